Source: an optimization exercise on an open RTL-to-GDS flow (aim: small area). Production flows keep margins and buffers that such runs may drop. At most, simulation tests tie the RTL to the original design; equivalence was not proved. The runs stand in the order in which they began. Some may have run side by side, so a run need not build on the results above it, and the first need not be the original design. The series may have gaps, and a smaller design here may also do less where the tests do not look. The RTL of runs 1 to 8, 10 to 13, 19, 22, 25, 27, 28 and 34 was laid out without a check of its function. No activity file was given, so power comes from the tool's default toggle rates. The flow treats the clock pin as an ideal source, which a real chip does not have.

===== design/flow/config.mk =====
export PLATFORM = sky130hd
export DESIGN_NAME = conv
export DESIGN_NICKNAME = conv
export VERILOG_FILES = /design/flow/design.v
export SDC_FILE = /design/flow/constraint.sdc
export NUM_CORES = 4
export LEC_CHECK = 0
export CAP_MARGIN = 20
export CORE_MARGIN = 2
export CORE_UTILIZATION = 40
export SLEW_MARGIN = 20

===== design/flow/constraint.sdc =====
create_clock -name core_clock -period 7.5 [get_ports {clk}]
set_input_delay 1.5000 -clock core_clock [delete_from_list [all_inputs] [get_ports {clk}]]
set_output_delay 1.5000 -clock core_clock [all_outputs]
set_load 0.01 [all_outputs]

===== design/flow/design.v =====
module mac(
    input [15:0] in,
    input [15:0] w,
    input [15:0] b,
    output [15:0] out
    );
wire [15:0] d;
assign d = w * in;
assign out = d + b;
endmodule
module register(
    input clk,
    input reset,
    input [15:0] in,
    output [15:0] out
    );
reg [15:0] data;
assign out[15:0] = data[15:0];
always @(posedge clk) begin
	if (reset) begin
		data[15:0] <= 16'b0000000000000000;
	end
	else begin
		data[15:0] <= in[15:0];
	end
end
endmodule
module shift
(
  input clk,
  input [15:0] data_in,
  output [15:0] data_out
);
parameter D = 25;
reg [D-1:0] hr_0; reg [D-1:0] hr_1; reg [D-1:0] hr_2; reg [D-1:0] hr_3;
reg [D-1:0] hr_4; reg [D-1:0] hr_5; reg [D-1:0] hr_6; reg [D-1:0] hr_7;
reg [D-1:0] hr_8; reg [D-1:0] hr_9; reg [D-1:0] hr_10; reg [D-1:0] hr_11;
reg [D-1:0] hr_12; reg [D-1:0] hr_13; reg [D-1:0] hr_14; reg [D-1:0] hr_15;
always @ (posedge clk) begin
  hr_0 [D-1:0] <= {hr_0[D-2:0], data_in[0]};
  hr_1 [D-1:0] <= {hr_1[D-2:0], data_in[1]};
  hr_2 [D-1:0] <= {hr_2[D-2:0], data_in[2]};
  hr_3 [D-1:0] <= {hr_3[D-2:0], data_in[3]};
  hr_4 [D-1:0] <= {hr_4[D-2:0], data_in[4]};
  hr_5 [D-1:0] <= {hr_5[D-2:0], data_in[5]};
  hr_6 [D-1:0] <= {hr_6[D-2:0], data_in[6]};
  hr_7 [D-1:0] <= {hr_7[D-2:0], data_in[7]};
  hr_8 [D-1:0] <= {hr_8[D-2:0], data_in[8]};
  hr_9 [D-1:0] <= {hr_9[D-2:0], data_in[9]};
  hr_10 [D-1:0] <= {hr_10[D-2:0], data_in[10]};
  hr_11 [D-1:0] <= {hr_11[D-2:0], data_in[11]};
  hr_12 [D-1:0] <= {hr_12[D-2:0], data_in[12]};
  hr_13 [D-1:0] <= {hr_13[D-2:0], data_in[13]};
  hr_14 [D-1:0] <= {hr_14[D-2:0], data_in[14]};
  hr_15 [D-1:0] <= {hr_15[D-2:0], data_in[15]};
end
assign data_out[0] = hr_0[D-1]; assign data_out[1] = hr_1[D-1];
assign data_out[2] = hr_2[D-1]; assign data_out[3] = hr_3[D-1];
assign data_out[4] = hr_4[D-1]; assign data_out[5] = hr_5[D-1];
assign data_out[6] = hr_6[D-1]; assign data_out[7] = hr_7[D-1];
assign data_out[8] = hr_8[D-1]; assign data_out[9] = hr_9[D-1];
assign data_out[10] = hr_10[D-1]; assign data_out[11] = hr_11[D-1];
assign data_out[12] = hr_12[D-1]; assign data_out[13] = hr_13[D-1];
assign data_out[14] = hr_14[D-1]; assign data_out[15] = hr_15[D-1];
endmodule
module conv(
    	input clk,
    	input reset,
    	input [15:0] pxl_in,
	output [15:0] pxl_out,
	output [9:0] count,
	output valid
    );
	localparam N = 28;	 
	localparam M = 28;	 
	localparam K = 3; 	 
	wire [15:0] wire_00; wire [15:0] wire_01; wire [15:0] wire_02;
	wire [15:0] wire_10; wire [15:0] wire_11; wire [15:0] wire_12;
	wire [15:0] wire_20; wire [15:0] wire_21; wire [15:0] wire_22;
	wire [15:0] reg_00; wire [15:0] reg_01; wire [15:0] reg_02; wire [15:0] sr_0;
	wire [15:0] reg_10; wire [15:0] reg_11; wire [15:0] reg_12; wire [15:0] sr_1;
	wire [15:0] reg_20; wire [15:0] reg_21; wire [15:0] reg_22;
	localparam [15:0] kernel_00 = -75; localparam [15:0] kernel_01 = 87; localparam [15:0] kernel_02 = -35;
	localparam [15:0] kernel_10 = 51; localparam [15:0] kernel_11 = 21; localparam [15:0] kernel_12 = 29;
	localparam [15:0] kernel_20 = -40; localparam [15:0] kernel_21 = 89; localparam [15:0] kernel_22 = -22;
	mac mac_00(pxl_in, kernel_00, 16'd0, wire_00);
	register r_00(clk, reset, wire_00, reg_00); 
	mac mac_01(pxl_in, kernel_01, reg_00, wire_01); 
	register r_01(clk, reset, wire_01, reg_01); 
	mac mac_02(pxl_in, kernel_02, reg_01, wire_02); 
	register r_02(clk, reset, wire_02, reg_02); 
	shift row_1(clk, reg_02, sr_0);
	mac mac_10(pxl_in, kernel_10, sr_0, wire_10); 
	register r_10(clk, reset, wire_10, reg_10); 
	mac mac_11(pxl_in, kernel_11, reg_10, wire_11); 
	register r_11(clk, reset, wire_11, reg_11); 
	mac mac_12(pxl_in, kernel_12, reg_11, wire_12); 
	register r_12(clk, reset, wire_12, reg_12); 
	shift row_2(clk, reg_12, sr_1);
	mac mac_20(pxl_in, kernel_20, sr_1, wire_20); 
	register r_20(clk, reset, wire_20, reg_20); 
	mac mac_21(pxl_in, kernel_21, reg_20, wire_21); 
	register r_21(clk, reset, wire_21, reg_21); 
	mac mac_22(pxl_in, kernel_22, reg_21, wire_22); 
	register r_22(clk, reset, wire_22, reg_22); 
	assign pxl_out = reg_22;	
	reg [9:0] counter;
	reg temp;
	always @(posedge clk) begin
		if (reset == 1) begin
			temp <= 0;
			counter = 0;
		end else begin
			counter = counter + 1;
			if (counter > ((K-1)*N + (K-1)) && counter < (M*N) + (K-1)) begin
				if ((counter - (K-1)) % N > 1) begin
					temp <= 1;
				end else begin
					temp <= 0;
				end
			end else begin
				temp <= 0; 
			end
		end
	end
	assign count = counter;
	assign valid = temp;
endmodule

===== design/flow/run.sh =====
#!/bin/bash
# synth_recipe.tcl (not shown) runs the flow's synth.tcl, then flattens the netlist and writes it again
# the make line also repeats each setting of config.mk as NAME=value (left out here)
make -C /OpenROAD-flow-scripts/flow DESIGN_CONFIG=/design/flow/config.mk WORK_HOME=/design/flow/orfs CLKGATE_MAP_FILE= SYNTH_SCRIPT=/design/flow/synth_recipe.tcl finish

==> summary.md, run 1 <==
| Metric | Value |
|---|---|
| DR vias | `19130` |
| Share of cells above drive strength 1 | `roughly 7.4%` |
| Final setup violation count | `0` |
| Status | `finished clean` |
| Setup CP Type | `input port to flip-flop` |
| Post-synthesis sequential area ratio | `a little over half` |
| Root Buffer Master | `clkbuf_16` |
| Prevailing post-synth register cell | `dfxtp_1` |
| CTS Sinks | `between 900 and 1000` |
| Cts bufs inserted | `approximately 90` |
| Die footprint | `~0.093 mm²` |
| Total wire length | `70.7 mm` |
| Worst-margin pin slew | `approximately 0.86 ns` |
| Sw Ratio | `a little over a third` |
| Area grow syn2layout | `14.3%` |
| Setup WS post-layout | `slightly above 0.8 ns` |
| Pwr dens | `531 mW/mm²` |
| Maximum number of pins on one net before global-route repair | `59` |
| RSZ-0062 raised after global routing | `false` |
| Setup Skew | `approximately 0.024 ns` |
| Critical path's largest stage delay | `between 0.7 and 0.8 ns` |
| Total grt overflow | `0` |
| VDD IR-drop max | `0.405 mV` |
| Number of global-route vias before repair | `20231` |
| Die Width | `306 µm` |
| Max-cap violation count | `0` |
| Asr flop ratio synth | `0%` |
| Dpl ws | `between 0.1 and 0.15 ns` |
| Wire per inst | `roughly 16 µm` |
| Yosys cell types | `78` |
| TritonRoute pass-1 iters | `5` |
| Initial antenna violation count | `3` |
| RePlAce Congestion | `slightly above 0.9` |
| Post-route DRC | `0` |
| CTS tree | `built` |
| Hold Path Class | `flip-flop to flip-flop` |
| Fmax | `150 MHz` |
| Tmin final | `approximately 6.7 ns` |
| Hold Violations, Final | `0` |
| Critical path buffers and inverters | `6` |
| CP Capture Type | `flip-flop` |
| Clock slew at reported path FFs | `0.06 ns` |
| Net Sw Power | `roughly 0.0080 W` |
| Setup_tns | `0 ns` |
| Period utilization | `approximately nine tenths` |
| IO buf count | `44` |
| Syn nets | `3527` |
| Nets | `3684` |
| Int Power | `0.0141 W` |
| CORE AREA | `approximately 0.090 mm²` |
| Vias/cell | `4.46` |
| Final ANT Viol Nets | `0` |
| Final Max Tran Viols | `0` |
| Standard-cell rows | `110` |
| Post-Syn Area | `roughly 0.036 mm²` |
| Register bit total from synthesis | `around 960` |
| Cell count after synthesis | `2890` |
| Starting Density | `approximately 40%` |
| Ports | `between 40 and 50` |
| Clk network pwr share | `between 20% and 30%` |
| Util after Layout | `46.2%` |
| Part of the power in registers | `approximately a third` |
| Detailed placement HPWL | `around 53 mm` |
| First-pass GRT wire length | `between 100 and 150 mm` |
| Clock Latency Late Sink | `approximately 0.65 ns` |
| CP Launch Type | `input port` |
| Max clock buf depth | `3` |
| Initial DRC Count | `just under 900` |
| Relative slew slack | `a little over two fifths` |
| Synth warn | `3` |
| Logic pwr share | `a little under half` |
| Cell family with the largest share of critical-path delay | `adder cells` |
| Avg Cell Area, Syn | `about 13 µm²` |
| Critical Path AT | `between 7 and 8 ns` |
| Required time of the worst setup path | `roughly 8.0 ns` |
| Critical path peak fanout | `8` |
| Slowest CP cell | `clkdlybuf4s50_1` |
| Leakage | `18.8 nW` |
| Post-synth EDFFs | `0` |
| GRT Util Overall | `between 10% and 20%` |
| H-tree Lvls | `3` |
| Die height | `just over 300 µm` |
-- synthesized netlist by cell type, drive strengths merged (5+ instances only) --
master  number  area share (%)
a211oi      11            0.25
a21o        27            0.56
a21oi      118             1.6
a31oi        5           0.086
and2        10            0.17
and3         9            0.15
buf         12            0.20
clkbuf      19            0.20
dfxtp      955              53
fa         288              16
ha         331              11
inv        435             4.5
nand2       26            0.29
nand2b       7            0.12
nand3       14            0.19
nor2       159             1.6
nor2b       41            0.71
nor3        19            0.26
nor4         9            0.20
o21ai       30            0.43
o21bai      72             1.5
or2          7            0.12
or3          6            0.12
xnor2      183             4.4
xor2        26            0.65
-- cells in the final DEF, fill, tap and decap left out, drive strengths merged, types with 4 or more instances in the layout --
cell	count
a2111oi	4
a211o	4
a211oi	11
a21boi	4
a21o	27
a21oi	118
a31oi	5
and2	10
and3	9
buf	52
clkbuf	124
clkdlybuf4s50	42
clkinv	24
clkinvlp	6
dfxtp	955
fa	288
ha	331
inv	442
nand2	26
nand2b	7
nand3	14
nor2	159
nor2b	41
nor3	19
nor3b	4
nor4	9
o211ai	4
o21a	4
o21ai	30
o21bai	72
o22ai	4
or2	7
or3	6
xnor2	183
xor2	26
-- metrics by stage --
step | cells | area [µm²] | power (W) | hold slack, ns
final | 4293 | 41600 | 0.0221 | 0.309
after global routing | 4293 | 41600 | 0.0241 | 0.318
after CTS | 4292 | 41600 | 0.0224 | 0.314
after detailed placement | 4129 | 38500 | 0.0177 | 0.312
after global placement | 4129 | 38500 | 0.0176 | 0.310
after floorplan | 2890 | 36400 | 0.0151 | 0.310
-- cell families after synthesis --
group / Yosys count / share of synthesized area [%]
buffers and inverters: 467 / 4.90
DFF: 955 / 52.6
muxes: 4 / 0.127
xor gates and xnor gates: 209 / 5.07
and+or+nand+nor: 327 / 4.43
AOI/OAI and AO/OA: 309 / 5.66
adders and majority gates: 619 / 27.2
-- repair_timing --
item | in CTS | in global routing
setup buffers | 0 | 0
gates resized for setup | 0 | 1
setup endpoints to repair | 0 | 1
hold buffers | 0 | 0
-- path summary, 6_finish.rpt --
kind | start | end | slack (ns) | cells after the start
hold reg to reg | row_2.hr_5[15] | row_2.hr_5[16] | 0.31 | 0
hold / removal | row_2.hr_5[15] | row_2.hr_5[16] | 0.31 | 0
setup reg to reg | counter[1] | temp | 0.84 | 21
setup / recovery | pxl_in[4] | r_22.data[15] | 0.83 | 25
-- final cells by class --
cell class,instances,area (µm²)
fillers,8203,48400
diodes,1,2.50
flip-flops and latches,955,19100
clock buffers,124,2620
multi-input cells,1468,15500
well taps,1176,1470
inverters,436,1640
repair buffers,94,850
clock inverters,39,414
-- metal layers --
metal | GRT usage [%] | vias to the layer above | part of all wire (%)
met4 | 4.32 | 0 | 2.1
met1 | 22.1 | 9222 | 48
met5 | 0 | - | 0
met2 | 24.7 | 332 | 45
met3 | 3.46 | 103 | 5.0
li1 | - | 9473 | -
-- power groups by stage --
stage	Combinational, W	Clock [W]	Sequential, W
2_1_floorplan	0.00771	0	0.00738
3_3_place_gp	0.0101	0	0.00757
3_5_place_dp	0.0101	0	0.00759
4_1_cts	0.0102	0.00466	0.00752
5_1_grt	0.0116	0.00487	0.00766
6_report	0.0101	0.00451	0.00747
==> run 2, diff against run 1 <==
==> design/flow/design.v (replaced) <==
module conv(
  input clk,
  input reset,
  input [15:0] pxl_in,
  output [15:0] pxl_out,
  output [9:0] count,
  output valid
);
  reg [15:0] xr;
  reg [15:0] q00, q01, q02, q10, q11, q12, q20, q21;
  reg [25*16-1:0] l1, l2;
  wire [15:0] l1o = l1[25*16-1:24*16];
  wire [15:0] l2o = l2[25*16-1:24*16];
  wire s1, c2;
  ha us1 (xr[0], xr[1], s1, c2);
  wire s3, c4;
  fa us3 (xr[1], xr[2], c2, s3, c4);
  wire s5, c6;
  fa us5 (xr[2], xr[3], c4, s5, c6);
  wire s7, c8;
  fa us7 (xr[3], xr[4], c6, s7, c8);
  wire s9, c10;
  fa us9 (xr[4], xr[5], c8, s9, c10);
  wire s11, c12;
  fa us11 (xr[5], xr[6], c10, s11, c12);
  wire s13, c14;
  fa us13 (xr[6], xr[7], c12, s13, c14);
  wire s15, c16;
  fa us15 (xr[7], xr[8], c14, s15, c16);
  wire s17, c18;
  fa us17 (xr[8], xr[9], c16, s17, c18);
  wire s19, c20;
  fa us19 (xr[10], xr[9], c18, s19, c20);
  wire s21, c22;
  fa us21 (xr[10], xr[11], c20, s21, c22);
  wire s23, c24;
  fa us23 (xr[11], xr[12], c22, s23, c24);
  wire s25, c26;
  fa us25 (xr[12], xr[13], c24, s25, c26);
  wire s27, c28;
  fa us27 (xr[13], xr[14], c26, s27, c28);
  wire x29 = xr[14] ^ xr[15];
  wire x30 = x29 ^ c28;
  wire s31, c32;
  ha us31 (xr[0], xr[2], s31, c32);
  wire s33, c34;
  fa us33 (xr[1], xr[3], c32, s33, c34);
  wire s35, c36;
  fa us35 (xr[2], xr[4], c34, s35, c36);
  wire s37, c38;
  fa us37 (xr[3], xr[5], c36, s37, c38);
  wire s39, c40;
  fa us39 (xr[4], xr[6], c38, s39, c40);
  wire s41, c42;
  fa us41 (xr[5], xr[7], c40, s41, c42);
  wire s43, c44;
  fa us43 (xr[6], xr[8], c42, s43, c44);
  wire s45, c46;
  fa us45 (xr[7], xr[9], c44, s45, c46);
  wire s47, c48;
  fa us47 (xr[10], xr[8], c46, s47, c48);
  wire s49, c50;
  fa us49 (xr[11], xr[9], c48, s49, c50);
  wire s51, c52;
  fa us51 (xr[10], xr[12], c50, s51, c52);
  wire s53, c54;
  fa us53 (xr[11], xr[13], c52, s53, c54);
  wire s55, c56;
  fa us55 (xr[12], xr[14], c54, s55, c56);
  wire x57 = xr[13] ^ xr[15];
  wire x58 = x57 ^ c56;
  wire s59, c60;
  ha us59 (xr[0], xr[1], s59, c60);
  wire s61, c62;
  fa us61 (xr[1], xr[2], c60, s61, c62);
  wire s63, c64;
  fa us63 (xr[3], s31, c62, s63, c64);
  wire s65, c66;
  fa us65 (xr[4], s33, c64, s65, c66);
  wire s67, c68;
  fa us67 (xr[5], s35, c66, s67, c68);
  wire s69, c70;
  fa us69 (xr[6], s37, c68, s69, c70);
  wire s71, c72;
  fa us71 (xr[7], s39, c70, s71, c72);
  wire s73, c74;
  fa us73 (xr[8], s41, c72, s73, c74);
  wire s75, c76;
  fa us75 (xr[9], s43, c74, s75, c76);
  wire s77, c78;
  fa us77 (xr[10], s45, c76, s77, c78);
  wire s79, c80;
  fa us79 (xr[11], s47, c78, s79, c80);
  wire s81, c82;
  fa us81 (xr[12], s49, c80, s81, c82);
  wire s83, c84;
  fa us83 (xr[13], s51, c82, s83, c84);
  wire s85, c86;
  fa us85 (xr[14], s53, c84, s85, c86);
  wire x87 = xr[15] ^ s55;
  wire x88 = x87 ^ c86;
  wire s89, c90;
  ha us89 (xr[0], xr[2], s89, c90);
  wire s91, c92;
  fa us91 (xr[1], xr[3], c90, s91, c92);
  wire s93, c94;
  fa us93 (xr[4], s31, c92, s93, c94);
  wire s95, c96;
  fa us95 (xr[5], s33, c94, s95, c96);
  wire s97, c98;
  fa us97 (xr[6], s35, c96, s97, c98);
  wire s99, c100;
  fa us99 (xr[7], s37, c98, s99, c100);
  wire s101, c102;
  fa us101 (xr[8], s39, c100, s101, c102);
  wire s103, c104;
  fa us103 (xr[9], s41, c102, s103, c104);
  wire s105, c106;
  fa us105 (xr[10], s43, c104, s105, c106);
  wire s107, c108;
  fa us107 (xr[11], s45, c106, s107, c108);
  wire s109, c110;
  fa us109 (xr[12], s47, c108, s109, c110);
  wire s111, c112;
  fa us111 (xr[13], s49, c110, s111, c112);
  wire s113, c114;
  fa us113 (xr[14], s51, c112, s113, c114);
  wire x115 = xr[15] ^ s53;
  wire x116 = x115 ^ c114;
  wire s117, c118;
  ha us117 (xr[0], s69, s117, c118);
  wire s119, c120;
  fa us119 (xr[1], c118, s71, s119, c120);
  wire s121, c122;
  fa us121 (xr[2], c120, s73, s121, c122);
  wire s123, c124;
  fa us123 (xr[3], c122, s75, s123, c124);
  wire s125, c126;
  fa us125 (xr[4], c124, s77, s125, c126);
  wire s127, c128;
  fa us127 (xr[5], c126, s79, s127, c128);
  wire s129, c130;
  fa us129 (xr[6], c128, s81, s129, c130);
  wire s131, c132;
  fa us131 (xr[7], c130, s83, s131, c132);
  wire s133, c134;
  fa us133 (xr[8], c132, s85, s133, c134);
  wire x135 = xr[9] ^ x88;
  wire x136 = c134 ^ x135;
  wire s137, c138;
  ha us137 (xr[0], s9, s137, c138);
  wire s139, c140;
  fa us139 (xr[1], c138, s11, s139, c140);
  wire s141, c142;
  fa us141 (xr[2], c140, s13, s141, c142);
  wire s143, c144;
  fa us143 (xr[3], c142, s15, s143, c144);
  wire s145, c146;
  fa us145 (xr[4], c144, s17, s145, c146);
  wire s147, c148;
  fa us147 (xr[5], c146, s19, s147, c148);
  wire s149, c150;
  fa us149 (xr[6], c148, s21, s149, c150);
  wire s151, c152;
  fa us151 (xr[7], c150, s23, s151, c152);
  wire s153, c154;
  fa us153 (xr[8], c152, s25, s153, c154);
  wire s155, c156;
  fa us155 (xr[9], c154, s27, s155, c156);
  wire x157 = xr[10] ^ x30;
  wire x158 = c156 ^ x157;
  wire s159, c160;
  ha us159 (xr[0], s91, s159, c160);
  wire s161, c162;
  fa us161 (xr[1], c160, s93, s161, c162);
  wire s163, c164;
  fa us163 (xr[2], c162, s95, s163, c164);
  wire s165, c166;
  fa us165 (xr[3], c164, s97, s165, c166);
  wire s167, c168;
  fa us167 (xr[4], c166, s99, s167, c168);
  wire s169, c170;
  fa us169 (xr[5], c168, s101, s169, c170);
  wire s171, c172;
  fa us171 (xr[6], c170, s103, s171, c172);
  wire s173, c174;
  fa us173 (xr[7], c172, s105, s173, c174);
  wire s175, c176;
  fa us175 (xr[8], c174, s107, s175, c176);
  wire s177, c178;
  fa us177 (xr[9], c176, s109, s177, c178);
  wire s179, c180;
  fa us179 (xr[10], c178, s111, s179, c180);
  wire s181, c182;
  fa us181 (xr[11], c180, s113, s181, c182);
  wire x183 = xr[12] ^ x116;
  wire x184 = c182 ^ x183;
  wire s185, c186;
  ha us185 (xr[0], s63, s185, c186);
  wire s187, c188;
  fa us187 (xr[1], c186, s65, s187, c188);
  wire s189, c190;
  fa us189 (s31, c188, s67, s189, c190);
  wire s191, c192;
  fa us191 (s33, c190, s69, s191, c192);
  wire s193, c194;
  fa us193 (s35, c192, s71, s193, c194);
  wire s195, c196;
  fa us195 (s37, c194, s73, s195, c196);
  wire s197, c198;
  fa us197 (s39, c196, s75, s197, c198);
  wire s199, c200;
  fa us199 (s41, c198, s77, s199, c200);
  wire s201, c202;
  fa us201 (s43, c200, s79, s201, c202);
  wire s203, c204;
  fa us203 (s45, c202, s81, s203, c204);
  wire s205, c206;
  fa us205 (s47, c204, s83, s205, c206);
  wire s207, c208;
  fa us207 (s49, c206, s85, s207, c208);
  wire x209 = s51 ^ x88;
  wire x210 = c208 ^ x209;
  wire s211, c212;
  ha us211 (xr[0], s61, s211, c212);
  wire s213, c214;
  fa us213 (s1, c212, s63, s213, c214);
  wire s215, c216;
  fa us215 (s3, c214, s65, s215, c216);
  wire s217, c218;
  fa us217 (s5, c216, s67, s217, c218);
  wire s219, c220;
  fa us219 (s7, c218, s117, s219, c220);
  wire s221, c222;
  fa us221 (s9, c220, s119, s221, c222);
  wire s223, c224;
  fa us223 (s11, c222, s121, s223, c224);
  wire s225, c226;
  fa us225 (s13, c224, s123, s225, c226);
  wire s227, c228;
  fa us227 (s15, c226, s125, s227, c228);
  wire s229, c230;
  fa us229 (s17, c228, s127, s229, c230);
  wire s231, c232;
  fa us231 (s19, c230, s129, s231, c232);
  wire s233, c234;
  fa us233 (s21, c232, s131, s233, c234);
  wire s235, c236;
  fa us235 (s23, c234, s133, s235, c236);
  wire x237 = s25 ^ x136;
  wire x238 = c236 ^ x237;
  wire s239, c240;
  ha us239 (xr[0], xr[3], s239, c240);
  wire s241, c242;
  fa us241 (xr[4], c240, s59, s241, c242);
  wire s243, c244;
  fa us243 (xr[5], c242, s61, s243, c244);
  wire s245, c246;
  fa us245 (xr[6], c244, s63, s245, c246);
  wire s247, c248;
  fa us247 (xr[7], c246, s65, s247, c248);
  wire s249, c250;
  fa us249 (xr[8], c248, s67, s249, c250);
  wire s251, c252;
  fa us251 (xr[9], c250, s69, s251, c252);
  wire s253, c254;
  fa us253 (xr[10], c252, s71, s253, c254);
  wire s255, c256;
  fa us255 (xr[11], c254, s73, s255, c256);
  wire s257, c258;
  fa us257 (xr[12], c256, s75, s257, c258);
  wire s259, c260;
  fa us259 (xr[13], c258, s77, s259, c260);
  wire s261, c262;
  fa us261 (xr[14], c260, s79, s261, c262);
  wire x263 = xr[15] ^ c262;
  wire x264 = s81 ^ x263;
  wire i265 = ~xr[0];
  wire i266 = ~s59;
  wire i267 = ~s61;
  wire i268 = ~s63;
  wire i269 = ~s65;
  wire i270 = ~s67;
  wire i271 = ~s117;
  wire i272 = ~s119;
  wire i273 = ~s121;
  wire i274 = ~s123;
  wire i275 = ~s125;
  wire i276 = ~s127;
  wire i277 = ~s129;
  wire i278 = ~s131;
  wire i279 = ~s133;
  wire i280 = ~x136;
  wire i281 = ~i265;
  wire s282, c283;
  ha us282 (i265, i266, s282, c283);
  wire s284, c285;
  ha us284 (i267, c283, s284, c285);
  wire s286, c287;
  ha us286 (i268, c285, s286, c287);
  wire s288, c289;
  ha us288 (i269, c287, s288, c289);
  wire s290, c291;
  ha us290 (i270, c289, s290, c291);
  wire s292, c293;
  ha us292 (i271, c291, s292, c293);
  wire s294, c295;
  ha us294 (i272, c293, s294, c295);
  wire s296, c297;
  ha us296 (i273, c295, s296, c297);
  wire s298, c299;
  ha us298 (i274, c297, s298, c299);
  wire s300, c301;
  ha us300 (i275, c299, s300, c301);
  wire s302, c303;
  ha us302 (i276, c301, s302, c303);
  wire s304, c305;
  ha us304 (i277, c303, s304, c305);
  wire s306, c307;
  ha us306 (i278, c305, s306, c307);
  wire s308, c309;
  ha us308 (i279, c307, s308, c309);
  wire x310 = i280 ^ c309;
  wire s311, c312;
  ha us311 (q00[0], xr[0], s311, c312);
  wire s313, c314;
  fa us313 (q00[1], c312, s59, s313, c314);
  wire s315, c316;
  fa us315 (q00[2], c314, s211, s315, c316);
  wire s317, c318;
  fa us317 (q00[3], c316, s213, s317, c318);
  wire s319, c320;
  fa us319 (q00[4], c318, s215, s319, c320);
  wire s321, c322;
  fa us321 (q00[5], c320, s217, s321, c322);
  wire s323, c324;
  fa us323 (q00[6], c322, s219, s323, c324);
  wire s325, c326;
  fa us325 (q00[7], c324, s221, s325, c326);
  wire s327, c328;
  fa us327 (q00[8], c326, s223, s327, c328);
  wire s329, c330;
  fa us329 (q00[9], c328, s225, s329, c330);
  wire s331, c332;
  fa us331 (q00[10], c330, s227, s331, c332);
  wire s333, c334;
  fa us333 (q00[11], c332, s229, s333, c334);
  wire s335, c336;
  fa us335 (q00[12], c334, s231, s335, c336);
  wire s337, c338;
  fa us337 (q00[13], c336, s233, s337, c338);
  wire s339, c340;
  fa us339 (q00[14], c338, s235, s339, c340);
  wire x341 = q00[15] ^ x238;
  wire x342 = c340 ^ x341;
  wire i343 = ~s1;
  wire i344 = ~s3;
  wire i345 = ~s5;
  wire i346 = ~s7;
  wire i347 = ~s137;
  wire i348 = ~s139;
  wire i349 = ~s141;
  wire i350 = ~s143;
  wire i351 = ~s145;
  wire i352 = ~s147;
  wire i353 = ~s149;
  wire i354 = ~s151;
  wire i355 = ~s153;
  wire i356 = ~s155;
  wire i357 = ~x158;
  wire s358 = ~(i265 ^ q01[0]);
  wire c359 = i265 | q01[0];
  wire s360, c361;
  fa us360 (i343, q01[1], c359, s360, c361);
  wire s362, c363;
  fa us362 (i344, q01[2], c361, s362, c363);
  wire s364, c365;
  fa us364 (i345, q01[3], c363, s364, c365);
  wire s366, c367;
  fa us366 (i346, q01[4], c365, s366, c367);
  wire s368, c369;
  fa us368 (i347, q01[5], c367, s368, c369);
  wire s370, c371;
  fa us370 (i348, q01[6], c369, s370, c371);
  wire s372, c373;
  fa us372 (i349, q01[7], c371, s372, c373);
  wire s374, c375;
  fa us374 (i350, q01[8], c373, s374, c375);
  wire s376, c377;
  fa us376 (i351, q01[9], c375, s376, c377);
  wire s378, c379;
  fa us378 (i352, q01[10], c377, s378, c379);
  wire s380, c381;
  fa us380 (i353, q01[11], c379, s380, c381);
  wire s382, c383;
  fa us382 (i354, q01[12], c381, s382, c383);
  wire s384, c385;
  fa us384 (i355, q01[13], c383, s384, c385);
  wire s386, c387;
  fa us386 (i356, q01[14], c385, s386, c387);
  wire x388 = i357 ^ q01[15];
  wire x389 = x388 ^ c387;
  wire s390, c391;
  ha us390 (l1o[0], xr[0], s390, c391);
  wire s392, c393;
  fa us392 (l1o[1], c391, s59, s392, c393);
  wire s394, c395;
  fa us394 (l1o[2], c393, s61, s394, c395);
  wire s396, c397;
  fa us396 (l1o[3], c395, s185, s396, c397);
  wire s398, c399;
  fa us398 (l1o[4], c397, s187, s398, c399);
  wire s400, c401;
  fa us400 (l1o[5], c399, s189, s400, c401);
  wire s402, c403;
  fa us402 (l1o[6], c401, s191, s402, c403);
  wire s404, c405;
  fa us404 (l1o[7], c403, s193, s404, c405);
  wire s406, c407;
  fa us406 (l1o[8], c405, s195, s406, c407);
  wire s408, c409;
  fa us408 (l1o[9], c407, s197, s408, c409);
  wire s410, c411;
  fa us410 (l1o[10], c409, s199, s410, c411);
  wire s412, c413;
  fa us412 (l1o[11], c411, s201, s412, c413);
  wire s414, c415;
  fa us414 (l1o[12], c413, s203, s414, c415);
  wire s416, c417;
  fa us416 (l1o[13], c415, s205, s416, c417);
  wire s418, c419;
  fa us418 (l1o[14], c417, s207, s418, c419);
  wire x420 = l1o[15] ^ x210;
  wire x421 = c419 ^ x420;
  wire s422, c423;
  ha us422 (q10[0], xr[0], s422, c423);
  wire s424, c425;
  fa us424 (q10[1], xr[1], c423, s424, c425);
  wire s426, c427;
  fa us426 (q10[2], s89, c425, s426, c427);
  wire s428, c429;
  fa us428 (q10[3], s91, c427, s428, c429);
  wire s430, c431;
  fa us430 (q10[4], s93, c429, s430, c431);
  wire s432, c433;
  fa us432 (q10[5], s95, c431, s432, c433);
  wire s434, c435;
  fa us434 (q10[6], s97, c433, s434, c435);
  wire s436, c437;
  fa us436 (q10[7], s99, c435, s436, c437);
  wire s438, c439;
  fa us438 (q10[8], s101, c437, s438, c439);
  wire s440, c441;
  fa us440 (q10[9], s103, c439, s440, c441);
  wire s442, c443;
  fa us442 (q10[10], s105, c441, s442, c443);
  wire s444, c445;
  fa us444 (q10[11], s107, c443, s444, c445);
  wire s446, c447;
  fa us446 (q10[12], s109, c445, s446, c447);
  wire s448, c449;
  fa us448 (q10[13], s111, c447, s448, c449);
  wire s450, c451;
  fa us450 (q10[14], s113, c449, s450, c451);
  wire x452 = q10[15] ^ x116;
  wire x453 = x452 ^ c451;
  wire s454, c455;
  ha us454 (q11[0], xr[0], s454, c455);
  wire s456, c457;
  fa us456 (q11[1], xr[1], c455, s456, c457);
  wire s458, c459;
  fa us458 (q11[2], s89, c457, s458, c459);
  wire s460, c461;
  fa us460 (q11[3], s159, c459, s460, c461);
  wire s462, c463;
  fa us462 (q11[4], c461, s161, s462, c463);
  wire s464, c465;
  fa us464 (q11[5], c463, s163, s464, c465);
  wire s466, c467;
  fa us466 (q11[6], c465, s165, s466, c467);
  wire s468, c469;
  fa us468 (q11[7], c467, s167, s468, c469);
  wire s470, c471;
  fa us470 (q11[8], c469, s169, s470, c471);
  wire s472, c473;
  fa us472 (q11[9], c471, s171, s472, c473);
  wire s474, c475;
  fa us474 (q11[10], c473, s173, s474, c475);
  wire s476, c477;
  fa us476 (q11[11], c475, s175, s476, c477);
  wire s478, c479;
  fa us478 (q11[12], c477, s177, s478, c479);
  wire s480, c481;
  fa us480 (q11[13], c479, s179, s480, c481);
  wire s482, c483;
  fa us482 (q11[14], c481, s181, s482, c483);
  wire x484 = q11[15] ^ x184;
  wire x485 = c483 ^ x484;
  wire i486 = ~xr[1];
  wire i487 = ~s31;
  wire i488 = ~s33;
  wire i489 = ~s35;
  wire i490 = ~s37;
  wire i491 = ~s39;
  wire i492 = ~s41;
  wire i493 = ~s43;
  wire i494 = ~s45;
  wire i495 = ~s47;
  wire i496 = ~s49;
  wire i497 = ~s51;
  wire s498 = ~(i265 ^ l2o[3]);
  wire c499 = i265 | l2o[3];
  wire s500, c501;
  fa us500 (i486, l2o[4], c499, s500, c501);
  wire s502, c503;
  fa us502 (i487, l2o[5], c501, s502, c503);
  wire s504, c505;
  fa us504 (i488, l2o[6], c503, s504, c505);
  wire s506, c507;
  fa us506 (i489, l2o[7], c505, s506, c507);
  wire s508, c509;
  fa us508 (i490, l2o[8], c507, s508, c509);
  wire s510, c511;
  fa us510 (i491, l2o[9], c509, s510, c511);
  wire s512, c513;
  fa us512 (i492, l2o[10], c511, s512, c513);
  wire s514, c515;
  fa us514 (i493, l2o[11], c513, s514, c515);
  wire s516, c517;
  fa us516 (i494, l2o[12], c515, s516, c517);
  wire s518, c519;
  fa us518 (i495, l2o[13], c517, s518, c519);
  wire s520, c521;
  fa us520 (i496, l2o[14], c519, s520, c521);
  wire x522 = i497 ^ l2o[15];
  wire x523 = x522 ^ c521;
  wire s524, c525;
  ha us524 (q20[0], xr[0], s524, c525);
  wire s526, c527;
  fa us526 (q20[1], xr[1], c525, s526, c527);
  wire s528, c529;
  fa us528 (q20[2], xr[2], c527, s528, c529);
  wire s530, c531;
  fa us530 (q20[3], s239, c529, s530, c531);
  wire s532, c533;
  fa us532 (q20[4], s241, c531, s532, c533);
  wire s534, c535;
  fa us534 (q20[5], s243, c533, s534, c535);
  wire s536, c537;
  fa us536 (q20[6], s245, c535, s536, c537);
  wire s538, c539;
  fa us538 (q20[7], s247, c537, s538, c539);
  wire s540, c541;
  fa us540 (q20[8], s249, c539, s540, c541);
  wire s542, c543;
  fa us542 (q20[9], s251, c541, s542, c543);
  wire s544, c545;
  fa us544 (q20[10], s253, c543, s544, c545);
  wire s546, c547;
  fa us546 (q20[11], s255, c545, s546, c547);
  wire s548, c549;
  fa us548 (q20[12], s257, c547, s548, c549);
  wire s550, c551;
  fa us550 (q20[13], s259, c549, s550, c551);
  wire s552, c553;
  fa us552 (q20[14], s261, c551, s552, c553);
  wire x554 = q20[15] ^ x264;
  wire x555 = x554 ^ c553;
  wire i556 = ~s69;
  wire i557 = ~s71;
  wire i558 = ~s73;
  wire i559 = ~s75;
  wire i560 = ~s77;
  wire i561 = ~s79;
  wire i562 = ~s81;
  wire i563 = ~s83;
  wire i564 = ~s85;
  wire s565 = ~(i265 ^ q21[1]);
  wire c566 = i265 | q21[1];
  wire s567, c568;
  fa us567 (i266, q21[2], c566, s567, c568);
  wire s569, c570;
  fa us569 (i267, q21[3], c568, s569, c570);
  wire s571, c572;
  fa us571 (i268, q21[4], c570, s571, c572);
  wire s573, c574;
  fa us573 (i269, q21[5], c572, s573, c574);
  wire s575, c576;
  fa us575 (i270, q21[6], c574, s575, c576);
  wire s577, c578;
  fa us577 (i556, q21[7], c576, s577, c578);
  wire s579, c580;
  fa us579 (i557, q21[8], c578, s579, c580);
  wire s581, c582;
  fa us581 (i558, q21[9], c580, s581, c582);
  wire s583, c584;
  fa us583 (i559, q21[10], c582, s583, c584);
  wire s585, c586;
  fa us585 (i560, q21[11], c584, s585, c586);
  wire s587, c588;
  fa us587 (i561, q21[12], c586, s587, c588);
  wire s589, c590;
  fa us589 (i562, q21[13], c588, s589, c590);
  wire s591, c592;
  fa us591 (i563, q21[14], c590, s591, c592);
  wire x593 = i564 ^ q21[15];
  wire x594 = x593 ^ c592;
  wire [15:0] q00_d = {x310, s308, s306, s304, s302, s300, s298, s296, s294, s292, s290, s288, s286, s284, s282, i281};
  wire [15:0] q01_d = {x342, s339, s337, s335, s333, s331, s329, s327, s325, s323, s321, s319, s317, s315, s313, s311};
  wire [15:0] q02_d = {x389, s386, s384, s382, s380, s378, s376, s374, s372, s370, s368, s366, s364, s362, s360, s358};
  wire [15:0] q10_d = {x421, s418, s416, s414, s412, s410, s408, s406, s404, s402, s400, s398, s396, s394, s392, s390};
  wire [15:0] q11_d = {x453, s450, s448, s446, s444, s442, s440, s438, s436, s434, s432, s430, s428, s426, s424, s422};
  wire [15:0] q12_d = {x485, s482, s480, s478, s476, s474, s472, s470, s468, s466, s464, s462, s460, s458, s456, s454};
  wire [15:0] q20_d = {x523, s520, s518, s516, s514, s512, s510, s508, s506, s504, s502, s500, s498, l2o[2], l2o[1], l2o[0]};
  wire [15:0] q21_d = {x555, s552, s550, s548, s546, s544, s542, s540, s538, s536, s534, s532, s530, s528, s526, s524};
  assign pxl_out = {x594, s591, s589, s587, s585, s583, s581, s579, s577, s575, s573, s571, s569, s567, s565, q21[0]};
  always @(posedge clk) begin
    xr <= pxl_in;
    q00 <= q00_d;
    q01 <= q01_d;
    q02 <= q02_d;
    l1 <= {l1[24*16-1:0], q02};
    q10 <= q10_d;
    q11 <= q11_d;
    q12 <= q12_d;
    l2 <= {l2[24*16-1:0], q12};
    q20 <= q20_d;
    q21 <= q21_d;
  end
  reg [9:0] counter;
  reg vld;
  wire [9:0] cn = counter + 10'd1;
  wire [9:0] cm = cn - 10'd2;
  always @(posedge clk) begin
    if (reset) begin
      counter <= 10'd0;
      vld <= 1'b0;
    end else begin
      counter <= cn;
      vld <= (cn > 10'd58) && (cn < 10'd786) && ((cm % 10'd28) > 10'd1);
    end
  end
  assign count = counter;
  assign valid = vld;
endmodule
module fa(input a, input b, input c, output s, output co);
  assign s = a ^ b ^ c;
  assign co = (a & b) | (c & (a ^ b));
endmodule
module ha(input a, input b, output s, output co);
  assign s = a ^ b;
  assign co = a & b;
endmodule
--- a/design/flow/config.mk
+++ b/design/flow/config.mk
@@ -6,6 +6,8 @@
 export NUM_CORES = 4
 export LEC_CHECK = 0
+export ABC_AREA = 1
 export CAP_MARGIN = 20
 export CORE_MARGIN = 2
 export CORE_UTILIZATION = 40
 export SLEW_MARGIN = 20
+export SYNTH_HIERARCHICAL = 1
==> run 2 against run 1 <==
  * Now fails the layout checks on negative setup slack
  * First-iteration DRC count shrank 53%
  * Register-to-register slack lost 0.86 ns
  * Final area shrank 25%
  * Synthesized cell count shrank 45%
  * Flip-flop and latch count is the same
  * Utilization grew 2.0 points
  * Wire length shrank 47%
  * Cell count shrank 37%
  * Clock power shrank 4.9%
  * Count of clock-buffer cells in the layout shrank 2
  * Die area shrank 28%
  * Critical path type is now flip-flop to output port
  * Highest routed layer unchanged
==> summary.md, run 2 <==
| Metric | Value |
|---|---|
| Top-area cell type share of the netlist area | `73.6% (+21 points)` |
| Slowest CP cell | `fa_2` |
| Final cell count without fillers | `2689 (-37%)` |
| Max-cap violation count | `0 (unchanged)` |
| Final Max Tran Viols | `0 (unchanged)` |
| Biggest regs | `l1: 400 flops, l2: 400 flops` |
| Relative slew slack | `37.0% (-5.1 points)` |
| Clock slew at reported path FFs | `0.06 ns (about the same)` |
| H-tree Lvls | `3 (unchanged)` |
| Most common cell in the netlist | `dfxtp_1` |
| Fillers | `5398 (-34%)` |
| Cts bufs inserted | `86 (-6.5%)` |
| Register area | `0.0191 mm² (about the same)` |
| Critical path peak fanout | `4 (-4)` |
| Most common cell after layout, fill and taps aside | `dfxtp_1` |
| Vias/cell | `3.96 (-11%)` |
| Avg Cell Area, Syn | `16.4 µm² (+30%)` |
| Maximum number of pins on one net before global-route repair | `16 (-73%)` |
| Fmax | `123 MHz (-18%)` |
| First-pass GRT wire length | `61.6 mm (-46%)` |
| Asr flop ratio synth | `0% (unchanged)` |
| Worst hold slack | `0.303 ns (-0.00565 ns)` |
| Setup Skew | `0.0230 ns (-0.00125 ns)` |
| Die height | `259 µm (-15%)` |
| Hold Path Class | `flip-flop to flip-flop` |
| Dpl ws | `-0.602 ns (-0.727 ns)` |
| Clock Latency Late Sink | `0.63 ns (-0.02 ns)` |
| Most frequent CP cell | `fa_2` |
| Critical Path AT | `6.63 ns (-0.57 ns)` |
| Main combinational cell family by area after synthesis | `adder cells` |
| Max clock buf depth | `3 (unchanged)` |
| Post-synth top cells | `dfxtp_1, fa_1, inv_1` |
| Post-Syn Area | `0.0260 mm² (-29%)` |
| Multi-input gate area | `0.00663 mm² (-57%)` |
| Die footprint | `0.0670 mm² (-28%)` |
| Status | `complete, but fails checks` |
| Metal-1 WL | `17.7 mm (-48%)` |
| Final ANT Viol Nets | `0 (unchanged)` |
| Most frequent cells in the layout | `dfxtp_1, fa_1, fa_2` |
| Number of global-route vias before repair | `11650 (-42%)` |
| Detailed placement HPWL | `25.1 mm (-53%)` |
| Hold Violations, Final | `0 (unchanged)` |
| Share of cells above drive strength 1 | `20.1% (+13 points)` |
| Top Layer Used | `met4` |
| RSZ-0062 raised after global routing | `true` |
| CP Cell Sequence | `ha_4 > fa_2 > fa_2 > fa_2 > fa_2 > fa_2 > fa_2 > inv_1 > fa_2 > fa_2 > fa_2 > fa_2 > fa_2 > fa_2 > fa_2 > xnor2_2 > xor2_1 > buf_4 > buf_6` |
| Xor/xnor share of the synthesized area | `1.25% (-3.8 points)` |
| Post-route DRC | `0 (unchanged)` |
| GRT Util Overall | `11.8% (-4.0 points)` |
| Met3 WL | `1.26 mm (-64%)` |
| Area grow syn2layout | `19.4%` |
| Leakage | `12.9 nW (-31%)` |
| Final setup violation count | `4 (+4)` |
| RePlAce Congestion | `0.789 (-13%)` |
| Tmin final | `8.13 ns (+1.45 ns)` |
| Util after Layout | `48.2% (+2.0 points)` |
| Inst Count DP | `2532 (-39%)` |
| Synth area leader | `dfxtp_1` |
| Starting Density | `40.4% (-0.041 points)` |
| Top cells by area, synth | `dfxtp_1, fa_1, ha_1` |
| Syn nets | `1866 (-47%)` |
| Met2 Wirelength | `17.2 mm (-46%)` |
| Critical path's largest stage delay | `0.56 ns (-0.23 ns)` |
| Post-synthesis sequential area ratio | `73.6% (+21 points)` |
| Register bit total from synthesis | `955 (unchanged)` |
| CTS Sinks | `955 (unchanged)` |
| TritonRoute pass-1 iters | `4 (-1)` |
| Synth Area in Adders | `18.9% (-8.3 points)` |
| Synth warn | `7 (+4)` |
| Compound-gate portion of the synthesized area | `0.313% (-5.3 points)` |
| Simple-gate share of the synthesized area | `3.95% (-0.49 points)` |
| Total grt overflow | `0 (unchanged)` |
| Yosys cell types | `31 (-60%)` |
| # diodes | `0 (-1)` |
| DR vias | `10648 (-44%)` |
| Setup CP Type | `flip-flop to output port` |
| CTS tree | `built` |
| Root Buffer Master | `clkbuf_16` |
| Ports | `45 (unchanged)` |
| Prevailing post-synth register cell | `dfxtp_1` |
| Mux contribution to synthesized area | `0% (-0.13 points)` |
| Worst-margin pin slew | `0.944 ns (+0.0814 ns)` |
| Standard-cell rows | `93 (-15%)` |
| Violated checks | `negative setup slack` |
| IO buf count | `44 (unchanged)` |
| Period utilization | `108% (+19 points)` |
| Initial antenna violation count | `0 (-3)` |
| Wire per inst | `13.8 µm (-16%)` |
| Die Width | `259 µm (-15%)` |
| Total wire length | `37.1 mm (-47%)` |
| CTS Hold Buffers Added | `0 (unchanged)` |
| Setup WS post-layout | `-0.627 ns (-1.45 ns)` |
| VDD IR-drop max | `0.339 mV (-16%)` |
| CP Capture Type | `output port` |
| CORE AREA | `0.0643 mm² (-29%)` |
| Post-synth EDFFs | `0 (unchanged)` |
| Pwr dens | `546 mW/mm² (+2.8%)` |
| Nets | `2047 (-44%)` |
| Cell count after synthesis | `1587 (-45%)` |
| PnR Total Power | `0.0169 W (-23%)` |
| CP Launch Type | `flip-flop` |
| Cell family with the largest share of critical-path delay | `adder cells` |
| Critical path buffers and inverters | `3 (-3)` |
| Initial DRC Count | `410 (-53%)` |
| Required time of the worst setup path | `6.00 ns (-2.02 ns)` |
run 2: metrics by stage:
step	cell area (µm²)	TNS, ns
after floorplan	26100	-0.0369
after global placement	27900	-1.59
after detailed placement	27900	-2.00
after CTS	30900	-1.71
after global routing	31000	-1.84
final	31000	-1.07
run 2: final cells by class:
class | instances | area share (%)
Inverter | 99 | 1.20
Clock inverter | 32 | 1.18
Timing Repair Buffer | 111 | 3.08
Tap cell | 855 | 3.45
Clock buffer | 122 | 8.02
Multi-Input combinational cell | 515 | 21.4
Sequential cell | 955 | 61.7
run 2: what timing repair did:
item | CTS | global route
pin swaps | 5 | 13
endpoints found under the setup margin | 9 | 8
buffers inserted | 1 | 2
resized for setup | 53 | 33
run 2: kinds of logic (layout without fill, tap and decap cells):
kind of cell,Yosys count,in the layout
and+or+nand+nor,204,204
buffers and inverters,117,364
AOI/OAI and AO/OA,13,13
adders and majority gates,261,261
xor gates and xnor gates,37,37
DFF,955,955
run 2: modules after synthesis (local to each module, per instance):
module / cells inside / area [µm²] / flip-flops and latches / copies in the design
conv: 1338 / 21200 / 955 / 1
ha: 1 / 12.5 / 0 / 29
fa: 1 / 20.0 / 0 / 220
run 2: path summary, 6_finish.rpt:
kind / startpoint / end / slack, ns / depth (start not counted)
setup / recovery: xr[0] / pxl_out[15] / -0.63 / 19
hold / removal: l1[145] / l1[161] / 0.30 / 0
setup reg to reg: xr[0] / q01[15] / -0.02 / 21
hold reg to reg: l1[145] / l1[161] / 0.30 / 0
run 2: power breakdown:
part	leakage [nW]	internal (W)	switching [W]
clock	1.39	0.00247	0.00182
combinational	3.50	0.00205	0.00207
sequential	8.06	0.00775	0.000752
run 2: routing by layer:
layer,vias to the layer above,GRT usage (%)
met4,0,3.97
met3,76,2.93
li1,5225,-
met1,5209,16.0
met5,-,0
met2,138,18.5
==> run 3, diff against run 2 <==
--- a/design/flow/config.mk
+++ b/design/flow/config.mk
@@ -9,5 +9,6 @@
 export CAP_MARGIN = 20
 export CORE_MARGIN = 2
-export CORE_UTILIZATION = 40
+export CORE_UTILIZATION = 60
+export CTS_BUF_LIST = sky130_fd_sc_hd__clkbuf_4
 export SLEW_MARGIN = 20
 export SYNTH_HIERARCHICAL = 1
==> run 3 against run 2 <==
  * Via count increased by 7.2%
  * Count of clock-buffer cells in the layout increased by 203
  * Fmax decreased by 4.7%
  * Worst setup slack lost 0.40 ns
  * Synthesized area did not move
  * Sequential share of layout area up 0.83 points
  * Synthesized cell count is the same
  * Clock skew rose by 0.033 ns
  * Critical endpoint unchanged
  * Still fails the layout checks on negative setup slack
  * Largest cell class unchanged
  * Critical path depth is 1 lower
==> summary.md, run 3 <==
| Metric | Value |
|---|---|
| Status | `complete, but fails checks` |
| Violated checks | `negative setup slack` |
| CP Capture Type | `output port` |
| First-pass GRT wire length | `61.9 mm (+0.59%)` |
| CP Launch Type | `flip-flop` |
| Most common cell in the netlist | `dfxtp_1` |
| Post-synth top cells | `dfxtp_1, fa_1, inv_1` |
| Post-route DRC | `0 (unchanged)` |
| TritonRoute pass-1 iters | `4 (unchanged)` |
| Avg Cell Area, Syn | `16.4 µm² (unchanged)` |
| Period utilization | `114% (+5.4 points)` |
| PnR Total Power | `0.0163 W (-3.9%)` |
| Nets | `2168 (+5.9%)` |
| Synth warn | `7 (unchanged)` |
| IO buf count | `44 (unchanged)` |
| Cts bufs inserted | `209 (+140%)` |
| Share of cells above drive strength 1 | `28.5% (+8.4 points)` |
| Worst-margin pin slew | `0.768 ns (-0.177 ns)` |
| Prevailing post-synth register cell | `dfxtp_1` |
| Relative slew slack | `48.8% (+12 points)` |
| H-tree Lvls | `4 (+1)` |
| Util after Layout | `71.3% (+23 points)` |
| Slowest CP cell | `fa_2` |
| Cell count after synthesis | `1587 (unchanged)` |
| CORE AREA | `0.0429 mm² (-33%)` |
| Asr flop ratio synth | `0% (unchanged)` |
| Setup Skew | `0.0564 ns (+0.0334 ns)` |
| Area grow syn2layout | `17.8%` |
| Root Buffer Master | `clkbuf_4` |
| Vias/cell | `4.32 (+9.2%)` |
| RePlAce Congestion | `0.797 (+0.99%)` |
| Post-route cell area | `0.0306 mm² (-1.3%)` |
| Fmax | `117 MHz (-4.7%)` |
| Required time of the worst setup path | `6.00 ns (about the same)` |
| Detailed placement HPWL | `22.9 mm (-8.6%)` |
| Maximum number of pins on one net before global-route repair | `17 (+1)` |
| Syn nets | `1866 (unchanged)` |
| Max-cap violation count | `0 (unchanged)` |
| Number of global-route vias before repair | `12559 (+7.8%)` |
| Clk network pwr share | `23.9% (-1.5 points)` |
| Part of the power in registers | `52.3% (+2.0 points)` |
| Hold Violations, Final | `0 (unchanged)` |
| Die height | `212 µm (-18%)` |
| Initial antenna violation count | `3 (+3)` |
| Standard-cell rows | `76 (-18%)` |
| Total wire length | `36.2 mm (-2.4%)` |
| Final ANT Viol Nets | `0 (unchanged)` |
| Most frequent cells in the layout | `dfxtp_1, clkbuf_4, fa_1` |
| RSZ-0062 raised after global routing | `true` |
| Critical Path AT | `7.03 ns (+0.40 ns)` |
| Logic pwr share | `23.8% (-0.6 points)` |
| Post-Syn Area | `0.0260 mm² (unchanged)` |
| Clock slew at reported path FFs | `0.08 ns (+0.02 ns)` |
| CTS tree | `built` |
| Tmin final | `8.53 ns (+0.403 ns)` |
| Register bit total from synthesis | `955 (unchanged)` |
| Dpl ws | `-0.578 ns (+0.0243 ns)` |
| Top cells by area, synth | `dfxtp_1, fa_1, ha_1` |
| Initial DRC Count | `396 (-3.4%)` |
| GRT Util Overall | `18.2% (+6.4 points)` |
| Post-synth EDFFs | `0 (unchanged)` |
| Most frequent CP cell | `fa_2` |
| Die Width | `212 µm (-18%)` |
| Final Max Tran Viols | `0 (unchanged)` |
| Most common cell after layout, fill and taps aside | `dfxtp_1` |
| Net Sw Power | `0.00450 W (-3.2%)` |
| Pwr dens | `531 mW/mm² (-2.6%)` |
| Leakage | `13.2 nW (+1.9%)` |
| Critical path peak fanout | `2 (-2)` |
| Top-area cell type share of the netlist area | `73.6% (unchanged)` |
| Total grt overflow | `0 (unchanged)` |
| Final setup violation count | `5 (+1)` |
| Die footprint | `0.0450 mm² (-33%)` |
| Hold Path Class | `flip-flop to flip-flop` |
| Biggest regs | `l1: 400 flops, l2: 400 flops` |
| Int Power | `0.0118 W (-4.2%)` |
| Setup CP Type | `flip-flop to output port` |
| Post-synthesis sequential area ratio | `73.6% (unchanged)` |
| VDD IR-drop max | `0.486 mV (+44%)` |
| Yosys cell types | `31 (unchanged)` |
| Sw Ratio | `27.7% (+0.21 points)` |
| Wire per inst | `13.7 µm (-0.61%)` |
| CP Cell Sequence | `ha_4 > fa_2 > fa_2 > inv_1 > fa_1 > fa_2 > fa_2 > fa_2 > fa_2 > fa_2 > fa_2 > fa_2 > fa_2 > fa_2 > fa_2 > xnor2_2 > xor2_2 > buf_2` |
| Ports | `45 (unchanged)` |
| CTS Sinks | `955 (unchanged)` |
| DR vias | `11412 (+7.2%)` |
| Starting Density | `60.6% (+20 points)` |
| Setup WS post-layout | `-1.03 ns (-0.403 ns)` |
| Critical path's largest stage delay | `0.58 ns (+0.02 ns)` |
| Max clock buf depth | `3 (unchanged)` |
| Synth area leader | `dfxtp_1` |
| Clock Latency Late Sink | `0.99 ns (+0.36 ns)` |
| Placed instance area | `0.0276 mm² (-1.3%)` |
-- run 3: cell counts after synthesis --
No cell type changed its count.
-- run 3: worst paths after layout --
path | end | slack [ns] | startpoint | cells past startpoint
max | pxl_out[15] | -1.03 | xr[1] | 18
min | l1[394] | 0.30 | l1[378] | 0
max reg2reg | q01[15] | -0.01 | xr[1] | 21
min reg2reg | l1[394] | 0.30 | l1[378] | 0
-- run 3: stage by stage --
stage,instances,hold WS (ns),setup TNS [ns]
floorplan,1587,0.310,-0.0369
global placement,2257,0.311,-1.38
detailed placement,2257,0.312,-1.67
CTS,2631,0.292,-3.48
global route,2640,0.291,-4.13
finish,2640,0.302,-2.35
-- run 3: timing repair --
item / CTS / global route
setup buffers: 3 / 3
hold buffers: 0 / 0
pin swaps: 20 / 14
gates cloned: 0 / 0
endpoints found under the setup margin: 11 / 10
resized for setup: 64 / 43
-- run 3: worst max-delay path: cells and delay by family, from the launching register on --
kind                     cells  cell delay [ns]
flip-flops                   1             0.36
buffers and inverters        2             0.24
adder cells (fa/ha/maj)     14             5.03
XOR/XNOR                     2             0.41
-- run 3: power groups by stage --
| stage | combinational (W) | sequential (W) | clock, W |
|---|---|---|---|
| 4_1_cts | 0.00386 | 0.00858 | 0.00405 |
| 6_report | 0.00386 | 0.00851 | 0.00388 |
| 3_3_place_gp | 0.00371 | 0.00862 | 0 |
| 3_5_place_dp | 0.00370 | 0.00861 | 0 |
| 2_1_floorplan | 0.00254 | 0.00830 | 0 |
| 5_1_grt | 0.00450 | 0.00879 | 0.00433 |
-- run 3: kinds of logic after synthesis --
family | share of synthesized area (%)
AOI/OAI and AO/OA | 0.313
xor gates and xnor gates | 1.25
adders and majority gates | 18.9
buffers and inverters | 1.95
DFF | 73.6
and+or+nand+nor | 3.95
-- run 3: layout make-up --
type / instances / area (µm²)
Multi-Input combinational cell: 515 / 6680
Fill cell: 2924 / 12300
Clock inverter: 46 / 287
Inverter: 99 / 372
Tap cell: 585 / 732
Clock buffer: 325 / 2440
Antenna cell: 6 / 15.0
Timing Repair Buffer: 109 / 936
Sequential cell: 955 / 19100
-- run 3: routing by layer --
metal / share of wire [%] / track usage (%) / vias up
met3: 4.2 / 5.54 / 60
li1: - / - / 5617
met5: 0.036 / 0 / -
met2: 45 / 26.0 / 193
met1: 49 / 24.8 / 5540
met4: 2.1 / 10.0 / 2
-- run 3: per-module statistics from Yosys (local to each module, per instance) --
| module | area [µm²] | copies in the design | cells inside | flip-flops and latches |
|---|---|---|---|---|
| conv | 21200 | 1 | 1338 | 955 |
| fa | 20.0 | 220 | 1 | 0 |
| ha | 12.5 | 29 | 1 | 0 |
## Run 4: large edit since run 3, in outline
design/flow/design.v: 653 -> 677 lines; modules unchanged: 2
  conv: edited, 645 -> 669 lines, not shown
--- a/design/flow/config.mk
+++ b/design/flow/config.mk
@@ -9,6 +9,5 @@
 export CAP_MARGIN = 20
 export CORE_MARGIN = 2
-export CORE_UTILIZATION = 60
-export CTS_BUF_LIST = sky130_fd_sc_hd__clkbuf_4
+export CORE_UTILIZATION = 40
 export SLEW_MARGIN = 20
 export SYNTH_HIERARCHICAL = 1
==> run 4 against run 3 <==
  * Still fails the layout checks on negative setup slack
  * Synthesized area shrank 2.3%
  * Die area rose by 46%
  * Clock power up 15%
  * Combinational power down 12%
  * Via count shrank 11%
  * Global-route usage down 6.3 points
  * Fmax is 13% higher
  * Final area is 0.55% higher
  * Sequential share of layout area is 0.44 points lower
  * Largest power group unchanged
  * Highest routed layer unchanged
==> summary.md, run 4 <==
| Metric | Value |
|---|---|
| Status | `complete, but fails checks` |
| Violated checks | `negative setup slack` |
| Cts bufs inserted | `88 (-58%)` |
| Total wire length | `35.8 mm (-1.2%)` |
| Max-cap violation count | `0 (unchanged)` |
| CTS tree | `built` |
| Top-area cell type share of the netlist area | `75.3% (+1.6 points)` |
| Reg-to-Reg Start | `r20[0]` |
| Syn nets | `1793 (-3.9%)` |
| Nets | `2001 (-7.7%)` |
| Critical Path AT | `8.05 ns (+1.02 ns)` |
| Total grt overflow | `0 (unchanged)` |
| Hold Path Class | `flip-flop to flip-flop` |
| Tmin final | `7.55 ns (-0.983 ns)` |
| Reg2reg setup slack | `1.22 ns (+1.23 ns)` |
| Die footprint | `0.0655 mm² (+46%)` |
| Required time of the worst setup path | `8.00 ns (+2.00 ns)` |
| Min-Delay Endpoint | `line1[166]` |
| VDD IR-drop max | `0.257 mV (-47%)` |
| TritonRoute pass-1 iters | `4 (unchanged)` |
| Register bit total from synthesis | `954 (-0.10%)` |
| Fmax | `133 MHz (+13%)` |
| Final setup violation count | `2 (-3)` |
| Setup_tns | `-0.0636 ns (+2.29 ns)` |
| GRT Util Overall | `11.9% (-6.3 points)` |
| Instance count on the critical path | `24 (+6)` |
| Standard-cell rows | `92 (+21%)` |
| Cell count after synthesis | `1503 (-5.3%)` |
| Slowest CP cell | `fa_2` |
| Critical path peak fanout | `3 (+1)` |
| Die Width | `256 µm (+21%)` |
| Post-Syn Area | `0.0254 mm² (-2.3%)` |
| Cell family with the largest share of critical-path delay | `adder cells` |
| Clock Latency Late Sink | `0.62 ns (-0.37 ns)` |
| Initial antenna violation count | `2 (-1)` |
| Period utilization | `101% (-13 points)` |
| Synth area leader | `dfxtp_1` |
| CORE AREA | `0.0629 mm² (+47%)` |
| Area grow syn2layout | `21.2%` |
| DR vias | `10208 (-11%)` |
| IO buf count | `44 (unchanged)` |
| Leakage | `13.0 nW (-1.5%)` |
| Asr flop ratio synth | `0% (unchanged)` |
| Final Max Tran Viols | `0 (unchanged)` |
| Hold Violations, Final | `0 (unchanged)` |
| Clock slew at reported path FFs | `0.06 ns (-0.02 ns)` |
| Placed instance area | `0.0277 mm² (+0.33%)` |
| Post-route DRC | `0 (unchanged)` |
| Min-delay src | `line1[150]` |
| Critical path's largest stage delay | `0.57 ns (about the same)` |
| Util after Layout | `48.9% (-22 points)` |
| Top cells by area, synth | `dfxtp_1, fa_1, ha_1` |
| Crit path from | `pxl_in[1]` |
| Prevailing post-synth register cell | `dfxtp_1` |
| CP Cell Sequence | `buf_12 > ha_4 > fa_2 > fa_2 > fa_2 > fa_2 > fa_2 > fa_2 > inv_2 > fa_2 > fa_2 > fa_2 > fa_2 > fa_2 > fa_2 > fa_2 > fa_1 > fa_2 > xnor2_2 > nand2_1 > nand2_1 > inv_1 > nand2_1 > nand2_1` |
| Worst r2r dst | `r21[15]` |
| Setup Skew | `0.0239 ns (-0.0325 ns)` |
| Synth warn | `7 (unchanged)` |
| Starting Density | `40.4% (-20 points)` |
| Final ANT Viol Nets | `0 (unchanged)` |
| Post-synthesis sequential area ratio | `75.3% (+1.6 points)` |
| Setup WS post-layout | `-0.0468 ns (+0.983 ns)` |
| Vias/cell | `3.89 (-10%)` |
| RePlAce Congestion | `0.826 (+3.7%)` |
| Detailed placement HPWL | `23.8 mm (+4.0%)` |
| Initial DRC Count | `342 (-14%)` |
| Setup CP Type | `input port to flip-flop` |
| CP Launch Type | `input port` |
| First-pass GRT wire length | `61.3 mm (-1.1%)` |
| Most frequent CP cell | `fa_2` |
| Die height | `256 µm (+21%)` |
| H-tree Lvls | `3 (-1)` |
| Critical path buffers and inverters | `3 (+1)` |
| Ports | `45 (unchanged)` |
| Most common cell in the netlist | `dfxtp_1` |
| Max clock buf depth | `3 (unchanged)` |
| Post-synth top cells | `dfxtp_1, fa_1, inv_1` |
| Root Buffer Master | `clkbuf_16` |
| Maximum number of pins on one net before global-route repair | `17 (unchanged)` |
| Post-synth EDFFs | `0 (unchanged)` |
| CP Capture Type | `flip-flop` |
| Share of cells above drive strength 1 | `19.4% (-9.1 points)` |
| CTS Sinks | `954 (-0.10%)` |
| Biggest regs | `line1: 400 flops, line2: 400 flops` |
| Worst Hold Depth | `0 (unchanged)` |
| Wire per inst | `13.6 µm (-0.54%)` |
| Yosys cell types | `17 (-45%)` |
| RSZ-0062 raised after global routing | `true` |
| Worst-margin pin slew | `0.812 ns (+0.0445 ns)` |
| Relative slew slack | `45.7% (-3.1 points)` |
| Most common cell after layout, fill and taps aside | `dfxtp_1` |
| Worst r2r path cells | `23 (+9.5%)` |
| Avg Cell Area, Syn | `16.9 µm² (+3.2%)` |
| Most frequent cells in the layout | `dfxtp_1, fa_1, fa_2` |
| CTS Hold Buffers Added | `0 (unchanged)` |
| # diodes | `0 (-6)` |
| Number of global-route vias before repair | `11594 (-7.7%)` |
| Pwr dens | `534 mW/mm² (+0.41%)` |
| Post-route cell area | `0.0308 mm² (+0.55%)` |
[run 4: changes by cell type after synthesis, sizes merged, moves of 8 or more]
| cell | change |
|---|---|
| fa | +8 |
| nand3 | -32 |
| nand4 | -15 |
| buf | -17 |
| xor2 | -10 |
| nor2 | -14 |
| inv | +23 |
| xnor2 | -8 |
[run 4: through the flow]
step                      hold WS [ns]  total power, W  setup WS (ns)  instances
after global placement           0.311          0.0120          -1.14       2461
after detailed placement         0.312          0.0120          -1.22       2461
final                            0.310          0.0164        -0.0468       2623
after floorplan                  0.310          0.0104         -0.415       1503
after global routing             0.312          0.0176         -0.256       2623
after CTS                        0.300          0.0167         -0.130       2621
[run 4: worst max path at each step]
stage | endpoint | slack (ns)
3_5_place_dp | r01[15] | -1.22
3_3_place_gp | r00[15] | -1.14
6_report | r02[15] | -0.05
4_1_cts | r02[15] | -0.13
2_1_floorplan | r02[15] | -0.41
5_1_grt | r00[15] | -0.26
[run 4: layer usage]
metal | global-route usage (%) | vias up | wire, µm
met5 | 0 | - | 23
met4 | 4.32 | 4 | 909
met3 | 3.21 | 79 | 1550
met2 | 17.6 | 137 | 15800
met1 | 16.8 | 5035 | 17500
li1 | - | 4953 | -
[run 4: cell families (layout without fill, tap and decap cells)]
kind of cell | Yosys count | after routing | synth area share [%]
simple gates | 136 | 136 | 2.12
xor+xnor | 19 | 19 | 0.656
buf+inv | 121 | 395 | 1.79
compound gates | 1 | 1 | 0.0197
fa+ha+maj | 272 | 272 | 20.2
flops | 954 | 954 | 75.3
[run 4: where the power goes]
part	leakage, nW	internal [W]	total (W)	switching [W]
Clock	1.44	0.00268	0.00448	0.00180
Sequential	8.05	0.00777	0.00853	0.000758
Combinational	3.51	0.00170	0.00340	0.00170
[run 4: modules after synthesis, one instance, submodules excluded]
module / cells / times used
conv: 1253 / 1
ha: 1 / 25
fa: 1 / 225
[run 4: timing repair]
item / 4_1_cts / 5_1_grt
endpoints found under the hold margin: 0 / 0
buffers inserted: 4 / 3
pin swaps: 21 / 6
gates resized for setup: 25 / 19
setup endpoints to repair: 16 / 10
[run 4: layout make-up]
cell class / count / area (µm²)
clock buffers: 122 / 2490
clock inverters: 34 / 473
fillers: 5301 / 32100
inverters: 120 / 460
multi-input cells: 428 / 6150
flip-flops and latches: 954 / 19100
well taps: 846 / 1060
repair buffers: 119 / 1030
==> run 5: too many edits to list; what changed since run 4 <==
design/flow/design.v: 677 -> 785 lines; modules unchanged: 2
  conv: edited, 669 -> 777 lines, not shown
==> run 5 against run 4 <==
  * Now clean on timing, DRC and antenna
  * Combinational power shrank 6%
  * Sequential power grew 2%
  * Flip-flop and latch count grew 19
  * Sequential share of layout area grew 0.57 points
  * Largest power group unchanged
  * Highest routed layer unchanged
==> summary.md, run 5 <==
| Metric | Value |
|---|---|
| VDD IR-drop max | `0.325 mV (+27%)` |
| Tmin final | `7.30 ns (-0.248 ns)` |
| Cts bufs inserted | `90 (+2.3%)` |
| Die Width | `259 µm (+1.4%)` |
| Clock Latency Late Sink | `0.63 ns (about the same)` |
| # diodes | `0 (unchanged)` |
| Hold Violations, Final | `0 (unchanged)` |
| Starting Density | `40.5% (+0.080 points)` |
| Clock slew at reported path FFs | `0.06 ns (about the same)` |
| Post-CTS setup buffers | `0 (-4)` |
| Most common cell in the netlist | `dfxtp_1` |
| Top cells by area, synth | `dfxtp_1, fa_1, ha_1` |
| Most common cell after layout, fill and taps aside | `dfxtp_1` |
| Pwr dens | `529 mW/mm² (-0.88%)` |
| H-tree Lvls | `3 (unchanged)` |
| Worst r2r path cells | `18 (-22%)` |
| TritonRoute pass-1 iters | `4 (unchanged)` |
| Wire per inst | `13.6 µm (-0.24%)` |
| Final ANT Viol Nets | `0 (unchanged)` |
| Root Buffer Master | `clkbuf_16` |
| Hold Path Class | `flip-flop to flip-flop` |
| DR vias | `10300 (+0.90%)` |
| Inst Count DP | `2490 (+1.2%)` |
| Vias/cell | `3.89 (about the same)` |
| Most frequent cells in the layout | `dfxtp_1, fa_1, inv_1` |
| Fmax | `137 MHz (+3.4%)` |
| Max clock buf depth | `3 (unchanged)` |
| Avg Cell Area, Syn | `17.0 µm² (+0.89%)` |
| RePlAce Congestion | `0.800 (-3.2%)` |
| Die height | `259 µm (+1.4%)` |
| RSZ-0062 raised after global routing | `false` |
| Post-synth EDFFs | `0 (unchanged)` |
| Final setup violation count | `0 (-2)` |
| Slowest CP cell | `fa_2` |
| Area grow syn2layout | `19.2%` |
| IO buf count | `44 (unchanged)` |
| Synth warn | `7 (unchanged)` |
| Post-route DRC | `0 (unchanged)` |
| Final cell count without fillers | `2648 (+0.95%)` |
| Final Max Tran Viols | `0 (unchanged)` |
| Syn nets | `1836 (+2.4%)` |
| CTS Hold Buffers Added | `0 (unchanged)` |
| Critical path's largest stage delay | `0.47 ns (-0.10 ns)` |
| Worst r2r dst | `r01[14]` |
| Leakage | `13.3 nW (+2.4%)` |
| Most frequent CP cell | `fa_1` |
| CP Launch Type | `input port` |
| Worst-margin pin slew | `0.780 ns (-0.0324 ns)` |
| Cell count after synthesis | `1531 (+1.9%)` |
| CTS tree | `built` |
| Nets | `2032 (+1.5%)` |
| CP Cell Sequence | `clkdlybuf4s50_1 > buf_4 > ha_1 > fa_1 > fa_1 > fa_1 > fa_1 > fa_1 > fa_2 > fa_1 > fa_1 > fa_1 > fa_1 > fa_1 > fa_1 > fa_1 > ha_1` |
| CTS Sinks | `973 (+2.0%)` |
| Critical Path AT | `7.80 ns (-0.25 ns)` |
| Share of cells above drive strength 1 | `12.9% (-6.5 points)` |
| Min-Delay Endpoint | `line2[128]` |
| Setup CP Type | `input port to flip-flop` |
| Post-route cell area | `0.0311 mm² (+1.1%)` |
| Register bit total from synthesis | `973 (+2.0%)` |
| Required time of the worst setup path | `8.00 ns (about the same)` |
| Period utilization | `97.3% (-3.3 points)` |
| Asr flop ratio synth | `0% (unchanged)` |
| Total wire length | `36.0 mm (+0.71%)` |
| Initial DRC Count | `331 (-3.2%)` |
| Post-synthesis sequential area ratio | `74.7% (-0.57 points)` |
| Max-cap violation count | `0 (unchanged)` |
| Initial antenna violation count | `1 (-1)` |
| Reg2reg setup slack | `1.55 ns (+0.33 ns)` |
| Worst Hold Depth | `0 (unchanged)` |
| Synth area leader | `dfxtp_1` |
| Ports | `45 (unchanged)` |
| Top-area cell type share of the netlist area | `74.7% (-0.57 points)` |
| Placed instance area | `0.0280 mm² (+1.4%)` |
| Detailed placement HPWL | `24.5 mm (+2.6%)` |
| Die footprint | `0.0673 mm² (+2.7%)` |
| CP Capture Type | `flip-flop` |
| Fillers | `5435 (+2.5%)` |
| Standard-cell rows | `93 (+1.1%)` |
| Biggest regs | `line1: 400 flops, line2: 400 flops` |
| Yosys cell types | `22 (+5)` |
| First-pass GRT wire length | `61.4 mm (+0.27%)` |
| Relative slew slack | `47.9% (+2.2 points)` |
| PnR Total Power | `0.0164 W (+0.17%)` |
| Prevailing post-synth register cell | `dfxtp_1` |
| Min-delay src | `line2[112]` |
| CORE AREA | `0.0645 mm² (+2.6%)` |
| Total grt overflow | `0 (unchanged)` |
| Post-cts gate resize count | `0 (-100%)` |
| Status | `finished clean` |
| Reg-to-Reg Start | `r00[0]` |
| Post-Syn Area | `0.0261 mm² (+2.8%)` |
| Setup Skew | `0.0221 ns (-0.00174 ns)` |
| GRT Util Overall | `11.8% (-0.11 points)` |
| Post-synth top cells | `dfxtp_1, fa_1, inv_1` |
| Maximum number of pins on one net before global-route repair | `17 (unchanged)` |
| Critical path peak fanout | `9 (+6)` |
| Number of global-route vias before repair | `11507 (-0.75%)` |
run 5: worst max-delay path: cells and delay by family:
| kind | cells | cell delay (ns) |
|---|---|---|
| buf+inv | 2 | 0.59 |
| fa+ha+maj | 15 | 5.70 |
run 5: worst max path at each step:
stage                     depth (start not counted)  slack [ns]  startpoint       to
after floorplan                                  16        0.21   pxl_in[1]  r02[13]
after global routing                             18        0.04   pxl_in[0]  r01[14]
after detailed placement                         18       -0.64   pxl_in[1]  r01[14]
after global placement                           18       -0.51   pxl_in[1]  r01[14]
final                                            17        0.20   pxl_in[0]  r11[14]
after CTS                                        18        0.08   pxl_in[1]  r01[14]
run 5: logic make-up (layout without fill, tap and decap cells):
kind of cell             count (synthesis)  count (layout)  share of synthesized area (%)
buffers and inverters                  146             408                           2.33
AND/OR/NAND/NOR                         83              83                           1.29
XOR/XNOR                                35              35                           1.20
adder cells (fa/ha/maj)                287             287                           20.3
flip-flops                             973             973                           74.7
AO/OA/AOI/OAI                            7               7                          0.158
run 5: layer usage:
| metal | vias to the layer above | global-route usage, % | routed length (µm) | share of wire [%] |
|---|---|---|---|---|
| met3 | 82 | 3.50 | 1790 | 5.0 |
| li1 | 5021 | - | - | - |
| met1 | 5054 | 16.2 | 17300 | 48 |
| met2 | 141 | 17.6 | 16000 | 44 |
| met4 | 2 | 4.33 | 1030 | 2.8 |
| met5 | - | 0 | 7 | 0.019 |
run 5: layout make-up:
type	instances	area, µm²	area share (%)
inverter	129	484	1.56
clock inverter	34	464	1.49
clock buffer	124	2540	8.18
timing repair buffer	121	1020	3.30
tap	855	1070	3.44
sequential	973	19500	62.7
multi-input combinational	412	6020	19.4
run 5: per-stage QoR:
stage                     worst slack, ns  setup TNS (ns)  utilization, %  hold slack [ns]
after floorplan                     0.214               0               -            0.310
after CTS                          0.0751               0            48.2            0.310
after global placement             -0.507          -12.15            43.5            0.311
final                               0.201               0            48.2            0.312
after detailed placement           -0.639          -14.73            43.5            0.312
after global routing               0.0418               0            48.2            0.318
run 5: power breakdown:
| part | leakage, nW | switching (W) | internal, W |
|---|---|---|---|
| Sequential | 8.21 | 0.000775 | 0.00793 |
| Combinational | 3.65 | 0.00165 | 0.00155 |
| Clock | 1.45 | 0.00186 | 0.00267 |
| Total | 13.3 | 0.00428 | 0.0122 |
run 5: Yosys stat by module (local to each module, per instance):
module	area, µm²	cells inside
ha	12.5	1
conv	21100	1270
fa	20.0	1
==> run 6, diff against run 5 <==
--- a/design/flow/config.mk
+++ b/design/flow/config.mk
@@ -10,4 +10,6 @@
 export CORE_MARGIN = 2
 export CORE_UTILIZATION = 40
+export CTS_CLUSTER_DIAMETER = 100
+export CTS_CLUSTER_SIZE = 30
 export SLEW_MARGIN = 20
 export SYNTH_HIERARCHICAL = 1
==> run 6 against run 5 <==
  * Critical endpoint is now r01[14]
  * Critical path depth up 1
  * Utilization down 2.8 points
  * Sequential power about the same
  * Cell count down 4.0%
  * Still clean on timing, DRC and antenna
  * Synthesized cell count unchanged
  * Fmax about the same
  * Non-clock buffer count unchanged
  * Clock skew down 0.0036 ns
  * Sequential share of layout area up 3.8 points
  * Worst hold slack better by 0.0038 ns
  * Synthesized area unchanged
  * Critical path type unchanged
  * Die area unchanged
==> summary.md, run 6 <==
| Metric | Value |
|---|---|
| CP Capture Type | `flip-flop` |
| Ports | `45 (unchanged)` |
| Most common cell in the netlist | `dfxtp_1` |
| Clock slew at reported path FFs | `0.10 ns (+0.04 ns)` |
| Detailed placement HPWL | `24.5 mm (unchanged)` |
| Top cells by area, synth | `dfxtp_1, fa_1, ha_1` |
| Max-cap violation count | `0 (unchanged)` |
| Relative slew slack | `47.6% (-0.26 points)` |
| Prevailing post-synth register cell | `dfxtp_1` |
| Clock Latency Late Sink | `0.60 ns (-0.03 ns)` |
| CP Cell Sequence | `clkdlybuf4s50_1 > buf_6 > ha_1 > fa_1 > fa_1 > fa_1 > fa_1 > fa_2 > fa_1 > inv_1 > fa_2 > fa_1 > fa_2 > fa_1 > fa_1 > fa_2 > fa_1 > inv_1` |
| Critical Path AT | `7.79 ns (about the same)` |
| Post-Syn Area | `0.0261 mm² (unchanged)` |
| Reg2reg setup slack | `1.53 ns (-0.02 ns)` |
| IO buf count | `44 (unchanged)` |
| Cts bufs inserted | `41 (-54%)` |
| Worst Hold Depth | `0 (unchanged)` |
| Register bit total from synthesis | `973 (unchanged)` |
| Standard-cell rows | `93 (unchanged)` |
| Cell count after synthesis | `1531 (unchanged)` |
| Hold Path Class | `flip-flop to flip-flop` |
| Starting Density | `40.5% (unchanged)` |
| Total wire length | `34.6 mm (-3.9%)` |
| Initial DRC Count | `393 (+19%)` |
| Post-CTS setup buffers | `0 (unchanged)` |
| Critical path's largest stage delay | `0.54 ns (+0.07 ns)` |
| Critical path peak fanout | `9 (unchanged)` |
| Avg Cell Area, Syn | `17.0 µm² (unchanged)` |
| Worst r2r dst | `r01[14]` |
| Post-synth top cells | `dfxtp_1, fa_1, inv_1` |
| CTS Hold Buffers Added | `0 (unchanged)` |
| Worst r2r path cells | `18 (unchanged)` |
| Hold Violations, Final | `0 (unchanged)` |
| Die Width | `259 µm (unchanged)` |
| CP Launch Type | `input port` |
| Required time of the worst setup path | `7.99 ns (about the same)` |
| Status | `finished clean` |
| Leakage | `12.5 nW (-6.4%)` |
| RSZ-0062 raised after global routing | `false` |
| CTS Sinks | `973 (unchanged)` |
| Util after Layout | `45.4% (-2.8 points)` |
| Top-area cell type share of the netlist area | `74.7% (unchanged)` |
| Root Buffer Master | `clkbuf_16` |
| TritonRoute pass-1 iters | `4 (unchanged)` |
| First-pass GRT wire length | `58.9 mm (-4.2%)` |
| Post-synth EDFFs | `0 (unchanged)` |
| Worst-margin pin slew | `0.784 ns (+0.00396 ns)` |
| GRT Util Overall | `11.2% (-0.56 points)` |
| CTS tree | `built` |
| Total grt overflow | `0 (unchanged)` |
| CORE AREA | `0.0645 mm² (unchanged)` |
| Fillers | `5604 (+3.1%)` |
| DR vias | `9939 (-3.5%)` |
| Reg-to-Reg Start | `r00[0]` |
| Final Max Tran Viols | `0 (unchanged)` |
| Synth warn | `7 (unchanged)` |
| Min-delay src | `line2[196]` |
| Max clock buf depth | `3 (unchanged)` |
| Placed instance area | `0.0280 mm² (unchanged)` |
| Wire per inst | `13.6 µm (+0.14%)` |
| Asr flop ratio synth | `0% (unchanged)` |
| Biggest regs | `line1: 400 flops, line2: 400 flops` |
| Post-route cell area | `0.0293 mm² (-5.8%)` |
| Die height | `259 µm (unchanged)` |
| Most frequent cells in the layout | `dfxtp_1, fa_1, inv_1` |
| Setup CP Type | `input port to flip-flop` |
| Tmin final | `7.30 ns (-0.00333 ns)` |
| Syn nets | `1836 (unchanged)` |
| Final setup violation count | `0 (unchanged)` |
| Yosys cell types | `22 (unchanged)` |
| Min-Delay Endpoint | `line2[212]` |
| Most common cell after layout, fill and taps aside | `dfxtp_1` |
| Synth area leader | `dfxtp_1` |
| VDD IR-drop max | `0.218 mV (-33%)` |
| # diodes | `0 (unchanged)` |
| Post-synthesis sequential area ratio | `74.7% (unchanged)` |
| Nets | `1983 (-2.4%)` |
| Initial antenna violation count | `0 (-1)` |
| Post-route DRC | `0 (unchanged)` |
| Die footprint | `0.0673 mm² (unchanged)` |
| Fmax | `137 MHz (about the same)` |
| Most frequent CP cell | `fa_1` |
| Period utilization | `97.3% (about the same)` |
| Maximum number of pins on one net before global-route repair | `31 (+14)` |
| Area grow syn2layout | `12.3%` |
| H-tree Lvls | `2 (-1)` |
| RePlAce Congestion | `0.800 (unchanged)` |
| Share of cells above drive strength 1 | `8.54% (-4.4 points)` |
| Number of global-route vias before repair | `10911 (-5.2%)` |
| Final ANT Viol Nets | `0 (unchanged)` |
| Slowest CP cell | `fa_1` |
| Setup Skew | `0.0185 ns (-0.00358 ns)` |
| Vias/cell | `3.91 (+0.56%)` |
| Pwr dens | `494 mW/mm² (-6.6%)` |
==> run 6: cell counts after synthesis <==
Identical to the previous run, type by type.
==> run 6: kinds of logic after synthesis <==
group	synth area share, %
AO/OA/AOI/OAI	0.158
XOR/XNOR	1.20
adder cells (fa/ha/maj)	20.3
buffers and inverters	2.33
flip-flops	74.7
AND/OR/NAND/NOR	1.29
==> run 6: power by group <==
part	total, W	internal, W	switching, W
registers	0.00868	0.00791	0.000763
logic	0.00320	0.00155	0.00165
clock network	0.00259	0.00108	0.00152
==> run 6: area by class of cell <==
cell class | instances | area (µm²) | share of cell area, %
sequential | 973 | 19500 | 66.5
timing repair buffer | 121 | 1030 | 3.51
clock inverter | 8 | 131 | 0.449
inverter | 129 | 484 | 1.65
clock buffer | 43 | 1080 | 3.67
tap | 855 | 1070 | 3.65
multi-input combinational | 412 | 6020 | 20.6
==> run 6: per-stage QoR <==
stage               setup TNS (ns)  cells  hold WS (ns)  setup WS, ns  power (W)
finish                           0   2541         0.316         0.204     0.0145
global route                     0   2541         0.320        0.0180     0.0156
CTS                              0   2541         0.321        0.0207     0.0148
detailed placement          -14.73   2490         0.312        -0.639     0.0121
global placement            -12.15   2490         0.311        -0.507     0.0121
floorplan                        0   1531         0.310         0.214     0.0106
==> run 6: layer usage <==
| layer | up-vias | track usage (%) | part of all wire, % |
|---|---|---|---|
| met2 | 97 | 17.1 | 44 |
| met5 | - | 0 | 0 |
| met1 | 4925 | 16.4 | 50 |
| met4 | 0 | 3.40 | 2.5 |
| li1 | 4858 | - | - |
| met3 | 59 | 1.99 | 3.9 |
==> run 6: worst max-delay path, delay by kind of cell <==
kind / cells / cell delay [ns]
fa+ha+maj: 14 / 5.59
buf+inv: 4 / 0.69
==> run 6: worst max path at each step <==
stage	startpoint	to	depth (start not counted)
finish	pxl_in[0]	r01[14]	18
global route	pxl_in[0]	r01[14]	18
detailed placement	pxl_in[1]	r01[14]	18
CTS	pxl_in[1]	r01[14]	18
floorplan	pxl_in[1]	r02[13]	16
global placement	pxl_in[1]	r01[14]	18
==> run 6: timing repair <==
action,CTS,global route
endpoints found under the setup margin,0,11
hold endpoints to repair,0,0
resized for setup,0,14
==> run 6: Yosys stat by module, one instance, submodules excluded <==
module | cell area (µm²) | flip-flops and latches | cells | times used
conv | 21100 | 973 | 1270 | 1
fa | 20.0 | 0 | 1 | 225
ha | 12.5 | 0 | 1 | 36
==> run 7, diff against run 6 <==
--- a/design/flow/config.mk
+++ b/design/flow/config.mk
@@ -10,6 +10,6 @@
 export CORE_MARGIN = 2
 export CORE_UTILIZATION = 40
-export CTS_CLUSTER_DIAMETER = 100
-export CTS_CLUSTER_SIZE = 30
+export CTS_CLUSTER_DIAMETER = 150
+export CTS_CLUSTER_SIZE = 25
 export SLEW_MARGIN = 20
 export SYNTH_HIERARCHICAL = 1
==> run 7 against run 6 <==
  * Still clean on timing, DRC and antenna
  * Clock skew rose by 0.012 ns
  * Fmax fell by 0.41%
  * Total power fell by 0.14%
  * Cell count fell by 0.12%
  * Global-route usage barely moved
  * Via count fell by 0.27%
  * Largest cell class unchanged
==> summary.md, run 7 <==
| Metric | Value |
|---|---|
| CTS Sinks | `973 (unchanged)` |
| Int Power | `0.0106 W (+0.38%)` |
| Fillers | `5611 (+0.12%)` |
| Die height | `259 µm (unchanged)` |
| Critical path peak fanout | `9 (unchanged)` |
| Setup WS post-layout | `0.174 ns (-0.0299 ns)` |
| DR vias | `9912 (-0.27%)` |
| Min-Delay Endpoint | `line2[110]` |
| Inst Count DP | `2490 (unchanged)` |
| Post-Syn Area | `0.0261 mm² (unchanged)` |
| Avg Cell Area, Syn | `17.0 µm² (unchanged)` |
| Total grt overflow | `0 (unchanged)` |
| First-pass GRT wire length | `59.0 mm (+0.20%)` |
| Biggest regs | `line1: 400 flops, line2: 400 flops` |
| Cts bufs inserted | `44 (+7.3%)` |
| Worst r2r path cells | `18 (unchanged)` |
| Vias/cell | `3.91 (-0.15%)` |
| Reg-to-Reg Start | `r00[0]` |
| Area grow syn2layout | `12.2%` |
| Final ANT Viol Nets | `0 (unchanged)` |
| Max clock buf depth | `3 (unchanged)` |
| Post-synthesis sequential area ratio | `74.7% (unchanged)` |
| Post-synth EDFFs | `0 (unchanged)` |
| Number of global-route vias before repair | `10894 (-0.16%)` |
| Post-route DRC | `0 (unchanged)` |
| Top cells by area, synth | `dfxtp_1, fa_1, ha_1` |
| Logic pwr share | `22.2% (about the same)` |
| Reg2reg setup slack | `1.56 ns (+0.03 ns)` |
| Die footprint | `0.0673 mm² (unchanged)` |
| Relative slew slack | `47.6% (about the same)` |
| Maximum number of pins on one net before global-route repair | `26 (-16%)` |
| TritonRoute pass-1 iters | `5 (+1)` |
| Prevailing post-synth register cell | `dfxtp_1` |
| Standard-cell rows | `93 (unchanged)` |
| Post-cts gate resize count | `0 (unchanged)` |
| Asr flop ratio synth | `0% (unchanged)` |
| Top-area cell type share of the netlist area | `74.7% (unchanged)` |
| RePlAce Congestion | `0.800 (unchanged)` |
| Net Sw Power | `0.00387 W (-1.5%)` |
| Ports | `45 (unchanged)` |
| Part of the power in registers | `60.1% (about the same)` |
| Fmax | `137 MHz (-0.41%)` |
| Initial DRC Count | `352 (-10%)` |
| Setup CP Type | `input port to flip-flop` |
| Setup Skew | `0.0301 ns (+0.0115 ns)` |
| # diodes | `0 (unchanged)` |
| Clock Latency Late Sink | `0.60 ns (about the same)` |
| Register bit total from synthesis | `973 (unchanged)` |
| CORE AREA | `0.0645 mm² (unchanged)` |
| Share of cells above drive strength 1 | `8.44% (-0.10 points)` |
| Nets | `1986 (+0.15%)` |
| VDD IR-drop max | `0.259 mV (+19%)` |
| CP Launch Type | `input port` |
| Initial antenna violation count | `0 (unchanged)` |
| Placed instance area | `0.0280 mm² (unchanged)` |
| Most common cell after layout, fill and taps aside | `dfxtp_1` |
| Min-delay src | `line2[94]` |
| Final Max Tran Viols | `0 (unchanged)` |
| Setup_tns | `0 ns (unchanged)` |
| IO buf count | `44 (unchanged)` |
| Hold Path Class | `flip-flop to flip-flop` |
| Period utilization | `97.7% (+0.40 points)` |
| Worst-margin pin slew | `0.783 ns (-0.000483 ns)` |
| Root Buffer Master | `clkbuf_16` |
| Post-route cell area | `0.0293 mm² (-0.11%)` |
| Die Width | `259 µm (unchanged)` |
| Post-synth top cells | `dfxtp_1, fa_1, inv_1` |
| Clk network pwr share | `17.7% (-0.2 points)` |
| Starting Density | `40.5% (unchanged)` |
| Worst r2r dst | `r01[14]` |
| Dpl ws | `-0.639 ns (unchanged)` |
| H-tree Lvls | `2 (unchanged)` |
| Pwr dens | `494 mW/mm² (about the same)` |
| Wire per inst | `13.7 µm (+0.59%)` |
| Final cell count without fillers | `2538 (-0.12%)` |
| Util after Layout | `45.4% (-0.049 points)` |
| Hold Violations, Final | `0 (unchanged)` |
| Required time of the worst setup path | `7.97 ns (-0.02 ns)` |
| Synth warn | `7 (unchanged)` |
| RSZ-0062 raised after global routing | `false` |
| CTS Hold Buffers Added | `0 (unchanged)` |
| Most frequent cells in the layout | `dfxtp_1, fa_1, inv_1` |
| Worst Hold Depth | `0 (unchanged)` |
| Final setup violation count | `0 (unchanged)` |
| Yosys cell types | `22 (unchanged)` |
| CTS tree | `built` |
| Critical Path AT | `7.80 ns (about the same)` |
| CP Capture Type | `flip-flop` |
| Detailed placement HPWL | `24.5 mm (unchanged)` |
| Syn nets | `1836 (unchanged)` |
| GRT Util Overall | `11.2% (+0.022 points)` |
| Sw Ratio | `26.8% (-0.38 points)` |
| Max-cap violation count | `0 (unchanged)` |
| Cell count after synthesis | `1531 (unchanged)` |
| Synth area leader | `dfxtp_1` |
| Clock slew at reported path FFs | `0.10 ns (about the same)` |
| Leakage | `12.4 nW (-0.10%)` |
| Crit path from | `pxl_in[0]` |
| Total wire length | `34.8 mm (+0.47%)` |
| Tmin final | `7.33 ns (+0.0299 ns)` |
| Post-CTS setup buffers | `0 (unchanged)` |
| Status | `finished clean` |
| Most common cell in the netlist | `dfxtp_1` |
[run 7: layout make-up]
cell class	instances	area (µm²)	area share (%)
Inverter	129	484	1.66
Sequential cell	973	19500	66.6
Timing Repair Buffer	121	1020	3.49
Multi-Input combinational cell	412	6020	20.6
Tap cell	855	1070	3.66
Clock buffer	47	1160	3.98
Clock inverter	1	16.3	0.0556
[run 7: power by group through the flow]
stage	clock, W	sequential (W)	combinational (W)
floorplan	0	0.00850	0.00206
global placement	0	0.00881	0.00326
detailed placement	0	0.00882	0.00331
CTS	0.00267	0.00877	0.00336
global route	0.00285	0.00899	0.00376
finish	0.00256	0.00868	0.00320
[run 7: layer usage]
metal	GRT usage, %	wire, µm	up-vias
li1	-	-	4848
met1	16.3	17600	4920
met2	17.1	15300	99
met3	2.18	1250	45
met4	3.30	704	0
met5	0	0	-
[run 7: cell families after synthesis]
| group | after synthesis | synth area share, % |
|---|---|---|
| XOR/XNOR | 35 | 1.20 |
| flip-flops | 973 | 74.7 |
| AND/OR/NAND/NOR | 83 | 1.29 |
| AO/OA/AOI/OAI | 7 | 0.158 |
| buffers and inverters | 146 | 2.33 |
| adder cells (fa/ha/maj) | 287 | 20.3 |
[run 7: critical path, stage by stage]
cell and delay, ns:
clkdlybuf4s50_1 0.40, buf_4 0.19, ha_1 0.21, fa_1 0.39, fa_1 0.39, fa_1 0.39
fa_1 0.39, fa_1 0.40, fa_2 0.47, fa_1 0.40, fa_1 0.38, fa_1 0.39
fa_1 0.39, fa_1 0.39, fa_1 0.39, fa_1 0.45, ha_1 0.27
[run 7: metrics by stage]
| step | power [W] | hold slack [ns] |
|---|---|---|
| finish | 0.0144 | 0.310 |
| global route | 0.0156 | 0.309 |
| CTS | 0.0148 | 0.310 |
| detailed placement | 0.0121 | 0.312 |
| global placement | 0.0121 | 0.311 |
| floorplan | 0.0106 | 0.310 |
[run 7: modules after synthesis (local to each module, per instance)]
| module | cells inside | cell area [µm²] | copies in the design |
|---|---|---|---|
| conv | 1270 | 21100 | 1 |
| fa | 1 | 20.0 | 225 |
| ha | 1 | 12.5 | 36 |
[run 7: worst max-delay path by stage]
stage | end | slack [ns] | cells after the start
final | r11[14] | 0.17 | 17
after global routing | r11[14] | 0.006 | 17
after CTS | r01[14] | 0.05 | 18
after detailed placement | r01[14] | -0.64 | 18
after global placement | r01[14] | -0.51 | 18
after floorplan | r02[13] | 0.21 | 16
==> run 8, diff against run 7 <==
--- a/design/flow/config.mk
+++ b/design/flow/config.mk
@@ -7,9 +7,10 @@
 export LEC_CHECK = 0
 export ABC_AREA = 1
-export CAP_MARGIN = 20
+export CAP_MARGIN = 0
 export CORE_MARGIN = 2
 export CORE_UTILIZATION = 40
 export CTS_CLUSTER_DIAMETER = 150
 export CTS_CLUSTER_SIZE = 25
-export SLEW_MARGIN = 20
+export GPL_TIMING_DRIVEN = 0
+export SLEW_MARGIN = 0
 export SYNTH_HIERARCHICAL = 1
==> run 8 against run 7 <==
  * Still clean on timing, DRC and antenna
  * Combinational power decreased by 5%
  * Final area down 1.7%
  * Cell count is 2.3% lower
  * Clock power about the same
  * Worst hold slack improved by 0.0057 ns
  * Highest routed layer is now met5
==> summary.md, run 8 <==
| Metric | Value |
|---|---|
| GRT Util Overall | `10.8% (-0.41 points)` |
| Detailed placement HPWL | `22.9 mm (-6.5%)` |
| Asr flop ratio synth | `0% (unchanged)` |
| Top cells by area, synth | `dfxtp_1, fa_1, ha_1` |
| Yosys cell types | `22 (unchanged)` |
| Min-delay src | `line2[232]` |
| Compound-gate portion of the synthesized area | `0.158% (unchanged)` |
| Relative slew slack | `47.2% (-0.45 points)` |
| Post-synth EDFFs | `0 (unchanged)` |
| Tmin final | `7.18 ns (-0.143 ns)` |
| Standard-cell rows | `93 (unchanged)` |
| Total wire length | `33.4 mm (-3.8%)` |
| Critical path peak fanout | `18 (+9)` |
| Most frequent cells in the layout | `dfxtp_1, fa_1, inv_1` |
| Clock Latency Late Sink | `0.60 ns (about the same)` |
| Initial antenna violation count | `5 (+5)` |
| RePlAce Congestion | `0.775 (-3.1%)` |
| Final setup violation count | `0 (unchanged)` |
| Worst-margin pin slew | `0.790 ns (+0.00666 ns)` |
| Biggest regs | `line1: 400 flops, line2: 400 flops` |
| First-pass GRT wire length | `57.3 mm (-2.9%)` |
| Post-route DRC | `0 (unchanged)` |
| VDD IR-drop max | `0.251 mV (-3.0%)` |
| Mux contribution to synthesized area | `0% (unchanged)` |
| Required time of the worst setup path | `7.99 ns (+0.02 ns)` |
| Avg Cell Area, Syn | `17.0 µm² (unchanged)` |
| Clock slew at reported path FFs | `0.10 ns (about the same)` |
| Ports | `45 (unchanged)` |
| Synth area leader | `dfxtp_1` |
| Most common cell after layout, fill and taps aside | `dfxtp_1` |
| Setup Skew | `0.0293 ns (-0.000829 ns)` |
| Synth Area in Adders | `20.3% (unchanged)` |
| Number of global-route vias before repair | `10708 (-1.7%)` |
| Root Buffer Master | `clkbuf_16` |
| CORE AREA | `0.0645 mm² (unchanged)` |
| Vias/cell | `3.93 (+0.56%)` |
| Final Max Tran Viols | `0 (unchanged)` |
| Simple-gate share of the synthesized area | `1.29% (unchanged)` |
| # diodes | `0 (unchanged)` |
| Post-synthesis sequential area ratio | `74.7% (unchanged)` |
| Prevailing post-synth register cell | `dfxtp_1` |
| Period utilization | `95.8% (-1.9 points)` |
| Max clock buf depth | `3 (unchanged)` |
| Maximum number of pins on one net before global-route repair | `26 (unchanged)` |
| Post-route cell area | `0.0288 mm² (-1.7%)` |
| Total grt overflow | `0 (unchanged)` |
| Syn nets | `1836 (unchanged)` |
| Fillers | `5721 (+2.0%)` |
| Nets | `1927 (-3.0%)` |
| Post-synth top cells | `dfxtp_1, fa_1, inv_1` |
| Setup CP Type | `input port to flip-flop` |
| Reg-to-Reg Start | `r00[0]` |
| Die height | `259 µm (unchanged)` |
| TritonRoute pass-1 iters | `4 (-1)` |
| Crit path from | `pxl_in[0]` |
| RSZ-0062 raised after global routing | `false` |
| Main combinational cell family by area after synthesis | `adder cells` |
| IO buf count | `43 (-2.3%)` |
| Top-area cell type share of the netlist area | `74.7% (unchanged)` |
| Cts bufs inserted | `44 (unchanged)` |
| DR vias | `9736 (-1.8%)` |
| Register bit total from synthesis | `973 (unchanged)` |
| Placed instance area | `0.0276 mm² (-1.7%)` |
| H-tree Lvls | `2 (unchanged)` |
| CTS Sinks | `973 (unchanged)` |
| Initial DRC Count | `350 (-0.57%)` |
| Die footprint | `0.0673 mm² (unchanged)` |
| CTS tree | `built` |
| Xor/xnor share of the synthesized area | `1.20% (unchanged)` |
| Critical Path AT | `7.68 ns (-0.12 ns)` |
| Most common cell in the netlist | `dfxtp_1` |
| Fmax | `139 MHz (+2.0%)` |
| CP Capture Type | `flip-flop` |
| Max-cap violation count | `0 (unchanged)` |
| Starting Density | `40.5% (unchanged)` |
| Status | `finished clean` |
| Synth warn | `7 (unchanged)` |
| PnR Total Power | `0.0142 W (-1.4%)` |
| Final ANT Viol Nets | `0 (unchanged)` |
| Hold Path Class | `flip-flop to flip-flop` |
| Register area | `0.0195 mm² (unchanged)` |
| CP Launch Type | `input port` |
| Die Width | `259 µm (unchanged)` |
| Post-Syn Area | `0.0261 mm² (unchanged)` |
| Area grow syn2layout | `10.3%` |
| Pwr dens | `495 mW/mm² (+0.34%)` |
| Multi-input gate area | `0.00601 mm² (-0.12%)` |
| Wire per inst | `13.5 µm (-1.6%)` |
| Share of cells above drive strength 1 | `5.23% (-3.2 points)` |
| Hold Violations, Final | `0 (unchanged)` |
| Leakage | `12.1 nW (-2.4%)` |
| Cell count after synthesis | `1531 (unchanged)` |
-- run 8: changes by cell type in the layout (fill, tap and decap cells not counted) --
cell             change
clkinvlp_4           +1
fa_1                 +3
clkbuf_1             +1
buf_4               -58
buf_2                +3
clkbuf_2             +1
clkdlybuf4s50_1      -6
inv_2                -1
inv_6                +2
clkinv_8             -1
clkbuf_16            -1
fa_2                 -3
-- run 8: kinds of logic (layout without fill, tap and decap cells) --
group,Yosys count,in the layout
xor gates and xnor gates,35,35
and+or+nand+nor,83,83
AOI/OAI and AO/OA,7,7
buffers and inverters,146,239
adders and majority gates,287,287
DFF,973,973
-- run 8: final timing paths --
check        slack [ns]  cells past startpoint         end
max reg2reg        1.46                     18     r01[14]
max                0.32                     17     r01[14]
min                0.32                      0  line2[248]
min reg2reg        0.32                      0  line2[248]
-- run 8: routing by layer --
metal | part of all wire, % | GRT usage (%)
met5 | 0.12 | 0
met4 | 2.6 | 3.51
met3 | 3.5 | 2.26
met2 | 44 | 16.5
met1 | 50 | 15.5
-- run 8: cell type report --
| class | instances | share of cell area, % |
|---|---|---|
| Sequential cell | 973 | 67.7 |
| Clock buffer | 46 | 3.96 |
| Clock inverter | 2 | 0.0609 |
| Timing Repair Buffer | 45 | 1.48 |
| Buffer | 17 | 0.431 |
| Multi-Input combinational cell | 412 | 20.9 |
| Inverter | 129 | 1.70 |
| Tap cell | 855 | 3.72 |
-- run 8: what timing repair did --
item                                    in CTS  in global routing
resized for setup                           19                 16
buffers inserted                             0                  2
cloned                                       0                  0
hold buffers                                 0                  0
endpoints found under the setup margin      49                 18
-- run 8: Yosys stat by module (local to each module, per instance) --
module	times used	flip-flops and latches	cell area [µm²]	cells inside
conv	1	973	21100	1270
fa	225	0	20.0	1
ha	36	0	12.5	1
-- run 8: metrics by stage --
step	setup TNS [ns]	hold slack, ns	worst slack, ns	cells	utilization, %
2_1_floorplan	0	0.310	0.214	1531	-
4_1_cts	0	0.317	0.00310	2477	44.6
6_report	0	0.315	0.317	2479	44.6
3_3_place_gp	-62.11	0.311	-1.61	2429	42.8
5_1_grt	0	0.322	0.0696	2479	44.6
3_5_place_dp	-66.34	0.312	-1.70	2429	42.8
-- run 8: power breakdown --
part           total, W  switching [W]  leakage, nW  internal [W]
clock network   0.00254        0.00144        0.571       0.00109
logic           0.00303        0.00155         3.37       0.00149
registers       0.00868       0.000763         8.21       0.00792
-- run 8: critical path: stages --
cell and delay [ns]:
buf_4 0.21, ha_1 0.24, fa_1 0.38, fa_1 0.39, fa_1 0.39, fa_1 0.39, fa_1 0.39, fa_2 0.60
inv_1 0.13, fa_1 0.40, fa_1 0.38, fa_1 0.47, fa_1 0.42, fa_1 0.40, fa_1 0.39, fa_1 0.54
inv_1 0.04
==> run 9: too many edits to list; what changed since run 8 <==
design/flow/design.v: 785 -> 732 lines; modules unchanged: 2
  conv: edited, 777 -> 724 lines, not shown
==> run 9 against run 8 <==
  * Count of clock-buffer cells in the layout decreased by 1
  * Clock skew shrank 0.0037 ns
  * Wire length fell by 3.1%
  * Synthesized area shrank 0.87%
  * Fmax fell by 1.7%
  * Synthesized cell count shrank 0.72%
  * Register-to-register slack lost 0.48 ns
  * Clock power about the same
  * Sequential power fell by 2%
  * Die area fell by 0.85%
  * Critical path type unchanged
  * Critical endpoint is now r22[12]
  * Largest power group unchanged
==> summary.md, run 9 <==
| Metric | Value |
|---|---|
| Most common cell after layout, fill and taps aside | `dfxtp_1` |
| Worst-margin pin slew | `0.845 ns (+0.0549 ns)` |
| Fmax | `137 MHz (-1.7%)` |
| Met3 WL | `1.25 mm (+7.2%)` |
| Cts bufs inserted | `44 (unchanged)` |
| Die footprint | `0.0667 mm² (-0.85%)` |
| VDD IR-drop max | `0.242 mV (-3.7%)` |
| CORE AREA | `0.0642 mm² (-0.36%)` |
| Max clock buf depth | `3 (unchanged)` |
| Period utilization | `97.4% (+1.7 points)` |
| Clock Latency Late Sink | `0.60 ns (about the same)` |
| Metal-1 WL | `16.1 mm (-3.0%)` |
| Setup CP Type | `input port to flip-flop` |
| Yosys cell types | `16 (-27%)` |
| Final setup violation count | `0 (unchanged)` |
| Logic pwr share | `23.1% (+1.8 points)` |
| PnR Total Power | `0.0143 W (+0.67%)` |
| CP Capture Type | `flip-flop` |
| Top cells by area, synth | `dfxtp_1, fa_1, ha_1` |
| Critical Path AT | `7.78 ns (+0.10 ns)` |
| Wire per inst | `13.1 µm (-3.1%)` |
| Asr flop ratio synth | `0% (unchanged)` |
| Synth warn | `7 (unchanged)` |
| Standard-cell rows | `93 (unchanged)` |
| GRT Util Overall | `10.5% (-0.36 points)` |
| Register bit total from synthesis | `964 (-0.92%)` |
| Share of cells above drive strength 1 | `6.84% (+1.6 points)` |
| Fillers | `5659 (-1.1%)` |
| Die height | `258 µm (-0.43%)` |
| Part of the power in registers | `59.5% (-1.4 points)` |
| Sw Ratio | `26.5% (+0.11 points)` |
| Hold Violations, Final | `0 (unchanged)` |
| Prevailing post-synth register cell | `dfxtp_1` |
| Worst hold slack | `0.316 ns (+0.00106 ns)` |
| Int Power | `0.0105 W (+0.52%)` |
| Leakage | `12.1 nW (-0.23%)` |
| Required time of the worst setup path | `7.97 ns (-0.02 ns)` |
| Nets | `1926 (-0.052%)` |
| First-pass GRT wire length | `55.6 mm (-2.9%)` |
| Critical path peak fanout | `14 (-4)` |
| Pwr dens | `500 mW/mm² (+0.84%)` |
| Post-Syn Area | `0.0259 mm² (-0.87%)` |
| Ports | `45 (unchanged)` |
| Total grt overflow | `0 (unchanged)` |
| Net Sw Power | `0.00380 W (+1.1%)` |
| Post-route DRC | `0 (unchanged)` |
| Most common cell in the netlist | `dfxtp_1` |
| Relative slew slack | `43.5% (-3.7 points)` |
| Final Max Tran Viols | `0 (unchanged)` |
| Clk network pwr share | `17.5% (-0.3 points)` |
| Inst Count DP | `2418 (-0.45%)` |
| Syn nets | `1826 (-0.54%)` |
| RePlAce Congestion | `0.765 (-1.3%)` |
| Maximum number of pins on one net before global-route repair | `26 (unchanged)` |
| IO buf count | `43 (unchanged)` |
| Initial DRC Count | `368 (+5.1%)` |
| Max-cap violation count | `0 (unchanged)` |
| Post-synth top cells | `dfxtp_1, fa_1, inv_1` |
| Number of global-route vias before repair | `10615 (-0.87%)` |
| Biggest regs | `line1: 400 flops, line2: 400 flops` |
| Status | `finished clean` |
| Setup Skew | `0.0255 ns (-0.00371 ns)` |
| Initial antenna violation count | `4 (-1)` |
| Root Buffer Master | `clkbuf_16` |
| Starting Density | `40.3% (-0.21 points)` |
| CTS tree | `built` |
| Cell count after synthesis | `1520 (-0.72%)` |
| Final ANT Viol Nets | `0 (unchanged)` |
| Tmin final | `7.31 ns (+0.125 ns)` |
| Final cell count without fillers | `2478 (-0.040%)` |
| Die Width | `258 µm (-0.43%)` |
| Top-area cell type share of the netlist area | `74.6% (about the same)` |
| DR vias | `9800 (+0.66%)` |
| CTS Hold Buffers Added | `0 (unchanged)` |
| Vias/cell | `3.95 (+0.70%)` |
| Avg Cell Area, Syn | `17.0 µm² (-0.15%)` |
| Top Layer Used | `met5` |
| Total wire length | `32.4 mm (-3.1%)` |
| Detailed placement HPWL | `21.9 mm (-4.1%)` |
| Reg2reg setup slack | `0.98 ns (-0.48 ns)` |
| H-tree Lvls | `2 (unchanged)` |
| TritonRoute pass-1 iters | `4 (unchanged)` |
| Synth area leader | `dfxtp_1` |
| Clock slew at reported path FFs | `0.10 ns (about the same)` |
| Met2 Wirelength | `14.4 mm (-2.8%)` |
| CTS Sinks | `964 (-0.92%)` |
| CP Launch Type | `input port` |
| Most frequent cells in the layout | `dfxtp_1, fa_1, inv_1` |
| Post-synthesis sequential area ratio | `74.6% (about the same)` |
| Post-synth EDFFs | `0 (unchanged)` |
| Hold Path Class | `flip-flop to flip-flop` |
| Area grow syn2layout | `11.0%` |
==> run 9: changes by cell type after synthesis, moves of 3 or more <==
cell / delta
dfxtp_1: -9
xnor2_1: -8
nand3_1: +3
nand2_1: +16
inv_1: -13
==> run 9: kinds of logic (layout without fill, tap and decap cells) <==
| logic type | count (synthesis) | in the layout | synth area share [%] |
|---|---|---|---|
| AOI/OAI and AO/OA | 4 | 4 | 0.0774 |
| xor gates and xnor gates | 29 | 29 | 1.01 |
| adders and majority gates | 288 | 288 | 20.5 |
| buffers and inverters | 133 | 235 | 2.16 |
| DFF | 964 | 964 | 74.6 |
| other | 0 | 1 | 0 |
| and+or+nand+nor | 102 | 102 | 1.58 |
==> run 9: layout make-up <==
| class | count | area (µm²) | share of cell area [%] |
|---|---|---|---|
| clock buffers | 45 | 1130 | 3.92 |
| plain buffers | 17 | 124 | 0.431 |
| multi-input cells | 423 | 6110 | 21.3 |
| inverters | 116 | 435 | 1.52 |
| well taps | 855 | 1070 | 3.73 |
| clock inverters | 3 | 33.8 | 0.118 |
| diodes | 1 | 2.50 | 0.00872 |
| repair buffers | 54 | 509 | 1.77 |
| flip-flops and latches | 964 | 19300 | 67.2 |
==> run 9: power groups by stage <==
stage | sequential, W | clock (W) | combinational [W]
floorplan | 0.00839 | 0 | 0.00214
global placement | 0.00866 | 0 | 0.00328
detailed placement | 0.00866 | 0 | 0.00333
CTS | 0.00862 | 0.00262 | 0.00341
global route | 0.00884 | 0.00280 | 0.00391
finish | 0.00853 | 0.00251 | 0.00331
==> run 9: what timing repair did <==
action / in CTS / in global routing
pin swaps: 1 / 6
buffers inserted: 1 / 10
cloned: 0 / 0
gates resized for setup: 40 / 19
endpoints found under the setup margin: 48 / 6
hold endpoints to repair: 0 / 0
==> run 9: worst paths after layout <==
path / start / end / depth (start not counted)
setup / recovery: pxl_in[1] / r22[12] / 19
hold / removal: line1[175] / line1[191] / 0
setup reg to reg: r00[0] / r01[15] / 20
hold reg to reg: line1[175] / line1[191] / 0
==> run 9: critical path, stage by stage <==
cell,delay (ns)
buf_8,0.15
ha_4,0.18
fa_2,0.66
inv_1,0.09
fa_1,0.41
fa_1,0.45
ha_1,0.21
fa_1,0.48
inv_1,0.05
fa_1,0.38
fa_1,0.41
fa_1,0.40
fa_1,0.39
fa_1,0.41
fa_1,0.40
fa_1,0.38
fa_1,0.50
inv_1,0.04
ha_1,0.26
==> run 9: layer usage <==
metal / GRT usage (%) / vias to the layer above
met5: 0 / -
met4: 3.11 / 6
met3: 2.37 / 57
met2: 15.9 / 96
met1: 15.0 / 4903
li1: - / 4738
==> run 9: stage by stage <==
| stage | setup slack, ns | util, % | setup TNS (ns) | instance area, µm² |
|---|---|---|---|---|
| global route | -0.00144 | 44.7 | -0.00249 | 28700 |
| CTS | 0.00175 | 44.5 | 0 | 28600 |
| detailed placement | -1.91 | 42.6 | -70.05 | 27400 |
| finish | 0.192 | 44.7 | 0 | 28700 |
| floorplan | 0.00859 | - | 0 | 25900 |
| global placement | -1.86 | 42.6 | -66.49 | 27400 |
==> run 9: modules after synthesis, one instance, submodules excluded <==
module | flip-flops and latches | area [µm²] | cells | copies in the design
conv | 964 | 20800 | 1252 | 1
fa | 0 | 20.0 | 1 | 224
ha | 0 | 12.5 | 1 | 44
==> run 10, diff against run 9 <==
--- a/design/flow/design.v
+++ b/design/flow/design.v
@@ -58,6 +58,8 @@
   wire s27, c28;
   fa us27 (pxl_in[14], pxl_in[13], c26, s27, c28);
-  wire x29 = pxl_in[15] ^ pxl_in[14];
-  wire x30 = x29 ^ c28;
+  wire x29;
+  xo ux29 (pxl_in[15], pxl_in[14], x29);
+  wire x30;
+  xo ux30 (x29, c28, x30);
   wire s31, c32;
   ha us31 (pxl_in[2], pxl_in[0], s31, c32);
@@ -86,6 +88,8 @@
   wire s55, c56;
   fa us55 (pxl_in[14], pxl_in[12], c54, s55, c56);
-  wire x57 = pxl_in[15] ^ pxl_in[13];
-  wire x58 = x57 ^ c56;
+  wire x57;
+  xo ux57 (pxl_in[15], pxl_in[13], x57);
+  wire x58;
+  xo ux58 (x57, c56, x58);
   wire s59, c60;
   ha us59 (pxl_in[3], pxl_in[0], s59, c60);
@@ -112,6 +116,8 @@
   wire s81, c82;
   ha us81 (pxl_in[14], pxl_in[11], s81, c82);
-  wire x83 = pxl_in[15] ^ pxl_in[12];
-  wire x84 = x83 ^ c82;
+  wire x83;
+  xo ux83 (pxl_in[15], pxl_in[12], x83);
+  wire x84;
+  xo ux84 (x83, c82, x84);
   wire s85, c86;
   ha us85 (pxl_in[0], s5, s85, c86);
@@ -144,7 +150,10 @@
   wire s113, c114;
   ha us113 (c110, s111, s113, c114);
-  wire x115 = x30 ^ s77;
-  wire x116 = x115 ^ c112;
-  wire x117 = x116 ^ c114;
+  wire x115;
+  xo ux115 (x30, s77, x115);
+  wire x116;
+  xo ux116 (x115, c112, x116);
+  wire x117;
+  xo ux117 (x116, c114, x117);
   wire s118, c119;
   ha us118 (r00[0], pxl_in[0], s118, c119);
@@ -207,8 +216,12 @@
   wire s176, c177;
   fa us176 (i175, s173, c169, s176, c177);
-  wire x178 = r00[15] ^ x84;
-  wire x179 = x178 ^ s19;
-  wire x180 = x179 ^ c174;
-  wire x181 = x180 ^ c177;
+  wire x178;
+  xo ux178 (r00[15], x84, x178);
+  wire x179;
+  xo ux179 (x178, s19, x179);
+  wire x180;
+  xo ux180 (x179, c174, x180);
+  wire x181;
+  xo ux181 (x180, c177, x181);
   wire s182, c183;
   ha us182 (r01[0], pxl_in[0], s182, c183);
@@ -274,8 +287,12 @@
   wire s243, c244;
   fa us243 (i242, s240, c236, s243, c244);
-  wire x245 = r01[15] ^ pxl_in[10];
-  wire x246 = x245 ^ x30;
-  wire x247 = x246 ^ c241;
-  wire x248 = x247 ^ c244;
+  wire x245;
+  xo ux245 (r01[15], pxl_in[10], x245);
+  wire x246;
+  xo ux246 (x245, x30, x246);
+  wire x247;
+  xo ux247 (x246, c241, x247);
+  wire x248;
+  xo ux248 (x247, c244, x248);
   wire s249, c250;
   fa us249 (r02[13], p_r02_13_1, p_r02_13_2, s249, c250);
@@ -283,5 +300,6 @@
   wire s252, c253;
   fa us252 (p_r02_14_1, i251, c250, s252, c253);
-  wire x254 = r02[15] ^ c253;
+  wire x254;
+  xo ux254 (r02[15], c253, x254);
   wire i255 = ~line1_o[0];
   wire s256, c257;
@@ -345,8 +363,12 @@
   wire s314, c315;
   ha us314 (c307, s312, s314, c315);
-  wire x316 = line1_o[15] ^ x30;
-  wire x317 = x316 ^ s21;
-  wire x318 = c313 ^ x317;
-  wire x319 = c315 ^ x318;
+  wire x316;
+  xo ux316 (line1_o[15], x30, x316);
+  wire x317;
+  xo ux317 (x316, s21, x317);
+  wire x318;
+  xo ux318 (c313, x317, x318);
+  wire x319;
+  xo ux319 (c315, x318, x319);
   wire s320, c321;
   ha us320 (r10[0], pxl_in[0], s320, c321);
@@ -407,10 +429,16 @@
   wire s376, c377;
   ha us376 (c369, s374, s376, c377);
-  wire x378 = r10[15] ^ c371;
-  wire x379 = x378 ^ pxl_in[11];
-  wire x380 = x379 ^ x58;
-  wire x381 = x380 ^ c373;
-  wire x382 = x381 ^ c375;
-  wire x383 = x382 ^ c377;
+  wire x378;
+  xo ux378 (r10[15], c371, x378);
+  wire x379;
+  xo ux379 (x378, pxl_in[11], x379);
+  wire x380;
+  xo ux380 (x379, x58, x380);
+  wire x381;
+  xo ux381 (x380, c373, x381);
+  wire x382;
+  xo ux382 (x381, c375, x382);
+  wire x383;
+  xo ux383 (x382, c377, x383);
   wire s384, c385;
   ha us384 (r11[0], pxl_in[0], s384, c385);
@@ -471,10 +499,16 @@
   wire s440, c441;
   ha us440 (c435, s438, s440, c441);
-  wire x442 = r11[15] ^ s23;
-  wire x443 = x442 ^ x58;
-  wire x444 = x443 ^ c22;
-  wire x445 = x444 ^ c437;
-  wire x446 = x445 ^ c439;
-  wire x447 = x446 ^ c441;
+  wire x442;
+  xo ux442 (r11[15], s23, x442);
+  wire x443;
+  xo ux443 (x442, x58, x443);
+  wire x444;
+  xo ux444 (x443, c22, x444);
+  wire x445;
+  xo ux445 (x444, c437, x445);
+  wire x446;
+  xo ux446 (x445, c439, x446);
+  wire x447;
+  xo ux447 (x446, c441, x447);
   wire i448 = ~pxl_in[0];
   wire s449, c450;
@@ -513,6 +547,8 @@
   wire s482, c483;
   fa us482 (line2_o[14], i481, c480, s482, c483);
-  wire x484 = line2_o[15] ^ s51;
-  wire x485 = x484 ^ c483;
+  wire x484;
+  xo ux484 (line2_o[15], s51, x484);
+  wire x485;
+  xo ux485 (x484, c483, x485);
   wire s486, c487;
   ha us486 (r20[0], pxl_in[0], s486, c487);
@@ -569,9 +605,14 @@
   wire s538, c539;
   ha us538 (s536, c533, s538, c539);
-  wire x540 = r20[15] ^ x84;
-  wire x541 = x540 ^ s49;
-  wire x542 = c535 ^ x541;
-  wire x543 = x542 ^ c537;
-  wire x544 = x543 ^ c539;
+  wire x540;
+  xo ux540 (r20[15], x84, x540);
+  wire x541;
+  xo ux541 (x540, s49, x541);
+  wire x542;
+  xo ux542 (c535, x541, x542);
+  wire x543;
+  xo ux543 (x542, c537, x543);
+  wire x544;
+  xo ux544 (x543, c539, x544);
   wire s545, c546;
   ha us545 (r21[1], i448, s545, c546);
@@ -637,21 +678,29 @@
   wire s606, c607;
   fa us606 (r21[14], c602, i605, s606, c607);
-  wire x608 = r21[15] ^ pxl_in[11];
-  wire x609 = x608 ^ s27;
-  wire x610 = x609 ^ c604;
-  wire x611 = x610 ^ c607;
+  wire x608;
+  xo ux608 (r21[15], pxl_in[11], x608);
+  wire x609;
+  xo ux609 (x608, s27, x609);
+  wire x610;
+  xo ux610 (x609, c604, x610);
+  wire x611;
+  xo ux611 (x610, c607, x611);
   wire i612 = ~r22[5];
   wire i613 = ~p_r22_13_1;
   wire i614 = ~r22[0];
-  wire s615 = ~(r22[1] ^ r22[0]);
-  wire c616 = r22[1] | r22[0];
+  wire s615, c616;
+  xn us615 (r22[1], r22[0], s615);
+  o2 uc616 (r22[1], r22[0], c616);
   wire s617, c618;
   ha us617 (r22[2], c616, s617, c618);
-  wire s619 = ~(r22[3] ^ c618);
-  wire c620 = r22[3] | c618;
-  wire s621 = ~(r22[4] ^ c620);
-  wire c622 = r22[4] | c620;
-  wire s623 = ~(i612 ^ c622);
-  wire c624 = i612 | c622;
+  wire s619, c620;
+  xn us619 (r22[3], c618, s619);
+  o2 uc620 (r22[3], c618, c620);
+  wire s621, c622;
+  xn us621 (r22[4], c620, s621);
+  o2 uc622 (r22[4], c620, c622);
+  wire s623, c624;
+  xn us623 (i612, c622, s623);
+  o2 uc624 (i612, c622, c624);
   wire s625, c626;
   ha us625 (r22[6], c624, s625, c626);
@@ -675,5 +724,6 @@
   wire s644, c645;
   fa us644 (r22[14], c641, c643, s644, c645);
-  wire x646 = r22[15] ^ c645;
+  wire x646;
+  xo ux646 (r22[15], c645, x646);
   wire i647 = ~x646;
   wire [15:0] line1_i = {x254, s252, s249, r02[12], r02[11], r02[10], r02[9], r02[8], r02[7], r02[6], r02[5], r02[4], r02[3], r02[2], r02[1], r02[0]};
@@ -731,2 +781,11 @@
   assign co = a & b;
 endmodule
+module xo(input a, input b, output s);
+  assign s = a ^ b;
+endmodule
+module xn(input a, input b, output s);
+  assign s = ~(a ^ b);
+endmodule
+module o2(input a, input b, output s);
+  assign s = a | b;
+endmodule
--- a/design/flow/config.mk
+++ b/design/flow/config.mk
@@ -6,5 +6,5 @@
 export NUM_CORES = 4
 export LEC_CHECK = 0
-export ABC_AREA = 1
+export ABC_AREA = 0
 export CAP_MARGIN = 0
 export CORE_MARGIN = 2
==> run 10 against run 9 <==
  * Still clean on timing, DRC and antenna
  * Worst setup slack got worse by 0.031 ns
  * Worst hold slack got worse by 0.012 ns
  * Via count fell by 6.8%
  * Utilization rose by 0.11 points
  * Critical path depth fell by 2
  * Wire length fell by 3.0%
  * Flip-flop and latch count did not move
  * Register-to-register slack improved by 0.27 ns
  * Clock skew rose by 0.0067 ns
  * Die area fell by 1.1%
  * Clock power barely moved
  * Largest power group unchanged
  * Highest routed layer unchanged
==> summary.md, run 10 <==
| Metric | Value |
|---|---|
| Status | `finished clean` |
| Starting Density | `40.5% (+0.26 points)` |
| DR vias | `9135 (-6.8%)` |
| Prevailing post-synth register cell | `dfxtp_1` |
| Slowest CP cell | `fa_1` |
| Post-synth top cells | `dfxtp_1, fa_1, inv_1` |
| First-pass GRT wire length | `53.5 mm (-3.8%)` |
| Post-synthesis sequential area ratio | `75.5% (+0.87 points)` |
| Initial antenna violation count | `4 (unchanged)` |
| CP Capture Type | `flip-flop` |
| Simple-gate share of the synthesized area | `0.475% (-1.1 points)` |
| Final Max Tran Viols | `0 (unchanged)` |
| CP Cell Sequence | `clkbuf_4 > ha_1 > fa_1 > fa_1 > fa_1 > fa_1 > fa_1 > fa_1 > fa_1 > fa_1 > fa_1 > fa_1 > fa_1 > fa_1 > ha_1 > ha_1 > xor2_1` |
| Logic pwr share | `21.5% (-1.6 points)` |
| Most frequent CP cell | `fa_1` |
| Post-Syn Area | `0.0256 mm² (-1.2%)` |
| Most frequent cells in the layout | `dfxtp_1, fa_1, inv_1` |
| Period utilization | `97.9% (+0.42 points)` |
| Pwr dens | `498 mW/mm² (-0.29%)` |
| Setup Skew | `0.0322 ns (+0.00669 ns)` |
| Synth area leader | `dfxtp_1` |
| Compound-gate portion of the synthesized area | `0.235% (+0.16 points)` |
| Ports | `45 (unchanged)` |
| Hold Path Class | `flip-flop to flip-flop` |
| Int Power | `0.0104 W (-1.1%)` |
| Setup CP Type | `input port to flip-flop` |
| Util after Layout | `44.8% (+0.11 points)` |
| Standard-cell rows | `92 (-1.1%)` |
| Net Sw Power | `0.00365 W (-3.8%)` |
| Mux contribution to synthesized area | `0% (unchanged)` |
| Biggest regs | `line1: 400 flops, line2: 400 flops` |
| Root Buffer Master | `clkbuf_16` |
| Maximum number of pins on one net before global-route repair | `26 (unchanged)` |
| Clock Latency Late Sink | `0.60 ns (about the same)` |
| CORE AREA | `0.0631 mm² (-1.8%)` |
| Clock slew at reported path FFs | `0.10 ns (about the same)` |
| TritonRoute pass-1 iters | `4 (unchanged)` |
| Nets | `1803 (-6.4%)` |
| PnR Total Power | `0.0141 W (-1.8%)` |
| Register bit total from synthesis | `964 (unchanged)` |
| Synth Area in Adders | `20.6% (+0.043 points)` |
| CTS tree | `built` |
| RePlAce Congestion | `0.738 (-3.5%)` |
| Total grt overflow | `0 (unchanged)` |
| Max clock buf depth | `3 (unchanged)` |
| Number of global-route vias before repair | `10051 (-5.3%)` |
| Max-cap violation count | `0 (unchanged)` |
| Fillers | `5533 (-2.2%)` |
| Area grow syn2layout | `10.6%` |
| Sw Ratio | `25.9% (-0.53 points)` |
| Post-synth EDFFs | `0 (unchanged)` |
| Asr flop ratio synth | `0% (unchanged)` |
| Xor/xnor share of the synthesized area | `1.78% (+0.77 points)` |
| Instance count on the critical path | `17 (-2)` |
| Part of the power in registers | `60.6% (+1.1 points)` |
| Initial DRC Count | `357 (-3.0%)` |
| GRT Util Overall | `10.2% (-0.28 points)` |
| Relative slew slack | `43.6% (+0.049 points)` |
| Cts bufs inserted | `44 (unchanged)` |
| Critical path buffers and inverters | `1 (-3)` |
| Worst r2r path cells | `16 (-20%)` |
| Worst hold slack | `0.304 ns (-0.0120 ns)` |
| Share of cells above drive strength 1 | `5.32% (-1.5 points)` |
| Most common cell in the netlist | `dfxtp_1` |
| Most common cell after layout, fill and taps aside | `dfxtp_1` |
| Critical Path AT | `7.80 ns (+0.02 ns)` |
| Top cells by area, synth | `dfxtp_1, fa_1, ha_1` |
| Required time of the worst setup path | `7.96 ns (about the same)` |
| Clk network pwr share | `17.9% (+0.4 points)` |
| H-tree Lvls | `2 (unchanged)` |
| Yosys cell types | `22 (+6)` |
| Placed instance area | `0.0271 mm² (-1.1%)` |
| Total wire length | `31.4 mm (-3.0%)` |
| Hold Violations, Final | `0 (unchanged)` |
| Setup WS post-layout | `0.160 ns (-0.0314 ns)` |
| Top-area cell type share of the netlist area | `75.5% (+0.87 points)` |
| Cell count after synthesis | `1409 (-7.3%)` |
| Final setup violation count | `0 (unchanged)` |
| Final ANT Viol Nets | `0 (unchanged)` |
| Main combinational cell family by area after synthesis | `adder cells` |
| Post-route cell area | `0.0283 mm² (-1.6%)` |
| Critical path peak fanout | `11 (-3)` |
| Avg Cell Area, Syn | `18.1 µm² (+6.6%)` |
| CP Launch Type | `input port` |
| Critical path's largest stage delay | `0.67 ns (about the same)` |
| Cell family with the largest share of critical-path delay | `adder cells` |
| Die Width | `257 µm (-0.57%)` |
| Fmax | `136 MHz (-0.43%)` |
| Die height | `257 µm (-0.57%)` |
| Worst-margin pin slew | `0.844 ns (-0.000730 ns)` |
| Dpl ws | `-1.94 ns (-0.0346 ns)` |
| Detailed placement HPWL | `20.8 mm (-4.9%)` |
| IO buf count | `44 (+2.3%)` |
| VDD IR-drop max | `0.238 mV (-1.4%)` |
| Die footprint | `0.0659 mm² (-1.1%)` |
| Synth warn | `7 (unchanged)` |
| Wire per inst | `13.4 µm (+2.3%)` |
| Tmin final | `7.34 ns (+0.0314 ns)` |
| Worst Hold Depth | `0 (unchanged)` |
| CTS Sinks | `964 (unchanged)` |
| Syn nets | `1711 (-6.3%)` |
| Post-route DRC | `0 (unchanged)` |
| Leakage | `11.7 nW (-3.1%)` |
| Vias/cell | `3.89 (-1.7%)` |
==> run 10: cell count changes in the layout (fill, tap and decap cells not counted), moves of 3 or more <==
cell     previous run  this run
xnor2_1            15         6
buf_4              28        18
nand2_1            65         1
nor2b_1             0         8
xor2_2              3         0
fa_2               21         7
xor2_1              9        46
nor2_1             21         3
o21ai_0             4         0
inv_1             115        65
nand3_1            13         1
or2_1               0         4
fa_1              206       220
==> run 10: worst paths after layout <==
kind / startpoint / endpoint / slack [ns]
setup reg to reg: r01[0] / r02[12] / 1.25
hold / removal: line2[381] / line2[397] / 0.30
hold reg to reg: line2[381] / line2[397] / 0.30
setup / recovery: pxl_in[2] / r12[15] / 0.16
==> run 10: routing by layer <==
metal	up-vias	GRT usage, %	wire (µm)
met5	-	0	42
met4	6	3.04	691
met1	4538	14.9	15900
li1	4434	-	-
met2	93	15.1	13500
met3	64	2.35	1300
==> run 10: final cells by class <==
| type | count | area, µm² | area share [%] |
|---|---|---|---|
| Antenna cell | 1 | 2.50 | 0.00885 |
| Buffer | 16 | 120 | 0.425 |
| Clock buffer | 45 | 1130 | 3.98 |
| Clock inverter | 3 | 33.8 | 0.120 |
| Inverter | 65 | 244 | 0.863 |
| Multi-Input combinational cell | 364 | 5920 | 21.0 |
| Sequential cell | 964 | 19300 | 68.3 |
| Tap cell | 846 | 1060 | 3.75 |
| Timing Repair Buffer | 46 | 455 | 1.61 |
==> run 10: worst reg2reg max path: stages, from the launching register on <==
cell,delay (ns)
dfxtp_1,0.31
ha_1,0.20
fa_1,0.40
fa_1,0.40
fa_1,0.39
fa_1,0.38
fa_1,0.38
fa_1,0.38
fa_1,0.39
fa_1,0.39
fa_1,0.38
fa_1,0.49
inv_1,0.05
fa_1,0.40
fa_1,0.39
fa_1,0.45
ha_1,0.35
==> run 10: cells by family after synthesis <==
| group | count (synthesis) |
|---|---|
| and+or+nand+nor | 21 |
| buffers and inverters | 81 |
| AOI/OAI and AO/OA | 7 |
| adders and majority gates | 284 |
| DFF | 964 |
| xor gates and xnor gates | 52 |
==> run 10: power groups by stage <==
stage | clock, W | sequential [W] | combinational, W
after detailed placement | 0 | 0.00867 | 0.00312
after global placement | 0 | 0.00867 | 0.00312
after CTS | 0.00262 | 0.00862 | 0.00319
final | 0.00252 | 0.00854 | 0.00302
after floorplan | 0 | 0.00839 | 0.00200
after global routing | 0.00280 | 0.00884 | 0.00357
==> run 10: metrics by stage <==
step	std cells	TNS (ns)
after floorplan	1409	0
final	2350	0
after detailed placement	2299	-69.21
after global placement	2299	-66.55
after CTS	2348	0
after global routing	2349	-0.00621
==> run 10: per-module statistics from Yosys (local to each module, per instance) <==
module	cell area, µm²	flops+latches	cells	times used
conv	20100	964	1087	1
fa	20.0	0	1	224
ha	12.5	0	1	44
xn	8.76	0	1	4
xo	8.76	0	1	46
o2	6.26	0	1	4
==> run 10: what timing repair did <==
| action | CTS | global route |
|---|---|---|
| gates resized for setup | 26 | 5 |
| pin swaps | 1 | 1 |
| endpoints found under the setup margin | 50 | 7 |
| buffers inserted | 1 | 1 |
| gates cloned | 0 | 0 |
| hold buffers | 0 | 0 |
--- run 11: outline of the changes from run 10 ---
design/flow/design.v: 791 -> 724 lines; modules unchanged: 5
  conv: edited, 774 -> 707 lines, not shown
==> run 11 against run 10 <==
  * The layout now fails its checks (negative setup slack)
  * Wire length about the same
  * Worst setup slack worse by 0.22 ns
  * Final area up 0.39%
  * Synthesized area down 1.8%
  * Global-route usage up 0.38 points
  * Register-to-register slack worse by 0.35 ns
  * Sequential share of layout area down 0.90 points
  * Clock power about the same
  * Utilization up 1.0 points
==> summary.md, run 11 <==
| Metric | Value |
|---|---|
| Die footprint | `0.0648 mm² (-1.7%)` |
| Syn nets | `1660 (-3.0%)` |
| Clock slew at reported path FFs | `0.11 ns (about the same)` |
| Violated checks | `negative setup slack` |
| Die height | `255 µm (-0.87%)` |
| # diodes | `0 (-1)` |
| Top-area cell type share of the netlist area | `76.1% (+0.63 points)` |
| CORE AREA | `0.0619 mm² (-1.8%)` |
| TritonRoute pass-1 iters | `4 (unchanged)` |
| Cell family with the largest share of critical-path delay | `adder cells` |
| Most frequent CP cell | `fa_2` |
| CP Launch Type | `input port` |
| Top cells by area, synth | `dfxtp_1, fa_1, ha_1` |
| Clock Latency Late Sink | `0.61 ns (about the same)` |
| Pwr dens | `496 mW/mm² (-0.48%)` |
| Setup CP Type | `input port to flip-flop` |
| CTS Sinks | `955 (-0.93%)` |
| Post-synth EDFFs | `0 (unchanged)` |
| VDD IR-drop max | `0.258 mV (+8.3%)` |
| CP Cell Sequence | `buf_16 > buf_8 > fa_2 > fa_2 > fa_2 > fa_2 > fa_2 > fa_2 > fa_2 > fa_2 > fa_2 > fa_2 > fa_2 > fa_2 > fa_2 > inv_2 > fa_2 > fa_2 > xor2_1` |
| Post-synthesis sequential area ratio | `76.1% (+0.63 points)` |
| Ports | `45 (unchanged)` |
| Util after Layout | `45.8% (+1.0 points)` |
| Total wire length | `31.5 mm (about the same)` |
| Die Width | `255 µm (-0.87%)` |
| Critical path buffers and inverters | `3 (+2)` |
| Synth warn | `7 (unchanged)` |
| Number of global-route vias before repair | `9828 (-2.2%)` |
| DR vias | `9045 (-0.99%)` |
| Avg Cell Area, Syn | `18.3 µm² (+0.82%)` |
| Leakage | `11.6 nW (-1.3%)` |
| Post-Syn Area | `0.0251 mm² (-1.8%)` |
| Starting Density | `40.5% (about the same)` |
| Slowest CP cell | `fa_2` |
| Synth area leader | `dfxtp_1` |
| Post-synth top cells | `dfxtp_1, fa_1, inv_1` |
| First-pass GRT wire length | `53.4 mm (-0.16%)` |
| Area grow syn2layout | `13.0%` |
| Final setup violation count | `3 (+3)` |
| Critical path peak fanout | `4 (-7)` |
| CTS tree | `built` |
| Critical Path AT | `8.03 ns (+0.23 ns)` |
| Most common cell after layout, fill and taps aside | `dfxtp_1` |
| Worst hold slack | `0.295 ns (-0.00931 ns)` |
| Share of cells above drive strength 1 | `14.6% (+9.3 points)` |
| Critical path's largest stage delay | `0.56 ns (-0.11 ns)` |
| Asr flop ratio synth | `0% (unchanged)` |
| Final ANT Viol Nets | `0 (unchanged)` |
| Most common cell in the netlist | `dfxtp_1` |
| Most frequent cells in the layout | `dfxtp_1, fa_1, fa_2` |
| Initial antenna violation count | `3 (-1)` |
| Detailed placement HPWL | `20.2 mm (-3.0%)` |
| Maximum number of pins on one net before global-route repair | `26 (unchanged)` |
| Setup WS post-layout | `-0.0591 ns (-0.220 ns)` |
| RSZ-0062 raised after global routing | `true` |
| Standard-cell rows | `91 (-1.1%)` |
| Max clock buf depth | `3 (unchanged)` |
| Cell count after synthesis | `1373 (-2.6%)` |
| Fillers | `5339 (-3.5%)` |
| Status | `complete, but fails checks` |
| Yosys cell types | `22 (unchanged)` |
| Biggest regs | `line1: 400 flops, line2: 400 flops` |
| Setup Skew | `0.0349 ns (+0.00271 ns)` |
| Required time of the worst setup path | `7.98 ns (+0.02 ns)` |
| Cts bufs inserted | `44 (unchanged)` |
| Prevailing post-synth register cell | `dfxtp_1` |
| Total grt overflow | `0 (unchanged)` |
| Post-route DRC | `0 (unchanged)` |
| Hold Violations, Final | `0 (unchanged)` |
| Fmax | `132 MHz (-2.9%)` |
| Worst-margin pin slew | `0.835 ns (-0.00879 ns)` |
| H-tree Lvls | `2 (unchanged)` |
| Period utilization | `101% (+2.9 points)` |
| RePlAce Congestion | `0.723 (-2.1%)` |
| Relative slew slack | `44.3% (+0.76 points)` |
| Nets | `1789 (-0.78%)` |
| Hold Path Class | `flip-flop to flip-flop` |
| Wire per inst | `13.4 µm (+0.43%)` |
| Root Buffer Master | `clkbuf_16` |
| Max-cap violation count | `0 (unchanged)` |
| Vias/cell | `3.86 (-0.60%)` |
| Tmin final | `7.56 ns (+0.220 ns)` |
| Register bit total from synthesis | `955 (-0.93%)` |
| Dpl ws | `-2.28 ns (-0.332 ns)` |
| Final Max Tran Viols | `0 (unchanged)` |
| GRT Util Overall | `10.6% (+0.38 points)` |
| CP Capture Type | `flip-flop` |
| IO buf count | `44 (unchanged)` |
| Initial DRC Count | `343 (-3.9%)` |
-- run 11: cell types whose count changed after synthesis, sizes merged --
cell	delta
dfxtp	-9
ha	-15
inv	-5
xor2	-7
-- run 11: layer usage --
metal | vias up | global-route usage (%) | share of wire, %
met5 | - | 0 | 0.14
met2 | 86 | 15.8 | 44
li1 | 4386 | - | -
met4 | 6 | 3.48 | 2.4
met3 | 57 | 2.40 | 3.7
met1 | 4510 | 15.2 | 50
-- run 11: Yosys stat by module (local to each module, per instance) --
module  times used  cells  area, µm²
conv             1   1073      19900
fa             224      1       20.0
ha              29      1       12.5
o2               4      1       6.26
xn               4      1       8.76
xo              39      1       8.76
-- run 11: worst register-to-register path: cells and delay by family, from the launching register on --
family | cells | cell delay, ns
flip-flops | 1 | 0.31
XOR/XNOR | 1 | 0.14
buffers and inverters | 2 | 0.11
adder cells (fa/ha/maj) | 17 | 5.89
-- run 11: cell type report --
type                       instances  area [µm²]  area share [%]
clock buffer                      45        1130            3.97
timing repair buffer              83         776            2.73
tap                              837        1050            3.69
inverter                          60         225           0.794
sequential                       955       19100            67.4
buffer                            16         120           0.423
multi-input combinational        342        5920            20.9
clock inverter                     3        37.5           0.132
-- run 11: cells by family after synthesis --
kind of cell             after synthesis  synth area share, %
AO/OA/AOI/OAI                          7                0.239
XOR/XNOR                              45                 1.57
adder cells (fa/ha/maj)              269                 20.2
buffers and inverters                 76                 1.38
flip-flops                           955                 76.1
AND/OR/NAND/NOR                       21                0.483
-- run 11: path summary, 6_finish.rpt --
| check | start | to | slack, ns | depth (start not counted) |
|---|---|---|---|---|
| worst min register to register | line2[335] | line2[351] | 0.30 | 0 |
| worst max-delay path | pxl_in[1] | r02[15] | -0.06 | 19 |
| worst max register to register | r21[1] | r22[15] | 0.90 | 20 |
| worst min-delay path | line2[335] | line2[351] | 0.30 | 0 |
-- run 11: through the flow --
step	power, W	cell area (µm²)	setup TNS [ns]	cells
CTS	0.0143	28000	-0.117	2308
floorplan	0.0103	25300	-2.26	1373
global placement	0.0117	26800	-59.29	2254
finish	0.0141	28400	-0.104	2341
detailed placement	0.0116	26800	-61.07	2254
global route	0.0152	28400	-0.553	2341
-- run 11: what timing repair did --
action / in CTS / in global routing
hold buffers: 0 / 0
gates resized for setup: 39 / 31
buffers inserted: 6 / 33
pin swaps: 3 / 29
endpoints found under the setup margin: 39 / 13
endpoints found under the hold margin: 0 / 0
cloned: 0 / 0
-- run 11: power by group --
group          total (W)  internal (W)  switching, W
Clock            0.00251       0.00109       0.00143
Combinational    0.00310       0.00159       0.00151
Sequential       0.00846       0.00776      0.000703
==> run 12: too many edits to list; what changed since run 11 <==
design/flow/design.v: 724 -> 759 lines; modules unchanged: 5
  conv: edited, 707 -> 742 lines, shown in part
==> module conv, changes in run 12, first 43 of 1048 lines <==
@@ -10,4 +10,5 @@
   reg [15:0] r01;
   reg [15:0] r02;
+  reg p_r02_14_1;
   reg [15:0] r10;
   reg [15:0] r11;
@@ -46,5 +47,5 @@
   fa us23 (pxl_in[12], pxl_in[11], c22, s23, c24);
   wire s25, c26;
-  fa us25 (pxl_in[13], pxl_in[12], c24, s25, c26);
+  ha us25 (pxl_in[13], pxl_in[12], s25, c26);
   wire s27, c28;
   fa us27 (pxl_in[14], pxl_in[13], c26, s27, c28);
@@ -78,5 +79,5 @@
   fa us53 (pxl_in[13], pxl_in[11], c52, s53, c54);
   wire s55, c56;
-  fa us55 (pxl_in[14], pxl_in[12], c54, s55, c56);
+  ha us55 (pxl_in[14], pxl_in[12], s55, c56);
   wire x57;
   xo ux57 (pxl_in[15], pxl_in[13], x57);
@@ -132,555 +133,585 @@
   fa us103 (s71, s23, c102, s103, c104);
   wire s105, c106;
-  fa us105 (s73, s25, c104, s105, c106);
+  fa us105 (s25, s73, c24, s105, c106);
   wire s107, c108;
-  fa us107 (s75, s27, c106, s107, c108);
-  wire x109;
-  xo ux109 (s77, x30, x109);
-  wire x110;
-  xo ux110 (x109, c108, x110);
+  ha us107 (s105, c104, s107, c108);
+  wire s109, c110;
+  fa us109 (s27, s75, c106, s109, c110);
   wire s111, c112;
-  ha us111 (r00[0], pxl_in[0], s111, c112);
-  wire s113, c114;
-  fa us113 (r00[1], pxl_in[1], c112, s113, c114);
-  wire s115, c116;
-  fa us115 (r00[2], pxl_in[2], c114, s115, c116);
-  wire s117, c118;
-  fa us117 (r00[3], s59, c116, s117, c118);
-  wire s119, c120;
==> run 12 against run 11 <==
  * The run now finishes clean
  * Synthesized cell count rose by 1.2%
  * Count of clock-buffer cells in the layout unchanged
  * Wire length rose by 3.2%
  * Register-to-register slack improved by 0.07 ns
  * Final area increased by 0.52%
  * Synthesized area increased by 0.60%
  * Sequential share of layout area shrank 0.28 points
  * Highest routed layer unchanged
==> summary.md, run 12 <==
| Metric | Value |
|---|---|
| Status | `finished clean` |
| Post-route DRC | `0 (unchanged)` |
| Dpl ws | `-2.15 ns (+0.122 ns)` |
| Relative slew slack | `40.7% (-3.6 points)` |
| Root Buffer Master | `clkbuf_16` |
| Ports | `45 (unchanged)` |
| CP Launch Type | `input port` |
| Final Max Tran Viols | `0 (unchanged)` |
| Wire per inst | `13.7 µm (+1.9%)` |
| Nets | `1813 (+1.3%)` |
| GRT Util Overall | `10.5% (-0.030 points)` |
| Standard-cell rows | `92 (+1.1%)` |
| Most common cell after layout, fill and taps aside | `dfxtp_1` |
| Most common cell in the netlist | `dfxtp_1` |
| Final ANT Viol Nets | `0 (unchanged)` |
| Avg Cell Area, Syn | `18.2 µm² (-0.63%)` |
| Initial DRC Count | `423 (+23%)` |
| Hold Path Class | `flip-flop to flip-flop` |
| Prevailing post-synth register cell | `dfxtp_1` |
| Max clock buf depth | `3 (unchanged)` |
| CTS tree | `built` |
| Worst-margin pin slew | `0.886 ns (+0.0509 ns)` |
| Critical path buffers and inverters | `4 (+1)` |
| Yosys cell types | `24 (+9.1%)` |
| Die footprint | `0.0652 mm² (+0.59%)` |
| Critical Path AT | `7.89 ns (-0.14 ns)` |
| Maximum number of pins on one net before global-route repair | `26 (unchanged)` |
| Top cells by area, synth | `dfxtp_1, fa_1, ha_1` |
| Fillers | `5398 (+1.1%)` |
| Share of cells above drive strength 1 | `13.0% (-1.6 points)` |
| Syn nets | `1681 (+1.3%)` |
| Met3 usage | `2.45% (+0.052 points)` |
| Die height | `255 µm (+0.30%)` |
| Most frequent CP cell | `fa_2` |
| Post-Syn Area | `0.0253 mm² (+0.60%)` |
| Setup CP Type | `input port to flip-flop` |
| Critical path peak fanout | `7 (+3)` |
| Post-synthesis sequential area ratio | `75.8% (-0.38 points)` |
| IO buf count | `44 (unchanged)` |
| Clock Latency Late Sink | `0.59 ns (-0.02 ns)` |
| First-pass GRT wire length | `54.7 mm (+2.4%)` |
| H-tree Lvls | `2 (unchanged)` |
| Slowest CP cell | `fa_2` |
| CTS Hold Buffers Added | `0 (unchanged)` |
| CORE AREA | `0.0627 mm² (+1.3%)` |
| Max-cap violation count | `0 (unchanged)` |
| Setup_tns | `0 ns (+0.104 ns)` |
| Grt met1 use | `15.1% (-0.11 points)` |
| Hold Violations, Final | `0 (unchanged)` |
| Top-area cell type share of the netlist area | `75.8% (-0.38 points)` |
| Cell count after synthesis | `1390 (+1.2%)` |
| Final setup violation count | `0 (-3)` |
| Cell family with the largest share of critical-path delay | `adder cells` |
| Total wire length | `32.4 mm (+3.2%)` |
| Final cell count without fillers | `2370 (+1.2%)` |
| Leakage | `11.7 nW (+1.3%)` |
| Required time of the worst setup path | `7.96 ns (-0.02 ns)` |
| RePlAce Congestion | `0.718 (-0.72%)` |
| Register bit total from synthesis | `956 (+0.10%)` |
| Period utilization | `99.1% (-1.7 points)` |
| Number of global-route vias before repair | `10064 (+2.4%)` |
| Asr flop ratio synth | `0% (unchanged)` |
| Detailed placement HPWL | `21.2 mm (+4.6%)` |
| Starting Density | `40.3% (-0.27 points)` |
| # diodes | `0 (unchanged)` |
| Total grt overflow | `0 (unchanged)` |
| RSZ-0062 raised after global routing | `true` |
| Inst Count DP | `2280 (+1.2%)` |
| Synth area leader | `dfxtp_1` |
| VDD IR-drop max | `0.275 mV (+6.7%)` |
| TritonRoute pass-1 iters | `4 (unchanged)` |
| Pwr dens | `494 mW/mm² (-0.41%)` |
| CP Capture Type | `flip-flop` |
| Clock slew at reported path FFs | `0.10 ns (about the same)` |
| GR peak layer | `met2` |
| Multi-input gate area | `0.00600 mm² (+1.2%)` |
| Post-synth top cells | `dfxtp_1, fa_1, inv_1` |
| Vias/cell | `3.90 (+0.85%)` |
| Fmax | `135 MHz (+1.7%)` |
| Register area | `0.0191 mm² (+0.11%)` |
| CTS Sinks | `956 (+0.10%)` |
| Setup WS post-layout | `0.0702 ns (+0.129 ns)` |
| CP Cell Sequence | `buf_16 > ha_4 > fa_2 > inv_2 > fa_2 > fa_1 > ha_2 > fa_1 > inv_2 > fa_2 > fa_2 > fa_2 > inv_2 > fa_2 > fa_2 > fa_2 > fa_2 > fa_2 > fa_2 > fa_1` |
| Most frequent cells in the layout | `dfxtp_1, fa_1, fa_2` |
| Biggest regs | `line1: 400 flops, line2: 400 flops` |
| Setup Skew | `0.0244 ns (-0.0105 ns)` |
| Initial antenna violation count | `4 (+1)` |
| Critical path's largest stage delay | `0.58 ns (+0.02 ns)` |
| Synth warn | `7 (unchanged)` |
| Area grow syn2layout | `12.9% (about the same)` |
| Post-synth EDFFs | `0 (unchanged)` |
| DR vias | `9235 (+2.1%)` |
| GR Layer Usage met2 | `15.9% (+0.078 points)` |
| Tmin final | `7.43 ns (-0.129 ns)` |
| Cts bufs inserted | `44 (unchanged)` |
| Die Width | `255 µm (+0.30%)` |
## run 12: repair_timing
item                                    CTS  global route
pin swaps                                15            12
resized for setup                        35            10
setup buffers                            14            26
gates cloned                              0             2
endpoints found under the setup margin   41            10
## run 12: layout make-up
cell class / count / area share [%]
Tap cell: 846 / 3.71
Clock buffer: 45 / 3.95
Timing Repair Buffer: 86 / 2.89
Clock inverter: 3 / 0.132
Sequential cell: 956 / 67.1
Multi-Input combinational cell: 359 / 21.0
Inverter: 59 / 0.776
Buffer: 16 / 0.421
## run 12: through the flow
stage                     utilization [%]  hold WS (ns)  total power (W)  area, µm²
after floorplan                         -         0.310           0.0103      25500
after CTS                            45.0         0.309           0.0144      28200
final                                45.5         0.316           0.0141      28500
after detailed placement             43.0         0.312           0.0117      26900
after global placement               43.0         0.311           0.0117      26900
after global routing                 45.5         0.322           0.0152      28500
## run 12: final timing paths
path	start	cells past startpoint	endpoint	slack, ns
worst max-delay path	pxl_in[0]	20	r22[13]	0.07
worst max register to register	r01[0]	18	r02[15]	0.97
worst min register to register	line1[351]	0	line1[367]	0.32
worst min-delay path	line1[351]	0	line1[367]	0.32
## run 12: per-module statistics from Yosys, one instance, submodules excluded
module | flops+latches | times used | area (µm²)
fa | 0 | 223 | 20.0
conv | 956 | 1 | 19900
xn | 0 | 5 | 8.76
xo | 0 | 44 | 8.76
ha | 0 | 37 | 12.5
o2 | 0 | 5 | 6.26
## run 12: cell families after synthesis
| kind of cell | share of synthesized area (%) |
|---|---|
| flops | 75.8 |
| fa+ha+maj | 20.2 |
| buf+inv | 1.35 |
| xor+xnor | 1.77 |
| simple gates | 0.728 |
| compound gates | 0.178 |
## run 12: worst reg2reg max path, delay by kind of cell (launching register included)
family / cells / cell delay, ns
buffers and inverters: 1 / 0.05
adders and majority gates: 16 / 5.86
DFF: 1 / 0.32
xor gates and xnor gates: 1 / 0.16
## run 12: layer usage
layer	part of all wire [%]	vias up	routed length [µm]
li1	-	4458	-
met1	49	4616	16000
met2	44	92	14400
met3	3.8	61	1240
met4	2.3	8	753
met5	0.15	-	48
## run 12: power by group
part / switching [W] / internal [W]
Clock: 0.00143 / 0.00109
Sequential: 0.000712 / 0.00776
Combinational: 0.00152 / 0.00157
Total: 0.00366 / 0.0104
==> run 13, diff against run 12 <==
==> design/flow/design.v: back to that of run 10 <==
==> design/flow/flow/run.sh (new file) <==
#!/bin/bash
# The standard layout (standard.sh), with the port buffers made from the
# smallest buffer cell instead of the default choice.  ORFS writes each
# step's full log under orfs/logs/; make's own output goes to standard.log.
set -euo pipefail
export BUFFER_PORTS_ARGS="-buffer_cell sky130_fd_sc_hd__buf_1"
bash standard.sh > standard.log 2>&1
==> design/flow/standard.sh (new file) <==
#!/bin/bash
# synth_recipe.tcl (not shown) runs the flow's synth.tcl, then flattens the netlist and writes it again
# the make line also repeats each setting of config.mk as NAME=value (left out here)
make -C /OpenROAD-flow-scripts/flow DESIGN_CONFIG=/design/flow/config.mk WORK_HOME=/design/flow/orfs CLKGATE_MAP_FILE= SYNTH_SCRIPT=/design/flow/synth_recipe.tcl "${@:-finish}"
removed: design/flow/run.sh
==> run 13 against run 12 <==
  * Largest power group unchanged
  * Combinational power is 6% lower
  * Cell count is 0.76% lower
  * Critical path depth is 1 lower
  * Fmax is 1.5% higher
  * Critical endpoint is now r22[12]
  * Utilization is 1.0 points lower
  * Still clean
  * Clock skew is 0.00090 ns lower
  * First-iteration DRC count is 31% lower
  * Sequential share of layout area is 1.7 points higher
  * Synthesized area is 1.2% higher
  * Flip-flop and latch count is 8 higher
==> summary.md, run 13 <==
| Metric | Value |
|---|---|
| Tmin final | `7.32 ns (-0.112 ns)` |
| H-tree Lvls | `2 (unchanged)` |
| Top-area cell type share of the netlist area | `75.5% (-0.25 points)` |
| First-pass GRT wire length | `53.9 mm (-1.3%)` |
| Setup WS post-layout | `0.182 ns (+0.112 ns)` |
| Synth warn | `7 (unchanged)` |
| Initial DRC Count | `292 (-31%)` |
| IO buf count | `44 (unchanged)` |
| Asr flop ratio synth | `0% (unchanged)` |
| Most frequent cells in the layout | `dfxtp_1, fa_1, inv_1` |
| Critical path peak fanout | `18 (+11)` |
| Total grt overflow | `0 (unchanged)` |
| Die Width | `257 µm (+0.58%)` |
| Share of cells above drive strength 1 | `5.84% (-7.1 points)` |
| Post-route DRC | `0 (unchanged)` |
| Hold Path Class | `flip-flop to flip-flop` |
| Synth area leader | `dfxtp_1` |
| Die height | `257 µm (+0.58%)` |
| Reg-to-Reg Start | `r01[0]` |
| Fillers | `5623 (+4.2%)` |
| Critical path buffers and inverters | `4 (unchanged)` |
| CTS tree | `built` |
| Area grow syn2layout | `9.73%` |
| Max clock buf depth | `3 (unchanged)` |
| Period utilization | `97.6% (-1.5 points)` |
| Clock Latency Late Sink | `0.60 ns (about the same)` |
| Avg Cell Area, Syn | `18.1 µm² (-0.19%)` |
| Die footprint | `0.0659 mm² (+1.2%)` |
| Clock slew at reported path FFs | `0.11 ns (about the same)` |
| Initial antenna violation count | `4 (unchanged)` |
| Crit path from | `pxl_in[0]` |
| Status | `finished clean` |
| CP Capture Type | `flip-flop` |
| Register bit total from synthesis | `964 (+0.84%)` |
| Biggest regs | `line1: 400 flops, line2: 400 flops` |
| Leakage | `11.6 nW (-0.83%)` |
| Required time of the worst setup path | `7.99 ns (+0.03 ns)` |
| Prevailing post-synth register cell | `dfxtp_1` |
| CTS Hold Buffers Added | `0 (unchanged)` |
| Setup CP Type | `input port to flip-flop` |
| Final setup violation count | `0 (unchanged)` |
| Cell count after synthesis | `1409 (+1.4%)` |
| GRT Util Overall | `10.3% (-0.19 points)` |
| Critical Path AT | `7.81 ns (-0.08 ns)` |
| RePlAce Congestion | `0.767 (+6.9%)` |
| TritonRoute pass-1 iters | `4 (unchanged)` |
| CP Launch Type | `input port` |
| Setup Skew | `0.0235 ns (-0.000898 ns)` |
| PnR Total Power | `0.0140 W (-0.91%)` |
| Syn nets | `1711 (+1.8%)` |
| CP Cell Sequence | `buf_4 > ha_4 > fa_2 > inv_1 > fa_1 > fa_1 > ha_1 > fa_1 > inv_1 > fa_1 > fa_2 > fa_1 > fa_1 > fa_1 > fa_1 > fa_1 > fa_1 > inv_1 > ha_1` |
| Detailed placement HPWL | `20.9 mm (-1.2%)` |
| Maximum number of pins on one net before global-route repair | `26 (unchanged)` |
| Placed instance area | `0.0268 mm² (-0.61%)` |
| Hold Violations, Final | `0 (unchanged)` |
| Most common cell after layout, fill and taps aside | `dfxtp_1` |
| Relative slew slack | `34.9% (-5.8 points)` |
| Post-Syn Area | `0.0256 mm² (+1.2%)` |
| Post-synth top cells | `dfxtp_1, fa_1, inv_1` |
| Post-synthesis sequential area ratio | `75.5% (-0.25 points)` |
| Register area | `0.0193 mm² (+0.84%)` |
| DR vias | `9164 (-0.77%)` |
| Post-synth EDFFs | `0 (unchanged)` |
| Final Max Tran Viols | `0 (unchanged)` |
| Cts bufs inserted | `44 (unchanged)` |
| VDD IR-drop max | `0.251 mV (-8.9%)` |
| Number of global-route vias before repair | `10174 (+1.1%)` |
| Yosys cell types | `22 (-8.3%)` |
| Max-cap violation count | `0 (unchanged)` |
| Slowest CP cell | `fa_2` |
| Cell family with the largest share of critical-path delay | `adder cells` |
| Fmax | `137 MHz (+1.5%)` |
| Most frequent CP cell | `fa_1` |
| Total wire length | `31.7 mm (-2.4%)` |
| Final ANT Viol Nets | `0 (unchanged)` |
| Critical path's largest stage delay | `0.65 ns (+0.07 ns)` |
| Multi-input gate area | `0.00594 mm² (-0.98%)` |
| CTS Sinks | `964 (+0.84%)` |
| Dpl ws | `-1.58 ns (+0.578 ns)` |
| Standard-cell rows | `92 (unchanged)` |
| Min-delay src | `line2[365]` |
| Ports | `45 (unchanged)` |
| Starting Density | `40.5% (+0.25 points)` |
| Nets | `1806 (-0.39%)` |
| Root Buffer Master | `clkbuf_16` |
| Top cells by area, synth | `dfxtp_1, fa_1, ha_1` |
| Pwr dens | `498 mW/mm² (+0.77%)` |
| Worst-margin pin slew | `0.976 ns (+0.0899 ns)` |
| Post-route cell area | `0.0280 mm² (-1.7%)` |
| CORE AREA | `0.0631 mm² (+0.55%)` |
| Wire per inst | `13.5 µm (-1.7%)` |
| # diodes | `0 (unchanged)` |
| Vias/cell | `3.90 (about the same)` |
| RSZ-0062 raised after global routing | `true` |
| Most common cell in the netlist | `dfxtp_1` |
-- run 13: cells by family (layout without fill, tap and decap cells) --
| kind of cell | after synthesis | after routing | share of synthesized area (%) |
|---|---|---|---|
| xor+xnor | 52 | 52 | 1.78 |
| buf+inv | 81 | 178 | 1.42 |
| simple gates | 21 | 21 | 0.475 |
| flops | 964 | 964 | 75.5 |
| compound gates | 7 | 7 | 0.235 |
| fa+ha+maj | 284 | 284 | 20.6 |
-- run 13: worst paths after layout --
check,end,slack (ns),cells past startpoint
worst max-delay path,r22[12],0.18,19
worst min-delay path,line2[381],0.31,0
worst max register to register,r02[12],1.26,16
worst min register to register,line2[381],0.31,0
-- run 13: metrics by stage --
stage / utilization [%] / setup TNS [ns] / cells / hold slack [ns]
2_1_floorplan: - / 0 / 1409 / 0.310
3_3_place_gp: 42.5 / -36.28 / 2299 / 0.311
3_5_place_dp: 42.5 / -38.16 / 2299 / 0.312
4_1_cts: 44.3 / -0.0507 / 2347 / 0.319
5_1_grt: 44.5 / -0.0209 / 2352 / 0.325
6_report: 44.5 / 0 / 2352 / 0.314
-- run 13: what timing repair did --
item	CTS	global route
gates cloned	0	0
pin swaps	0	1
resized for setup	19	11
buffers inserted	0	5
setup endpoints to repair	27	10
-- run 13: cell type report --
cell class	instances	area share, %
multi-input cells	364	21.2
flip-flops and latches	964	68.8
plain buffers	16	0.428
repair buffers	49	0.803
inverters	65	0.870
clock inverters	3	0.120
clock buffers	45	4.02
well taps	846	3.77
-- run 13: per-module statistics from Yosys (local to each module, per instance) --
module  times used  cells
conv             1   1087
fa             224      1
ha              44      1
o2               4      1
xn               4      1
xo              46      1
-- run 13: power by group --
part	total, W	internal, W	switching [W]
clock network	0.00251	0.00108	0.00143
logic	0.00290	0.00140	0.00150
registers	0.00854	0.00783	0.000716
-- run 13: routing by layer --
| metal | vias to the layer above | global-route usage (%) | part of all wire, % | wire length (µm) |
|---|---|---|---|---|
| met3 | 58 | 2.73 | 4.5 | 1410 |
| li1 | 4439 | - | - | - |
| met5 | - | 0 | 0.15 | 48 |
| met1 | 4561 | 14.8 | 50 | 15700 |
| met2 | 98 | 15.3 | 43 | 13700 |
| met4 | 8 | 3.49 | 2.3 | 737 |
==> run 14, diff against run 13 <==
--- a/design/flow/design.v
+++ b/design/flow/design.v
@@ -768,8 +768,12 @@
   assign count = counter;
   wire [7:0] ce = counter[9:2];
-  wire [4:0] m7 = ce[2:0] + ce[5:3] + ce[7:6];
-  wire col_bad = counter[1] & (m7 == 5'd0 || m7 == 5'd7 || m7 == 5'd14);
-  wire in_rng = (counter >= 10'd59) && (counter <= 10'd785);
-  assign valid = in_rng & ~col_bad;
+  wire [1:0] w1 = ce[0] + ce[3] + ce[6];
+  wire [1:0] w2 = ce[1] + ce[4] + ce[7];
+  wire [1:0] w4 = ce[2] + ce[5];
+  wire [4:0] vs7 = w1 + {w2, 1'b0} + {w4, 2'b0};
+  wire m0 = (vs7 == 5'd0) | (vs7 == 5'd7) | (vs7 == 5'd14);
+  wire ge = (|ce[7:4]) | (&ce[3:0]);
+  wire le = (ce <= 8'd196);
+  assign valid = ge & le & ~(counter[1] & m0);
 endmodule
 module fa(input a, input b, input c, output s, output co);
==> design/flow/run.sh (new file) <==
#!/bin/bash
# synth_recipe.tcl (not shown) runs the flow's synth.tcl, then flattens the netlist and writes it again
# the make line also repeats each setting of config.mk as NAME=value (left out here)
make -C /OpenROAD-flow-scripts/flow DESIGN_CONFIG=/design/flow/config.mk WORK_HOME=/design/flow/orfs CLKGATE_MAP_FILE= SYNTH_SCRIPT=/design/flow/synth_recipe.tcl finish
removed: design/flow/flow/run.sh
removed: design/flow/standard.sh
==> run 14 against run 13 <==
  * Register-to-register slack about the same
  * Critical path type unchanged
  * Fmax rose by 0.26%
  * Clock skew is 0.0023 ns lower
  * Critical endpoint unchanged
  * Still clean
==> summary.md, run 14 <==
| Metric | Value |
|---|---|
| Post-synth top cells | `dfxtp_1, fa_1, inv_1` |
| Final Max Tran Viols | `0 (unchanged)` |
| Post-route cell area | `0.0282 mm² (+0.73%)` |
| CP Capture Type | `flip-flop` |
| Number of global-route vias before repair | `10205 (+0.30%)` |
| Pwr dens | `497 mW/mm² (-0.18%)` |
| Leakage | `11.7 nW (+0.73%)` |
| GR peak layer | `met2` |
| Maximum number of pins on one net before global-route repair | `26 (unchanged)` |
| Root Buffer Master | `clkbuf_16` |
| Register bit total from synthesis | `964 (unchanged)` |
| Initial DRC Count | `343 (+17%)` |
| Placed instance area | `0.0270 mm² (+0.97%)` |
| Relative slew slack | `42.1% (+7.2 points)` |
| Setup Skew | `0.0212 ns (-0.00231 ns)` |
| Post-synth EDFFs | `0 (unchanged)` |
| H-tree Lvls | `2 (unchanged)` |
| Wire per inst | `13.5 µm (+0.25%)` |
| Die height | `257 µm (about the same)` |
| Tmin final | `7.30 ns (-0.0186 ns)` |
| Clock slew at reported path FFs | `0.11 ns (about the same)` |
| Vias/cell | `3.95 (+1.3%)` |
| CTS Sinks | `964 (unchanged)` |
| Avg Cell Area, Syn | `18.1 µm² (about the same)` |
| Area grow syn2layout | `10.6%` |
| Min-Delay Endpoint | `line2[27]` |
| Critical path peak fanout | `14 (-4)` |
| Cell count after synthesis | `1409 (unchanged)` |
| Min-delay src | `line2[11]` |
| CP Launch Type | `input port` |
| Detailed placement HPWL | `21.0 mm (+0.42%)` |
| Total wire length | `31.7 mm (+0.12%)` |
| Multi-input gate area | `0.00593 mm² (-0.15%)` |
| Setup CP Type | `input port to flip-flop` |
| Standard-cell rows | `92 (unchanged)` |
| IO buf count | `44 (unchanged)` |
| Final setup violation count | `0 (unchanged)` |
| Biggest regs | `line1: 400 flops, line2: 400 flops` |
| Hold Violations, Final | `0 (unchanged)` |
| Ports | `45 (unchanged)` |
| Prevailing post-synth register cell | `dfxtp_1` |
| Clock Latency Late Sink | `0.59 ns (about the same)` |
| Top cells by area, synth | `dfxtp_1, fa_1, ha_1` |
| TritonRoute pass-1 iters | `4 (unchanged)` |
| Asr flop ratio synth | `0% (unchanged)` |
| Period utilization | `97.3% (-0.25 points)` |
| Initial antenna violation count | `4 (unchanged)` |
| Syn nets | `1708 (-0.18%)` |
| Dpl ws | `-1.95 ns (-0.376 ns)` |
| Top-area cell type share of the netlist area | `75.6% (about the same)` |
| Total grt overflow | `0 (unchanged)` |
| Share of cells above drive strength 1 | `5.52% (-0.32 points)` |
| GR Layer Usage met2 | `15.3% (+0.038 points)` |
| Critical Path AT | `7.77 ns (-0.04 ns)` |
| CORE AREA | `0.0631 mm² (unchanged)` |
| Worst r2r dst | `r02[12]` |
| Reg2reg setup slack | `1.26 ns (about the same)` |
| VDD IR-drop max | `0.233 mV (-6.9%)` |
| Required time of the worst setup path | `7.97 ns (-0.02 ns)` |
| Worst Hold Depth | `0 (unchanged)` |
| Reg-to-Reg Start | `r01[0]` |
| Die footprint | `0.0659 mm² (about the same)` |
| CTS tree | `built` |
| Final ANT Viol Nets | `0 (unchanged)` |
| Post-Syn Area | `0.0255 mm² (about the same)` |
| Fillers | `5567 (-1.0%)` |
| First-pass GRT wire length | `54.2 mm (+0.59%)` |
| Most common cell in the netlist | `dfxtp_1` |
| Hold Path Class | `flip-flop to flip-flop` |
| Most frequent cells in the layout | `dfxtp_1, fa_1, inv_1` |
| GRT Util Overall | `10.3% (about the same)` |
| Post-synthesis sequential area ratio | `75.6% (about the same)` |
| Max-cap violation count | `0 (unchanged)` |
| Max clock buf depth | `3 (unchanged)` |
| Worst-margin pin slew | `0.866 ns (-0.111 ns)` |
| Post-route DRC | `0 (unchanged)` |
| DR vias | `9275 (+1.2%)` |
| Synth area leader | `dfxtp_1` |
| Starting Density | `40.5% (about the same)` |
| Most common cell after layout, fill and taps aside | `dfxtp_1` |
| Nets | `1800 (-0.33%)` |
| Register area | `0.0193 mm² (unchanged)` |
| Yosys cell types | `24 (+9.1%)` |
| Die Width | `257 µm (about the same)` |
| # diodes | `0 (unchanged)` |
| Synth warn | `7 (unchanged)` |
| Grt met1 use | `15.0% (+0.22 points)` |
| Status | `finished clean` |
| Worst r2r path cells | `16 (unchanged)` |
| Fmax | `137 MHz (+0.26%)` |
| CTS Hold Buffers Added | `0 (unchanged)` |
| Met3 usage | `2.53% (-0.20 points)` |
| Cts bufs inserted | `44 (unchanged)` |
| Setup WS post-layout | `0.201 ns (+0.0186 ns)` |
| RePlAce Congestion | `0.751 (-2.2%)` |
[run 14: changes by cell type after synthesis, sizes merged, moves of 2 or more]
cell    change
ha          -2
inv         -3
o311a       +2
nand3b      +2
a21oi       -2
[run 14: final cells by class]
class,instances,area share (%)
Buffer,16,0.425
Tap cell,846,3.75
Clock inverter,3,0.120
Clock buffer,45,3.99
Inverter,62,0.824
Timing Repair Buffer,46,1.59
Multi-Input combinational cell,367,21.0
Sequential cell,964,68.3
[run 14: worst max-delay path, stage by stage]
cell and delay, ns:
buf_6 0.17, ha_4 0.19, fa_2 0.63, inv_1 0.09, fa_1 0.41, fa_1 0.45
ha_1 0.21, fa_1 0.48, inv_1 0.05, fa_1 0.37, fa_1 0.40, fa_1 0.44
fa_1 0.40, fa_1 0.39, fa_1 0.39, fa_1 0.38, fa_1 0.50, inv_1 0.05
ha_1 0.26
[run 14: how the worst max path moves through the flow]
stage                     depth (start not counted)  slack (ns)  startpoint      end
after floorplan                                  18       0.009   pxl_in[1]  r22[12]
after global placement                           19       -1.93   pxl_in[1]  r22[12]
after detailed placement                         19       -1.95   pxl_in[1]  r22[12]
after CTS                                        17       0.007   pxl_in[1]  r02[12]
after global routing                             17      -0.007   pxl_in[2]  r12[15]
final                                            19        0.20   pxl_in[1]  r22[12]
[run 14: kinds of logic (layout without fill, tap and decap cells)]
group | after synthesis | after routing | share of synthesized area (%)
compound gates | 5 | 5 | 0.176
xor+xnor | 52 | 52 | 1.78
fa+ha+maj | 281 | 281 | 20.4
buf+inv | 78 | 172 | 1.38
flops | 964 | 964 | 75.6
simple gates | 29 | 29 | 0.696
[run 14: what timing repair did]
item | in CTS | in global routing
hold endpoints to repair | 0 | 0
resized for setup | 24 | 12
endpoints found under the setup margin | 50 | 10
setup buffers | 1 | 1
pin swaps | 1 | 2
[run 14: metrics by stage]
step / util (%) / power (W) / TNS (ns) / hold WS, ns / std cells
2_1_floorplan: - / 0.0104 / 0 / 0.310 / 1409
3_3_place_gp: 42.9 / 0.0118 / -66.60 / 0.311 / 2299
3_5_place_dp: 42.9 / 0.0118 / -68.78 / 0.312 / 2299
4_1_cts: 44.7 / 0.0144 / 0 / 0.309 / 2348
5_1_grt: 44.8 / 0.0152 / -0.00678 / 0.314 / 2349
6_report: 44.8 / 0.0140 / 0 / 0.312 / 2349
[run 14: power by group]
part           switching [W]  internal (W)  leakage (nW)  total [W]
Clock                0.00143       0.00108         0.570    0.00251
Sequential          0.000710       0.00783          8.13    0.00854
Combinational        0.00148       0.00150          3.03    0.00298
Total                0.00362        0.0104          11.7     0.0140
[run 14: per-module statistics from Yosys, one instance, submodules excluded]
module  times used  flops+latches
o2               4              0
xo              46              0
fa             224              0
xn               4              0
conv             1            964
ha              44              0
[run 14: per-layer routing]
metal | vias up | share of wire, %
met1 | 4666 | 50
met3 | 62 | 4.3
li1 | 4450 | -
met2 | 89 | 43
met4 | 8 | 2.3
met5 | - | 0.15
==> run 15, diff against run 14 <==
==> design/flow/flow/run.sh (new file) <==
#!/bin/bash
# The standard layout (standard.sh) with two changes: the port buffers are
# the smallest buffer cell, and clock tree synthesis puts up to 35 flip-flops
# (within 90 um) on one leaf buffer and adds no dummy loads.
# ORFS writes each step's full log under orfs/logs/; make's output goes to
# standard.log.
set -euo pipefail
export BUFFER_PORTS_ARGS="-buffer_cell sky130_fd_sc_hd__buf_1"
export CTS_ARGS="-sink_clustering_enable -repair_clock_nets -dont_use_dummy_load -sink_clustering_size 35 -sink_clustering_max_diameter 90"
bash standard.sh > standard.log 2>&1
==> design/flow/standard.sh (new file) <==
#!/bin/bash
# synth_recipe.tcl (not shown) runs the flow's synth.tcl, then flattens the netlist and writes it again
# the make line also repeats each setting of config.mk as NAME=value (left out here)
make -C /OpenROAD-flow-scripts/flow DESIGN_CONFIG=/design/flow/config.mk WORK_HOME=/design/flow/orfs CLKGATE_MAP_FILE= SYNTH_SCRIPT=/design/flow/synth_recipe.tcl "${@:-finish}"
removed: design/flow/run.sh
==> run 15 against run 14 <==
  * Still clean on timing, DRC and antenna
  * Clock power is 13% lower
  * Die area stayed put
  * Clock skew is 0.026 ns higher
  * First-iteration DRC count is 2.0% lower
  * Wire length is 2.1% higher
  * Flip-flop and latch count stayed put
  * Sequential share of layout area is 1.0 points higher
  * Register-to-register slack worse by 0.09 ns
  * Sequential power hardly changed
  * Via count is 0.60% lower
  * Non-clock buffer count is 14 higher
  * Largest cell class unchanged
  * Largest power group unchanged
  * Highest routed layer unchanged
==> summary.md, run 15 <==
| Metric | Value |
|---|---|
| Top cells by area, synth | `dfxtp_1, fa_1, ha_1` |
| Asr flop ratio synth | `0% (unchanged)` |
| Setup CP Type | `input port to flip-flop` |
| Critical Path AT | `7.78 ns (about the same)` |
| Critical path peak fanout | `8 (-6)` |
| Relative slew slack | `34.5% (-7.6 points)` |
| Cell family with the largest share of critical-path delay | `adder cells` |
| Net Sw Power | `0.00359 W (-0.78%)` |
| CTS Hold Buffers Added | `0 (unchanged)` |
| Status | `finished clean` |
| DR vias | `9219 (-0.60%)` |
| Die height | `257 µm (unchanged)` |
| Most common cell in the netlist | `dfxtp_1` |
| Post-synth EDFFs | `0 (unchanged)` |
| Sw Ratio | `26.3% (+0.53 points)` |
| # diodes | `0 (unchanged)` |
| CP Cell Sequence | `buf_6 > buf_12 > ha_4 > fa_2 > fa_2 > fa_2 > fa_2 > fa_2 > fa_2 > fa_2 > fa_2 > fa_2 > fa_2 > fa_1 > inv_1 > fa_1 > fa_1 > ha_1` |
| Number of global-route vias before repair | `10119 (-0.84%)` |
| Register bit total from synthesis | `964 (unchanged)` |
| Clock slew at reported path FFs | `0.11 ns (about the same)` |
| Setup Skew | `0.0474 ns (+0.0262 ns)` |
| RSZ-0062 raised after global routing | `false` |
| Prevailing post-synth register cell | `dfxtp_1` |
| Vias/cell | `3.92 (-0.60%)` |
| Worst-margin pin slew | `0.983 ns (+0.117 ns)` |
| Post-route DRC | `0 (unchanged)` |
| Critical path buffers and inverters | `3 (-1)` |
| Slowest CP cell | `fa_1` |
| Clk network pwr share | `16.0% (-1.9 points)` |
| Most common cell after layout, fill and taps aside | `dfxtp_1` |
| Util after Layout | `44.1% (-0.67 points)` |
| Starting Density | `40.5% (unchanged)` |
| Initial DRC Count | `336 (-2.0%)` |
| Required time of the worst setup path | `7.97 ns (about the same)` |
| Hold Path Class | `flip-flop to flip-flop` |
| Top-area cell type share of the netlist area | `75.6% (unchanged)` |
| Leakage | `11.5 nW (-1.6%)` |
| Detailed placement HPWL | `21.3 mm (+1.5%)` |
| Int Power | `0.0101 W (-3.5%)` |
| Avg Cell Area, Syn | `18.1 µm² (unchanged)` |
| Die footprint | `0.0659 mm² (unchanged)` |
| Most frequent cells in the layout | `dfxtp_1, fa_1, inv_1` |
| CORE AREA | `0.0631 mm² (unchanged)` |
| Biggest regs | `line1: 400 flops, line2: 400 flops` |
| Total grt overflow | `0 (unchanged)` |
| Final ANT Viol Nets | `0 (unchanged)` |
| Fmax | `137 MHz (-0.20%)` |
| Die Width | `257 µm (unchanged)` |
| Share of cells above drive strength 1 | `5.92% (+0.40 points)` |
| Area grow syn2layout | `8.93%` |
| CTS tree | `built` |
| Initial antenna violation count | `4 (unchanged)` |
| Post-Syn Area | `0.0255 mm² (unchanged)` |
| RePlAce Congestion | `0.752 (+0.11%)` |
| Critical path's largest stage delay | `0.52 ns (-0.11 ns)` |
| Part of the power in registers | `62.5% (+1.7 points)` |
| Post-synthesis sequential area ratio | `75.6% (unchanged)` |
| Maximum number of pins on one net before global-route repair | `36 (+38%)` |
| IO buf count | `44 (unchanged)` |
| H-tree Lvls | `2 (unchanged)` |
| Final setup violation count | `0 (unchanged)` |
| CTS Sinks | `964 (unchanged)` |
| Tmin final | `7.31 ns (+0.0147 ns)` |
| Final Max Tran Viols | `0 (unchanged)` |
| TritonRoute pass-1 iters | `4 (unchanged)` |
| GRT Util Overall | `10.6% (+0.24 points)` |
| Logic pwr share | `21.4% (about the same)` |
| First-pass GRT wire length | `55.0 mm (+1.4%)` |
| Yosys cell types | `24 (unchanged)` |
| Cts bufs inserted | `34 (-23%)` |
| Ports | `45 (unchanged)` |
| Synth warn | `7 (unchanged)` |
| Wire per inst | `13.8 µm (+2.1%)` |
| Synth area leader | `dfxtp_1` |
| Reg2reg setup slack | `1.17 ns (-0.09 ns)` |
| Hold Violations, Final | `0 (unchanged)` |
| Syn nets | `1708 (unchanged)` |
| Most frequent CP cell | `fa_2` |
| Worst hold slack | `0.320 ns (+0.00789 ns)` |
| Period utilization | `97.5% (+0.20 points)` |
| Post-synth top cells | `dfxtp_1, fa_1, inv_1` |
| Max clock buf depth | `3 (unchanged)` |
| Pwr dens | `490 mW/mm² (-1.3%)` |
| Nets | `1804 (+0.22%)` |
| Total wire length | `32.4 mm (+2.1%)` |
| CP Launch Type | `input port` |
| Max-cap violation count | `0 (unchanged)` |
| Standard-cell rows | `92 (unchanged)` |
| Clock Latency Late Sink | `0.59 ns (about the same)` |
| Cell count after synthesis | `1409 (unchanged)` |
| Root Buffer Master | `clkbuf_16` |
| VDD IR-drop max | `0.308 mV (+32%)` |
| CP Capture Type | `flip-flop` |
==> run 15: cell counts after synthesis <==
Identical to the previous run, type by type.
==> run 15: metal layers <==
| metal | part of all wire (%) | routed length, µm | global-route usage [%] |
|---|---|---|---|
| met3 | 3.7 | 1180 | 2.25 |
| met5 | 0.15 | 47 | 0 |
| met1 | 50 | 16300 | 15.5 |
| met4 | 2.2 | 709 | 3.33 |
| met2 | 44 | 14100 | 15.7 |
==> run 15: per-module statistics from Yosys, one instance, submodules excluded <==
module	cells	copies in the design	cell area, µm²	flip-flops and latches
xn	1	4	8.76	0
conv	1087	1	20000	964
ha	1	44	12.5	0
o2	1	4	6.26	0
fa	1	224	20.0	0
xo	1	46	8.76	0
==> run 15: worst paths after layout <==
check                     to       start  depth (start not counted)
setup / recovery     r02[12]   pxl_in[1]                         18
hold / removal    line1[354]  line1[338]                          0
setup reg to reg     r02[12]      r01[0]                         16
hold reg to reg   line1[354]  line1[338]                          0
==> run 15: power by group through the flow <==
stage	clock network, W	logic, W	registers [W]
after global routing	0.00246	0.00349	0.00884
after global placement	0	0.00298	0.00866
after floorplan	0	0.00200	0.00839
after CTS	0.00229	0.00308	0.00862
after detailed placement	0	0.00299	0.00867
final	0.00219	0.00292	0.00853
==> run 15: logic make-up (layout without fill, tap and decap cells) <==
kind of cell	Yosys count	count (layout)	synth area share, %
AO/OA/AOI/OAI	5	5	0.176
XOR/XNOR	52	52	1.78
flip-flops	964	964	75.6
buffers and inverters	78	172	1.38
adder cells (fa/ha/maj)	281	281	20.4
AND/OR/NAND/NOR	29	29	0.696
==> run 15: layout make-up <==
type | count | area (µm²)
fill | 5613 | 35300
sequential | 964 | 19300
multi-input combinational | 367 | 5940
tap | 846 | 1060
clock buffer | 34 | 851
timing repair buffer | 60 | 318
inverter | 62 | 233
buffer | 16 | 120
==> run 15: stage by stage <==
stage	total power [W]	worst slack, ns	instance area, µm²	TNS (ns)	std cells
6_report	0.0136	0.186	27800	0	2349
3_3_place_gp	0.0116	-1.61	26800	-37.38	2299
3_5_place_dp	0.0117	-1.60	26800	-37.29	2300
2_1_floorplan	0.0104	0.00859	25500	0	1409
4_1_cts	0.0140	0.0450	27800	0	2349
5_1_grt	0.0148	0.00945	27800	0	2349
==> run 15: what timing repair did <==
action,in CTS,in global routing
buffers inserted,15,0
resized for setup,26,12
cloned,0,0
pin swaps,10,2
setup endpoints to repair,29,10
==> run 16, diff against run 15 <==
==> design/flow/flow/run.sh (replaced) <==
#!/bin/bash
# The standard layout (standard.sh) with two changes: the port buffers are
# the two-strength buffer cell, and clock tree synthesis puts up to 28 flip-flops
# (within 80 um) on one leaf buffer and adds no dummy loads.
# ORFS writes each step's full log under orfs/logs/; make's output goes to
# standard.log.
set -euo pipefail
export BUFFER_PORTS_ARGS="-buffer_cell sky130_fd_sc_hd__buf_2"
export CTS_ARGS="-sink_clustering_enable -repair_clock_nets -dont_use_dummy_load -sink_clustering_size 28 -sink_clustering_max_diameter 80"
bash standard.sh > standard.log 2>&1
--- a/design/flow/config.mk
+++ b/design/flow/config.mk
@@ -9,5 +9,5 @@
 export CAP_MARGIN = 0
 export CORE_MARGIN = 2
-export CORE_UTILIZATION = 40
+export CORE_UTILIZATION = 55
 export CTS_CLUSTER_DIAMETER = 150
 export CTS_CLUSTER_SIZE = 25
==> run 16 against run 15 <==
  * Still clean
  * Cell count decreased by 10%
  * Flip-flop and latch count unchanged
  * Clock skew decreased by 0.0079 ns
  * Die area decreased by 27%
  * Largest power group unchanged
  * Largest cell class unchanged
  * Wire length decreased by 1.8%
  * Count of clock-buffer cells in the layout increased by 9
  * Clock power increased by 11%
  * Total power increased by 1.9%
  * Critical path type unchanged
  * Synthesized area unchanged
==> summary.md, run 16 <==
| Metric | Value |
|---|---|
| Slowest CP cell | `fa_1` |
| Hold Violations, Final | `0 (unchanged)` |
| Final Max Tran Viols | `0 (unchanged)` |
| DR vias | `9159 (-0.65%)` |
| Most common cell after layout, fill and taps aside | `dfxtp_1` |
| Initial antenna violation count | `2 (-2)` |
| # diodes | `0 (unchanged)` |
| VDD IR-drop max | `0.300 mV (-2.6%)` |
| Post-synth top cells | `dfxtp_1, fa_1, inv_1` |
| Crit path from | `pxl_in[1]` |
| Critical path's largest stage delay | `0.73 ns (+0.21 ns)` |
| Detailed placement HPWL | `21.0 mm (-1.3%)` |
| Setup_tns | `0 ns (unchanged)` |
| Setup crit end | `r02[12]` |
| CP Capture Type | `flip-flop` |
| Ports | `45 (unchanged)` |
| Initial DRC Count | `270 (-20%)` |
| Leakage | `11.7 nW (+1.8%)` |
| Post-Syn Area | `0.0255 mm² (unchanged)` |
| Post-route DRC | `0 (unchanged)` |
| Util after Layout | `60.8% (+17 points)` |
| Synth warn | `7 (unchanged)` |
| Max-cap violation count | `0 (unchanged)` |
| Met3 usage | `2.57% (+0.31 points)` |
| Maximum number of pins on one net before global-route repair | `29 (-19%)` |
| Register bit total from synthesis | `964 (unchanged)` |
| Relative slew slack | `55.7% (+21 points)` |
| Critical path peak fanout | `14 (+6)` |
| Period utilization | `97.4% (about the same)` |
| IO buf count | `44 (unchanged)` |
| Area grow syn2layout | `8.43%` |
| Avg Cell Area, Syn | `18.1 µm² (unchanged)` |
| Clock Latency Late Sink | `0.58 ns (about the same)` |
| Max clock buf depth | `3 (unchanged)` |
| Setup CP Type | `input port to flip-flop` |
| Worst-margin pin slew | `0.663 ns (-0.319 ns)` |
| Clock slew at reported path FFs | `0.10 ns (about the same)` |
| Cts bufs inserted | `43 (+26%)` |
| First-pass GRT wire length | `53.9 mm (-2.0%)` |
| Die Width | `220 µm (-14%)` |
| CTS tree | `built` |
| Top cells by area, synth | `dfxtp_1, fa_1, ha_1` |
| Biggest regs | `line1: 400 flops, line2: 400 flops` |
| Most frequent cells in the layout | `dfxtp_1, fa_1, inv_1` |
| Fmax | `137 MHz (about the same)` |
| RSZ-0062 raised after global routing | `false` |
| Syn nets | `1708 (unchanged)` |
| CP Cell Sequence | `buf_6 > ha_4 > fa_2 > fa_2 > fa_2 > fa_2 > fa_2 > fa_2 > fa_1 > fa_1 > fa_1 > inv_1 > fa_1 > fa_1 > fa_1 > fa_1 > ha_1` |
| Nets | `1805 (+0.055%)` |
| TritonRoute pass-1 iters | `4 (unchanged)` |
| Setup Skew | `0.0395 ns (-0.00790 ns)` |
| H-tree Lvls | `2 (unchanged)` |
| Final setup violation count | `0 (unchanged)` |
| Reg-to-Reg Start | `r01[0]` |
| Tmin final | `7.31 ns (-0.00627 ns)` |
| Final cell count without fillers | `2104 (-10%)` |
| Cell count after synthesis | `1409 (unchanged)` |
| GR Layer Usage met2 | `23.2% (+7.5 points)` |
| Critical Path AT | `7.77 ns (about the same)` |
| Root Buffer Master | `clkbuf_16` |
| Wire per inst | `15.1 µm (+9.7%)` |
| Top-area cell type share of the netlist area | `75.6% (unchanged)` |
| Starting Density | `56.0% (+16 points)` |
| CTS Sinks | `964 (unchanged)` |
| Pwr dens | `502 mW/mm² (+2.3%)` |
| Status | `finished clean` |
| Min-delay src | `line2[20]` |
| Vias/cell | `4.35 (+11%)` |
| Fillers | `3382 (-40%)` |
| Final ANT Viol Nets | `0 (unchanged)` |
| Share of cells above drive strength 1 | `8.05% (+2.1 points)` |
| Number of global-route vias before repair | `10093 (-0.26%)` |
| Prevailing post-synth register cell | `dfxtp_1` |
| Grt met1 use | `20.6% (+5.1 points)` |
| Most frequent CP cell | `fa_1` |
| Inst Count DP | `2053 (-11%)` |
| GR peak layer | `met2` |
| Post-synth EDFFs | `0 (unchanged)` |
| Post-synthesis sequential area ratio | `75.6% (unchanged)` |
| Standard-cell rows | `78 (-15%)` |
| CP Launch Type | `input port` |
| Yosys cell types | `24 (unchanged)` |
| Total grt overflow | `0 (unchanged)` |
| GRT Util Overall | `14.6% (+4.0 points)` |
| Die height | `220 µm (-14%)` |
| Reg2reg setup slack | `1.23 ns (+0.06 ns)` |
| RePlAce Congestion | `0.740 (-1.6%)` |
| Asr flop ratio synth | `0% (unchanged)` |
| CORE AREA | `0.0456 mm² (-28%)` |
| Worst r2r path cells | `16 (unchanged)` |
| Required time of the worst setup path | `7.96 ns (about the same)` |
| Most common cell in the netlist | `dfxtp_1` |
| Hold Path Class | `flip-flop to flip-flop` |
| Die footprint | `0.0482 mm² (-27%)` |
| Total wire length | `31.8 mm (-1.8%)` |
| Synth area leader | `dfxtp_1` |
| Worst r2r dst | `r02[12]` |
[run 16: per-stage QoR]
stage	total power [W]	hold WS [ns]	worst slack (ns)	cell area, µm²
2_1_floorplan	0.0104	0.310	0.00859	25500
3_3_place_gp	0.0117	0.311	-0.928	26500
3_5_place_dp	0.0117	0.312	-0.967	26500
4_1_cts	0.0143	0.303	0.0170	27600
5_1_grt	0.0150	0.305	0.0224	27700
6_report	0.0139	0.303	0.193	27700
[run 16: cell type report]
cell class,count,area (µm²),share of cell area (%)
Tap cell,600,751,2.71
Inverter,62,233,0.840
Multi-Input combinational cell,367,5920,21.4
Clock buffer,43,1080,3.89
Buffer,16,120,0.434
Sequential cell,964,19300,69.7
Timing Repair Buffer,52,295,1.07
[run 16: worst max-delay path, delay by kind of cell]
family / cells / cell delay (ns)
adders and majority gates: 15 / 6.02
buffers and inverters: 2 / 0.23
[run 16: layer usage]
metal / vias to the layer above / routed length, µm
met3: 58 / 923
met1: 4576 / 15400
li1: 4440 / -
met5: - / 30
met4: 4 / 763
met2: 81 / 14600
[run 16: how the worst min path moves through the flow]
stage,end,slack (ns),depth (start not counted)
2_1_floorplan,line1[0],0.31,0
3_3_place_gp,line2[151],0.31,0
3_5_place_dp,line2[296],0.31,0
4_1_cts,line2[36],0.30,0
5_1_grt,line2[36],0.30,0
6_report,line2[36],0.30,0
[run 16: cells by family (layout without fill, tap and decap cells)]
family                     Yosys count  after routing  share of synthesized area, %
AOI/OAI and AO/OA                    5              5                         0.176
adders and majority gates          281            281                          20.4
and+or+nand+nor                     29             29                         0.696
xor gates and xnor gates            52             52                          1.78
buffers and inverters               78            173                          1.38
DFF                                964            964                          75.6
[run 16: timing repair]
| action | in CTS | in global routing |
|---|---|---|
| pin swaps | 1 | 2 |
| hold buffers | 0 | 0 |
| setup endpoints to repair | 8 | 4 |
| setup buffers | 2 | 6 |
| resized for setup | 5 | 7 |
[run 16: where the power goes]
group          total [W]  internal [W]  switching (W)  leakage, nW
registers        0.00855       0.00782       0.000725         8.13
clock network    0.00243       0.00103        0.00140        0.530
logic            0.00291       0.00142        0.00149         3.08
total             0.0139        0.0103        0.00362         11.7
[run 16: modules after synthesis (local to each module, per instance)]
module	times used	flip-flops and latches	cell area, µm²	cells
o2	4	0	6.26	1
fa	224	0	20.0	1
xn	4	0	8.76	1
xo	46	0	8.76	1
conv	1	964	20000	1087
ha	44	0	12.5	1
==> run 17, diff against run 16 <==
==> design/flow/flow/run.sh (replaced) <==
#!/bin/bash
# The standard layout (standard.sh) with two changes: the port buffers are
# the two-strength buffer cell, and clock tree synthesis puts up to 30 flip-flops
# (within 70 um) on one leaf buffer and adds no dummy loads.
# ORFS writes each step's full log under orfs/logs/; make's output goes to
# standard.log.
set -euo pipefail
export BUFFER_PORTS_ARGS="-buffer_cell sky130_fd_sc_hd__buf_2"
export CTS_ARGS="-sink_clustering_enable -repair_clock_nets -dont_use_dummy_load -sink_clustering_size 30 -sink_clustering_max_diameter 70"
bash standard.sh > standard.log 2>&1
--- a/design/flow/config.mk
+++ b/design/flow/config.mk
@@ -9,5 +9,5 @@
 export CAP_MARGIN = 0
 export CORE_MARGIN = 2
-export CORE_UTILIZATION = 55
+export CORE_UTILIZATION = 45
 export CTS_CLUSTER_DIAMETER = 150
 export CTS_CLUSTER_SIZE = 25
==> run 17 against run 16 <==
  * Wire length fell by 0.47%
  * Cell count rose by 7.1%
  * Largest cell class unchanged
  * Critical endpoint is now r12[15]
  * Clock power barely moved
  * Fmax barely moved
==> summary.md, run 17 <==
| Metric | Value |
|---|---|
| Setup CP Type | `input port to flip-flop` |
| Leakage | `11.7 nW (-0.21%)` |
| Avg Cell Area, Syn | `18.1 µm² (unchanged)` |
| Hold Violations, Final | `0 (unchanged)` |
| Syn nets | `1708 (unchanged)` |
| Synth area leader | `dfxtp_1` |
| CORE AREA | `0.0563 mm² (+23%)` |
| Final setup violation count | `0 (unchanged)` |
| Detailed placement HPWL | `21.0 mm (about the same)` |
| Required time of the worst setup path | `7.94 ns (-0.02 ns)` |
| Prevailing post-synth register cell | `dfxtp_1` |
| Initial antenna violation count | `3 (+1)` |
| Tmin final | `7.31 ns (+0.00588 ns)` |
| Initial DRC Count | `316 (+17%)` |
| Top cells by area, synth | `dfxtp_1, fa_1, ha_1` |
| Fmax | `137 MHz (about the same)` |
| Post-route cell area | `0.0278 mm² (+0.53%)` |
| Register bit total from synthesis | `964 (unchanged)` |
| Status | `finished clean` |
| Post-synthesis sequential area ratio | `75.6% (unchanged)` |
| Biggest regs | `line1: 400 flops, line2: 400 flops` |
| Maximum number of pins on one net before global-route repair | `31 (+6.9%)` |
| CTS tree | `built` |
| CTS Sinks | `964 (unchanged)` |
| Pwr dens | `498 mW/mm² (-0.77%)` |
| Relative slew slack | `56.7% (+0.93 points)` |
| Area grow syn2layout | `9.00%` |
| Worst r2r path cells | `16 (unchanged)` |
| Wire per inst | `14.0 µm (-7.1%)` |
| Starting Density | `45.4% (-11 points)` |
| Most common cell after layout, fill and taps aside | `dfxtp_1` |
| Cell count after synthesis | `1409 (unchanged)` |
| CP Capture Type | `flip-flop` |
| Clock slew at reported path FFs | `0.10 ns (about the same)` |
| Hold Path Class | `flip-flop to flip-flop` |
| Die Width | `242 µm (+10%)` |
| Share of cells above drive strength 1 | `7.48% (-0.57 points)` |
| Total grt overflow | `0 (unchanged)` |
| Die height | `242 µm (+10%)` |
| Reg-to-Reg Start | `r01[0]` |
| H-tree Lvls | `2 (unchanged)` |
| CTS Hold Buffers Added | `0 (unchanged)` |
| VDD IR-drop max | `0.307 mV (+2.4%)` |
| Placed instance area | `0.0267 mm² (+0.74%)` |
| Most common cell in the netlist | `dfxtp_1` |
| Ports | `45 (unchanged)` |
| Period utilization | `97.5% (about the same)` |
| # diodes | `0 (unchanged)` |
| DR vias | `9190 (+0.34%)` |
| Critical Path AT | `7.75 ns (-0.02 ns)` |
| Inst Count DP | `2209 (+7.6%)` |
| Worst r2r dst | `r02[12]` |
| Setup Skew | `0.0615 ns (+0.0220 ns)` |
| Nets | `1799 (-0.33%)` |
| Asr flop ratio synth | `0% (unchanged)` |
| Vias/cell | `4.08 (-6.3%)` |
| GRT Util Overall | `11.6% (-3.0 points)` |
| RSZ-0062 raised after global routing | `false` |
| Final Max Tran Viols | `0 (unchanged)` |
| RePlAce Congestion | `0.733 (-0.89%)` |
| Worst-margin pin slew | `0.649 ns (-0.0139 ns)` |
| Max-cap violation count | `0 (unchanged)` |
| Cts bufs inserted | `43 (unchanged)` |
| Top-area cell type share of the netlist area | `75.6% (unchanged)` |
| Worst hold slack | `0.271 ns (-0.0314 ns)` |
| Post-synth top cells | `dfxtp_1, fa_1, inv_1` |
| Max clock buf depth | `3 (unchanged)` |
| Reg2reg setup slack | `1.12 ns (-0.11 ns)` |
| First-pass GRT wire length | `53.9 mm (about the same)` |
| Total wire length | `31.6 mm (-0.47%)` |
| Die footprint | `0.0587 mm² (+22%)` |
| Final cell count without fillers | `2254 (+7.1%)` |
| Post-synth EDFFs | `0 (unchanged)` |
| Min-Delay Endpoint | `line2[309]` |
| Number of global-route vias before repair | `9999 (-0.93%)` |
| Root Buffer Master | `clkbuf_16` |
| Post-route DRC | `0 (unchanged)` |
| Post-Syn Area | `0.0255 mm² (unchanged)` |
| CP Launch Type | `input port` |
| Final ANT Viol Nets | `0 (unchanged)` |
| Synth warn | `7 (unchanged)` |
| Clock Latency Late Sink | `0.59 ns (about the same)` |
| TritonRoute pass-1 iters | `4 (unchanged)` |
| Fillers | `4747 (+40%)` |
| Standard-cell rows | `87 (+12%)` |
| IO buf count | `44 (unchanged)` |
| Yosys cell types | `24 (unchanged)` |
| Most frequent cells in the layout | `dfxtp_1, fa_1, inv_1` |
| Min-delay src | `line2[293]` |
| Worst Hold Depth | `0 (unchanged)` |
| Critical path peak fanout | `11 (-3)` |
run 17: cell counts after synthesis:
No cell type changed its count.
run 17: logic make-up (layout without fill, tap and decap cells):
logic type,Yosys count,in the layout,synth area share (%)
AO/OA/AOI/OAI,5,5,0.176
adder cells (fa/ha/maj),281,281,20.4
buffers and inverters,78,167,1.38
flip-flops,964,964,75.6
AND/OR/NAND/NOR,29,29,0.696
XOR/XNOR,52,52,1.78
run 17: worst max-delay path by stage:
stage | from | end | slack [ns] | cells after the start
after floorplan | pxl_in[1] | r22[12] | 0.009 | 18
after global placement | pxl_in[1] | r02[12] | -0.97 | 17
after detailed placement | pxl_in[1] | r02[12] | -1.02 | 17
after CTS | pxl_in[1] | r02[12] | 0.01 | 17
after global routing | pxl_in[0] | r02[12] | 0.009 | 17
final | pxl_in[2] | r12[15] | 0.19 | 17
run 17: Yosys stat by module, one instance, submodules excluded:
module / copies in the design / cells / flops+latches
xn: 4 / 1 / 0
conv: 1 / 1087 / 964
ha: 44 / 1 / 0
fa: 224 / 1 / 0
xo: 46 / 1 / 0
o2: 4 / 1 / 0
run 17: area by class of cell:
cell class | count | area (µm²) | share of cell area (%)
flip-flops and latches | 964 | 19300 | 69.3
multi-input cells | 367 | 5910 | 21.2
clock buffers | 43 | 1080 | 3.86
well taps | 756 | 946 | 3.40
repair buffers | 46 | 254 | 0.912
inverters | 62 | 233 | 0.836
plain buffers | 16 | 120 | 0.431
run 17: layer usage:
layer  global-route usage, %  up-vias  wire, µm
li1                        -     4436         -
met1                    16.7     4605     15600
met2                    17.8       84     14200
met3                    2.40       61      1130
met4                    3.70        4       751
met5                       0        -        25
run 17: power breakdown:
| group | internal, W | total (W) | switching (W) |
|---|---|---|---|
| logic | 0.00141 | 0.00289 | 0.00148 |
| registers | 0.00782 | 0.00855 | 0.000721 |
| clock network | 0.00103 | 0.00242 | 0.00139 |
run 17: critical path, cell delays in order:
cell and delay, ns:
buf_4 0.20, ha_1 0.26, fa_1 0.40, fa_1 0.41, fa_1 0.39, fa_1 0.40
fa_1 0.40, fa_1 0.58, fa_1 0.44, fa_1 0.39, fa_1 0.40, fa_1 0.39
fa_1 0.38, fa_1 0.39, fa_1 0.45, ha_1 0.20, xor2_1 0.16
run 17: what timing repair did:
item,in CTS,in global routing
pin swaps,0,1
buffers inserted,0,2
setup endpoints to repair,9,6
resized for setup,6,4
run 17: through the flow:
stage | setup TNS [ns] | power, W | util, % | setup WS [ns]
after floorplan | 0 | 0.0104 | - | 0.00859
after global placement | -14.61 | 0.0117 | 47.5 | -0.969
after detailed placement | -15.75 | 0.0117 | 47.5 | -1.02
after CTS | 0 | 0.0142 | 49.4 | 0.00984
after global routing | 0 | 0.0150 | 49.5 | 0.00935
final | 0 | 0.0139 | 49.5 | 0.187
==> run 18, diff against run 17 <==
==> design/flow/flow/run.sh (replaced) <==
#!/bin/bash
# The standard layout (standard.sh) with two changes: the port buffers are
# the two-strength buffer cell, and clock tree synthesis puts up to 33 flip-flops
# (within 90 um) on one leaf buffer and adds no dummy loads.
# ORFS writes each step's full log under orfs/logs/; make's output goes to
# standard.log.
set -euo pipefail
export BUFFER_PORTS_ARGS="-buffer_cell sky130_fd_sc_hd__buf_2"
export CTS_ARGS="-sink_clustering_enable -repair_clock_nets -dont_use_dummy_load -sink_clustering_size 33 -sink_clustering_max_diameter 90"
bash standard.sh > standard.log 2>&1
--- a/design/flow/config.mk
+++ b/design/flow/config.mk
@@ -9,5 +9,5 @@
 export CAP_MARGIN = 0
 export CORE_MARGIN = 2
-export CORE_UTILIZATION = 45
+export CORE_UTILIZATION = 40
 export CTS_CLUSTER_DIAMETER = 150
 export CTS_CLUSTER_SIZE = 25
==> run 18 against run 17 <==
  * Highest routed layer unchanged
  * Cell count increased by 3.7%
  * Clock skew shrank 0.0058 ns
  * Still clean on timing, DRC and antenna
  * Critical endpoint is now r02[12]
  * Synthesized area unchanged
  * Final area fell by 0.18%
  * Non-clock buffer count stayed put
  * Critical path type unchanged
  * Sequential power about the same
==> summary.md, run 18 <==
| Metric | Value |
|---|---|
| Post-synth top cells | `dfxtp_1, fa_1, inv_1` |
| Most frequent cells in the layout | `dfxtp_1, fa_1, inv_1` |
| Ports | `45 (unchanged)` |
| Worst hold slack | `0.309 ns (+0.0371 ns)` |
| Post-route DRC | `0 (unchanged)` |
| Asr flop ratio synth | `0% (unchanged)` |
| Wire per inst | `13.5 µm (-3.6%)` |
| Prevailing post-synth register cell | `dfxtp_1` |
| Net Sw Power | `0.00357 W (-0.75%)` |
| Post-Syn Area | `0.0255 mm² (unchanged)` |
| Final ANT Viol Nets | `0 (unchanged)` |
| Crit path from | `pxl_in[1]` |
| Die footprint | `0.0659 mm² (+12%)` |
| Die Width | `257 µm (+6.0%)` |
| Clock Latency Late Sink | `0.59 ns (about the same)` |
| DR vias | `9199 (+0.098%)` |
| Yosys cell types | `24 (unchanged)` |
| Top-area cell type share of the netlist area | `75.6% (unchanged)` |
| Share of cells above drive strength 1 | `7.38% (-0.099 points)` |
| Status | `finished clean` |
| Standard-cell rows | `92 (+5.7%)` |
| Part of the power in registers | `62.4% (+0.7 points)` |
| Initial DRC Count | `346 (+9.5%)` |
| Cell count after synthesis | `1409 (unchanged)` |
| Starting Density | `40.5% (-4.9 points)` |
| Maximum number of pins on one net before global-route repair | `34 (+9.7%)` |
| Top cells by area, synth | `dfxtp_1, fa_1, ha_1` |
| Area grow syn2layout | `8.80%` |
| Min-delay src | `line2[345]` |
| Synth warn | `7 (unchanged)` |
| Die height | `257 µm (+6.0%)` |
| Vias/cell | `3.93 (-3.5%)` |
| Total grt overflow | `0 (unchanged)` |
| Critical Path AT | `7.77 ns (+0.02 ns)` |
| Avg Cell Area, Syn | `18.1 µm² (unchanged)` |
| CTS Sinks | `964 (unchanged)` |
| VDD IR-drop max | `0.300 mV (-2.3%)` |
| CP Capture Type | `flip-flop` |
| Post-synthesis sequential area ratio | `75.6% (unchanged)` |
| Sw Ratio | `26.1% (+0.15 points)` |
| Cts bufs inserted | `36 (-16%)` |
| Hold Path Class | `flip-flop to flip-flop` |
| Critical path peak fanout | `14 (+3)` |
| Hold Violations, Final | `0 (unchanged)` |
| CORE AREA | `0.0631 mm² (+12%)` |
| Final Max Tran Viols | `0 (unchanged)` |
| Post-synth EDFFs | `0 (unchanged)` |
| Worst-margin pin slew | `0.645 ns (-0.00477 ns)` |
| Most common cell after layout, fill and taps aside | `dfxtp_1` |
| Final setup violation count | `0 (unchanged)` |
| Reg-to-Reg Start | `r00[0]` |
| Most common cell in the netlist | `dfxtp_1` |
| First-pass GRT wire length | `54.3 mm (+0.84%)` |
| Clock slew at reported path FFs | `0.12 ns (+0.02 ns)` |
| Tmin final | `7.31 ns (+0.000680 ns)` |
| RSZ-0062 raised after global routing | `false` |
| Period utilization | `97.5% (about the same)` |
| Total wire length | `31.6 mm (about the same)` |
| Pwr dens | `492 mW/mm² (-1.1%)` |
| Max-cap violation count | `0 (unchanged)` |
| Required time of the worst setup path | `7.95 ns (about the same)` |
| Biggest regs | `line1: 400 flops, line2: 400 flops` |
| Root Buffer Master | `clkbuf_16` |
| Number of global-route vias before repair | `10128 (+1.3%)` |
| Syn nets | `1708 (unchanged)` |
| Detailed placement HPWL | `21.1 mm (+0.36%)` |
| Setup Skew | `0.0558 ns (-0.00577 ns)` |
| Reg2reg setup slack | `1.20 ns (+0.08 ns)` |
| Register bit total from synthesis | `964 (unchanged)` |
| Logic pwr share | `21.3% (+0.4 points)` |
| TritonRoute pass-1 iters | `4 (unchanged)` |
| Nets | `1792 (-0.39%)` |
| Leakage | `11.6 nW (-0.78%)` |
| CP Launch Type | `input port` |
| Synth area leader | `dfxtp_1` |
| Int Power | `0.0101 W (-1.5%)` |
| H-tree Lvls | `2 (unchanged)` |
| RePlAce Congestion | `0.756 (+3.2%)` |
| Fmax | `137 MHz (about the same)` |
| CTS tree | `built` |
| Relative slew slack | `57.0% (+0.32 points)` |
| GRT Util Overall | `10.4% (-1.3 points)` |
| IO buf count | `44 (unchanged)` |
| Placed instance area | `0.0268 mm² (+0.42%)` |
| Post-route cell area | `0.0278 mm² (-0.18%)` |
| Clk network pwr share | `16.4% (-1.1 points)` |
| Setup CP Type | `input port to flip-flop` |
| Max clock buf depth | `3 (unchanged)` |
| Initial antenna violation count | `5 (+2)` |
| CTS Hold Buffers Added | `0 (unchanged)` |
## run 18: cell counts after synthesis
No cell type changed its count.
## run 18: cell type report
| class | count | area (µm²) |
|---|---|---|
| fill | 5600 | 35300 |
| sequential | 964 | 19300 |
| multi-input combinational | 367 | 5930 |
| tap | 846 | 1060 |
| clock buffer | 36 | 901 |
| timing repair buffer | 46 | 250 |
| inverter | 62 | 233 |
| buffer | 16 | 120 |
| antenna | 1 | 2.50 |
## run 18: path summary, 6_finish.rpt
check	endpoint	cells past startpoint
worst max register to register	r01[15]	16
worst max-delay path	r02[12]	17
worst min-delay path	line2[361]	0
worst min register to register	line2[361]	0
## run 18: timing repair
action	in CTS	in global routing
pin swaps	1	1
resized for setup	5	10
setup endpoints to repair	8	7
buffers inserted	2	0
## run 18: metal layers
metal  up-vias  wire, µm  track usage [%]
met5         -        54                0
met4        10       740             3.34
met3        54      1500             2.43
met2        88     13600             15.4
met1      4635     15700             15.0
li1       4412         -                -
## run 18: Yosys stat by module (local to each module, per instance)
| module | cells | cell area (µm²) |
|---|---|---|
| conv | 1087 | 20000 |
| fa | 1 | 20.0 |
| ha | 1 | 12.5 |
| o2 | 1 | 6.26 |
| xn | 1 | 8.76 |
| xo | 1 | 8.76 |
## run 18: cells by family (layout without fill, tap and decap cells)
family | count (synthesis) | count (layout) | synth area share (%)
other | 0 | 1 | 0
AND/OR/NAND/NOR | 29 | 29 | 0.696
AO/OA/AOI/OAI | 5 | 5 | 0.176
XOR/XNOR | 52 | 52 | 1.78
flip-flops | 964 | 964 | 75.6
buffers and inverters | 78 | 160 | 1.38
adder cells (fa/ha/maj) | 281 | 281 | 20.4
## run 18: critical path: stages
cell and delay (ns):
buf_6 0.17, ha_4 0.19, fa_2 0.38, fa_2 0.59, fa_1 0.46, fa_1 0.42
fa_1 0.39, fa_1 0.49, inv_1 0.05, fa_1 0.38, fa_1 0.41, fa_1 0.38
fa_1 0.38, fa_1 0.38, fa_1 0.39, fa_1 0.45, ha_1 0.33
## run 18: power groups by stage
stage / registers, W / logic [W] / clock network, W
2_1_floorplan: 0.00839 / 0.00200 / 0
3_3_place_gp: 0.00866 / 0.00299 / 0
3_5_place_dp: 0.00867 / 0.00301 / 0
4_1_cts: 0.00861 / 0.00308 / 0.00235
5_1_grt: 0.00884 / 0.00350 / 0.00252
6_report: 0.00853 / 0.00291 / 0.00224
## run 18: per-stage QoR
stage                     setup WS (ns)  cells  TNS (ns)  power, W  util (%)
after floorplan                 0.00859   1409         0    0.0104         -
after global placement           -0.968   2299    -14.68    0.0116      42.5
after detailed placement          -1.00   2299    -16.00    0.0117      42.5
after CTS                       0.00985   2337         0    0.0140      44.0
after global routing            0.00851   2337         0    0.0148      44.0
final                             0.186   2338         0    0.0137      44.1
--- run 19: outline of the changes from run 18 ---
design/flow/design.v: 795 -> 761 lines; modules unchanged: 5
  conv: edited, 778 -> 744 lines, not shown
==> run 19 against run 18 <==
  * Die area is 0.97% lower
  * Non-clock buffer count increased by 7
  * Via count fell by 1.2%
  * Utilization increased by 0.20 points
  * Worst hold slack worse by 0.058 ns
  * Final area about the same
  * Wire length down 0.33%
  * Register-to-register slack worse by 0.25 ns
  * Total power decreased by 0.19%
  * Critical path depth stayed put
  * Largest cell class unchanged
  * Flip-flop and latch count fell by 4
  * Fmax decreased by 1.4%
==> summary.md, run 19 <==
| Metric | Value |
|---|---|
| Status | `finished clean` |
| Register bit total from synthesis | `960 (-0.41%)` |
| Post-route DRC | `0 (unchanged)` |
| Syn nets | `1679 (-1.7%)` |
| Cts bufs inserted | `39 (+8.3%)` |
| Initial antenna violation count | `4 (-1)` |
| Instance count on the critical path | `17 (unchanged)` |
| Most frequent CP cell | `fa_1` |
| Setup WS post-layout | `0.0859 ns (-0.100 ns)` |
| Most common cell after layout, fill and taps aside | `dfxtp_1` |
| CTS tree | `built` |
| Synth area leader | `dfxtp_1` |
| Cell count after synthesis | `1392 (-1.2%)` |
| Standard-cell rows | `92 (unchanged)` |
| Most common cell in the netlist | `dfxtp_1` |
| Final ANT Viol Nets | `0 (unchanged)` |
| Critical path peak fanout | `18 (+4)` |
| Compound-gate portion of the synthesized area | `0.178% (+0.0018 points)` |
| Hold Path Class | `flip-flop to flip-flop` |
| Synth warn | `7 (unchanged)` |
| Setup Skew | `0.0692 ns (+0.0134 ns)` |
| Most frequent cells in the layout | `dfxtp_1, fa_1, inv_1` |
| Setup CP Type | `input port to flip-flop` |
| Logic pwr share | `20.8% (-0.5 points)` |
| Slowest CP cell | `fa_2` |
| Part of the power in registers | `62.3% (about the same)` |
| Final Max Tran Viols | `0 (unchanged)` |
| Net Sw Power | `0.00355 W (-0.53%)` |
| Worst r2r path cells | `18 (+2)` |
| Asr flop ratio synth | `0% (unchanged)` |
| Ports | `45 (unchanged)` |
| Critical path buffers and inverters | `1 (-1)` |
| Avg Cell Area, Syn | `18.2 µm² (+0.22%)` |
| Util after Layout | `44.3% (+0.20 points)` |
| Pwr dens | `492 mW/mm² (-0.11%)` |
| Top cells by area, synth | `dfxtp_1, fa_1, ha_1` |
| Critical Path AT | `7.87 ns (+0.10 ns)` |
| Worst Hold Depth | `0 (unchanged)` |
| Max-cap violation count | `0 (unchanged)` |
| Die footprint | `0.0653 mm² (-0.97%)` |
| Worst-margin pin slew | `0.605 ns (-0.0393 ns)` |
| Leakage | `11.5 nW (-0.76%)` |
| CTS Hold Buffers Added | `0 (unchanged)` |
| Final setup violation count | `0 (unchanged)` |
| Period utilization | `98.9% (+1.3 points)` |
| Synth Area in Adders | `20.0% (-0.45 points)` |
| TritonRoute pass-1 iters | `4 (unchanged)` |
| Relative slew slack | `59.6% (+2.6 points)` |
| Total wire length | `31.5 mm (-0.33%)` |
| Crit path from | `pxl_in[0]` |
| Required time of the worst setup path | `7.95 ns (about the same)` |
| First-pass GRT wire length | `53.8 mm (-1.0%)` |
| Clock slew at reported path FFs | `0.11 ns (about the same)` |
| GRT Util Overall | `10.4% (about the same)` |
| Maximum number of pins on one net before global-route repair | `34 (unchanged)` |
| Critical path's largest stage delay | `0.51 ns (-0.08 ns)` |
| Post-synth top cells | `dfxtp_1, fa_1, inv_1` |
| Max clock buf depth | `3 (unchanged)` |
| DR vias | `9088 (-1.2%)` |
| Starting Density | `40.3% (-0.18 points)` |
| Main combinational cell family by area after synthesis | `adder cells` |
| VDD IR-drop max | `0.253 mV (-16%)` |
| Initial DRC Count | `349 (+0.87%)` |
| Tmin final | `7.41 ns (+0.100 ns)` |
| Fmax | `135 MHz (-1.4%)` |
| # diodes | `0 (-1)` |
| RePlAce Congestion | `0.762 (+0.78%)` |
| Setup_tns | `0 ns (unchanged)` |
| Cell family with the largest share of critical-path delay | `adder cells` |
| Clock Latency Late Sink | `0.56 ns (-0.03 ns)` |
| Nets | `1773 (-1.1%)` |
| PnR Total Power | `0.0136 W (-0.19%)` |
| Reg-to-Reg Start | `r00[0]` |
| Root Buffer Master | `clkbuf_16` |
| Yosys cell types | `24 (unchanged)` |
| CORE AREA | `0.0627 mm² (-0.55%)` |
| Detailed placement HPWL | `21.1 mm (about the same)` |
| Die height | `255 µm (-0.49%)` |
| Mux contribution to synthesized area | `0% (unchanged)` |
| Number of global-route vias before repair | `9858 (-2.7%)` |
| Simple-gate share of the synthesized area | `0.727% (+0.032 points)` |
| Total grt overflow | `0 (unchanged)` |
| Hold Violations, Final | `0 (unchanged)` |
| Post-synthesis sequential area ratio | `76.0% (+0.43 points)` |
| H-tree Lvls | `2 (unchanged)` |
| Min-delay src | `line1[211]` |
| CTS Sinks | `960 (-0.41%)` |
| Biggest regs | `line1: 400 flops, line2: 400 flops` |
| Vias/cell | `3.90 (-0.87%)` |
| Area grow syn2layout | `9.79%` |
| CP Launch Type | `input port` |
| Wire per inst | `13.5 µm (about the same)` |
| Die Width | `255 µm (-0.49%)` |
| Post-synth EDFFs | `0 (unchanged)` |
| Int Power | `0.0101 W (about the same)` |
| CP Cell Sequence | `buf_12 > ha_1 > fa_2 > fa_1 > fa_1 > fa_1 > fa_1 > fa_1 > fa_1 > fa_1 > fa_1 > fa_1 > fa_1 > fa_1 > fa_1 > fa_1 > xor2_1` |
| Dpl ws | `-1.09 ns (-0.0868 ns)` |
| RSZ-0062 raised after global routing | `true` |
| Post-Syn Area | `0.0253 mm² (-0.98%)` |
| Top-area cell type share of the netlist area | `76.0% (+0.43 points)` |
| IO buf count | `44 (unchanged)` |
| Xor/xnor share of the synthesized area | `1.77% (-0.017 points)` |
| Prevailing post-synth register cell | `dfxtp_1` |
| Clk network pwr share | `16.9% (+0.5 points)` |
| Reg2reg setup slack | `0.95 ns (-0.25 ns)` |
| CP Capture Type | `flip-flop` |
| Share of cells above drive strength 1 | `10.0% (+2.7 points)` |
| Sw Ratio | `26.0% (-0.088 points)` |
-- run 19: cell types whose count changed in the layout (fill, tap and decap cells not counted), sizes merged --
cell,change
or2,+1
buf,+6
fa,-2
xor2,-2
inv,-1
dfxtp,-4
diode,-1
clkbuf,+4
ha,-10
xnor2,+1
-- run 19: kinds of logic (layout without fill, tap and decap cells) --
logic type | Yosys count | after routing
simple gates | 30 | 30
flops | 960 | 960
buf+inv | 77 | 169
fa+ha+maj | 269 | 269
compound gates | 5 | 5
xor+xnor | 51 | 51
-- run 19: worst reg2reg max path, delay by kind of cell (launching register included) --
kind / cells / cell delay [ns]
fa+ha+maj: 16 / 5.88
flops: 1 / 0.32
buf+inv: 1 / 0.04
xor+xnor: 1 / 0.22
-- run 19: metal layers --
layer | share of wire, % | up-vias | GRT usage [%]
li1 | - | 4383 | -
met1 | 49 | 4560 | 14.7
met2 | 45 | 81 | 15.9
met3 | 4.1 | 56 | 2.59
met4 | 2.2 | 8 | 2.71
met5 | 0.17 | - | 0
-- run 19: power groups by stage --
| stage | clock network (W) | registers, W | logic, W |
|---|---|---|---|
| after floorplan | 0 | 0.00835 | 0.00189 |
| after global placement | 0 | 0.00863 | 0.00296 |
| after detailed placement | 0 | 0.00865 | 0.00294 |
| after CTS | 0.00242 | 0.00859 | 0.00300 |
| after global routing | 0.00259 | 0.00881 | 0.00336 |
| final | 0.00231 | 0.00850 | 0.00284 |
-- run 19: modules after synthesis (local to each module, per instance) --
module	flip-flops and latches	cells inside
xn	0	1
fa	0	1
o2	0	1
xo	0	1
conv	960	1082
ha	0	1
-- run 19: cell type report --
type | count | area, µm²
plain buffers | 16 | 120
inverters | 61 | 229
clock buffers | 39 | 976
repair buffers | 53 | 335
multi-input cells | 355 | 5830
fillers | 5465 | 35000
flip-flops and latches | 960 | 19200
well taps | 846 | 1060
-- run 19: through the flow --
step	hold slack (ns)	cells	instance area, µm²
final	0.250	2330	27800
after global routing	0.242	2330	27800
after CTS	0.251	2321	27700
after detailed placement	0.312	2282	26600
after global placement	0.310	2282	26600
after floorplan	0.310	1392	25400
-- run 19: what timing repair did --
action,CTS,global route
setup buffers,0,9
endpoints found under the hold margin,0,0
gates resized for setup,11,9
endpoints found under the setup margin,17,7
-- run 19: final timing paths --
path	endpoint
setup / recovery	r12[15]
setup reg to reg	r01[15]
hold reg to reg	line1[227]
hold / removal	line1[227]
==> run 20, diff against run 19 <==
--- a/design/flow/design.v
+++ b/design/flow/design.v
@@ -656,39 +656,39 @@
   wire i587 = ~r22[14];
   wire i588 = ~p_r22_14_1;
-  wire i589 = ~r22[0];
-  wire s590, c591;
-  xn us590 (r22[1], r22[0], s590);
+  assign pxl_out[0] = ~r22[0];
+  wire c591;
+  xn us590 (r22[1], r22[0], pxl_out[1]);
   o2 uc591 (r22[1], r22[0], c591);
-  wire s592, c593;
-  ha us592 (r22[2], c591, s592, c593);
-  wire s594, c595;
-  xn us594 (r22[3], c593, s594);
+  wire c593;
+  ha us592 (r22[2], c591, pxl_out[2], c593);
+  wire c595;
+  xn us594 (r22[3], c593, pxl_out[3]);
   o2 uc595 (r22[3], c593, c595);
-  wire s596, c597;
-  xn us596 (r22[4], c595, s596);
+  wire c597;
+  xn us596 (r22[4], c595, pxl_out[4]);
   o2 uc597 (r22[4], c595, c597);
-  wire s598, c599;
-  xn us598 (i586, c597, s598);
+  wire c599;
+  xn us598 (i586, c597, pxl_out[5]);
   o2 uc599 (i586, c597, c599);
-  wire s600, c601;
-  ha us600 (r22[6], c599, s600, c601);
-  wire s602, c603;
-  ha us602 (r22[7], c601, s602, c603);
-  wire s604, c605;
-  ha us604 (r22[8], c603, s604, c605);
-  wire s606, c607;
-  ha us606 (r22[9], c605, s606, c607);
-  wire s608, c609;
-  ha us608 (r22[10], c607, s608, c609);
-  wire s610, c611;
-  ha us610 (r22[11], c609, s610, c611);
-  wire s612, c613;
-  ha us612 (r22[12], c611, s612, c613);
-  wire s614, c615;
-  fa us614 (r22[13], p_r22_13_1, c613, s614, c615);
+  wire c601;
+  ha us600 (r22[6], c599, pxl_out[6], c601);
+  wire c603;
+  ha us602 (r22[7], c601, pxl_out[7], c603);
+  wire c605;
+  ha us604 (r22[8], c603, pxl_out[8], c605);
+  wire c607;
+  ha us606 (r22[9], c605, pxl_out[9], c607);
+  wire c609;
+  ha us608 (r22[10], c607, pxl_out[10], c609);
+  wire c611;
+  ha us610 (r22[11], c609, pxl_out[11], c611);
+  wire c613;
+  ha us612 (r22[12], c611, pxl_out[12], c613);
+  wire c615;
+  fa us614 (r22[13], p_r22_13_1, c613, pxl_out[13], c615);
   wire s616, c617;
   fa us616 (p_r22_14_2, i587, i588, s616, c617);
-  wire s618, c619;
-  xn us618 (s616, c615, s618);
+  wire c619;
+  xn us618 (s616, c615, pxl_out[14]);
   o2 uc619 (s616, c615, c619);
   wire x620;
@@ -696,8 +696,7 @@
   wire x621;
   xo ux621 (x620, c619, x621);
-  wire i622 = ~x621;
+  assign pxl_out[15] = ~x621;
   wire [15:0] line1_i = {x248, s246, r02[13], r02[12], r02[11], r02[10], r02[9], r02[8], r02[7], r02[6], r02[5], r02[4], r02[3], r02[2], r02[1], r02[0]};
   wire [15:0] line2_i = {r12[15], r12[14], r12[13], r12[12], r12[11], r12[10], r12[9], r12[8], r12[7], r12[6], r12[5], r12[4], r12[3], r12[2], r12[1], r12[0]};
-  assign pxl_out = {i622, s618, s614, s612, s610, s608, s606, s604, s602, s600, s598, s596, s594, s592, s590, i589};
   always @(posedge clk) begin
     r00 <= {x113, s109, s105, s103, s101, s99, s97, s95, s93, s91, s89, s87, s85, s3, s1, pxl_in[0]};
==> run 20 against run 19 <==
  * Still clean
  * Worst hold slack improved by 0.036 ns
  * Count of clock-buffer cells in the layout fell by 1
  * Wire length rose by 0.88%
  * Sequential share of layout area rose by 0.32 points
  * Cell count fell by 0.99%
  * Critical path depth did not move
  * Via count fell by 0.28%
  * Utilization rose by 0.36 points
  * Worst setup slack improved by 0.030 ns
  * Synthesized cell count fell by 1.1%
  * Largest cell class unchanged
  * Highest routed layer unchanged
==> summary.md, run 20 <==
| Metric | Value |
|---|---|
| Most frequent cells in the layout | `dfxtp_1, fa_1, inv_1` |
| CTS tree | `built` |
| Most frequent CP cell | `fa_1` |
| Die Width | `255 µm (-0.23%)` |
| Register area | `0.0192 mm² (unchanged)` |
| Final Max Tran Viols | `0 (unchanged)` |
| Die height | `255 µm (-0.23%)` |
| Relative slew slack | `55.3% (-4.3 points)` |
| Top cells by area, synth | `dfxtp_1, fa_1, ha_1` |
| Placed instance area | `0.0265 mm² (-0.49%)` |
| Most common cell in the netlist | `dfxtp_1` |
| CTS Hold Buffers Added | `0 (unchanged)` |
| Number of global-route vias before repair | `9951 (+0.94%)` |
| Util after Layout | `44.6% (+0.36 points)` |
| Post-synth top cells | `dfxtp_1, fa_1, inv_1` |
| H-tree Lvls | `2 (unchanged)` |
| Post-route cell area | `0.0276 mm² (-0.46%)` |
| Post-synth EDFFs | `0 (unchanged)` |
| Synth area leader | `dfxtp_1` |
| Post-route DRC | `0 (unchanged)` |
| Max clock buf depth | `3 (unchanged)` |
| Max-cap violation count | `0 (unchanged)` |
| Register bit total from synthesis | `960 (unchanged)` |
| # diodes | `0 (unchanged)` |
| Final cell count without fillers | `2307 (-0.99%)` |
| Worst hold slack | `0.286 ns (+0.0362 ns)` |
| First-pass GRT wire length | `53.7 mm (-0.22%)` |
| Cts bufs inserted | `38 (-2.6%)` |
| Avg Cell Area, Syn | `18.3 µm² (+0.68%)` |
| Cell count after synthesis | `1376 (-1.1%)` |
| VDD IR-drop max | `0.290 mV (+14%)` |
| Area grow syn2layout | `9.80% (about the same)` |
| Post-synthesis sequential area ratio | `76.4% (+0.36 points)` |
| Cell family with the largest share of critical-path delay | `adder cells` |
| Leakage | `11.5 nW (-0.62%)` |
| Critical path's largest stage delay | `0.51 ns (about the same)` |
| Standard-cell rows | `91 (-1.1%)` |
| Fmax | `135 MHz (+0.40%)` |
| Clock slew at reported path FFs | `0.11 ns (about the same)` |
| Hold Violations, Final | `0 (unchanged)` |
| Maximum number of pins on one net before global-route repair | `34 (unchanged)` |
| Share of cells above drive strength 1 | `9.12% (-0.92 points)` |
| Wire per inst | `13.8 µm (+1.9%)` |
| Hold Path Class | `flip-flop to flip-flop` |
| Root Buffer Master | `clkbuf_16` |
| Asr flop ratio synth | `0% (unchanged)` |
| Synth warn | `7 (unchanged)` |
| Pwr dens | `490 mW/mm² (-0.37%)` |
| Final ANT Viol Nets | `0 (unchanged)` |
| CORE AREA | `0.0619 mm² (-1.3%)` |
| Prevailing post-synth register cell | `dfxtp_1` |
| Top-area cell type share of the netlist area | `76.4% (+0.36 points)` |
| DR vias | `9063 (-0.28%)` |
| Total grt overflow | `0 (unchanged)` |
| CP Launch Type | `input port` |
| CP Capture Type | `flip-flop` |
| Met3 usage | `2.65% (+0.065 points)` |
| GR Layer Usage met2 | `16.3% (+0.37 points)` |
| Syn nets | `1663 (-0.95%)` |
| Fillers | `5432 (-0.60%)` |
| Inst Count DP | `2257 (-1.1%)` |
| Critical path buffers and inverters | `1 (unchanged)` |
| Most common cell after layout, fill and taps aside | `dfxtp_1` |
| Critical Path AT | `7.83 ns (-0.04 ns)` |
| Detailed placement HPWL | `21.1 mm (+0.30%)` |
| Final setup violation count | `0 (unchanged)` |
| Setup Skew | `0.0694 ns (+0.000244 ns)` |
| RePlAce Congestion | `0.767 (+0.56%)` |
| GRT Util Overall | `10.6% (+0.28 points)` |
| Required time of the worst setup path | `7.95 ns (about the same)` |
| Post-Syn Area | `0.0252 mm² (-0.47%)` |
| Biggest regs | `line1: 400 flops, line2: 400 flops` |
| Period utilization | `98.5% (-0.40 points)` |
| Tmin final | `7.38 ns (-0.0297 ns)` |
| Grt met1 use | `15.0% (+0.30 points)` |
| Die footprint | `0.0649 mm² (-0.47%)` |
| Starting Density | `40.6% (+0.32 points)` |
| Multi-input gate area | `0.00583 mm² (about the same)` |
| TritonRoute pass-1 iters | `4 (unchanged)` |
| Status | `finished clean` |
| Nets | `1759 (-0.79%)` |
| Yosys cell types | `23 (-4.2%)` |
| CP Cell Sequence | `buf_8 > ha_1 > fa_2 > fa_1 > fa_1 > fa_1 > fa_1 > fa_1 > fa_1 > fa_1 > fa_2 > fa_1 > fa_1 > fa_1 > fa_1 > fa_1 > xor2_1` |
| Clock Latency Late Sink | `0.60 ns (+0.04 ns)` |
| PnR Total Power | `0.0135 W (-0.84%)` |
| Initial antenna violation count | `4 (unchanged)` |
| Worst-margin pin slew | `0.670 ns (+0.0646 ns)` |
| CTS Sinks | `960 (unchanged)` |
| Setup CP Type | `input port to flip-flop` |
| GR peak layer | `met2` |
| IO buf count | `44 (unchanged)` |
| Critical path peak fanout | `11 (-7)` |
| Ports | `45 (unchanged)` |
| Vias/cell | `3.93 (+0.72%)` |
| Initial DRC Count | `272 (-22%)` |
| Total wire length | `31.8 mm (+0.88%)` |
| Slowest CP cell | `fa_2` |
==> run 20: changes by cell type after synthesis, sizes merged <==
cell and change:
buf -16
==> run 20: worst register-to-register path, delay by kind of cell, from the launching register on <==
kind / cells / cell delay (ns)
adders and majority gates: 16 / 5.87
DFF: 1 / 0.32
buffers and inverters: 1 / 0.04
xor gates and xnor gates: 1 / 0.17
==> run 20: kinds of logic after synthesis <==
group | count (synthesis) | share of synthesized area [%]
simple gates | 30 | 0.731
fa+ha+maj | 269 | 20.1
compound gates | 5 | 0.179
xor+xnor | 51 | 1.77
flops | 960 | 76.4
buf+inv | 61 | 0.910
==> run 20: power by group <==
part	switching [W]	internal, W
registers	0.000721	0.00779
logic	0.00145	0.00129
clock network	0.00137	0.000918
==> run 20: layer usage <==
layer	up-vias	wire [µm]	part of all wire [%]
li1	4344	-	-
met5	-	46	0.14
met1	4560	15300	48
met2	89	14400	45
met4	8	793	2.5
met3	62	1320	4.1
==> run 20: final cells by class <==
class	instances	area share [%]
multi-input combinational	355	21.1
tap	837	3.79
timing repair buffer	56	1.32
sequential	960	69.5
inverter	61	0.829
clock buffer	38	3.44
==> run 20: metrics by stage <==
step                      setup TNS [ns]  setup slack (ns)
final                                  0             0.116
after global placement            -20.61             -1.12
after floorplan                  -0.0130           -0.0130
after detailed placement          -21.30             -1.11
after global routing            -0.00318          -0.00318
after CTS                              0            0.0150
==> run 20: worst paths after layout <==
path	from	end	slack, ns	cells after the start
setup / recovery	pxl_in[2]	r12[15]	0.12	17
hold / removal	line2[151]	line2[167]	0.29	0
setup reg to reg	r00[0]	r01[15]	1.00	18
hold reg to reg	line2[151]	line2[167]	0.29	0
==> run 20: per-module statistics from Yosys (local to each module, per instance) <==
module | copies in the design | area, µm² | cells
o2 | 5 | 6.26 | 1
xn | 5 | 8.76 | 1
conv | 1 | 19800 | 1066
xo | 44 | 8.76 | 1
fa | 222 | 20.0 | 1
ha | 34 | 12.5 | 1
==> run 20: timing repair <==
item | 4_1_cts | 5_1_grt
gates resized for setup | 11 | 7
setup buffers | 0 | 12
endpoints found under the setup margin | 17 | 7
pin swaps | 0 | 2
==> run 21, diff against run 20 <==
--- a/design/flow/flow/run.sh
+++ b/design/flow/flow/run.sh
@@ -1,5 +1,5 @@
 #!/bin/bash
 # The standard layout (standard.sh) with two changes: the port buffers are
-# the two-strength buffer cell, and clock tree synthesis puts up to 33 flip-flops
+# the two-strength buffer cell (buf_2), and clock tree synthesis puts up to 33 flip-flops
 # (within 90 um) on one leaf buffer and adds no dummy loads.
 # ORFS writes each step's full log under orfs/logs/; make's output goes to
==> run 21 against run 20 <==
  * Flip-flop and latch count did not move
  * Count of clock-buffer cells in the layout unchanged
  * Synthesized area stayed put
  * Non-clock buffer count did not move
  * Largest power group unchanged
  * Highest routed layer unchanged
==> summary.md, run 21 <==
| Metric | Value |
|---|---|
| CP Cell Sequence | `buf_8 > ha_1 > fa_2 > fa_1 > fa_1 > fa_1 > fa_1 > fa_1 > fa_1 > fa_1 > fa_2 > fa_1 > fa_1 > fa_1 > fa_1 > fa_1 > xor2_1` |
| Top cells by area, synth | `dfxtp_1, fa_1, ha_1` |
| Hold Path Class | `flip-flop to flip-flop` |
| RePlAce Congestion | `0.767 (unchanged)` |
| Final ANT Viol Nets | `0 (unchanged)` |
| Register bit total from synthesis | `960 (unchanged)` |
| DR vias | `9063 (unchanged)` |
| Max-cap violation count | `0 (unchanged)` |
| Critical path peak fanout | `11 (unchanged)` |
| VDD IR-drop max | `0.290 mV (unchanged)` |
| CTS Sinks | `960 (unchanged)` |
| CP Launch Type | `input port` |
| Top-area cell type share of the netlist area | `76.4% (unchanged)` |
| Setup CP Type | `input port to flip-flop` |
| Critical Path AT | `7.83 ns (about the same)` |
| Total wire length | `31.8 mm (unchanged)` |
| Initial antenna violation count | `4 (unchanged)` |
| Most common cell after layout, fill and taps aside | `dfxtp_1` |
| Placed instance area | `0.0265 mm² (unchanged)` |
| Post-synth EDFFs | `0 (unchanged)` |
| PnR Total Power | `0.0135 W (unchanged)` |
| IO buf count | `44 (unchanged)` |
| CP Capture Type | `flip-flop` |
| Critical path's largest stage delay | `0.51 ns (about the same)` |
| Fmax | `135 MHz (unchanged)` |
| Util after Layout | `44.6% (unchanged)` |
| Die footprint | `0.0649 mm² (unchanged)` |
| Leakage | `11.5 nW (unchanged)` |
| Prevailing post-synth register cell | `dfxtp_1` |
| Most frequent CP cell | `fa_1` |
| Post-route cell area | `0.0276 mm² (unchanged)` |
| H-tree Lvls | `2 (unchanged)` |
| Cell family with the largest share of critical-path delay | `adder cells` |
| Mux contribution to synthesized area | `0% (unchanged)` |
| Main combinational cell family by area after synthesis | `adder cells` |
| Simple-gate share of the synthesized area | `0.731% (unchanged)` |
| Setup Skew | `0.0694 ns (unchanged)` |
| Worst-margin pin slew | `0.670 ns (unchanged)` |
| Synth Area in Adders | `20.1% (unchanged)` |
| Vias/cell | `3.93 (unchanged)` |
| Detailed placement HPWL | `21.1 mm (unchanged)` |
| Register area | `0.0192 mm² (unchanged)` |
| Share of cells above drive strength 1 | `9.12% (unchanged)` |
| CORE AREA | `0.0619 mm² (unchanged)` |
| Root Buffer Master | `clkbuf_16` |
| Area grow syn2layout | `9.80% (unchanged)` |
| Compound-gate portion of the synthesized area | `0.179% (unchanged)` |
| Final cell count without fillers | `2307 (unchanged)` |
| Relative slew slack | `55.3% (unchanged)` |
| Clock slew at reported path FFs | `0.11 ns (about the same)` |
| Clock Latency Late Sink | `0.60 ns (about the same)` |
| Initial DRC Count | `272 (unchanged)` |
| Xor/xnor share of the synthesized area | `1.77% (unchanged)` |
| Maximum number of pins on one net before global-route repair | `34 (unchanged)` |
| Asr flop ratio synth | `0% (unchanged)` |
| Post-route DRC | `0 (unchanged)` |
| CTS tree | `built` |
| Required time of the worst setup path | `7.95 ns (about the same)` |
| Cell count after synthesis | `1376 (unchanged)` |
| Yosys cell types | `23 (unchanged)` |
| Synth area leader | `dfxtp_1` |
| Post-synth top cells | `dfxtp_1, fa_1, inv_1` |
| Hold Violations, Final | `0 (unchanged)` |
| Fillers | `5432 (unchanged)` |
| Die Width | `255 µm (unchanged)` |
| Avg Cell Area, Syn | `18.3 µm² (unchanged)` |
| Multi-input gate area | `0.00583 mm² (unchanged)` |
| TritonRoute pass-1 iters | `4 (unchanged)` |
| Most frequent cells in the layout | `dfxtp_1, fa_1, inv_1` |
| Tmin final | `7.38 ns (unchanged)` |
| # diodes | `0 (unchanged)` |
| Max clock buf depth | `3 (unchanged)` |
| Total grt overflow | `0 (unchanged)` |
| Period utilization | `98.5% (unchanged)` |
| First-pass GRT wire length | `53.7 mm (unchanged)` |
| Pwr dens | `490 mW/mm² (unchanged)` |
| Wire per inst | `13.8 µm (unchanged)` |
| Synth warn | `7 (unchanged)` |
| Status | `finished clean` |
| Number of global-route vias before repair | `9951 (unchanged)` |
| Final setup violation count | `0 (unchanged)` |
| Most common cell in the netlist | `dfxtp_1` |
| Critical path buffers and inverters | `1 (unchanged)` |
| Syn nets | `1663 (unchanged)` |
| Biggest regs | `line1: 400 flops, line2: 400 flops` |
| Ports | `45 (unchanged)` |
| Inst Count DP | `2257 (unchanged)` |
| Post-synthesis sequential area ratio | `76.4% (unchanged)` |
| CTS Hold Buffers Added | `0 (unchanged)` |
| Standard-cell rows | `91 (unchanged)` |
| Post-Syn Area | `0.0252 mm² (unchanged)` |
| Nets | `1759 (unchanged)` |
| GRT Util Overall | `10.6% (unchanged)` |
| Final Max Tran Viols | `0 (unchanged)` |
| Cts bufs inserted | `38 (unchanged)` |
| Starting Density | `40.6% (unchanged)` |
| Slowest CP cell | `fa_2` |
| Die height | `255 µm (unchanged)` |
==> run 21: cell counts after synthesis <==
Identical to the previous run, type by type.
==> run 21: per-stage QoR <==
stage	setup WS [ns]	hold WS (ns)	setup TNS, ns
after global routing	-0.00318	0.288	-0.00318
final	0.116	0.286	0
after CTS	0.0150	0.287	0
after global placement	-1.12	0.310	-20.61
after detailed placement	-1.11	0.312	-21.30
after floorplan	-0.0130	0.310	-0.0130
==> run 21: logic make-up after synthesis <==
| logic type | Yosys count |
|---|---|
| AOI/OAI and AO/OA | 5 |
| and+or+nand+nor | 30 |
| xor gates and xnor gates | 51 |
| DFF | 960 |
| buffers and inverters | 61 |
| adders and majority gates | 269 |
==> run 21: per-layer routing <==
| metal | vias to the layer above | part of all wire, % | GRT usage (%) |
|---|---|---|---|
| met5 | - | 0.14 | 0 |
| met1 | 4560 | 48 | 15.0 |
| met4 | 8 | 2.5 | 3.14 |
| met3 | 62 | 4.1 | 2.65 |
| li1 | 4344 | - | - |
| met2 | 89 | 45 | 16.3 |
==> run 21: path summary, 6_finish.rpt <==
| kind | startpoint | end | slack [ns] | cells after the start |
|---|---|---|---|---|
| max reg2reg | r00[0] | r01[15] | 1.00 | 18 |
| min | line2[151] | line2[167] | 0.29 | 0 |
| max | pxl_in[2] | r12[15] | 0.12 | 17 |
| min reg2reg | line2[151] | line2[167] | 0.29 | 0 |
==> run 21: what timing repair did <==
action / CTS / global route
cloned: 0 / 0
gates resized for setup: 11 / 7
endpoints found under the setup margin: 17 / 7
setup buffers: 0 / 12
pin swaps: 0 / 2
==> run 21: final cells by class <==
type / count / area share, %
inverter: 61 / 0.829
timing repair buffer: 56 / 1.32
sequential: 960 / 69.5
clock buffer: 38 / 3.44
multi-input combinational: 355 / 21.1
tap: 837 / 3.79
==> run 21: worst reg2reg max path: cells and delay by family (launching register included) <==
family     cells  cell delay (ns)
fa+ha+maj     16             5.87
flops          1             0.32
xor+xnor       1             0.17
buf+inv        1             0.04
==> run 21: modules after synthesis, one instance, submodules excluded <==
module  area, µm²  flops+latches  cells inside  times used
xn           8.76              0             1           5
ha           12.5              0             1          34
conv        19800            960          1066           1
xo           8.76              0             1          44
o2           6.26              0             1           5
fa           20.0              0             1         222
==> run 21: report_power, final <==
part	leakage (nW)	internal (W)	total [W]	switching [W]
combinational	2.90	0.00129	0.00274	0.00145
clock	0.468	0.000918	0.00229	0.00137
sequential	8.10	0.00779	0.00851	0.000721
==> run 22, diff against run 21 <==
==> design/flow/design.v (replaced) <==
module conv(
  input clk,
  input reset,
  input [15:0] pxl_in,
  output [15:0] pxl_out,
  output [9:0] count,
  output valid
);
  reg [15:0] r00;
  reg [15:0] r01;
  reg [15:0] r02;
  reg [15:0] r10;
  reg [15:0] r11;
  reg p_r11_14_1;
  reg [15:0] r12;
  reg p_r12_14_1;
  reg [15:0] r20;
  reg [15:0] r21;
  reg [15:0] r22;
  reg [25*16-1:0] line1;
  wire [15:0] line1_o = line1[25*16-1:24*16];
  reg [25*16-1:0] line2;
  wire [15:0] line2_o = line2[25*16-1:24*16];
  wire s1, c2;
  ha us1 (pxl_in[2], pxl_in[0], s1, c2);
  wire s3, c4;
  fa us3 (pxl_in[3], pxl_in[1], c2, s3, c4);
  wire s5, c6;
  fa us5 (pxl_in[4], pxl_in[2], c4, s5, c6);
  wire s7, c8;
  fa us7 (pxl_in[5], pxl_in[3], c6, s7, c8);
  wire s9, c10;
  fa us9 (pxl_in[6], pxl_in[4], c8, s9, c10);
  wire s11, c12;
  fa us11 (pxl_in[7], pxl_in[5], c10, s11, c12);
  wire s13, c14;
  fa us13 (pxl_in[8], pxl_in[6], c12, s13, c14);
  wire s15, c16;
  fa us15 (pxl_in[9], pxl_in[7], c14, s15, c16);
  wire s17, c18;
  fa us17 (pxl_in[10], pxl_in[8], c16, s17, c18);
  wire s19, c20;
  fa us19 (pxl_in[11], pxl_in[9], c18, s19, c20);
  wire s21, c22;
  fa us21 (pxl_in[12], pxl_in[10], c20, s21, c22);
  wire s23, c24;
  fa us23 (pxl_in[13], pxl_in[11], c22, s23, c24);
  wire s25, c26;
  fa us25 (pxl_in[14], pxl_in[12], c24, s25, c26);
  wire x27;
  xo ux27 (pxl_in[15], pxl_in[13], x27);
  wire x28;
  xo ux28 (x27, c26, x28);
  wire s29, c30;
  ha us29 (pxl_in[1], pxl_in[0], s29, c30);
  wire s31, c32;
  fa us31 (pxl_in[2], pxl_in[1], c30, s31, c32);
  wire s33, c34;
  fa us33 (pxl_in[3], s1, c32, s33, c34);
  wire s35, c36;
  fa us35 (pxl_in[4], s3, c34, s35, c36);
  wire s37, c38;
  fa us37 (pxl_in[5], s5, c36, s37, c38);
  wire s39, c40;
  fa us39 (pxl_in[6], s7, c38, s39, c40);
  wire s41, c42;
  fa us41 (pxl_in[7], s9, c40, s41, c42);
  wire s43, c44;
  fa us43 (pxl_in[8], s11, c42, s43, c44);
  wire s45, c46;
  fa us45 (pxl_in[9], s13, c44, s45, c46);
  wire s47, c48;
  fa us47 (pxl_in[10], s15, c46, s47, c48);
  wire s49, c50;
  fa us49 (pxl_in[11], s17, c48, s49, c50);
  wire s51, c52;
  fa us51 (pxl_in[12], s19, c50, s51, c52);
  wire s53, c54;
  fa us53 (pxl_in[13], s21, c52, s53, c54);
  wire s55, c56;
  fa us55 (pxl_in[14], s23, c54, s55, c56);
  wire x57;
  xo ux57 (pxl_in[15], s25, x57);
  wire x58;
  xo ux58 (x57, c56, x58);
  wire s59, c60;
  ha us59 (pxl_in[0], s39, s59, c60);
  wire s61, c62;
  fa us61 (pxl_in[1], c60, s41, s61, c62);
  wire s63, c64;
  fa us63 (pxl_in[2], s43, c62, s63, c64);
  wire s65, c66;
  fa us65 (pxl_in[3], s45, c64, s65, c66);
  wire s67, c68;
  fa us67 (pxl_in[4], s47, c66, s67, c68);
  wire s69, c70;
  fa us69 (pxl_in[5], s49, c68, s69, c70);
  wire s71, c72;
  fa us71 (pxl_in[6], s51, c70, s71, c72);
  wire s73, c74;
  fa us73 (pxl_in[7], s53, c72, s73, c74);
  wire s75, c76;
  fa us75 (pxl_in[8], s55, c74, s75, c76);
  wire x77;
  xo ux77 (pxl_in[9], x58, x77);
  wire x78;
  xo ux78 (x77, c76, x78);
  wire s79, c80;
  ha us79 (r00[0], pxl_in[0], s79, c80);
  wire s81, c82;
  fa us81 (r00[1], pxl_in[1], c80, s81, c82);
  wire s83, c84;
  fa us83 (r00[2], pxl_in[2], c82, s83, c84);
  wire s85, c86;
  fa us85 (r00[3], pxl_in[3], c84, s85, c86);
  wire i87 = ~s85;
  wire s88, c89;
  ha us88 (pxl_in[0], i87, s88, c89);
  wire s90, c91;
  fa us90 (r00[4], pxl_in[4], c86, s90, c91);
  wire i92 = ~s90;
  wire s93, c94;
  fa us93 (s29, c89, i92, s93, c94);
  wire s95, c96;
  fa us95 (r00[5], pxl_in[5], c91, s95, c96);
  wire i97 = ~s95;
  wire s98, c99;
  fa us98 (s31, c94, i97, s98, c99);
  wire s100, c101;
  fa us100 (r00[6], pxl_in[6], c96, s100, c101);
  wire i102 = ~s100;
  wire s103, c104;
  fa us103 (s33, i102, c99, s103, c104);
  wire s105, c106;
  fa us105 (r00[7], pxl_in[7], c101, s105, c106);
  wire i107 = ~s105;
  wire s108, c109;
  fa us108 (s35, i107, c104, s108, c109);
  wire s110, c111;
  fa us110 (r00[8], pxl_in[8], c106, s110, c111);
  wire i112 = ~s110;
  wire s113, c114;
  fa us113 (s37, i112, c109, s113, c114);
  wire s115, c116;
  fa us115 (r00[9], pxl_in[9], c111, s115, c116);
  wire i117 = ~s115;
  wire s118, c119;
  fa us118 (s39, i117, c114, s118, c119);
  wire s120, c121;
  fa us120 (r00[10], pxl_in[10], c116, s120, c121);
  wire i122 = ~s120;
  wire s123, c124;
  fa us123 (s41, i122, c119, s123, c124);
  wire s125, c126;
  fa us125 (r00[11], pxl_in[11], c121, s125, c126);
  wire i127 = ~s125;
  wire s128, c129;
  fa us128 (s43, i127, c124, s128, c129);
  wire s130, c131;
  fa us130 (r00[12], pxl_in[12], c126, s130, c131);
  wire i132 = ~s130;
  wire s133, c134;
  fa us133 (s45, i132, c129, s133, c134);
  wire s135, c136;
  fa us135 (r00[13], pxl_in[13], c131, s135, c136);
  wire i137 = ~s135;
  wire s138, c139;
  fa us138 (s47, i137, c134, s138, c139);
  wire s140, c141;
  fa us140 (r00[14], pxl_in[14], c136, s140, c141);
  wire i142 = ~s140;
  wire s143, c144;
  fa us143 (s49, i142, c139, s143, c144);
  wire x145;
  xo ux145 (r00[15], pxl_in[15], x145);
  wire x146;
  xo ux146 (x145, s51, x146);
  wire x147;
  xo ux147 (x146, c141, x147);
  wire x148;
  xo ux148 (x147, c144, x148);
  wire i149 = ~r01[0];
  wire s150, c151;
  ha us150 (i149, pxl_in[0], s150, c151);
  wire i152 = ~r01[1];
  wire s153, c154;
  fa us153 (i152, pxl_in[1], c151, s153, c154);
  wire i155 = ~r01[2];
  wire s156, c157;
  fa us156 (i155, s1, c154, s156, c157);
  wire s158, c159;
  fa us158 (r01[3], s3, c157, s158, c159);
  wire i160 = ~pxl_in[0];
  wire s161, c162;
  ha us161 (i160, s158, s161, c162);
  wire s163, c164;
  fa us163 (r01[4], s5, c159, s163, c164);
  wire i165 = ~pxl_in[1];
  wire s166, c167;
  fa us166 (i165, c162, s163, s166, c167);
  wire s168, c169;
  fa us168 (r01[5], s7, c164, s168, c169);
  wire i170 = ~s1;
  wire s171, c172;
  fa us171 (i170, c167, s168, s171, c172);
  wire s173, c174;
  fa us173 (r01[6], s9, c169, s173, c174);
  wire i175 = ~s3;
  wire s176, c177;
  fa us176 (i175, s173, c172, s176, c177);
  wire s178, c179;
  fa us178 (r01[7], s11, c174, s178, c179);
  wire i180 = ~s5;
  wire s181, c182;
  fa us181 (i180, s178, c177, s181, c182);
  wire s183, c184;
  fa us183 (r01[8], s13, c179, s183, c184);
  wire i185 = ~s7;
  wire s186, c187;
  fa us186 (i185, s183, c182, s186, c187);
  wire s188, c189;
  fa us188 (r01[9], s15, c184, s188, c189);
  wire i190 = ~s9;
  wire s191, c192;
  fa us191 (i190, s188, c187, s191, c192);
  wire s193, c194;
  fa us193 (r01[10], s17, c189, s193, c194);
  wire i195 = ~s11;
  wire s196, c197;
  fa us196 (i195, s193, c192, s196, c197);
  wire s198, c199;
  fa us198 (r01[11], s19, c194, s198, c199);
  wire i200 = ~s13;
  wire s201, c202;
  fa us201 (i200, s198, c197, s201, c202);
  wire s203, c204;
  fa us203 (r01[12], s21, c199, s203, c204);
  wire i205 = ~s15;
  wire s206, c207;
  fa us206 (i205, s203, c202, s206, c207);
  wire s208, c209;
  fa us208 (r01[13], s23, c204, s208, c209);
  wire i210 = ~s17;
  wire s211, c212;
  fa us211 (i210, s208, c207, s211, c212);
  wire s213, c214;
  fa us213 (r01[14], s25, c209, s213, c214);
  wire i215 = ~s19;
  wire s216, c217;
  fa us216 (i215, s213, c212, s216, c217);
  wire x218;
  xo ux218 (r01[15], s21, x218);
  wire x219;
  xo ux219 (x218, x28, x219);
  wire x220;
  xo ux220 (x219, c214, x220);
  wire x221;
  xo ux221 (x220, c217, x221);
  wire s222, c223;
  ha us222 (line1_o[0], pxl_in[0], s222, c223);
  wire s224, c225;
  fa us224 (line1_o[1], c223, s29, s224, c225);
  wire s226, c227;
  fa us226 (line1_o[2], s31, c225, s226, c227);
  wire s228, c229;
  fa us228 (line1_o[3], pxl_in[0], s33, s228, c229);
  wire s230, c231;
  ha us230 (c227, s228, s230, c231);
  wire s232, c233;
  fa us232 (line1_o[4], pxl_in[1], s35, s232, c233);
  wire s234, c235;
  fa us234 (c229, c231, s232, s234, c235);
  wire s236, c237;
  fa us236 (line1_o[5], s1, s37, s236, c237);
  wire s238, c239;
  fa us238 (c233, c235, s236, s238, c239);
  wire s240, c241;
  fa us240 (line1_o[6], s3, s39, s240, c241);
  wire s242, c243;
  fa us242 (c237, s240, c239, s242, c243);
  wire s244, c245;
  fa us244 (line1_o[7], s5, s41, s244, c245);
  wire s246, c247;
  fa us246 (c241, s244, c243, s246, c247);
  wire s248, c249;
  fa us248 (line1_o[8], s7, s43, s248, c249);
  wire s250, c251;
  fa us250 (c245, s248, c247, s250, c251);
  wire s252, c253;
  fa us252 (line1_o[9], s9, s45, s252, c253);
  wire s254, c255;
  fa us254 (c249, s252, c251, s254, c255);
  wire s256, c257;
  fa us256 (line1_o[10], s11, s47, s256, c257);
  wire s258, c259;
  fa us258 (c253, s256, c255, s258, c259);
  wire s260, c261;
  fa us260 (line1_o[11], s13, s49, s260, c261);
  wire s262, c263;
  fa us262 (c257, s260, c259, s262, c263);
  wire s264, c265;
  fa us264 (line1_o[12], s15, s51, s264, c265);
  wire s266, c267;
  fa us266 (c261, s264, c263, s266, c267);
  wire s268, c269;
  fa us268 (line1_o[13], s17, s53, s268, c269);
  wire s270, c271;
  fa us270 (c265, s268, c267, s270, c271);
  wire s272, c273;
  fa us272 (line1_o[14], s19, s55, s272, c273);
  wire s274, c275;
  fa us274 (c269, s272, c271, s274, c275);
  wire x276;
  xo ux276 (line1_o[15], s21, x276);
  wire x277;
  xo ux277 (x276, x58, x277);
  wire x278;
  xo ux278 (x277, c273, x278);
  wire x279;
  xo ux279 (x278, c275, x279);
  wire s280, c281;
  ha us280 (r10[0], i160, s280, c281);
  wire i282 = ~s29;
  wire s283, c284;
  fa us283 (r10[1], c281, i282, s283, c284);
  wire i285 = ~s31;
  wire s286, c287;
  fa us286 (r10[2], i285, c284, s286, c287);
  wire i288 = ~s33;
  wire s289, c290;
  fa us289 (r10[3], i288, c287, s289, c290);
  wire i291 = ~s35;
  wire s292, c293;
  fa us292 (r10[4], i291, c290, s292, c293);
  wire s294, c295;
  fa us294 (r10[5], pxl_in[0], c293, s294, c295);
  wire i296 = ~s37;
  wire s297, c298;
  ha us297 (i296, s294, s297, c298);
  wire s299, c300;
  fa us299 (r10[6], pxl_in[1], c295, s299, c300);
  wire i301 = ~s39;
  wire s302, c303;
  fa us302 (i301, c298, s299, s302, c303);
  wire s304, c305;
  fa us304 (r10[7], pxl_in[2], c300, s304, c305);
  wire i306 = ~s41;
  wire s307, c308;
  fa us307 (i306, c303, s304, s307, c308);
  wire s309, c310;
  fa us309 (r10[8], pxl_in[3], c305, s309, c310);
  wire i311 = ~s43;
  wire s312, c313;
  fa us312 (i311, s309, c308, s312, c313);
  wire s314, c315;
  fa us314 (r10[9], pxl_in[4], c310, s314, c315);
  wire i316 = ~s45;
  wire s317, c318;
  fa us317 (i316, s314, c313, s317, c318);
  wire s319, c320;
  fa us319 (r10[10], pxl_in[5], c315, s319, c320);
  wire i321 = ~s47;
  wire s322, c323;
  fa us322 (i321, s319, c318, s322, c323);
  wire s324, c325;
  fa us324 (r10[11], pxl_in[6], c320, s324, c325);
  wire i326 = ~s49;
  wire s327, c328;
  fa us327 (i326, s324, c323, s327, c328);
  wire s329, c330;
  fa us329 (r10[12], pxl_in[7], c325, s329, c330);
  wire i331 = ~s51;
  wire s332, c333;
  fa us332 (i331, s329, c328, s332, c333);
  wire s334, c335;
  fa us334 (r10[13], pxl_in[8], c330, s334, c335);
  wire i336 = ~s53;
  wire s337, c338;
  fa us337 (i336, s334, c333, s337, c338);
  wire s339, c340;
  fa us339 (r10[14], pxl_in[9], c335, s339, c340);
  wire i341 = ~s55;
  wire s342, c343;
  ha us342 (i341, s339, s342, c343);
  wire x344;
  xo ux344 (r10[15], pxl_in[10], x344);
  wire x345;
  xo ux345 (x344, x58, x345);
  wire x346;
  xo ux346 (x345, c340, x346);
  wire x347;
  xo ux347 (x346, c343, x347);
  wire s348, c349;
  ha us348 (r11[0], i160, s348, c349);
  wire s350, c351;
  fa us350 (r11[1], c349, i282, s350, c351);
  wire s352, c353;
  fa us352 (r11[2], i285, c351, s352, c353);
  wire s354, c355;
  fa us354 (r11[3], pxl_in[0], c353, s354, c355);
  wire s356, c357;
  ha us356 (i288, s354, s356, c357);
  wire s358, c359;
  fa us358 (r11[4], pxl_in[1], c355, s358, c359);
  wire s360, c361;
  fa us360 (i291, c357, s358, s360, c361);
  wire s362, c363;
  fa us362 (r11[5], s1, c359, s362, c363);
  wire s364, c365;
  fa us364 (i296, c361, s362, s364, c365);
  wire s366, c367;
  fa us366 (r11[6], s3, c363, s366, c367);
  wire s368, c369;
  fa us368 (i301, s366, c365, s368, c369);
  wire s370, c371;
  fa us370 (r11[7], s5, c367, s370, c371);
  wire s372, c373;
  fa us372 (i306, s370, c369, s372, c373);
  wire s374, c375;
  fa us374 (r11[8], s7, c371, s374, c375);
  wire s376, c377;
  fa us376 (i311, s374, c373, s376, c377);
  wire s378, c379;
  fa us378 (r11[9], s9, c375, s378, c379);
  wire s380, c381;
  fa us380 (i316, s378, c377, s380, c381);
  wire s382, c383;
  fa us382 (r11[10], s11, c379, s382, c383);
  wire s384, c385;
  fa us384 (i321, s382, c381, s384, c385);
  wire s386, c387;
  fa us386 (r11[11], s13, c383, s386, c387);
  wire s388, c389;
  fa us388 (i326, s386, c385, s388, c389);
  wire s390, c391;
  fa us390 (r11[12], s15, c387, s390, c391);
  wire s392, c393;
  fa us392 (i331, s390, c389, s392, c393);
  wire s394, c395;
  fa us394 (r11[13], s17, c391, s394, c395);
  wire s396, c397;
  fa us396 (i336, s394, c393, s396, c397);
  wire s398, c399;
  fa us398 (r11[14], p_r11_14_1, s19, s398, c399);
  wire s400, c401;
  fa us400 (s398, i341, c395, s400, c401);
  wire x402;
  xo ux402 (r11[15], s21, x402);
  wire x403;
  xo ux403 (c399, x402, x403);
  wire x404;
  xo ux404 (x403, x58, x404);
  wire x405;
  xo ux405 (x404, c401, x405);
  wire s406, c407;
  ha us406 (r12[14], p_r12_14_1, s406, c407);
  wire x408;
  xo ux408 (r12[15], c407, x408);
  wire s409, c410;
  ha us409 (line2_o[3], i160, s409, c410);
  wire s411, c412;
  fa us411 (line2_o[4], i165, c410, s411, c412);
  wire s413, c414;
  fa us413 (line2_o[5], i170, c412, s413, c414);
  wire s415, c416;
  fa us415 (line2_o[6], i175, c414, s415, c416);
  wire s417, c418;
  fa us417 (line2_o[7], i180, c416, s417, c418);
  wire s419, c420;
  fa us419 (line2_o[8], i185, c418, s419, c420);
  wire s421, c422;
  fa us421 (line2_o[9], i190, c420, s421, c422);
  wire s423, c424;
  fa us423 (line2_o[10], i195, c422, s423, c424);
  wire s425, c426;
  fa us425 (line2_o[11], i200, c424, s425, c426);
  wire s427, c428;
  fa us427 (line2_o[12], i205, c426, s427, c428);
  wire s429, c430;
  fa us429 (line2_o[13], i210, c428, s429, c430);
  wire s431, c432;
  fa us431 (line2_o[14], i215, c430, s431, c432);
  wire x433;
  xo ux433 (line2_o[15], s21, x433);
  wire x434;
  xo ux434 (x433, c432, x434);
  wire s435, c436;
  ha us435 (r20[0], pxl_in[0], s435, c436);
  wire s437, c438;
  fa us437 (r20[1], pxl_in[1], c436, s437, c438);
  wire s439, c440;
  fa us439 (r20[2], pxl_in[2], c438, s439, c440);
  wire s441, c442;
  fa us441 (r20[3], pxl_in[3], pxl_in[0], s441, c442);
  wire s443, c444;
  ha us443 (s441, c440, s443, c444);
  wire s445, c446;
  fa us445 (r20[4], pxl_in[4], s29, s445, c446);
  wire s447, c448;
  fa us447 (c442, s445, c444, s447, c448);
  wire s449, c450;
  fa us449 (r20[5], pxl_in[5], s31, s449, c450);
  wire s451, c452;
  fa us451 (c446, s449, c448, s451, c452);
  wire s453, c454;
  fa us453 (r20[6], pxl_in[6], c450, s453, c454);
  wire s455, c456;
  fa us455 (s33, s453, c452, s455, c456);
  wire s457, c458;
  fa us457 (r20[7], pxl_in[7], c454, s457, c458);
  wire s459, c460;
  fa us459 (s35, s457, c456, s459, c460);
  wire s461, c462;
  fa us461 (r20[8], pxl_in[8], c458, s461, c462);
  wire s463, c464;
  fa us463 (s37, s461, c460, s463, c464);
  wire s465, c466;
  fa us465 (r20[9], pxl_in[9], c462, s465, c466);
  wire s467, c468;
  fa us467 (s39, s465, c464, s467, c468);
  wire s469, c470;
  fa us469 (r20[10], pxl_in[10], s41, s469, c470);
  wire s471, c472;
  fa us471 (c466, s469, c468, s471, c472);
  wire s473, c474;
  fa us473 (r20[11], pxl_in[11], s43, s473, c474);
  wire s475, c476;
  fa us475 (c470, s473, c472, s475, c476);
  wire s477, c478;
  fa us477 (r20[12], pxl_in[12], s45, s477, c478);
  wire s479, c480;
  fa us479 (c474, s477, c476, s479, c480);
  wire s481, c482;
  fa us481 (r20[13], pxl_in[13], s47, s481, c482);
  wire s483, c484;
  fa us483 (c478, s481, c480, s483, c484);
  wire s485, c486;
  fa us485 (r20[14], pxl_in[14], s49, s485, c486);
  wire s487, c488;
  fa us487 (c482, s485, c484, s487, c488);
  wire x489;
  xo ux489 (r20[15], pxl_in[15], x489);
  wire x490;
  xo ux490 (x489, s51, x490);
  wire x491;
  xo ux491 (c486, x490, x491);
  wire x492;
  xo ux492 (x491, c488, x492);
  wire s493, c494;
  ha us493 (r21[1], i160, s493, c494);
  wire s495, c496;
  fa us495 (r21[2], c494, i282, s495, c496);
  wire s497, c498;
  fa us497 (r21[3], i285, c496, s497, c498);
  wire s499, c500;
  fa us499 (r21[4], i288, c498, s499, c500);
  wire s501, c502;
  fa us501 (r21[5], i291, c500, s501, c502);
  wire s503, c504;
  fa us503 (r21[6], i296, c502, s503, c504);
  wire s505, c506;
  fa us505 (r21[7], i301, c504, s505, c506);
  wire s507, c508;
  fa us507 (r21[8], i306, c506, s507, c508);
  wire s509, c510;
  fa us509 (r21[9], i311, c508, s509, c510);
  wire s511, c512;
  fa us511 (r21[10], i316, c510, s511, c512);
  wire s513, c514;
  fa us513 (r21[11], i321, c512, s513, c514);
  wire s515, c516;
  fa us515 (r21[12], i326, c514, s515, c516);
  wire s517, c518;
  fa us517 (r21[13], i331, c516, s517, c518);
  wire s519, c520;
  fa us519 (r21[14], i336, c518, s519, c520);
  wire x521;
  xo ux521 (r21[15], s55, x521);
  wire x522;
  xo ux522 (c520, x521, x522);
  assign pxl_out[0] = ~r22[0];
  wire c525;
  ha us524 (r22[1], r22[0], pxl_out[1], c525);
  wire c527;
  xn us526 (r22[2], c525, pxl_out[2]);
  o2 uc527 (r22[2], c525, c527);
  wire c529;
  ha us528 (r22[3], c527, pxl_out[3], c529);
  wire c531;
  xn us530 (r22[4], c529, pxl_out[4]);
  o2 uc531 (r22[4], c529, c531);
  wire c533;
  ha us532 (r22[5], c531, pxl_out[5], c533);
  wire c535;
  ha us534 (r22[6], c533, pxl_out[6], c535);
  wire c537;
  ha us536 (r22[7], c535, pxl_out[7], c537);
  wire c539;
  ha us538 (r22[8], c537, pxl_out[8], c539);
  wire c541;
  ha us540 (r22[9], c539, pxl_out[9], c541);
  wire c543;
  ha us542 (r22[10], c541, pxl_out[10], c543);
  wire c545;
  ha us544 (r22[11], c543, pxl_out[11], c545);
  wire c547;
  ha us546 (r22[12], c545, pxl_out[12], c547);
  wire c549;
  ha us548 (r22[13], c547, pxl_out[13], c549);
  wire c551;
  ha us550 (r22[14], c549, pxl_out[14], c551);
  xo ux552 (r22[15], c551, pxl_out[15]);
  wire [15:0] line1_i = {r02[15], r02[14], r02[13], r02[12], r02[11], r02[10], r02[9], r02[8], r02[7], r02[6], r02[5], r02[4], r02[3], r02[2], r02[1], r02[0]};
  wire [15:0] line2_i = {x408, s406, r12[13], r12[12], r12[11], r12[10], r12[9], r12[8], r12[7], r12[6], r12[5], r12[4], r12[3], r12[2], r12[1], r12[0]};
  always @(posedge clk) begin
    r00 <= {x78, s75, s73, s71, s69, s67, s65, s63, s61, s59, s37, s35, s33, s31, s29, pxl_in[0]};
    r01 <= {x148, s143, s138, s133, s128, s123, s118, s113, s108, s103, s98, s93, s88, s83, s81, s79};
    r02 <= {x221, s216, s211, s206, s201, s196, s191, s186, s181, s176, s171, s166, s161, s156, s153, s150};
    r10 <= {x279, s274, s270, s266, s262, s258, s254, s250, s246, s242, s238, s234, s230, s226, s224, s222};
    r11 <= {x347, s342, s337, s332, s327, s322, s317, s312, s307, s302, s297, s292, s289, s286, s283, s280};
    p_r11_14_1 <= c338;
    r12 <= {x405, s400, s396, s392, s388, s384, s380, s376, s372, s368, s364, s360, s356, s352, s350, s348};
    p_r12_14_1 <= c397;
    r20 <= {x434, s431, s429, s427, s425, s423, s421, s419, s417, s415, s413, s411, s409, line2_o[2], line2_o[1], line2_o[0]};
    r21 <= {x492, s487, s483, s479, s475, s471, s467, s463, s459, s455, s451, s447, s443, s439, s437, s435};
    r22 <= {x522, s519, s517, s515, s513, s511, s509, s507, s505, s503, s501, s499, s497, s495, s493, r21[0]};
    line1 <= {line1[24*16-1:0], line1_i};
    line2 <= {line2[24*16-1:0], line2_i};
  end
  reg [9:0] counter;
  wire [10:0] cy;
  wire [9:0] cn;
  assign cy[0] = 1'b1;
  genvar gi;
  generate for (gi = 0; gi < 10; gi = gi + 1) begin : inc
    assign cn[gi] = counter[gi] ^ cy[gi];
    assign cy[gi+1] = counter[gi] & cy[gi];
  end endgenerate
  always @(posedge clk) begin
    if (reset) counter <= 10'd0;
    else counter <= cn;
  end
  assign count = counter;
  wire [7:0] ce = counter[9:2];
  wire [1:0] w1 = ce[0] + ce[3] + ce[6];
  wire [1:0] w2 = ce[1] + ce[4] + ce[7];
  wire [1:0] w4 = ce[2] + ce[5];
  wire [4:0] vs7 = w1 + {w2, 1'b0} + {w4, 2'b0};
  wire m0 = (vs7 == 5'd0) | (vs7 == 5'd7) | (vs7 == 5'd14);
  wire ge = (|ce[7:4]) | (&ce[3:0]);
  wire le = (ce <= 8'd196);
  assign valid = ge & le & ~(counter[1] & m0);
endmodule
module fa(input a, input b, input c, output s, output co);
  assign s = a ^ b ^ c;
  assign co = (a & b) | (c & (a ^ b));
endmodule
module ha(input a, input b, output s, output co);
  assign s = a ^ b;
  assign co = a & b;
endmodule
module xo(input a, input b, output s);
  assign s = a ^ b;
endmodule
module xn(input a, input b, output s);
  assign s = ~(a ^ b);
endmodule
module o2(input a, input b, output s);
  assign s = a | b;
endmodule
==> run 22 against run 21 <==
  * Register-to-register slack improved by 0.07 ns
  * Critical path type unchanged
  * Worst hold slack better by 0.026 ns
  * Synthesized cell count is 3.9% lower
  * Non-clock buffer count increased by 24
  * Total power rose by 1.8%
  * Highest routed layer unchanged
  * Cell count fell by 3.8%
  * Fmax about the same
==> summary.md, run 22 <==
| Metric | Value |
|---|---|
| GRT Util Overall | `10.4% (-0.20 points)` |
| H-tree Lvls | `2 (unchanged)` |
| Vias/cell | `3.93 (about the same)` |
| Post-Syn Area | `0.0245 mm² (-2.6%)` |
| Nets | `1706 (-3.0%)` |
| Clock Latency Late Sink | `0.58 ns (-0.02 ns)` |
| Cell count after synthesis | `1323 (-3.9%)` |
| Share of cells above drive strength 1 | `14.3% (+5.1 points)` |
| Cts bufs inserted | `35 (-7.9%)` |
| Post-route DRC | `0 (unchanged)` |
| Critical path peak fanout | `5 (-6)` |
| Clock slew at reported path FFs | `0.11 ns (about the same)` |
| Total grt overflow | `0 (unchanged)` |
| Final setup violation count | `0 (unchanged)` |
| Pwr dens | `507 mW/mm² (+3.5%)` |
| DR vias | `8725 (-3.7%)` |
| Die height | `252 µm (-1.3%)` |
| Period utilization | `98.5% (about the same)` |
| Post-synth top cells | `dfxtp_1, fa_1, inv_1` |
| Total wire length | `30.8 mm (-3.2%)` |
| Hold Path Class | `flip-flop to flip-flop` |
| Fmax | `135 MHz (about the same)` |
| Critical path's largest stage delay | `0.69 ns (+0.18 ns)` |
| CTS tree | `built` |
| Logic pwr share | `22.3% (+2.1 points)` |
| CP Cell Sequence | `buf_16 > ha_4 > fa_2 > fa_2 > fa_2 > fa_2 > fa_2 > fa_2 > fa_2 > fa_1 > fa_2 > fa_2 > fa_2 > fa_2 > fa_2 > fa_2 > fa_2 > xor2_1` |
| # diodes | `0 (unchanged)` |
| Top-area cell type share of the netlist area | `78.0% (+1.7 points)` |
| Setup WS post-layout | `0.114 ns (-0.00140 ns)` |
| Post-route cell area | `0.0272 mm² (-1.6%)` |
| Status | `finished clean` |
| CORE AREA | `0.0605 mm² (-2.4%)` |
| Hold Violations, Final | `0 (unchanged)` |
| Wire per inst | `13.9 µm (+0.63%)` |
| RSZ-0062 raised after global routing | `true` |
| Most common cell after layout, fill and taps aside | `dfxtp_1` |
| Standard-cell rows | `90 (-1.1%)` |
| Most frequent CP cell | `fa_2` |
| Register bit total from synthesis | `956 (-0.42%)` |
| Root Buffer Master | `clkbuf_16` |
| CTS Sinks | `956 (-0.42%)` |
| Slowest CP cell | `fa_2` |
| VDD IR-drop max | `0.246 mV (-15%)` |
| Yosys cell types | `23 (unchanged)` |
| Avg Cell Area, Syn | `18.5 µm² (+1.3%)` |
| Dpl ws | `-0.950 ns (+0.164 ns)` |
| Final cell count without fillers | `2220 (-3.8%)` |
| Final ANT Viol Nets | `0 (unchanged)` |
| CP Capture Type | `flip-flop` |
| Max clock buf depth | `3 (unchanged)` |
| Clk network pwr share | `16.0% (-0.9 points)` |
| Post-synth EDFFs | `0 (unchanged)` |
| Net Sw Power | `0.00365 W (+3.0%)` |
| Number of global-route vias before repair | `9497 (-4.6%)` |
| TritonRoute pass-1 iters | `4 (unchanged)` |
| Ports | `45 (unchanged)` |
| Max-cap violation count | `0 (unchanged)` |
| Die Width | `252 µm (-1.3%)` |
| Synth warn | `7 (unchanged)` |
| IO buf count | `44 (unchanged)` |
| Setup CP Type | `input port to flip-flop` |
| Detailed placement HPWL | `20.3 mm (-4.0%)` |
| Post-synthesis sequential area ratio | `78.0% (+1.7 points)` |
| Relative slew slack | `73.3% (+18 points)` |
| Prevailing post-synth register cell | `dfxtp_1` |
| Syn nets | `1589 (-4.4%)` |
| Sw Ratio | `26.5% (+0.32 points)` |
| Initial antenna violation count | `1 (-3)` |
| Placed instance area | `0.0259 mm² (-2.3%)` |
| CTS Hold Buffers Added | `0 (unchanged)` |
| RePlAce Congestion | `0.745 (-2.9%)` |
| Starting Density | `40.6% (-0.081 points)` |
| Asr flop ratio synth | `0% (unchanged)` |
| Tmin final | `7.39 ns (+0.00139 ns)` |
| Area grow syn2layout | `10.9%` |
| Required time of the worst setup path | `7.97 ns (+0.02 ns)` |
| Synth area leader | `dfxtp_1` |
| Inst Count DP | `2149 (-4.8%)` |
| Final Max Tran Viols | `0 (unchanged)` |
| Worst hold slack | `0.312 ns (+0.0261 ns)` |
| Int Power | `0.0101 W (+1.4%)` |
| CP Launch Type | `input port` |
| Top cells by area, synth | `dfxtp_1, fa_1, ha_1` |
| Part of the power in registers | `61.7% (-1.1 points)` |
| First-pass GRT wire length | `52.1 mm (-3.0%)` |
| Setup Skew | `0.0248 ns (-0.0446 ns)` |
| Worst-margin pin slew | `0.400 ns (-0.270 ns)` |
| Most common cell in the netlist | `dfxtp_1` |
| Die footprint | `0.0633 mm² (-2.5%)` |
| Biggest regs | `line1: 400 flops, line2: 400 flops` |
| Maximum number of pins on one net before global-route repair | `34 (unchanged)` |
| Most frequent cells in the layout | `dfxtp_1, fa_1, fa_2` |
| Critical Path AT | `7.86 ns (+0.03 ns)` |
| Initial DRC Count | `290 (+6.6%)` |
| Leakage | `11.2 nW (-2.3%)` |
==> run 22: changes by cell type in the layout (fill, tap and decap cells not counted), sizes merged <==
cell      delta
xor2         -8
ha           -3
clkbuf       -1
dfxtp        -4
xnor2        -3
buf         +22
inv         -15
or2          -3
fa          -18
clkinvlp     +1
==> run 22: power groups by stage <==
stage | logic, W | registers (W) | clock network (W)
4_1_cts | 0.00317 | 0.00859 | 0.00231
6_report | 0.00307 | 0.00850 | 0.00221
5_1_grt | 0.00368 | 0.00880 | 0.00249
2_1_floorplan | 0.00208 | 0.00835 | 0
3_5_place_dp | 0.00307 | 0.00864 | 0
3_3_place_gp | 0.00311 | 0.00864 | 0
==> run 22: modules after synthesis (local to each module, per instance) <==
| module | times used | cells | cell area [µm²] | flops+latches |
|---|---|---|---|---|
| conv | 1 | 1048 | 19700 | 956 |
| o2 | 2 | 1 | 6.26 | 0 |
| xo | 36 | 1 | 8.76 | 0 |
| ha | 31 | 1 | 12.5 | 0 |
| xn | 2 | 1 | 8.76 | 0 |
| fa | 204 | 1 | 20.0 | 0 |
==> run 22: path summary, 6_finish.rpt <==
kind	start	endpoint	slack, ns	depth (start not counted)
min	line2[166]	line2[182]	0.31	0
max reg2reg	r01[0]	r02[15]	1.07	18
min reg2reg	line2[166]	line2[182]	0.31	0
max	pxl_in[1]	r10[15]	0.11	18
==> run 22: kinds of logic after synthesis <==
family | after synthesis | synth area share [%]
adders and majority gates | 248 | 19.0
and+or+nand+nor | 27 | 0.673
xor gates and xnor gates | 40 | 1.43
DFF | 956 | 78.0
buffers and inverters | 47 | 0.719
AOI/OAI and AO/OA | 5 | 0.184
==> run 22: final cells by class <==
class | instances | area [µm²]
fillers | 5139 | 33300
flip-flops and latches | 956 | 19100
multi-input cells | 320 | 5440
well taps | 782 | 978
clock buffers | 35 | 876
repair buffers | 80 | 579
inverters | 47 | 180
==> run 22: per-layer routing <==
layer / up-vias / share of wire (%) / global-route usage, %
met4: 2 / 2.2 / 3.28
met5: - / 0.052 / 0
met1: 4359 / 52 / 15.4
met2: 77 / 43 / 15.5
met3: 46 / 3.1 / 2.00
li1: 4241 / - / -
==> run 22: per-stage QoR <==
step | power (W) | TNS [ns] | util, %
final | 0.0138 | 0 | 45.0
after global routing | 0.0150 | -0.0493 | 45.0
after CTS | 0.0141 | 0 | 44.4
after detailed placement | 0.0117 | -15.33 | 42.9
after global placement | 0.0117 | -15.30 | 42.9
after floorplan | 0.0104 | -0.206 | -
==> run 22: repair_timing <==
| action | in CTS | in global routing |
|---|---|---|
| gates resized for setup | 12 | 12 |
| cloned | 0 | 2 |
| pin swaps | 2 | 19 |
| endpoints found under the setup margin | 12 | 8 |
| setup buffers | 2 | 32 |
==> run 22: worst max-delay path: cells and delay by family <==
family / cells / cell delay, ns
fa+ha+maj: 16 / 6.05
xor+xnor: 1 / 0.16
buf+inv: 1 / 0.12
==> run 23, diff against run 22 <==
==> design/flow/design.v (replaced) <==
module conv(
  input clk,
  input reset,
  input [15:0] pxl_in,
  output [15:0] pxl_out,
  output [9:0] count,
  output valid
);
  reg [15:0] r00;
  reg [15:0] r01;
  reg p_r01_14_1;
  reg [15:0] r02;
  reg p_r02_14_1;
  reg [15:0] r10;
  reg p_r10_14_1;
  reg [15:0] r11;
  reg p_r11_14_1;
  reg [15:0] r12;
  reg p_r12_14_1;
  reg [15:0] r20;
  reg [15:0] r21;
  reg [15:0] r22;
  reg [25*16-1:0] line1;
  wire [15:0] line1_o = line1[25*16-1:24*16];
  reg [25*16-1:0] line2;
  wire [15:0] line2_o = line2[25*16-1:24*16];
  wire s1, c2;
  ha us1 (pxl_in[2], pxl_in[0], s1, c2);
  wire s3, c4;
  fa us3 (pxl_in[3], pxl_in[1], c2, s3, c4);
  wire s5, c6;
  fa us5 (pxl_in[4], pxl_in[2], c4, s5, c6);
  wire s7, c8;
  fa us7 (pxl_in[5], pxl_in[3], c6, s7, c8);
  wire s9, c10;
  fa us9 (pxl_in[6], pxl_in[4], c8, s9, c10);
  wire s11, c12;
  fa us11 (pxl_in[7], pxl_in[5], c10, s11, c12);
  wire s13, c14;
  fa us13 (pxl_in[8], pxl_in[6], c12, s13, c14);
  wire s15, c16;
  fa us15 (pxl_in[9], pxl_in[7], c14, s15, c16);
  wire s17, c18;
  fa us17 (pxl_in[10], pxl_in[8], c16, s17, c18);
  wire s19, c20;
  fa us19 (pxl_in[11], pxl_in[9], c18, s19, c20);
  wire s21, c22;
  fa us21 (pxl_in[12], pxl_in[10], c20, s21, c22);
  wire s23, c24;
  fa us23 (pxl_in[13], pxl_in[11], c22, s23, c24);
  wire s25, c26;
  fa us25 (pxl_in[14], pxl_in[12], c24, s25, c26);
  wire x27;
  xo ux27 (pxl_in[15], pxl_in[13], x27);
  wire x28;
  xo ux28 (x27, c26, x28);
  wire s29, c30;
  ha us29 (pxl_in[1], pxl_in[0], s29, c30);
  wire s31, c32;
  fa us31 (pxl_in[2], pxl_in[1], c30, s31, c32);
  wire s33, c34;
  fa us33 (pxl_in[3], s1, c32, s33, c34);
  wire s35, c36;
  fa us35 (pxl_in[4], s3, c34, s35, c36);
  wire s37, c38;
  fa us37 (pxl_in[5], s5, c36, s37, c38);
  wire s39, c40;
  fa us39 (pxl_in[6], s7, c38, s39, c40);
  wire s41, c42;
  fa us41 (pxl_in[7], s9, c40, s41, c42);
  wire s43, c44;
  fa us43 (pxl_in[8], s11, c42, s43, c44);
  wire s45, c46;
  fa us45 (pxl_in[9], s13, c44, s45, c46);
  wire s47, c48;
  fa us47 (pxl_in[10], s15, c46, s47, c48);
  wire s49, c50;
  fa us49 (pxl_in[11], s17, c48, s49, c50);
  wire s51, c52;
  fa us51 (pxl_in[12], s19, c50, s51, c52);
  wire s53, c54;
  fa us53 (pxl_in[13], s21, c52, s53, c54);
  wire s55, c56;
  fa us55 (pxl_in[14], s23, c54, s55, c56);
  wire x57;
  xo ux57 (pxl_in[15], s25, x57);
  wire x58;
  xo ux58 (x57, c56, x58);
  wire s59, c60;
  ha us59 (pxl_in[0], s39, s59, c60);
  wire s61, c62;
  fa us61 (pxl_in[1], c60, s41, s61, c62);
  wire s63, c64;
  fa us63 (pxl_in[2], s43, c62, s63, c64);
  wire s65, c66;
  fa us65 (pxl_in[3], s45, c64, s65, c66);
  wire s67, c68;
  fa us67 (pxl_in[4], s47, c66, s67, c68);
  wire s69, c70;
  fa us69 (pxl_in[5], s49, c68, s69, c70);
  wire s71, c72;
  fa us71 (pxl_in[6], s51, c70, s71, c72);
  wire s73, c74;
  fa us73 (pxl_in[7], s53, c72, s73, c74);
  wire s75, c76;
  fa us75 (pxl_in[8], s55, c74, s75, c76);
  wire x77;
  xo ux77 (pxl_in[9], x58, x77);
  wire x78;
  xo ux78 (x77, c76, x78);
  wire s79, c80;
  ha us79 (r00[0], pxl_in[0], s79, c80);
  wire s81, c82;
  fa us81 (r00[1], pxl_in[1], c80, s81, c82);
  wire s83, c84;
  fa us83 (r00[2], pxl_in[2], c82, s83, c84);
  wire s85, c86;
  fa us85 (r00[3], pxl_in[3], c84, s85, c86);
  wire i87 = ~s85;
  wire s88, c89;
  ha us88 (pxl_in[0], i87, s88, c89);
  wire s90, c91;
  fa us90 (r00[4], pxl_in[4], c86, s90, c91);
  wire i92 = ~s90;
  wire s93, c94;
  fa us93 (s29, c89, i92, s93, c94);
  wire s95, c96;
  fa us95 (r00[5], pxl_in[5], c91, s95, c96);
  wire i97 = ~s95;
  wire s98, c99;
  fa us98 (s31, c94, i97, s98, c99);
  wire s100, c101;
  fa us100 (r00[6], pxl_in[6], c96, s100, c101);
  wire i102 = ~s100;
  wire s103, c104;
  fa us103 (s33, i102, c99, s103, c104);
  wire s105, c106;
  fa us105 (r00[7], pxl_in[7], c101, s105, c106);
  wire i107 = ~s105;
  wire s108, c109;
  fa us108 (s35, i107, c104, s108, c109);
  wire s110, c111;
  fa us110 (r00[8], pxl_in[8], c106, s110, c111);
  wire i112 = ~s110;
  wire s113, c114;
  fa us113 (s37, i112, c109, s113, c114);
  wire s115, c116;
  fa us115 (r00[9], pxl_in[9], c111, s115, c116);
  wire i117 = ~s115;
  wire s118, c119;
  fa us118 (s39, i117, c114, s118, c119);
  wire s120, c121;
  fa us120 (r00[10], pxl_in[10], c116, s120, c121);
  wire i122 = ~s120;
  wire s123, c124;
  fa us123 (s41, i122, c119, s123, c124);
  wire s125, c126;
  fa us125 (r00[11], pxl_in[11], c121, s125, c126);
  wire i127 = ~s125;
  wire s128, c129;
  fa us128 (s43, i127, c124, s128, c129);
  wire s130, c131;
  fa us130 (r00[12], pxl_in[12], c126, s130, c131);
  wire i132 = ~s130;
  wire s133, c134;
  fa us133 (s45, i132, c129, s133, c134);
  wire s135, c136;
  fa us135 (r00[13], pxl_in[13], c131, s135, c136);
  wire i137 = ~s135;
  wire s138, c139;
  fa us138 (s47, i137, c134, s138, c139);
  wire s140, c141;
  fa us140 (r00[14], pxl_in[14], c136, s140, c141);
  wire i142 = ~s140;
  wire s143, c144;
  ha us143 (s49, i142, s143, c144);
  wire x145;
  xo ux145 (r00[15], pxl_in[15], x145);
  wire x146;
  xo ux146 (x145, s51, x146);
  wire x147;
  xo ux147 (x146, c141, x147);
  wire x148;
  xo ux148 (x147, c144, x148);
  wire i149 = ~r01[0];
  wire s150, c151;
  ha us150 (i149, pxl_in[0], s150, c151);
  wire i152 = ~r01[1];
  wire s153, c154;
  fa us153 (i152, pxl_in[1], c151, s153, c154);
  wire i155 = ~r01[2];
  wire s156, c157;
  fa us156 (i155, s1, c154, s156, c157);
  wire s158, c159;
  fa us158 (r01[3], s3, c157, s158, c159);
  wire i160 = ~pxl_in[0];
  wire s161, c162;
  ha us161 (i160, s158, s161, c162);
  wire s163, c164;
  fa us163 (r01[4], s5, c159, s163, c164);
  wire i165 = ~pxl_in[1];
  wire s166, c167;
  fa us166 (i165, c162, s163, s166, c167);
  wire s168, c169;
  fa us168 (r01[5], s7, c164, s168, c169);
  wire i170 = ~s1;
  wire s171, c172;
  fa us171 (i170, c167, s168, s171, c172);
  wire s173, c174;
  fa us173 (r01[6], s9, c169, s173, c174);
  wire i175 = ~s3;
  wire s176, c177;
  fa us176 (i175, s173, c172, s176, c177);
  wire s178, c179;
  fa us178 (r01[7], s11, c174, s178, c179);
  wire i180 = ~s5;
  wire s181, c182;
  fa us181 (i180, s178, c177, s181, c182);
  wire s183, c184;
  fa us183 (r01[8], s13, c179, s183, c184);
  wire i185 = ~s7;
  wire s186, c187;
  fa us186 (i185, s183, c182, s186, c187);
  wire s188, c189;
  fa us188 (r01[9], s15, c184, s188, c189);
  wire i190 = ~s9;
  wire s191, c192;
  fa us191 (i190, s188, c187, s191, c192);
  wire s193, c194;
  fa us193 (r01[10], s17, c189, s193, c194);
  wire i195 = ~s11;
  wire s196, c197;
  fa us196 (i195, s193, c192, s196, c197);
  wire s198, c199;
  fa us198 (r01[11], s19, c194, s198, c199);
  wire i200 = ~s13;
  wire s201, c202;
  fa us201 (i200, s198, c197, s201, c202);
  wire s203, c204;
  fa us203 (r01[12], s21, c199, s203, c204);
  wire i205 = ~s15;
  wire s206, c207;
  fa us206 (i205, s203, c202, s206, c207);
  wire s208, c209;
  fa us208 (r01[13], s23, c204, s208, c209);
  wire i210 = ~s17;
  wire s211, c212;
  fa us211 (i210, s208, c207, s211, c212);
  wire s213, c214;
  fa us213 (r01[14], p_r01_14_1, s25, s213, c214);
  wire i215 = ~s19;
  wire s216, c217;
  fa us216 (i215, c209, s213, s216, c217);
  wire x218;
  xo ux218 (r01[15], s21, x218);
  wire x219;
  xo ux219 (x218, x28, x219);
  wire x220;
  xo ux220 (x219, c214, x220);
  wire x221;
  xo ux221 (x220, c217, x221);
  wire s222, c223;
  ha us222 (r02[14], p_r02_14_1, s222, c223);
  wire x224;
  xo ux224 (r02[15], c223, x224);
  wire s225, c226;
  ha us225 (line1_o[0], pxl_in[0], s225, c226);
  wire s227, c228;
  fa us227 (line1_o[1], c226, s29, s227, c228);
  wire s229, c230;
  fa us229 (line1_o[2], s31, c228, s229, c230);
  wire s231, c232;
  fa us231 (line1_o[3], pxl_in[0], s33, s231, c232);
  wire s233, c234;
  ha us233 (c230, s231, s233, c234);
  wire s235, c236;
  fa us235 (line1_o[4], pxl_in[1], s35, s235, c236);
  wire s237, c238;
  fa us237 (c232, c234, s235, s237, c238);
  wire s239, c240;
  fa us239 (line1_o[5], s1, s37, s239, c240);
  wire s241, c242;
  fa us241 (c236, c238, s239, s241, c242);
  wire s243, c244;
  fa us243 (line1_o[6], s3, s39, s243, c244);
  wire s245, c246;
  fa us245 (c240, s243, c242, s245, c246);
  wire s247, c248;
  fa us247 (line1_o[7], s5, s41, s247, c248);
  wire s249, c250;
  fa us249 (c244, s247, c246, s249, c250);
  wire s251, c252;
  fa us251 (line1_o[8], s7, s43, s251, c252);
  wire s253, c254;
  fa us253 (c248, s251, c250, s253, c254);
  wire s255, c256;
  fa us255 (line1_o[9], s9, s45, s255, c256);
  wire s257, c258;
  fa us257 (c252, s255, c254, s257, c258);
  wire s259, c260;
  fa us259 (line1_o[10], s11, s47, s259, c260);
  wire s261, c262;
  fa us261 (c256, s259, c258, s261, c262);
  wire s263, c264;
  fa us263 (line1_o[11], s13, s49, s263, c264);
  wire s265, c266;
  fa us265 (c260, s263, c262, s265, c266);
  wire s267, c268;
  fa us267 (line1_o[12], s15, s51, s267, c268);
  wire s269, c270;
  fa us269 (c264, s267, c266, s269, c270);
  wire s271, c272;
  fa us271 (line1_o[13], s17, s53, s271, c272);
  wire s273, c274;
  fa us273 (c268, s271, c270, s273, c274);
  wire s275, c276;
  fa us275 (line1_o[14], s19, s55, s275, c276);
  wire s277, c278;
  ha us277 (c272, s275, s277, c278);
  wire x279;
  xo ux279 (line1_o[15], s21, x279);
  wire x280;
  xo ux280 (x279, x58, x280);
  wire x281;
  xo ux281 (x280, c276, x281);
  wire x282;
  xo ux282 (x281, c278, x282);
  wire s283, c284;
  ha us283 (r10[0], i160, s283, c284);
  wire i285 = ~s29;
  wire s286, c287;
  fa us286 (r10[1], c284, i285, s286, c287);
  wire i288 = ~s31;
  wire s289, c290;
  fa us289 (r10[2], i288, c287, s289, c290);
  wire i291 = ~s33;
  wire s292, c293;
  fa us292 (r10[3], i291, c290, s292, c293);
  wire i294 = ~s35;
  wire s295, c296;
  fa us295 (r10[4], i294, c293, s295, c296);
  wire s297, c298;
  fa us297 (r10[5], pxl_in[0], c296, s297, c298);
  wire i299 = ~s37;
  wire s300, c301;
  ha us300 (i299, s297, s300, c301);
  wire s302, c303;
  fa us302 (r10[6], pxl_in[1], c298, s302, c303);
  wire i304 = ~s39;
  wire s305, c306;
  fa us305 (i304, c301, s302, s305, c306);
  wire s307, c308;
  fa us307 (r10[7], pxl_in[2], c303, s307, c308);
  wire i309 = ~s41;
  wire s310, c311;
  fa us310 (i309, c306, s307, s310, c311);
  wire s312, c313;
  fa us312 (r10[8], pxl_in[3], c308, s312, c313);
  wire i314 = ~s43;
  wire s315, c316;
  fa us315 (i314, s312, c311, s315, c316);
  wire s317, c318;
  fa us317 (r10[9], pxl_in[4], c313, s317, c318);
  wire i319 = ~s45;
  wire s320, c321;
  fa us320 (i319, s317, c316, s320, c321);
  wire s322, c323;
  fa us322 (r10[10], pxl_in[5], c318, s322, c323);
  wire i324 = ~s47;
  wire s325, c326;
  fa us325 (i324, s322, c321, s325, c326);
  wire s327, c328;
  fa us327 (r10[11], pxl_in[6], c323, s327, c328);
  wire i329 = ~s49;
  wire s330, c331;
  fa us330 (i329, s327, c326, s330, c331);
  wire s332, c333;
  fa us332 (r10[12], pxl_in[7], c328, s332, c333);
  wire i334 = ~s51;
  wire s335, c336;
  fa us335 (i334, s332, c331, s335, c336);
  wire s337, c338;
  fa us337 (r10[13], pxl_in[8], c333, s337, c338);
  wire i339 = ~s53;
  wire s340, c341;
  fa us340 (i339, s337, c336, s340, c341);
  wire s342, c343;
  fa us342 (r10[14], p_r10_14_1, pxl_in[9], s342, c343);
  wire i344 = ~s55;
  wire s345, c346;
  fa us345 (s342, i344, c338, s345, c346);
  wire x347;
  xo ux347 (r10[15], pxl_in[10], x347);
  wire x348;
  xo ux348 (x347, c343, x348);
  wire x349;
  xo ux349 (x348, x58, x349);
  wire x350;
  xo ux350 (x349, c346, x350);
  wire s351, c352;
  ha us351 (r11[0], i160, s351, c352);
  wire s353, c354;
  fa us353 (r11[1], c352, i285, s353, c354);
  wire s355, c356;
  fa us355 (r11[2], i288, c354, s355, c356);
  wire s357, c358;
  fa us357 (r11[3], pxl_in[0], c356, s357, c358);
  wire s359, c360;
  ha us359 (i291, s357, s359, c360);
  wire s361, c362;
  fa us361 (r11[4], pxl_in[1], c358, s361, c362);
  wire s363, c364;
  fa us363 (i294, c360, s361, s363, c364);
  wire s365, c366;
  fa us365 (r11[5], s1, c362, s365, c366);
  wire s367, c368;
  fa us367 (i299, c364, s365, s367, c368);
  wire s369, c370;
  fa us369 (r11[6], s3, c366, s369, c370);
  wire s371, c372;
  fa us371 (i304, s369, c368, s371, c372);
  wire s373, c374;
  fa us373 (r11[7], s5, c370, s373, c374);
  wire s375, c376;
  fa us375 (i309, s373, c372, s375, c376);
  wire s377, c378;
  fa us377 (r11[8], s7, c374, s377, c378);
  wire s379, c380;
  fa us379 (i314, s377, c376, s379, c380);
  wire s381, c382;
  fa us381 (r11[9], s9, c378, s381, c382);
  wire s383, c384;
  fa us383 (i319, s381, c380, s383, c384);
  wire s385, c386;
  fa us385 (r11[10], s11, c382, s385, c386);
  wire s387, c388;
  fa us387 (i324, s385, c384, s387, c388);
  wire s389, c390;
  fa us389 (r11[11], s13, c386, s389, c390);
  wire s391, c392;
  fa us391 (i329, s389, c388, s391, c392);
  wire s393, c394;
  fa us393 (r11[12], s15, c390, s393, c394);
  wire s395, c396;
  fa us395 (i334, s393, c392, s395, c396);
  wire s397, c398;
  fa us397 (r11[13], s17, c394, s397, c398);
  wire s399, c400;
  fa us399 (i339, s397, c396, s399, c400);
  wire s401, c402;
  fa us401 (r11[14], p_r11_14_1, s19, s401, c402);
  wire s403, c404;
  fa us403 (s401, i344, c398, s403, c404);
  wire x405;
  xo ux405 (r11[15], s21, x405);
  wire x406;
  xo ux406 (c402, x405, x406);
  wire x407;
  xo ux407 (x406, x58, x407);
  wire x408;
  xo ux408 (x407, c404, x408);
  wire s409, c410;
  ha us409 (r12[14], p_r12_14_1, s409, c410);
  wire x411;
  xo ux411 (r12[15], c410, x411);
  wire s412, c413;
  ha us412 (line2_o[3], i160, s412, c413);
  wire s414, c415;
  fa us414 (line2_o[4], i165, c413, s414, c415);
  wire s416, c417;
  fa us416 (line2_o[5], i170, c415, s416, c417);
  wire s418, c419;
  fa us418 (line2_o[6], i175, c417, s418, c419);
  wire s420, c421;
  fa us420 (line2_o[7], i180, c419, s420, c421);
  wire s422, c423;
  fa us422 (line2_o[8], i185, c421, s422, c423);
  wire s424, c425;
  fa us424 (line2_o[9], i190, c423, s424, c425);
  wire s426, c427;
  fa us426 (line2_o[10], i195, c425, s426, c427);
  wire s428, c429;
  fa us428 (line2_o[11], i200, c427, s428, c429);
  wire s430, c431;
  fa us430 (line2_o[12], i205, c429, s430, c431);
  wire s432, c433;
  fa us432 (line2_o[13], i210, c431, s432, c433);
  wire s434, c435;
  fa us434 (line2_o[14], i215, c433, s434, c435);
  wire x436;
  xo ux436 (line2_o[15], s21, x436);
  wire x437;
  xo ux437 (x436, c435, x437);
  wire s438, c439;
  ha us438 (r20[0], pxl_in[0], s438, c439);
  wire s440, c441;
  fa us440 (r20[1], pxl_in[1], c439, s440, c441);
  wire s442, c443;
  fa us442 (r20[2], pxl_in[2], c441, s442, c443);
  wire s444, c445;
  fa us444 (r20[3], pxl_in[3], pxl_in[0], s444, c445);
  wire s446, c447;
  ha us446 (s444, c443, s446, c447);
  wire s448, c449;
  fa us448 (r20[4], pxl_in[4], s29, s448, c449);
  wire s450, c451;
  fa us450 (c445, s448, c447, s450, c451);
  wire s452, c453;
  fa us452 (r20[5], pxl_in[5], s31, s452, c453);
  wire s454, c455;
  fa us454 (c449, s452, c451, s454, c455);
  wire s456, c457;
  fa us456 (r20[6], pxl_in[6], c453, s456, c457);
  wire s458, c459;
  fa us458 (s33, s456, c455, s458, c459);
  wire s460, c461;
  fa us460 (r20[7], pxl_in[7], c457, s460, c461);
  wire s462, c463;
  fa us462 (s35, s460, c459, s462, c463);
  wire s464, c465;
  fa us464 (r20[8], pxl_in[8], c461, s464, c465);
  wire s466, c467;
  fa us466 (s37, s464, c463, s466, c467);
  wire s468, c469;
  fa us468 (r20[9], pxl_in[9], c465, s468, c469);
  wire s470, c471;
  fa us470 (s39, s468, c467, s470, c471);
  wire s472, c473;
  fa us472 (r20[10], pxl_in[10], s41, s472, c473);
  wire s474, c475;
  fa us474 (c469, s472, c471, s474, c475);
  wire s476, c477;
  fa us476 (r20[11], pxl_in[11], s43, s476, c477);
  wire s478, c479;
  fa us478 (c473, s476, c475, s478, c479);
  wire s480, c481;
  fa us480 (r20[12], pxl_in[12], s45, s480, c481);
  wire s482, c483;
  fa us482 (c477, s480, c479, s482, c483);
  wire s484, c485;
  fa us484 (r20[13], pxl_in[13], s47, s484, c485);
  wire s486, c487;
  fa us486 (c481, s484, c483, s486, c487);
  wire s488, c489;
  fa us488 (r20[14], pxl_in[14], s49, s488, c489);
  wire s490, c491;
  fa us490 (c485, s488, c487, s490, c491);
  wire x492;
  xo ux492 (r20[15], pxl_in[15], x492);
  wire x493;
  xo ux493 (x492, s51, x493);
  wire x494;
  xo ux494 (c489, x493, x494);
  wire x495;
  xo ux495 (x494, c491, x495);
  wire s496, c497;
  ha us496 (r21[1], i160, s496, c497);
  wire s498, c499;
  fa us498 (r21[2], c497, i285, s498, c499);
  wire s500, c501;
  fa us500 (r21[3], i288, c499, s500, c501);
  wire s502, c503;
  fa us502 (r21[4], i291, c501, s502, c503);
  wire s504, c505;
  fa us504 (r21[5], i294, c503, s504, c505);
  wire s506, c507;
  fa us506 (r21[6], i299, c505, s506, c507);
  wire s508, c509;
  fa us508 (r21[7], i304, c507, s508, c509);
  wire s510, c511;
  fa us510 (r21[8], i309, c509, s510, c511);
  wire s512, c513;
  fa us512 (r21[9], i314, c511, s512, c513);
  wire s514, c515;
  fa us514 (r21[10], i319, c513, s514, c515);
  wire s516, c517;
  fa us516 (r21[11], i324, c515, s516, c517);
  wire s518, c519;
  fa us518 (r21[12], i329, c517, s518, c519);
  wire s520, c521;
  fa us520 (r21[13], i334, c519, s520, c521);
  wire s522, c523;
  fa us522 (r21[14], i339, c521, s522, c523);
  wire x524;
  xo ux524 (r21[15], s55, x524);
  wire x525;
  xo ux525 (c523, x524, x525);
  assign pxl_out[0] = ~r22[0];
  wire c528;
  ha us527 (r22[1], r22[0], pxl_out[1], c528);
  wire c530;
  xn us529 (r22[2], c528, pxl_out[2]);
  o2 uc530 (r22[2], c528, c530);
  wire c532;
  ha us531 (r22[3], c530, pxl_out[3], c532);
  wire c534;
  xn us533 (r22[4], c532, pxl_out[4]);
  o2 uc534 (r22[4], c532, c534);
  wire c536;
  ha us535 (r22[5], c534, pxl_out[5], c536);
  wire c538;
  ha us537 (r22[6], c536, pxl_out[6], c538);
  wire c540;
  ha us539 (r22[7], c538, pxl_out[7], c540);
  wire c542;
  ha us541 (r22[8], c540, pxl_out[8], c542);
  wire c544;
  ha us543 (r22[9], c542, pxl_out[9], c544);
  wire c546;
  ha us545 (r22[10], c544, pxl_out[10], c546);
  wire c548;
  ha us547 (r22[11], c546, pxl_out[11], c548);
  wire c550;
  ha us549 (r22[12], c548, pxl_out[12], c550);
  wire c552;
  ha us551 (r22[13], c550, pxl_out[13], c552);
  wire c554;
  ha us553 (r22[14], c552, pxl_out[14], c554);
  xo ux555 (r22[15], c554, pxl_out[15]);
  wire [15:0] line1_i = {x224, s222, r02[13], r02[12], r02[11], r02[10], r02[9], r02[8], r02[7], r02[6], r02[5], r02[4], r02[3], r02[2], r02[1], r02[0]};
  wire [15:0] line2_i = {x411, s409, r12[13], r12[12], r12[11], r12[10], r12[9], r12[8], r12[7], r12[6], r12[5], r12[4], r12[3], r12[2], r12[1], r12[0]};
  always @(posedge clk) begin
    r00 <= {x78, s75, s73, s71, s69, s67, s65, s63, s61, s59, s37, s35, s33, s31, s29, pxl_in[0]};
    r01 <= {x148, s143, s138, s133, s128, s123, s118, s113, s108, s103, s98, s93, s88, s83, s81, s79};
    p_r01_14_1 <= c139;
    r02 <= {x221, s216, s211, s206, s201, s196, s191, s186, s181, s176, s171, s166, s161, s156, s153, s150};
    p_r02_14_1 <= c212;
    r10 <= {x282, s277, s273, s269, s265, s261, s257, s253, s249, s245, s241, s237, s233, s229, s227, s225};
    p_r10_14_1 <= c274;
    r11 <= {x350, s345, s340, s335, s330, s325, s320, s315, s310, s305, s300, s295, s292, s289, s286, s283};
    p_r11_14_1 <= c341;
    r12 <= {x408, s403, s399, s395, s391, s387, s383, s379, s375, s371, s367, s363, s359, s355, s353, s351};
    p_r12_14_1 <= c400;
    r20 <= {x437, s434, s432, s430, s428, s426, s424, s422, s420, s418, s416, s414, s412, line2_o[2], line2_o[1], line2_o[0]};
    r21 <= {x495, s490, s486, s482, s478, s474, s470, s466, s462, s458, s454, s450, s446, s442, s440, s438};
    r22 <= {x525, s522, s520, s518, s516, s514, s512, s510, s508, s506, s504, s502, s500, s498, s496, r21[0]};
    line1 <= {line1[24*16-1:0], line1_i};
    line2 <= {line2[24*16-1:0], line2_i};
  end
  reg [9:0] counter;
  wire [10:0] cy;
  wire [9:0] cn;
  assign cy[0] = 1'b1;
  genvar gi;
  generate for (gi = 0; gi < 10; gi = gi + 1) begin : inc
    assign cn[gi] = counter[gi] ^ cy[gi];
    assign cy[gi+1] = counter[gi] & cy[gi];
  end endgenerate
  always @(posedge clk) begin
    if (reset) counter <= 10'd0;
    else counter <= cn;
  end
  assign count = counter;
  wire [7:0] ce = counter[9:2];
  wire [1:0] w1 = ce[0] + ce[3] + ce[6];
  wire [1:0] w2 = ce[1] + ce[4] + ce[7];
  wire [1:0] w4 = ce[2] + ce[5];
  wire [4:0] vs7 = w1 + {w2, 1'b0} + {w4, 2'b0};
  wire m0 = (vs7 == 5'd0) | (vs7 == 5'd7) | (vs7 == 5'd14);
  wire ge = (|ce[7:4]) | (&ce[3:0]);
  wire le = (ce <= 8'd196);
  assign valid = ge & le & ~(counter[1] & m0);
endmodule
module fa(input a, input b, input c, output s, output co);
  assign s = a ^ b ^ c;
  assign co = (a & b) | (c & (a ^ b));
endmodule
module ha(input a, input b, output s, output co);
  assign s = a ^ b;
  assign co = a & b;
endmodule
module xo(input a, input b, output s);
  assign s = a ^ b;
endmodule
module xn(input a, input b, output s);
  assign s = ~(a ^ b);
endmodule
module o2(input a, input b, output s);
  assign s = a | b;
endmodule
==> run 23 against run 22 <==
  * Highest routed layer unchanged
  * Critical path depth is 2 lower
  * Die area up 0.30%
  * Flip-flop and latch count up 3
  * Via count decreased by 0.26%
  * Largest power group unchanged
  * Synthesized area up 0.30%
  * Still clean
  * Total power fell by 1.0%
  * Sequential share of layout area up 0.93 points
  * Fmax is essentially flat
  * Non-clock buffer count fell by 24
  * Count of clock-buffer cells in the layout unchanged
  * Wire length down 0.87%
==> summary.md, run 23 <==
| Metric | Value |
|---|---|
| Status | `finished clean` |
| Crit path from | `pxl_in[1]` |
| Hold Violations, Final | `0 (unchanged)` |
| Synth Area in Adders | `18.9% (-0.037 points)` |
| Total wire length | `30.5 mm (-0.87%)` |
| Cell count after synthesis | `1328 (+0.38%)` |
| Max clock buf depth | `3 (unchanged)` |
| Final setup violation count | `0 (unchanged)` |
| # diodes | `0 (unchanged)` |
| Wire per inst | `13.9 µm (about the same)` |
| CP Cell Sequence | `buf_4 > ha_4 > fa_2 > fa_2 > fa_2 > fa_2 > fa_2 > fa_2 > fa_2 > fa_2 > fa_1 > fa_1 > fa_1 > fa_1 > fa_1 > fa_1` |
| Most common cell after layout, fill and taps aside | `dfxtp_1` |
| Setup Skew | `0.0529 ns (+0.0281 ns)` |
| Post-route DRC | `0 (unchanged)` |
| Fillers | `5268 (+2.5%)` |
| GR Layer Usage met2 | `15.3% (-0.18 points)` |
| Detailed placement HPWL | `20.3 mm (about the same)` |
| Pwr dens | `507 mW/mm² (about the same)` |
| RePlAce Congestion | `0.749 (+0.66%)` |
| Part of the power in registers | `62.5% (+0.8 points)` |
| Clk network pwr share | `16.2% (+0.2 points)` |
| Ports | `45 (unchanged)` |
| Prevailing post-synth register cell | `dfxtp_1` |
| Sw Ratio | `26.4% (-0.12 points)` |
| Main combinational cell family by area after synthesis | `adder cells` |
| Yosys cell types | `23 (unchanged)` |
| Vias/cell | `3.95 (+0.60%)` |
| Most frequent cells in the layout | `dfxtp_1, fa_1, fa_2` |
| Simple-gate share of the synthesized area | `0.671% (-0.0020 points)` |
| Critical Path AT | `7.80 ns (-0.06 ns)` |
| Synth warn | `7 (unchanged)` |
| Share of cells above drive strength 1 | `10.4% (-3.9 points)` |
| Root Buffer Master | `clkbuf_16` |
| Post-Syn Area | `0.0246 mm² (+0.30%)` |
| CTS Sinks | `959 (+0.31%)` |
| CTS Hold Buffers Added | `0 (unchanged)` |
| Number of global-route vias before repair | `9448 (-0.52%)` |
| CP Launch Type | `input port` |
| Clock Latency Late Sink | `0.57 ns (about the same)` |
| Relative slew slack | `72.8% (-0.49 points)` |
| Util after Layout | `44.4% (-0.53 points)` |
| Biggest regs | `line1: 400 flops, line2: 400 flops` |
| Fmax | `135 MHz (about the same)` |
| Logic pwr share | `21.3% (-1.0 points)` |
| Period utilization | `98.6% (about the same)` |
| Worst-margin pin slew | `0.407 ns (+0.00729 ns)` |
| TritonRoute pass-1 iters | `4 (unchanged)` |
| Net Sw Power | `0.00360 W (-1.4%)` |
| CP Capture Type | `flip-flop` |
| CTS tree | `built` |
| Post-synth EDFFs | `0 (unchanged)` |
| Initial antenna violation count | `1 (unchanged)` |
| Cell family with the largest share of critical-path delay | `adder cells` |
| Xor/xnor share of the synthesized area | `1.46% (+0.031 points)` |
| Top-area cell type share of the netlist area | `78.0% (about the same)` |
| Max-cap violation count | `0 (unchanged)` |
| Starting Density | `40.6% (+0.046 points)` |
| Standard-cell rows | `90 (unchanged)` |
| Top cells by area, synth | `dfxtp_1, fa_1, ha_1` |
| Asr flop ratio synth | `0% (unchanged)` |
| Leakage | `11.1 nW (-0.69%)` |
| Most common cell in the netlist | `dfxtp_1` |
| Setup_tns | `0 ns (unchanged)` |
| Compound-gate portion of the synthesized area | `0.183% (-0.00055 points)` |
| Grt met1 use | `15.2% (-0.27 points)` |
| Post-synthesis sequential area ratio | `78.0% (about the same)` |
| Final ANT Viol Nets | `0 (unchanged)` |
| Register bit total from synthesis | `959 (+0.31%)` |
| Die height | `252 µm (+0.15%)` |
| Required time of the worst setup path | `7.91 ns (-0.06 ns)` |
| Initial DRC Count | `344 (+19%)` |
| Reg-to-Reg Start | `r00[0]` |
| VDD IR-drop max | `0.256 mV (+4.0%)` |
| Slowest CP cell | `fa_2` |
| Area grow syn2layout | `9.43%` |
| GRT Util Overall | `10.2% (-0.28 points)` |
| Tmin final | `7.39 ns (+0.00730 ns)` |
| Most frequent CP cell | `fa_2` |
| H-tree Lvls | `2 (unchanged)` |
| Critical path buffers and inverters | `1 (unchanged)` |
| Synth area leader | `dfxtp_1` |
| Cts bufs inserted | `35 (unchanged)` |
| GR peak layer | `met2` |
| Total grt overflow | `0 (unchanged)` |
| First-pass GRT wire length | `51.1 mm (-1.9%)` |
| IO buf count | `44 (unchanged)` |
| RSZ-0062 raised after global routing | `false` |
| Nets | `1688 (-1.1%)` |
| Die footprint | `0.0635 mm² (+0.30%)` |
| Die Width | `252 µm (+0.15%)` |
| Setup CP Type | `input port to flip-flop` |
| Int Power | `0.0100 W (-0.85%)` |
| Syn nets | `1595 (+0.38%)` |
| Final Max Tran Viols | `0 (unchanged)` |
| Critical path peak fanout | `11 (+6)` |
| Critical path's largest stage delay | `0.70 ns (about the same)` |
| Maximum number of pins on one net before global-route repair | `34 (unchanged)` |
| Hold Path Class | `flip-flop to flip-flop` |
| DR vias | `8702 (-0.26%)` |
| Min-delay src | `line1[338]` |
| CORE AREA | `0.0606 mm² (+0.19%)` |
| Mux contribution to synthesized area | `0% (unchanged)` |
| Clock slew at reported path FFs | `0.11 ns (about the same)` |
| Post-synth top cells | `dfxtp_1, fa_1, inv_1` |
| Avg Cell Area, Syn | `18.5 µm² (about the same)` |
| Met3 usage | `1.83% (-0.18 points)` |
-- run 23: layer usage --
metal | share of wire (%) | wire length, µm | vias to the layer above
met1 | 51 | 15600 | 4371
met4 | 2.0 | 607 | 2
li1 | - | - | 4203
met3 | 3.1 | 943 | 50
met5 | 0.043 | 13 | -
met2 | 44 | 13300 | 76
-- run 23: layout make-up --
cell class | instances | area [µm²] | share of cell area, %
Clock buffer | 35 | 876 | 3.25
Sequential cell | 959 | 19200 | 71.3
Multi-Input combinational cell | 322 | 5360 | 19.9
Tap cell | 782 | 978 | 3.63
Timing Repair Buffer | 56 | 322 | 1.19
Inverter | 47 | 180 | 0.669
-- run 23: per-module statistics from Yosys (local to each module, per instance) --
| module | times used | area [µm²] | flops+latches | cells |
|---|---|---|---|---|
| conv | 1 | 19800 | 959 | 1051 |
| fa | 203 | 20.0 | 0 | 1 |
| xn | 2 | 8.76 | 0 | 1 |
| ha | 33 | 12.5 | 0 | 1 |
| o2 | 2 | 6.26 | 0 | 1 |
| xo | 37 | 8.76 | 0 | 1 |
-- run 23: power groups by stage --
stage / logic, W / registers, W / clock network (W)
final: 0.00291 / 0.00852 / 0.00221
after floorplan: 0.00198 / 0.00837 / 0
after global routing: 0.00350 / 0.00883 / 0.00247
after CTS: 0.00306 / 0.00861 / 0.00229
after global placement: 0.00298 / 0.00867 / 0
after detailed placement: 0.00299 / 0.00865 / 0
-- run 23: repair_timing --
action	4_1_cts	5_1_grt
setup endpoints to repair	14	11
resized for setup	9	15
pin swaps	3	6
setup buffers	3	9
-- run 23: per-stage QoR --
stage / std cells / setup slack (ns) / cell area [µm²] / power [W] / hold slack (ns)
after floorplan: 1328 / 0.0169 / 24700 / 0.0104 / 0.310
after global placement: 2154 / -0.812 / 25900 / 0.0116 / 0.311
after detailed placement: 2154 / -0.802 / 25900 / 0.0116 / 0.312
after CTS: 2192 / 0.00353 / 26800 / 0.0140 / 0.306
after global routing: 2201 / 0.00610 / 26900 / 0.0148 / 0.320
final: 2201 / 0.107 / 26900 / 0.0136 / 0.305
-- run 23: logic make-up after synthesis --
| kind of cell | Yosys count |
|---|---|
| compound gates | 5 |
| xor+xnor | 41 |
| fa+ha+maj | 249 |
| buf+inv | 47 |
| flops | 959 |
| simple gates | 27 |
-- run 23: worst paths after layout --
path / slack [ns] / cells after the start / endpoint
max: 0.11 / 16 / r10[13]
max reg2reg: 1.04 / 18 / r01[15]
min: 0.31 / 0 / line1[354]
min reg2reg: 0.31 / 0 / line1[354]
==> run 24, diff against run 23 <==
==> design/flow/flow/run.sh (replaced) <==
#!/bin/bash
# The standard layout (standard.sh) with two changes: the port buffers are
# the two-strength buffer cell (buf_2), and clock tree synthesis puts up to 30 flip-flops
# (within 70 um) on one leaf buffer and adds no dummy loads.
# ORFS writes each step's full log under orfs/logs/; make's output goes to
# standard.log.
set -euo pipefail
export BUFFER_PORTS_ARGS="-buffer_cell sky130_fd_sc_hd__buf_2"
export CTS_ARGS="-sink_clustering_enable -repair_clock_nets -dont_use_dummy_load -sink_clustering_size 30 -sink_clustering_max_diameter 70"
bash standard.sh > standard.log 2>&1
--- a/design/flow/config.mk
+++ b/design/flow/config.mk
@@ -9,5 +9,5 @@
 export CAP_MARGIN = 0
 export CORE_MARGIN = 2
-export CORE_UTILIZATION = 40
+export CORE_UTILIZATION = 55
 export CTS_CLUSTER_DIAMETER = 150
 export CTS_CLUSTER_SIZE = 25
==> run 24 against run 23 <==
  * Critical path depth grew 3
  * Worst hold slack lost 0.031 ns
  * Worst setup slack gained 0.0058 ns
  * Wire length grew 1.4%
  * Count of clock-buffer cells in the layout grew 7
  * First-iteration DRC count grew 10%
  * Still clean on timing, DRC and antenna
  * Largest power group unchanged
  * Combinational power shrank 2%
  * Non-clock buffer count shrank 5
  * Final area shrank 0.40%
  * Clock skew is essentially flat
==> summary.md, run 24 <==
| Metric | Value |
|---|---|
| CP Cell Sequence | `buf_6 > ha_1 > fa_1 > fa_1 > fa_1 > fa_1 > fa_1 > fa_1 > fa_1 > fa_1 > fa_1 > fa_1 > fa_1 > fa_2 > fa_2 > fa_1 > inv_1 > ha_1 > xor2_1` |
| Critical Path AT | `7.82 ns (+0.02 ns)` |
| Synth area leader | `dfxtp_1` |
| Post-synth top cells | `dfxtp_1, fa_1, inv_1` |
| Hold Path Class | `flip-flop to flip-flop` |
| CTS tree | `built` |
| Post-synth EDFFs | `0 (unchanged)` |
| Top-area cell type share of the netlist area | `78.0% (unchanged)` |
| Yosys cell types | `23 (unchanged)` |
| Worst-margin pin slew | `0.513 ns (+0.106 ns)` |
| Compound-gate portion of the synthesized area | `0.183% (unchanged)` |
| Asr flop ratio synth | `0% (unchanged)` |
| Prevailing post-synth register cell | `dfxtp_1` |
| Total wire length | `31.0 mm (+1.4%)` |
| Max clock buf depth | `3 (unchanged)` |
| Leakage | `11.2 nW (+0.60%)` |
| RSZ-0062 raised after global routing | `true` |
| # diodes | `0 (unchanged)` |
| Fmax | `135 MHz (about the same)` |
| Top cells by area, synth | `dfxtp_1, fa_1, ha_1` |
| Critical path peak fanout | `14 (+3)` |
| Avg Cell Area, Syn | `18.5 µm² (unchanged)` |
| Total grt overflow | `0 (unchanged)` |
| Slowest CP cell | `fa_1` |
| Most common cell in the netlist | `dfxtp_1` |
| Post-Syn Area | `0.0246 mm² (unchanged)` |
| Maximum number of pins on one net before global-route repair | `31 (-8.8%)` |
| Root Buffer Master | `clkbuf_16` |
| Dpl ws | `-0.838 ns (-0.0359 ns)` |
| CTS Hold Buffers Added | `0 (unchanged)` |
| Wire per inst | `15.4 µm (+11%)` |
| CORE AREA | `0.0442 mm² (-27%)` |
| Register bit total from synthesis | `959 (unchanged)` |
| Biggest regs | `line1: 400 flops, line2: 400 flops` |
| Xor/xnor share of the synthesized area | `1.46% (unchanged)` |
| Share of cells above drive strength 1 | `10.2% (-0.16 points)` |
| Area grow syn2layout | `8.99%` |
| CTS Sinks | `959 (unchanged)` |
| Final Max Tran Viols | `0 (unchanged)` |
| Initial DRC Count | `380 (+10%)` |
| Clock Latency Late Sink | `0.59 ns (+0.02 ns)` |
| Main combinational cell family by area after synthesis | `adder cells` |
| Relative slew slack | `65.7% (-7.2 points)` |
| Status | `finished clean` |
| Number of global-route vias before repair | `9453 (+0.053%)` |
| Final ANT Viol Nets | `0 (unchanged)` |
| Most frequent cells in the layout | `dfxtp_1, fa_1, fa_2` |
| Standard-cell rows | `77 (-14%)` |
| RePlAce Congestion | `0.762 (+1.7%)` |
| Synth Area in Adders | `18.9% (unchanged)` |
| CP Capture Type | `flip-flop` |
| Critical path's largest stage delay | `0.48 ns (-0.22 ns)` |
| VDD IR-drop max | `0.262 mV (+2.6%)` |
| Setup WS post-layout | `0.113 ns (+0.00577 ns)` |
| Synth warn | `7 (unchanged)` |
| Die Width | `215 µm (-14%)` |
| Required time of the worst setup path | `7.94 ns (+0.03 ns)` |
| Post-route DRC | `0 (unchanged)` |
| Die footprint | `0.0464 mm² (-27%)` |
| Hold Violations, Final | `0 (unchanged)` |
| Detailed placement HPWL | `20.4 mm (+0.73%)` |
| IO buf count | `44 (unchanged)` |
| Setup Skew | `0.0524 ns (-0.000495 ns)` |
| Ports | `45 (unchanged)` |
| Syn nets | `1595 (unchanged)` |
| Vias/cell | `4.29 (+8.6%)` |
| Setup_tns | `0 ns (unchanged)` |
| GRT Util Overall | `14.5% (+4.3 points)` |
| Starting Density | `55.6% (+15 points)` |
| Setup CP Type | `input port to flip-flop` |
| Simple-gate share of the synthesized area | `0.671% (unchanged)` |
| Tmin final | `7.39 ns (-0.00577 ns)` |
| TritonRoute pass-1 iters | `6 (+2)` |
| Pwr dens | `515 mW/mm² (+1.6%)` |
| Mux contribution to synthesized area | `0% (unchanged)` |
| Cell count after synthesis | `1328 (unchanged)` |
| Most frequent CP cell | `fa_1` |
| Period utilization | `98.5% (about the same)` |
| DR vias | `8644 (-0.67%)` |
| Die height | `215 µm (-14%)` |
| Clock slew at reported path FFs | `0.10 ns (about the same)` |
| Most common cell after layout, fill and taps aside | `dfxtp_1` |
| Initial antenna violation count | `0 (-1)` |
| H-tree Lvls | `2 (unchanged)` |
| First-pass GRT wire length | `52.2 mm (+2.1%)` |
| Cts bufs inserted | `42 (+20%)` |
| Post-synthesis sequential area ratio | `78.0% (unchanged)` |
| Final setup violation count | `0 (unchanged)` |
| Nets | `1690 (+0.12%)` |
| CP Launch Type | `input port` |
| Max-cap violation count | `0 (unchanged)` |
## run 24: cell counts after synthesis
Identical to the previous run, type by type.
## run 24: cells by family after synthesis
family,after synthesis
xor+xnor,41
fa+ha+maj,249
flops,959
simple gates,27
compound gates,5
buf+inv,47
## run 24: per-module statistics from Yosys (local to each module, per instance)
| module | flip-flops and latches | cells inside | copies in the design |
|---|---|---|---|
| o2 | 0 | 1 | 2 |
| xn | 0 | 1 | 2 |
| ha | 0 | 1 | 33 |
| fa | 0 | 1 | 203 |
| conv | 959 | 1051 | 1 |
| xo | 0 | 1 | 37 |
## run 24: final cells by class
class	count	area (µm²)
sequential	959	19200
fill	3279	17400
multi-input combinational	322	5360
clock buffer	42	1050
tap	592	741
timing repair buffer	51	284
inverter	47	180
## run 24: final timing paths
kind                    from          to  slack (ns)  cells past startpoint
setup / recovery   pxl_in[0]     r01[15]        0.11                     19
hold / removal    line2[286]  line2[302]        0.27                      0
setup reg to reg      r00[0]     r01[15]        0.89                     18
hold reg to reg   line2[286]  line2[302]        0.27                      0
## run 24: timing repair
item                                    4_1_cts  5_1_grt
endpoints found under the setup margin       16       12
resized for setup                            11        9
pin swaps                                     1        4
setup buffers                                 1        6
## run 24: per-layer routing
metal	wire (µm)	track usage [%]	up-vias	share of wire [%]
met2	14200	22.5	80	46
li1	-	-	4215	-
met1	15000	20.7	4298	48
met4	744	4.14	0	2.4
met3	1050	3.27	51	3.4
met5	0	0	-	0
## run 24: worst max-delay path, delay by kind of cell
kind	cells	cell delay, ns
XOR/XNOR	1	0.16
adder cells (fa/ha/maj)	16	5.94
buffers and inverters	2	0.20
## run 24: where the power goes
part	leakage [nW]	internal (W)	switching [W]
clock	0.518	0.00101	0.00139
sequential	8.09	0.00780	0.000747
combinational	2.59	0.00136	0.00149
total	11.2	0.0102	0.00363
## run 24: through the flow
stage                     hold slack [ns]  instance area (µm²)  util (%)  cells  power, W
after floorplan                     0.310                24700         -   1328    0.0104
after global placement              0.312                25600      58.0   1964    0.0116
after detailed placement            0.312                25600      58.0   1964    0.0116
after CTS                           0.274                26700      60.4   2007    0.0142
after global routing                0.270                26800      60.6   2013    0.0150
final                               0.274                26800      60.6   2013    0.0138
==> run 25, diff against run 24 <==
--- a/design/flow/design.v
+++ b/design/flow/design.v
@@ -554,70 +554,84 @@
   wire x495;
   xo ux495 (x494, c491, x495);
-  wire s496, c497;
-  ha us496 (r21[1], i160, s496, c497);
-  wire s498, c499;
-  fa us498 (r21[2], c497, i285, s498, c499);
-  wire s500, c501;
-  fa us500 (r21[3], i288, c499, s500, c501);
+  wire i496 = ~r21[0];
+  wire s497, c498;
+  fa us497 (r21[1], r21[0], i160, s497, c498);
+  wire s499, c500;
+  fa us499 (r21[2], i285, c498, s499, c500);
+  wire i501 = ~s499;
   wire s502, c503;
-  fa us502 (r21[4], i291, c501, s502, c503);
+  fa us502 (r21[3], i288, c500, s502, c503);
   wire s504, c505;
-  fa us504 (r21[5], i294, c503, s504, c505);
+  ha us504 (s499, s502, s504, c505);
   wire s506, c507;
-  fa us506 (r21[6], i299, c505, s506, c507);
+  fa us506 (r21[4], i291, c503, s506, c507);
   wire s508, c509;
-  fa us508 (r21[7], i304, c507, s508, c509);
+  xn us508 (c505, s506, s508);
+  o2 uc509 (c505, s506, c509);
   wire s510, c511;
-  fa us510 (r21[8], i309, c509, s510, c511);
+  fa us510 (r21[5], i294, c507, s510, c511);
   wire s512, c513;
-  fa us512 (r21[9], i314, c511, s512, c513);
+  ha us512 (c509, s510, s512, c513);
   wire s514, c515;
-  fa us514 (r21[10], i319, c513, s514, c515);
+  fa us514 (r21[6], i299, c511, s514, c515);
   wire s516, c517;
-  fa us516 (r21[11], i324, c515, s516, c517);
+  ha us516 (c513, s514, s516, c517);
   wire s518, c519;
-  fa us518 (r21[12], i329, c517, s518, c519);
+  fa us518 (r21[7], i304, c515, s518, c519);
   wire s520, c521;
-  fa us520 (r21[13], i334, c519, s520, c521);
+  ha us520 (c517, s518, s520, c521);
   wire s522, c523;
-  fa us522 (r21[14], i339, c521, s522, c523);
-  wire x524;
-  xo ux524 (r21[15], s55, x524);
-  wire x525;
-  xo ux525 (c523, x524, x525);
-  assign pxl_out[0] = ~r22[0];
-  wire c528;
-  ha us527 (r22[1], r22[0], pxl_out[1], c528);
-  wire c530;
-  xn us529 (r22[2], c528, pxl_out[2]);
-  o2 uc530 (r22[2], c528, c530);
-  wire c532;
-  ha us531 (r22[3], c530, pxl_out[3], c532);
-  wire c534;
-  xn us533 (r22[4], c532, pxl_out[4]);
-  o2 uc534 (r22[4], c532, c534);
-  wire c536;
-  ha us535 (r22[5], c534, pxl_out[5], c536);
-  wire c538;
-  ha us537 (r22[6], c536, pxl_out[6], c538);
-  wire c540;
-  ha us539 (r22[7], c538, pxl_out[7], c540);
-  wire c542;
-  ha us541 (r22[8], c540, pxl_out[8], c542);
-  wire c544;
-  ha us543 (r22[9], c542, pxl_out[9], c544);
-  wire c546;
-  ha us545 (r22[10], c544, pxl_out[10], c546);
-  wire c548;
-  ha us547 (r22[11], c546, pxl_out[11], c548);
-  wire c550;
-  ha us549 (r22[12], c548, pxl_out[12], c550);
-  wire c552;
-  ha us551 (r22[13], c550, pxl_out[13], c552);
-  wire c554;
-  ha us553 (r22[14], c552, pxl_out[14], c554);
-  xo ux555 (r22[15], c554, pxl_out[15]);
+  fa us522 (r21[8], i309, c519, s522, c523);
+  wire s524, c525;
+  ha us524 (c521, s522, s524, c525);
+  wire s526, c527;
+  fa us526 (r21[9], i314, c523, s526, c527);
+  wire s528, c529;
+  ha us528 (c525, s526, s528, c529);
+  wire s530, c531;
+  fa us530 (r21[10], i319, c527, s530, c531);
+  wire s532, c533;
+  ha us532 (c529, s530, s532, c533);
+  wire s534, c535;
+  fa us534 (r21[11], i324, c531, s534, c535);
+  wire s536, c537;
+  ha us536 (c533, s534, s536, c537);
+  wire s538, c539;
+  fa us538 (r21[12], i329, c535, s538, c539);
+  wire s540, c541;
+  ha us540 (c537, s538, s540, c541);
+  wire s542, c543;
+  fa us542 (r21[13], i334, c539, s542, c543);
+  wire s544, c545;
+  ha us544 (c541, s542, s544, c545);
+  wire s546, c547;
+  fa us546 (r21[14], i339, c543, s546, c547);
+  wire s548, c549;
+  ha us548 (c545, s546, s548, c549);
+  wire x550;
+  xo ux550 (r21[15], i344, x550);
+  wire x551;
+  xo ux551 (c547, x550, x551);
+  wire x552;
+  xo ux552 (c549, x551, x552);
+  wire i553 = ~x552;
   wire [15:0] line1_i = {x224, s222, r02[13], r02[12], r02[11], r02[10], r02[9], r02[8], r02[7], r02[6], r02[5], r02[4], r02[3], r02[2], r02[1], r02[0]};
   wire [15:0] line2_i = {x411, s409, r12[13], r12[12], r12[11], r12[10], r12[9], r12[8], r12[7], r12[6], r12[5], r12[4], r12[3], r12[2], r12[1], r12[0]};
+  assign pxl_out[0] = r22[0];
+  assign pxl_out[1] = r22[1];
+  assign pxl_out[2] = r22[2];
+  assign pxl_out[3] = r22[3];
+  assign pxl_out[4] = r22[4];
+  assign pxl_out[5] = r22[5];
+  assign pxl_out[6] = r22[6];
+  assign pxl_out[7] = r22[7];
+  assign pxl_out[8] = r22[8];
+  assign pxl_out[9] = r22[9];
+  assign pxl_out[10] = r22[10];
+  assign pxl_out[11] = r22[11];
+  assign pxl_out[12] = r22[12];
+  assign pxl_out[13] = r22[13];
+  assign pxl_out[14] = r22[14];
+  assign pxl_out[15] = r22[15];
   always @(posedge clk) begin
     r00 <= {x78, s75, s73, s71, s69, s67, s65, s63, s61, s59, s37, s35, s33, s31, s29, pxl_in[0]};
@@ -634,5 +648,5 @@
     r20 <= {x437, s434, s432, s430, s428, s426, s424, s422, s420, s418, s416, s414, s412, line2_o[2], line2_o[1], line2_o[0]};
     r21 <= {x495, s490, s486, s482, s478, s474, s470, s466, s462, s458, s454, s450, s446, s442, s440, s438};
-    r22 <= {x525, s522, s520, s518, s516, s514, s512, s510, s508, s506, s504, s502, s500, s498, s496, r21[0]};
+    r22 <= {i553, s548, s544, s540, s536, s532, s528, s524, s520, s516, s512, s508, s504, i501, s497, i496};
     line1 <= {line1[24*16-1:0], line1_i};
     line2 <= {line2[24*16-1:0], line2_i};
==> design/flow/flow/run.sh (replaced) <==
#!/bin/bash
# The standard layout (standard.sh) with two changes: the port buffers are
# the two-strength buffer cell (buf_2), and clock tree synthesis puts up to 33 flip-flops
# (within 90 um) on one leaf buffer and adds no dummy loads.
# ORFS writes each step's full log under orfs/logs/; make's output goes to
# standard.log.
set -euo pipefail
export BUFFER_PORTS_ARGS="-buffer_cell sky130_fd_sc_hd__buf_2"
export CTS_ARGS="-sink_clustering_enable -repair_clock_nets -dont_use_dummy_load -sink_clustering_size 33 -sink_clustering_max_diameter 90"
bash standard.sh > standard.log 2>&1
--- a/design/flow/config.mk
+++ b/design/flow/config.mk
@@ -9,5 +9,5 @@
 export CAP_MARGIN = 0
 export CORE_MARGIN = 2
-export CORE_UTILIZATION = 55
+export CORE_UTILIZATION = 40
 export CTS_CLUSTER_DIAMETER = 150
 export CTS_CLUSTER_SIZE = 25
==> run 25 against run 24 <==
  * Largest power group unchanged
  * Worst hold slack improved by 0.020 ns
  * Combinational power rose by 8.4%
  * Synthesized cell count barely moved
  * Via count up 1.2%
  * Total power up 0.42%
  * Non-clock buffer count rose by 19
  * Cell count increased by 10%
  * Wire length is 0.13% lower
==> summary.md, run 25 <==
| Metric | Value |
|---|---|
| RSZ-0062 raised after global routing | `false` |
| Prevailing post-synth register cell | `dfxtp_1` |
| Status | `finished clean` |
| Final Max Tran Viols | `0 (unchanged)` |
| CP Capture Type | `flip-flop` |
| TritonRoute pass-1 iters | `4 (-2)` |
| Critical path peak fanout | `7 (-7)` |
| Most frequent cells in the layout | `dfxtp_1, fa_1, fa_2` |
| CTS Hold Buffers Added | `0 (unchanged)` |
| Total grt overflow | `0 (unchanged)` |
| Biggest regs | `line1: 400 flops, line2: 400 flops` |
| Worst-margin pin slew | `0.422 ns (-0.0916 ns)` |
| Nets | `1701 (+0.65%)` |
| Initial DRC Count | `310 (-18%)` |
| Period utilization | `97.8% (-0.66 points)` |
| Register bit total from synthesis | `959 (unchanged)` |
| H-tree Lvls | `2 (unchanged)` |
| Post-synthesis sequential area ratio | `78.1% (about the same)` |
| Most common cell after layout, fill and taps aside | `dfxtp_1` |
| Syn nets | `1593 (-0.13%)` |
| Avg Cell Area, Syn | `18.5 µm² (about the same)` |
| Starting Density | `40.6% (-15 points)` |
| Top cells by area, synth | `dfxtp_1, fa_1, ha_1` |
| Setup Skew | `0.0349 ns (-0.0176 ns)` |
| Util after Layout | `44.7% (-16 points)` |
| Final setup violation count | `0 (unchanged)` |
| Pwr dens | `512 mW/mm² (-0.55%)` |
| Post-route DRC | `0 (unchanged)` |
| Asr flop ratio synth | `0% (unchanged)` |
| Number of global-route vias before repair | `9614 (+1.7%)` |
| Critical Path AT | `7.77 ns (-0.05 ns)` |
| Setup CP Type | `input port to flip-flop` |
| Hold Violations, Final | `0 (unchanged)` |
| Clock slew at reported path FFs | `0.11 ns (about the same)` |
| Clock Latency Late Sink | `0.57 ns (-0.02 ns)` |
| Tmin final | `7.34 ns (-0.0496 ns)` |
| Cts bufs inserted | `36 (-14%)` |
| Post-Syn Area | `0.0246 mm² (about the same)` |
| Total wire length | `30.9 mm (-0.13%)` |
| Worst hold slack | `0.295 ns (+0.0205 ns)` |
| Leakage | `11.2 nW (+0.16%)` |
| Standard-cell rows | `90 (+17%)` |
| Fmax | `136 MHz (+0.68%)` |
| Post-synth top cells | `dfxtp_1, fa_1, inv_1` |
| CTS tree | `built` |
| Synth area leader | `dfxtp_1` |
| Detailed placement HPWL | `20.3 mm (-0.60%)` |
| Ports | `45 (unchanged)` |
| Max-cap violation count | `0 (unchanged)` |
| CTS Sinks | `959 (unchanged)` |
| Wire per inst | `14.0 µm (-9.2%)` |
| Top-area cell type share of the netlist area | `78.1% (about the same)` |
| Root Buffer Master | `clkbuf_16` |
| Share of cells above drive strength 1 | `11.4% (+1.2 points)` |
| Fillers | `5303 (+62%)` |
| Initial antenna violation count | `1 (+1)` |
| Die height | `252 µm (+17%)` |
| Most common cell in the netlist | `dfxtp_1` |
| Post-synth EDFFs | `0 (unchanged)` |
| Final ANT Viol Nets | `0 (unchanged)` |
| Relative slew slack | `71.9% (+6.2 points)` |
| Maximum number of pins on one net before global-route repair | `34 (+9.7%)` |
| DR vias | `8745 (+1.2%)` |
| Area grow syn2layout | `10.1%` |
| Vias/cell | `3.95 (-8.1%)` |
| CP Launch Type | `input port` |
| Synth warn | `7 (unchanged)` |
| Hold Path Class | `flip-flop to flip-flop` |
| Required time of the worst setup path | `7.93 ns (about the same)` |
| Die Width | `252 µm (+17%)` |
| VDD IR-drop max | `0.228 mV (-13%)` |
| # diodes | `0 (unchanged)` |
| GRT Util Overall | `10.4% (-4.1 points)` |
| First-pass GRT wire length | `51.9 mm (-0.48%)` |
| Die footprint | `0.0635 mm² (+37%)` |
| Yosys cell types | `23 (unchanged)` |
| RePlAce Congestion | `0.735 (-3.5%)` |
| Max clock buf depth | `3 (unchanged)` |
| Cell count after synthesis | `1327 (-0.075%)` |
| IO buf count | `44 (unchanged)` |
| CORE AREA | `0.0606 mm² (+37%)` |
run 25: cell types whose count changed after synthesis, sizes merged:
cell,delta
or2,-1
ha,-2
xnor2,-1
inv,+2
fa,+1
run 25: what timing repair did:
| action | CTS | global route |
|---|---|---|
| buffers inserted | 26 | 0 |
| pin swaps | 15 | 7 |
| gates resized for setup | 19 | 12 |
| endpoints found under the setup margin | 13 | 11 |
| cloned | 0 | 0 |
run 25: Yosys stat by module, one instance, submodules excluded:
module / cell area (µm²) / cells inside / flip-flops and latches / copies in the design
o2: 6.26 / 1 / 0 / 1
xn: 8.76 / 1 / 0 / 1
xo: 8.76 / 1 / 0 / 37
conv: 19800 / 1053 / 959 / 1
fa: 20.0 / 1 / 0 / 204
ha: 12.5 / 1 / 0 / 31
run 25: critical path, stage by stage:
cell    delay, ns
buf_4        0.18
ha_2         0.21
fa_1         0.63
fa_2         0.46
fa_2         0.35
fa_2         0.40
fa_2         0.38
fa_2         0.38
fa_2         0.41
fa_2         0.40
fa_2         0.35
fa_2         0.36
fa_2         0.35
fa_2         0.62
fa_1         0.42
ha_2         0.19
xor2_1       0.15
run 25: report_power, final:
group | leakage (nW) | switching, W | internal (W)
logic | 2.68 | 0.00160 | 0.00149
clock network | 0.444 | 0.00136 | 0.000873
registers | 8.09 | 0.000730 | 0.00781
run 25: layer usage:
layer	track usage (%)	wire length, µm	part of all wire, %	vias to the layer above
met2	15.8	13700	44	77
met3	1.92	893	2.9	50
met1	15.2	15600	51	4382
met4	3.35	718	2.3	2
li1	-	-	-	4234
met5	0	12	0.039	-
run 25: through the flow:
stage | instances | setup TNS, ns | total power, W | instance area [µm²] | setup slack, ns
floorplan | 1327 | -0.0138 | 0.0104 | 24700 | -0.0138
global placement | 2153 | -17.04 | 0.0117 | 25900 | -1.08
detailed placement | 2153 | -17.63 | 0.0117 | 25900 | -1.10
CTS | 2215 | 0 | 0.0142 | 27000 | 0.00501
global route | 2215 | 0 | 0.0150 | 27100 | 0.00928
finish | 2215 | 0 | 0.0139 | 27100 | 0.162
run 25: final cells by class:
type / instances / area, µm² / share of cell area [%]
Timing Repair Buffer: 70 / 447 / 1.65
Clock buffer: 36 / 901 / 3.33
Inverter: 49 / 188 / 0.693
Tap cell: 782 / 978 / 3.61
Multi-Input combinational cell: 319 / 5360 / 19.8
Sequential cell: 959 / 19200 / 70.9
run 25: cells by family after synthesis:
kind of cell | share of synthesized area [%]
XOR/XNOR | 1.42
AND/OR/NAND/NOR | 0.646
AO/OA/AOI/OAI | 0.183
adder cells (fa/ha/maj) | 18.9
buffers and inverters | 0.748
flip-flops | 78.1
run 25: path summary, 6_finish.rpt:
check | slack [ns] | cells past startpoint | to | startpoint
worst min-delay path | 0.29 | 0 | line1[43] | line1[27]
worst max-delay path | 0.16 | 17 | r10[15] | pxl_in[2]
worst max register to register | 1.07 | 18 | r01[15] | r00[0]
worst min register to register | 0.29 | 0 | line1[43] | line1[27]
==> run 26, diff against run 25 <==
==> design/flow/design.v: back to that of run 23 <==
==> design/flow/flow/run.sh (replaced) <==
#!/bin/bash
# The standard layout (standard.sh) with two changes: the port buffers are
# the two-strength buffer cell (buf_2), and clock tree synthesis puts up to 31 flip-flops
# (within 80 um) on one leaf buffer and adds no dummy loads.
# ORFS writes each step's full log under orfs/logs/; make's output goes to
# standard.log.
set -euo pipefail
export BUFFER_PORTS_ARGS="-buffer_cell sky130_fd_sc_hd__buf_2"
export CTS_ARGS="-sink_clustering_enable -repair_clock_nets -dont_use_dummy_load -sink_clustering_size 31 -sink_clustering_max_diameter 80"
bash standard.sh > standard.log 2>&1
--- a/design/flow/config.mk
+++ b/design/flow/config.mk
@@ -13,4 +13,5 @@
 export CTS_CLUSTER_SIZE = 25
 export GPL_TIMING_DRIVEN = 0
+export PLACE_DENSITY = 0.75
 export SLEW_MARGIN = 0
 export SYNTH_HIERARCHICAL = 1
==> run 26 against run 25 <==
  * Worst hold slack lost 0.0077 ns
  * Clock skew grew 0.0025 ns
  * Register-to-register slack is essentially flat
  * Combinational power shrank 6%
  * Critical path depth is the same
==> summary.md, run 26 <==
| Metric | Value |
|---|---|
| Most common cell in the netlist | `dfxtp_1` |
| TritonRoute pass-1 iters | `4 (unchanged)` |
| Die footprint | `0.0635 mm² (about the same)` |
| Number of global-route vias before repair | `9579 (-0.36%)` |
| Final setup violation count | `0 (unchanged)` |
| Pwr dens | `510 mW/mm² (-0.34%)` |
| Total grt overflow | `0 (unchanged)` |
| Share of cells above drive strength 1 | `10.1% (-1.4 points)` |
| Die height | `252 µm (about the same)` |
| Maximum number of pins on one net before global-route repair | `32 (-5.9%)` |
| GRT Util Overall | `10.3% (-0.15 points)` |
| Dpl ws | `-0.764 ns (+0.339 ns)` |
| Wire per inst | `14.0 µm (+0.42%)` |
| Synth area leader | `dfxtp_1` |
| VDD IR-drop max | `0.234 mV (+2.7%)` |
| Multi-input gate area | `0.00536 mm² (unchanged)` |
| DR vias | `8697 (-0.55%)` |
| Synth Area in Adders | `18.9% (about the same)` |
| Worst-margin pin slew | `0.432 ns (+0.0101 ns)` |
| Register area | `0.0192 mm² (unchanged)` |
| Most frequent CP cell | `fa_1` |
| Ports | `45 (unchanged)` |
| Compound-gate portion of the synthesized area | `0.183% (about the same)` |
| Final ANT Viol Nets | `0 (unchanged)` |
| Main combinational cell family by area after synthesis | `adder cells` |
| Tmin final | `7.37 ns (+0.0309 ns)` |
| Avg Cell Area, Syn | `18.5 µm² (about the same)` |
| Period utilization | `98.2% (+0.41 points)` |
| Xor/xnor share of the synthesized area | `1.46% (+0.035 points)` |
| IO buf count | `44 (unchanged)` |
| Hold Violations, Final | `0 (unchanged)` |
| CP Cell Sequence | `buf_4 > inv_1 > ha_1 > fa_1 > fa_1 > fa_1 > fa_1 > fa_1 > fa_1 > fa_1 > fa_2 > fa_2 > fa_2 > fa_2 > fa_1 > fa_1 > fa_1` |
| PnR Total Power | `0.0138 W (-0.74%)` |
| Fillers | `5181 (-2.3%)` |
| Worst hold slack | `0.287 ns (-0.00772 ns)` |
| Setup CP Type | `input port to flip-flop` |
| Post-synth top cells | `dfxtp_1, fa_1, inv_1` |
| RSZ-0062 raised after global routing | `false` |
| Simple-gate share of the synthesized area | `0.671% (+0.025 points)` |
| Critical Path AT | `7.80 ns (+0.03 ns)` |
| Critical path peak fanout | `14 (+7)` |
| Critical path buffers and inverters | `2 (+1)` |
| CTS tree | `built` |
| Nets | `1688 (-0.76%)` |
| First-pass GRT wire length | `51.4 mm (-1.0%)` |
| Register bit total from synthesis | `959 (unchanged)` |
| Fmax | `136 MHz (-0.42%)` |
| Hold Path Class | `flip-flop to flip-flop` |
| Root Buffer Master | `clkbuf_16` |
| Post-synthesis sequential area ratio | `78.0% (about the same)` |
| CORE AREA | `0.0606 mm² (unchanged)` |
| Synth warn | `7 (unchanged)` |
| Biggest regs | `line1: 400 flops, line2: 400 flops` |
| CTS Sinks | `959 (unchanged)` |
| Initial antenna violation count | `1 (unchanged)` |
| Area grow syn2layout | `9.61%` |
| Status | `finished clean` |
| Clock Latency Late Sink | `0.55 ns (-0.02 ns)` |
| Mux contribution to synthesized area | `0% (unchanged)` |
| Most common cell after layout, fill and taps aside | `dfxtp_1` |
| Initial DRC Count | `288 (-7.1%)` |
| Relative slew slack | `71.2% (-0.64 points)` |
| Cts bufs inserted | `38 (+5.6%)` |
| RePlAce Congestion | `0.767 (+4.4%)` |
| Vias/cell | `3.95 (about the same)` |
| Setup Skew | `0.0374 ns (+0.00254 ns)` |
| Most frequent cells in the layout | `dfxtp_1, fa_1, fa_2` |
| Leakage | `11.2 nW (-0.48%)` |
| Critical path's largest stage delay | `0.49 ns (-0.14 ns)` |
| Post-route DRC | `0 (unchanged)` |
| Cell family with the largest share of critical-path delay | `adder cells` |
| Total wire length | `30.8 mm (-0.22%)` |
| Die Width | `252 µm (about the same)` |
| H-tree Lvls | `2 (unchanged)` |
| Max clock buf depth | `3 (unchanged)` |
| Setup WS post-layout | `0.131 ns (-0.0309 ns)` |
| # diodes | `0 (unchanged)` |
| Standard-cell rows | `90 (unchanged)` |
| Post-Syn Area | `0.0246 mm² (about the same)` |
| Syn nets | `1595 (+0.13%)` |
| Post-synth EDFFs | `0 (unchanged)` |
| CP Launch Type | `input port` |
| Clock slew at reported path FFs | `0.11 ns (about the same)` |
| Cell count after synthesis | `1328 (+0.075%)` |
| CP Capture Type | `flip-flop` |
| Top cells by area, synth | `dfxtp_1, fa_1, ha_1` |
| Starting Density | `40.6% (about the same)` |
| Final Max Tran Viols | `0 (unchanged)` |
| Asr flop ratio synth | `0% (unchanged)` |
| Yosys cell types | `23 (unchanged)` |
| Top-area cell type share of the netlist area | `78.0% (about the same)` |
| Max-cap violation count | `0 (unchanged)` |
| Detailed placement HPWL | `20.5 mm (+0.66%)` |
| Slowest CP cell | `fa_1` |
| Required time of the worst setup path | `7.93 ns (about the same)` |
| Prevailing post-synth register cell | `dfxtp_1` |
run 26: cell types whose count changed in the layout (fill, tap and decap cells not counted), moves of 2 or more:
| cell | before | now |
|---|---|---|
| buf_4 | 26 | 10 |
| clkbuf_16 | 36 | 38 |
| ha_1 | 39 | 43 |
| ha_2 | 2 | 0 |
| xor2_1 | 35 | 37 |
| xor2_2 | 3 | 1 |
run 26: cells by family (layout without fill, tap and decap cells):
family,Yosys count,in the layout
AOI/OAI and AO/OA,5,5
xor gates and xnor gates,41,41
and+or+nand+nor,27,27
DFF,959,959
adders and majority gates,249,249
buffers and inverters,47,138
run 26: cell type report:
type	instances	area share [%]
clock buffers	38	3.53
repair buffers	53	1.11
well taps	782	3.63
flip-flops and latches	959	71.2
multi-input cells	322	19.9
inverters	47	0.654
run 26: final timing paths:
path	from	to	slack [ns]	cells past startpoint
worst max register to register	r00[0]	r01[15]	1.08	18
worst min register to register	line2[234]	line2[250]	0.29	0
worst min-delay path	line2[234]	line2[250]	0.29	0
worst max-delay path	pxl_in[0]	r12[13]	0.13	17
run 26: repair_timing:
action / in CTS / in global routing
hold buffers: 0 / 0
buffers inserted: 1 / 8
resized for setup: 7 / 13
hold endpoints to repair: 0 / 0
pin swaps: 1 / 5
endpoints found under the setup margin: 10 / 12
run 26: Yosys stat by module (local to each module, per instance):
module	times used	flops+latches	cells inside	area, µm²
conv	1	959	1051	19800
fa	203	0	1	20.0
ha	33	0	1	12.5
xn	2	0	1	8.76
xo	37	0	1	8.76
o2	2	0	1	6.26
run 26: power breakdown:
part,switching (W),total [W],leakage [nW],internal (W)
sequential,0.000760,0.00856,8.09,0.00781
combinational,0.00152,0.00291,2.60,0.00139
clock,0.00137,0.00229,0.468,0.000918
total,0.00365,0.0138,11.2,0.0101
run 26: worst register-to-register path, cell delays in order, from the launching register on:
cell and delay [ns]:
dfxtp_1 0.32, ha_1 0.21, fa_1 0.38, fa_1 0.39
fa_1 0.38, fa_1 0.39, fa_1 0.38, fa_1 0.39
fa_1 0.39, fa_1 0.39, fa_2 0.35, fa_1 0.39
fa_1 0.39, fa_2 0.35, fa_2 0.34, fa_1 0.48
inv_1 0.04, ha_1 0.19, xor2_1 0.17
run 26: through the flow:
step / instances / util [%] / TNS [ns] / area, µm²
after detailed placement: 2154 / 42.7 / -15.26 / 25900
after floorplan: 1328 / - / 0 / 24700
after global placement: 2154 / 42.7 / -14.10 / 25900
final: 2201 / 44.5 / 0 / 27000
after CTS: 2193 / 44.3 / 0 / 26900
after global routing: 2201 / 44.5 / 0 / 27000
run 26: layer usage:
metal	part of all wire [%]	vias to the layer above	routed length, µm	track usage, %
li1	-	4206	-	-
met1	50	4344	15500	15.0
met2	44	102	13500	15.6
met3	4.3	43	1330	2.23
met4	1.7	2	521	2.42
met5	0.052	-	16	0
==> run 27, diff against run 26 <==
--- a/design/flow/design.v
+++ b/design/flow/design.v
@@ -15,7 +15,8 @@
   reg p_r10_14_1;
   reg [15:0] r11;
+  reg p_r11_13_1;
   reg p_r11_14_1;
   reg [15:0] r12;
-  reg p_r12_14_1;
+  reg p_r12_13_1;
   reg [15:0] r20;
   reg [15:0] r21;
@@ -384,5 +385,5 @@
   wire i339 = ~s53;
   wire s340, c341;
-  fa us340 (i339, s337, c336, s340, c341);
+  ha us340 (i339, s337, s340, c341);
   wire s342, c343;
   fa us342 (r10[14], p_r10_14_1, pxl_in[9], s342, c343);
@@ -445,179 +446,185 @@
   fa us395 (i334, s393, c392, s395, c396);
   wire s397, c398;
-  fa us397 (r11[13], s17, c394, s397, c398);
+  fa us397 (r11[13], p_r11_13_1, s17, s397, c398);
   wire s399, c400;
-  fa us399 (i339, s397, c396, s399, c400);
+  fa us399 (s397, i339, c394, s399, c400);
   wire s401, c402;
   fa us401 (r11[14], p_r11_14_1, s19, s401, c402);
   wire s403, c404;
-  fa us403 (s401, i344, c398, s403, c404);
-  wire x405;
-  xo ux405 (r11[15], s21, x405);
-  wire x406;
-  xo ux406 (c402, x405, x406);
+  fa us403 (c398, s401, c400, s403, c404);
+  wire s405, c406;
+  ha us405 (i344, s403, s405, c406);
   wire x407;
-  xo ux407 (x406, x58, x407);
+  xo ux407 (r11[15], s21, x407);
   wire x408;
-  xo ux408 (x407, c404, x408);
-  wire s409, c410;
-  ha us409 (r12[14], p_r12_14_1, s409, c410);
+  xo ux408 (c402, x407, x408);
+  wire x409;
+  xo ux409 (x408, x58, x409);
+  wire x410;
+  xo ux410 (x409, c404, x410);
   wire x411;
-  xo ux411 (r12[15], c410, x411);
+  xo ux411 (x410, c406, x411);
   wire s412, c413;
-  ha us412 (line2_o[3], i160, s412, c413);
+  ha us412 (r12[13], p_r12_13_1, s412, c413);
   wire s414, c415;
-  fa us414 (line2_o[4], i165, c413, s414, c415);
-  wire s416, c417;
-  fa us416 (line2_o[5], i170, c415, s416, c417);
-  wire s418, c419;
-  fa us418 (line2_o[6], i175, c417, s418, c419);
-  wire s420, c421;
-  fa us420 (line2_o[7], i180, c419, s420, c421);
-  wire s422, c423;
-  fa us422 (line2_o[8], i185, c421, s422, c423);
-  wire s424, c425;
-  fa us424 (line2_o[9], i190, c423, s424, c425);
-  wire s426, c427;
-  fa us426 (line2_o[10], i195, c425, s426, c427);
-  wire s428, c429;
-  fa us428 (line2_o[11], i200, c427, s428, c429);
-  wire s430, c431;
-  fa us430 (line2_o[12], i205, c429, s430, c431);
-  wire s432, c433;
-  fa us432 (line2_o[13], i210, c431, s432, c433);
-  wire s434, c435;
-  fa us434 (line2_o[14], i215, c433, s434, c435);
-  wire x436;
-  xo ux436 (line2_o[15], s21, x436);
-  wire x437;
-  xo ux437 (x436, c435, x437);
-  wire s438, c439;
-  ha us438 (r20[0], pxl_in[0], s438, c439);
-  wire s440, c441;
-  fa us440 (r20[1], pxl_in[1], c439, s440, c441);
-  wire s442, c443;
-  fa us442 (r20[2], pxl_in[2], c441, s442, c443);
-  wire s444, c445;
-  fa us444 (r20[3], pxl_in[3], pxl_in[0], s444, c445);
-  wire s446, c447;
-  ha us446 (s444, c443, s446, c447);
-  wire s448, c449;
-  fa us448 (r20[4], pxl_in[4], s29, s448, c449);
-  wire s450, c451;
-  fa us450 (c445, s448, c447, s450, c451);
-  wire s452, c453;
-  fa us452 (r20[5], pxl_in[5], s31, s452, c453);
-  wire s454, c455;
-  fa us454 (c449, s452, c451, s454, c455);
-  wire s456, c457;
-  fa us456 (r20[6], pxl_in[6], c453, s456, c457);
-  wire s458, c459;
-  fa us458 (s33, s456, c455, s458, c459);
-  wire s460, c461;
-  fa us460 (r20[7], pxl_in[7], c457, s460, c461);
-  wire s462, c463;
-  fa us462 (s35, s460, c459, s462, c463);
-  wire s464, c465;
-  fa us464 (r20[8], pxl_in[8], c461, s464, c465);
-  wire s466, c467;
-  fa us466 (s37, s464, c463, s466, c467);
-  wire s468, c469;
-  fa us468 (r20[9], pxl_in[9], c465, s468, c469);
-  wire s470, c471;
-  fa us470 (s39, s468, c467, s470, c471);
-  wire s472, c473;
-  fa us472 (r20[10], pxl_in[10], s41, s472, c473);
-  wire s474, c475;
-  fa us474 (c469, s472, c471, s474, c475);
-  wire s476, c477;
-  fa us476 (r20[11], pxl_in[11], s43, s476, c477);
-  wire s478, c479;
-  fa us478 (c473, s476, c475, s478, c479);
-  wire s480, c481;
-  fa us480 (r20[12], pxl_in[12], s45, s480, c481);
-  wire s482, c483;
-  fa us482 (c477, s480, c479, s482, c483);
-  wire s484, c485;
-  fa us484 (r20[13], pxl_in[13], s47, s484, c485);
-  wire s486, c487;
-  fa us486 (c481, s484, c483, s486, c487);
-  wire s488, c489;
-  fa us488 (r20[14], pxl_in[14], s49, s488, c489);
-  wire s490, c491;
-  fa us490 (c485, s488, c487, s490, c491);
-  wire x492;
-  xo ux492 (r20[15], pxl_in[15], x492);
-  wire x493;
-  xo ux493 (x492, s51, x493);
-  wire x494;
-  xo ux494 (c489, x493, x494);
-  wire x495;
-  xo ux495 (x494, c491, x495);
-  wire s496, c497;
-  ha us496 (r21[1], i160, s496, c497);
-  wire s498, c499;
-  fa us498 (r21[2], c497, i285, s498, c499);
-  wire s500, c501;
-  fa us500 (r21[3], i288, c499, s500, c501);
-  wire s502, c503;
-  fa us502 (r21[4], i291, c501, s502, c503);
-  wire s504, c505;
-  fa us504 (r21[5], i294, c503, s504, c505);
-  wire s506, c507;
-  fa us506 (r21[6], i299, c505, s506, c507);
-  wire s508, c509;
-  fa us508 (r21[7], i304, c507, s508, c509);
-  wire s510, c511;
-  fa us510 (r21[8], i309, c509, s510, c511);
-  wire s512, c513;
-  fa us512 (r21[9], i314, c511, s512, c513);
-  wire s514, c515;
-  fa us514 (r21[10], i319, c513, s514, c515);
-  wire s516, c517;
-  fa us516 (r21[11], i324, c515, s516, c517);
-  wire s518, c519;
-  fa us518 (r21[12], i329, c517, s518, c519);
-  wire s520, c521;
-  fa us520 (r21[13], i334, c519, s520, c521);
-  wire s522, c523;
-  fa us522 (r21[14], i339, c521, s522, c523);
-  wire x524;
-  xo ux524 (r21[15], s55, x524);
-  wire x525;
-  xo ux525 (c523, x524, x525);
+  ha us414 (r12[14], c413, s414, c415);
+  wire x416;
+  xo ux416 (r12[15], c415, x416);
+  wire s417, c418;
+  ha us417 (line2_o[3], i160, s417, c418);
+  wire s419, c420;
+  fa us419 (line2_o[4], i165, c418, s419, c420);
+  wire s421, c422;
+  fa us421 (line2_o[5], i170, c420, s421, c422);
+  wire s423, c424;
+  fa us423 (line2_o[6], i175, c422, s423, c424);
+  wire s425, c426;
+  fa us425 (line2_o[7], i180, c424, s425, c426);
+  wire s427, c428;
+  fa us427 (line2_o[8], i185, c426, s427, c428);
+  wire s429, c430;
+  fa us429 (line2_o[9], i190, c428, s429, c430);
+  wire s431, c432;
+  fa us431 (line2_o[10], i195, c430, s431, c432);
+  wire s433, c434;
+  fa us433 (line2_o[11], i200, c432, s433, c434);
+  wire s435, c436;
+  fa us435 (line2_o[12], i205, c434, s435, c436);
+  wire s437, c438;
+  fa us437 (line2_o[13], i210, c436, s437, c438);
+  wire s439, c440;
+  fa us439 (line2_o[14], i215, c438, s439, c440);
+  wire x441;
+  xo ux441 (line2_o[15], s21, x441);
+  wire x442;
+  xo ux442 (x441, c440, x442);
+  wire s443, c444;
+  ha us443 (r20[0], pxl_in[0], s443, c444);
+  wire s445, c446;
+  fa us445 (r20[1], pxl_in[1], c444, s445, c446);
+  wire s447, c448;
+  fa us447 (r20[2], pxl_in[2], c446, s447, c448);
+  wire s449, c450;
+  fa us449 (r20[3], pxl_in[3], pxl_in[0], s449, c450);
+  wire s451, c452;
+  ha us451 (s449, c448, s451, c452);
+  wire s453, c454;
+  fa us453 (r20[4], pxl_in[4], s29, s453, c454);
+  wire s455, c456;
+  fa us455 (c450, s453, c452, s455, c456);
+  wire s457, c458;
+  fa us457 (r20[5], pxl_in[5], s31, s457, c458);
+  wire s459, c460;
+  fa us459 (c454, s457, c456, s459, c460);
+  wire s461, c462;
+  fa us461 (r20[6], pxl_in[6], c458, s461, c462);
+  wire s463, c464;
+  fa us463 (s33, s461, c460, s463, c464);
+  wire s465, c466;
+  fa us465 (r20[7], pxl_in[7], c462, s465, c466);
+  wire s467, c468;
+  fa us467 (s35, s465, c464, s467, c468);
+  wire s469, c470;
+  fa us469 (r20[8], pxl_in[8], c466, s469, c470);
+  wire s471, c472;
+  fa us471 (s37, s469, c468, s471, c472);
+  wire s473, c474;
+  fa us473 (r20[9], pxl_in[9], c470, s473, c474);
+  wire s475, c476;
+  fa us475 (s39, s473, c472, s475, c476);
+  wire s477, c478;
+  fa us477 (r20[10], pxl_in[10], s41, s477, c478);
+  wire s479, c480;
+  fa us479 (c474, s477, c476, s479, c480);
+  wire s481, c482;
+  fa us481 (r20[11], pxl_in[11], s43, s481, c482);
+  wire s483, c484;
+  fa us483 (c478, s481, c480, s483, c484);
+  wire s485, c486;
+  fa us485 (r20[12], pxl_in[12], s45, s485, c486);
+  wire s487, c488;
+  fa us487 (c482, s485, c484, s487, c488);
+  wire s489, c490;
+  fa us489 (r20[13], pxl_in[13], s47, s489, c490);
+  wire s491, c492;
+  fa us491 (c486, s489, c488, s491, c492);
+  wire s493, c494;
+  fa us493 (r20[14], pxl_in[14], s49, s493, c494);
+  wire s495, c496;
+  fa us495 (c490, s493, c492, s495, c496);
+  wire x497;
+  xo ux497 (r20[15], pxl_in[15], x497);
+  wire x498;
+  xo ux498 (x497, s51, x498);
+  wire x499;
+  xo ux499 (c494, x498, x499);
+  wire x500;
+  xo ux500 (x499, c496, x500);
+  wire s501, c502;
+  ha us501 (r21[1], i160, s501, c502);
+  wire s503, c504;
+  fa us503 (r21[2], c502, i285, s503, c504);
+  wire s505, c506;
+  fa us505 (r21[3], i288, c504, s505, c506);
+  wire s507, c508;
+  fa us507 (r21[4], i291, c506, s507, c508);
+  wire s509, c510;
+  fa us509 (r21[5], i294, c508, s509, c510);
+  wire s511, c512;
+  fa us511 (r21[6], i299, c510, s511, c512);
+  wire s513, c514;
+  fa us513 (r21[7], i304, c512, s513, c514);
+  wire s515, c516;
+  fa us515 (r21[8], i309, c514, s515, c516);
+  wire s517, c518;
+  fa us517 (r21[9], i314, c516, s517, c518);
+  wire s519, c520;
+  fa us519 (r21[10], i319, c518, s519, c520);
+  wire s521, c522;
+  fa us521 (r21[11], i324, c520, s521, c522);
+  wire s523, c524;
+  fa us523 (r21[12], i329, c522, s523, c524);
+  wire s525, c526;
+  fa us525 (r21[13], i334, c524, s525, c526);
+  wire s527, c528;
+  fa us527 (r21[14], i339, c526, s527, c528);
+  wire x529;
+  xo ux529 (r21[15], s55, x529);
+  wire x530;
+  xo ux530 (c528, x529, x530);
   assign pxl_out[0] = ~r22[0];
-  wire c528;
-  ha us527 (r22[1], r22[0], pxl_out[1], c528);
-  wire c530;
-  xn us529 (r22[2], c528, pxl_out[2]);
-  o2 uc530 (r22[2], c528, c530);
-  wire c532;
-  ha us531 (r22[3], c530, pxl_out[3], c532);
-  wire c534;
-  xn us533 (r22[4], c532, pxl_out[4]);
-  o2 uc534 (r22[4], c532, c534);
-  wire c536;
-  ha us535 (r22[5], c534, pxl_out[5], c536);
-  wire c538;
-  ha us537 (r22[6], c536, pxl_out[6], c538);
-  wire c540;
-  ha us539 (r22[7], c538, pxl_out[7], c540);
-  wire c542;
-  ha us541 (r22[8], c540, pxl_out[8], c542);
-  wire c544;
-  ha us543 (r22[9], c542, pxl_out[9], c544);
-  wire c546;
-  ha us545 (r22[10], c544, pxl_out[10], c546);
-  wire c548;
-  ha us547 (r22[11], c546, pxl_out[11], c548);
-  wire c550;
-  ha us549 (r22[12], c548, pxl_out[12], c550);
-  wire c552;
-  ha us551 (r22[13], c550, pxl_out[13], c552);
-  wire c554;
-  ha us553 (r22[14], c552, pxl_out[14], c554);
-  xo ux555 (r22[15], c554, pxl_out[15]);
+  wire c533;
+  ha us532 (r22[1], r22[0], pxl_out[1], c533);
+  wire c535;
+  xn us534 (r22[2], c533, pxl_out[2]);
+  o2 uc535 (r22[2], c533, c535);
+  wire c537;
+  ha us536 (r22[3], c535, pxl_out[3], c537);
+  wire c539;
+  xn us538 (r22[4], c537, pxl_out[4]);
+  o2 uc539 (r22[4], c537, c539);
+  wire c541;
+  ha us540 (r22[5], c539, pxl_out[5], c541);
+  wire c543;
+  ha us542 (r22[6], c541, pxl_out[6], c543);
+  wire c545;
+  ha us544 (r22[7], c543, pxl_out[7], c545);
+  wire c547;
+  ha us546 (r22[8], c545, pxl_out[8], c547);
+  wire c549;
+  ha us548 (r22[9], c547, pxl_out[9], c549);
+  wire c551;
+  ha us550 (r22[10], c549, pxl_out[10], c551);
+  wire c553;
+  ha us552 (r22[11], c551, pxl_out[11], c553);
+  wire c555;
+  ha us554 (r22[12], c553, pxl_out[12], c555);
+  wire c557;
+  ha us556 (r22[13], c555, pxl_out[13], c557);
+  wire c559;
+  ha us558 (r22[14], c557, pxl_out[14], c559);
+  xo ux560 (r22[15], c559, pxl_out[15]);
   wire [15:0] line1_i = {x224, s222, r02[13], r02[12], r02[11], r02[10], r02[9], r02[8], r02[7], r02[6], r02[5], r02[4], r02[3], r02[2], r02[1], r02[0]};
-  wire [15:0] line2_i = {x411, s409, r12[13], r12[12], r12[11], r12[10], r12[9], r12[8], r12[7], r12[6], r12[5], r12[4], r12[3], r12[2], r12[1], r12[0]};
+  wire [15:0] line2_i = {x416, s414, s412, r12[12], r12[11], r12[10], r12[9], r12[8], r12[7], r12[6], r12[5], r12[4], r12[3], r12[2], r12[1], r12[0]};
   always @(posedge clk) begin
     r00 <= {x78, s75, s73, s71, s69, s67, s65, s63, s61, s59, s37, s35, s33, s31, s29, pxl_in[0]};
@@ -629,10 +636,11 @@
     p_r10_14_1 <= c274;
     r11 <= {x350, s345, s340, s335, s330, s325, s320, s315, s310, s305, s300, s295, s292, s289, s286, s283};
+    p_r11_13_1 <= c336;
     p_r11_14_1 <= c341;
-    r12 <= {x408, s403, s399, s395, s391, s387, s383, s379, s375, s371, s367, s363, s359, s355, s353, s351};
-    p_r12_14_1 <= c400;
-    r20 <= {x437, s434, s432, s430, s428, s426, s424, s422, s420, s418, s416, s414, s412, line2_o[2], line2_o[1], line2_o[0]};
-    r21 <= {x495, s490, s486, s482, s478, s474, s470, s466, s462, s458, s454, s450, s446, s442, s440, s438};
-    r22 <= {x525, s522, s520, s518, s516, s514, s512, s510, s508, s506, s504, s502, s500, s498, s496, r21[0]};
+    r12 <= {x411, s405, s399, s395, s391, s387, s383, s379, s375, s371, s367, s363, s359, s355, s353, s351};
+    p_r12_13_1 <= c396;
+    r20 <= {x442, s439, s437, s435, s433, s431, s429, s427, s425, s423, s421, s419, s417, line2_o[2], line2_o[1], line2_o[0]};
+    r21 <= {x500, s495, s491, s487, s483, s479, s475, s471, s467, s463, s459, s455, s451, s447, s445, s443};
+    r22 <= {x530, s527, s525, s523, s521, s519, s517, s515, s513, s511, s509, s507, s505, s503, s501, r21[0]};
     line1 <= {line1[24*16-1:0], line1_i};
     line2 <= {line2[24*16-1:0], line2_i};
==> design/flow/flow/run.sh (replaced) <==
#!/bin/bash
# The standard layout (standard.sh) with two changes: the port buffers are
# the two-strength buffer cell (buf_2), and clock tree synthesis puts up to 33 flip-flops
# (within 90 um) on one leaf buffer and adds no dummy loads.
# ORFS writes each step's full log under orfs/logs/; make's output goes to
# standard.log.
set -euo pipefail
export BUFFER_PORTS_ARGS="-buffer_cell sky130_fd_sc_hd__buf_2"
export CTS_ARGS="-sink_clustering_enable -repair_clock_nets -dont_use_dummy_load -sink_clustering_size 33 -sink_clustering_max_diameter 90"
bash standard.sh > standard.log 2>&1
--- a/design/flow/config.mk
+++ b/design/flow/config.mk
@@ -13,5 +13,4 @@
 export CTS_CLUSTER_SIZE = 25
 export GPL_TIMING_DRIVEN = 0
-export PLACE_DENSITY = 0.75
 export SLEW_MARGIN = 0
 export SYNTH_HIERARCHICAL = 1
==> run 27 against run 26 <==
  * Flip-flop and latch count grew 1
  * Via count grew 0.36%
  * Final area shrank 0.21%
  * Critical endpoint is now r10[13]
  * Sequential power is essentially flat
  * Total power shrank 0.89%
  * Largest cell class unchanged
  * Die area grew 0.19%
  * Critical path depth is the same
  * Register-to-register slack is essentially flat
  * Still clean on timing, DRC and antenna
  * Synthesized area grew 0.19%
  * Sequential share of layout area grew 0.23 points
  * Worst hold slack is essentially flat
==> summary.md, run 27 <==
| Metric | Value |
|---|---|
| Critical Path AT | `7.83 ns (+0.03 ns)` |
| Ports | `45 (unchanged)` |
| Cell family with the largest share of critical-path delay | `adder cells` |
| PnR Total Power | `0.0136 W (-0.89%)` |
| Vias/cell | `3.97 (+0.40%)` |
| Tmin final | `7.35 ns (-0.0165 ns)` |
| # diodes | `0 (unchanged)` |
| Initial DRC Count | `307 (+6.6%)` |
| CP Capture Type | `flip-flop` |
| Post-synth top cells | `dfxtp_1, fa_1, ha_1, inv_1, xor2_1` |
| CORE AREA | `0.0606 mm² (unchanged)` |
| Post-route DRC | `0 (unchanged)` |
| Crit path from | `pxl_in[1]` |
| VDD IR-drop max | `0.258 mV (+10%)` |
| CTS tree | `built` |
| Cts bufs inserted | `36 (-5.3%)` |
| Most common cell in the netlist | `dfxtp_1` |
| First-pass GRT wire length | `52.5 mm (+2.1%)` |
| Starting Density | `40.7% (+0.076 points)` |
| Clock slew at reported path FFs | `0.11 ns (about the same)` |
| Standard-cell rows | `90 (unchanged)` |
| Most frequent cells in the layout | `dfxtp_1, fa_1, ha_1` |
| Prevailing post-synth register cell | `dfxtp_1` |
| Share of cells above drive strength 1 | `9.10% (-0.98 points)` |
| Root Buffer Master | `clkbuf_16` |
| Post-Syn Area | `0.0246 mm² (+0.19%)` |
| Synth area leader | `dfxtp_1` |
| Worst-margin pin slew | `0.509 ns (+0.0777 ns)` |
| Fmax | `136 MHz (+0.22%)` |
| Die footprint | `0.0636 mm² (+0.19%)` |
| Cell count after synthesis | `1332 (+0.30%)` |
| Nets | `1689 (+0.059%)` |
| CTS Sinks | `960 (+0.10%)` |
| Setup Skew | `0.0522 ns (+0.0148 ns)` |
| Clock Latency Late Sink | `0.59 ns (+0.04 ns)` |
| Final cell count without fillers | `2200 (-0.045%)` |
| Asr flop ratio synth | `0% (unchanged)` |
| Number of global-route vias before repair | `9622 (+0.45%)` |
| Period utilization | `98.0% (-0.22 points)` |
| Maximum number of pins on one net before global-route repair | `34 (+6.3%)` |
| Wire per inst | `14.0 µm (about the same)` |
| Avg Cell Area, Syn | `18.5 µm² (-0.11%)` |
| Hold Violations, Final | `0 (unchanged)` |
| Multi-input gate area | `0.00535 mm² (-0.12%)` |
| Final setup violation count | `0 (unchanged)` |
| CP Launch Type | `input port` |
| Leakage | `11.2 nW (about the same)` |
| Most common cell after layout, fill and taps aside | `dfxtp_1` |
| Initial antenna violation count | `1 (unchanged)` |
| TritonRoute pass-1 iters | `4 (unchanged)` |
| Biggest regs | `line1: 400 flops, line2: 400 flops` |
| Inst Count DP | `2158 (+0.19%)` |
| Final Max Tran Viols | `0 (unchanged)` |
| Reg-to-Reg Start | `r00[0]` |
| Dpl ws | `-0.777 ns (-0.0137 ns)` |
| Register area | `0.0192 mm² (+0.10%)` |
| Top cells by area, synth | `dfxtp_1, fa_1, ha_1` |
| Die Width | `252 µm (about the same)` |
| Post-synth EDFFs | `0 (unchanged)` |
| Required time of the worst setup path | `7.98 ns (+0.05 ns)` |
| RSZ-0062 raised after global routing | `false` |
| Synth warn | `7 (unchanged)` |
| Detailed placement HPWL | `20.6 mm (+0.77%)` |
| DR vias | `8728 (+0.36%)` |
| Total grt overflow | `0 (unchanged)` |
| Fillers | `5274 (+1.8%)` |
| Setup WS post-layout | `0.148 ns (+0.0165 ns)` |
| Final ANT Viol Nets | `0 (unchanged)` |
| Most frequent CP cell | `fa_1` |
| Critical path buffers and inverters | `2 (unchanged)` |
| Syn nets | `1601 (+0.38%)` |
| Relative slew slack | `65.9% (-5.3 points)` |
| GRT Util Overall | `10.5% (+0.24 points)` |
| Status | `finished clean` |
| Max clock buf depth | `3 (unchanged)` |
| Yosys cell types | `23 (unchanged)` |
| Pwr dens | `507 mW/mm² (-0.68%)` |
| Post-synthesis sequential area ratio | `78.0% (about the same)` |
| Area grow syn2layout | `9.17%` |
| Slowest CP cell | `fa_2` |
| Setup_tns | `0 ns (unchanged)` |
| Util after Layout | `44.4% (-0.095 points)` |
| Hold Path Class | `flip-flop to flip-flop` |
| Min-delay src | `r02[11]` |
| Critical path peak fanout | `11 (-3)` |
| Max-cap violation count | `0 (unchanged)` |
| Total wire length | `30.8 mm (-0.13%)` |
| Critical path's largest stage delay | `0.60 ns (+0.11 ns)` |
| Die height | `252 µm (about the same)` |
| Setup CP Type | `input port to flip-flop` |
| IO buf count | `44 (unchanged)` |
| Register bit total from synthesis | `960 (+0.10%)` |
| H-tree Lvls | `2 (unchanged)` |
| RePlAce Congestion | `0.752 (-2.0%)` |
| CP Cell Sequence | `buf_4 > ha_4 > fa_2 > fa_2 > fa_2 > buf_4 > fa_1 > fa_1 > fa_1 > fa_1 > fa_1 > fa_1 > fa_1 > fa_1 > fa_1 > fa_1 > fa_1` |
| Top-area cell type share of the netlist area | `78.0% (about the same)` |
run 27: cell count changes after synthesis, sizes merged:
cell   change
dfxtp      +1
xor2       +1
fa         -1
ha         +3
run 27: kinds of logic after synthesis:
logic type / after synthesis / share of synthesized area [%]
buffers and inverters: 47 / 0.716
AOI/OAI and AO/OA: 5 / 0.183
and+or+nand+nor: 27 / 0.670
adders and majority gates: 251 / 19.0
DFF: 960 / 78.0
xor gates and xnor gates: 42 / 1.49
run 27: cell type report:
| class | instances | area share [%] |
|---|---|---|
| clock buffer | 36 | 3.35 |
| inverter | 47 | 0.670 |
| multi-input combinational | 325 | 19.9 |
| sequential | 960 | 71.4 |
| tap | 782 | 3.64 |
| timing repair buffer | 50 | 1.02 |
run 27: metal layers:
layer / wire, µm / vias up / global-route usage (%)
met5: 12 / - / 0
met1: 15600 / 4380 / 15.4
met2: 13400 / 87 / 15.7
met3: 1140 / 45 / 2.17
li1: - / 4214 / -
met4: 627 / 2 / 3.09
run 27: final timing paths:
path                to  slack, ns  cells after the start
min          line1[11]       0.29                      0
max            r10[13]       0.15                     17
max reg2reg    r01[15]       1.07                     18
min reg2reg  line1[11]       0.29                      0
run 27: through the flow:
stage / hold WS, ns / instance area [µm²]
4_1_cts: 0.289 / 26900
5_1_grt: 0.286 / 26900
2_1_floorplan: 0.310 / 24700
3_5_place_dp: 0.312 / 25900
3_3_place_gp: 0.311 / 25900
6_report: 0.287 / 26900
run 27: modules after synthesis, one instance, submodules excluded:
module | cells | times used
fa | 1 | 202
o2 | 1 | 2
xo | 1 | 38
xn | 1 | 2
ha | 1 | 36
conv | 1052 | 1
run 27: what timing repair did:
| action | CTS | global route |
|---|---|---|
| resized for setup | 4 | 9 |
| hold buffers | 0 | 0 |
| setup buffers | 4 | 2 |
| hold endpoints to repair | 0 | 0 |
| pin swaps | 3 | 1 |
| endpoints found under the setup margin | 6 | 10 |
run 27: worst register-to-register path, cell delays in order (launching register included):
cell and delay, ns:
dfxtp_1 0.32, ha_1 0.20, fa_1 0.38, fa_1 0.39, fa_1 0.39, fa_1 0.39
fa_1 0.39, fa_1 0.38, fa_1 0.39, fa_1 0.40, fa_2 0.35, fa_1 0.38
fa_1 0.40, fa_2 0.35, fa_2 0.35, fa_1 0.49, inv_1 0.04, ha_1 0.18
xor2_1 0.16
run 27: power breakdown:
part | total, W | internal [W] | switching (W)
Combinational | 0.00286 | 0.00136 | 0.00150
Sequential | 0.00854 | 0.00781 | 0.000734
Clock | 0.00223 | 0.000873 | 0.00136
Total | 0.0136 | 0.0100 | 0.00360
==> run 28, diff against run 27 <==
==> design/flow/design.v (replaced) <==
module conv(
  input clk,
  input reset,
  input [15:0] pxl_in,
  output [15:0] pxl_out,
  output [9:0] count,
  output valid
);
  reg [15:0] r00;
  reg p_r00_14_1;
  reg [15:0] r01;
  reg p_r01_13_1;
  reg p_r01_14_1;
  reg [15:0] r02;
  reg p_r02_13_1;
  reg p_r02_14_1;
  reg [15:0] r10;
  reg p_r10_13_1;
  reg p_r10_14_1;
  reg p_r10_14_2;
  reg [15:0] r11;
  reg p_r11_13_1;
  reg p_r11_14_1;
  reg [15:0] r12;
  reg p_r12_13_1;
  reg p_r12_14_1;
  reg [15:0] r20;
  reg [15:0] r21;
  reg [15:0] r22;
  reg [25*16-1:0] line1;
  wire [15:0] line1_o = line1[25*16-1:24*16];
  reg [25*16-1:0] line2;
  wire [15:0] line2_o = line2[25*16-1:24*16];
  wire s1, c2;
  ha us1 (pxl_in[2], pxl_in[0], s1, c2);
  wire s3, c4;
  fa us3 (pxl_in[3], pxl_in[1], c2, s3, c4);
  wire s5, c6;
  fa us5 (pxl_in[4], pxl_in[2], c4, s5, c6);
  wire s7, c8;
  fa us7 (pxl_in[5], pxl_in[3], c6, s7, c8);
  wire s9, c10;
  fa us9 (pxl_in[6], pxl_in[4], c8, s9, c10);
  wire s11, c12;
  fa us11 (pxl_in[7], pxl_in[5], c10, s11, c12);
  wire s13, c14;
  fa us13 (pxl_in[8], pxl_in[6], c12, s13, c14);
  wire s15, c16;
  fa us15 (pxl_in[9], pxl_in[7], c14, s15, c16);
  wire s17, c18;
  fa us17 (pxl_in[10], pxl_in[8], c16, s17, c18);
  wire s19, c20;
  fa us19 (pxl_in[11], pxl_in[9], c18, s19, c20);
  wire s21, c22;
  fa us21 (pxl_in[12], pxl_in[10], c20, s21, c22);
  wire s23, c24;
  fa us23 (pxl_in[13], pxl_in[11], c22, s23, c24);
  wire s25, c26;
  fa us25 (pxl_in[14], pxl_in[12], c24, s25, c26);
  wire x27;
  xo ux27 (pxl_in[15], pxl_in[13], x27);
  wire x28;
  xo ux28 (x27, c26, x28);
  wire s29, c30;
  ha us29 (pxl_in[1], pxl_in[0], s29, c30);
  wire s31, c32;
  fa us31 (pxl_in[2], pxl_in[1], c30, s31, c32);
  wire s33, c34;
  fa us33 (pxl_in[3], s1, c32, s33, c34);
  wire s35, c36;
  fa us35 (pxl_in[4], s3, c34, s35, c36);
  wire s37, c38;
  fa us37 (pxl_in[5], s5, c36, s37, c38);
  wire s39, c40;
  fa us39 (pxl_in[6], s7, c38, s39, c40);
  wire s41, c42;
  fa us41 (pxl_in[7], s9, c40, s41, c42);
  wire s43, c44;
  fa us43 (pxl_in[8], s11, c42, s43, c44);
  wire s45, c46;
  fa us45 (pxl_in[9], s13, c44, s45, c46);
  wire s47, c48;
  fa us47 (pxl_in[10], s15, c46, s47, c48);
  wire s49, c50;
  fa us49 (pxl_in[11], s17, c48, s49, c50);
  wire s51, c52;
  fa us51 (pxl_in[12], s19, c50, s51, c52);
  wire s53, c54;
  fa us53 (pxl_in[13], s21, c52, s53, c54);
  wire s55, c56;
  ha us55 (pxl_in[14], s23, s55, c56);
  wire x57;
  xo ux57 (pxl_in[15], c56, x57);
  wire x58;
  xo ux58 (s25, x57, x58);
  wire s59, c60;
  ha us59 (pxl_in[0], s39, s59, c60);
  wire s61, c62;
  fa us61 (pxl_in[1], c60, s41, s61, c62);
  wire s63, c64;
  fa us63 (pxl_in[2], s43, c62, s63, c64);
  wire s65, c66;
  fa us65 (pxl_in[3], s45, c64, s65, c66);
  wire s67, c68;
  fa us67 (pxl_in[4], s47, c66, s67, c68);
  wire s69, c70;
  fa us69 (pxl_in[5], s49, c68, s69, c70);
  wire s71, c72;
  fa us71 (pxl_in[6], s51, c70, s71, c72);
  wire s73, c74;
  fa us73 (pxl_in[7], s53, c72, s73, c74);
  wire s75, c76;
  fa us75 (pxl_in[8], s55, c54, s75, c76);
  wire x77;
  xo ux77 (pxl_in[9], x58, x77);
  wire x78;
  xo ux78 (c76, x77, x78);
  wire s79, c80;
  ha us79 (r00[0], pxl_in[0], s79, c80);
  wire s81, c82;
  fa us81 (r00[1], pxl_in[1], c80, s81, c82);
  wire s83, c84;
  fa us83 (r00[2], pxl_in[2], c82, s83, c84);
  wire s85, c86;
  fa us85 (r00[3], pxl_in[3], c84, s85, c86);
  wire i87 = ~s85;
  wire s88, c89;
  ha us88 (pxl_in[0], i87, s88, c89);
  wire s90, c91;
  fa us90 (r00[4], pxl_in[4], c86, s90, c91);
  wire i92 = ~s90;
  wire s93, c94;
  fa us93 (s29, c89, i92, s93, c94);
  wire s95, c96;
  fa us95 (r00[5], pxl_in[5], c91, s95, c96);
  wire i97 = ~s95;
  wire s98, c99;
  fa us98 (s31, c94, i97, s98, c99);
  wire s100, c101;
  fa us100 (r00[6], pxl_in[6], c96, s100, c101);
  wire i102 = ~s100;
  wire s103, c104;
  fa us103 (s33, i102, c99, s103, c104);
  wire s105, c106;
  fa us105 (r00[7], pxl_in[7], c101, s105, c106);
  wire i107 = ~s105;
  wire s108, c109;
  fa us108 (s35, i107, c104, s108, c109);
  wire s110, c111;
  fa us110 (r00[8], pxl_in[8], c106, s110, c111);
  wire i112 = ~s110;
  wire s113, c114;
  fa us113 (s37, i112, c109, s113, c114);
  wire s115, c116;
  fa us115 (r00[9], pxl_in[9], c111, s115, c116);
  wire i117 = ~s115;
  wire s118, c119;
  fa us118 (s39, i117, c114, s118, c119);
  wire s120, c121;
  fa us120 (r00[10], pxl_in[10], c116, s120, c121);
  wire i122 = ~s120;
  wire s123, c124;
  fa us123 (s41, i122, c119, s123, c124);
  wire s125, c126;
  fa us125 (r00[11], pxl_in[11], c121, s125, c126);
  wire i127 = ~s125;
  wire s128, c129;
  fa us128 (s43, i127, c124, s128, c129);
  wire s130, c131;
  fa us130 (r00[12], pxl_in[12], c126, s130, c131);
  wire i132 = ~s130;
  wire s133, c134;
  fa us133 (s45, i132, c129, s133, c134);
  wire s135, c136;
  fa us135 (r00[13], pxl_in[13], c131, s135, c136);
  wire i137 = ~s135;
  wire s138, c139;
  ha us138 (s47, i137, s138, c139);
  wire s140, c141;
  fa us140 (r00[14], p_r00_14_1, pxl_in[14], s140, c141);
  wire i142 = ~s49;
  wire s143, c144;
  fa us143 (s140, i142, c136, s143, c144);
  wire x145;
  xo ux145 (r00[15], pxl_in[15], x145);
  wire x146;
  xo ux146 (x145, c141, x146);
  wire x147;
  xo ux147 (x146, s51, x147);
  wire x148;
  xo ux148 (x147, c144, x148);
  wire i149 = ~r01[0];
  wire s150, c151;
  ha us150 (i149, pxl_in[0], s150, c151);
  wire i152 = ~r01[1];
  wire s153, c154;
  fa us153 (i152, pxl_in[1], c151, s153, c154);
  wire i155 = ~r01[2];
  wire s156, c157;
  fa us156 (i155, s1, c154, s156, c157);
  wire s158, c159;
  fa us158 (r01[3], s3, c157, s158, c159);
  wire i160 = ~pxl_in[0];
  wire s161, c162;
  ha us161 (i160, s158, s161, c162);
  wire s163, c164;
  fa us163 (r01[4], s5, c159, s163, c164);
  wire i165 = ~pxl_in[1];
  wire s166, c167;
  fa us166 (i165, c162, s163, s166, c167);
  wire s168, c169;
  fa us168 (r01[5], s7, c164, s168, c169);
  wire i170 = ~s1;
  wire s171, c172;
  fa us171 (i170, c167, s168, s171, c172);
  wire s173, c174;
  fa us173 (r01[6], s9, c169, s173, c174);
  wire i175 = ~s3;
  wire s176, c177;
  fa us176 (i175, s173, c172, s176, c177);
  wire s178, c179;
  fa us178 (r01[7], s11, c174, s178, c179);
  wire i180 = ~s5;
  wire s181, c182;
  fa us181 (i180, s178, c177, s181, c182);
  wire s183, c184;
  fa us183 (r01[8], s13, c179, s183, c184);
  wire i185 = ~s7;
  wire s186, c187;
  fa us186 (i185, s183, c182, s186, c187);
  wire s188, c189;
  fa us188 (r01[9], s15, c184, s188, c189);
  wire i190 = ~s9;
  wire s191, c192;
  fa us191 (i190, s188, c187, s191, c192);
  wire s193, c194;
  fa us193 (r01[10], s17, c189, s193, c194);
  wire i195 = ~s11;
  wire s196, c197;
  fa us196 (i195, s193, c192, s196, c197);
  wire s198, c199;
  fa us198 (r01[11], s19, c194, s198, c199);
  wire i200 = ~s13;
  wire s201, c202;
  fa us201 (i200, s198, c197, s201, c202);
  wire s203, c204;
  fa us203 (r01[12], s21, c199, s203, c204);
  wire i205 = ~s15;
  wire s206, c207;
  fa us206 (i205, s203, c202, s206, c207);
  wire s208, c209;
  fa us208 (r01[13], p_r01_13_1, s23, s208, c209);
  wire i210 = ~s17;
  wire s211, c212;
  fa us211 (i210, c204, s208, s211, c212);
  wire s213, c214;
  fa us213 (p_r01_14_1, s25, c209, s213, c214);
  wire i215 = ~s213;
  wire s216, c217;
  fa us216 (r01[14], s19, i215, s216, c217);
  wire x218;
  xo ux218 (r01[15], s21, x218);
  wire x219;
  xo ux219 (x218, x28, x219);
  wire x220;
  xo ux220 (x219, c214, x220);
  wire x221;
  xo ux221 (x220, c217, x221);
  wire s222, c223;
  ha us222 (r02[13], p_r02_13_1, s222, c223);
  wire i224 = ~r02[14];
  wire s225, c226;
  fa us225 (p_r02_14_1, i224, c223, s225, c226);
  wire x227;
  xo ux227 (r02[15], c226, x227);
  wire s228, c229;
  ha us228 (line1_o[0], pxl_in[0], s228, c229);
  wire s230, c231;
  fa us230 (line1_o[1], c229, s29, s230, c231);
  wire s232, c233;
  fa us232 (line1_o[2], s31, c231, s232, c233);
  wire s234, c235;
  fa us234 (line1_o[3], pxl_in[0], s33, s234, c235);
  wire s236, c237;
  ha us236 (c233, s234, s236, c237);
  wire s238, c239;
  fa us238 (line1_o[4], pxl_in[1], s35, s238, c239);
  wire s240, c241;
  fa us240 (c235, c237, s238, s240, c241);
  wire s242, c243;
  fa us242 (line1_o[5], s1, s37, s242, c243);
  wire s244, c245;
  fa us244 (c239, c241, s242, s244, c245);
  wire s246, c247;
  fa us246 (line1_o[6], s3, s39, s246, c247);
  wire s248, c249;
  fa us248 (c243, s246, c245, s248, c249);
  wire s250, c251;
  fa us250 (line1_o[7], s5, s41, s250, c251);
  wire s252, c253;
  fa us252 (c247, s250, c249, s252, c253);
  wire s254, c255;
  fa us254 (line1_o[8], s7, s43, s254, c255);
  wire s256, c257;
  fa us256 (c251, s254, c253, s256, c257);
  wire s258, c259;
  fa us258 (line1_o[9], s9, s45, s258, c259);
  wire s260, c261;
  fa us260 (c255, s258, c257, s260, c261);
  wire s262, c263;
  fa us262 (line1_o[10], s11, s47, s262, c263);
  wire s264, c265;
  fa us264 (c259, s262, c261, s264, c265);
  wire s266, c267;
  fa us266 (line1_o[11], s13, s49, s266, c267);
  wire s268, c269;
  fa us268 (c263, s266, c265, s268, c269);
  wire s270, c271;
  fa us270 (line1_o[12], s15, s51, s270, c271);
  wire s272, c273;
  fa us272 (c267, s270, c269, s272, c273);
  wire s274, c275;
  fa us274 (line1_o[13], s17, s53, s274, c275);
  wire s276, c277;
  ha us276 (c271, s274, s276, c277);
  wire s278, c279;
  fa us278 (line1_o[14], s19, s55, s278, c279);
  wire s280, c281;
  ha us280 (c54, s278, s280, c281);
  wire x282;
  xo ux282 (line1_o[15], s21, x282);
  wire x283;
  xo ux283 (x282, x58, x283);
  wire x284;
  xo ux284 (c279, x283, x284);
  wire x285;
  xo ux285 (c281, x284, x285);
  wire s286, c287;
  ha us286 (r10[0], i160, s286, c287);
  wire i288 = ~s29;
  wire s289, c290;
  fa us289 (r10[1], c287, i288, s289, c290);
  wire i291 = ~s31;
  wire s292, c293;
  fa us292 (r10[2], i291, c290, s292, c293);
  wire i294 = ~s33;
  wire s295, c296;
  fa us295 (r10[3], i294, c293, s295, c296);
  wire i297 = ~s35;
  wire s298, c299;
  fa us298 (r10[4], i297, c296, s298, c299);
  wire s300, c301;
  fa us300 (r10[5], pxl_in[0], c299, s300, c301);
  wire i302 = ~s37;
  wire s303, c304;
  ha us303 (i302, s300, s303, c304);
  wire s305, c306;
  fa us305 (r10[6], pxl_in[1], c301, s305, c306);
  wire i307 = ~s39;
  wire s308, c309;
  fa us308 (i307, c304, s305, s308, c309);
  wire s310, c311;
  fa us310 (r10[7], pxl_in[2], c306, s310, c311);
  wire i312 = ~s41;
  wire s313, c314;
  fa us313 (i312, c309, s310, s313, c314);
  wire s315, c316;
  fa us315 (r10[8], pxl_in[3], c311, s315, c316);
  wire i317 = ~s43;
  wire s318, c319;
  fa us318 (i317, s315, c314, s318, c319);
  wire s320, c321;
  fa us320 (r10[9], pxl_in[4], c316, s320, c321);
  wire i322 = ~s45;
  wire s323, c324;
  fa us323 (i322, s320, c319, s323, c324);
  wire s325, c326;
  fa us325 (r10[10], pxl_in[5], c321, s325, c326);
  wire i327 = ~s47;
  wire s328, c329;
  fa us328 (i327, s325, c324, s328, c329);
  wire s330, c331;
  fa us330 (r10[11], pxl_in[6], c326, s330, c331);
  wire s332, c333;
  fa us332 (i142, s330, c329, s332, c333);
  wire s334, c335;
  fa us334 (r10[12], pxl_in[7], c331, s334, c335);
  wire i336 = ~s51;
  wire s337, c338;
  fa us337 (i336, s334, c333, s337, c338);
  wire s339, c340;
  fa us339 (r10[13], p_r10_13_1, pxl_in[8], s339, c340);
  wire i341 = ~s53;
  wire s342, c343;
  fa us342 (s339, i341, c335, s342, c343);
  wire s344, c345;
  fa us344 (r10[14], p_r10_14_1, p_r10_14_2, s344, c345);
  wire s346, c347;
  fa us346 (s344, pxl_in[9], c340, s346, c347);
  wire i348 = ~s346;
  wire s349, c350;
  fa us349 (i348, s55, c54, s349, c350);
  wire x351;
  xo ux351 (r10[15], c345, x351);
  wire x352;
  xo ux352 (x351, pxl_in[10], x352);
  wire x353;
  xo ux353 (x352, c347, x353);
  wire x354;
  xo ux354 (x353, x58, x354);
  wire x355;
  xo ux355 (c350, x354, x355);
  wire s356, c357;
  ha us356 (r11[0], i160, s356, c357);
  wire s358, c359;
  fa us358 (r11[1], c357, i288, s358, c359);
  wire s360, c361;
  fa us360 (r11[2], i291, c359, s360, c361);
  wire s362, c363;
  fa us362 (r11[3], pxl_in[0], c361, s362, c363);
  wire s364, c365;
  ha us364 (i294, s362, s364, c365);
  wire s366, c367;
  fa us366 (r11[4], pxl_in[1], c363, s366, c367);
  wire s368, c369;
  fa us368 (i297, c365, s366, s368, c369);
  wire s370, c371;
  fa us370 (r11[5], s1, c367, s370, c371);
  wire s372, c373;
  fa us372 (i302, c369, s370, s372, c373);
  wire s374, c375;
  fa us374 (r11[6], s3, c371, s374, c375);
  wire s376, c377;
  fa us376 (i307, s374, c373, s376, c377);
  wire s378, c379;
  fa us378 (r11[7], s5, c375, s378, c379);
  wire s380, c381;
  fa us380 (i312, s378, c377, s380, c381);
  wire s382, c383;
  fa us382 (r11[8], s7, c379, s382, c383);
  wire s384, c385;
  fa us384 (i317, s382, c381, s384, c385);
  wire s386, c387;
  fa us386 (r11[9], s9, c383, s386, c387);
  wire s388, c389;
  fa us388 (i322, s386, c385, s388, c389);
  wire s390, c391;
  fa us390 (r11[10], s11, c387, s390, c391);
  wire s392, c393;
  fa us392 (i327, s390, c389, s392, c393);
  wire s394, c395;
  fa us394 (r11[11], s13, c391, s394, c395);
  wire s396, c397;
  fa us396 (i142, s394, c393, s396, c397);
  wire s398, c399;
  fa us398 (r11[12], s15, c395, s398, c399);
  wire s400, c401;
  fa us400 (i336, s398, c397, s400, c401);
  wire s402, c403;
  fa us402 (r11[13], p_r11_13_1, s17, s402, c403);
  wire s404, c405;
  fa us404 (s402, i341, c399, s404, c405);
  wire s406, c407;
  fa us406 (p_r11_14_1, s19, c403, s406, c407);
  wire s408, c409;
  fa us408 (r11[14], s55, c54, s408, c409);
  wire i410 = ~s408;
  wire s411, c412;
  ha us411 (s406, i410, s411, c412);
  wire x413;
  xo ux413 (r11[15], s21, x413);
  wire x414;
  xo ux414 (c407, x413, x414);
  wire x415;
  xo ux415 (x414, x58, x415);
  wire x416;
  xo ux416 (c409, x415, x416);
  wire x417;
  xo ux417 (x416, c412, x417);
  wire s418, c419;
  ha us418 (r12[13], p_r12_13_1, s418, c419);
  wire s420, c421;
  fa us420 (r12[14], p_r12_14_1, c419, s420, c421);
  wire x422;
  xo ux422 (r12[15], c421, x422);
  wire s423, c424;
  ha us423 (line2_o[3], i160, s423, c424);
  wire s425, c426;
  fa us425 (line2_o[4], i165, c424, s425, c426);
  wire s427, c428;
  fa us427 (line2_o[5], i170, c426, s427, c428);
  wire s429, c430;
  fa us429 (line2_o[6], i175, c428, s429, c430);
  wire s431, c432;
  fa us431 (line2_o[7], i180, c430, s431, c432);
  wire s433, c434;
  fa us433 (line2_o[8], i185, c432, s433, c434);
  wire s435, c436;
  fa us435 (line2_o[9], i190, c434, s435, c436);
  wire s437, c438;
  fa us437 (line2_o[10], i195, c436, s437, c438);
  wire s439, c440;
  fa us439 (line2_o[11], i200, c438, s439, c440);
  wire s441, c442;
  fa us441 (line2_o[12], i205, c440, s441, c442);
  wire s443, c444;
  fa us443 (line2_o[13], i210, c442, s443, c444);
  wire i445 = ~s19;
  wire s446, c447;
  fa us446 (line2_o[14], i445, c444, s446, c447);
  wire x448;
  xo ux448 (line2_o[15], s21, x448);
  wire x449;
  xo ux449 (x448, c447, x449);
  wire s450, c451;
  ha us450 (r20[0], pxl_in[0], s450, c451);
  wire s452, c453;
  fa us452 (r20[1], pxl_in[1], c451, s452, c453);
  wire s454, c455;
  fa us454 (r20[2], pxl_in[2], c453, s454, c455);
  wire s456, c457;
  fa us456 (r20[3], pxl_in[3], pxl_in[0], s456, c457);
  wire s458, c459;
  ha us458 (s456, c455, s458, c459);
  wire s460, c461;
  fa us460 (r20[4], pxl_in[4], s29, s460, c461);
  wire s462, c463;
  fa us462 (c457, s460, c459, s462, c463);
  wire s464, c465;
  fa us464 (r20[5], pxl_in[5], s31, s464, c465);
  wire s466, c467;
  fa us466 (c461, s464, c463, s466, c467);
  wire s468, c469;
  fa us468 (r20[6], pxl_in[6], c465, s468, c469);
  wire s470, c471;
  fa us470 (s33, s468, c467, s470, c471);
  wire s472, c473;
  fa us472 (r20[7], pxl_in[7], c469, s472, c473);
  wire s474, c475;
  fa us474 (s35, s472, c471, s474, c475);
  wire s476, c477;
  fa us476 (r20[8], pxl_in[8], c473, s476, c477);
  wire s478, c479;
  fa us478 (s37, s476, c475, s478, c479);
  wire s480, c481;
  fa us480 (r20[9], pxl_in[9], c477, s480, c481);
  wire s482, c483;
  fa us482 (s39, s480, c479, s482, c483);
  wire s484, c485;
  fa us484 (r20[10], pxl_in[10], s41, s484, c485);
  wire s486, c487;
  fa us486 (c481, s484, c483, s486, c487);
  wire s488, c489;
  fa us488 (r20[11], pxl_in[11], s43, s488, c489);
  wire s490, c491;
  fa us490 (c485, s488, c487, s490, c491);
  wire s492, c493;
  fa us492 (r20[12], pxl_in[12], s45, s492, c493);
  wire s494, c495;
  fa us494 (c489, s492, c491, s494, c495);
  wire s496, c497;
  fa us496 (r20[13], pxl_in[13], s47, s496, c497);
  wire s498, c499;
  fa us498 (c493, s496, c495, s498, c499);
  wire s500, c501;
  fa us500 (r20[14], pxl_in[14], s49, s500, c501);
  wire s502, c503;
  fa us502 (c497, s500, c499, s502, c503);
  wire x504;
  xo ux504 (r20[15], pxl_in[15], x504);
  wire x505;
  xo ux505 (x504, s51, x505);
  wire x506;
  xo ux506 (c501, x505, x506);
  wire x507;
  xo ux507 (x506, c503, x507);
  wire s508, c509;
  ha us508 (r21[1], i160, s508, c509);
  wire s510, c511;
  fa us510 (r21[2], c509, i288, s510, c511);
  wire s512, c513;
  fa us512 (r21[3], i291, c511, s512, c513);
  wire s514, c515;
  fa us514 (r21[4], i294, c513, s514, c515);
  wire s516, c517;
  fa us516 (r21[5], i297, c515, s516, c517);
  wire s518, c519;
  fa us518 (r21[6], i302, c517, s518, c519);
  wire s520, c521;
  fa us520 (r21[7], i307, c519, s520, c521);
  wire s522, c523;
  fa us522 (r21[8], i312, c521, s522, c523);
  wire s524, c525;
  fa us524 (r21[9], i317, c523, s524, c525);
  wire s526, c527;
  fa us526 (r21[10], i322, c525, s526, c527);
  wire s528, c529;
  fa us528 (r21[11], i327, c527, s528, c529);
  wire s530, c531;
  fa us530 (r21[12], i142, c529, s530, c531);
  wire s532, c533;
  fa us532 (r21[13], i336, c531, s532, c533);
  wire s534, c535;
  fa us534 (r21[14], i341, c533, s534, c535);
  wire x536;
  xo ux536 (r21[15], s55, x536);
  wire x537;
  xo ux537 (c54, x536, x537);
  wire x538;
  xo ux538 (x537, c535, x538);
  assign pxl_out[0] = ~r22[0];
  wire c541;
  ha us540 (r22[1], r22[0], pxl_out[1], c541);
  wire c543;
  xn us542 (r22[2], c541, pxl_out[2]);
  o2 uc543 (r22[2], c541, c543);
  wire c545;
  ha us544 (r22[3], c543, pxl_out[3], c545);
  wire c547;
  xn us546 (r22[4], c545, pxl_out[4]);
  o2 uc547 (r22[4], c545, c547);
  wire c549;
  ha us548 (r22[5], c547, pxl_out[5], c549);
  wire c551;
  ha us550 (r22[6], c549, pxl_out[6], c551);
  wire c553;
  ha us552 (r22[7], c551, pxl_out[7], c553);
  wire c555;
  ha us554 (r22[8], c553, pxl_out[8], c555);
  wire c557;
  ha us556 (r22[9], c555, pxl_out[9], c557);
  wire c559;
  ha us558 (r22[10], c557, pxl_out[10], c559);
  wire c561;
  ha us560 (r22[11], c559, pxl_out[11], c561);
  wire c563;
  ha us562 (r22[12], c561, pxl_out[12], c563);
  wire c565;
  ha us564 (r22[13], c563, pxl_out[13], c565);
  wire c567;
  xn us566 (r22[14], c565, pxl_out[14]);
  o2 uc567 (r22[14], c565, c567);
  xo ux568 (r22[15], c567, pxl_out[15]);
  wire [15:0] line1_i = {x227, s225, s222, r02[12], r02[11], r02[10], r02[9], r02[8], r02[7], r02[6], r02[5], r02[4], r02[3], r02[2], r02[1], r02[0]};
  wire [15:0] line2_i = {x422, s420, s418, r12[12], r12[11], r12[10], r12[9], r12[8], r12[7], r12[6], r12[5], r12[4], r12[3], r12[2], r12[1], r12[0]};
  always @(posedge clk) begin
    r00 <= {x78, s75, s73, s71, s69, s67, s65, s63, s61, s59, s37, s35, s33, s31, s29, pxl_in[0]};
    p_r00_14_1 <= c74;
    r01 <= {x148, s143, s138, s133, s128, s123, s118, s113, s108, s103, s98, s93, s88, s83, s81, s79};
    p_r01_13_1 <= c134;
    p_r01_14_1 <= c139;
    r02 <= {x221, s216, s211, s206, s201, s196, s191, s186, s181, s176, s171, s166, s161, s156, s153, s150};
    p_r02_13_1 <= c207;
    p_r02_14_1 <= c212;
    r10 <= {x285, s280, s276, s272, s268, s264, s260, s256, s252, s248, s244, s240, s236, s232, s230, s228};
    p_r10_13_1 <= c273;
    p_r10_14_1 <= c275;
    p_r10_14_2 <= c277;
    r11 <= {x355, s349, s342, s337, s332, s328, s323, s318, s313, s308, s303, s298, s295, s292, s289, s286};
    p_r11_13_1 <= c338;
    p_r11_14_1 <= c343;
    r12 <= {x417, s411, s404, s400, s396, s392, s388, s384, s380, s376, s372, s368, s364, s360, s358, s356};
    p_r12_13_1 <= c401;
    p_r12_14_1 <= c405;
    r20 <= {x449, s446, s443, s441, s439, s437, s435, s433, s431, s429, s427, s425, s423, line2_o[2], line2_o[1], line2_o[0]};
    r21 <= {x507, s502, s498, s494, s490, s486, s482, s478, s474, s470, s466, s462, s458, s454, s452, s450};
    r22 <= {x538, s534, s532, s530, s528, s526, s524, s522, s520, s518, s516, s514, s512, s510, s508, r21[0]};
    line1 <= {line1[24*16-1:0], line1_i};
    line2 <= {line2[24*16-1:0], line2_i};
  end
  reg [9:0] counter;
  wire [10:0] cy;
  wire [9:0] cn;
  assign cy[0] = 1'b1;
  genvar gi;
  generate for (gi = 0; gi < 10; gi = gi + 1) begin : inc
    assign cn[gi] = counter[gi] ^ cy[gi];
    assign cy[gi+1] = counter[gi] & cy[gi];
  end endgenerate
  always @(posedge clk) begin
    if (reset) counter <= 10'd0;
    else counter <= cn;
  end
  assign count = counter;
  wire [7:0] ce = counter[9:2];
  wire [1:0] w1 = ce[0] + ce[3] + ce[6];
  wire [1:0] w2 = ce[1] + ce[4] + ce[7];
  wire [1:0] w4 = ce[2] + ce[5];
  wire [4:0] vs7 = w1 + {w2, 1'b0} + {w4, 2'b0};
  wire m0 = (vs7 == 5'd0) | (vs7 == 5'd7) | (vs7 == 5'd14);
  wire ge = (|ce[7:4]) | (&ce[3:0]);
  wire le = (ce <= 8'd196);
  assign valid = ge & le & ~(counter[1] & m0);
endmodule
module fa(input a, input b, input c, output s, output co);
  assign s = a ^ b ^ c;
  assign co = (a & b) | (c & (a ^ b));
endmodule
module ha(input a, input b, output s, output co);
  assign s = a ^ b;
  assign co = a & b;
endmodule
module xo(input a, input b, output s);
  assign s = a ^ b;
endmodule
module xn(input a, input b, output s);
  assign s = ~(a ^ b);
endmodule
module o2(input a, input b, output s);
  assign s = a | b;
endmodule
==> run 28 against run 27 <==
  * Still clean on timing, DRC and antenna
  * Non-clock buffer count decreased by 6
  * Wire length barely moved
  * Sequential share of layout area about the same
  * Clock power is 2% higher
  * Via count about the same
  * Synthesized area up 0.76%
  * First-iteration DRC count is 8.1% higher
  * Critical endpoint is now r22[15]
  * Largest power group unchanged
==> summary.md, run 28 <==
| Metric | Value |
|---|---|
| Leakage | `11.2 nW (+0.82%)` |
| Hold Violations, Final | `0 (unchanged)` |
| Dpl ws | `-0.770 ns (+0.00727 ns)` |
| Max clock buf depth | `3 (unchanged)` |
| Hold Path Class | `flip-flop to flip-flop` |
| Nets | `1698 (+0.53%)` |
| Max-cap violation count | `0 (unchanged)` |
| CORE AREA | `0.0616 mm² (+1.7%)` |
| Placed instance area | `0.0261 mm² (+0.72%)` |
| Yosys cell types | `23 (unchanged)` |
| Area grow syn2layout | `9.08% (about the same)` |
| Initial antenna violation count | `0 (-1)` |
| Part of the power in registers | `63.1% (+0.5 points)` |
| Cell count after synthesis | `1345 (+0.98%)` |
| Fmax | `137 MHz (+0.97%)` |
| Critical Path AT | `7.75 ns (-0.08 ns)` |
| Cell family with the largest share of critical-path delay | `adder cells` |
| Register bit total from synthesis | `966 (+0.63%)` |
| PnR Total Power | `0.0136 W (about the same)` |
| Final ANT Viol Nets | `0 (unchanged)` |
| Post-synth top cells | `dfxtp_1, fa_1, inv_1` |
| Clk network pwr share | `16.6% (+0.2 points)` |
| Setup WS post-layout | `0.219 ns (+0.0708 ns)` |
| Most frequent CP cell | `fa_1` |
| Top cells by area, synth | `dfxtp_1, fa_1, ha_1` |
| Root Buffer Master | `clkbuf_16` |
| VDD IR-drop max | `0.308 mV (+19%)` |
| Synth area leader | `dfxtp_1` |
| Setup Skew | `0.0416 ns (-0.0105 ns)` |
| Critical path buffers and inverters | `2 (unchanged)` |
| CTS tree | `built` |
| CP Cell Sequence | `buf_4 > ha_1 > fa_1 > fa_1 > fa_1 > fa_1 > fa_1 > inv_1 > fa_1 > fa_1 > fa_1 > fa_1 > fa_1 > fa_1 > fa_1 > xor2_1` |
| Most frequent cells in the layout | `dfxtp_1, fa_1, inv_1` |
| Required time of the worst setup path | `7.97 ns (about the same)` |
| Most common cell after layout, fill and taps aside | `dfxtp_1` |
| Starting Density | `40.3% (-0.37 points)` |
| Post-route DRC | `0 (unchanged)` |
| Status | `finished clean` |
| Pwr dens | `504 mW/mm² (-0.60%)` |
| Avg Cell Area, Syn | `18.5 µm² (-0.21%)` |
| Clock slew at reported path FFs | `0.11 ns (about the same)` |
| Int Power | `0.0101 W (+0.18%)` |
| Final setup violation count | `0 (unchanged)` |
| Setup CP Type | `input port to flip-flop` |
| Wire per inst | `13.6 µm (-2.8%)` |
| Biggest regs | `line1: 400 flops, line2: 400 flops` |
| CTS Hold Buffers Added | `0 (unchanged)` |
| IO buf count | `44 (unchanged)` |
| CTS Sinks | `966 (+0.63%)` |
| Tmin final | `7.28 ns (-0.0708 ns)` |
| RSZ-0062 raised after global routing | `false` |
| Post-CTS setup buffers | `0 (-4)` |
| Top-area cell type share of the netlist area | `77.9% (-0.11 points)` |
| Die Width | `253 µm (+0.37%)` |
| Relative slew slack | `63.1% (-2.9 points)` |
| Period utilization | `97.1% (-0.94 points)` |
| Standard-cell rows | `91 (+1.1%)` |
| Slowest CP cell | `fa_1` |
| Logic pwr share | `20.3% (-0.7 points)` |
| Initial DRC Count | `332 (+8.1%)` |
| Most common cell in the netlist | `dfxtp_1` |
| First-pass GRT wire length | `53.1 mm (+1.3%)` |
| H-tree Lvls | `2 (unchanged)` |
| Maximum number of pins on one net before global-route repair | `34 (unchanged)` |
| Synth warn | `7 (unchanged)` |
| Post-Syn Area | `0.0248 mm² (+0.76%)` |
| Final Max Tran Viols | `0 (unchanged)` |
| Critical path peak fanout | `7 (-4)` |
| Syn nets | `1615 (+0.87%)` |
| Post-route cell area | `0.0271 mm² (+0.68%)` |
| Die height | `253 µm (+0.37%)` |
| Die footprint | `0.0641 mm² (+0.75%)` |
| TritonRoute pass-1 iters | `4 (unchanged)` |
| Worst hold slack | `0.299 ns (+0.0114 ns)` |
| GRT Util Overall | `10.5% (+0.052 points)` |
| Cts bufs inserted | `37 (+2.8%)` |
| # diodes | `0 (unchanged)` |
| Share of cells above drive strength 1 | `6.87% (-2.2 points)` |
| CP Launch Type | `input port` |
| Vias/cell | `3.86 (-2.7%)` |
| Worst-margin pin slew | `0.554 ns (+0.0441 ns)` |
| Detailed placement HPWL | `20.6 mm (-0.22%)` |
| Clock Latency Late Sink | `0.58 ns (about the same)` |
| Setup_tns | `0 ns (unchanged)` |
| Total wire length | `30.8 mm (about the same)` |
| Ports | `45 (unchanged)` |
| Prevailing post-synth register cell | `dfxtp_1` |
| Number of global-route vias before repair | `9661 (+0.41%)` |
| DR vias | `8732 (+0.046%)` |
| Sw Ratio | `26.3% (-0.078 points)` |
| Total grt overflow | `0 (unchanged)` |
| Asr flop ratio synth | `0% (unchanged)` |
| Critical path's largest stage delay | `0.84 ns (+0.24 ns)` |
| Fillers | `5364 (+1.7%)` |
| Post-synth EDFFs | `0 (unchanged)` |
| CP Capture Type | `flip-flop` |
| Post-synthesis sequential area ratio | `77.9% (-0.11 points)` |
| RePlAce Congestion | `0.755 (+0.36%)` |
| Net Sw Power | `0.00359 W (-0.22%)` |
run 28: changes by cell type after synthesis, sizes merged:
cell,delta
dfxtp,+6
fa,+2
ha,-1
inv,+2
or2,+1
xnor2,+1
xor2,+2
run 28: layer usage:
metal	up-vias	global-route usage [%]	wire length (µm)
li1	4237	-	-
met5	-	0	0
met4	0	3.06	563
met2	88	15.9	13500
met3	39	1.98	1050
met1	4368	15.5	15700
run 28: repair_timing:
action | in CTS | in global routing
endpoints found under the setup margin | 4 | 12
gates resized for setup | 5 | 15
pin swaps | 0 | 1
run 28: cells by family after synthesis:
| kind of cell | share of synthesized area (%) |
|---|---|
| fa+ha+maj | 18.9 |
| flops | 77.9 |
| xor+xnor | 1.59 |
| simple gates | 0.690 |
| compound gates | 0.181 |
| buf+inv | 0.741 |
run 28: stage by stage:
stage | utilization (%) | cells
6_report | 44.0 | 2263
5_1_grt | 44.0 | 2263
4_1_cts | 43.9 | 2263
3_5_place_dp | 42.4 | 2226
3_3_place_gp | 42.4 | 2226
2_1_floorplan | - | 1345
run 28: final timing paths:
kind	from	endpoint	slack (ns)	cells past startpoint
max	pxl_in[2]	r22[15]	0.22	16
min	line2[269]	line2[285]	0.30	0
max reg2reg	r00[0]	r01[15]	1.24	16
min reg2reg	line2[269]	line2[285]	0.30	0
run 28: final cells by class:
| class | instances | area [µm²] | share of cell area (%) |
|---|---|---|---|
| Tap cell | 837 | 1050 | 3.87 |
| Sequential cell | 966 | 19300 | 71.4 |
| Inverter | 49 | 184 | 0.679 |
| Timing Repair Buffer | 44 | 231 | 0.855 |
| Clock buffer | 37 | 926 | 3.42 |
| Multi-Input combinational cell | 330 | 5360 | 19.8 |
run 28: Yosys stat by module (local to each module, per instance):
module | cells inside | flops+latches | times used
fa | 1 | 0 | 204
o2 | 1 | 0 | 3
xn | 1 | 0 | 3
xo | 1 | 0 | 40
ha | 1 | 0 | 35
conv | 1060 | 966 | 1
run 28: power groups by stage:
| stage | Sequential, W | Combinational (W) | Clock [W] |
|---|---|---|---|
| finish | 0.00861 | 0.00277 | 0.00227 |
| global route | 0.00892 | 0.00337 | 0.00256 |
| CTS | 0.00869 | 0.00294 | 0.00237 |
| detailed placement | 0.00873 | 0.00286 | 0 |
| global placement | 0.00874 | 0.00288 | 0 |
| floorplan | 0.00844 | 0.00194 | 0 |
==> run 29, diff against run 28 <==
==> design/flow/design.v (replaced) <==
module conv(
  input clk,
  input reset,
  input [15:0] pxl_in,
  output [15:0] pxl_out,
  output [9:0] count,
  output valid
);
  reg [15:0] r00;
  reg [15:0] r01;
  reg p_r01_14_1;
  reg [15:0] r02;
  reg p_r02_14_1;
  reg [15:0] r10;
  reg p_r10_14_1;
  reg [15:0] r11;
  reg p_r11_14_1;
  reg [15:0] r12;
  reg p_r12_14_1;
  reg [15:0] r20;
  reg [15:0] r21;
  reg [15:0] r22;
  reg [25*16-1:0] line1;
  wire [15:0] line1_o = line1[25*16-1:24*16];
  reg [25*16-1:0] line2;
  wire [15:0] line2_o = line2[25*16-1:24*16];
  wire s1, c2;
  ha us1 (pxl_in[2], pxl_in[0], s1, c2);
  wire s3, c4;
  fa us3 (pxl_in[3], pxl_in[1], c2, s3, c4);
  wire s5, c6;
  fa us5 (pxl_in[4], pxl_in[2], c4, s5, c6);
  wire s7, c8;
  fa us7 (pxl_in[5], pxl_in[3], c6, s7, c8);
  wire s9, c10;
  fa us9 (pxl_in[6], pxl_in[4], c8, s9, c10);
  wire s11, c12;
  fa us11 (pxl_in[7], pxl_in[5], c10, s11, c12);
  wire s13, c14;
  fa us13 (pxl_in[8], pxl_in[6], c12, s13, c14);
  wire s15, c16;
  fa us15 (pxl_in[9], pxl_in[7], c14, s15, c16);
  wire s17, c18;
  fa us17 (pxl_in[10], pxl_in[8], c16, s17, c18);
  wire s19, c20;
  fa us19 (pxl_in[11], pxl_in[9], c18, s19, c20);
  wire s21, c22;
  fa us21 (pxl_in[12], pxl_in[10], c20, s21, c22);
  wire s23, c24;
  fa us23 (pxl_in[13], pxl_in[11], c22, s23, c24);
  wire s25, c26;
  fa us25 (pxl_in[14], pxl_in[12], c24, s25, c26);
  wire x27;
  xo ux27 (pxl_in[15], pxl_in[13], x27);
  wire x28;
  xo ux28 (x27, c26, x28);
  wire s29, c30;
  ha us29 (pxl_in[1], pxl_in[0], s29, c30);
  wire s31, c32;
  fa us31 (pxl_in[2], pxl_in[1], c30, s31, c32);
  wire s33, c34;
  fa us33 (pxl_in[3], s1, c32, s33, c34);
  wire s35, c36;
  fa us35 (pxl_in[4], s3, c34, s35, c36);
  wire s37, c38;
  fa us37 (pxl_in[5], s5, c36, s37, c38);
  wire s39, c40;
  fa us39 (pxl_in[6], s7, c38, s39, c40);
  wire s41, c42;
  fa us41 (pxl_in[7], s9, c40, s41, c42);
  wire s43, c44;
  fa us43 (pxl_in[8], s11, c42, s43, c44);
  wire s45, c46;
  fa us45 (pxl_in[9], s13, c44, s45, c46);
  wire s47, c48;
  fa us47 (pxl_in[10], s15, c46, s47, c48);
  wire s49, c50;
  fa us49 (pxl_in[11], s17, c48, s49, c50);
  wire s51, c52;
  fa us51 (pxl_in[12], s19, c50, s51, c52);
  wire s53, c54;
  fa us53 (pxl_in[13], s21, c52, s53, c54);
  wire s55, c56;
  fa us55 (pxl_in[14], s23, c54, s55, c56);
  wire x57;
  xo ux57 (pxl_in[15], s25, x57);
  wire x58;
  xo ux58 (x57, c56, x58);
  wire s59, c60;
  ha us59 (pxl_in[0], s39, s59, c60);
  wire s61, c62;
  fa us61 (pxl_in[1], c60, s41, s61, c62);
  wire s63, c64;
  fa us63 (pxl_in[2], s43, c62, s63, c64);
  wire s65, c66;
  fa us65 (pxl_in[3], s45, c64, s65, c66);
  wire s67, c68;
  fa us67 (pxl_in[4], s47, c66, s67, c68);
  wire s69, c70;
  fa us69 (pxl_in[5], s49, c68, s69, c70);
  wire s71, c72;
  fa us71 (pxl_in[6], s51, c70, s71, c72);
  wire s73, c74;
  fa us73 (pxl_in[7], s53, c72, s73, c74);
  wire s75, c76;
  fa us75 (pxl_in[8], s55, c74, s75, c76);
  wire x77;
  xo ux77 (pxl_in[9], x58, x77);
  wire x78;
  xo ux78 (x77, c76, x78);
  wire s79, c80;
  ha us79 (r00[0], pxl_in[0], s79, c80);
  wire s81, c82;
  fa us81 (r00[1], pxl_in[1], c80, s81, c82);
  wire s83, c84;
  fa us83 (r00[2], pxl_in[2], c82, s83, c84);
  wire s85, c86;
  fa us85 (r00[3], pxl_in[3], c84, s85, c86);
  wire i87 = ~s85;
  wire s88, c89;
  ha us88 (pxl_in[0], i87, s88, c89);
  wire s90, c91;
  fa us90 (r00[4], pxl_in[4], c86, s90, c91);
  wire i92 = ~s90;
  wire s93, c94;
  fa us93 (s29, c89, i92, s93, c94);
  wire s95, c96;
  fa us95 (r00[5], pxl_in[5], c91, s95, c96);
  wire i97 = ~s95;
  wire s98, c99;
  fa us98 (s31, c94, i97, s98, c99);
  wire s100, c101;
  fa us100 (r00[6], pxl_in[6], c96, s100, c101);
  wire i102 = ~s100;
  wire s103, c104;
  fa us103 (s33, i102, c99, s103, c104);
  wire s105, c106;
  fa us105 (r00[7], pxl_in[7], c101, s105, c106);
  wire i107 = ~s105;
  wire s108, c109;
  fa us108 (s35, i107, c104, s108, c109);
  wire s110, c111;
  fa us110 (r00[8], pxl_in[8], c106, s110, c111);
  wire i112 = ~s110;
  wire s113, c114;
  fa us113 (s37, i112, c109, s113, c114);
  wire s115, c116;
  fa us115 (r00[9], pxl_in[9], c111, s115, c116);
  wire i117 = ~s115;
  wire s118, c119;
  fa us118 (s39, i117, c114, s118, c119);
  wire s120, c121;
  fa us120 (r00[10], pxl_in[10], c116, s120, c121);
  wire i122 = ~s120;
  wire s123, c124;
  fa us123 (s41, i122, c119, s123, c124);
  wire s125, c126;
  fa us125 (r00[11], pxl_in[11], c121, s125, c126);
  wire i127 = ~s125;
  wire s128, c129;
  fa us128 (s43, i127, c124, s128, c129);
  wire s130, c131;
  fa us130 (r00[12], pxl_in[12], c126, s130, c131);
  wire i132 = ~s130;
  wire s133, c134;
  fa us133 (s45, i132, c129, s133, c134);
  wire s135, c136;
  fa us135 (r00[13], pxl_in[13], c131, s135, c136);
  wire i137 = ~s135;
  wire s138, c139;
  fa us138 (s47, i137, c134, s138, c139);
  wire s140, c141;
  fa us140 (r00[14], pxl_in[14], c136, s140, c141);
  wire i142 = ~s140;
  wire s143, c144;
  ha us143 (s49, i142, s143, c144);
  wire x145;
  xo ux145 (r00[15], pxl_in[15], x145);
  wire x146;
  xo ux146 (x145, s51, x146);
  wire x147;
  xo ux147 (x146, c141, x147);
  wire x148;
  xo ux148 (x147, c144, x148);
  wire i149 = ~r01[0];
  wire s150, c151;
  ha us150 (i149, pxl_in[0], s150, c151);
  wire i152 = ~r01[1];
  wire s153, c154;
  fa us153 (i152, pxl_in[1], c151, s153, c154);
  wire i155 = ~r01[2];
  wire s156, c157;
  fa us156 (i155, s1, c154, s156, c157);
  wire s158, c159;
  fa us158 (r01[3], s3, c157, s158, c159);
  wire i160 = ~pxl_in[0];
  wire s161, c162;
  ha us161 (i160, s158, s161, c162);
  wire s163, c164;
  fa us163 (r01[4], s5, c159, s163, c164);
  wire i165 = ~pxl_in[1];
  wire s166, c167;
  fa us166 (i165, c162, s163, s166, c167);
  wire s168, c169;
  fa us168 (r01[5], s7, c164, s168, c169);
  wire i170 = ~s1;
  wire s171, c172;
  fa us171 (i170, c167, s168, s171, c172);
  wire s173, c174;
  fa us173 (r01[6], s9, c169, s173, c174);
  wire i175 = ~s3;
  wire s176, c177;
  fa us176 (i175, s173, c172, s176, c177);
  wire s178, c179;
  fa us178 (r01[7], s11, c174, s178, c179);
  wire i180 = ~s5;
  wire s181, c182;
  fa us181 (i180, s178, c177, s181, c182);
  wire s183, c184;
  fa us183 (r01[8], s13, c179, s183, c184);
  wire i185 = ~s7;
  wire s186, c187;
  fa us186 (i185, s183, c182, s186, c187);
  wire s188, c189;
  fa us188 (r01[9], s15, c184, s188, c189);
  wire i190 = ~s9;
  wire s191, c192;
  fa us191 (i190, s188, c187, s191, c192);
  wire s193, c194;
  fa us193 (r01[10], s17, c189, s193, c194);
  wire i195 = ~s11;
  wire s196, c197;
  fa us196 (i195, s193, c192, s196, c197);
  wire s198, c199;
  fa us198 (r01[11], s19, c194, s198, c199);
  wire i200 = ~s13;
  wire s201, c202;
  fa us201 (i200, s198, c197, s201, c202);
  wire s203, c204;
  fa us203 (r01[12], s21, c199, s203, c204);
  wire i205 = ~s15;
  wire s206, c207;
  fa us206 (i205, s203, c202, s206, c207);
  wire s208, c209;
  fa us208 (r01[13], s23, c204, s208, c209);
  wire i210 = ~s17;
  wire s211, c212;
  fa us211 (i210, s208, c207, s211, c212);
  wire s213, c214;
  fa us213 (r01[14], p_r01_14_1, s25, s213, c214);
  wire i215 = ~s19;
  wire s216, c217;
  fa us216 (i215, c209, s213, s216, c217);
  wire x218;
  xo ux218 (r01[15], s21, x218);
  wire x219;
  xo ux219 (x218, x28, x219);
  wire x220;
  xo ux220 (x219, c214, x220);
  wire x221;
  xo ux221 (x220, c217, x221);
  wire s222, c223;
  ha us222 (r02[14], p_r02_14_1, s222, c223);
  wire x224;
  xo ux224 (r02[15], c223, x224);
  wire s225, c226;
  ha us225 (line1_o[0], pxl_in[0], s225, c226);
  wire s227, c228;
  fa us227 (line1_o[1], c226, s29, s227, c228);
  wire s229, c230;
  fa us229 (line1_o[2], s31, c228, s229, c230);
  wire s231, c232;
  fa us231 (line1_o[3], pxl_in[0], s33, s231, c232);
  wire s233, c234;
  ha us233 (c230, s231, s233, c234);
  wire s235, c236;
  fa us235 (line1_o[4], pxl_in[1], s35, s235, c236);
  wire s237, c238;
  fa us237 (c232, c234, s235, s237, c238);
  wire s239, c240;
  fa us239 (line1_o[5], s1, s37, s239, c240);
  wire s241, c242;
  fa us241 (c236, c238, s239, s241, c242);
  wire s243, c244;
  fa us243 (line1_o[6], s3, s39, s243, c244);
  wire s245, c246;
  fa us245 (c240, s243, c242, s245, c246);
  wire s247, c248;
  fa us247 (line1_o[7], s5, s41, s247, c248);
  wire s249, c250;
  fa us249 (c244, s247, c246, s249, c250);
  wire s251, c252;
  fa us251 (line1_o[8], s7, s43, s251, c252);
  wire s253, c254;
  fa us253 (c248, s251, c250, s253, c254);
  wire s255, c256;
  fa us255 (line1_o[9], s9, s45, s255, c256);
  wire s257, c258;
  fa us257 (c252, s255, c254, s257, c258);
  wire s259, c260;
  fa us259 (line1_o[10], s11, s47, s259, c260);
  wire s261, c262;
  fa us261 (c256, s259, c258, s261, c262);
  wire s263, c264;
  fa us263 (line1_o[11], s13, s49, s263, c264);
  wire s265, c266;
  fa us265 (c260, s263, c262, s265, c266);
  wire s267, c268;
  fa us267 (line1_o[12], s15, s51, s267, c268);
  wire s269, c270;
  fa us269 (c264, s267, c266, s269, c270);
  wire s271, c272;
  fa us271 (line1_o[13], s17, s53, s271, c272);
  wire s273, c274;
  fa us273 (c268, s271, c270, s273, c274);
  wire s275, c276;
  fa us275 (line1_o[14], s19, s55, s275, c276);
  wire s277, c278;
  ha us277 (c272, s275, s277, c278);
  wire x279;
  xo ux279 (line1_o[15], s21, x279);
  wire x280;
  xo ux280 (x279, x58, x280);
  wire x281;
  xo ux281 (x280, c276, x281);
  wire x282;
  xo ux282 (x281, c278, x282);
  wire s283, c284;
  ha us283 (r10[0], i160, s283, c284);
  wire i285 = ~s29;
  wire s286, c287;
  fa us286 (r10[1], c284, i285, s286, c287);
  wire i288 = ~s31;
  wire s289, c290;
  fa us289 (r10[2], i288, c287, s289, c290);
  wire i291 = ~s33;
  wire s292, c293;
  fa us292 (r10[3], i291, c290, s292, c293);
  wire i294 = ~s35;
  wire s295, c296;
  fa us295 (r10[4], i294, c293, s295, c296);
  wire s297, c298;
  fa us297 (r10[5], pxl_in[0], c296, s297, c298);
  wire i299 = ~s37;
  wire s300, c301;
  ha us300 (i299, s297, s300, c301);
  wire s302, c303;
  fa us302 (r10[6], pxl_in[1], c298, s302, c303);
  wire i304 = ~s39;
  wire s305, c306;
  fa us305 (i304, c301, s302, s305, c306);
  wire s307, c308;
  fa us307 (r10[7], pxl_in[2], c303, s307, c308);
  wire i309 = ~s41;
  wire s310, c311;
  fa us310 (i309, c306, s307, s310, c311);
  wire s312, c313;
  fa us312 (r10[8], pxl_in[3], c308, s312, c313);
  wire i314 = ~s43;
  wire s315, c316;
  fa us315 (i314, s312, c311, s315, c316);
  wire s317, c318;
  fa us317 (r10[9], pxl_in[4], c313, s317, c318);
  wire i319 = ~s45;
  wire s320, c321;
  fa us320 (i319, s317, c316, s320, c321);
  wire s322, c323;
  fa us322 (r10[10], pxl_in[5], c318, s322, c323);
  wire i324 = ~s47;
  wire s325, c326;
  fa us325 (i324, s322, c321, s325, c326);
  wire s327, c328;
  fa us327 (r10[11], pxl_in[6], c323, s327, c328);
  wire i329 = ~s49;
  wire s330, c331;
  fa us330 (i329, s327, c326, s330, c331);
  wire s332, c333;
  fa us332 (r10[12], pxl_in[7], c328, s332, c333);
  wire i334 = ~s51;
  wire s335, c336;
  fa us335 (i334, s332, c331, s335, c336);
  wire s337, c338;
  fa us337 (r10[13], pxl_in[8], c333, s337, c338);
  wire i339 = ~s53;
  wire s340, c341;
  fa us340 (i339, s337, c336, s340, c341);
  wire s342, c343;
  fa us342 (r10[14], p_r10_14_1, pxl_in[9], s342, c343);
  wire i344 = ~s55;
  wire s345, c346;
  fa us345 (s342, i344, c338, s345, c346);
  wire x347;
  xo ux347 (r10[15], pxl_in[10], x347);
  wire x348;
  xo ux348 (x347, c343, x348);
  wire x349;
  xo ux349 (x348, x58, x349);
  wire x350;
  xo ux350 (x349, c346, x350);
  wire s351, c352;
  ha us351 (r11[0], i160, s351, c352);
  wire s353, c354;
  fa us353 (r11[1], c352, i285, s353, c354);
  wire s355, c356;
  fa us355 (r11[2], i288, c354, s355, c356);
  wire s357, c358;
  fa us357 (r11[3], pxl_in[0], c356, s357, c358);
  wire s359, c360;
  ha us359 (i291, s357, s359, c360);
  wire s361, c362;
  fa us361 (r11[4], pxl_in[1], c358, s361, c362);
  wire s363, c364;
  fa us363 (i294, c360, s361, s363, c364);
  wire s365, c366;
  fa us365 (r11[5], s1, c362, s365, c366);
  wire s367, c368;
  fa us367 (i299, c364, s365, s367, c368);
  wire s369, c370;
  fa us369 (r11[6], s3, c366, s369, c370);
  wire s371, c372;
  fa us371 (i304, s369, c368, s371, c372);
  wire s373, c374;
  fa us373 (r11[7], s5, c370, s373, c374);
  wire s375, c376;
  fa us375 (i309, s373, c372, s375, c376);
  wire s377, c378;
  fa us377 (r11[8], s7, c374, s377, c378);
  wire s379, c380;
  fa us379 (i314, s377, c376, s379, c380);
  wire s381, c382;
  fa us381 (r11[9], s9, c378, s381, c382);
  wire s383, c384;
  fa us383 (i319, s381, c380, s383, c384);
  wire s385, c386;
  fa us385 (r11[10], s11, c382, s385, c386);
  wire s387, c388;
  fa us387 (i324, s385, c384, s387, c388);
  wire s389, c390;
  fa us389 (r11[11], s13, c386, s389, c390);
  wire s391, c392;
  fa us391 (i329, s389, c388, s391, c392);
  wire s393, c394;
  fa us393 (r11[12], s15, c390, s393, c394);
  wire s395, c396;
  fa us395 (i334, s393, c392, s395, c396);
  wire s397, c398;
  fa us397 (r11[13], s17, c394, s397, c398);
  wire s399, c400;
  fa us399 (i339, s397, c396, s399, c400);
  wire s401, c402;
  fa us401 (r11[14], p_r11_14_1, s19, s401, c402);
  wire s403, c404;
  fa us403 (s401, i344, c398, s403, c404);
  wire x405;
  xo ux405 (r11[15], s21, x405);
  wire x406;
  xo ux406 (c402, x405, x406);
  wire x407;
  xo ux407 (x406, x58, x407);
  wire x408;
  xo ux408 (x407, c404, x408);
  wire s409, c410;
  ha us409 (r12[14], p_r12_14_1, s409, c410);
  wire x411;
  xo ux411 (r12[15], c410, x411);
  wire s412, c413;
  ha us412 (line2_o[3], i160, s412, c413);
  wire s414, c415;
  fa us414 (line2_o[4], i165, c413, s414, c415);
  wire s416, c417;
  fa us416 (line2_o[5], i170, c415, s416, c417);
  wire s418, c419;
  fa us418 (line2_o[6], i175, c417, s418, c419);
  wire s420, c421;
  fa us420 (line2_o[7], i180, c419, s420, c421);
  wire s422, c423;
  fa us422 (line2_o[8], i185, c421, s422, c423);
  wire s424, c425;
  fa us424 (line2_o[9], i190, c423, s424, c425);
  wire s426, c427;
  fa us426 (line2_o[10], i195, c425, s426, c427);
  wire s428, c429;
  fa us428 (line2_o[11], i200, c427, s428, c429);
  wire s430, c431;
  fa us430 (line2_o[12], i205, c429, s430, c431);
  wire s432, c433;
  fa us432 (line2_o[13], i210, c431, s432, c433);
  wire s434, c435;
  fa us434 (line2_o[14], i215, c433, s434, c435);
  wire x436;
  xo ux436 (line2_o[15], s21, x436);
  wire x437;
  xo ux437 (x436, c435, x437);
  wire s438, c439;
  ha us438 (r20[0], pxl_in[0], s438, c439);
  wire s440, c441;
  fa us440 (r20[1], pxl_in[1], c439, s440, c441);
  wire s442, c443;
  fa us442 (r20[2], pxl_in[2], c441, s442, c443);
  wire s444, c445;
  fa us444 (r20[3], pxl_in[3], pxl_in[0], s444, c445);
  wire s446, c447;
  ha us446 (s444, c443, s446, c447);
  wire s448, c449;
  fa us448 (r20[4], pxl_in[4], s29, s448, c449);
  wire s450, c451;
  fa us450 (c445, s448, c447, s450, c451);
  wire s452, c453;
  fa us452 (r20[5], pxl_in[5], s31, s452, c453);
  wire s454, c455;
  fa us454 (c449, s452, c451, s454, c455);
  wire s456, c457;
  fa us456 (r20[6], pxl_in[6], c453, s456, c457);
  wire s458, c459;
  fa us458 (s33, s456, c455, s458, c459);
  wire s460, c461;
  fa us460 (r20[7], pxl_in[7], c457, s460, c461);
  wire s462, c463;
  fa us462 (s35, s460, c459, s462, c463);
  wire s464, c465;
  fa us464 (r20[8], pxl_in[8], c461, s464, c465);
  wire s466, c467;
  fa us466 (s37, s464, c463, s466, c467);
  wire s468, c469;
  fa us468 (r20[9], pxl_in[9], c465, s468, c469);
  wire s470, c471;
  fa us470 (s39, s468, c467, s470, c471);
  wire s472, c473;
  fa us472 (r20[10], pxl_in[10], s41, s472, c473);
  wire s474, c475;
  fa us474 (c469, s472, c471, s474, c475);
  wire s476, c477;
  fa us476 (r20[11], pxl_in[11], s43, s476, c477);
  wire s478, c479;
  fa us478 (c473, s476, c475, s478, c479);
  wire s480, c481;
  fa us480 (r20[12], pxl_in[12], s45, s480, c481);
  wire s482, c483;
  fa us482 (c477, s480, c479, s482, c483);
  wire s484, c485;
  fa us484 (r20[13], pxl_in[13], s47, s484, c485);
  wire s486, c487;
  fa us486 (c481, s484, c483, s486, c487);
  wire s488, c489;
  fa us488 (r20[14], pxl_in[14], s49, s488, c489);
  wire s490, c491;
  fa us490 (c485, s488, c487, s490, c491);
  wire x492;
  xo ux492 (r20[15], pxl_in[15], x492);
  wire x493;
  xo ux493 (x492, s51, x493);
  wire x494;
  xo ux494 (c489, x493, x494);
  wire x495;
  xo ux495 (x494, c491, x495);
  wire s496, c497;
  ha us496 (r21[1], i160, s496, c497);
  wire s498, c499;
  fa us498 (r21[2], c497, i285, s498, c499);
  wire s500, c501;
  fa us500 (r21[3], i288, c499, s500, c501);
  wire s502, c503;
  fa us502 (r21[4], i291, c501, s502, c503);
  wire s504, c505;
  fa us504 (r21[5], i294, c503, s504, c505);
  wire s506, c507;
  fa us506 (r21[6], i299, c505, s506, c507);
  wire s508, c509;
  fa us508 (r21[7], i304, c507, s508, c509);
  wire s510, c511;
  fa us510 (r21[8], i309, c509, s510, c511);
  wire s512, c513;
  fa us512 (r21[9], i314, c511, s512, c513);
  wire s514, c515;
  fa us514 (r21[10], i319, c513, s514, c515);
  wire s516, c517;
  fa us516 (r21[11], i324, c515, s516, c517);
  wire s518, c519;
  fa us518 (r21[12], i329, c517, s518, c519);
  wire s520, c521;
  fa us520 (r21[13], i334, c519, s520, c521);
  wire s522, c523;
  fa us522 (r21[14], i339, c521, s522, c523);
  wire x524;
  xo ux524 (r21[15], s55, x524);
  wire x525;
  xo ux525 (c523, x524, x525);
  assign pxl_out[0] = ~r22[0];
  wire c528;
  ha us527 (r22[1], r22[0], pxl_out[1], c528);
  wire c530;
  xn us529 (r22[2], c528, pxl_out[2]);
  o2 uc530 (r22[2], c528, c530);
  wire c532;
  ha us531 (r22[3], c530, pxl_out[3], c532);
  wire c534;
  xn us533 (r22[4], c532, pxl_out[4]);
  o2 uc534 (r22[4], c532, c534);
  wire c536;
  ha us535 (r22[5], c534, pxl_out[5], c536);
  wire c538;
  ha us537 (r22[6], c536, pxl_out[6], c538);
  wire c540;
  ha us539 (r22[7], c538, pxl_out[7], c540);
  wire c542;
  ha us541 (r22[8], c540, pxl_out[8], c542);
  wire c544;
  ha us543 (r22[9], c542, pxl_out[9], c544);
  wire c546;
  ha us545 (r22[10], c544, pxl_out[10], c546);
  wire c548;
  ha us547 (r22[11], c546, pxl_out[11], c548);
  wire c550;
  ha us549 (r22[12], c548, pxl_out[12], c550);
  wire c552;
  ha us551 (r22[13], c550, pxl_out[13], c552);
  wire c554;
  ha us553 (r22[14], c552, pxl_out[14], c554);
  xo ux555 (r22[15], c554, pxl_out[15]);
  wire [15:0] line1_i = {x224, s222, r02[13], r02[12], r02[11], r02[10], r02[9], r02[8], r02[7], r02[6], r02[5], r02[4], r02[3], r02[2], r02[1], r02[0]};
  wire [15:0] line2_i = {x411, s409, r12[13], r12[12], r12[11], r12[10], r12[9], r12[8], r12[7], r12[6], r12[5], r12[4], r12[3], r12[2], r12[1], r12[0]};
  always @(posedge clk) begin
    r00 <= {x78, s75, s73, s71, s69, s67, s65, s63, s61, s59, s37, s35, s33, s31, s29, pxl_in[0]};
    r01 <= {x148, s143, s138, s133, s128, s123, s118, s113, s108, s103, s98, s93, s88, s83, s81, s79};
    p_r01_14_1 <= c139;
    r02 <= {x221, s216, s211, s206, s201, s196, s191, s186, s181, s176, s171, s166, s161, s156, s153, s150};
    p_r02_14_1 <= c212;
    r10 <= {x282, s277, s273, s269, s265, s261, s257, s253, s249, s245, s241, s237, s233, s229, s227, s225};
    p_r10_14_1 <= c274;
    r11 <= {x350, s345, s340, s335, s330, s325, s320, s315, s310, s305, s300, s295, s292, s289, s286, s283};
    p_r11_14_1 <= c341;
    r12 <= {x408, s403, s399, s395, s391, s387, s383, s379, s375, s371, s367, s363, s359, s355, s353, s351};
    p_r12_14_1 <= c400;
    r20 <= {x437, s434, s432, s430, s428, s426, s424, s422, s420, s418, s416, s414, s412, line2_o[2], line2_o[1], line2_o[0]};
    r21 <= {x495, s490, s486, s482, s478, s474, s470, s466, s462, s458, s454, s450, s446, s442, s440, s438};
    r22 <= {x525, s522, s520, s518, s516, s514, s512, s510, s508, s506, s504, s502, s500, s498, s496, r21[0]};
    line1 <= {line1[24*16-1:0], line1_i};
    line2 <= {line2[24*16-1:0], line2_i};
  end
  reg [9:0] counter;
  wire [10:0] cy;
  wire [9:0] cn;
  assign cy[0] = 1'b1;
  genvar gi;
  generate for (gi = 0; gi < 10; gi = gi + 1) begin : inc
    assign cn[gi] = counter[gi] ^ cy[gi];
    assign cy[gi+1] = counter[gi] & cy[gi];
  end endgenerate
  always @(posedge clk) begin
    if (reset) counter <= 10'd0;
    else counter <= cn;
  end
  assign count = counter;
  wire [7:0] ce = cn[9:2];
  wire [1:0] w1 = ce[0] + ce[3] + ce[6];
  wire [1:0] w2 = ce[1] + ce[4] + ce[7];
  wire [1:0] w4 = ce[2] + ce[5];
  wire [4:0] vs7 = w1 + {w2, 1'b0} + {w4, 2'b0};
  wire m0 = (vs7 == 5'd0) | (vs7 == 5'd7) | (vs7 == 5'd14);
  wire ge = (|ce[7:4]) | (&ce[3:0]);
  wire le = (ce <= 8'd196);
  reg vld;
  always @(posedge clk) begin
    if (reset) vld <= 1'b0;
    else vld <= ge & le & ~(cn[1] & m0);
  end
  assign valid = vld;
endmodule
module fa(input a, input b, input c, output s, output co);
  assign s = a ^ b ^ c;
  assign co = (a & b) | (c & (a ^ b));
endmodule
module ha(input a, input b, output s, output co);
  assign s = a ^ b;
  assign co = a & b;
endmodule
module xo(input a, input b, output s);
  assign s = a ^ b;
endmodule
module xn(input a, input b, output s);
  assign s = ~(a ^ b);
endmodule
module o2(input a, input b, output s);
  assign s = a | b;
endmodule
==> run 29 against run 28 <==
  * Die area down 0.95%
  * Final area shrank 0.29%
  * Combinational power rose by 7%
  * Non-clock buffer count is 24 higher
  * Register-to-register slack got worse by 0.24 ns
  * Synthesized area decreased by 0.96%
  * Largest power group unchanged
==> summary.md, run 29 <==
| Metric | Value |
|---|---|
| DR vias | `8705 (-0.31%)` |
| Max clock buf depth | `3 (unchanged)` |
| Setup WS post-layout | `0.157 ns (-0.0617 ns)` |
| Most frequent cells in the layout | `dfxtp_1, fa_1` |
| Starting Density | `40.6% (+0.28 points)` |
| Setup CP Type | `input port to flip-flop` |
| Ports | `45 (unchanged)` |
| CORE AREA | `0.0606 mm² (-1.6%)` |
| Nets | `1695 (-0.18%)` |
| Main combinational cell family by area after synthesis | `adder cells` |
| Pwr dens | `508 mW/mm² (+0.88%)` |
| Critical Path AT | `7.80 ns (+0.05 ns)` |
| Prevailing post-synth register cell | `dfxtp_1` |
| Final ANT Viol Nets | `0 (unchanged)` |
| CP Capture Type | `flip-flop` |
| Net Sw Power | `0.00362 W (+0.90%)` |
| Initial DRC Count | `345 (+3.9%)` |
| Xor/xnor share of the synthesized area | `1.57% (-0.020 points)` |
| Critical path peak fanout | `11 (+4)` |
| CP Launch Type | `input port` |
| Register area | `0.0192 mm² (-0.62%)` |
| Required time of the worst setup path | `7.96 ns (about the same)` |
| Final cell count without fillers | `2208 (-2.4%)` |
| Post-synth top cells | `dfxtp_1, fa_1, ha_1` |
| Synth area leader | `dfxtp_1` |
| RSZ-0062 raised after global routing | `false` |
| GRT Util Overall | `10.4% (-0.099 points)` |
| Clk network pwr share | `16.4% (-0.2 points)` |
| Cts bufs inserted | `36 (-2.7%)` |
| Top cells by area, synth | `dfxtp_1, fa_1, ha_1` |
| Cell family with the largest share of critical-path delay | `adder cells` |
| Critical path's largest stage delay | `0.61 ns (-0.23 ns)` |
| Initial antenna violation count | `1 (+1)` |
| # diodes | `0 (unchanged)` |
| Area grow syn2layout | `9.82%` |
| Root Buffer Master | `clkbuf_16` |
| Fillers | `5242 (-2.3%)` |
| Simple-gate share of the synthesized area | `0.392% (-0.30 points)` |
| Cell count after synthesis | `1323 (-1.6%)` |
| Logic pwr share | `21.5% (+1.2 points)` |
| Slowest CP cell | `fa_2` |
| First-pass GRT wire length | `52.3 mm (-1.6%)` |
| CTS tree | `built` |
| Maximum number of pins on one net before global-route repair | `34 (unchanged)` |
| Hold Path Class | `flip-flop to flip-flop` |
| Synth warn | `7 (unchanged)` |
| Top-area cell type share of the netlist area | `78.1% (+0.27 points)` |
| Clock Latency Late Sink | `0.59 ns (about the same)` |
| Period utilization | `97.9% (+0.82 points)` |
| H-tree Lvls | `2 (unchanged)` |
| Register bit total from synthesis | `960 (-0.62%)` |
| Most frequent CP cell | `fa_2` |
| Fmax | `136 MHz (-0.84%)` |
| Post-synthesis sequential area ratio | `78.1% (+0.27 points)` |
| Post-Syn Area | `0.0246 mm² (-0.96%)` |
| PnR Total Power | `0.0137 W (+0.59%)` |
| Clock slew at reported path FFs | `0.11 ns (about the same)` |
| Vias/cell | `3.94 (+2.2%)` |
| Critical path buffers and inverters | `1 (-1)` |
| Final Max Tran Viols | `0 (unchanged)` |
| Status | `finished clean` |
| Die footprint | `0.0635 mm² (-0.95%)` |
| Post-route DRC | `0 (unchanged)` |
| TritonRoute pass-1 iters | `4 (unchanged)` |
| Die height | `252 µm (-0.47%)` |
| IO buf count | `44 (unchanged)` |
| Int Power | `0.0101 W (+0.47%)` |
| Share of cells above drive strength 1 | `10.7% (+3.8 points)` |
| Sw Ratio | `26.4% (+0.083 points)` |
| Total wire length | `30.4 mm (-1.2%)` |
| Most common cell in the netlist | `dfxtp_1` |
| Yosys cell types | `19 (-17%)` |
| Die Width | `252 µm (-0.47%)` |
| Part of the power in registers | `62.1% (-1.0 points)` |
| Mux contribution to synthesized area | `0% (unchanged)` |
| Dpl ws | `-0.836 ns (-0.0657 ns)` |
| Post-synth EDFFs | `0 (unchanged)` |
| CP Cell Sequence | `buf_6 > ha_4 > fa_2 > fa_2 > fa_2 > fa_2 > fa_2 > fa_2 > fa_2 > fa_2 > fa_2 > fa_2 > fa_2 > fa_2 > fa_2 > fa_1 > ha_2 > xor2_1` |
| Leakage | `11.2 nW (-0.39%)` |
| Total grt overflow | `0 (unchanged)` |
| CTS Sinks | `960 (-0.62%)` |
| Wire per inst | `13.8 µm (+1.3%)` |
| Avg Cell Area, Syn | `18.6 µm² (+0.68%)` |
| Worst-margin pin slew | `0.404 ns (-0.149 ns)` |
| Synth Area in Adders | `18.9% (about the same)` |
| RePlAce Congestion | `0.734 (-2.8%)` |
| Compound-gate portion of the synthesized area | `0.300% (+0.12 points)` |
| Relative slew slack | `73.0% (+10 points)` |
| Hold Violations, Final | `0 (unchanged)` |
| Max-cap violation count | `0 (unchanged)` |
| Number of global-route vias before repair | `9540 (-1.3%)` |
| Inst Count DP | `2149 (-3.5%)` |
| Detailed placement HPWL | `20.1 mm (-2.2%)` |
| Most common cell after layout, fill and taps aside | `dfxtp_1` |
| Standard-cell rows | `90 (-1.1%)` |
| Final setup violation count | `0 (unchanged)` |
| Syn nets | `1590 (-1.5%)` |
| Multi-input gate area | `0.00534 mm² (-0.42%)` |
| Tmin final | `7.34 ns (+0.0617 ns)` |
| Setup Skew | `0.0665 ns (+0.0249 ns)` |
| Asr flop ratio synth | `0% (unchanged)` |
| Setup_tns | `0 ns (unchanged)` |
| VDD IR-drop max | `0.265 mV (-14%)` |
| Biggest regs | `line1: 400 flops, line2: 400 flops` |
| Util after Layout | `44.6% (+0.61 points)` |
run 29: Yosys stat by module (local to each module, per instance):
module | cells inside | flops+latches | copies in the design
conv | 1046 | 960 | 1
fa | 1 | 0 | 203
ha | 1 | 0 | 33
xn | 1 | 0 | 2
xo | 1 | 0 | 37
o2 | 1 | 0 | 2
run 29: path summary, 6_finish.rpt:
check                    end        from  cells after the start  slack [ns]
hold / removal    line2[152]  line2[136]                      0        0.31
setup reg to reg     r01[15]      r00[0]                     18        1.00
hold reg to reg   line2[152]  line2[136]                      0        0.31
setup / recovery     r10[15]   pxl_in[1]                     18        0.16
run 29: layout make-up:
type	count	area share (%)
buffer	1	0.0139
clock buffer	36	3.34
inverter	43	0.598
multi-input combinational	319	19.8
sequential	960	71.2
tap	782	3.62
timing repair buffer	67	1.51
run 29: power by group through the flow:
stage	Combinational (W)	Clock (W)	Sequential, W
3_5_place_dp	0.00299	0	0.00865
2_1_floorplan	0.00199	0	0.00838
3_3_place_gp	0.00298	0	0.00867
5_1_grt	0.00356	0.00253	0.00884
6_report	0.00296	0.00224	0.00852
4_1_cts	0.00307	0.00234	0.00861
run 29: worst reg2reg max path, stage by stage (launching register included):
cell	delay (ns)
dfxtp_1	0.32
ha_1	0.20
fa_1	0.38
fa_1	0.39
fa_1	0.39
fa_1	0.39
fa_1	0.39
fa_1	0.39
fa_1	0.38
fa_1	0.39
fa_1	0.39
fa_1	0.39
fa_1	0.41
fa_2	0.36
fa_2	0.35
fa_1	0.49
inv_1	0.04
ha_1	0.18
xor2_1	0.17
run 29: per-layer routing:
layer / up-vias / GRT usage (%) / routed length (µm)
met5: - / 0 / 11
met4: 2 / 3.28 / 714
met3: 55 / 2.03 / 968
met2: 77 / 15.3 / 12900
met1: 4354 / 15.6 / 15900
li1: 4217 / - / -
run 29: through the flow:
stage | hold slack [ns] | area [µm²]
after global routing | 0.315 | 27000
after global placement | 0.312 | 25900
after floorplan | 0.310 | 24700
after CTS | 0.316 | 26800
after detailed placement | 0.312 | 25900
final | 0.312 | 27000
run 29: cells by family after synthesis:
logic type	after synthesis
AOI/OAI and AO/OA	8
xor gates and xnor gates	44
adders and majority gates	249
buffers and inverters	44
DFF	960
and+or+nand+nor	18
run 29: timing repair:
item	4_1_cts	5_1_grt
hold buffers	0	0
gates resized for setup	9	9
pin swaps	3	9
setup endpoints to repair	12	8
setup buffers	3	20
==> run 30, diff against run 29 <==
==> design/flow/flow/run.sh (replaced) <==
#!/bin/bash
# The standard layout (standard.sh) with two changes: the port buffers are
# the two-strength buffer cell (buf_2), and clock tree synthesis puts up to 32 flip-flops
# (within 80 um) on one leaf buffer and adds no dummy loads.
# ORFS writes each step's full log under orfs/logs/; make's output goes to
# standard.log.
set -euo pipefail
export BUFFER_PORTS_ARGS="-buffer_cell sky130_fd_sc_hd__buf_2"
export CTS_ARGS="-sink_clustering_enable -repair_clock_nets -dont_use_dummy_load -sink_clustering_size 32 -sink_clustering_max_diameter 80"
bash standard.sh > standard.log 2>&1
==> run 30 against run 29 <==
  * Final area is 0.24% higher
  * Cell count is 0.18% higher
  * Global-route usage hardly changed
  * Register-to-register slack worse by 0.03 ns
  * Worst setup slack worse by 0.023 ns
  * Sequential power hardly changed
  * Synthesized cell count stayed put
  * Critical path depth stayed put
  * Fmax is 0.31% lower
  * Non-clock buffer count is 2 higher
  * Combinational power hardly changed
  * Critical endpoint unchanged
  * Largest cell class unchanged
==> summary.md, run 30 <==
| Metric | Value |
|---|---|
| Final Max Tran Viols | `0 (unchanged)` |
| Most frequent cells in the layout | `dfxtp_1, fa_1` |
| Prevailing post-synth register cell | `dfxtp_1` |
| Die height | `252 µm (unchanged)` |
| Relative slew slack | `73.0% (about the same)` |
| Initial antenna violation count | `1 (unchanged)` |
| Synth area leader | `dfxtp_1` |
| Number of global-route vias before repair | `9624 (+0.88%)` |
| CP Launch Type | `input port` |
| Initial DRC Count | `339 (-1.7%)` |
| H-tree Lvls | `2 (unchanged)` |
| Register bit total from synthesis | `960 (unchanged)` |
| Root Buffer Master | `clkbuf_16` |
| Post-synthesis sequential area ratio | `78.1% (unchanged)` |
| Max-cap violation count | `0 (unchanged)` |
| VDD IR-drop max | `0.261 mV (-1.3%)` |
| Post-Syn Area | `0.0246 mm² (unchanged)` |
| Post-synth EDFFs | `0 (unchanged)` |
| CTS tree | `built` |
| Required time of the worst setup path | `7.94 ns (-0.02 ns)` |
| # diodes | `0 (unchanged)` |
| Top-area cell type share of the netlist area | `78.1% (unchanged)` |
| Max clock buf depth | `3 (unchanged)` |
| Critical Path AT | `7.80 ns (about the same)` |
| Clock Latency Late Sink | `0.58 ns (about the same)` |
| Xor/xnor share of the synthesized area | `1.57% (unchanged)` |
| Starting Density | `40.6% (unchanged)` |
| CORE AREA | `0.0606 mm² (unchanged)` |
| Critical path peak fanout | `14 (+3)` |
| CP Cell Sequence | `buf_6 > ha_4 > fa_2 > fa_2 > fa_2 > fa_2 > fa_2 > fa_2 > fa_2 > fa_2 > fa_2 > fa_2 > fa_2 > fa_2 > fa_2 > fa_1 > ha_2 > xor2_1` |
| Biggest regs | `line1: 400 flops, line2: 400 flops` |
| Mux contribution to synthesized area | `0% (unchanged)` |
| Critical path's largest stage delay | `0.60 ns (about the same)` |
| Hold Violations, Final | `0 (unchanged)` |
| Maximum number of pins on one net before global-route repair | `33 (-2.9%)` |
| Setup_tns | `0 ns (unchanged)` |
| Pwr dens | `509 mW/mm² (+0.15%)` |
| Detailed placement HPWL | `20.1 mm (unchanged)` |
| Setup Skew | `0.0553 ns (-0.0111 ns)` |
| Vias/cell | `3.94 (about the same)` |
| Most common cell in the netlist | `dfxtp_1` |
| Cell count after synthesis | `1323 (unchanged)` |
| Fmax | `136 MHz (-0.31%)` |
| Worst r2r dst | `r01[15]` |
| Most common cell after layout, fill and taps aside | `dfxtp_1` |
| Worst-margin pin slew | `0.404 ns (-0.000143 ns)` |
| Simple-gate share of the synthesized area | `0.392% (unchanged)` |
| Standard-cell rows | `90 (unchanged)` |
| CP Capture Type | `flip-flop` |
| Status | `finished clean` |
| Dpl ws | `-0.836 ns (unchanged)` |
| Crit path from | `pxl_in[0]` |
| Synth Area in Adders | `18.9% (unchanged)` |
| Die footprint | `0.0635 mm² (unchanged)` |
| Period utilization | `98.2% (+0.30 points)` |
| Setup crit end | `r10[15]` |
| Asr flop ratio synth | `0% (unchanged)` |
| Compound-gate portion of the synthesized area | `0.300% (unchanged)` |
| Die Width | `252 µm (unchanged)` |
| Hold Path Class | `flip-flop to flip-flop` |
| Avg Cell Area, Syn | `18.6 µm² (unchanged)` |
| Reg-to-Reg Start | `r00[0]` |
| IO buf count | `44 (unchanged)` |
| Share of cells above drive strength 1 | `10.9% (+0.25 points)` |
| Setup WS post-layout | `0.134 ns (-0.0227 ns)` |
| Cts bufs inserted | `38 (+5.6%)` |
| Met3 WL | `990 µm (+2.3%)` |
| Post-route DRC | `0 (unchanged)` |
| Main combinational cell family by area after synthesis | `adder cells` |
| Final setup violation count | `0 (unchanged)` |
| Synth warn | `7 (unchanged)` |
| CTS Sinks | `960 (unchanged)` |
| Reg2reg setup slack | `0.97 ns (-0.03 ns)` |
| Nets | `1699 (+0.24%)` |
| Wire per inst | `13.7 µm (-0.24%)` |
| Yosys cell types | `19 (unchanged)` |
| Top Layer Used | `met5` |
| Most frequent CP cell | `fa_2` |
| Syn nets | `1590 (unchanged)` |
| Metal-1 WL | `15.7 mm (-1.2%)` |
| DR vias | `8722 (+0.20%)` |
| Area grow syn2layout | `10.1%` |
| Leakage | `11.2 nW (+0.31%)` |
| First-pass GRT wire length | `52.6 mm (+0.55%)` |
| Slowest CP cell | `fa_2` |
| Final ANT Viol Nets | `0 (unchanged)` |
| Tmin final | `7.37 ns (+0.0227 ns)` |
| RePlAce Congestion | `0.734 (unchanged)` |
| Post-synth top cells | `dfxtp_1, fa_1, ha_1` |
| Total wire length | `30.4 mm (about the same)` |
| Worst r2r path cells | `18 (unchanged)` |
| Total grt overflow | `0 (unchanged)` |
| GRT Util Overall | `10.5% (+0.036 points)` |
| Met2 Wirelength | `13.0 mm (+1.3%)` |
| Fillers | `5250 (+0.15%)` |
| TritonRoute pass-1 iters | `4 (unchanged)` |
| Top cells by area, synth | `dfxtp_1, fa_1, ha_1` |
| Clock slew at reported path FFs | `0.11 ns (about the same)` |
| Setup CP Type | `input port to flip-flop` |
| Ports | `45 (unchanged)` |
==> run 30: cell types whose count changed in the layout (fill, tap and decap cells not counted), sizes merged <==
cell	previous run	this run
buf	66	68
clkbuf	38	40
==> run 30: worst min-delay path by stage <==
stage	from	to	slack, ns	cells past startpoint
finish	line2[155]	line2[171]	0.30	0
global route	line2[155]	line2[171]	0.29	0
CTS	line2[155]	line2[171]	0.30	0
detailed placement	line1[134]	line1[150]	0.31	0
global placement	line1[131]	line1[147]	0.31	0
floorplan	r02[0]	line1[0]	0.31	0
==> run 30: area by class of cell <==
| type | instances | area, µm² | share of cell area [%] |
|---|---|---|---|
| Multi-Input combinational cell | 319 | 5340 | 19.7 |
| Buffer | 1 | 3.75 | 0.0139 |
| Inverter | 43 | 161 | 0.596 |
| Clock buffer | 38 | 951 | 3.51 |
| Tap cell | 782 | 978 | 3.61 |
| Sequential cell | 960 | 19200 | 71.0 |
| Timing Repair Buffer | 69 | 423 | 1.56 |
==> run 30: stage by stage <==
step	total power, W	hold slack [ns]	utilization (%)	instances	area [µm²]
3_5_place_dp	0.0116	0.312	42.7	2149	25900
3_3_place_gp	0.0117	0.312	42.7	2149	25900
5_1_grt	0.0150	0.293	44.7	2212	27100
2_1_floorplan	0.0104	0.310	-	1323	24700
6_report	0.0138	0.295	44.7	2212	27100
4_1_cts	0.0141	0.297	44.4	2190	26900
==> run 30: layer usage <==
metal	vias up	track usage, %
li1	4221	-
met1	4370	15.5
met2	83	15.4
met3	46	2.10
met4	2	3.38
met5	-	0
==> run 30: kinds of logic after synthesis <==
group	Yosys count
AOI/OAI and AO/OA	8
xor gates and xnor gates	44
adders and majority gates	249
buffers and inverters	44
DFF	960
and+or+nand+nor	18
==> run 30: worst max-delay path: cells and delay by family <==
family,cells,cell delay (ns)
XOR/XNOR,1,0.16
adder cells (fa/ha/maj),16,5.95
buffers and inverters,1,0.15
==> run 30: Yosys stat by module (local to each module, per instance) <==
module	cell area, µm²	cells
conv	19800	1046
fa	20.0	1
ha	12.5	1
o2	6.26	1
xn	8.76	1
xo	8.76	1
==> run 30: power breakdown <==
group          total [W]  internal (W)  leakage (nW)  switching, W
combinational    0.00296       0.00143          2.67       0.00153
sequential       0.00853       0.00781          8.10      0.000719
clock            0.00229      0.000918         0.468       0.00137
==> run 30: what timing repair did <==
action / in CTS / in global routing
resized for setup: 9 / 9
setup buffers: 3 / 22
hold buffers: 0 / 0
endpoints found under the setup margin: 12 / 8
pin swaps: 3 / 9
==> run 31, diff against run 30 <==
==> design/flow/flow/run.sh (replaced) <==
#!/bin/bash
# The standard layout (standard.sh) with two changes: the port buffers are
# the two-strength buffer cell (buf_2), and clock tree synthesis puts up to 31 flip-flops
# (within 85 um) on one leaf buffer and adds no dummy loads.
# ORFS writes each step's full log under orfs/logs/; make's output goes to
# standard.log.
set -euo pipefail
export BUFFER_PORTS_ARGS="-buffer_cell sky130_fd_sc_hd__buf_2"
export CTS_ARGS="-sink_clustering_enable -repair_clock_nets -dont_use_dummy_load -sink_clustering_size 31 -sink_clustering_max_diameter 85"
bash standard.sh > standard.log 2>&1
==> run 31 against run 30 <==
  * Still clean on timing, DRC and antenna
  * Register-to-register slack improved by 0.03 ns
  * Wire length hardly changed
  * Combinational power about the same
  * Worst hold slack improved by 0.0077 ns
  * Flip-flop and latch count unchanged
==> summary.md, run 31 <==
| Metric | Value |
|---|---|
| Setup WS post-layout | `0.139 ns (+0.00486 ns)` |
| Initial DRC Count | `301 (-11%)` |
| RSZ-0062 raised after global routing | `false` |
| GRT Util Overall | `10.5% (+0.018 points)` |
| Register area | `0.0192 mm² (unchanged)` |
| Post-synth EDFFs | `0 (unchanged)` |
| Standard-cell rows | `90 (unchanged)` |
| CORE AREA | `0.0606 mm² (unchanged)` |
| Final setup violation count | `0 (unchanged)` |
| TritonRoute pass-1 iters | `4 (unchanged)` |
| Initial antenna violation count | `1 (unchanged)` |
| Most common cell after layout, fill and taps aside | `dfxtp_1` |
| Syn nets | `1590 (unchanged)` |
| Leakage | `11.2 nW (-0.13%)` |
| Synth area leader | `dfxtp_1` |
| Required time of the worst setup path | `7.95 ns (about the same)` |
| Tmin final | `7.36 ns (-0.00486 ns)` |
| Most frequent CP cell | `fa_2` |
| DR vias | `8729 (+0.080%)` |
| Area grow syn2layout | `9.99% (about the same)` |
| Critical path's largest stage delay | `0.60 ns (about the same)` |
| Die Width | `252 µm (unchanged)` |
| Setup CP Type | `input port to flip-flop` |
| Min-Delay Endpoint | `line2[152]` |
| Wire per inst | `13.8 µm (+0.18%)` |
| Multi-input gate area | `0.00534 mm² (unchanged)` |
| Starting Density | `40.6% (unchanged)` |
| Period utilization | `98.1% (about the same)` |
| Max-cap violation count | `0 (unchanged)` |
| Top cells by area, synth | `dfxtp_1, fa_1, ha_1` |
| Final cell count without fillers | `2209 (-0.14%)` |
| Final ANT Viol Nets | `0 (unchanged)` |
| Cell family with the largest share of critical-path delay | `adder cells` |
| Pwr dens | `509 mW/mm² (about the same)` |
| Worst-margin pin slew | `0.410 ns (+0.00542 ns)` |
| Fmax | `136 MHz (about the same)` |
| Synth warn | `7 (unchanged)` |
| Max clock buf depth | `3 (unchanged)` |
| Post-synth top cells | `dfxtp_1, fa_1, ha_1` |
| VDD IR-drop max | `0.260 mV (-0.56%)` |
| Yosys cell types | `19 (unchanged)` |
| Min-delay src | `line2[136]` |
| Avg Cell Area, Syn | `18.6 µm² (unchanged)` |
| Top-area cell type share of the netlist area | `78.1% (unchanged)` |
| Die height | `252 µm (unchanged)` |
| H-tree Lvls | `2 (unchanged)` |
| Hold Path Class | `flip-flop to flip-flop` |
| First-pass GRT wire length | `52.6 mm (about the same)` |
| Die footprint | `0.0635 mm² (unchanged)` |
| Worst r2r path cells | `18 (unchanged)` |
| Final Max Tran Viols | `0 (unchanged)` |
| Reg2reg setup slack | `1.00 ns (+0.03 ns)` |
| Post-Syn Area | `0.0246 mm² (unchanged)` |
| Cell count after synthesis | `1323 (unchanged)` |
| Slowest CP cell | `fa_2` |
| Fillers | `5251 (+0.019%)` |
| Clock slew at reported path FFs | `0.10 ns (about the same)` |
| Maximum number of pins on one net before global-route repair | `32 (-3.0%)` |
| Setup Skew | `0.0528 ns (-0.00252 ns)` |
| Ports | `45 (unchanged)` |
| Critical path buffers and inverters | `1 (unchanged)` |
| Most frequent cells in the layout | `dfxtp_1, fa_1` |
| Critical path peak fanout | `11 (-3)` |
| # diodes | `0 (unchanged)` |
| Cts bufs inserted | `38 (unchanged)` |
| Worst r2r dst | `r01[15]` |
| Root Buffer Master | `clkbuf_16` |
| Register bit total from synthesis | `960 (unchanged)` |
| Prevailing post-synth register cell | `dfxtp_1` |
| Worst Hold Depth | `0 (unchanged)` |
| IO buf count | `44 (unchanged)` |
| Clock Latency Late Sink | `0.58 ns (about the same)` |
| Relative slew slack | `72.7% (-0.36 points)` |
| Most common cell in the netlist | `dfxtp_1` |
| Vias/cell | `3.95 (+0.22%)` |
| PnR Total Power | `0.0138 W (about the same)` |
| Detailed placement HPWL | `20.1 mm (unchanged)` |
| Inst Count DP | `2149 (unchanged)` |
| Status | `finished clean` |
| CTS tree | `built` |
| CP Cell Sequence | `buf_6 > ha_4 > fa_2 > fa_2 > fa_2 > fa_2 > fa_2 > fa_2 > fa_2 > fa_2 > fa_2 > fa_2 > fa_2 > fa_2 > fa_2 > fa_1 > ha_2 > xor2_1` |
| Post-route DRC | `0 (unchanged)` |
| Dpl ws | `-0.836 ns (unchanged)` |
| Nets | `1696 (-0.18%)` |
| Post-synthesis sequential area ratio | `78.1% (unchanged)` |
| RePlAce Congestion | `0.734 (unchanged)` |
| Util after Layout | `44.7% (about the same)` |
| CP Capture Type | `flip-flop` |
| Hold Violations, Final | `0 (unchanged)` |
| Total wire length | `30.4 mm (about the same)` |
| CP Launch Type | `input port` |
| Reg-to-Reg Start | `r00[0]` |
| Biggest regs | `line1: 400 flops, line2: 400 flops` |
| Worst hold slack | `0.303 ns (+0.00775 ns)` |
| Total grt overflow | `0 (unchanged)` |
| CTS Sinks | `960 (unchanged)` |
| Number of global-route vias before repair | `9647 (+0.24%)` |
| Critical Path AT | `7.81 ns (about the same)` |
| Asr flop ratio synth | `0% (unchanged)` |
| Share of cells above drive strength 1 | `10.7% (-0.19 points)` |
[run 31: cell counts after synthesis]
No cell type changed its count.
[run 31: metrics by stage]
stage                     setup TNS (ns)  instance area [µm²]
after floorplan                        0                24700
after detailed placement          -16.59                25900
final                                  0                27100
after global routing                   0                27100
after CTS                              0                26900
after global placement            -15.78                25900
[run 31: worst reg2reg max path, delay by kind of cell (launching register included)]
kind       cells  cell delay [ns]
flops          1             0.32
fa+ha+maj     16             5.86
xor+xnor       1             0.17
buf+inv        1             0.04
[run 31: routing by layer]
layer,GRT usage (%),routed length (µm),share of wire [%],vias to the layer above
met5,0,11,0.036,-
met4,3.28,666,2.2,2
met3,2.18,1120,3.7,53
met2,15.4,13000,43,80
met1,15.6,15700,51,4381
li1,-,-,-,4213
[run 31: where the power goes]
group | leakage, nW | total, W | switching (W) | internal [W]
sequential | 8.10 | 0.00853 | 0.000721 | 0.00781
combinational | 2.65 | 0.00294 | 0.00152 | 0.00142
clock | 0.468 | 0.00230 | 0.00138 | 0.000918
total | 11.2 | 0.0138 | 0.00362 | 0.0101
[run 31: logic make-up (layout without fill, tap and decap cells)]
kind of cell | Yosys count | count (layout) | synth area share [%]
AND/OR/NAND/NOR | 18 | 18 | 0.392
buffers and inverters | 44 | 148 | 0.672
AO/OA/AOI/OAI | 8 | 8 | 0.300
adder cells (fa/ha/maj) | 249 | 249 | 18.9
flip-flops | 960 | 960 | 78.1
XOR/XNOR | 44 | 44 | 1.57
[run 31: worst max path at each step]
stage,endpoint,depth (start not counted),start
finish,r10[15],18,pxl_in[1]
global route,r10[15],18,pxl_in[1]
CTS,r10[13],16,pxl_in[1]
floorplan,r10[15],16,pxl_in[2]
global placement,r12[13],17,pxl_in[0]
detailed placement,r12[13],17,pxl_in[0]
[run 31: layout make-up]
type                            count  share of cell area [%]
Sequential cell                   960                    71.0
Multi-Input combinational cell    319                    19.7
Tap cell                          782                    3.62
Clock buffer                       38                    3.52
Timing Repair Buffer               66                    1.48
Inverter                           43                   0.597
Buffer                              1                  0.0139
[run 31: what timing repair did]
action / 4_1_cts / 5_1_grt
hold buffers: 0 / 0
buffers inserted: 3 / 19
setup endpoints to repair: 12 / 8
gates resized for setup: 9 / 9
pin swaps: 3 / 9
[run 31: Yosys stat by module, one instance, submodules excluded]
module,flops+latches,cells inside
xo,0,1
o2,0,1
xn,0,1
ha,0,1
conv,960,1046
fa,0,1
==> run 32, diff against run 31 <==
==> design/flow/flow/run.sh (replaced) <==
#!/bin/bash
# The standard layout (standard.sh) with two changes: the port buffers are
# the two-strength buffer cell (buf_2), and clock tree synthesis puts up to 31 flip-flops
# (within 80 um) on one leaf buffer and adds no dummy loads.
# ORFS writes each step's full log under orfs/logs/; make's output goes to
# standard.log.
set -euo pipefail
export BUFFER_PORTS_ARGS="-buffer_cell sky130_fd_sc_hd__buf_2"
export CTS_ARGS="-sink_clustering_enable -repair_clock_nets -dont_use_dummy_load -sink_clustering_size 31 -sink_clustering_max_diameter 80"
bash standard.sh > standard.log 2>&1
--- a/design/flow/config.mk
+++ b/design/flow/config.mk
@@ -9,5 +9,5 @@
 export CAP_MARGIN = 0
 export CORE_MARGIN = 2
-export CORE_UTILIZATION = 40
+export CORE_UTILIZATION = 48
 export CTS_CLUSTER_DIAMETER = 150
 export CTS_CLUSTER_SIZE = 25
==> run 32 against run 31 <==
  * Critical endpoint unchanged
  * Register-to-register slack hardly changed
  * Worst setup slack better by 0.0084 ns
  * Clock power hardly changed
  * Count of clock-buffer cells in the layout rose by 1
  * Sequential share of layout area up 0.26 points
  * Global-route usage up 1.9 points
  * Synthesized cell count did not move
  * Fmax increased by 0.11%
  * Combinational power barely moved
  * Critical path depth stayed put
  * Synthesized area stayed put
  * Critical path type unchanged
  * Via count fell by 0.63%
==> summary.md, run 32 <==
| Metric | Value |
|---|---|
| CP Capture Type | `flip-flop` |
| RePlAce Congestion | `0.764 (+4.2%)` |
| Register bit total from synthesis | `960 (unchanged)` |
| Register area | `0.0192 mm² (unchanged)` |
| CP Launch Type | `input port` |
| Critical Path AT | `7.80 ns (about the same)` |
| # diodes | `0 (unchanged)` |
| Cts bufs inserted | `39 (+2.6%)` |
| CTS Sinks | `960 (unchanged)` |
| Synth area leader | `dfxtp_1` |
| DR vias | `8674 (-0.63%)` |
| Maximum number of pins on one net before global-route repair | `32 (unchanged)` |
| Critical path peak fanout | `11 (unchanged)` |
| Max-cap violation count | `0 (unchanged)` |
| First-pass GRT wire length | `51.3 mm (-2.5%)` |
| Cell count after synthesis | `1323 (unchanged)` |
| Asr flop ratio synth | `0% (unchanged)` |
| Hold Path Class | `flip-flop to flip-flop` |
| Placed instance area | `0.0257 mm² (-0.53%)` |
| TritonRoute pass-1 iters | `4 (unchanged)` |
| Util after Layout | `53.5% (+8.9 points)` |
| Final setup violation count | `0 (unchanged)` |
| Post-synth top cells | `dfxtp_1, fa_1, ha_1` |
| Inst Count DP | `2039 (-5.1%)` |
| Post-Syn Area | `0.0246 mm² (unchanged)` |
| Number of global-route vias before repair | `9424 (-2.3%)` |
| Standard-cell rows | `82 (-8.9%)` |
| Prevailing post-synth register cell | `dfxtp_1` |
| Share of cells above drive strength 1 | `10.8% (+0.055 points)` |
| Starting Density | `48.8% (+8.2 points)` |
| Setup Skew | `0.0544 ns (+0.00157 ns)` |
| Biggest regs | `line1: 400 flops, line2: 400 flops` |
| Required time of the worst setup path | `7.95 ns (about the same)` |
| VDD IR-drop max | `0.294 mV (+13%)` |
| PnR Total Power | `0.0138 W (+0.18%)` |
| Fillers | `4076 (-22%)` |
| Top-area cell type share of the netlist area | `78.1% (unchanged)` |
| IO buf count | `44 (unchanged)` |
| Die Width | `230 µm (-8.6%)` |
| Max clock buf depth | `3 (unchanged)` |
| Area grow syn2layout | `9.60%` |
| GRT Util Overall | `12.4% (+1.9 points)` |
| Most frequent cells in the layout | `dfxtp_1, fa_1, inv_1, ha_1, fa_2` |
| Clock slew at reported path FFs | `0.11 ns (about the same)` |
| Fmax | `136 MHz (+0.11%)` |
| Clock Latency Late Sink | `0.58 ns (about the same)` |
| Root Buffer Master | `clkbuf_16` |
| Leakage | `11.2 nW (+0.20%)` |
| Most common cell after layout, fill and taps aside | `dfxtp_1` |
| Period utilization | `98.0% (-0.11 points)` |
| Setup CP Type | `input port to flip-flop` |
| Synth warn | `7 (unchanged)` |
| CORE AREA | `0.0504 mm² (-17%)` |
| Multi-input gate area | `0.00534 mm² (unchanged)` |
| Relative slew slack | `72.3% (-0.32 points)` |
| Worst-margin pin slew | `0.415 ns (+0.00527 ns)` |
| Avg Cell Area, Syn | `18.6 µm² (unchanged)` |
| Post-synth EDFFs | `0 (unchanged)` |
| Final ANT Viol Nets | `0 (unchanged)` |
| Die height | `230 µm (-8.6%)` |
| Nets | `1698 (+0.12%)` |
| Total grt overflow | `0 (unchanged)` |
| Final Max Tran Viols | `0 (unchanged)` |
| CTS tree | `built` |
| Status | `finished clean` |
| Syn nets | `1590 (unchanged)` |
| H-tree Lvls | `2 (unchanged)` |
| CTS Hold Buffers Added | `0 (unchanged)` |
| Initial antenna violation count | `0 (-1)` |
| Wire per inst | `14.5 µm (+5.6%)` |
| Most common cell in the netlist | `dfxtp_1` |
| Post-route cell area | `0.0270 mm² (-0.36%)` |
| Yosys cell types | `19 (unchanged)` |
| Die footprint | `0.0531 mm² (-16%)` |
| Pwr dens | `512 mW/mm² (+0.54%)` |
| Total wire length | `30.6 mm (+0.44%)` |
| Final cell count without fillers | `2101 (-4.9%)` |
| Hold Violations, Final | `0 (unchanged)` |
| Initial DRC Count | `320 (+6.3%)` |
| Tmin final | `7.35 ns (-0.00845 ns)` |
| Vias/cell | `4.13 (+4.5%)` |
| Detailed placement HPWL | `20.3 mm (+1.0%)` |
| Setup_tns | `0 ns (unchanged)` |
| Ports | `45 (unchanged)` |
| Post-synthesis sequential area ratio | `78.1% (unchanged)` |
| Post-route DRC | `0 (unchanged)` |
| Top cells by area, synth | `dfxtp_1, fa_1, ha_1` |
## run 32: metrics by stage
stage,setup WS [ns],hold slack [ns]
after floorplan,0.0169,0.310
after global placement,-0.832,0.311
after detailed placement,-0.871,0.312
after CTS,0.0104,0.314
after global routing,-0.00919,0.314
final,0.148,0.306
## run 32: Yosys stat by module, one instance, submodules excluded
module / cells inside / copies in the design / cell area, µm²
conv: 1046 / 1 / 19800
fa: 1 / 203 / 20.0
ha: 1 / 33 / 12.5
o2: 1 / 2 / 6.26
xn: 1 / 2 / 8.76
xo: 1 / 37 / 8.76
## run 32: report_power, final
| group | total (W) | internal, W | switching [W] |
|---|---|---|---|
| registers | 0.00854 | 0.00781 | 0.000731 |
| logic | 0.00293 | 0.00142 | 0.00152 |
| clock network | 0.00233 | 0.000941 | 0.00138 |
| total | 0.0138 | 0.0102 | 0.00363 |
## run 32: routing by layer
| metal | vias up | share of wire [%] | routed length (µm) | GRT usage (%) |
|---|---|---|---|---|
| li1 | 4214 | - | - | - |
| met1 | 4330 | 50 | 15200 | 18.0 |
| met2 | 83 | 45 | 13600 | 18.9 |
| met3 | 47 | 3.2 | 975 | 2.10 |
| met4 | 0 | 2.5 | 766 | 4.19 |
| met5 | - | 0 | 0 | 0 |
## run 32: layout make-up
cell class / instances / share of cell area (%)
flip-flops and latches: 960 / 71.3
well taps: 672 / 3.12
repair buffers: 67 / 1.54
inverters: 43 / 0.599
clock buffers: 39 / 3.62
multi-input cells: 319 / 19.8
plain buffers: 1 / 0.0139
## run 32: cell families (layout without fill, tap and decap cells)
logic type | count (synthesis) | count (layout) | share of synthesized area, %
and+or+nand+nor | 18 | 18 | 0.392
buffers and inverters | 44 | 150 | 0.672
DFF | 960 | 960 | 78.1
AOI/OAI and AO/OA | 8 | 8 | 0.300
xor gates and xnor gates | 44 | 44 | 1.57
adders and majority gates | 249 | 249 | 18.9
## run 32: final timing paths
path	from	endpoint	slack, ns	cells after the start
max	pxl_in[1]	r10[15]	0.15	18
min	line1[292]	line1[308]	0.31	0
max reg2reg	r00[0]	r01[15]	0.99	18
min reg2reg	line1[292]	line1[308]	0.31	0
## run 32: worst max-delay path: stages
cell	delay, ns
buf_8	0.15
ha_4	0.18
fa_2	0.40
fa_2	0.40
fa_2	0.41
fa_2	0.40
fa_2	0.39
fa_2	0.41
fa_2	0.38
fa_2	0.40
fa_2	0.37
fa_2	0.34
fa_2	0.34
fa_2	0.35
fa_2	0.61
fa_1	0.42
ha_2	0.19
xor2_1	0.16
## run 32: what timing repair did
item                                    CTS  global route
pin swaps                                 0            11
setup buffers                             0            23
endpoints found under the setup margin   13            13
resized for setup                         9            10
==> run 33, diff against run 32 <==
==> design/flow/flow/run.sh (replaced) <==
#!/bin/bash
# The standard layout (standard.sh) with two changes: the port buffers are
# the two-strength buffer cell (buf_2), and clock tree synthesis puts up to 33 flip-flops
# (within 90 um) on one leaf buffer and adds no dummy loads.
# ORFS writes each step's full log under orfs/logs/; make's output goes to
# standard.log.
set -euo pipefail
export BUFFER_PORTS_ARGS="-buffer_cell sky130_fd_sc_hd__buf_2"
export CTS_ARGS="-sink_clustering_enable -repair_clock_nets -dont_use_dummy_load -sink_clustering_size 33 -sink_clustering_max_diameter 90"
bash standard.sh > standard.log 2>&1
==> run 33 against run 32 <==
  * Still clean on timing, DRC and antenna
  * Sequential power hardly changed
  * Count of clock-buffer cells in the layout is 3 lower
  * Die area stayed put
  * Wire length is 1.1% lower
  * Utilization is 0.39 points lower
  * Synthesized area stayed put
  * Register-to-register slack worse by 0.02 ns
  * Critical path depth stayed put
  * Final area is 0.74% lower
  * Critical endpoint is now r11[15]
==> summary.md, run 33 <==
| Metric | Value |
|---|---|
| Status | `finished clean` |
| Root Buffer Master | `clkbuf_16` |
| Worst-margin pin slew | `0.412 ns (-0.00249 ns)` |
| Period utilization | `97.9% (-0.18 points)` |
| Fillers | `4087 (+0.27%)` |
| Vias/cell | `4.12 (-0.18%)` |
| Initial antenna violation count | `0 (unchanged)` |
| Metal-1 WL | `15.1 mm (-0.53%)` |
| Leakage | `11.1 nW (-1.1%)` |
| Number of global-route vias before repair | `9375 (-0.52%)` |
| Post-synth EDFFs | `0 (unchanged)` |
| Cell count after synthesis | `1323 (unchanged)` |
| Yosys cell types | `19 (unchanged)` |
| PnR Total Power | `0.0136 W (-1.1%)` |
| Nets | `1679 (-1.1%)` |
| Synth area leader | `dfxtp_1` |
| Asr flop ratio synth | `0% (unchanged)` |
| CORE AREA | `0.0504 mm² (unchanged)` |
| Area grow syn2layout | `8.79%` |
| Multi-input gate area | `0.00534 mm² (unchanged)` |
| Most frequent cells in the layout | `dfxtp_1, fa_1, ha_1, fa_2` |
| Final Max Tran Viols | `0 (unchanged)` |
| # diodes | `0 (unchanged)` |
| Final ANT Viol Nets | `0 (unchanged)` |
| Ports | `45 (unchanged)` |
| Syn nets | `1590 (unchanged)` |
| Wire per inst | `14.5 µm (-0.19%)` |
| Met2 Wirelength | `13.6 mm (-0.35%)` |
| Setup WS post-layout | `0.161 ns (+0.0131 ns)` |
| Biggest regs | `line1: 400 flops, line2: 400 flops` |
| Detailed placement HPWL | `20.3 mm (unchanged)` |
| DR vias | `8580 (-1.1%)` |
| Register bit total from synthesis | `960 (unchanged)` |
| Dpl ws | `-0.871 ns (unchanged)` |
| Post-route DRC | `0 (unchanged)` |
| Standard-cell rows | `82 (unchanged)` |
| Pwr dens | `510 mW/mm² (-0.39%)` |
| Cts bufs inserted | `36 (-7.7%)` |
| Clock slew at reported path FFs | `0.11 ns (about the same)` |
| Die height | `230 µm (unchanged)` |
| Top Layer Used | `met4` |
| Inst Count DP | `2039 (unchanged)` |
| Post-Syn Area | `0.0246 mm² (unchanged)` |
| Util after Layout | `53.1% (-0.39 points)` |
| Prevailing post-synth register cell | `dfxtp_1` |
| Starting Density | `48.8% (unchanged)` |
| Top cells by area, synth | `dfxtp_1, fa_1, ha_1` |
| Fmax | `136 MHz (+0.18%)` |
| Most common cell in the netlist | `dfxtp_1` |
| Relative slew slack | `72.5% (+0.17 points)` |
| Post-synthesis sequential area ratio | `78.1% (unchanged)` |
| Maximum number of pins on one net before global-route repair | `34 (+6.3%)` |
| CTS Sinks | `960 (unchanged)` |
| Synth warn | `7 (unchanged)` |
| Total wire length | `30.2 mm (-1.1%)` |
| Register area | `0.0192 mm² (unchanged)` |
| Met3 WL | `876 µm (-10%)` |
| Tmin final | `7.34 ns (-0.0131 ns)` |
| IO buf count | `44 (unchanged)` |
| Critical path peak fanout | `11 (unchanged)` |
| Post-synth top cells | `dfxtp_1, fa_1, ha_1` |
| Top-area cell type share of the netlist area | `78.1% (unchanged)` |
| CP Capture Type | `flip-flop` |
| Clock Latency Late Sink | `0.59 ns (about the same)` |
| RePlAce Congestion | `0.764 (unchanged)` |
| RSZ-0062 raised after global routing | `false` |
| CP Launch Type | `input port` |
| Setup Skew | `0.0531 ns (-0.00134 ns)` |
| Max-cap violation count | `0 (unchanged)` |
| Die Width | `230 µm (unchanged)` |
| Hold Path Class | `flip-flop to flip-flop` |
| Total grt overflow | `0 (unchanged)` |
| Max clock buf depth | `3 (unchanged)` |
| H-tree Lvls | `2 (unchanged)` |
| Setup CP Type | `input port to flip-flop` |
| VDD IR-drop max | `0.264 mV (-10%)` |
| Share of cells above drive strength 1 | `9.65% (-1.1 points)` |
| Avg Cell Area, Syn | `18.6 µm² (unchanged)` |
| Final cell count without fillers | `2082 (-0.90%)` |
| CTS tree | `built` |
| Most common cell after layout, fill and taps aside | `dfxtp_1` |
| Final setup violation count | `0 (unchanged)` |
| Die footprint | `0.0531 mm² (unchanged)` |
| Setup_tns | `0 ns (unchanged)` |
| First-pass GRT wire length | `51.2 mm (-0.12%)` |
| Initial DRC Count | `322 (+0.63%)` |
| Required time of the worst setup path | `7.93 ns (-0.02 ns)` |
| CTS Hold Buffers Added | `0 (unchanged)` |
| Hold Violations, Final | `0 (unchanged)` |
| Critical Path AT | `7.77 ns (-0.03 ns)` |
| GRT Util Overall | `12.3% (-0.036 points)` |
| TritonRoute pass-1 iters | `4 (unchanged)` |
==> run 33: final cells by class <==
cell class,count,area share [%]
sequential,960,71.8
inverter,43,0.617
tap,672,3.14
buffer,1,0.0140
multi-input combinational,319,20.0
timing repair buffer,51,1.08
clock buffer,36,3.37
==> run 33: Yosys stat by module (local to each module, per instance) <==
| module | cell area [µm²] | copies in the design |
|---|---|---|
| conv | 19800 | 1 |
| fa | 20.0 | 203 |
| ha | 12.5 | 33 |
| xn | 8.76 | 2 |
| xo | 8.76 | 37 |
| o2 | 6.26 | 2 |
==> run 33: through the flow <==
stage                     hold slack (ns)  cell area, µm²
after CTS                           0.290           26700
after global routing                0.291           26800
final                               0.282           26800
after floorplan                     0.310           24700
after detailed placement            0.312           25700
after global placement              0.311           25700
==> run 33: worst paths after layout <==
| path | from | endpoint | slack [ns] | cells after the start |
|---|---|---|---|---|
| worst max-delay path | pxl_in[1] | r11[15] | 0.16 | 18 |
| worst min-delay path | line1[276] | line1[292] | 0.28 | 0 |
| worst max register to register | r00[0] | r01[15] | 0.97 | 18 |
| worst min register to register | line1[276] | line1[292] | 0.28 | 0 |
==> run 33: power by group <==
group / internal, W / switching [W]
combinational: 0.00137 / 0.00150
sequential: 0.00780 / 0.000730
clock: 0.000873 / 0.00136
==> run 33: kinds of logic (layout without fill, tap and decap cells) <==
group / count (synthesis) / after routing / share of synthesized area [%]
flops: 960 / 960 / 78.1
fa+ha+maj: 249 / 249 / 18.9
xor+xnor: 44 / 44 / 1.57
buf+inv: 44 / 131 / 0.672
simple gates: 18 / 18 / 0.392
compound gates: 8 / 8 / 0.300
==> run 33: worst max-delay path: stages <==
cell and delay, ns:
buf_6 0.16, ha_4 0.18, fa_2 0.40, fa_2 0.41, fa_2 0.63, inv_1 0.14
fa_1 0.43, fa_1 0.40, fa_1 0.39, fa_1 0.39, fa_2 0.35, fa_2 0.35
fa_2 0.35, fa_2 0.35, fa_2 0.35, fa_1 0.43, fa_1 0.40, xor2_1 0.17
==> run 33: what timing repair did <==
action,4_1_cts,5_1_grt
endpoints found under the setup margin,13,11
resized for setup,7,11
setup buffers,0,7
pin swaps,0,3
==> run 33: per-layer routing <==
| metal | GRT usage (%) | up-vias |
|---|---|---|
| li1 | - | 4175 |
| met1 | 18.1 | 4292 |
| met2 | 18.8 | 76 |
| met3 | 2.11 | 37 |
| met4 | 3.91 | 0 |
| met5 | 0 | - |
==> run 34, diff against run 33 <==
--- a/design/flow/design.v
+++ b/design/flow/design.v
@@ -554,70 +554,84 @@
   wire x495;
   xo ux495 (x494, c491, x495);
-  wire s496, c497;
-  ha us496 (r21[1], i160, s496, c497);
-  wire s498, c499;
-  fa us498 (r21[2], c497, i285, s498, c499);
-  wire s500, c501;
-  fa us500 (r21[3], i288, c499, s500, c501);
+  wire i496 = ~r21[0];
+  wire s497, c498;
+  fa us497 (r21[1], r21[0], i160, s497, c498);
+  wire s499, c500;
+  fa us499 (r21[2], i285, c498, s499, c500);
+  wire i501 = ~s499;
   wire s502, c503;
-  fa us502 (r21[4], i291, c501, s502, c503);
+  fa us502 (r21[3], i288, c500, s502, c503);
   wire s504, c505;
-  fa us504 (r21[5], i294, c503, s504, c505);
+  ha us504 (s499, s502, s504, c505);
   wire s506, c507;
-  fa us506 (r21[6], i299, c505, s506, c507);
+  fa us506 (r21[4], i291, c503, s506, c507);
   wire s508, c509;
-  fa us508 (r21[7], i304, c507, s508, c509);
+  xn us508 (c505, s506, s508);
+  o2 uc509 (c505, s506, c509);
   wire s510, c511;
-  fa us510 (r21[8], i309, c509, s510, c511);
+  fa us510 (r21[5], i294, c507, s510, c511);
   wire s512, c513;
-  fa us512 (r21[9], i314, c511, s512, c513);
+  ha us512 (c509, s510, s512, c513);
   wire s514, c515;
-  fa us514 (r21[10], i319, c513, s514, c515);
+  fa us514 (r21[6], i299, c511, s514, c515);
   wire s516, c517;
-  fa us516 (r21[11], i324, c515, s516, c517);
+  ha us516 (c513, s514, s516, c517);
   wire s518, c519;
-  fa us518 (r21[12], i329, c517, s518, c519);
+  fa us518 (r21[7], i304, c515, s518, c519);
   wire s520, c521;
-  fa us520 (r21[13], i334, c519, s520, c521);
+  ha us520 (c517, s518, s520, c521);
   wire s522, c523;
-  fa us522 (r21[14], i339, c521, s522, c523);
-  wire x524;
-  xo ux524 (r21[15], s55, x524);
-  wire x525;
-  xo ux525 (c523, x524, x525);
-  assign pxl_out[0] = ~r22[0];
-  wire c528;
-  ha us527 (r22[1], r22[0], pxl_out[1], c528);
-  wire c530;
-  xn us529 (r22[2], c528, pxl_out[2]);
-  o2 uc530 (r22[2], c528, c530);
-  wire c532;
-  ha us531 (r22[3], c530, pxl_out[3], c532);
-  wire c534;
-  xn us533 (r22[4], c532, pxl_out[4]);
-  o2 uc534 (r22[4], c532, c534);
-  wire c536;
-  ha us535 (r22[5], c534, pxl_out[5], c536);
-  wire c538;
-  ha us537 (r22[6], c536, pxl_out[6], c538);
-  wire c540;
-  ha us539 (r22[7], c538, pxl_out[7], c540);
-  wire c542;
-  ha us541 (r22[8], c540, pxl_out[8], c542);
-  wire c544;
-  ha us543 (r22[9], c542, pxl_out[9], c544);
-  wire c546;
-  ha us545 (r22[10], c544, pxl_out[10], c546);
-  wire c548;
-  ha us547 (r22[11], c546, pxl_out[11], c548);
-  wire c550;
-  ha us549 (r22[12], c548, pxl_out[12], c550);
-  wire c552;
-  ha us551 (r22[13], c550, pxl_out[13], c552);
-  wire c554;
-  ha us553 (r22[14], c552, pxl_out[14], c554);
-  xo ux555 (r22[15], c554, pxl_out[15]);
+  fa us522 (r21[8], i309, c519, s522, c523);
+  wire s524, c525;
+  ha us524 (c521, s522, s524, c525);
+  wire s526, c527;
+  fa us526 (r21[9], i314, c523, s526, c527);
+  wire s528, c529;
+  ha us528 (c525, s526, s528, c529);
+  wire s530, c531;
+  fa us530 (r21[10], i319, c527, s530, c531);
+  wire s532, c533;
+  ha us532 (c529, s530, s532, c533);
+  wire s534, c535;
+  fa us534 (r21[11], i324, c531, s534, c535);
+  wire s536, c537;
+  ha us536 (c533, s534, s536, c537);
+  wire s538, c539;
+  fa us538 (r21[12], i329, c535, s538, c539);
+  wire s540, c541;
+  ha us540 (c537, s538, s540, c541);
+  wire s542, c543;
+  fa us542 (r21[13], i334, c539, s542, c543);
+  wire s544, c545;
+  ha us544 (c541, s542, s544, c545);
+  wire s546, c547;
+  fa us546 (r21[14], i339, c543, s546, c547);
+  wire s548, c549;
+  ha us548 (c545, s546, s548, c549);
+  wire x550;
+  xo ux550 (r21[15], i344, x550);
+  wire x551;
+  xo ux551 (c547, x550, x551);
+  wire x552;
+  xo ux552 (c549, x551, x552);
+  wire i553 = ~x552;
   wire [15:0] line1_i = {x224, s222, r02[13], r02[12], r02[11], r02[10], r02[9], r02[8], r02[7], r02[6], r02[5], r02[4], r02[3], r02[2], r02[1], r02[0]};
   wire [15:0] line2_i = {x411, s409, r12[13], r12[12], r12[11], r12[10], r12[9], r12[8], r12[7], r12[6], r12[5], r12[4], r12[3], r12[2], r12[1], r12[0]};
+  assign pxl_out[0] = r22[0];
+  assign pxl_out[1] = r22[1];
+  assign pxl_out[2] = r22[2];
+  assign pxl_out[3] = r22[3];
+  assign pxl_out[4] = r22[4];
+  assign pxl_out[5] = r22[5];
+  assign pxl_out[6] = r22[6];
+  assign pxl_out[7] = r22[7];
+  assign pxl_out[8] = r22[8];
+  assign pxl_out[9] = r22[9];
+  assign pxl_out[10] = r22[10];
+  assign pxl_out[11] = r22[11];
+  assign pxl_out[12] = r22[12];
+  assign pxl_out[13] = r22[13];
+  assign pxl_out[14] = r22[14];
+  assign pxl_out[15] = r22[15];
   always @(posedge clk) begin
     r00 <= {x78, s75, s73, s71, s69, s67, s65, s63, s61, s59, s37, s35, s33, s31, s29, pxl_in[0]};
@@ -634,5 +648,5 @@
     r20 <= {x437, s434, s432, s430, s428, s426, s424, s422, s420, s418, s416, s414, s412, line2_o[2], line2_o[1], line2_o[0]};
     r21 <= {x495, s490, s486, s482, s478, s474, s470, s466, s462, s458, s454, s450, s446, s442, s440, s438};
-    r22 <= {x525, s522, s520, s518, s516, s514, s512, s510, s508, s506, s504, s502, s500, s498, s496, r21[0]};
+    r22 <= {i553, s548, s544, s540, s536, s532, s528, s524, s520, s516, s512, s508, s504, i501, s497, i496};
     line1 <= {line1[24*16-1:0], line1_i};
     line2 <= {line2[24*16-1:0], line2_i};
==> run 34 against run 33 <==
  * Synthesized cell count down 0.30%
  * Still clean
  * First-iteration DRC count up 16%
  * Flip-flop and latch count unchanged
  * Critical endpoint is now r10[15]
==> summary.md, run 34 <==
| Metric | Value |
|---|---|
| Status | `finished clean` |
| Register bit total from synthesis | `960 (unchanged)` |
| Standard-cell rows | `82 (unchanged)` |
| Die height | `230 µm (about the same)` |
| CTS Hold Buffers Added | `0 (unchanged)` |
| Ports | `45 (unchanged)` |
| Max-cap violation count | `0 (unchanged)` |
| CORE AREA | `0.0504 mm² (unchanged)` |
| Slowest CP cell | `fa_2` |
| DR vias | `8698 (+1.4%)` |
| Root Buffer Master | `clkbuf_16` |
| CP Capture Type | `flip-flop` |
| Fmax | `137 MHz (+0.35%)` |
| IO buf count | `44 (unchanged)` |
| Maximum number of pins on one net before global-route repair | `34 (unchanged)` |
| Hold Path Class | `flip-flop to flip-flop` |
| Most common cell in the netlist | `dfxtp_1` |
| Final setup violation count | `0 (unchanged)` |
| Reg2reg setup slack | `1.03 ns (+0.06 ns)` |
| Setup CP Type | `input port to flip-flop` |
| Setup Skew | `0.0311 ns (-0.0220 ns)` |
| Total grt overflow | `0 (unchanged)` |
| Cts bufs inserted | `36 (unchanged)` |
| Cell count after synthesis | `1319 (-0.30%)` |
| RePlAce Congestion | `0.751 (-1.7%)` |
| Detailed placement HPWL | `19.8 mm (-2.7%)` |
| TritonRoute pass-1 iters | `4 (unchanged)` |
| Inst Count DP | `2035 (-0.20%)` |
| Post-synth top cells | `dfxtp_1, fa_1, inv_1` |
| Hold Violations, Final | `0 (unchanged)` |
| Worst r2r dst | `r01[15]` |
| Initial DRC Count | `374 (+16%)` |
| Die Width | `230 µm (about the same)` |
| Yosys cell types | `22 (+3)` |
| RSZ-0062 raised after global routing | `false` |
| Crit path from | `pxl_in[1]` |
| CTS Sinks | `960 (unchanged)` |
| Required time of the worst setup path | `7.97 ns (+0.04 ns)` |
| Die footprint | `0.0530 mm² (about the same)` |
| Leakage | `11.2 nW (+0.89%)` |
| Initial antenna violation count | `0 (unchanged)` |
| Top cells by area, synth | `dfxtp_1, fa_1, ha_1` |
| H-tree Lvls | `2 (unchanged)` |
| Most common cell after layout, fill and taps aside | `dfxtp_1` |
| Area grow syn2layout | `9.53%` |
| Setup_tns | `0 ns (unchanged)` |
| Biggest regs | `line1: 400 flops, line2: 400 flops` |
| Starting Density | `48.8% (about the same)` |
| Critical path peak fanout | `11 (unchanged)` |
| Worst-margin pin slew | `0.390 ns (-0.0227 ns)` |
| Fillers | `4063 (-0.59%)` |
| Placed instance area | `0.0257 mm² (about the same)` |
| Critical path's largest stage delay | `0.61 ns (-0.02 ns)` |
| Post-synthesis sequential area ratio | `78.2% (about the same)` |
| Final cell count without fillers | `2097 (+0.72%)` |
| Clock slew at reported path FFs | `0.11 ns (about the same)` |
| Reg-to-Reg Start | `r00[0]` |
| Max clock buf depth | `3 (unchanged)` |
| VDD IR-drop max | `0.256 mV (-3.0%)` |
| Post-synth EDFFs | `0 (unchanged)` |
| Final ANT Viol Nets | `0 (unchanged)` |
| Critical Path AT | `7.79 ns (+0.02 ns)` |
| GRT Util Overall | `12.3% (-0.053 points)` |
| Post-route DRC | `0 (unchanged)` |
| Most frequent CP cell | `fa_2` |
| PnR Total Power | `0.0138 W (+1.2%)` |
| Period utilization | `97.5% (-0.34 points)` |
| Synth area leader | `dfxtp_1` |
| Number of global-route vias before repair | `9466 (+0.97%)` |
| Syn nets | `1585 (-0.31%)` |
| Nets | `1693 (+0.83%)` |
| First-pass GRT wire length | `51.1 mm (-0.32%)` |
| Avg Cell Area, Syn | `18.6 µm² (+0.26%)` |
| Prevailing post-synth register cell | `dfxtp_1` |
| Top-area cell type share of the netlist area | `78.2% (about the same)` |
| Share of cells above drive strength 1 | `11.6% (+2.0 points)` |
| Pwr dens | `513 mW/mm² (+0.60%)` |
| Dpl ws | `-1.03 ns (-0.163 ns)` |
| Final Max Tran Viols | `0 (unchanged)` |
| Setup crit end | `r10[15]` |
| Most frequent cells in the layout | `dfxtp_1, fa_1, fa_2` |
| Worst r2r path cells | `18 (unchanged)` |
| Tmin final | `7.31 ns (-0.0256 ns)` |
| Post-route cell area | `0.0269 mm² (+0.65%)` |
| Relative slew slack | `74.0% (+1.5 points)` |
| Setup WS post-layout | `0.186 ns (+0.0256 ns)` |
| Post-Syn Area | `0.0246 mm² (about the same)` |
| Vias/cell | `4.15 (+0.65%)` |
| Clock Latency Late Sink | `0.58 ns (about the same)` |
| Asr flop ratio synth | `0% (unchanged)` |
| Total wire length | `30.0 mm (-0.80%)` |
| CP Cell Sequence | `buf_6 > ha_4 > fa_2 > fa_2 > fa_2 > fa_2 > fa_2 > fa_2 > fa_2 > fa_2 > fa_2 > fa_2 > fa_2 > fa_2 > fa_2 > fa_1 > ha_1 > xor2_1` |
| # diodes | `0 (unchanged)` |
| CP Launch Type | `input port` |
| Synth warn | `7 (unchanged)` |
| CTS tree | `built` |
| Wire per inst | `14.3 µm (-1.5%)` |
[run 34: cells by family after synthesis]
logic type               synth area share (%)
flip-flops                               78.2
adder cells (fa/ha/maj)                  18.9
buffers and inverters                   0.687
XOR/XNOR                                 1.56
AND/OR/NAND/NOR                         0.417
AO/OA/AOI/OAI                           0.244
[run 34: metal layers]
layer / track usage, % / routed length, µm
met5: 0 / 0
met4: 4.09 / 686
met3: 2.26 / 939
met2: 18.5 / 13400
met1: 18.0 / 15000
[run 34: what timing repair did]
| action | in CTS | in global routing |
|---|---|---|
| gates resized for setup | 17 | 15 |
| gates cloned | 0 | 0 |
| setup endpoints to repair | 10 | 9 |
| buffers inserted | 25 | 1 |
| pin swaps | 14 | 6 |
[run 34: worst min-delay path by stage]
stage                    start    endpoint  slack (ns)  depth (start not counted)
finish              line2[108]  line2[124]        0.30                          0
global route        line2[125]  line2[141]        0.31                          0
CTS                 line2[108]  line2[124]        0.29                          0
detailed placement  line1[136]  line1[152]        0.31                          0
global placement     line1[49]   line1[65]        0.31                          0
floorplan               r02[0]    line1[0]        0.31                          0
[run 34: layout make-up]
class | count | area, µm² | share of cell area, %
Buffer | 1 | 3.75 | 0.0139
Clock buffer | 36 | 901 | 3.35
Inverter | 44 | 169 | 0.627
Multi-Input combinational cell | 314 | 5340 | 19.8
Sequential cell | 960 | 19200 | 71.4
Tap cell | 672 | 841 | 3.12
Timing Repair Buffer | 70 | 455 | 1.69
[run 34: worst max-delay path, delay by kind of cell]
| family | cells | cell delay (ns) |
|---|---|---|
| fa+ha+maj | 16 | 5.93 |
| buf+inv | 1 | 0.15 |
| xor+xnor | 1 | 0.16 |
[run 34: report_power, final]
group / internal, W / switching, W
registers: 0.00781 / 0.000725
logic: 0.00148 / 0.00156
clock network: 0.000873 / 0.00136
total: 0.0102 / 0.00365
[run 34: per-stage QoR]
stage,utilization [%],hold WS (ns)
floorplan,-,0.310
global route,53.5,0.308
detailed placement,51.1,0.312
CTS,53.4,0.293
finish,53.5,0.295
global placement,51.1,0.310
[run 34: modules after synthesis, one instance, submodules excluded]
| module | area [µm²] | flip-flops and latches |
|---|---|---|
| conv | 19800 | 960 |
| xo | 8.76 | 0 |
| ha | 12.5 | 0 |
| fa | 20.0 | 0 |
| xn | 8.76 | 0 |
| o2 | 6.26 | 0 |
==> run 35, diff against run 34 <==
==> design/flow/design.v: back to that of run 29 <==
--- a/design/flow/flow/run.sh
+++ b/design/flow/flow/run.sh
@@ -7,4 +7,4 @@
 set -euo pipefail
 export BUFFER_PORTS_ARGS="-buffer_cell sky130_fd_sc_hd__buf_2"
-export CTS_ARGS="-sink_clustering_enable -repair_clock_nets -dont_use_dummy_load -sink_clustering_size 33 -sink_clustering_max_diameter 90"
+export CTS_ARGS="-sink_clustering_enable -repair_clock_nets -dont_use_dummy_load -sink_clustering_size 33 -sink_clustering_max_diameter 90 -root_buf sky130_fd_sc_hd__clkbuf_8 -buf_list sky130_fd_sc_hd__clkbuf_8 -sink_clustering_buffer sky130_fd_sc_hd__clkbuf_16"
 bash standard.sh > standard.log 2>&1
==> run 35 against run 34 <==
  * Register-to-register slack lost 0.07 ns
  * Critical path type unchanged
  * Largest cell class unchanged
  * Via count fell by 0.98%
  * Synthesized cell count grew 0.30%
  * Still clean
  * Final area shrank 0.91%
==> summary.md, run 35 <==
| Metric | Value |
|---|---|
| Top cells by area, synth | `dfxtp_1, fa_1, ha_1` |
| Asr flop ratio synth | `0% (unchanged)` |
| Worst-margin pin slew | `0.411 ns (+0.0215 ns)` |
| Max-cap violation count | `0 (unchanged)` |
| Die footprint | `0.0531 mm² (about the same)` |
| Pwr dens | `508 mW/mm² (-0.89%)` |
| CTS Sinks | `960 (unchanged)` |
| Initial antenna violation count | `0 (unchanged)` |
| Post-synthesis sequential area ratio | `78.1% (about the same)` |
| Critical path peak fanout | `11 (unchanged)` |
| Synth area leader | `dfxtp_1` |
| Max clock buf depth | `3 (unchanged)` |
| Tmin final | `7.28 ns (-0.0288 ns)` |
| Area grow syn2layout | `8.49%` |
| Synth warn | `7 (unchanged)` |
| Reg-to-Reg Start | `r00[0]` |
| Number of global-route vias before repair | `9351 (-1.2%)` |
| Nets | `1678 (-0.89%)` |
| Clock Latency Late Sink | `0.68 ns (+0.10 ns)` |
| Initial DRC Count | `290 (-22%)` |
| Prevailing post-synth register cell | `dfxtp_1` |
| Critical Path AT | `7.80 ns (about the same)` |
| CTS tree | `built` |
| Required time of the worst setup path | `8.01 ns (+0.04 ns)` |
| Placed instance area | `0.0257 mm² (about the same)` |
| Avg Cell Area, Syn | `18.6 µm² (-0.26%)` |
| Most common cell after layout, fill and taps aside | `dfxtp_1` |
| Vias/cell | `4.14 (-0.26%)` |
| Clk network pwr share | `15.9% (-0.3 points)` |
| Final Max Tran Viols | `0 (unchanged)` |
| Setup WS post-layout | `0.215 ns (+0.0288 ns)` |
| Starting Density | `48.8% (about the same)` |
| Cell count after synthesis | `1323 (+0.30%)` |
| Logic pwr share | `21.2% (-0.8 points)` |
| H-tree Lvls | `2 (unchanged)` |
| DR vias | `8613 (-0.98%)` |
| GRT Util Overall | `12.3% (+0.045 points)` |
| Sw Ratio | `26.4% (about the same)` |
| Most common cell in the netlist | `dfxtp_1` |
| Setup CP Type | `input port to flip-flop` |
| Cts bufs inserted | `36 (unchanged)` |
| Post-synth EDFFs | `0 (unchanged)` |
| Root Buffer Master | `clkbuf_8` |
| Post-route cell area | `0.0267 mm² (-0.91%)` |
| Min-delay src | `line1[276]` |
| Detailed placement HPWL | `20.3 mm (+2.8%)` |
| CP Capture Type | `flip-flop` |
| First-pass GRT wire length | `51.1 mm (about the same)` |
| Fillers | `4090 (+0.66%)` |
| Slowest CP cell | `fa_2` |
| Die height | `230 µm (about the same)` |
| TritonRoute pass-1 iters | `4 (unchanged)` |
| Final setup violation count | `0 (unchanged)` |
| Post-synth top cells | `dfxtp_1, fa_1, ha_1` |
| Worst r2r path cells | `18 (unchanged)` |
| Worst hold slack | `0.282 ns (-0.0128 ns)` |
| Biggest regs | `line1: 400 flops, line2: 400 flops` |
| Dpl ws | `-0.871 ns (+0.163 ns)` |
| Hold Path Class | `flip-flop to flip-flop` |
| Post-route DRC | `0 (unchanged)` |
| CORE AREA | `0.0504 mm² (unchanged)` |
| Util after Layout | `53.0% (-0.49 points)` |
| Maximum number of pins on one net before global-route repair | `34 (unchanged)` |
| Total grt overflow | `0 (unchanged)` |
| Status | `finished clean` |
| Top-area cell type share of the netlist area | `78.1% (about the same)` |
| Register bit total from synthesis | `960 (unchanged)` |
| Post-Syn Area | `0.0246 mm² (about the same)` |
| RSZ-0062 raised after global routing | `false` |
| IO buf count | `44 (unchanged)` |
| Leakage | `11.1 nW (-1.2%)` |
| Syn nets | `1590 (+0.32%)` |
| Yosys cell types | `19 (-14%)` |
| Period utilization | `97.1% (-0.38 points)` |
| Net Sw Power | `0.00358 W (-1.7%)` |
| RePlAce Congestion | `0.764 (+1.8%)` |
| Crit path from | `pxl_in[1]` |
| Die Width | `230 µm (about the same)` |
| Share of cells above drive strength 1 | `9.58% (-2.1 points)` |
| VDD IR-drop max | `0.264 mV (+2.9%)` |
| Worst Hold Depth | `0 (unchanged)` |
| Ports | `45 (unchanged)` |
| Most frequent cells in the layout | `dfxtp_1, fa_1, fa_2` |
| Int Power | `0.00998 W (-1.8%)` |
| Total wire length | `30.2 mm (+0.72%)` |
| Final ANT Viol Nets | `0 (unchanged)` |
| Standard-cell rows | `82 (unchanged)` |
| Critical path's largest stage delay | `0.62 ns (about the same)` |
| Relative slew slack | `72.6% (-1.4 points)` |
| CP Launch Type | `input port` |
| Hold Violations, Final | `0 (unchanged)` |
| Fmax | `137 MHz (+0.40%)` |
| CP Cell Sequence | `buf_4 > ha_4 > fa_2 > inv_2 > fa_1 > fa_1 > fa_1 > fa_1 > fa_1 > fa_2 > fa_2 > fa_2 > fa_2 > fa_2 > fa_2 > fa_1 > fa_1` |
| Part of the power in registers | `62.9% (+1.1 points)` |
| Clock slew at reported path FFs | `0.11 ns (about the same)` |
| Wire per inst | `14.5 µm (+1.4%)` |
| Setup Skew | `0.0698 ns (+0.0387 ns)` |
## run 35: cell types whose count changed in the layout (fill, tap and decap cells not counted), moves of 4 or more
| cell | change |
|---|---|
| buf_4 | -16 |
| clkbuf_16 | -5 |
| clkbuf_8 | +5 |
| fa_2 | -5 |
| inv_1 | +5 |
| inv_2 | -5 |
| fa_1 | +4 |
## run 35: power groups by stage
stage / combinational, W / sequential, W / clock, W
3_3_place_gp: 0.00300 / 0.00867 / 0
4_1_cts: 0.00305 / 0.00862 / 0.00226
3_5_place_dp: 0.00298 / 0.00867 / 0
2_1_floorplan: 0.00199 / 0.00838 / 0
5_1_grt: 0.00346 / 0.00884 / 0.00244
6_report: 0.00287 / 0.00853 / 0.00216
## run 35: worst max-delay path: cells and delay by family
kind | cells | cell delay [ns]
buffers and inverters | 2 | 0.29
adder cells (fa/ha/maj) | 15 | 5.98
## run 35: worst paths after layout
kind | slack [ns] | endpoint
max | 0.22 | r12[13]
max reg2reg | 0.96 | r01[15]
min reg2reg | 0.28 | line1[292]
min | 0.28 | line1[292]
## run 35: final cells by class
| cell class | instances | area [µm²] | share of cell area, % |
|---|---|---|---|
| Inverter | 43 | 161 | 0.605 |
| Antenna cell | 1 | 2.50 | 0.00938 |
| Clock buffer | 36 | 845 | 3.17 |
| Buffer | 1 | 3.75 | 0.0141 |
| Tap cell | 672 | 841 | 3.15 |
| Multi-Input combinational cell | 319 | 5340 | 20.0 |
| Timing Repair Buffer | 50 | 270 | 1.01 |
| Sequential cell | 960 | 19200 | 72.0 |
## run 35: repair_timing
action                                  4_1_cts  5_1_grt
buffers inserted                              0        6
hold buffers                                  0        0
gates resized for setup                       4       11
endpoints found under the setup margin        7        9
cloned                                        0        0
pin swaps                                     0        3
## run 35: per-layer routing
| layer | routed length [µm] | global-route usage (%) |
|---|---|---|
| met5 | 0 | 0 |
| met4 | 691 | 4.05 |
| met3 | 870 | 2.10 |
| met2 | 13500 | 18.8 |
| met1 | 15100 | 18.0 |
## run 35: per-stage QoR
stage                     cells  setup TNS (ns)  total power [W]
after floorplan            1323               0           0.0104
after global placement     2039          -16.46           0.0117
after detailed placement   2039          -17.38           0.0117
after CTS                  2075               0           0.0139
after global routing       2081               0           0.0147
final                      2082               0           0.0136
## run 35: kinds of logic (layout without fill, tap and decap cells)
group,Yosys count,count (layout),synth area share [%]
flip-flops,960,960,78.1
adder cells (fa/ha/maj),249,249,18.9
other,0,1,0
buffers and inverters,44,130,0.672
XOR/XNOR,44,44,1.57
AO/OA/AOI/OAI,8,8,0.300
AND/OR/NAND/NOR,18,18,0.392
## run 35: per-module statistics from Yosys, one instance, submodules excluded
module	area, µm²	cells inside	flops+latches
xn	8.76	1	0
conv	19800	1046	960
xo	8.76	1	0
fa	20.0	1	0
o2	6.26	1	0
ha	12.5	1	0
==> run 36, diff against run 35 <==
--- a/design/flow/flow/run.sh
+++ b/design/flow/flow/run.sh
@@ -2,5 +2,6 @@
 # The standard layout (standard.sh) with two changes: the port buffers are
 # the two-strength buffer cell (buf_2), and clock tree synthesis puts up to 33 flip-flops
-# (within 90 um) on one leaf buffer and adds no dummy loads.
+# (within 90 um) on one leaf buffer (clkbuf_16), builds the levels above the
+# leaves from clkbuf_8, and adds no dummy loads.
 # ORFS writes each step's full log under orfs/logs/; make's output goes to
 # standard.log.
==> run 36 against run 35 <==
  * Still clean
  * Worst hold slack is the same
  * Non-clock buffer count is the same
  * Utilization stayed put
  * Die area is the same
  * Via count did not move
  * Register-to-register slack about the same
  * Clock power hardly changed
  * Clock skew unchanged
  * Global-route usage did not move
  * Fmax unchanged
  * Flip-flop and latch count unchanged
  * Critical path type unchanged
  * Critical endpoint unchanged
  * Largest power group unchanged
  * Highest routed layer unchanged
==> summary.md, run 36 <==
| Metric | Value |
|---|---|
| Status | `finished clean` |
| Yosys cell types | `19 (unchanged)` |
| Total grt overflow | `0 (unchanged)` |
| Initial DRC Count | `290 (unchanged)` |
| Most common cell in the netlist | `dfxtp_1` |
| First-pass GRT wire length | `51.1 mm (unchanged)` |
| Final Max Tran Viols | `0 (unchanged)` |
| Final setup violation count | `0 (unchanged)` |
| Post-synth top cells | `dfxtp_1, fa_1, ha_1` |
| Logic pwr share | `21.2% (about the same)` |
| H-tree Lvls | `2 (unchanged)` |
| Worst r2r dst | `r01[15]` |
| Setup_tns | `0 ns (unchanged)` |
| Vias/cell | `4.14 (unchanged)` |
| Hold Violations, Final | `0 (unchanged)` |
| Part of the power in registers | `62.9% (about the same)` |
| Dpl ws | `-0.871 ns (unchanged)` |
| Period utilization | `97.1% (unchanged)` |
| Asr flop ratio synth | `0% (unchanged)` |
| Sw Ratio | `26.4% (unchanged)` |
| Ports | `45 (unchanged)` |
| Post-synthesis sequential area ratio | `78.1% (unchanged)` |
| Pwr dens | `508 mW/mm² (unchanged)` |
| Net Sw Power | `0.00358 W (unchanged)` |
| CP Launch Type | `input port` |
| Register bit total from synthesis | `960 (unchanged)` |
| Top cells by area, synth | `dfxtp_1, fa_1, ha_1` |
| Die Width | `230 µm (unchanged)` |
| Worst r2r path cells | `18 (unchanged)` |
| Post-synth EDFFs | `0 (unchanged)` |
| Max clock buf depth | `3 (unchanged)` |
| Setup CP Type | `input port to flip-flop` |
| Final ANT Viol Nets | `0 (unchanged)` |
| Total wire length | `30.2 mm (unchanged)` |
| Maximum number of pins on one net before global-route repair | `34 (unchanged)` |
| Fmax | `137 MHz (unchanged)` |
| Int Power | `0.00998 W (unchanged)` |
| Setup Skew | `0.0698 ns (unchanged)` |
| Relative slew slack | `72.6% (unchanged)` |
| Cell count after synthesis | `1323 (unchanged)` |
| Initial antenna violation count | `0 (unchanged)` |
| DR vias | `8613 (unchanged)` |
| Nets | `1678 (unchanged)` |
| Min-Delay Endpoint | `line1[292]` |
| Number of global-route vias before repair | `9351 (unchanged)` |
| Die height | `230 µm (unchanged)` |
| Most common cell after layout, fill and taps aside | `dfxtp_1` |
| Leakage | `11.1 nW (unchanged)` |
| CTS tree | `built` |
| Post-route DRC | `0 (unchanged)` |
| Reg-to-Reg Start | `r00[0]` |
| Area grow syn2layout | `8.49% (unchanged)` |
| Most frequent cells in the layout | `dfxtp_1, fa_1, fa_2` |
| Max-cap violation count | `0 (unchanged)` |
| CP Capture Type | `flip-flop` |
| RSZ-0062 raised after global routing | `false` |
| Util after Layout | `53.0% (unchanged)` |
| Root Buffer Master | `clkbuf_8` |
| Top-area cell type share of the netlist area | `78.1% (unchanged)` |
| Hold Path Class | `flip-flop to flip-flop` |
| VDD IR-drop max | `0.264 mV (unchanged)` |
| Clk network pwr share | `15.9% (about the same)` |
| Reg2reg setup slack | `0.96 ns (about the same)` |
| Detailed placement HPWL | `20.3 mm (unchanged)` |
| CTS Hold Buffers Added | `0 (unchanged)` |
| Avg Cell Area, Syn | `18.6 µm² (unchanged)` |
| Synth area leader | `dfxtp_1` |
| Cts bufs inserted | `36 (unchanged)` |
| Setup WS post-layout | `0.215 ns (unchanged)` |
| Syn nets | `1590 (unchanged)` |
| Die footprint | `0.0531 mm² (unchanged)` |
| Clock slew at reported path FFs | `0.11 ns (about the same)` |
| Standard-cell rows | `82 (unchanged)` |
| Worst-margin pin slew | `0.411 ns (unchanged)` |
| Share of cells above drive strength 1 | `9.58% (unchanged)` |
| Prevailing post-synth register cell | `dfxtp_1` |
| Worst Hold Depth | `0 (unchanged)` |
| Min-delay src | `line1[276]` |
| Clock Latency Late Sink | `0.68 ns (about the same)` |
| CTS Sinks | `960 (unchanged)` |
| Required time of the worst setup path | `8.01 ns (about the same)` |
| Synth warn | `7 (unchanged)` |
| GRT Util Overall | `12.3% (unchanged)` |
| TritonRoute pass-1 iters | `4 (unchanged)` |
| Biggest regs | `line1: 400 flops, line2: 400 flops` |
| RePlAce Congestion | `0.764 (unchanged)` |
| Starting Density | `48.8% (unchanged)` |
| Critical Path AT | `7.80 ns (about the same)` |
| Critical path peak fanout | `11 (unchanged)` |
| Tmin final | `7.28 ns (unchanged)` |
| CORE AREA | `0.0504 mm² (unchanged)` |
| IO buf count | `44 (unchanged)` |
| Wire per inst | `14.5 µm (unchanged)` |
| Post-Syn Area | `0.0246 mm² (unchanged)` |
## run 36: cell counts in the layout (fill, tap and decap cells not counted)
Identical to the previous run, type by type.
## run 36: metal layers
| metal | GRT usage (%) | wire (µm) |
|---|---|---|
| met1 | 18.0 | 15100 |
| met5 | 0 | 0 |
| met4 | 4.05 | 691 |
| met3 | 2.10 | 870 |
| met2 | 18.8 | 13500 |
## run 36: final cells by class
class                      instances  area [µm²]
sequential                       960       19200
fill                            4090       23700
tap                              672         841
inverter                          43         161
buffer                             1        3.75
clock buffer                      36         845
antenna                            1        2.50
timing repair buffer              50         270
multi-input combinational        319        5340
## run 36: stage by stage
step                      instance area (µm²)  power, W  hold slack (ns)  cells
after floorplan                         24700    0.0104            0.310   1323
after global placement                  25700    0.0117            0.311   2039
after detailed placement                25700    0.0117            0.312   2039
after CTS                               26600    0.0139            0.290   2075
after global routing                    26700    0.0147            0.291   2081
final                                   26700    0.0136            0.282   2082
## run 36: repair_timing
item	in CTS	in global routing
gates cloned	0	0
gates resized for setup	4	11
setup buffers	0	6
pin swaps	0	3
setup endpoints to repair	7	9
## run 36: Yosys stat by module, one instance, submodules excluded
module,flip-flops and latches,cells inside,times used,cell area (µm²)
conv,960,1046,1,19800
fa,0,1,203,20.0
ha,0,1,33,12.5
o2,0,1,2,6.26
xn,0,1,2,8.76
xo,0,1,37,8.76
## run 36: kinds of logic (layout without fill, tap and decap cells)
family	Yosys count	count (layout)	share of synthesized area, %
AO/OA/AOI/OAI	8	8	0.300
XOR/XNOR	44	44	1.57
buffers and inverters	44	130	0.672
AND/OR/NAND/NOR	18	18	0.392
adder cells (fa/ha/maj)	249	249	18.9
flip-flops	960	960	78.1
other	0	1	0
## run 36: worst max-delay path, stage by stage
cell and delay (ns):
buf_4 0.20, ha_4 0.20, fa_2 0.62, inv_2 0.09
fa_1 0.41, fa_1 0.40, fa_1 0.41, fa_1 0.40
fa_1 0.40, fa_2 0.35, fa_2 0.35, fa_2 0.35
fa_2 0.35, fa_2 0.34, fa_2 0.36, fa_1 0.60
fa_1 0.44
## run 36: how the worst max path moves through the flow
stage	from	endpoint	cells past startpoint
2_1_floorplan	pxl_in[2]	r10[15]	16
3_3_place_gp	pxl_in[1]	r12[13]	17
3_5_place_dp	pxl_in[1]	r12[13]	17
4_1_cts	pxl_in[2]	r00[15]	16
5_1_grt	pxl_in[0]	r12[13]	17
6_report	pxl_in[1]	r12[13]	17
## run 36: power groups by stage
stage	Clock [W]	Sequential, W	Combinational (W)
floorplan	0	0.00838	0.00199
global placement	0	0.00867	0.00300
detailed placement	0	0.00867	0.00298
CTS	0.00226	0.00862	0.00305
global route	0.00244	0.00884	0.00346
finish	0.00216	0.00853	0.00287

==> separate check: timing with driven ports <==
How much do the figures lean on ideal ports? The routed layouts below were timed once more, with nothing changed but the port constraints.
Step 1, drivers: a clkbuf_16 drives clk and a buf_2 each remaining input, both assumed.
Step 2 moves the port delays by t, midway between the first and last clock arrival at a register: inputs arrive t later, outputs are due t later. That takes back most of the time a late clock gives input paths.
a / b / c = ideal / step 1 / step 2; a / b = the first two.
run | shift t [ns] | setup WS [ns] | pins driven straight from the clock port
run 1 | 0.702 | 0.826 / 0.808 / 0.106 | 1
run 2 | 0.670 | -0.627 / -0.684 / -0.019 | 1
run 3 | 1.015 | -1.030 / -1.082 / -0.067 | 1
run 4 | 0.666 | -0.047 / -0.037 / -0.703 | 1
run 5 | 0.676 | 0.201 / 0.236 / -0.440 | 1
run 6 | 0.642 | 0.204 / 0.229 / -0.413 | 1
run 7 | 0.649 | 0.174 / 0.208 / -0.441 | 1
run 8 | 0.643 | 0.317 / 0.316 / -0.327 | 1
run 9 | 0.637 | 0.192 / 0.203 / -0.434 | 1
run 10 | 0.635 | 0.160 / 0.188 / -0.448 | 1
run 11 | 0.638 | -0.059 / -0.070 / -0.708 | 1
run 12 | 0.637 | 0.070 / 0.006 / -0.630 | 1
run 13 | 0.644 | 0.182 / 0.202 / -0.442 | 1
run 14 | 0.633 | 0.201 / 0.206 / -0.427 | 1
run 15 | 0.618 | 0.186 / 0.202 / -0.416 | 1
run 16 | 0.617 | 0.193 / 0.215 / -0.402 | 1
run 17 | 0.615 | 0.187 / 0.198 / -0.418 | 1
run 18 | 0.623 | 0.186 / 0.213 / -0.411 | 1
run 19 | 0.600 | 0.086 / 0.069 / -0.531 | 1
run 20 | 0.607 | 0.116 / 0.124 / -0.483 | 1
run 21 | 0.607 | 0.116 / 0.124 / -0.483 | 1
run 22 | 0.617 | 0.114 / 0.063 / -0.554 | 1
run 23 | 0.601 | 0.107 / 0.133 / -0.468 | 1
run 24 | 0.613 | 0.113 / 0.130 / -0.484 | 1
run 25 | 0.611 | 0.162 / 0.194 / -0.417 | 1
run 26 | 0.601 | 0.131 / 0.160 / -0.441 | 1
run 27 | 0.619 | 0.148 / 0.179 / -0.440 | 1
run 28 | 0.609 | 0.219 / 0.242 / -0.368 | 1
run 29 | 0.607 | 0.157 / 0.175 / -0.432 | 1
run 30 | 0.613 | 0.134 / 0.156 / -0.456 | 1
run 31 | 0.613 | 0.139 / 0.161 / -0.452 | 1
run 32 | 0.608 | 0.148 / 0.157 / -0.451 | 1
run 33 | 0.611 | 0.161 / 0.181 / -0.430 | 1
run 34 | 0.613 | 0.186 / 0.205 / -0.409 | 1
run 35 | 0.700 | 0.215 / 0.244 / -0.456 | 1
run 36 | 0.700 | 0.215 / 0.244 / -0.456 | 1
With both steps, setup timing fails in 31 of these runs, where it was met with ideal ports. For run 1, which loses most, drivers alone change the setup slack by -0.018 ns; drivers and shift together by -0.720 ns.
